Background: an optimization exercise with open tools, aiming at small area, a short achievable clock period and few clock cycles. Do not read the settings as production practice.
Where RTL was checked, it was by simulation tests only, not by an equivalence proof against the original.
Order is by start time. A run may have started before the one above it ended, and the first run may already hold edits.
Not every run is shown, and edits may drop behaviour that the tests do not exercise.
Only the layout flow was run in runs 2 to 5, 9 to 12, 23 to 25, 27, 30, 31, 38, 40, 49 and 50; the RTL was not checked for function there.

$ cat constraint.sdc
create_clock -name core_clock -period 12.0 [get_ports {clk}]
set_input_delay 2.4000 -clock core_clock [delete_from_list [all_inputs] [get_ports {clk}]]
set_output_delay 2.4000 -clock core_clock [all_outputs]
set_load 0.01 [all_outputs]
$ cat config.mk
export PLATFORM = sky130hd
export DESIGN_NAME = LearningMachine
export DESIGN_NICKNAME = LearningMachine
export VERILOG_FILES = /design/flow/design.v
export SDC_FILE = /design/flow/constraint.sdc
export NUM_CORES = 4
export LEC_CHECK = 0
export CAP_MARGIN = 20
export CORE_MARGIN = 2
export CORE_UTILIZATION = 40
export SLEW_MARGIN = 20
$ cat design.v
`timescale 1ns/1ns
module Controller(input clk, rst, start, compare, flag, output InitYin, InitW1, InitW2, InitB, InitFlag, InitAlpha, LdX1, LdX2, LdT, Select2, LdYin, LdFlag, LdAlphaT, LdW1, LdW2, LdB,ReadEn,Ready, output [1:0] Select1, Sel1, Sel2);
	reg initYin, initW1, initW2, initB, initFlag, initAlpha, ldX1, ldX2, ldT, select2, ldYin, ldFlag, ldAlphaT, ldW1, ldW2, ldB;
	reg [1:0] select1, sel1, sel2;
	reg [3:0] ns, ps;
	reg ldCnt, cntDown;
	reg readEn, ready;
	wire co;
	reg [7:0] Cout;
	always@(ps, start, co, compare, flag)begin
		ns = 4'b0;
		case(ps)
			4'b0000: begin
				ns = (start)? 4'b0001 : 4'b0000;
			  end
			4'b0001: begin
				ns = 4'b0010;
				end
			4'b0010: begin
				ns = 4'b0011;
				end
			4'b0011: begin
				ns = 4'b0100;
				end
			4'b0100: begin
				ns = 4'b0101;
				end
			4'b0101: begin
				ns = compare ? 4'b0110 : 4'b1010;
				end
			4'b0110: begin
				ns = 4'b0111;
				end
			4'b0111: begin
				ns = 4'b1000;
				end
			4'b1000: begin
				ns = 4'b1001;
				end
			4'b1001: begin
				ns = 4'b1010;
				end
			4'b1010: begin
				ns = (co == 0) ? 4'b0010 : 
				     (flag == 1) ? 4'b1011 : 
				     (flag == 0) ? 4'b0000 : 4'b1010;
				end
			4'b1011: begin
			  ns = 4'b0010;
			  end
			default: ns = 4'b0000;
		endcase
	end
	always@(ps)begin
		{initYin, initW1, initW2, initB, initFlag, ldCnt, initAlpha, ldX1, ldX2, ldT, cntDown, select2, ldYin, ldFlag, ldAlphaT, ldW1, ldW2, ldB} = 18'b0;
		readEn = 1'b0;
		ready = 1'b0;
		select1 = 2'b0;
		sel1 = 2'b0;
		sel2 = 2'b0;
		case(ps)
			4'b0000: begin
				ready = 1;
			  end
			4'b0001: begin
				initW1 = 1;
				initW2 = 1;
				initB = 1;
				initYin = 1;
				ldCnt = 1;
				initAlpha = 1;
				end
			4'b0010: begin
				ldX1 = 1;
				ldX2 = 1;
				ldT = 1;
				cntDown = 1;
				readEn = 1;
				end
			4'b0011: begin
				sel1 = 2'b00;
				sel2 = 2'b01;
				select1 = 2'b01;
				select2 = 1;
				ldYin = 1;
				end
			4'b0100: begin
				sel1 = 2'b01;
				sel2 = 2'b10;
				select1 = 2'b00;
				select2 = 1;
				ldYin = 1;
				end
			4'b0101: begin
				end
			4'b0110: begin
				sel1 = 2'b10;
				sel2 = 2'b0;
				ldAlphaT = 1;
				ldFlag = 1;
				end
			4'b0111: begin
				sel1 = 2'b11;
				sel2 = 2'b01;
				select2 = 1;
				select1 = 2'b10;
				ldW1 = 1;
				end
			4'b1000: begin
				sel1 = 2'b11;
				sel2 = 2'b10;
				select2 = 1;
				select1 = 2'b11;
				ldW2 = 1;
				end
			4'b1001: begin
				select2 = 0;
				select1 = 2'b01;
				ldB = 1;
				end
			4'b1010: begin
				end
			4'b1011: begin
			  ldCnt = 1;
			  initFlag = 1;
			  end
		endcase
	end
	always@(posedge clk,posedge rst)begin
		if(rst) ps <= 4'b0000;
		else ps <= ns;
	end
	always@(posedge clk, posedge rst)begin
	  if(rst)
	    Cout = 8'b11001000;
	  else begin
	    if(ldCnt) Cout <= 8'b11001000;
	    else if(cntDown) Cout <= Cout - 1;
	  end
  end
  assign co = ~|{Cout};
  assign InitYin = initYin;
  assign InitW1 = initW1;
  assign InitW2 = initW2;
  assign InitB = initB;
  assign InitFlag = initFlag;
  assign LdCnt = ldCnt;
  assign InitAlpha = initAlpha;
  assign LdX1 = ldX1;
  assign LdX2 = ldX2;
  assign LdT = ldT;
  assign CntDown = cntDown;
  assign Select1 = select1;
  assign Select2 = select2;
  assign LdYin = ldYin;
  assign LdFlag = ldFlag;
  assign LdAlphaT = ldAlphaT;
  assign LdW1 = ldW1;
  assign LdW2 = ldW2;
  assign LdB = ldB;
  assign Sel1 = sel1;
  assign Sel2 = sel2;
  assign ReadEn = readEn;
  assign Ready = ready;
endmodule
`timescale 1ns/1ns
module FlagReg(input clk,rst,loadData,initVal, output out);
  reg outData;
  assign out = outData;
  always@(posedge clk, posedge rst)begin
    if(rst) outData <= 1'b0;
    else
    begin
      if(initVal) outData <= 1'b0;
      else
    begin
    if (loadData) outData <= 1'b1;
    else outData <= outData;
    end
  end
  end
endmodule
`timescale 1ns/1ns
module Reg2bit(input clk,rst,loadData,initVal, input [1:0] inData, output[1:0] out);
  reg [1:0] outData;
  assign out = outData;
  always@(posedge clk, posedge rst)begin
    if(rst) outData <= 2'b0;
    else
    begin
      if(initVal) outData <= 2'b0;
      else
    begin
    if (loadData) outData <= inData;
    else outData <= outData;
    end
  end
  end
endmodule
`timescale 1ns/1ns
module Reg3bit(input clk,rst,loadData,initVal, input [2:0] inData, output[2:0] out);
  reg [2:0] outData;
  assign out = outData;
  always@(posedge clk, posedge rst)begin
    if(rst) outData <= 3'b0;
    else
    begin
      if(initVal) outData <= 3'b0;
      else
    begin
    if (loadData) outData <= inData;
    else outData <= outData;
    end
  end
  end
endmodule
`timescale 1ns/1ns
module Reg7bit(input clk,rst,loadData,initVal, input [6:0] inData, output[6:0] out);
  reg [6:0] outData;
  assign out = outData;
  always@(posedge clk, posedge rst)begin
    if(rst) outData <= 7'b0;
    else
    begin
      if(initVal) outData <= 7'b0;
      else
    begin
    if (loadData) outData <= inData;
    else outData <= outData;
    end
  end
  end
endmodule
`timescale 1ns/1ns
module Reg14bit(input clk,rst,loadData,initVal, input [13:0] inData, output[13:0] out);
  reg [13:0] outData;
  assign out = outData;
  always@(posedge clk, posedge rst)begin
    if(rst) outData <= 14'b0;
    else
    begin
      if(initVal) outData <= 14'b0;
      else
    begin
    if (loadData) outData <= inData;
    else outData <= outData;
    end
  end
  end
endmodule
`timescale 1ns/1ns
module Mux2to1(input select, input [13:0]in1,in2, output [13:0]MuxOut);
  assign MuxOut = ~select ? in1 : in2;
endmodule
`timescale 1ns/1ns
module Mux4to1(input [1:0]select, input [13:0]in1,in2,in3,in4, output [13:0]MuxOut);
  assign MuxOut = select==2'b00 ? in1 :
          select==2'b01 ? in2 :
          select==2'b10 ? in3 :
          select==2'b11 ? in4 : 14'bz;
endmodule
`timescale 1ns/1ns
module adder( input [13:0] op1, op2, output [13:0] result );
  assign result = op1 + op2;
endmodule
`timescale 1ns/1ns
module multiplier( input [13:0] op1, op2, output [13:0] result );
  wire [27:0] w;
  wire signed [13:0] operand1,operand2;
  assign operand1 = op1;
  assign operand2 = op2;
  assign w = operand1 * operand2;
  assign result = w[21:8];
endmodule
`timescale 1ns/1ns
module DataPath(input clk,rst, input [6:0] x1Data,x2Data, input [1:0] tData, input InitYin, InitW1, InitW2, InitB, InitFlag, InitAlpha, LdX1, LdX2, LdT, Select2, LdYin, LdFlag, LdAlphaT, LdW1, LdW2, LdB, input [1:0]  Select1, Sel1, Sel2, output compare, flag, output[1:0] signYin, output[13:0] w1,w2,b,Yin);
  wire [6:0] x1,x2;
  wire [1:0] t;
  wire [2:0] alpha,alphaT;
  wire [13:0] AddOut,MultOut,MultOp1,MultOp2,AddOp1,AddOp2;
  wire [13:0] castedT,castedAlphaT,castedAlpha,castedX1,castedX2;
  assign castedT = t[1] ? {4'b1111, t, 8'b0}: {4'b0, t, 8'b0};
  assign castedAlphaT = alphaT[2] ? {5'b11111, alphaT, 6'b0}: {5'b0, alphaT, 6'b0};
  assign castedAlpha = alpha[2] ? {5'b11111, alpha, 6'b0}: {5'b0, alpha, 6'b0};
  assign castedX1 = x1[6] ? {3'b111, x1, 4'b0}: {3'b0, x1, 4'b0};
  assign castedX2 = x2[6] ? {3'b111, x2, 4'b0}: {3'b0, x2, 4'b0};
  FlagReg FLAG(clk,rst,LdFlag,InitFlag, flag);
  Reg2bit T(clk,rst,LdT,1'b0,tData,t);
  Reg3bit ALPHA(clk,rst,InitAlpha,1'b0,3'b011, alpha);
  Reg3bit ALPHAT(clk,rst,LdAlphaT,1'b0,MultOut[8:6], alphaT);
  Reg7bit X1(clk,rst,LdX1,1'b0,x1Data, x1);
  Reg7bit X2(clk,rst,LdX2,1'b0,x2Data, x2);
  Reg14bit W1(clk,rst,LdW1,InitW1,AddOut, w1);
  Reg14bit W2(clk,rst,LdW2,InitW2,AddOut, w2);
  Reg14bit B (clk,rst,LdB,InitB,AddOut, b);
  Reg14bit YIN (clk,rst,LdYin,InitYin,AddOut, Yin);
  Mux4to1 MULTOP1(Sel1,w1,w2,castedT,castedAlphaT, MultOp1);
  Mux4to1 MULTOP2(Sel2,castedAlpha,castedX1,castedX2,14'b0, MultOp2);
  Mux4to1 ADDOP1(Select1,Yin,b,w1,w2, AddOp1);
  Mux2to1 ADDOP2(Select2,castedAlphaT,MultOut, AddOp2);
  multiplier MULTIPLIER(MultOp1,MultOp2, MultOut);
  adder ADDER(AddOp1,AddOp2, AddOut);
  assign compare = (Yin == 14'b0) ? 1 : (Yin[13] ^ t[1]);
  assign signYin = Yin[13] ? 2'b11 : 2'b01;  
endmodule
`timescale 1ns/1ns
module LearningMachine(input clk,rst, start, input [6:0] x1Data,x2Data, input [1:0] tData, output[1:0] signYin, output[13:0] w1,w2,b,Yin,output ReadEn, Ready);
  wire [1:0]Select1, Sel1, Sel2;
  wire  flag, InitYin, InitW1, InitW2, InitB, InitFlag, InitAlpha, LdX1, LdX2, LdT, Select2, LdYin, LdFlag, LdAlphaT, LdW1, LdW2, LdB;
  Controller controller(clk, rst, start, compare, flag, InitYin, InitW1, InitW2, InitB, InitFlag, InitAlpha, LdX1, LdX2, LdT, Select2, LdYin, LdFlag, LdAlphaT, LdW1, LdW2, LdB, ReadEn, Ready, Select1, Sel1, Sel2);
  DataPath datapath(clk,rst, x1Data,x2Data, tData, InitYin, InitW1, InitW2, InitB, InitFlag, InitAlpha, LdX1, LdX2, LdT, Select2, LdYin, LdFlag, LdAlphaT, LdW1, LdW2, LdB, Select1, Sel1, Sel2, compare, flag, signYin, w1,w2,b,Yin);
endmodule
$ cat run.sh
#!/bin/bash
# synth_recipe.tcl (not shown) runs the flow's synth.tcl, then flattens the netlist and writes it again
# the make line also repeats each setting of config.mk as NAME=value (left out here)
make -C /OpenROAD-flow-scripts/flow DESIGN_CONFIG=/design/flow/config.mk WORK_HOME=/design/flow/orfs CLKGATE_MAP_FILE= SYNTH_SCRIPT=/design/flow/synth_recipe.tcl finish
==> run summary, run 1 <==
Slew @ Worst Pin=around 1000 ps; Post-Synthesis Cells=between 900 and 1000; drt drc=0; Crit-path slowest cell=dfrtp_1; CTS sink cnt=89; # diodes=0; via count=roughly 7000; RSZ-0062 raised after global routing=false; leading cell type in the layout, fill and taps excluded=nand2_1; Worst EP arrival=9440 ps; r2r setup slk=roughly 2900 ps; floorplan die width=about 150 µm; Hold Path Origin=datapath.X1.outData[1]; most frequent cells in the layout=nand2_1, inv_1, dfrtp_1; top achievable clock speed=~110 MHz; Core Box Area=0.02189 mm²; CTS H-tree depth=3; worst reg-to-reg path cell count=33; Placement Cell Area=approximately 0.01 mm²; Final Cycle Share=76.18%; number of synthesized flops with an enable pin=0; antenna-violating nets left=0; share of layout cells above drive strength 1=6.244%; DRT Pass-1 Iters=6; largest net degree at the start of global routing=between 60 and 70; total gr overflow=0; HP Class=reg2reg; worst-path maximum fanout=22; die height=between 150 and 200 µm; worst hold slack=483.8 ps; Buffers on Ports=77; Routed WL=approximately 24 mm; CTS tree=done; Yosys top cell area share=between 20% and 30%; Main synth FF type=dfrtp_1; Critical Path Start Type=flip-flop; Layout Cell Area excl Fill=approximately 0.01 mm²; fraction of registers with async set/reset=100.0%; Starting Density=between 40% and 50%; drt initial violations=between 400 and 500; Max stage delay on crit path=between 800 and 900 ps; hold endpoint=datapath.X1.outData[1]; status=no timing/DRC/antenna violations; synthesized flop and latch total=89; final hold vios=0; Top Ports=79; global-route wire length before repair=slightly below 40 mm; Clock transition at path regs=roughly 80 ps; GP Congestion=between 0.8 and 0.9; area leader, netlist=dfrtp_1; # setup viols final=0; Max Slew Vio Count=0; Yosys cell types=70; routed length per instance=about 18 µm; warning count from the yosys run=10; sequential area share after synthesis=roughly a quarter; worst hold stages=2; dpl hpwl=around 19 mm; hold_buf cts=0; Slew HR=32.91%; Clock Tree Root=clkbuf_16; R2R Path Start=controller.ps[3]; gr usage total=a little over a fifth; MaxCap Viol Count=0; synth-to-layout area growth=14.80%; vias in the first global route=~7100; worst clock skew=12.58 ps; # nets final=between 1000 and 1500; post-CTS setup buffer count=0; mean area per synthesized cell=slightly above 9 µm²; Max clock buf depth=2; Mapped Area=slightly below 0.009 mm²; initial antenna violation count=0; worst r2r dst=datapath.YIN.outData[13]; die area=around 0.024 mm²; placement row count=54; Worst-Skew Late Latency=roughly 370 ps; routed vias/inst=between 5 and 6; Crit Path Class=reg2reg; CTS resizes=0; Final min period=between 9000 and 10000 ps; Crit path required time=about 12000 ps; total CTS buffers=9; setup TNS=0 ps; Synth area leaders=dfrtp_1, fa_1, ha_1; CP endpoint kind=flip-flop
-- worst max-delay path by stage --
stage / start / end / slack, ps / depth (start not counted)
after floorplan: controller.ps[1] / datapath.YIN.outData[13] / 3940 / 33
after global placement: controller.ps[3] / datapath.YIN.outData[13] / 3130 / 30
after detailed placement: controller.ps[3] / datapath.YIN.outData[13] / 2980 / 33
after CTS: controller.ps[3] / datapath.YIN.outData[13] / 2920 / 33
after global routing: controller.ps[1] / datapath.YIN.outData[13] / 2240 / 33
final: controller.ps[3] / datapath.YIN.outData[13] / 2860 / 33
-- layout make-up --
cell class                 instances  area, µm²
fill                            2167      11610
inverter                          96      361.6
clock buffer                       9      225.2
sequential                        89       2231
multi-input combinational        753       6181
clock inverter                     7      81.33
tap                              280      350.3
timing repair buffer              87      845.8
-- state kept, by name, indices dropped and copies added (netlist names), 2 cells and up --
register                 cells
datapath.W2.outData         14
controller.Cout              8
datapath.W1.outData         14
datapath.B.outData          14
datapath.X2.outData          7
datapath.YIN.outData        14
datapath.ALPHAT.outData      3
datapath.T.outData           2
controller.ps                4
datapath.X1.outData          7
-- cell usage after synthesis, types with 5 or more instances --
| cell | instances |
|---|---|
| a211oi_1 | 5 |
| a21o_1 | 14 |
| a21oi_1 | 42 |
| a22o_1 | 13 |
| a22oi_1 | 8 |
| and2_1 | 12 |
| clkbuf_1 | 28 |
| dfrtp_1 | 86 |
| fa_1 | 84 |
| ha_1 | 76 |
| inv_1 | 96 |
| mux2_2 | 5 |
| mux4_2 | 14 |
| nand2_1 | 195 |
| nand2b_1 | 10 |
| nand3_1 | 7 |
| nor2_1 | 66 |
| nor2b_1 | 10 |
| nor3_1 | 11 |
| o21a_1 | 6 |
| o21ai_0 | 57 |
| o21bai_1 | 7 |
| xnor2_1 | 32 |
| xor2_1 | 14 |
-- critical path, delay by kind of cell (launching register included) --
| family | cells | cell delay (ps) |
|---|---|---|
| adders and majority gates | 8 | 3190 |
| xor gates and xnor gates | 3 | 740 |
| buffers and inverters | 3 | 150 |
| AOI/OAI and AO/OA | 11 | 2720 |
| DFF | 1 | 810 |
| and+or+nand+nor | 8 | 1430 |
-- metrics by stage --
stage	utilization, %	instances	setup slack, ps
2_1_floorplan	-	976	3936
3_3_place_gp	45.54	1305	3133
3_5_place_dp	45.54	1305	2983
4_1_cts	46.94	1321	2918
5_1_grt	46.94	1321	2237
6_report	46.94	1321	2859
-- layer usage --
layer  wire length, µm  track usage [%]  up-vias
met2             11410            33.61      207
met3              1319            3.974       38
met5                 0                0        -
met4               456            5.242        0
met1             10890            29.37     3573
li1                  -                -     3366
-- cells by family (layout without fill, tap and decap cells) --
logic type	count (synthesis)	in the layout	synth area share (%)
buffers and inverters	134	199	6.025
other	1	1	0.04189
DFF	89	89	24.92
adders and majority gates	161	161	29.52
AOI/OAI and AO/OA	185	185	13.59
xor gates and xnor gates	48	48	5.018
and+or+nand+nor	335	335	16.28
muxes	23	23	4.599
Testbench counts, summed over its fixed seeds: cycles 833,903.
Power of run 1 is not shown: the default activity estimate is doubtful for this run.
==> run 2, diff against run 1 <==
--- a/design.v
+++ b/design.v
@@ -306,7 +306,66 @@
 `timescale 1ns/1ns
 module LearningMachine(input clk,rst, start, input [6:0] x1Data,x2Data, input [1:0] tData, output[1:0] signYin, output[13:0] w1,w2,b,Yin,output ReadEn, Ready);
-  wire [1:0]Select1, Sel1, Sel2;
-  wire  flag, InitYin, InitW1, InitW2, InitB, InitFlag, InitAlpha, LdX1, LdX2, LdT, Select2, LdYin, LdFlag, LdAlphaT, LdW1, LdW2, LdB;
-  Controller controller(clk, rst, start, compare, flag, InitYin, InitW1, InitW2, InitB, InitFlag, InitAlpha, LdX1, LdX2, LdT, Select2, LdYin, LdFlag, LdAlphaT, LdW1, LdW2, LdB, ReadEn, Ready, Select1, Sel1, Sel2);
-  DataPath datapath(clk,rst, x1Data,x2Data, tData, InitYin, InitW1, InitW2, InitB, InitFlag, InitAlpha, LdX1, LdX2, LdT, Select2, LdYin, LdFlag, LdAlphaT, LdW1, LdW2, LdB, Select1, Sel1, Sel2, compare, flag, signYin, w1,w2,b,Yin);
+  reg busy, rdEn, valid, xlast, flag;
+  reg [7:0] cnt;
+  reg [6:0] x1, x2;
+  reg t;
+  reg [11:0] u1, u2;
+  reg [7:0] v;
+  reg [13:0] yReg;
+  wire signed [18:0] p1 = $signed(u1) * $signed(x1);
+  wire signed [18:0] p2 = $signed(u2) * $signed(x2);
+  wire [13:0] y = {v, 6'b0} + p1[15:2] + p2[15:2];
+  wire mis = (y == 14'd0) | (y[13] ^ t);
+  wire upd = valid & mis;
+  wire [11:0] x1e = {{5{x1[6]}}, x1};
+  wire [11:0] x2e = {{5{x2[6]}}, x2};
+  wire [11:0] d1 = x1e + {x1e[10:0], 1'b0};
+  wire [11:0] d2 = x2e + {x2e[10:0], 1'b0};
+  wire [11:0] u1n = t ? u1 - d1 : u1 + d1;
+  wire [11:0] u2n = t ? u2 - d2 : u2 + d2;
+  wire [7:0]  vn  = t ? v - 8'd3 : v + 8'd3;
+  wire last = (cnt == 8'd199);
+  always @(posedge clk, posedge rst) begin
+    if (rst) begin
+      busy <= 1'b0; rdEn <= 1'b0; valid <= 1'b0; xlast <= 1'b0; flag <= 1'b0;
+      cnt <= 8'd0; x1 <= 7'd0; x2 <= 7'd0; t <= 1'b0;
+      u1 <= 12'd0; u2 <= 12'd0; v <= 8'd0; yReg <= 14'd0;
+    end else begin
+      yReg <= y;
+      if (!busy) begin
+        if (start) begin
+          busy <= 1'b1; rdEn <= 1'b1; valid <= 1'b0; xlast <= 1'b0; flag <= 1'b0;
+          cnt <= 8'd0; u1 <= 12'd0; u2 <= 12'd0; v <= 8'd0;
+        end
+      end else begin
+        valid <= rdEn;
+        if (rdEn) begin
+          x1 <= x1Data; x2 <= x2Data; t <= tData[1];
+          xlast <= last;
+          cnt <= last ? 8'd0 : cnt + 8'd1;
+        end
+        if (upd) begin
+          u1 <= u1n; u2 <= u2n; v <= vn;
+        end
+        if (rdEn && last) begin
+          flag <= 1'b0;
+          rdEn <= flag | upd;
+        end else if (!rdEn && xlast) begin
+          if (valid) begin
+            rdEn <= mis;
+            busy <= mis;
+          end
+        end else if (upd && !xlast) begin
+          flag <= 1'b1;
+        end
+      end
+    end
+  end
+  assign w1 = {u1, 2'b00};
+  assign w2 = {u2, 2'b00};
+  assign b = {v, 6'b0};
+  assign Yin = yReg;
+  assign signYin = {yReg[13], 1'b1};
+  assign ReadEn = rdEn;
+  assign Ready = ~busy;
 endmodule
==> run 2 against run 1 <==
Compared with the run above:
- still clean on timing, DRC and antenna
- routed wire length decreased by 0.61%
- register-to-register slack improved by 700 ps
- via count increased by 10%
- critical path depth did not move
- synthesized cell count up 21%
- clock skew down 2.2 ps
- sequential cell count decreased by 15
- worst setup slack gained 700 ps
- die area is 19% higher
- first-iteration DRC count down 21%
- utilization down 1.3 points
- worst hold slack improved by 18 ps
- highest routed layer unchanged
==> run summary, run 2 <==
Max stage delay on crit path=roughly 630 ps; DRT Pass-1 Iters=16; RSZ-0062 raised after global routing=false; top achievable clock speed=approximately 120 MHz; Mapped Area=about 0.011 mm²; total gr overflow=0; Critical Path Start Type=flip-flop; Final min period=8446 ps; area leader, netlist=fa_1; Largest Register=yReg; placement row count=59; CTS resizes=0; Slew @ Worst Pin=845.1 ps; Worst Setup SP=x2[2]; synth-to-layout area growth=11.52%; sequential area share after synthesis=between 10% and 20%; CTS sink cnt=74; Worst-Skew Late Latency=between 300 and 400 ps; routed length per instance=15.28 µm; initial antenna violation count=0; setup TNS=0 ps; Hold Path Origin=cnt[7]; final hold vios=0; fraction of registers with async set/reset=between 90% and 100%; most frequent cells in the layout=inv_1, ha_1, fa_1; Crit Path Class=reg2reg; largest net degree at the start of global routing=between 70 and 80; mean area per synthesized cell=9.044 µm²; warning count from the yosys run=2; CTS tree=done; post-CTS setup buffer count=0; Worst EP arrival=roughly 8700 ps; Crit-path slowest cell=dfrtp_1; status=no timing/DRC/antenna violations; # setup viols final=0; Placement Cell Area=about 0.012 mm²; via count=7912; R2R Path Start=x2[2]; Main synth FF type=dfrtp_1; CTS H-tree depth=3; drt drc=0; Post-synth top cells=inv_1, ha_1, fa_1; number of synthesized flops with an enable pin=0; Yosys cell types=between 50 and 60; # diodes=0; die area=about 0.028 mm²; GP Congestion=between 0.8 and 0.9; Core Box Area=roughly 0.026 mm²; # nets final=around 1500; CP endpoint kind=flip-flop; Clock transition at path regs=70 ps; vias in the first global route=slightly above 8000; max FFs per register=14; gr usage total=between 15 and 20%; count leader, synth=inv_1; routed vias/inst=about 5.1; Clock Tree Root=clkbuf_16; Routed WL=roughly 24 mm; Buffers on Ports=66; Yosys top cell area share=between 20 and 25%; Layout Cell Area excl Fill=roughly 0.012 mm²; MaxCap Viol Count=0; # fillers=2574; HP Class=reg2reg; Starting Density=between 40% and 50%; Crit path required time=roughly 12000 ps; worst-path maximum fanout=65; synthesized flop and latch total=74; dpl hpwl=18.42 mm; Final Cycle Share=70.38%; hold_buf cts=0; worst hold slack=around 500 ps; antenna-violating nets left=0; Top Ports=slightly below 80; Slew HR=between 40% and 50%; share of layout cells above drive strength 1=3.899%; leading cell type in the layout, fill and taps excluded=inv_1; Max Slew Vio Count=0; Synth area leaders=fa_1, dfrtp_1, ha_1; global-route wire length before repair=between 40 and 50 mm; floorplan die width=~170 µm; fin util=between 40% and 50%; Post-Synthesis Cells=around 1200; total CTS buffers=9; biggest regs=yReg x14, u1 x12, u2 x12; die height=approximately 170 µm; drt initial violations=about 380; worst clock skew=about 10 ps; Max clock buf depth=2
==> run 2: area by class of cell <==
type,instances,area [µm²],area share [%]
Clock buffer,9,225.2,1.889
Clock inverter,7,82.58,0.6927
Inverter,186,699.4,5.867
Multi-Input combinational cell,885,7949,66.68
Sequential cell,74,1852,15.53
Tap cell,335,419.2,3.516
Timing Repair Buffer,70,694.4,5.825
==> run 2: final timing paths <==
check,end,slack [ps],cells past startpoint
worst min-delay path,cnt[7],500,1
min in group asynchronous,cnt[1],2550,3
worst max register to register,v[7],3550,33
worst max-delay path,v[7],3550,33
worst min register to register,cnt[7],500,1
max in group asynchronous,yReg[3],8930,3
==> run 2: routing by layer <==
layer | part of all wire (%) | wire length, µm | GRT usage (%)
met4 | 1.4 | 329 | 4.197
met3 | 3.0 | 723 | 2.293
met5 | 0 | 0 | 0
met2 | 46 | 10960 | 29.73
met1 | 50 | 11920 | 25.67
==> run 2: cells by family after synthesis <==
| logic type | synth area share [%] |
|---|---|
| AO/OA/AOI/OAI | 10.83 |
| XOR/XNOR | 7.619 |
| adder cells (fa/ha/maj) | 36.91 |
| buffers and inverters | 8.638 |
| flip-flops | 17.32 |
| multiplexers | 1.709 |
| other | 0.07025 |
| AND/OR/NAND/NOR | 16.90 |
==> run 2: metrics by stage <==
stage,setup WS (ps),instances
4_1_cts,3588,1566
3_5_place_dp,3639,1550
5_1_grt,2963,1566
6_report,3554,1566
2_1_floorplan,4518,1191
3_3_place_gp,3683,1550
==> run 2: worst max-delay path, delay by kind of cell, from the launching register on <==
family | cells | cell delay [ps]
XOR/XNOR | 4 | 770
AND/OR/NAND/NOR | 6 | 1440
flip-flops | 1 | 630
AO/OA/AOI/OAI | 10 | 1530
multiplexers | 1 | 450
buffers and inverters | 5 | 550
adder cells (fa/ha/maj) | 7 | 2970
Power of run 2 is left out: the tool's default activity adds up to more than one toggle a clock period on the data nets, which glitch-free logic cannot reach.
==> run 3: too many edits to list; what changed since run 2 <==
design.v: 371 -> 953 lines; modules unchanged: 11
  LearningMachine: edited, 65 -> 647 lines, shown in part
==> module LearningMachine, changes in run 3, first 117 of 604 lines <==
@@ -7,8 +7,590 @@
   reg [7:0] v;
   reg [13:0] yReg;
-  wire signed [18:0] p1 = $signed(u1) * $signed(x1);
-  wire signed [18:0] p2 = $signed(u2) * $signed(x2);
-  wire [13:0] y = {v, 6'b0} + p1[15:2] + p2[15:2];
-  wire mis = (y == 14'd0) | (y[13] ^ t);
+  wire bo1;
+  wire bt2;
+  wire n3;
+  wire n4;
+  wire n5;
+  wire n6;
+  wire n7;
+  wire n8;
+  wire n9;
+  wire n10;
+  wire n11;
+  wire n12;
+  wire n13;
+  wire n14;
+  wire n15;
+  wire bo16;
+  wire bt17;
+  wire n18;
+  wire n19;
+  wire n20;
+  wire n21;
+  wire n22;
+  wire n23;
+  wire n24;
+  wire n25;
+  wire n26;
+  wire n27;
+  wire n28;
+  wire n29;
+  wire n30;
+  wire bo31;
+  wire bt32;
+  wire n33;
+  wire n34;
+  wire n35;
+  wire n36;
+  wire n37;
+  wire n38;
+  wire n39;
+  wire n40;
+  wire n41;
+  wire n42;
+  wire n43;
+  wire n44;
+  wire bo45;
+  wire bt46;
+  wire n47;
+  wire n48;
+  wire n49;
+  wire n50;
+  wire n51;
+  wire n52;
+  wire n53;
+  wire n54;
+  wire n55;
+  wire n56;
+  wire n57;
+  wire n58;
+  wire n59;
+  wire n60;
+  wire bo61;
+  wire bt62;
+  wire n63;
+  wire n64;
+  wire n65;
+  wire n66;
+  wire n67;
+  wire n68;
+  wire n69;
+  wire n70;
+  wire n71;
+  wire n72;
+  wire n73;
+  wire n74;
+  wire n75;
+  wire bo76;
+  wire bt77;
+  wire n78;
+  wire n79;
+  wire n80;
+  wire n81;
+  wire n82;
+  wire n83;
+  wire n84;
+  wire n85;
+  wire n86;
+  wire n87;
+  wire n88;
+  wire n89;
+  wire n90;
+  wire bo91;
+  wire bt92;
+  wire n93;
+  wire n94;
+  wire n95;
+  wire n96;
+  wire n97;
+  wire n98;
+  wire n99;
+  wire n100;
+  wire n101;
+  wire n102;
+  wire n103;
+  wire n104;
+  wire bo105;
+  wire bt106;
+  wire n107;
+  wire n108;
+  wire n109;
+  wire n110;
--- a/config.mk
+++ b/config.mk
@@ -6,6 +6,8 @@
 export NUM_CORES = 4
 export LEC_CHECK = 0
+export ABC_CLOCK_PERIOD_IN_PS = 5000
 export CAP_MARGIN = 20
 export CORE_MARGIN = 2
 export CORE_UTILIZATION = 40
+export SETUP_SLACK_MARGIN = 5
 export SLEW_MARGIN = 20
==> run 3 against run 2 <==
Compared with the run above:
- still clean on timing, DRC and antenna
- register-to-register slack gained 1800 ps
- fmax up 26%
- synthesized cell count decreased by 17%
- sequential share of layout area is 2.3 points higher
- die area down 13%
- final cell count down 17%
- critical path type unchanged
==> run summary, run 3 <==
gr usage total=a little under a fifth; Worst Path Buf+Inv=4; dpl hpwl=between 15 and 20 mm; R2R Path Start=x1[3]; Starting Density=40.82%; top achievable clock speed=149.5 MHz; Final Cycle Share=roughly 56%; share of layout cells above drive strength 1=around 8.0%; Largest Register=yReg; warning count from the yosys run=2; Worst Setup SP=x1[3]; routed length per instance=between 15 and 20 µm; fraction of registers with async set/reset=100.0%; # diodes=0; placed cell count=about 1300; Placement Cell Area=0.009957 mm²; # fillers=approximately 2200; routed vias/inst=5.335; Routed WL=roughly 22 mm; CP Cell Sequence=buf_4, ha_1, mux2_4, a22oi_2, xnor2_1, ha_1, inv_1, fa_1, fa_1, fa_1, inv_1, fa_1, ha_2, and2_4, a221o_1, a221oi_2, nand2_2, a311oi_2, o22ai_2, or2_4, buf_12, nand2_1, mux2_2; Clock transition at path regs=70 ps; placement row count=between 50 and 60; Post-synth top cells=inv_1, xnor2_1, ha_1; floorplan die width=between 150 and 200 µm; largest net degree at the start of global routing=75; Yosys cell types=62; Max stage delay on crit path=600 ps; die height=between 150 and 200 µm; hold_buf cts=0; antenna-violating nets left=0; final hold vios=0; Max Slew Vio Count=0; setup TNS=0 ps; Hold Path Origin=cnt[7]; drt initial violations=393; drt drc=0; worst clock skew=around 11 ps; post-route non-filler standard cell count=~1300; footprint of the multi-input gates=around 0.0066 mm²; # nets final=1182; Max clock buf depth=2; GP Congestion=between 0.8 and 0.9; Buffers on Ports=66; die area=0.02434 mm²; Register Area=0.001862 mm²; sequential area share after synthesis=between 20% and 30%; RSZ-0062 raised after global routing=false; Yosys top cell area share=20.04%; most frequent cells in the layout=inv_1, xnor2_1, ha_1; Slew @ Worst Pin=1062 ps; Crit path required time=12240 ps; synthesized flop and latch total=74; worst-path maximum fanout=46; CTS sink cnt=74; Post-Synthesis Cells=around 1000; Slew HR=between 20 and 30%; count leader, synth=inv_1; CTS H-tree depth=3; Core Box Area=roughly 0.023 mm²; DRT Pass-1 Iters=5; Critical Path Start Type=flip-flop; vias in the first global route=slightly below 7000; Worst EP arrival=~6900 ps; Clock Tree Root=clkbuf_16; CTS tree=done; CP endpoint kind=flip-flop; number of synthesized flops with an enable pin=0; status=no timing/DRC/antenna violations; area leader, netlist=dfrtp_1; biggest regs=yReg x14, u1 x12, u2 x12; total gr overflow=0; initial antenna violation count=0; HP Class=reg2reg; Synth area leaders=dfrtp_1, fa_1, xnor2_1; Top Ports=79; Mapped Area=0.009241 mm²; global-route wire length before repair=36.17 mm; MaxCap Viol Count=0; crit-path most repeated cell=fa_1; Final min period=between 6000 and 7000 ps; total CTS buffers=9; leading cell type in the layout, fill and taps excluded=inv_1; Worst-Skew Late Latency=360 ps; Main synth FF type=dfrtp_1; max FFs per register=14; # setup viols final=0; Crit-path slowest cell=fa_1; Layout Cell Area excl Fill=0.01043 mm²; family with the most delay on the worst path=adder cells; via count=around 6900; mean area per synthesized cell=between 9 and 10 µm²; synth-to-layout area growth=12.90%; Crit Path Class=reg2reg
[run 3: changes by cell type after synthesis, sizes merged, moves of 25 or more]
| cell | delta |
|---|---|
| clkbuf | +25 |
| and2 | -97 |
| fa | -43 |
| inv | -59 |
| a22oi | +64 |
| xnor2 | +48 |
| nand2 | -32 |
| ha | -43 |
[run 3: cell type report]
type                    count  area share (%)
repair buffers             79           7.651
well taps                 285           3.418
flip-flops and latches     74           17.84
multi-input cells         714           63.14
clock inverters             7           1.199
inverters                 127           4.593
clock buffers               9           2.159
[run 3: worst paths after layout]
path,end,slack [ps],depth (start not counted)
max in group asynchronous,x1[3],8950,4
min in group asynchronous,cnt[7],2420,3
max,u2[4],5310,23
min,cnt[7],500,1
min reg2reg,cnt[7],500,1
max reg2reg,u2[4],5310,23
[run 3: cells by family (layout without fill, tap and decap cells)]
kind of cell               count (synthesis)  count (layout)  synth area share (%)
buffers and inverters                    205             222                 9.450
AOI/OAI and AO/OA                        208             208                 15.25
other                                      2              11               0.08127
xor gates and xnor gates                 152             152                 14.55
muxes                                     48              48                 5.686
and+or+nand+nor                          137             137                 7.379
DFF                                       74              74                 20.04
adders and majority gates                158             158                 27.57
[run 3: layer usage]
layer	vias up	track usage (%)	part of all wire, %
met5	-	0	0
met4	0	7.820	3.2
met3	38	2.083	3.4
met2	153	30.17	45
met1	3393	26.66	48
li1	3325	-	-
[run 3: repair_timing]
action,4_1_cts,5_1_grt
endpoints found under the setup margin,33,26
setup buffers,3,1
resized for setup,8,14
pin swaps,0,3
[run 3: worst register-to-register path, stage by stage, from the launching register on]
cell and delay (ps):
dfrtp_4 510, buf_4 160, ha_1 170, mux2_4 340, a22oi_2 150, xnor2_1 140, ha_1 160, inv_1 60
fa_1 450, fa_1 480, fa_1 600, inv_1 70, fa_1 530, ha_2 320, and2_4 180, a221o_1 350
a221oi_2 300, nand2_2 130, a311oi_2 300, o22ai_2 180, or2_4 300, buf_12 180, nand2_1 180, mux2_2 340
[run 3: stage by stage]
stage	utilization, %	setup slack, ps	hold WS (ps)
after floorplan	-	5643	444.8
after global placement	43.98	4132	484.5
after detailed placement	43.98	4067	487.7
after CTS	45.71	5010	499.5
after global routing	46.08	5005	526.5
final	46.08	5309	499.5
Power of run 3 is left out for the same reason.
==> run 4, diff against run 3 <==
--- a/config.mk
+++ b/config.mk
@@ -6,8 +6,6 @@
 export NUM_CORES = 4
 export LEC_CHECK = 0
-export ABC_CLOCK_PERIOD_IN_PS = 5000
 export CAP_MARGIN = 20
 export CORE_MARGIN = 2
 export CORE_UTILIZATION = 40
-export SETUP_SLACK_MARGIN = 5
 export SLEW_MARGIN = 20
==> run 4 against run 3 <==
Compared with the run above:
- critical path depth did not move
- register-to-register slack lost 1300 ps
- worst hold slack better by 5.2 ps
- non-clock buffer count shrank 3
- die area did not move
- worst setup slack lost 1300 ps
- first-iteration DRC count is 11% lower
- via count fell by 0.65%
- final cell count shrank 0.23%
- fmax decreased by 16%
- utilization decreased by 0.37 points
==> run summary, run 4 <==
CP Cell Sequence=clkinv_1, ha_1, mux2_2, a22oi_1, xnor2_1, ha_1, inv_1, fa_1, fa_1, fa_1, inv_1, fa_1, ha_1, and2_4, a221o_1, a221oi_2, nand2_1, a31o_2, o22ai_2, or2_2, buf_4, mux2_1, a21o_1; fraction of registers with async set/reset=100.0%; Yosys cell types=62; Synth area leaders=dfrtp_1, fa_1, xnor2_1; antenna-violating nets left=0; number of synthesized flops with an enable pin=0; global-route wire length before repair=about 36 mm; die area=approximately 0.024 mm²; Slew @ Worst Pin=835.2 ps; worst-path maximum fanout=46; placement row count=55; worst clock skew=~10 ps; Final Cycle Share=around 66%; vias in the first global route=between 6000 and 7000; Mapped Area=0.009241 mm²; warning count from the yosys run=2; total gr overflow=0; sequential area share after synthesis=around 20%; DRT Pass-1 Iters=5; CTS H-tree depth=3; MaxCap Viol Count=0; max FFs per register=14; drt initial violations=348; Routed WL=around 22 mm; share of layout cells above drive strength 1=under 10%; Final min period=7977 ps; initial antenna violation count=0; total CTS buffers=9; # nets final=approximately 1200; Max clock buf depth=2; CTS resizes=0; family with the most delay on the worst path=adder cells; Crit-path slowest cell=dfrtp_1; status=no timing/DRC/antenna violations; post-CTS setup buffer count=0; gr usage total=approximately a fifth; Critical Path Start Type=flip-flop; Worst-Skew Late Latency=between 300 and 400 ps; leading cell type in the layout, fill and taps excluded=inv_1; Yosys top cell area share=roughly a fifth; most frequent cells in the layout=inv_1, xnor2_1, ha_1; # diodes=0; Post-Synthesis Cells=~980; Core Box Area=roughly 0.023 mm²; top achievable clock speed=about 130 MHz; mean area per synthesized cell=9.392 µm²; floorplan die width=around 160 µm; via count=roughly 6900; HP Class=reg2reg; hold_buf cts=0; Layout Cell Area excl Fill=0.01035 mm²; Starting Density=40.82%; synthesized flop and latch total=74; biggest regs=yReg x14, u1 x12, u2 x12; Crit path required time=~12000 ps; setup TNS=0 ps; GP Congestion=roughly 0.85; die height=approximately 160 µm; Worst Path Buf+Inv=4; count leader, synth=inv_1; Crit Path Class=reg2reg; drt drc=0; Top Ports=79; CTS tree=done; CTS sink cnt=74; CP endpoint kind=flip-flop; # fillers=roughly 2200; area leader, netlist=dfrtp_1; Buffers on Ports=66; routed vias/inst=5.313; Worst EP arrival=around 8200 ps; synth-to-layout area growth=12.00%; Post-synth top cells=inv_1, xnor2_1, ha_1; Slew HR=about 44%; routed length per instance=17.02 µm; Largest Register=yReg; Placement Cell Area=0.009957 mm²; RSZ-0062 raised after global routing=false; Max Slew Vio Count=0; largest net degree at the start of global routing=75; crit-path most repeated cell=fa_1; # setup viols final=0; dpl hpwl=about 17 mm; Main synth FF type=dfrtp_1; Clock transition at path regs=approximately 70 ps; Clock Tree Root=clkbuf_16; Max stage delay on crit path=just over 800 ps; final hold vios=0
[run 4: cell types whose count changed in the layout (fill, tap and decap cells not counted), moves of 2 or more]
| cell | change |
|---|---|
| buf_6 | -2 |
| dfrtp_4 | -2 |
| ha_2 | -2 |
| ha_1 | +3 |
| dfrtp_1 | +4 |
| dfrtp_2 | -2 |
[run 4: cell families after synthesis]
logic type / count (synthesis) / share of synthesized area [%]
AO/OA/AOI/OAI: 208 / 15.25
buffers and inverters: 205 / 9.450
adder cells (fa/ha/maj): 158 / 27.57
XOR/XNOR: 152 / 14.55
AND/OR/NAND/NOR: 137 / 7.379
flip-flops: 74 / 20.04
multiplexers: 48 / 5.686
other: 2 / 0.08127
[run 4: worst paths after layout]
check | from | end | cells after the start | slack, ps
worst max register to register | x1[3] | u1[11] | 23 | 4020
min in group asynchronous | rst | cnt[7] | 3 | 2420
worst min-delay path | cnt[7] | cnt[7] | 1 | 500
max in group asynchronous | rst | u1[0] | 4 | 8990
worst max-delay path | x1[3] | u1[11] | 23 | 4020
worst min register to register | cnt[7] | cnt[7] | 1 | 500
[run 4: final cells by class]
type	count	area [µm²]	area share [%]
clock inverter	7	125.1	1.209
tap	285	356.6	3.445
timing repair buffer	76	763.2	7.374
inverter	127	478.0	4.618
sequential	74	1852	17.89
multi-input combinational	714	6550	63.29
clock buffer	9	225.2	2.176
[run 4: routing by layer]
| layer | vias to the layer above | GRT usage, % | part of all wire, % |
|---|---|---|---|
| met5 | - | 0 | 0 |
| met4 | 0 | 7.820 | 3.2 |
| met3 | 38 | 2.083 | 3.4 |
| met2 | 152 | 29.96 | 45 |
| met1 | 3360 | 26.57 | 48 |
| li1 | 3314 | - | - |
[run 4: per-stage QoR]
| stage | util, % | hold WS (ps) | setup slack (ps) | cells |
|---|---|---|---|---|
| final | 45.71 | 504.7 | 4023 | 1292 |
| after global placement | 43.98 | 484.5 | 4132 | 1274 |
| after detailed placement | 43.98 | 487.7 | 4067 | 1274 |
| after global routing | 45.71 | 526.5 | 3541 | 1292 |
| after floorplan | - | 444.8 | 5643 | 993 |
| after CTS | 45.53 | 499.5 | 4058 | 1290 |
Power of run 4 is left out for the same reason.
--- run 5: outline of the changes from run 4 ---
design.v: 953 -> 1171 lines; modules unchanged: 11
  LearningMachine: edited, 647 -> 865 lines, shown in part
==> module LearningMachine, changes in run 5, first 105 of 1336 lines <==
@@ -1,12 +1,17 @@
 module LearningMachine(input clk,rst, start, input [6:0] x1Data,x2Data, input [1:0] tData, output[1:0] signYin, output[13:0] w1,w2,b,Yin,output ReadEn, Ready);
-  reg busy, rdEn, valid, xlast, flag;
+  reg busy, rdEn, valid;
+  reg xlast, flag;
   reg [7:0] cnt;
   reg [6:0] x1, x2;
+  reg [3:0] o1, o2;      
+  reg [2:0] tw1, tw2;    
   reg t;
   reg [11:0] u1, u2;
   reg [7:0] v;
   reg [13:0] yReg;
-  wire bo1;
-  wire bt2;
+  wire [13:0] ya, yb;
+  wire [11:0] u1n, u2n;
+  wire n1;
+  wire n2;
   wire n3;
   wire n4;
@@ -22,6 +27,6 @@
   wire n14;
   wire n15;
-  wire bo16;
-  wire bt17;
+  wire n16;
+  wire n17;
   wire n18;
   wire n19;
@@ -37,6 +42,6 @@
   wire n29;
   wire n30;
-  wire bo31;
-  wire bt32;
+  wire n31;
+  wire n32;
   wire n33;
   wire n34;
@@ -51,13 +56,13 @@
   wire n43;
   wire n44;
-  wire bo45;
-  wire bt46;
+  wire n45;
+  wire n46;
   wire n47;
   wire n48;
   wire n49;
-  wire n50;
-  wire n51;
-  wire n52;
-  wire n53;
+  wire s50;
+  wire c51;
+  wire s52;
+  wire c53;
   wire n54;
   wire n55;
@@ -67,6 +72,6 @@
   wire n59;
   wire n60;
-  wire bo61;
-  wire bt62;
+  wire n61;
+  wire n62;
   wire n63;
   wire n64;
@@ -82,6 +87,6 @@
   wire n74;
   wire n75;
-  wire bo76;
-  wire bt77;
+  wire n76;
+  wire n77;
   wire n78;
   wire n79;
@@ -97,6 +102,6 @@
   wire n89;
   wire n90;
-  wire bo91;
-  wire bt92;
+  wire n91;
+  wire n92;
   wire n93;
   wire n94;
@@ -108,485 +113,685 @@
   wire n100;
   wire n101;
-  wire n102;
-  wire n103;
-  wire n104;
-  wire bo105;
-  wire bt106;
-  wire n107;
-  wire n108;
-  wire n109;
-  wire n110;
-  wire n111;
-  wire n112;
-  wire n113;
-  wire n114;
-  wire n115;
-  wire n116;
-  wire n117;
--- a/config.mk
+++ b/config.mk
@@ -6,6 +6,8 @@
 export NUM_CORES = 4
 export LEC_CHECK = 0
+export ABC_CLOCK_PERIOD_IN_PS = 5000
 export CAP_MARGIN = 20
 export CORE_MARGIN = 2
 export CORE_UTILIZATION = 40
+export SETUP_SLACK_MARGIN = 5
 export SLEW_MARGIN = 20
==> run 5 against run 4 <==
Compared with the run above:
- still clean on timing, DRC and antenna
- critical path depth is 4 lower
- worst hold slack worse by 18 ps
- clock skew is 0.95 ps higher
- via count is 2.7% higher
- design area is 4.9% higher
- synthesized area is 5.9% higher
- routed wire length is 2.8% higher
- register-to-register slack better by 1800 ps
- sequential share of layout area is 0.22 points higher
- clock-buffer cell count is 3 higher
- utilization is 0.80 points lower
- synthesized cell count is 7.2% higher
- critical endpoint is now u2[2]
==> run summary, run 5 <==
floorplan die width=~160 µm; share of layout cells above drive strength 1=just over 5%; total gr overflow=0; HP Class=reg2reg; worst hold stages=2; gr usage total=18.51%; Worst EP arrival=between 6000 and 7000 ps; Starting Density=40.47%; # nets final=about 1300; top achievable clock speed=~160 MHz; CP endpoint kind=flip-flop; # setup viols final=0; hold_buf cts=0; # fillers=~2300; Final min period=around 6200 ps; total CTS buffers=9; Yosys cell types=between 50 and 60; biggest regs=yReg x14, u1 x12, u2 x12; CTS sink cnt=86; most frequent cells in the layout=xnor2_1, inv_1, ha_1; vias in the first global route=7297; Post-synth top cells=xnor2_1, inv_1, ha_1; Max stage delay on crit path=about 700 ps; worst-path maximum fanout=between 40 and 50; Yosys top cell area share=roughly 15%; fraction of registers with async set/reset=56.98%; die area=about 0.026 mm²; Core Box Area=between 0.02 and 0.025 mm²; footprint of the multi-input gates=around 0.007 mm²; dpl hpwl=between 15 and 20 mm; global-route wire length before repair=37.93 mm; Synth area leaders=fa_1, dfrtp_1, xnor2_1; via count=~7100; status=no timing/DRC/antenna violations; Crit-path slowest cell=dfxtp_1; final hold vios=0; mean area per synthesized cell=just over 9 µm²; fin util=between 40 and 50%; drt initial violations=between 300 and 400; Worst path depth=19; Placement Cell Area=roughly 0.011 mm²; area leader, netlist=fa_1; # diodes=0; drt drc=0; Layout Cell Area excl Fill=about 0.011 mm²; CTS H-tree depth=3; Post-Synthesis Cells=approximately 1100; Mapped Area=about 0.0098 mm²; crit-path most repeated cell=fa_1; Worst-Skew Late Latency=roughly 360 ps; placement row count=57; setup TNS=0 ps; Clock Tree Root=clkbuf_16; Main synth FF type=dfrtp_1; Top Ports=just under 80; Buffers on Ports=66; antenna-violating nets left=0; synthesized flop and latch total=86; GP Congestion=approximately 0.86; count leader, synth=xnor2_1; CTS resizes=0; Clock transition at path regs=about 70 ps; post-CTS setup buffer count=0; Slew HR=29.17%; Register Area=slightly below 0.002 mm²; warning count from the yosys run=2; largest net degree at the start of global routing=50; Worst Path Buf+Inv=4; Largest Register=yReg; initial antenna violation count=0; sequential area share after synthesis=a little over 20%; MaxCap Viol Count=0; routed vias/inst=around 5.0; max FFs per register=14; Routed WL=~23 mm; worst reg-to-reg path cell count=19; number of synthesized flops with an enable pin=0; Crit Path Class=reg2reg; Max Slew Vio Count=0; Crit path required time=about 12000 ps; Max clock buf depth=2; Slew @ Worst Pin=1059 ps; Critical Path Start Type=flip-flop; CP Cell Sequence=a22oi_1, xor2_1, fa_1, inv_1, fa_1, inv_1, fa_1, fa_1, inv_1, ha_1, o21ai_1, o21ai_1, a21oi_1, a211o_1, a31oi_1, mux2i_2, a21oi_4, buf_4, o41ai_1; leading cell type in the layout, fill and taps excluded=xnor2_1; synth-to-layout area growth=10.97%; die height=approximately 160 µm; DRT Pass-1 Iters=5; Final Cycle Share=51.78%; worst clock skew=10.88 ps; routed length per instance=between 15 and 20 µm; CTS tree=done; RSZ-0062 raised after global routing=false; family with the most delay on the worst path=adder cells
-- run 5: cell types whose count changed after synthesis, sizes merged, moves of 21 or more --
cell,before,now
nand2,26,66
xor2,33,73
dfxtp,0,37
nand3,33,6
dfrtp,74,49
xnor2,118,139
-- run 5: path summary, 6_finish.rpt --
check	from	endpoint	slack, ps
min	cnt[1]	cnt[1]	490
min reg2reg	cnt[1]	cnt[1]	490
max reg2reg	o1[0]	u2[2]	5790
max	o1[0]	u2[2]	5790
min in group asynchronous	rst	rdEn	2570
max in group asynchronous	rst	u2[0]	8940
-- run 5: area by class of cell --
| cell class | count | share of cell area [%] |
|---|---|---|
| multi-input cells | 781 | 64.90 |
| clock buffers | 12 | 2.466 |
| inverters | 121 | 4.183 |
| repair buffers | 70 | 6.361 |
| well taps | 324 | 3.734 |
| clock inverters | 4 | 0.2420 |
| flip-flops and latches | 86 | 18.11 |
-- run 5: through the flow --
stage	hold WS (ps)	worst slack (ps)	std cells
global placement	473.4	5913	1382
floorplan	450.1	6470	1064
global route	515.2	5421	1398
finish	486.3	5786	1398
detailed placement	477.7	5796	1382
CTS	489.3	5761	1398
-- run 5: cell families after synthesis --
| kind of cell | synth area share, % |
|---|---|
| XOR/XNOR | 19.28 |
| AO/OA/AOI/OAI | 14.30 |
| buffers and inverters | 8.299 |
| adder cells (fa/ha/maj) | 26.91 |
| AND/OR/NAND/NOR | 8.031 |
| flip-flops | 20.10 |
| multiplexers | 3.005 |
| other | 0.07675 |
-- run 5: worst register-to-register path: cells and delay by family (launching register included) --
kind	cells	cell delay [ps]
compound gates	8	1880
xor+xnor	1	200
fa+ha+maj	5	2440
buf+inv	4	470
flops	1	720
mux	1	380
-- run 5: metal layers --
metal | track usage (%) | vias up | wire, µm
li1 | - | 3480 | -
met5 | 0 | - | 0
met3 | 3.512 | 18 | 1226
met2 | 30.86 | 163 | 10500
met4 | 4.545 | 0 | 365
met1 | 24.87 | 3391 | 10530
Power of run 5 is left out for the same reason.
## Run 6: large edit since run 5, in outline
design.v: 1171 -> 1045 lines; modules unchanged: 11
  LearningMachine: edited, 865 -> 731 lines, shown in part
  LM_fa: new, 4 lines
  LM_ha: new, 4 lines
==> module LearningMachine as of run 6, first 105 of 731 lines <==
module LearningMachine(input clk,rst, start, input [6:0] x1Data,x2Data, input [1:0] tData, output[1:0] signYin, output[13:0] w1,w2,b,Yin,output ReadEn, Ready);
  reg busy, rdEn, valid;
  reg xlast, flag;
  reg [7:0] cnt;
  reg [6:0] x1, x2;
  reg [3:0] o1, o2;      
  reg [2:0] tw1, tw2;    
  reg t;
  reg [11:0] u1, u2;
  reg [7:0] v;
  reg [13:0] yReg;
  wire [13:0] ya, yb;
  wire [11:0] u1n, u2n;
  wire n1;
  wire n2;
  wire n3;
  wire n4;
  wire n5;
  wire n6;
  wire n7;
  wire n8;
  wire n9;
  wire n10;
  wire n11;
  wire n12;
  wire n13;
  wire n14;
  wire n15;
  wire n16;
  wire n17;
  wire n18;
  wire n19;
  wire n20;
  wire n21;
  wire n22;
  wire n23;
  wire n24;
  wire n25;
  wire n26;
  wire n27;
  wire n28;
  wire n29;
  wire n30;
  wire n31;
  wire n32;
  wire n33;
  wire n34;
  wire n35;
  wire n36;
  wire n37;
  wire n38;
  wire n39;
  wire n40;
  wire n41;
  wire n42;
  wire n43;
  wire n44;
  wire n45;
  wire n46;
  wire n47;
  wire n48;
  wire n49;
  wire s50;
  wire c51;
  wire s52;
  wire c53;
  wire n54;
  wire n55;
  wire n56;
  wire n57;
  wire n58;
  wire n59;
  wire n60;
  wire n61;
  wire n62;
  wire n63;
  wire n64;
  wire n65;
  wire n66;
  wire n67;
  wire n68;
  wire n69;
  wire n70;
  wire n71;
  wire n72;
  wire n73;
  wire n74;
  wire n75;
  wire n76;
  wire n77;
  wire n78;
  wire n79;
  wire n80;
  wire n81;
  wire n82;
  wire n83;
  wire n84;
  wire n85;
  wire n86;
  wire n87;
  wire n88;
  wire n89;
  wire n90;
  wire n91;
  wire n92;
==> module LM_fa as of run 6 <==
module LM_fa(input a, b, c, output s, co);
  assign s = a ^ b ^ c;
  assign co = (a & b) | (a & c) | (b & c);
endmodule
==> module LM_ha as of run 6 <==
module LM_ha(input a, b, output s, co);
  assign s = a ^ b;
  assign co = a & b;
endmodule
--- a/config.mk
+++ b/config.mk
@@ -12,2 +12,4 @@
 export SETUP_SLACK_MARGIN = 5
 export SLEW_MARGIN = 20
+export SYNTH_HIERARCHICAL = 1
+export SYNTH_MINIMUM_KEEP_SIZE = 0
==> run 6 against run 5 <==
Compared with the run above:
- final cell count decreased by 8.8%
- sequential cell count unchanged
- non-clock buffer count unchanged
- sequential share of layout area increased by 0.56 points
- synthesized area decreased by 3.1%
- design area decreased by 3.0%
==> run summary, run 6 <==
status=no timing/DRC/antenna violations; DRT Pass-1 Iters=5; post-CTS setup buffer count=0; number of synthesized flops with an enable pin=0; Critical Path Start Type=flip-flop; die height=about 160 µm; Routed WL=approximately 21 mm; Crit Path Class=reg2reg; final hold vios=0; Slew @ Worst Pin=approximately 1000 ps; Post-synth top cells=xnor2_1, fa_1, ha_1; CTS resizes=0; leading cell type in the layout, fill and taps excluded=xnor2_1; count leader, synth=xnor2_1; share of layout cells above drive strength 1=between 4 and 5%; area leader, netlist=fa_1; gr usage total=between 10% and 20%; antenna-violating nets left=0; worst hold slack=486.0 ps; worst-path maximum fanout=27; Largest Register=yReg; most frequent cells in the layout=xnor2_1, fa_1, ha_1; Final min period=5972 ps; Synth area leaders=fa_1, dfrtp_1, ha_1; total CTS buffers=9; Mapped Area=0.009484 mm²; Max clock buf depth=2; # nets final=around 1200; Hold Path Origin=flag; Layout Cell Area excl Fill=0.01053 mm²; synth-to-layout area growth=11.06%; drt drc=0; routed vias/inst=5.164; r2r setup slk=around 6000 ps; worst clock skew=15.77 ps; dpl hpwl=16.22 mm; MaxCap Viol Count=0; R2R Path Start=x1[3]; Buffers on Ports=66; largest net degree at the start of global routing=50; via count=6584; vias in the first global route=6607; # setup viols final=0; CTS tree=done; synthesized flop and latch total=86; hold endpoint=flag; CTS H-tree depth=3; drt initial violations=421; routed length per instance=between 15 and 20 µm; Yosys top cell area share=21.74%; Yosys cell types=58; Starting Density=approximately two fifths; warning count from the yosys run=8; CTS sink cnt=86; Worst-Skew Late Latency=350 ps; Worst EP arrival=around 6200 ps; Final Cycle Share=between 40 and 50%; Place WS=approximately 6100 ps; fin worst setup slack=about 6000 ps; RSZ-0062 raised after global routing=false; worst hold stages=2; hold_buf cts=0; HP Class=reg2reg; CP endpoint kind=flip-flop; top achievable clock speed=~170 MHz; Clock Tree Root=clkbuf_16; fraction of registers with async set/reset=a little under three fifths; floorplan die width=between 150 and 200 µm; Clock transition at path regs=70 ps; total gr overflow=0; worst reg-to-reg path cell count=16; GP Congestion=0.8477; # diodes=0; biggest regs=yReg x14, u1 x12, u2 x12; worst r2r dst=u1[8]; max FFs per register=14; Top Ports=between 70 and 80; Slew HR=roughly a third; Placement Cell Area=0.01023 mm²; initial antenna violation count=0; Crit path required time=between 10000 and 15000 ps; Main synth FF type=dfrtp_1; Core Box Area=about 0.023 mm²; die area=around 0.025 mm²; Max Slew Vio Count=0; Post-Synthesis Cells=a little over 900; global-route wire length before repair=roughly 35 mm; placement row count=between 50 and 60; mean area per synthesized cell=about 10 µm²; sequential area share after synthesis=roughly a fifth; setup TNS=0 ps
## run 6: cell types whose count changed in the layout (fill, tap and decap cells not counted), moves of 12 or more
| cell | delta |
|---|---|
| nand2_1 | +15 |
| xnor2_1 | -17 |
| inv_1 | -79 |
| fa_1 | +29 |
| xor2_1 | -22 |
| o31ai_1 | -12 |
| mux2i_1 | +26 |
## run 6: per-module statistics from Yosys (local to each module, per instance)
module / cells inside / cell area [µm²] / times used
LearningMachine: 800 / 7064 / 1
LM_ha: 1 / 12.51 / 35
LM_fa: 1 / 20.02 / 99
## run 6: area by class of cell
| class | instances | area, µm² |
|---|---|---|
| flip-flops and latches | 86 | 1967 |
| clock inverters | 5 | 37.54 |
| clock buffers | 11 | 264.0 |
| inverters | 42 | 157.7 |
| repair buffers | 70 | 690.7 |
| fillers | 2303 | 12870 |
| multi-input cells | 742 | 7017 |
| well taps | 319 | 399.1 |
## run 6: metrics by stage
| step | util [%] | cells |
|---|---|---|
| 2_1_floorplan | - | 945 |
| 3_3_place_gp | 43.72 | 1259 |
| 3_5_place_dp | 43.72 | 1259 |
| 4_1_cts | 45.01 | 1275 |
| 5_1_grt | 45.01 | 1275 |
| 6_report | 45.01 | 1275 |
## run 6: worst max-delay path by stage
stage | startpoint | to | slack, ps
after floorplan | x1[1] | v[0] | 6660
after global placement | x1[1] | u1[7] | 6110
after detailed placement | x1[1] | u1[0] | 6080
after CTS | x1[3] | u1[8] | 6040
after global routing | x1[1] | u1[1] | 5720
final | x1[3] | u1[8] | 6030
## run 6: layer usage
| layer | GRT usage (%) | up-vias | part of all wire, % |
|---|---|---|---|
| met4 | 4.462 | 0 | 1.5 |
| met3 | 2.792 | 17 | 3.7 |
| met5 | 0 | - | 0 |
| met1 | 24.70 | 3308 | 49 |
| li1 | - | 3138 | - |
| met2 | 28.07 | 121 | 46 |
## run 6: logic make-up after synthesis
logic type / Yosys count / share of synthesized area, %
AOI/OAI and AO/OA: 168 / 11.86
xor gates and xnor gates: 171 / 15.79
adders and majority gates: 193 / 33.61
buffers and inverters: 117 / 5.712
DFF: 86 / 20.74
muxes: 41 / 4.512
other: 2 / 0.07919
and+or+nand+nor: 156 / 7.692
## run 6: worst max-delay path, stage by stage (launching register included)
cell,delay (ps)
dfxtp_1,900
xnor2_1,200
fa_1,470
fa_1,600
fa_1,470
fa_1,620
inv_1,60
ha_1,330
a211oi_2,260
o21bai_2,130
o21ai_1,220
a21oi_1,120
nor3_2,270
mux2_4,260
nor2b_4,240
buf_4,460
mux2i_1,250
Testbench counts for the RTL of run 6, summed over its fixed seeds: cycles 145,544.
Power of run 6 is left out for the same reason.
==> run 7, diff against run 6 <==
==> flow/run.sh (new file) <==
#!/bin/bash
set -euo pipefail
bash standard.sh SETUP_SLACK_MARGIN=7.5 'BUFFER_PORTS_ARGS=-buffer_cell sky130_fd_sc_hd__buf_1' finish > standard_make.log 2>&1
==> standard.sh (new file) <==
#!/bin/bash
# synth_recipe.tcl (not shown) runs the flow's synth.tcl, then flattens the netlist and writes it again
# the make line also repeats each setting of config.mk as NAME=value (left out here)
make -C /OpenROAD-flow-scripts/flow DESIGN_CONFIG=/design/flow/config.mk WORK_HOME=/design/flow/orfs CLKGATE_MAP_FILE= SYNTH_SCRIPT=/design/flow/synth_recipe.tcl "${@:-finish}"
removed: run.sh
==> run 7 against run 6 <==
Compared with the run above:
- clock skew is 4.9 ps lower
- still clean
- fmax is 18% higher
- worst hold slack hardly changed
- synthesized cell count stayed put
- routed wire length is 11% higher
- via count is 3.2% higher
- highest routed layer unchanged
- utilization is 1.9 points higher
- critical path depth is 3 higher
- first-iteration DRC count is 13% lower
- final cell count is 2.8% higher
==> run summary, run 7 <==
fraction of registers with async set/reset=a little under three fifths; most frequent cells in the layout=xnor2_1, fa_1, nand2_1; MaxCap Viol Count=0; # nets final=between 1000 and 1500; die area=roughly 0.025 mm²; antenna-violating nets left=0; Clock transition at path regs=70 ps; Synth Area in Simple Gates=7.691%; Crit Path Class=reg2reg; Post-synth top cells=xnor2_1, fa_1, ha_1; GP Congestion=approximately 0.83; floorplan die width=approximately 160 µm; final hold vios=0; total CTS buffers=9; # diodes=0; drt initial violations=roughly 370; Main synth FF type=dfrtp_1; Adder-Cell Fraction of Synth Area=about a third; total gr overflow=0; Slew @ Worst Pin=between 900 and 1000 ps; Top Ports=79; Starting Density=about two fifths; RSZ-0062 raised after global routing=true; # setup viols final=0; mean area per synthesized cell=between 10 and 15 µm²; number of synthesized flops with an enable pin=0; Slew HR=between 30% and 40%; worst-path maximum fanout=7; Buffers on Ports=66; routed length per instance=17.49 µm; Post-Synthesis Cells=~930; Worst EP arrival=~5300 ps; Worst-Skew Late Latency=360 ps; biggest regs=yReg x14, u1 x12, u2 x12; XOR/XNOR Fraction of Synth Area=about 16%; global-route wire length before repair=approximately 37 mm; area leader, netlist=fa_1; drt drc=0; routed vias/inst=between 5 and 6; synthesized flop and latch total=86; Max clock buf depth=2; Crit path required time=about 12000 ps; synth-to-layout area growth=15.74%; CP endpoint kind=flip-flop; dpl hpwl=about 17 mm; initial antenna violation count=0; top achievable clock speed=approximately 200 MHz; Max Slew Vio Count=0; Largest Register=yReg; status=no timing/DRC/antenna violations; largest net degree at the start of global routing=50; Final min period=~5100 ps; Routed WL=roughly 23 mm; Max Used Layer=met4; vias in the first global route=6885; HP Class=reg2reg; Core Box Area=between 0.02 and 0.025 mm²; CTS tree=done; CTS sink cnt=86; Critical Path Start Type=flip-flop; via count=around 6800; Met1 Routed Length=between 10 and 15 mm; Yosys cell types=just under 60; die height=158.0 µm; post-synthesis mux area share=between 4 and 5%; placement row count=between 50 and 60; gr usage total=between 10% and 20%; share of layout cells above drive strength 1=between 10% and 20%; # fillers=2205; metal2 WL=~11 mm; Yosys top cell area share=a little over a fifth; Mapped Area=around 0.0095 mm²; Synth area leaders=fa_1, dfrtp_1, ha_1; met3 WL=866 µm; max FFs per register=14; sequential area share after synthesis=20.74%; DRT Pass-1 Iters=5; setup TNS=0 ps; worst clock skew=between 10 and 15 ps; CTS H-tree depth=3; Final Cycle Share=roughly 42%; warning count from the yosys run=8; leading cell type in the layout, fill and taps excluded=xnor2_1; largest family of logic cells by synthesized area=adder cells; Clock Tree Root=clkbuf_16; Synth Area in Compound Gates=a little under an eighth; count leader, synth=xnor2_1
==> run 7: cell type report <==
cell class / count / area (µm²) / share of cell area [%]
clock buffers: 10 / 250.2 / 2.280
clock inverters: 6 / 73.82 / 0.6725
inverters: 42 / 157.7 / 1.436
multi-input cells: 742 / 7412 / 67.53
flip-flops and latches: 86 / 2038 / 18.57
well taps: 319 / 399.1 / 3.636
repair buffers: 106 / 645.6 / 5.882
==> run 7: final timing paths <==
path | slack [ps] | cells past startpoint | start | endpoint
setup / recovery | 6930 | 19 | u1[3] | u1[7]
hold / removal | 490 | 2 | flag | flag
setup reg to reg | 6930 | 19 | u1[3] | u1[7]
hold reg to reg | 490 | 2 | flag | flag
max in group asynchronous | 9260 | 3 | rst | u1[5]
min in group asynchronous | 2210 | 3 | rst | rdEn
==> run 7: repair_timing <==
item / in CTS / in global routing
gates cloned: 2 / 1
endpoints found under the setup margin: 45 / 42
setup buffers: 30 / 3
hold buffers: 0 / 0
hold endpoints to repair: 0 / 0
resized for setup: 81 / 16
pin swaps: 23 / 3
==> run 7: metal layers <==
metal | up-vias | track usage (%)
li1 | 3213 | -
met1 | 3408 | 26.72
met2 | 140 | 31.43
met3 | 32 | 3.039
met4 | 0 | 6.478
met5 | - | 0
==> run 7: modules after synthesis, one instance, submodules excluded <==
module / cells inside / flops+latches
LM_ha: 1 / 0
LearningMachine: 800 / 86
LM_fa: 1 / 0
==> run 7: through the flow <==
| stage | hold slack (ps) | utilization [%] | setup slack (ps) | instance area, µm² | instances |
|---|---|---|---|---|---|
| 3_5_place_dp | 463.2 | 42.89 | 6102 | 10040 | 1259 |
| 5_1_grt | 504.4 | 46.90 | 6714 | 10980 | 1311 |
| 3_3_place_gp | 458.7 | 42.89 | 6129 | 10040 | 1259 |
| 2_1_floorplan | 437.2 | - | 7117 | 9897 | 945 |
| 6_report | 485.8 | 46.90 | 6928 | 10980 | 1311 |
| 4_1_cts | 481.4 | 46.38 | 6940 | 10850 | 1307 |
==> run 7: critical path: stages (launching register included) <==
cell	delay, ps
dfrtp_2	460
buf_4	150
a22oi_2	210
xnor2_2	150
fa_2	460
fa_1	530
fa_2	450
fa_1	540
inv_2	50
ha_4	270
o211ai_1	120
a211oi_2	230
o21ai_2	110
and4_4	160
nor3_4	130
mux2_4	330
nor2b_4	150
buf_4	150
buf_12	140
mux2i_1	120
Power of run 7 is left out for the same reason.
==> run 8, diff against run 7 <==
==> flow/run.sh (replaced) <==
#!/bin/bash
set -euo pipefail
bash standard.sh SETUP_SLACK_MARGIN=6.5 'BUFFER_PORTS_ARGS=-buffer_cell sky130_fd_sc_hd__buf_1' finish > standard_make.log 2>&1
==> run 8 against run 7 <==
Compared with the run above:
- first-iteration DRC count rose by 13%
- register-to-register slack got worse by 210 ps
- non-clock buffer count fell by 9
- critical path type unchanged
- design area fell by 3.4%
==> run summary, run 8 <==
status=no timing/DRC/antenna violations; CTS sink cnt=86; Final Cycle Share=between 40% and 50%; DRT Pass-1 Iters=5; worst-path maximum fanout=6; total gr overflow=0; antenna-violating nets left=0; synth-to-layout area growth=11.81%; Final min period=5284 ps; final hold vios=0; worst clock skew=approximately 14 ps; setup TNS=0 ps; placement row count=56; Slew HR=33.78%; hold endpoint=flag; largest net degree at the start of global routing=50; Main synth FF type=dfrtp_1; share of layout cells above drive strength 1=between 10% and 20%; sequential area share after synthesis=approximately a fifth; total CTS buffers=9; Yosys cell types=58; # diodes=0; Largest Register=yReg; GP Congestion=~0.84; worst reg-to-reg path cell count=17; Worst-Skew Late Latency=~360 ps; Top Ports=79; initial antenna violation count=0; gr usage total=approximately 18%; worst hold stages=2; # nets final=~1200; Synth area leaders=fa_1, dfrtp_1, ha_1; # fillers=between 2000 and 2500; drt drc=0; most frequent cells in the layout=xnor2_1, fa_1, nand2_1, ha_1, buf_1; worst r2r dst=yReg[12]; routed length per instance=between 15 and 20 µm; warning count from the yosys run=8; number of synthesized flops with an enable pin=0; drt initial violations=412; routed vias/inst=5.064; RSZ-0062 raised after global routing=false; CP endpoint kind=flip-flop; Core Box Area=0.02340 mm²; Routed WL=~21 mm; Buffers on Ports=between 60 and 70; Crit-path slowest cell=fa_1; fraction of registers with async set/reset=a little under three fifths; top achievable clock speed=about 190 MHz; floorplan die width=approximately 160 µm; Starting Density=roughly two fifths; Max Slew Vio Count=0; Post-synth top cells=xnor2_1, fa_1, ha_1; crit-path most repeated cell=fa_1; family with the most delay on the worst path=adder cells; mean area per synthesized cell=10.15 µm²; hold_buf cts=0; Max clock buf depth=2; Clock transition at path regs=around 70 ps; Mapped Area=0.009484 mm²; CP Cell Sequence=a22oi_2, xnor2_2, fa_1, fa_1, fa_1, fa_2, buf_4, buf_4, fa_1, a21o_1, a21o_1, a21oi_1, o21a_1, nor3_1, o31a_1, or3_1, a31o_1; Yosys top cell area share=21.74%; Post-Synthesis Cells=934; CTS tree=done; Worst EP arrival=5520 ps; Clock Tree Root=clkbuf_16; leading cell type in the layout, fill and taps excluded=xnor2_1; Slew @ Worst Pin=about 990 ps; synthesized flop and latch total=between 80 and 90; global-route wire length before repair=between 30 and 40 mm; Hold Path Origin=flag; max FFs per register=14; HP Class=reg2reg; MaxCap Viol Count=0; r2r setup slk=6720 ps; die area=roughly 0.025 mm²; Worst Path Buf+Inv=2; via count=around 6600; vias in the first global route=between 6000 and 7000; R2R Path Start=u1[1]; fin util=45.31%; die height=approximately 160 µm; area leader, netlist=fa_1; Crit path required time=12230 ps; Worst path depth=17; Critical Path Start Type=flip-flop; CTS H-tree depth=3; biggest regs=yReg x14, u1 x12, u2 x12; Max stage delay on crit path=620 ps; # setup viols final=0; dpl hpwl=~16 mm; count leader, synth=xnor2_1; Crit Path Class=reg2reg
## run 8: cell counts after synthesis
No cell type changed its count.
## run 8: worst max path at each step
stage                      from  endpoint  slack (ps)
final                     u1[1]  yReg[12]        6720
after global routing      u1[8]     u2[4]        6480
after CTS                 u1[1]     u1[1]        6520
after detailed placement  x1[3]     u1[1]        5950
after global placement    x1[1]     u1[7]        6060
after floorplan           x1[1]      v[0]        6660
## run 8: final cells by class
type	count	area, µm²	share of cell area, %
clock buffers	13	282.8	2.667
clock inverters	3	46.29	0.4366
inverters	42	157.7	1.487
multi-input cells	742	7161	67.53
flip-flops and latches	86	2037	19.21
well taps	319	399.1	3.764
repair buffers	97	520.5	4.909
## run 8: modules after synthesis (local to each module, per instance)
module / cells / flip-flops and latches
LM_fa: 1 / 0
LM_ha: 1 / 0
LearningMachine: 800 / 86
## run 8: what timing repair did
action,CTS,global route
resized for setup,17,69
pin swaps,1,13
setup endpoints to repair,32,33
buffers inserted,3,23
cloned,1,0
## run 8: stage by stage
stage | instances | area (µm²) | hold WS (ps) | setup WS [ps]
final | 1302 | 10600 | 483.7 | 6716
after global routing | 1302 | 10600 | 507.5 | 6484
after CTS | 1279 | 10240 | 487.2 | 6519
after detailed placement | 1259 | 9818 | 472.1 | 5954
after global placement | 1259 | 9818 | 458.3 | 6059
after floorplan | 945 | 9525 | 437.2 | 6661
## run 8: worst register-to-register path: stages, from the launching register on
cell     delay (ps)
dfrtp_2         450
a22oi_2         220
xnor2_2         100
fa_1            420
fa_1            530
fa_1            620
fa_2            460
buf_4           150
buf_4           130
fa_1            440
a21o_1          180
a21o_1          200
a21oi_1         200
o21a_1          180
nor3_1           70
o31a_1          290
or3_1           310
a31o_1          220
## run 8: logic make-up (layout without fill, tap and decap cells)
family                   Yosys count  after routing  synth area share [%]
adder cells (fa/ha/maj)          193            193                 33.61
XOR/XNOR                         171            171                 15.79
AO/OA/AOI/OAI                    168            168                 11.86
AND/OR/NAND/NOR                  156            156                 7.692
buffers and inverters            117            155                 5.712
flip-flops                        86             86                 20.74
multiplexers                      41             41                 4.512
other                              2             13               0.07919
## run 8: routing by layer
metal / global-route usage, % / up-vias / share of wire (%)
li1: - / 3191 / -
met1: 25.71 / 3249 / 50
met2: 28.22 / 138 / 46
met3: 2.354 / 15 / 3.3
met4: 3.904 / 0 / 1.1
met5: 0 / - / 0
Power of run 8 is left out for the same reason.
## Run 9: large edit since run 8, in outline
design.v: 1045 -> 1049 lines; modules unchanged: 13
  LearningMachine: edited, 731 -> 735 lines, shown in part
==> module LearningMachine, changes in run 9, first 72 of 384 lines <==
@@ -2,5 +2,5 @@
   reg busy, rdEn, valid;
   reg xlast, flag;
-  reg [7:0] cnt;
+  reg [7:0] cnt;      
   reg [6:0] x1, x2;
   reg [3:0] o1, o2;      
@@ -285,6 +285,6 @@
   wire s272;
   wire c273;
-  wire n274;
-  wire n275;
+  wire s274;
+  wire c275;
   wire n276;
   wire n277;
@@ -297,6 +297,6 @@
   wire n284;
   wire n285;
-  wire s286;
-  wire c287;
+  wire n286;
+  wire n287;
   wire s288;
   wire c289;
@@ -343,6 +343,6 @@
   wire s330;
   wire c331;
-  wire n332;
-  wire n333;
+  wire s332;
+  wire c333;
   wire n334;
   wire n335;
@@ -355,6 +355,6 @@
   wire n342;
   wire n343;
-  wire s344;
-  wire c345;
+  wire n344;
+  wire n345;
   wire s346;
   wire c347;
@@ -401,4 +401,6 @@
   wire s388;
   wire c389;
+  wire s390;
+  wire c391;
   assign n1 = ((o1[0] & u1[0])) ^ x1[1];
   assign n2 = ((o1[0] & u1[1]) | (tw1[0] & u1[0])) ^ x1[1];
@@ -502,169 +504,171 @@
   LM_ha hs102(n54, x2[1], s102, c103);
   LM_ha hs104(n55, c103, s104, c105);
-  LM_fa fs106(n3, n14, x1[3], s106, c107);
-  LM_fa fs108(n5, n16, n27, s108, c109);
+  LM_fa fs106(x1[3], x2[3], n3, s106, c107);
+  LM_fa fs108(x1[5], x2[5], n5, s108, c109);
   LM_ha hs110(n6, n17, s110, c111);
-  LM_fa fs112(n7, n18, n29, s112, c113);
-  LM_fa fs114(n39, n60, n71, s114, c115);
+  LM_fa fs112(x2[6], n7, n18, s112, c113);
+  LM_fa fs114(n29, n39, n60, s114, c115);
   LM_fa fs116(n8, n19, n30, s116, c117);
   LM_fa fs118(n40, n41, n61, s118, c119);
   LM_ha hs120(n72, n83, s120, c121);
-  LM_fa fs122(n9, n20, n31, s122, c123);
-  LM_fa fs124(n42, n62, n73, s124, c125);
-  LM_fa fs126(n84, n94, v[0], s126, c127);
-  LM_fa fs128(n10, n21, n32, s128, c129);
-  LM_fa fs130(n43, n63, n74, s130, c131);
-  LM_fa fs132(n85, n95, v[1], s132, c133);
-  LM_fa fs134(n11, n22, n33, s134, c135);
==> flow/run.sh (replaced) <==
#!/bin/bash
set -euo pipefail
bash standard.sh SETUP_SLACK_MARGIN=7 'BUFFER_PORTS_ARGS=-buffer_cell sky130_fd_sc_hd__buf_1' finish > standard_make.log 2>&1
==> run 9 against run 8 <==
Compared with the run above:
- die area grew 0.26%
- clock skew shrank 4.8 ps
- fmax grew 6.0%
- via count grew 4.4%
- critical path depth is the same
- global-route usage grew 1.6 points
- sequential cell count is the same
- register-to-register slack gained 300 ps
- largest cell class unchanged
- highest routed layer unchanged
==> run summary, run 9 <==
status=no timing/DRC/antenna violations; global-route wire length before repair=roughly 37 mm; fraction of registers with async set/reset=56.98%; Worst-Skew Late Latency=360 ps; most frequent cells in the layout=xnor2_1, fa_1, ha_1; leading cell type in the layout, fill and taps excluded=xnor2_1; RSZ-0062 raised after global routing=true; Slew HR=roughly 36%; die area=approximately 0.025 mm²; mean area per synthesized cell=approximately 10 µm²; vias in the first global route=6825; Final min period=around 5000 ps; largest net degree at the start of global routing=50; Crit path required time=around 12000 ps; CP Cell Sequence=buf_4, a22oi_2, xnor2_2, fa_1, fa_1, fa_1, fa_1, inv_1, ha_4, xnor2_1, nor4_2, and4_1, a21o_1, mux2i_4, nor2_4, clkbuf_16, mux2i_1; total CTS buffers=9; antenna-violating nets left=0; floorplan die width=roughly 160 µm; worst-path maximum fanout=8; CTS H-tree depth=3; Largest Register=yReg; Max clock buf depth=2; Yosys top cell area share=21.68%; drt initial violations=between 300 and 400; Slew @ Worst Pin=959.7 ps; worst clock skew=roughly 9 ps; crit-path most repeated cell=fa_1; number of synthesized flops with an enable pin=0; top achievable clock speed=200.6 MHz; Clock Tree Root=clkbuf_16; die height=158.2 µm; DRT Pass-1 Iters=5; MaxCap Viol Count=0; CTS tree=done; footprint of the multi-input gates=around 0.0074 mm²; hold_buf cts=0; sequential area share after synthesis=around a fifth; area leader, netlist=fa_1; initial antenna violation count=0; # diodes=0; Final Cycle Share=about 42%; share of layout cells above drive strength 1=between 15 and 20%; Core Box Area=~0.023 mm²; # setup viols final=0; via count=roughly 6900; total gr overflow=0; Buffers on Ports=66; CTS sink cnt=86; dpl hpwl=17.20 mm; Clock transition at path regs=about 70 ps; worst hold slack=484.3 ps; Crit-path slowest cell=fa_1; Max Slew Vio Count=0; routed vias/inst=slightly above 5; final hold vios=0; Worst EP arrival=5260 ps; GP Congestion=around 0.84; Synth area leaders=fa_1, dfrtp_1, xnor2_1; synthesized flop and latch total=86; # nets final=approximately 1200; Main synth FF type=dfrtp_1; Crit Path Class=reg2reg; biggest regs=yReg x14, u1 x12, u2 x12; placement row count=56; Starting Density=40.63%; drt drc=0; synth-to-layout area growth=15.47%; Max stage delay on crit path=roughly 570 ps; Post-Synthesis Cells=951; Mapped Area=0.009509 mm²; Post-synth top cells=xnor2_1, fa_1, ha_1; max FFs per register=14; HP Class=reg2reg; count leader, synth=xnor2_1; setup TNS=0 ps; gr usage total=a little under 20%; CP endpoint kind=flip-flop; # fillers=2244; Critical Path Start Type=flip-flop; warning count from the yosys run=8; Yosys cell types=53; Register Area=~0.002 mm²; routed length per instance=about 17 µm; Top Ports=79; Routed WL=about 23 mm
run 9: per-module statistics from Yosys, one instance, submodules excluded:
| module | flip-flops and latches | times used |
|---|---|---|
| LearningMachine | 86 | 1 |
| LM_fa | 0 | 99 |
| LM_ha | 0 | 36 |
run 9: kinds of logic after synthesis:
group	count (synthesis)	share of synthesized area (%)
buf+inv	117	5.237
compound gates	196	13.83
xor+xnor	169	15.57
flops	86	20.68
simple gates	159	7.921
fa+ha+maj	193	33.53
other cells	2	0.07898
mux	29	3.158
run 9: stage by stage:
step	cells	setup WS, ps	utilization (%)	area (µm²)
2_1_floorplan	962	7032	-	9557
3_3_place_gp	1274	6268	42.26	9889
3_5_place_dp	1274	6205	42.26	9889
4_1_cts	1322	6981	45.67	10690
5_1_grt	1332	6855	46.92	10980
6_report	1332	7014	46.92	10980
run 9: worst max-delay path: cells and delay by family, from the launching register on:
family	cells	cell delay (ps)
fa+ha+maj	5	2300
compound gates	2	350
flops	1	480
buf+inv	3	480
xor+xnor	2	180
simple gates	3	790
mux	2	300
run 9: worst paths after layout:
check                      start  endpoint  slack (ps)  depth (start not counted)
setup / recovery           u1[7]     u2[6]        7010                         17
hold / removal              flag      flag         480                          2
setup reg to reg           u1[7]     u2[6]        7010                         17
hold reg to reg             flag      flag         480                          2
max in group asynchronous    rst     u1[9]        9270                          3
min in group asynchronous    rst      busy        2210                          3
run 9: layout make-up:
class,instances,area share (%)
inverter,38,1.299
clock inverter,7,0.6495
tap,319,3.635
clock buffer,9,2.051
sequential,86,18.63
multi-input combinational,759,67.58
timing repair buffer,114,6.153
run 9: repair_timing:
| action | 4_1_cts | 5_1_grt |
|---|---|---|
| gates cloned | 1 | 2 |
| setup buffers | 31 | 8 |
| gates resized for setup | 79 | 49 |
| endpoints found under the setup margin | 36 | 35 |
| pin swaps | 19 | 12 |
run 9: routing by layer:
metal  GRT usage (%)  vias up  routed length, µm
met5               0        -                  0
met4           4.805        0                499
met3           4.161       32               1325
met2           30.72      174              10810
met1           26.73     3366              10650
li1                -     3313                  -
Power of run 9 is left out for the same reason.
==> run 10, diff against run 9 <==
--- a/design.v
+++ b/design.v
@@ -593,16 +593,16 @@
   wire s274;
   wire c275;
-  wire n276;
-  wire n277;
-  wire n278;
-  wire n279;
-  wire n280;
-  wire n281;
-  wire n282;
-  wire n283;
-  wire n284;
-  wire n285;
-  wire n286;
-  wire n287;
+  wire s276;
+  wire c277;
+  wire s278;
+  wire c279;
+  wire s280;
+  wire c281;
+  wire s282;
+  wire c283;
+  wire s284;
+  wire c285;
+  wire s286;
+  wire c287;
   wire s288;
   wire c289;
@@ -621,92 +621,183 @@
   wire s302;
   wire c303;
-  wire s304;
-  wire c305;
-  wire s306;
-  wire c307;
-  wire s308;
-  wire c309;
-  wire s310;
-  wire c311;
-  wire s312;
-  wire c313;
-  wire s314;
-  wire c315;
-  wire s316;
-  wire c317;
-  wire s318;
-  wire c319;
-  wire s320;
-  wire c321;
-  wire s322;
-  wire c323;
-  wire s324;
-  wire c325;
-  wire s326;
-  wire c327;
-  wire s328;
-  wire c329;
-  wire s330;
-  wire c331;
-  wire s332;
-  wire c333;
-  wire n334;
-  wire n335;
-  wire n336;
-  wire n337;
-  wire n338;
-  wire n339;
-  wire n340;
-  wire n341;
-  wire n342;
-  wire n343;
-  wire n344;
-  wire n345;
-  wire s346;
-  wire c347;
-  wire s348;
-  wire c349;
-  wire s350;
-  wire c351;
-  wire s352;
-  wire c353;
-  wire s354;
-  wire c355;
-  wire s356;
-  wire c357;
-  wire s358;
-  wire c359;
-  wire s360;
-  wire c361;
-  wire s362;
-  wire c363;
-  wire s364;
-  wire c365;
-  wire s366;
-  wire c367;
-  wire s368;
-  wire c369;
-  wire s370;
-  wire c371;
-  wire s372;
-  wire c373;
-  wire s374;
-  wire c375;
-  wire s376;
-  wire c377;
-  wire s378;
-  wire c379;
-  wire s380;
-  wire c381;
-  wire s382;
-  wire c383;
-  wire s384;
-  wire c385;
-  wire s386;
-  wire c387;
-  wire s388;
-  wire c389;
-  wire s390;
-  wire c391;
+  wire g304;
+  wire p305;
+  wire g306;
+  wire p307;
+  wire g308;
+  wire p309;
+  wire g310;
+  wire p311;
+  wire g312;
+  wire p313;
+  wire g314;
+  wire p315;
+  wire g316;
+  wire p317;
+  wire g318;
+  wire p319;
+  wire g320;
+  wire p321;
+  wire g322;
+  wire p323;
+  wire g324;
+  wire p325;
+  wire g326;
+  wire p327;
+  wire g328;
+  wire p329;
+  wire g330;
+  wire p331;
+  wire g332;
+  wire p333;
+  wire g334;
+  wire p335;
+  wire g336;
+  wire p337;
+  wire g338;
+  wire p339;
+  wire g340;
+  wire p341;
+  wire g342;
+  wire p343;
+  wire g344;
+  wire p345;
+  wire g346;
+  wire p347;
+  wire g348;
+  wire p349;
+  wire g350;
+  wire p351;
+  wire g352;
+  wire p353;
+  wire y354;
+  wire y355;
+  wire y356;
+  wire y357;
+  wire y358;
+  wire y359;
+  wire y360;
+  wire y361;
+  wire y362;
+  wire y363;
+  wire y364;
+  wire y365;
+  wire y366;
+  wire n367;
+  wire n368;
+  wire n369;
+  wire n370;
+  wire n371;
+  wire n372;
+  wire n373;
+  wire n374;
+  wire n375;
+  wire n376;
+  wire n377;
+  wire n378;
+  wire s379;
+  wire c380;
+  wire s381;
+  wire c382;
+  wire s383;
+  wire c384;
+  wire s385;
+  wire c386;
+  wire s387;
+  wire c388;
+  wire s389;
+  wire c390;
+  wire s391;
+  wire c392;
+  wire s393;
+  wire c394;
+  wire s395;
+  wire c396;
+  wire s397;
+  wire c398;
+  wire s399;
+  wire c400;
+  wire s401;
+  wire c402;
+  wire s403;
+  wire c404;
+  wire s405;
+  wire c406;
+  wire s407;
+  wire c408;
+  wire s409;
+  wire c410;
+  wire s411;
+  wire c412;
+  wire s413;
+  wire c414;
+  wire s415;
+  wire c416;
+  wire s417;
+  wire c418;
+  wire s419;
+  wire c420;
+  wire s421;
+  wire c422;
+  wire s423;
+  wire c424;
+  wire n425;
+  wire n426;
+  wire n427;
+  wire n428;
+  wire n429;
+  wire n430;
+  wire n431;
+  wire n432;
+  wire n433;
+  wire n434;
+  wire n435;
+  wire n436;
+  wire s437;
+  wire c438;
+  wire s439;
+  wire c440;
+  wire s441;
+  wire c442;
+  wire s443;
+  wire c444;
+  wire s445;
+  wire c446;
+  wire s447;
+  wire c448;
+  wire s449;
+  wire c450;
+  wire s451;
+  wire c452;
+  wire s453;
+  wire c454;
+  wire s455;
+  wire c456;
+  wire s457;
+  wire c458;
+  wire s459;
+  wire c460;
+  wire s461;
+  wire c462;
+  wire s463;
+  wire c464;
+  wire s465;
+  wire c466;
+  wire s467;
+  wire c468;
+  wire s469;
+  wire c470;
+  wire s471;
+  wire c472;
+  wire s473;
+  wire c474;
+  wire s475;
+  wire c476;
+  wire s477;
+  wire c478;
+  wire s479;
+  wire c480;
+  wire s481;
+  wire c482;
   assign n1 = ((o1[0] & u1[0])) ^ x1[1];
   assign n2 = ((o1[0] & u1[1]) | (tw1[0] & u1[0])) ^ x1[1];
@@ -897,77 +988,130 @@
   assign ya = {c273, c271, c269, c267, c265, c263, c261, c259, c257, c255, c253, c251, c249, s248};
   assign yb = {s274, s272, s270, s268, s266, s264, s262, s260, s258, s256, s254, s252, s250, s220};
-  assign n276 = x1[0] ^ t;
-  assign n277 = x1[1] ^ t;
-  assign n278 = x1[2] ^ t;
-  assign n279 = x1[3] ^ t;
-  assign n280 = x1[4] ^ t;
-  assign n281 = x1[5] ^ t;
-  assign n282 = x1[6] ^ t;
-  assign n283 = x1[6] ^ t;
-  assign n284 = x1[6] ^ t;
-  assign n285 = x1[6] ^ t;
-  assign n286 = x1[6] ^ t;
-  assign n287 = x1[6] ^ t;
-  LM_ha hs288(u1[1], n277, s288, c289);
-  LM_ha hs290(u1[2], n278, s290, c291);
-  LM_ha hs292(u1[3], n279, s292, c293);
-  LM_ha hs294(u1[4], n280, s294, c295);
-  LM_ha hs296(u1[5], n281, s296, c297);
-  LM_ha hs298(u1[6], n282, s298, c299);
-  LM_ha hs300(u1[7], n283, s300, c301);
-  LM_ha hs302(u1[8], n284, s302, c303);
-  LM_ha hs304(u1[9], n285, s304, c305);
-  LM_ha hs306(u1[10], n286, s306, c307);
-  LM_ha hs308(u1[11], n287, s308, c309);
-  LM_ha hs310(u1[0], n276, s310, c311);
-  LM_fa fs312(n276, t, s288, s312, c313);
-  LM_fa fs314(n277, c289, s290, s314, c315);
-  LM_fa fs316(n278, c291, s292, s316, c317);
-  LM_fa fs318(n279, c293, s294, s318, c319);
-  LM_fa fs320(n280, c295, s296, s320, c321);
-  LM_fa fs322(n281, c297, s298, s322, c323);
-  LM_fa fs324(n282, c299, s300, s324, c325);
-  LM_fa fs326(n283, c301, s302, s326, c327);
-  LM_fa fs328(n284, c303, s304, s328, c329);
-  LM_fa fs330(n285, c305, s306, s330, c331);
-  LM_fa fs332(n286, c307, s308, s332, c333);
-  assign u1n = {c331, c329, c327, c325, c323, c321, c319, c317, c315, c313, c311, s310} + {s332, s330, s328, s326, s324, s322, s320, s318, s316, s314, s312, t};
-  assign n334 = x2[0] ^ t;
-  assign n335 = x2[1] ^ t;
-  assign n336 = x2[2] ^ t;
-  assign n337 = x2[3] ^ t;
-  assign n338 = x2[4] ^ t;
-  assign n339 = x2[5] ^ t;
-  assign n340 = x2[6] ^ t;
-  assign n341 = x2[6] ^ t;
-  assign n342 = x2[6] ^ t;
-  assign n343 = x2[6] ^ t;
-  assign n344 = x2[6] ^ t;
-  assign n345 = x2[6] ^ t;
-  LM_ha hs346(u2[1], n335, s346, c347);
-  LM_ha hs348(u2[2], n336, s348, c349);
-  LM_ha hs350(u2[3], n337, s350, c351);
-  LM_ha hs352(u2[4], n338, s352, c353);
-  LM_ha hs354(u2[5], n339, s354, c355);
-  LM_ha hs356(u2[6], n340, s356, c357);
-  LM_ha hs358(u2[7], n341, s358, c359);
-  LM_ha hs360(u2[8], n342, s360, c361);
-  LM_ha hs362(u2[9], n343, s362, c363);
-  LM_ha hs364(u2[10], n344, s364, c365);
-  LM_ha hs366(u2[11], n345, s366, c367);
-  LM_ha hs368(u2[0], n334, s368, c369);
-  LM_fa fs370(n334, t, s346, s370, c371);
-  LM_fa fs372(n335, c347, s348, s372, c373);
-  LM_fa fs374(n336, c349, s350, s374, c375);
-  LM_fa fs376(n337, c351, s352, s376, c377);
-  LM_fa fs378(n338, c353, s354, s378, c379);
-  LM_fa fs380(n339, c355, s356, s380, c381);
-  LM_fa fs382(n340, c357, s358, s382, c383);
-  LM_fa fs384(n341, c359, s360, s384, c385);
-  LM_fa fs386(n342, c361, s362, s386, c387);
-  LM_fa fs388(n343, c363, s364, s388, c389);
-  LM_fa fs390(n344, c365, s366, s390, c391);
-  assign u2n = {c389, c387, c385, c383, c381, c379, c377, c375, c373, c371, c369, s368} + {s390, s388, s386, s384, s382, s380, s378, s376, s374, s372, s370, t};
-  wire [13:0] yt = ya + yb;
+  LM_ha hs276(s248, s220, s276, c277);
+  LM_ha hs278(c249, s250, s278, c279);
+  LM_ha hs280(c251, s252, s280, c281);
+  LM_ha hs282(c253, s254, s282, c283);
+  LM_ha hs284(c255, s256, s284, c285);
+  LM_ha hs286(c257, s258, s286, c287);
+  LM_ha hs288(c259, s260, s288, c289);
+  LM_ha hs290(c261, s262, s290, c291);
+  LM_ha hs292(c263, s264, s292, c293);
+  LM_ha hs294(c265, s266, s294, c295);
+  LM_ha hs296(c267, s268, s296, c297);
+  LM_ha hs298(c269, s270, s298, c299);
+  LM_ha hs300(c271, s272, s300, c301);
+  LM_ha hs302(c273, s274, s302, c303);
+  LM_g qg304(c279, s278, c277, g304);
+  LM_gp qg306(c283, s282, c281, s280, g306, p307);
+  LM_gp qg308(c287, s286, c285, s284, g308, p309);
+  LM_gp qg310(c291, s290, c289, s288, g310, p311);
+  LM_gp qg312(c295, s294, c293, s292, g312, p313);
+  LM_gp qg314(c299, s298, c297, s296, g314, p315);
+  LM_gp qg316(c303, s302, c301, s300, g316, p317);
+  LM_g qg318(c281, s280, g304, g318);
+  LM_g qg320(g306, p307, g304, g320);
+  LM_gp qg322(c289, s288, g308, p309, g322, p323);
+  LM_gp qg324(g310, p311, g308, p309, g324, p325);
+  LM_gp qg326(c297, s296, g312, p313, g326, p327);
+  LM_gp qg328(g314, p315, g312, p313, g328, p329);
+  LM_g qg330(c285, s284, g320, g330);
+  LM_g qg332(g308, p309, g320, g332);
+  LM_g qg334(g322, p323, g320, g334);
+  LM_g qg336(g324, p325, g320, g336);
+  LM_gp qg338(c301, s300, g328, p329, g338, p339);
+  LM_gp qg340(g316, p317, g328, p329, g340, p341);
+  LM_g qg342(c293, s292, g336, g342);
+  LM_g qg344(g312, p313, g336, g344);
+  LM_g qg346(g326, p327, g336, g346);
+  LM_g qg348(g328, p329, g336, g348);
+  LM_g qg350(g338, p339, g336, g350);
+  LM_g qg352(g340, p341, g336, g352);
+  assign y354 = s278 ^ c277;
+  assign y355 = s280 ^ g304;
+  assign y356 = s282 ^ g318;
+  assign y357 = s284 ^ g320;
+  assign y358 = s286 ^ g330;
+  assign y359 = s288 ^ g332;
+  assign y360 = s290 ^ g334;
+  assign y361 = s292 ^ g336;
+  assign y362 = s294 ^ g342;
+  assign y363 = s296 ^ g344;
+  assign y364 = s298 ^ g346;
+  assign y365 = s300 ^ g348;
+  assign y366 = s302 ^ g350;
+  assign yt = {y366, y365, y364, y363, y362, y361, y360, y359, y358, y357, y356, y355, y354, s276};
+  assign n367 = x1[0] ^ t;
+  assign n368 = x1[1] ^ t;
+  assign n369 = x1[2] ^ t;
+  assign n370 = x1[3] ^ t;
+  assign n371 = x1[4] ^ t;
+  assign n372 = x1[5] ^ t;
+  assign n373 = x1[6] ^ t;
+  assign n374 = x1[6] ^ t;
+  assign n375 = x1[6] ^ t;
+  assign n376 = x1[6] ^ t;
+  assign n377 = x1[6] ^ t;
+  assign n378 = x1[6] ^ t;
+  LM_ha hs379(u1[1], n368, s379, c380);
+  LM_ha hs381(u1[2], n369, s381, c382);
+  LM_ha hs383(u1[3], n370, s383, c384);
+  LM_ha hs385(u1[4], n371, s385, c386);
+  LM_ha hs387(u1[5], n372, s387, c388);
+  LM_ha hs389(u1[6], n373, s389, c390);
+  LM_ha hs391(u1[7], n374, s391, c392);
+  LM_ha hs393(u1[8], n375, s393, c394);
+  LM_ha hs395(u1[9], n376, s395, c396);
+  LM_ha hs397(u1[10], n377, s397, c398);
+  LM_ha hs399(u1[11], n378, s399, c400);
+  LM_ha hs401(u1[0], n367, s401, c402);
+  LM_fa fs403(n367, t, s379, s403, c404);
+  LM_fa fs405(n368, c380, s381, s405, c406);
+  LM_fa fs407(n369, c382, s383, s407, c408);
+  LM_fa fs409(n370, c384, s385, s409, c410);
+  LM_fa fs411(n371, c386, s387, s411, c412);
+  LM_fa fs413(n372, c388, s389, s413, c414);
+  LM_fa fs415(n373, c390, s391, s415, c416);
+  LM_fa fs417(n374, c392, s393, s417, c418);
+  LM_fa fs419(n375, c394, s395, s419, c420);
+  LM_fa fs421(n376, c396, s397, s421, c422);
+  LM_fa fs423(n377, c398, s399, s423, c424);
+  assign u1n = {c422, c420, c418, c416, c414, c412, c410, c408, c406, c404, c402, s401} + {s423, s421, s419, s417, s415, s413, s411, s409, s407, s405, s403, t};
+  assign n425 = x2[0] ^ t;
+  assign n426 = x2[1] ^ t;
+  assign n427 = x2[2] ^ t;
+  assign n428 = x2[3] ^ t;
+  assign n429 = x2[4] ^ t;
+  assign n430 = x2[5] ^ t;
+  assign n431 = x2[6] ^ t;
+  assign n432 = x2[6] ^ t;
+  assign n433 = x2[6] ^ t;
+  assign n434 = x2[6] ^ t;
+  assign n435 = x2[6] ^ t;
+  assign n436 = x2[6] ^ t;
+  LM_ha hs437(u2[1], n426, s437, c438);
+  LM_ha hs439(u2[2], n427, s439, c440);
+  LM_ha hs441(u2[3], n428, s441, c442);
+  LM_ha hs443(u2[4], n429, s443, c444);
+  LM_ha hs445(u2[5], n430, s445, c446);
+  LM_ha hs447(u2[6], n431, s447, c448);
+  LM_ha hs449(u2[7], n432, s449, c450);
+  LM_ha hs451(u2[8], n433, s451, c452);
+  LM_ha hs453(u2[9], n434, s453, c454);
+  LM_ha hs455(u2[10], n435, s455, c456);
+  LM_ha hs457(u2[11], n436, s457, c458);
+  LM_ha hs459(u2[0], n425, s459, c460);
+  LM_fa fs461(n425, t, s437, s461, c462);
+  LM_fa fs463(n426, c438, s439, s463, c464);
+  LM_fa fs465(n427, c440, s441, s465, c466);
+  LM_fa fs467(n428, c442, s443, s467, c468);
+  LM_fa fs469(n429, c444, s445, s469, c470);
+  LM_fa fs471(n430, c446, s447, s471, c472);
+  LM_fa fs473(n431, c448, s449, s473, c474);
+  LM_fa fs475(n432, c450, s451, s475, c476);
+  LM_fa fs477(n433, c452, s453, s477, c478);
+  LM_fa fs479(n434, c454, s455, s479, c480);
+  LM_fa fs481(n435, c456, s457, s481, c482);
+  assign u2n = {c480, c478, c476, c474, c472, c470, c468, c466, c464, c462, c460, s459} + {s481, s479, s477, s475, s473, s471, s469, s467, s465, s463, s461, t};
+  wire [13:0] yt;    
   wire [13:0] y = {yt[13] ^ t, yt[12:0]};
   wire [13:0] zx = ya ^ yb ^ {ya[12:0] | yb[12:0], 1'b0} ^ {t, 13'd0};
@@ -1048,2 +1192,9 @@
   assign co = a & b;
 endmodule
+module LM_gp(input gh, ph, gl, pl, output g, p);
+  assign g = gh | (ph & gl);
+  assign p = ph & pl;
+endmodule
+module LM_g(input gh, ph, gl, output g);
+  assign g = gh | (ph & gl);
+endmodule
==> run 10 against run 9 <==
Compared with the run above:
- still clean
- register-to-register slack got worse by 30 ps
- worst setup slack got worse by 28 ps
- die area fell by 1.4%
- utilization rose by 0.63 points
- routed wire length rose by 4.5%
- design area rose by 0.73%
- clock skew rose by 2.5 ps
- global-route usage rose by 0.59 points
- fmax fell by 0.55%
- sequential cell count did not move
- clock-buffer cell count rose by 1
- critical endpoint is now v[2]
- highest routed layer unchanged
==> run summary, run 10 <==
leading cell type in the layout, fill and taps excluded=xnor2_1; Max Used Layer=met4; Worst-Skew Late Latency=about 360 ps; CTS tree=done; number of synthesized flops with an enable pin=0; Clock transition at path regs=70 ps; status=no timing/DRC/antenna violations; Critical Path Start Type=flip-flop; synthesized flop and latch total=between 80 and 90; largest net degree at the start of global routing=50; Top Ports=just under 80; floorplan die width=approximately 160 µm; dpl hpwl=approximately 17 mm; most frequent cells in the layout=xnor2_1, fa_1, ha_1; Synth area leaders=fa_1, dfrtp_1, ha_1; met1 Use GR=28.25%; area leader, netlist=fa_1; Crit Path Class=reg2reg; Worst Path Buf+Inv=2; Core Box Area=between 0.02 and 0.025 mm²; CTS sink cnt=86; crit-path most repeated cell=a21o_1; setup TNS=0 ps; # nets final=approximately 1200; share of layout cells above drive strength 1=roughly a fifth; sequential area share after synthesis=between 20% and 30%; initial antenna violation count=0; DRT Pass-1 Iters=5; CTS H-tree depth=3; Yosys cell types=54; HP Class=reg2reg; metal2 WL=11.46 mm; Place WS=around 6000 ps; Register Area=0.002052 mm²; vias in the first global route=6728; GRT Max-Usage Layer=met2; routed length per instance=18.38 µm; Clock Tree Root=clkbuf_16; Slew @ Worst Pin=around 1000 ps; global-route wire length before repair=about 38 mm; Final Cycle Share=41.78%; GP Congestion=~0.86; family with the most delay on the worst path=adder cells; Mapped Area=0.009376 mm²; # setup viols final=0; CP endpoint kind=flip-flop; mean area per synthesized cell=~10 µm²; Slew HR=approximately a third; biggest regs=yReg x14, u1 x12, u2 x12; Largest Register=yReg; Starting Density=between 40% and 50%; antenna-violating nets left=0; RSZ-0062 raised after global routing=true; Post-Synthesis Cells=926; placed cell count=1253; Max Slew Vio Count=0; drt initial violations=606; Worst EP arrival=around 5300 ps; total CTS buffers=9; Post-synth top cells=xnor2_1, fa_1, ha_1; total gr overflow=0; count leader, synth=xnor2_1; Main synth FF type=dfrtp_1; Buffers on Ports=between 60 and 70; MaxCap Viol Count=0; Crit path required time=around 12000 ps; placement row count=56; CP Cell Sequence=buf_4, a22oi_1, xnor2_1, fa_1, fa_1, fa_1, fa_2, ha_4, a21o_1, a21o_1, a21o_1, a21o_1, xor2_2, a22o_4, a21oi_4, buf_12, o41ai_4; Layout Cell Area excl Fill=between 0.01 and 0.015 mm²; top achievable clock speed=~200 MHz; Max clock buf depth=2; routed vias/inst=between 5 and 6; Routed WL=about 24 mm; GR Util met2=31.98%; Placement Cell Area=a little under 0.01 mm²; Met1 Routed Length=~11 mm; Final min period=about 5000 ps; met3 Resource Use GR=around 3.2%; drt drc=0; met3 WL=1.309 mm; Max stage delay on crit path=about 650 ps; max FFs per register=14; worst clock skew=11.42 ps; fraction of registers with async set/reset=between 50 and 60%; die height=between 150 and 200 µm; warning count from the yosys run=8; synth-to-layout area growth=17.96%; Crit-path slowest cell=fa_2; # fillers=approximately 2200; footprint of the multi-input gates=~0.0075 mm²; Yosys top cell area share=21.78%; final hold vios=0; die area=0.02468 mm²; via count=about 7000; fin worst setup slack=approximately 7000 ps; post-route non-filler standard cell count=roughly 1300; worst-path maximum fanout=11; gr usage total=19.88%
run 10: cell count changes in the layout (fill, tap and decap cells not counted), sizes merged, moves of 8 or more:
cell,before,now
a21o,12,30
a22o,1,24
and2,2,12
buf,112,120
mux2i,21,5
nand2,71,50
nand2b,16,7
nand3,18,7
nor2,19,43
o21ai,45,21
run 10: what timing repair did:
item,CTS,global route
pin swaps,8,38
gates cloned,4,2
setup buffers,34,14
gates resized for setup,60,86
setup endpoints to repair,36,36
hold buffers,0,0
run 10: worst paths after layout:
kind                        from     end  slack, ps  cells past startpoint
max in group asynchronous    rst  u2[11]       9260                      3
hold reg to reg             flag    flag        470                      2
setup / recovery           u1[7]    v[2]       6990                     17
hold / removal              flag    flag        470                      2
min in group asynchronous    rst   u1[1]       2210                      3
setup reg to reg           u1[7]    v[2]       6990                     17
run 10: cell type report:
| type | count | share of cell area (%) |
|---|---|---|
| Clock inverter | 6 | 0.5995 |
| Multi-Input combinational cell | 744 | 67.57 |
| Timing Repair Buffer | 120 | 6.290 |
| Inverter | 38 | 1.290 |
| Tap cell | 319 | 3.609 |
| Clock buffer | 10 | 2.070 |
| Sequential cell | 86 | 18.55 |
| Antenna cell | 1 | 0.02262 |
run 10: worst reg2reg max path: stages (launching register included):
cell and delay (ps):
dfrtp_2 460, buf_4 180, a22oi_1 220, xnor2_1 130
fa_1 410, fa_1 530, fa_1 450, fa_2 650
ha_4 240, a21o_1 160, a21o_1 160, a21o_1 170
a21o_1 180, xor2_2 220, a22o_4 250, a21oi_4 50
buf_12 160, o41ai_4 320
run 10: modules after synthesis, one instance, submodules excluded:
module	copies in the design	cell area [µm²]	flip-flops and latches
LearningMachine	1	6541	86
LM_fa	99	20.02	0
LM_gp	10	13.76	0
LM_ha	50	12.51	0
LM_g	12	7.507	0
run 10: through the flow:
stage / hold WS, ps / utilization (%)
floorplan: 428.4 / -
global placement: 439.2 / 42.06
detailed placement: 447.6 / 42.06
CTS: 458.4 / 45.47
global route: 500.4 / 47.54
finish: 465.5 / 47.55
run 10: cells by family (layout without fill, tap and decap cells):
family / after synthesis / after routing / share of synthesized area, %
adder cells (fa/ha/maj): 193 / 193 / 33.92
XOR/XNOR: 168 / 168 / 15.77
AND/OR/NAND/NOR: 148 / 148 / 7.526
buffers and inverters: 113 / 174 / 5.124
flip-flops: 86 / 86 / 20.98
multiplexers: 8 / 8 / 0.8940
AO/OA/AOI/OAI: 208 / 214 / 15.71
other: 2 / 14 / 0.08009
Power of run 10 is left out for the same reason.
==> run 11, diff against run 10 <==
==> design.v: back to that of run 9 <==
==> flow/run.sh (replaced) <==
#!/bin/bash
set -euo pipefail
bash standard.sh SETUP_SLACK_MARGIN=8 'BUFFER_PORTS_ARGS=-buffer_cell sky130_fd_sc_hd__buf_1' finish > standard_make.log 2>&1
==> run 11 against run 10 <==
Compared with the run above:
- critical endpoint is now u2[8]
- still clean on timing, DRC and antenna
- non-clock buffer count unchanged
- routed wire length down 0.71%
- worst hold slack better by 22 ps
==> run summary, run 11 <==
status=no timing/DRC/antenna violations; XOR/XNOR Fraction of Synth Area=roughly 16%; Crit Path Class=reg2reg; initial antenna violation count=0; drt drc=0; # setup viols final=0; worst-path maximum fanout=11; floorplan die width=around 160 µm; total gr overflow=0; die height=about 160 µm; via count=roughly 7000; max FFs per register=14; Synth Area in Compound Gates=between 10 and 15%; CTS H-tree depth=3; Largest Register=yReg; gr usage total=20.62%; worst reg-to-reg path cell count=16; CTS tree=done; Yosys cell types=53; final hold vios=0; die area=0.02502 mm²; warning count from the yosys run=8; share of layout cells above drive strength 1=23.55%; GP Congestion=0.8582; dpl hpwl=about 18 mm; Place WS=roughly 6500 ps; setup TNS=0 ps; number of synthesized flops with an enable pin=0; top achievable clock speed=slightly above 200 MHz; Core Box Area=roughly 0.023 mm²; largest family of logic cells by synthesized area=adder cells; Max Slew Vio Count=0; worst clock skew=between 10 and 15 ps; Buffers on Ports=66; hold_buf cts=0; fraction of registers with async set/reset=56.98%; Worst-Skew Late Latency=370 ps; RSZ-0062 raised after global routing=true; total CTS buffers=9; MaxCap Viol Count=0; Final Cycle Share=41.44%; Max clock buf depth=2; worst hold slack=487.5 ps; drt initial violations=between 300 and 400; Post-Synthesis Cells=951; # nets final=~1200; biggest regs=yReg x14, u1 x12, u2 x12; Main synth FF type=dfrtp_1; Crit path required time=between 10000 and 15000 ps; Synth Area in Simple Gates=roughly 7.9%; post-synthesis mux area share=3.158%; Final min period=4973 ps; synthesized flop and latch total=86; # diodes=0; placement row count=56; HP Class=reg2reg; Worst EP arrival=5210 ps; synth-to-layout area growth=18.92%; Mapped Area=~0.0095 mm²; largest net degree at the start of global routing=50; Top Ports=79; routed length per instance=18.06 µm; r2r setup slk=7030 ps; routed vias/inst=approximately 5.2; Critical Path Start Type=flip-flop; antenna-violating nets left=0; leading cell type in the layout, fill and taps excluded=xnor2_1; Adder-Cell Fraction of Synth Area=between 30% and 40%; mean area per synthesized cell=9.999 µm²; DRT Pass-1 Iters=6; fin worst setup slack=roughly 7000 ps; area leader, netlist=fa_1; Routed WL=roughly 24 mm; global-route wire length before repair=roughly 39 mm; count leader, synth=xnor2_1; sequential area share after synthesis=between 20% and 30%; Post-synth top cells=xnor2_1, fa_1, ha_1; CTS sink cnt=86; Slew HR=about 40%; most frequent cells in the layout=xnor2_1, ha_1, fa_1; worst hold stages=2; vias in the first global route=a little over 7000; Starting Density=between 40% and 50%; CP endpoint kind=flip-flop; Slew @ Worst Pin=883.6 ps; Clock transition at path regs=approximately 70 ps; Synth area leaders=fa_1, dfrtp_1, xnor2_1; Clock Tree Root=clkbuf_16; Yosys top cell area share=approximately 22%
==> run 11: cell types whose count changed after synthesis, moves of 7 or more <==
cell,change
xnor2_1,+8
nand3_1,+11
a21o_1,-18
o31ai_1,-7
nand2b_1,+9
mux2i_1,+16
and2_1,-10
a22o_1,-20
nor2_1,-24
nand2_1,+21
o21ai_0,+22
==> run 11: metrics by stage <==
step | area, µm² | cells | utilization (%)
2_1_floorplan | 9847 | 962 | -
3_3_place_gp | 10060 | 1274 | 42.97
3_5_place_dp | 10060 | 1274 | 42.97
4_1_cts | 11150 | 1335 | 47.63
5_1_grt | 11310 | 1338 | 48.32
6_report | 11310 | 1338 | 48.32
==> run 11: metal layers <==
| metal | GRT usage (%) | share of wire (%) |
|---|---|---|
| met1 | 27.83 | 45 |
| met2 | 34.18 | 48 |
| met3 | 3.723 | 4.7 |
| met4 | 5.405 | 1.6 |
| met5 | 0 | 0 |
==> run 11: cells by family after synthesis <==
group,after synthesis
buf+inv,117
flops,86
other cells,2
compound gates,196
fa+ha+maj,193
simple gates,159
mux,29
xor+xnor,169
==> run 11: final timing paths <==
check / to / startpoint
min in group asynchronous: yReg[11] / rst
max in group asynchronous: u1[11] / rst
worst max register to register: u2[8] / x1[6]
worst min register to register: cnt[2] / cnt[2]
worst max-delay path: u2[8] / x1[6]
worst min-delay path: cnt[2] / cnt[2]
==> run 11: worst max-delay path: stages (launching register included) <==
cell      delay, ps
dfxtp_2         580
xnor2_1         180
fa_1            440
fa_1            540
fa_1            440
fa_1            560
inv_2            50
ha_4            220
a21o_4          240
nor3_4          170
a211oi_4        120
a211oi_4        360
mux2i_4         430
nor2_4          100
buf_12          150
buf_12          140
mux2i_1         120
==> run 11: per-module statistics from Yosys, one instance, submodules excluded <==
module	flip-flops and latches	times used	cell area, µm²	cells inside
LM_ha	0	36	12.51	1
LM_fa	0	99	20.02	1
LearningMachine	86	1	7077	816
==> run 11: cell type report <==
class,count,area [µm²]
Multi-Input combinational cell,759,7682
Fill cell,2235,12090
Tap cell,319,399.1
Clock inverter,7,66.31
Inverter,38,142.6
Timing Repair Buffer,120,739.5
Clock buffer,9,225.2
Sequential cell,86,2053
==> run 11: repair_timing <==
action                     4_1_cts  5_1_grt
pin swaps                       43       20
buffers inserted                43        2
setup endpoints to repair       44       44
gates cloned                     2        1
resized for setup              120       31
Power of run 11 is left out for the same reason.
==> run 12, diff against run 11 <==
==> design.v: back to that of run 10 <==
==> run 12 against run 11 <==
Compared with the run above:
- fmax up 1.7%
- via count up 0.75%
- design area down 0.30%
- register-to-register slack better by 80 ps
- critical path depth up 1
- largest cell class unchanged
==> run summary, run 12 <==
final hold vios=0; CP endpoint kind=flip-flop; die area=~0.025 mm²; CTS sink cnt=86; Met1 Routed Length=roughly 11 mm; most frequent cells in the layout=xnor2_1, ha_1, fa_1; GR Util met2=about a third; Buffers on Ports=66; Main synth FF type=dfrtp_1; Synth area leaders=fa_1, dfrtp_1, ha_1; fraction of registers with async set/reset=a little under three fifths; warning count from the yosys run=8; total CTS buffers=9; Post-Synthesis Cells=926; # setup viols final=0; hold_buf cts=0; max FFs per register=14; met3 WL=between 1 and 1.5 mm; leading cell type in the layout, fill and taps excluded=xnor2_1; worst reg-to-reg path cell count=17; # nets final=between 1000 and 1500; GP Congestion=~0.86; share of layout cells above drive strength 1=about a quarter; mean area per synthesized cell=~10 µm²; MaxCap Viol Count=0; largest net degree at the start of global routing=50; die height=157.1 µm; placed cell count=around 1300; hold endpoint=flag; sequential area share after synthesis=20.98%; Top Ports=79; Final Cycle Share=40.76%; Crit Path Class=reg2reg; # diodes=0; placement row count=56; Max Slew Vio Count=0; Critical Path Start Type=flip-flop; antenna-violating nets left=0; Final min period=roughly 4900 ps; DRT Pass-1 Iters=6; worst r2r dst=v[0]; Clock Tree Root=clkbuf_16; synthesized flop and latch total=86; Starting Density=40.31%; post-route non-filler standard cell count=1319; # fillers=~2200; Core Box Area=between 0.02 and 0.025 mm²; Routed WL=~24 mm; floorplan die width=approximately 160 µm; Slew @ Worst Pin=914.2 ps; top achievable clock speed=roughly 200 MHz; metal2 WL=11.59 mm; biggest regs=yReg x14, u1 x12, u2 x12; CTS tree=done; Clock transition at path regs=about 70 ps; CTS H-tree depth=3; synth-to-layout area growth=20.24%; Post-synth top cells=xnor2_1, fa_1, ha_1; via count=around 7000; initial antenna violation count=0; global-route wire length before repair=a little under 40 mm; count leader, synth=xnor2_1; number of synthesized flops with an enable pin=0; drt drc=0; routed length per instance=roughly 19 µm; gr usage total=between 20% and 30%; vias in the first global route=7136; worst hold slack=477.7 ps; GRT Max-Usage Layer=met2; Worst EP arrival=about 5100 ps; total gr overflow=0; r2r setup slk=a little over 7000 ps; Crit path required time=approximately 12000 ps; routed vias/inst=roughly 5.3; HP Class=reg2reg; Yosys cell types=54; met1 Use GR=between 20% and 30%; area leader, netlist=fa_1; Largest Register=yReg; drt initial violations=about 420; Hold Path Origin=flag; Placement Cell Area=0.009950 mm²; Max Used Layer=met4; Yosys top cell area share=between 20% and 30%; Worst-Skew Late Latency=~360 ps; dpl hpwl=between 15 and 20 mm; status=no timing/DRC/antenna violations; worst hold stages=2; Max clock buf depth=2; RSZ-0062 raised after global routing=true; Slew HR=about two fifths; Mapped Area=about 0.0094 mm²; met3 Resource Use GR=3.331%; worst clock skew=13.24 ps; Layout Cell Area excl Fill=around 0.011 mm²; worst-path maximum fanout=6; R2R Path Start=u2[8]; setup TNS=0 ps
==> run 12: cell count changes after synthesis, moves of 9 or more <==
| cell | previous run | this run |
|---|---|---|
| nand2b_1 | 16 | 7 |
| a21o_1 | 12 | 30 |
| nand3_1 | 18 | 7 |
| o21ai_0 | 42 | 20 |
| nand2_1 | 71 | 50 |
| a22o_1 | 1 | 21 |
| nor2_1 | 19 | 43 |
| and2_1 | 2 | 12 |
| mux2i_1 | 21 | 5 |
==> run 12: per-stage QoR <==
stage / util (%) / setup slack (ps)
floorplan: - / 7283
global placement: 42.77 / 6078
detailed placement: 42.77 / 6039
CTS: 47.47 / 7157
global route: 48.47 / 6976
finish: 48.47 / 7109
==> run 12: layout make-up <==
cell class                      instances  area, µm²  area share (%)
Sequential cell                        86       2059           18.27
Tap cell                              319      399.1           3.540
Multi-Input combinational cell        744       7687           68.18
Clock buffer                            9      225.2           1.998
Timing Repair Buffer                  116      706.9           6.270
Clock inverter                          7      53.80          0.4772
Inverter                               38      142.6           1.265
==> run 12: per-module statistics from Yosys, one instance, submodules excluded <==
module / flops+latches / area [µm²]
LM_fa: 0 / 20.02
LM_g: 0 / 7.507
LM_ha: 0 / 12.51
LearningMachine: 86 / 6541
LM_gp: 0 / 13.76
==> run 12: critical path, cell delays in order (launching register included) <==
cell     delay, ps
dfrtp_2        490
buf_4          180
a22oi_2        160
xnor2_1        150
ha_1           300
fa_1           590
fa_1           440
fa_2           620
ha_4           230
and2_4         130
a21o_1         180
a21o_1         150
a21o_1         180
xor2_2         210
a22o_4         280
a21oi_4         60
buf_12         160
mux2_4         250
==> run 12: logic make-up (layout without fill, tap and decap cells) <==
group                    count (synthesis)  count (layout)  synth area share [%]
AO/OA/AOI/OAI                          208             214                 15.71
XOR/XNOR                               168             168                 15.77
adder cells (fa/ha/maj)                193             193                 33.92
buffers and inverters                  113             170                 5.124
flip-flops                              86              86                 20.98
multiplexers                             8               8                0.8940
other                                    2              13               0.08009
AND/OR/NAND/NOR                        148             148                 7.526
==> run 12: how the worst max path moves through the flow <==
stage | start | to | slack, ps
2_1_floorplan | u1[8] | v[2] | 7280
5_1_grt | u2[8] | v[0] | 6980
6_report | u2[8] | v[0] | 7110
3_3_place_gp | x1[5] | u2[4] | 6080
3_5_place_dp | x1[5] | v[0] | 6040
4_1_cts | u1[7] | v[0] | 7160
==> run 12: repair_timing <==
action,CTS,global route
cloned,6,0
pin swaps,67,23
endpoints found under the setup margin,44,43
resized for setup,131,38
buffers inserted,39,6
hold endpoints to repair,0,0
Power of run 12 is left out for the same reason.
==> run 13, diff against run 12 <==
--- a/design.v
+++ b/design.v
@@ -684,120 +684,4 @@
   wire y365;
   wire y366;
-  wire n367;
-  wire n368;
-  wire n369;
-  wire n370;
-  wire n371;
-  wire n372;
-  wire n373;
-  wire n374;
-  wire n375;
-  wire n376;
-  wire n377;
-  wire n378;
-  wire s379;
-  wire c380;
-  wire s381;
-  wire c382;
-  wire s383;
-  wire c384;
-  wire s385;
-  wire c386;
-  wire s387;
-  wire c388;
-  wire s389;
-  wire c390;
-  wire s391;
-  wire c392;
-  wire s393;
-  wire c394;
-  wire s395;
-  wire c396;
-  wire s397;
-  wire c398;
-  wire s399;
-  wire c400;
-  wire s401;
-  wire c402;
-  wire s403;
-  wire c404;
-  wire s405;
-  wire c406;
-  wire s407;
-  wire c408;
-  wire s409;
-  wire c410;
-  wire s411;
-  wire c412;
-  wire s413;
-  wire c414;
-  wire s415;
-  wire c416;
-  wire s417;
-  wire c418;
-  wire s419;
-  wire c420;
-  wire s421;
-  wire c422;
-  wire s423;
-  wire c424;
-  wire n425;
-  wire n426;
-  wire n427;
-  wire n428;
-  wire n429;
-  wire n430;
-  wire n431;
-  wire n432;
-  wire n433;
-  wire n434;
-  wire n435;
-  wire n436;
-  wire s437;
-  wire c438;
-  wire s439;
-  wire c440;
-  wire s441;
-  wire c442;
-  wire s443;
-  wire c444;
-  wire s445;
-  wire c446;
-  wire s447;
-  wire c448;
-  wire s449;
-  wire c450;
-  wire s451;
-  wire c452;
-  wire s453;
-  wire c454;
-  wire s455;
-  wire c456;
-  wire s457;
-  wire c458;
-  wire s459;
-  wire c460;
-  wire s461;
-  wire c462;
-  wire s463;
-  wire c464;
-  wire s465;
-  wire c466;
-  wire s467;
-  wire c468;
-  wire s469;
-  wire c470;
-  wire s471;
-  wire c472;
-  wire s473;
-  wire c474;
-  wire s475;
-  wire c476;
-  wire s477;
-  wire c478;
-  wire s479;
-  wire c480;
-  wire s481;
-  wire c482;
   assign n1 = ((o1[0] & u1[0])) ^ x1[1];
   assign n2 = ((o1[0] & u1[1]) | (tw1[0] & u1[0])) ^ x1[1];
@@ -1041,76 +925,10 @@
   assign y366 = s302 ^ g350;
   assign yt = {y366, y365, y364, y363, y362, y361, y360, y359, y358, y357, y356, y355, y354, s276};
-  assign n367 = x1[0] ^ t;
-  assign n368 = x1[1] ^ t;
-  assign n369 = x1[2] ^ t;
-  assign n370 = x1[3] ^ t;
-  assign n371 = x1[4] ^ t;
-  assign n372 = x1[5] ^ t;
-  assign n373 = x1[6] ^ t;
-  assign n374 = x1[6] ^ t;
-  assign n375 = x1[6] ^ t;
-  assign n376 = x1[6] ^ t;
-  assign n377 = x1[6] ^ t;
-  assign n378 = x1[6] ^ t;
-  LM_ha hs379(u1[1], n368, s379, c380);
-  LM_ha hs381(u1[2], n369, s381, c382);
-  LM_ha hs383(u1[3], n370, s383, c384);
-  LM_ha hs385(u1[4], n371, s385, c386);
-  LM_ha hs387(u1[5], n372, s387, c388);
-  LM_ha hs389(u1[6], n373, s389, c390);
-  LM_ha hs391(u1[7], n374, s391, c392);
-  LM_ha hs393(u1[8], n375, s393, c394);
-  LM_ha hs395(u1[9], n376, s395, c396);
-  LM_ha hs397(u1[10], n377, s397, c398);
-  LM_ha hs399(u1[11], n378, s399, c400);
-  LM_ha hs401(u1[0], n367, s401, c402);
-  LM_fa fs403(n367, t, s379, s403, c404);
-  LM_fa fs405(n368, c380, s381, s405, c406);
-  LM_fa fs407(n369, c382, s383, s407, c408);
-  LM_fa fs409(n370, c384, s385, s409, c410);
-  LM_fa fs411(n371, c386, s387, s411, c412);
-  LM_fa fs413(n372, c388, s389, s413, c414);
-  LM_fa fs415(n373, c390, s391, s415, c416);
-  LM_fa fs417(n374, c392, s393, s417, c418);
-  LM_fa fs419(n375, c394, s395, s419, c420);
-  LM_fa fs421(n376, c396, s397, s421, c422);
-  LM_fa fs423(n377, c398, s399, s423, c424);
-  assign u1n = {c422, c420, c418, c416, c414, c412, c410, c408, c406, c404, c402, s401} + {s423, s421, s419, s417, s415, s413, s411, s409, s407, s405, s403, t};
-  assign n425 = x2[0] ^ t;
-  assign n426 = x2[1] ^ t;
-  assign n427 = x2[2] ^ t;
-  assign n428 = x2[3] ^ t;
-  assign n429 = x2[4] ^ t;
-  assign n430 = x2[5] ^ t;
-  assign n431 = x2[6] ^ t;
-  assign n432 = x2[6] ^ t;
-  assign n433 = x2[6] ^ t;
-  assign n434 = x2[6] ^ t;
-  assign n435 = x2[6] ^ t;
-  assign n436 = x2[6] ^ t;
-  LM_ha hs437(u2[1], n426, s437, c438);
-  LM_ha hs439(u2[2], n427, s439, c440);
-  LM_ha hs441(u2[3], n428, s441, c442);
-  LM_ha hs443(u2[4], n429, s443, c444);
-  LM_ha hs445(u2[5], n430, s445, c446);
-  LM_ha hs447(u2[6], n431, s447, c448);
-  LM_ha hs449(u2[7], n432, s449, c450);
-  LM_ha hs451(u2[8], n433, s451, c452);
-  LM_ha hs453(u2[9], n434, s453, c454);
-  LM_ha hs455(u2[10], n435, s455, c456);
-  LM_ha hs457(u2[11], n436, s457, c458);
-  LM_ha hs459(u2[0], n425, s459, c460);
-  LM_fa fs461(n425, t, s437, s461, c462);
-  LM_fa fs463(n426, c438, s439, s463, c464);
-  LM_fa fs465(n427, c440, s441, s465, c466);
-  LM_fa fs467(n428, c442, s443, s467, c468);
-  LM_fa fs469(n429, c444, s445, s469, c470);
-  LM_fa fs471(n430, c446, s447, s471, c472);
-  LM_fa fs473(n431, c448, s449, s473, c474);
-  LM_fa fs475(n432, c450, s451, s475, c476);
-  LM_fa fs477(n433, c452, s453, s477, c478);
-  LM_fa fs479(n434, c454, s455, s479, c480);
-  LM_fa fs481(n435, c456, s457, s481, c482);
-  assign u2n = {c480, c478, c476, c474, c472, c470, c468, c466, c464, c462, c460, s459} + {s481, s479, s477, s475, s473, s471, s469, s467, s465, s463, s461, t};
+  wire [5:0] xl1 = x1[5:0] ^ {6{t}};
+  wire xs1 = x1[6] ^ t;
+  assign u1n = u1 + {4'd0, ~xs1, xs1, xl1} + {4'd0, ~xs1, xl1, t} + {4'b1111, 6'd0, t, 1'b0};
+  wire [5:0] xl2 = x2[5:0] ^ {6{t}};
+  wire xs2 = x2[6] ^ t;
+  assign u2n = u2 + {4'd0, ~xs2, xs2, xl2} + {4'd0, ~xs2, xl2, t} + {4'b1111, 6'd0, t, 1'b0};
   wire [13:0] yt;    
   wire [13:0] y = {yt[13] ^ t, yt[12:0]};
@@ -1119,5 +937,5 @@
   wire mis = yzero | yt[13];
   wire upd = valid & mis;
-  wire [7:0] vn = t ? v - 8'd3 : v + 8'd3;
+  wire [7:0] vn = v + {{6{t}}, ~t, 1'b1};    
   wire last = (cnt == 8'd14);
   function [6:0] booth(input [6:0] x);
==> flow/run.sh (replaced) <==
#!/bin/bash
set -euo pipefail
bash standard.sh SETUP_SLACK_MARGIN=7 'BUFFER_PORTS_ARGS=-buffer_cell sky130_fd_sc_hd__buf_1' finish > standard_make.log 2>&1
==> run 13 against run 12 <==
Compared with the run above:
- via count down 1.8%
- global-route usage shrank 0.65 points
- clock skew fell by 0.98 ps
- non-clock buffer count grew 11
- die area decreased by 4.3%
- critical path depth grew 1
- critical path type unchanged
==> run summary, run 13 <==
status=no timing/DRC/antenna violations; Post-synth top cells=xnor2_1, fa_1, inv_1; Routed WL=23.95 mm; Synth area leaders=fa_1, dfrtp_1, xnor2_1; area leader, netlist=fa_1; MaxCap Viol Count=0; CTS tree=done; Mapped Area=0.008962 mm²; Post-Synthesis Cells=between 900 and 1000; final hold vios=0; routed vias/inst=between 5 and 6; gr usage total=20.13%; Buffers on Ports=66; Critical Path Start Type=flip-flop; Crit-path slowest cell=fa_2; most frequent cells in the layout=xnor2_1, inv_1, buf_1; RSZ-0062 raised after global routing=true; drt initial violations=446; Slew HR=a little under two fifths; Slew @ Worst Pin=935.5 ps; family with the most delay on the worst path=adder cells; sequential area share after synthesis=between 20% and 30%; CP Cell Sequence=a22oi_2, xnor2_2, fa_2, fa_2, fa_1, fa_2, ha_4, a21o_1, a21o_1, a21o_4, a21o_1, xnor2_2, nor2_2, a21oi_4, buf_4, buf_12, buf_16, a32o_1; dpl hpwl=roughly 16 mm; die area=0.02362 mm²; global-route wire length before repair=37.49 mm; total gr overflow=0; # nets final=between 1000 and 1500; Clock Tree Root=clkbuf_16; biggest regs=yReg x14, u1 x12, u2 x12; hold_buf cts=0; placement row count=54; Yosys top cell area share=between 20% and 30%; Max clock buf depth=2; Core Box Area=between 0.02 and 0.025 mm²; mean area per synthesized cell=between 9 and 10 µm²; Top Ports=79; Max stage delay on crit path=640 ps; Worst-Skew Late Latency=between 300 and 400 ps; Max Slew Vio Count=0; largest net degree at the start of global routing=50; Yosys cell types=between 50 and 60; Clock transition at path regs=approximately 70 ps; worst clock skew=roughly 12 ps; count leader, synth=xnor2_1; # diodes=0; max FFs per register=14; GRT Max-Usage Layer=met2; Main synth FF type=dfrtp_1; CP endpoint kind=flip-flop; # setup viols final=0; Crit path required time=12250 ps; met1 Use GR=a little over a quarter; synthesized flop and latch total=86; Starting Density=40.94%; Final min period=around 5100 ps; Met1 Routed Length=10.54 mm; share of layout cells above drive strength 1=roughly 22%; total CTS buffers=9; Final Cycle Share=a little over two fifths; antenna-violating nets left=0; initial antenna violation count=0; vias in the first global route=roughly 7000; via count=about 7000; CTS sink cnt=between 80 and 90; worst-path maximum fanout=15; number of synthesized flops with an enable pin=0; drt drc=0; metal2 WL=11.33 mm; CTS H-tree depth=3; floorplan die width=between 150 and 200 µm; top achievable clock speed=a little under 200 MHz; GR Util met2=approximately a third; leading cell type in the layout, fill and taps excluded=xnor2_1; Worst Path Buf+Inv=3; warning count from the yosys run=8; setup TNS=0 ps; Max Used Layer=met4; routed length per instance=about 18 µm; HP Class=reg2reg; # fillers=a little over 2000; Largest Register=yReg; met3 Resource Use GR=approximately 3.6%; Worst EP arrival=between 5000 and 6000 ps; die height=153.7 µm; Crit Path Class=reg2reg; GP Congestion=0.8310; met3 WL=around 1.3 mm; fraction of registers with async set/reset=~57%; synth-to-layout area growth=19.80%; DRT Pass-1 Iters=5
==> run 13: changes by cell type in the layout (fill, tap and decap cells not counted), moves of 7 or more <==
cell	previous run	this run
fa_1	70	62
xnor2_1	117	109
nor2_1	43	34
nand2_2	7	0
inv_1	37	69
o21ai_0	18	35
buf_4	37	49
nand3_1	7	29
ha_1	83	58
a22o_1	19	0
==> run 13: worst reg2reg max path, stage by stage (launching register included) <==
cell and delay, ps:
dfrtp_2 500, a22oi_2 240, xnor2_2 150, fa_2 480
fa_2 360, fa_1 500, fa_2 640, ha_4 220
a21o_1 190, a21o_1 190, a21o_4 190, a21o_1 180
xnor2_2 150, nor2_2 170, a21oi_4 60, buf_4 170
buf_12 140, buf_16 160, a32o_1 260
==> run 13: layout make-up <==
class	instances	area, µm²	share of cell area (%)
tap	280	350.3	3.263
multi-input combinational	717	6925	64.50
clock buffer	10	250.2	2.331
sequential	86	2062	19.21
inverter	70	262.8	2.447
clock inverter	6	57.56	0.5361
timing repair buffer	127	828.3	7.715
==> run 13: kinds of logic (layout without fill, tap and decap cells) <==
kind of cell | after synthesis | after routing | share of synthesized area [%]
compound gates | 197 | 197 | 14.84
simple gates | 174 | 174 | 9.396
xor+xnor | 167 | 167 | 16.40
fa+ha+maj | 155 | 155 | 29.18
buf+inv | 148 | 213 | 6.841
flops | 86 | 86 | 21.95
mux | 11 | 11 | 1.312
other cells | 2 | 13 | 0.08380
==> run 13: final timing paths <==
check | slack, ps | endpoint | cells past startpoint | start
max in group asynchronous | 9240 | u2[11] | 3 | rst
min | 480 | flag | 2 | flag
min in group asynchronous | 2200 | rdEn | 3 | rst
max reg2reg | 6930 | u1[5] | 18 | u1[5]
max | 6930 | u1[5] | 18 | u1[5]
min reg2reg | 480 | flag | 2 | flag
==> run 13: repair_timing <==
item / CTS / global route
hold endpoints to repair: 0 / 0
cloned: 2 / 3
pin swaps: 31 / 36
setup buffers: 43 / 9
resized for setup: 114 / 56
endpoints found under the setup margin: 36 / 33
==> run 13: stage by stage <==
step / hold slack [ps] / instances / setup WS (ps) / utilization (%) / cell area [µm²]
floorplan: 446.4 / 951 / 7003 / - / 9060
global placement: 470.2 / 1223 / 5978 / 42.54 / 9313
detailed placement: 469.5 / 1223 / 5936 / 42.54 / 9313
CTS: 484.7 / 1284 / 6943 / 47.42 / 10380
global route: 506.7 / 1296 / 6766 / 49.05 / 10740
finish: 481.0 / 1296 / 6926 / 49.05 / 10740
Testbench counts for the RTL of run 13, summed over its fixed seeds: cycles 145,544.
Power of run 13 is left out for the same reason.
==> run 14, diff against run 13 <==
==> flow/run.sh (replaced) <==
#!/bin/bash
set -euo pipefail
bash standard.sh SETUP_SLACK_MARGIN=7.5 'BUFFER_PORTS_ARGS=-buffer_cell sky130_fd_sc_hd__buf_1' finish > standard_make.log 2>&1
==> run 14 against run 13 <==
Compared with the run above:
- utilization up 0.27 points
- design area up 0.55%
- global-route usage down 0.22 points
- final cell count about the same
- clock-buffer cell count up 4
- critical path depth unchanged
- routed wire length down 5.0%
- clock skew about the same
==> run summary, run 14 <==
dpl hpwl=between 15 and 20 mm; worst-path maximum fanout=8; die height=around 150 µm; R2R Path Start=u1[7]; total gr overflow=0; Worst EP arrival=just over 5000 ps; worst clock skew=between 10 and 15 ps; Post-Synthesis Cells=940; Met1 Routed Length=10.37 mm; top achievable clock speed=approximately 200 MHz; routed vias/inst=approximately 5.3; largest net degree at the start of global routing=50; Clock Tree Root=clkbuf_16; routed length per instance=approximately 18 µm; hold_buf cts=0; leading cell type in the layout, fill and taps excluded=xnor2_1; status=no timing/DRC/antenna violations; biggest regs=yReg x14, u1 x12, u2 x12; worst r2r dst=u1[5]; RSZ-0062 raised after global routing=true; Largest Register=yReg; worst reg-to-reg path cell count=18; synth-to-layout area growth=20.45%; Worst-Skew Late Latency=roughly 360 ps; GP Congestion=approximately 0.83; r2r setup slk=between 7000 and 8000 ps; number of synthesized flops with an enable pin=0; MaxCap Viol Count=0; CTS sink cnt=86; fraction of registers with async set/reset=between 50% and 60%; HP Class=reg2reg; global-route wire length before repair=roughly 37 mm; Max Used Layer=met4; count leader, synth=xnor2_1; Yosys cell types=55; via count=just under 7000; Synth area leaders=fa_1, dfrtp_1, xnor2_1; Slew @ Worst Pin=roughly 1000 ps; initial antenna violation count=0; CTS H-tree depth=3; Slew HR=35.02%; Top Ports=79; floorplan die width=about 150 µm; Final min period=roughly 5000 ps; Mapped Area=between 0.008 and 0.009 mm²; hold endpoint=flag; CTS tree=done; antenna-violating nets left=0; Core Box Area=between 0.02 and 0.025 mm²; Crit Path Class=reg2reg; met3 WL=~930 µm; # fillers=2003; share of layout cells above drive strength 1=22.86%; worst hold stages=2; Buffers on Ports=66; die area=between 0.02 and 0.025 mm²; metal2 WL=approximately 11 mm; Max clock buf depth=2; Max Slew Vio Count=0; Post-synth top cells=xnor2_1, fa_1, inv_1; Critical Path Start Type=flip-flop; synthesized flop and latch total=between 80 and 90; vias in the first global route=between 7000 and 8000; Clock transition at path regs=around 60 ps; sequential area share after synthesis=21.95%; most frequent cells in the layout=xnor2_1, inv_1, buf_1; area leader, netlist=fa_1; # diodes=0; Starting Density=between 40% and 50%; # setup viols final=0; drt drc=0; Main synth FF type=dfrtp_1; Crit path required time=12240 ps; max FFs per register=14; Final Cycle Share=41.02%; DRT Pass-1 Iters=4; Hold Path Origin=flag; setup TNS=0 ps; warning count from the yosys run=8; drt initial violations=429; final hold vios=0; placement row count=54; # nets final=between 1000 and 1500; mean area per synthesized cell=~9.5 µm²; Yosys top cell area share=about a fifth; Routed WL=about 23 mm; gr usage total=19.92%; total CTS buffers=9; CP endpoint kind=flip-flop
==> run 14: area by class of cell <==
| cell class | count | area [µm²] | area share, % |
|---|---|---|---|
| sequential | 86 | 2067 | 19.15 |
| multi-input combinational | 717 | 6985 | 64.71 |
| timing repair buffer | 126 | 815.8 | 7.557 |
| clock inverter | 2 | 38.79 | 0.3593 |
| clock buffer | 14 | 275.3 | 2.550 |
| tap | 280 | 350.3 | 3.245 |
| inverter | 70 | 262.8 | 2.434 |
==> run 14: stage by stage <==
step / hold WS, ps / cells / utilization, % / setup WS (ps) / instance area (µm²)
after floorplan: 446.4 / 951 / - / 7112 / 9301
after global placement: 468.9 / 1223 / 43.16 / 6061 / 9448
after detailed placement: 474.1 / 1223 / 43.16 / 6060 / 9448
after CTS: 483.9 / 1290 / 48.67 / 7068 / 10650
after global routing: 521.8 / 1295 / 49.31 / 6911 / 10800
final: 478.0 / 1295 / 49.31 / 7078 / 10800
==> run 14: worst max path at each step <==
stage               cells after the start    end   from  slack (ps)
global route                           18  u1[5]  u2[5]        6910
CTS                                    17  u1[5]  u2[6]        7070
detailed placement                     17   v[7]  x2[3]        6060
finish                                 18  u1[5]  u1[7]        7080
floorplan                              17  u1[5]  u2[6]        7110
global placement                       18   v[7]  o2[0]        6060
==> run 14: critical path, cell delays in order (launching register included) <==
cell and delay (ps):
dfrtp_2 500, buf_6 150, a22oi_2 160, xnor2_2 150, fa_2 480, fa_2 400, fa_2 540, fa_2 490
ha_4 260, and2_1 160, and2_1 150, and2_1 130, a21o_1 200, xnor2_2 160, nor2_2 70, a21oi_4 160
buf_12 150, mux2_4 300, a32o_1 200
==> run 14: modules after synthesis (local to each module, per instance) <==
module,flops+latches,times used,cells inside
LM_g,0,12,1
LM_ha,0,26,1
LM_gp,0,10,2
LM_fa,0,77,1
LearningMachine,86,1,805
==> run 14: routing by layer <==
layer | up-vias | track usage [%]
met2 | 139 | 33.63
met5 | - | 0
met1 | 3415 | 27.13
li1 | 3259 | -
met3 | 17 | 2.762
met4 | 0 | 4.849
==> run 14: repair_timing <==
item                                    CTS  global route
endpoints found under the hold margin     0             0
buffers inserted                         49             4
gates cloned                              2             1
endpoints found under the setup margin   40            40
gates resized for setup                 133            21
pin swaps                                61            23
==> run 14: cell families after synthesis <==
logic type | count (synthesis) | synth area share [%]
AND/OR/NAND/NOR | 174 | 9.396
XOR/XNOR | 167 | 16.40
flip-flops | 86 | 21.95
multiplexers | 11 | 1.312
AO/OA/AOI/OAI | 197 | 14.84
other | 2 | 0.08380
adder cells (fa/ha/maj) | 155 | 29.18
buffers and inverters | 148 | 6.841
Power of run 14 is left out for the same reason.
==> run 15, diff against run 14 <==
--- a/config.mk
+++ b/config.mk
@@ -9,5 +9,5 @@
 export CAP_MARGIN = 20
 export CORE_MARGIN = 2
-export CORE_UTILIZATION = 40
+export CORE_UTILIZATION = 60
 export SETUP_SLACK_MARGIN = 5
 export SLEW_MARGIN = 20
==> run 15 against run 14 <==
Compared with the run above:
- largest cell class unchanged
- synthesized area stayed put
- highest routed layer unchanged
- sequential cell count stayed put
- still clean on timing, DRC and antenna
- fmax shrank 2.0%
==> run summary, run 15 <==
status=no timing/DRC/antenna violations; # setup viols final=0; largest net degree at the start of global routing=48; Slew HR=a little over a third; crit path capture=u1[5]; floorplan die width=roughly 130 µm; Max clock buf depth=2; # nets final=between 1000 and 1500; drt drc=0; global-route wire length before repair=~36 mm; Mapped Area=~0.009 mm²; Routed WL=roughly 23 mm; die height=~130 µm; area leader, netlist=fa_1; CTS H-tree depth=3; Starting Density=61.43%; number of synthesized flops with an enable pin=0; mean area per synthesized cell=about 9.5 µm²; fraction of registers with async set/reset=56.98%; # fillers=1076; total gr overflow=0; antenna-violating nets left=0; Crit Path Class=reg2reg; synthesized flop and latch total=86; fin util=73.64%; hold_buf cts=0; drt initial violations=538; sequential area share after synthesis=between 20% and 30%; most frequent cells in the layout=xnor2_1, inv_1, buf_1; Clock transition at path regs=about 80 ps; Yosys cell types=55; Core Box Area=approximately 0.015 mm²; CTS tree=done; worst r2r dst=u1[5]; worst-path maximum fanout=7; Buffers on Ports=66; Clock Tree Root=clkbuf_16; max FFs per register=14; warning count from the yosys run=8; Post-synth top cells=xnor2_1, fa_1, inv_1; routed length per instance=between 15 and 20 µm; Main synth FF type=dfrtp_1; routed vias/inst=a little under 6; Crit-path slowest cell=fa_2; Max stage delay on crit path=slightly above 600 ps; crit-path most repeated cell=a21o_1; placement row count=44; Worst-Skew Late Latency=~360 ps; total CTS buffers=9; RSZ-0062 raised after global routing=true; worst hold stages=2; Max Slew Vio Count=0; R2R Path Start=u1[10]; Largest Register=yReg; leading cell type in the layout, fill and taps excluded=xnor2_1; biggest regs=yReg x14, u1 x12, u2 x12; Crit path required time=between 10000 and 15000 ps; fin worst setup slack=roughly 7000 ps; HP Class=reg2reg; CP endpoint kind=flip-flop; setup TNS=0 ps; Slew @ Worst Pin=about 950 ps; gr usage total=~29%; r2r setup slk=between 6000 and 7000 ps; Worst EP arrival=between 5000 and 6000 ps; Post-Synthesis Cells=940; via count=between 7000 and 8000; worst hold slack=479.7 ps; # diodes=0; final hold vios=0; die area=0.01593 mm²; CP Cell Sequence=a22oi_2, xnor2_1, fa_2, fa_2, fa_1, fa_2, ha_4, a21o_1, a21o_1, a21o_1, a21o_1, xnor2_2, nor2_2, a21oi_4, buf_12, mux2_4, a32o_1; worst clock skew=about 13 ps; Yosys top cell area share=20.10%; top achievable clock speed=about 200 MHz; dpl hpwl=15.51 mm; Final min period=roughly 5000 ps; synth-to-layout area growth=19.87%; count leader, synth=xnor2_1; initial antenna violation count=0; Critical Path Start Type=flip-flop; CTS sink cnt=between 80 and 90; Final Cycle Share=between 40% and 50%; Place WS=approximately 6000 ps; MaxCap Viol Count=0; Worst Setup SP=u1[10]; Top Ports=79; share of layout cells above drive strength 1=roughly a quarter; GP Congestion=0.8522; worst reg-to-reg path cell count=17; DRT Pass-1 Iters=5; Synth area leaders=fa_1, dfrtp_1, xnor2_1; vias in the first global route=roughly 7000
run 15: cell counts after synthesis:
No cell type changed its count.
run 15: final cells by class:
| type | instances | area, µm² | share of cell area [%] |
|---|---|---|---|
| Multi-Input combinational cell | 717 | 7030 | 65.44 |
| Sequential cell | 86 | 2062 | 19.19 |
| Tap cell | 184 | 230.2 | 2.143 |
| Inverter | 70 | 262.8 | 2.446 |
| Timing Repair Buffer | 125 | 839.6 | 7.815 |
| Clock buffer | 11 | 275.3 | 2.562 |
| Clock inverter | 5 | 42.54 | 0.3960 |
run 15: logic make-up after synthesis:
| logic type | count (synthesis) | synth area share [%] |
|---|---|---|
| other cells | 2 | 0.08380 |
| fa+ha+maj | 155 | 29.18 |
| simple gates | 174 | 9.396 |
| xor+xnor | 167 | 16.40 |
| flops | 86 | 21.95 |
| buf+inv | 148 | 6.841 |
| mux | 11 | 1.312 |
| compound gates | 197 | 14.84 |
run 15: how the worst min path moves through the flow:
stage	startpoint	end	slack, ps
6_report	flag	flag	480
5_1_grt	flag	flag	510
4_1_cts	flag	flag	480
3_5_place_dp	flag	flag	480
3_3_place_gp	flag	flag	460
2_1_floorplan	flag	flag	450
run 15: repair_timing:
item	4_1_cts	5_1_grt
cloned	2	4
setup endpoints to repair	41	40
setup buffers	37	12
gates resized for setup	85	86
pin swaps	28	40
run 15: critical path, delay by kind of cell, from the launching register on:
kind	cells	cell delay (ps)
adder cells (fa/ha/maj)	5	2230
AO/OA/AOI/OAI	7	1310
flip-flops	1	460
XOR/XNOR	2	380
multiplexers	1	290
buffers and inverters	1	160
AND/OR/NAND/NOR	1	80
run 15: metal layers:
metal | vias to the layer above | routed length (µm) | global-route usage (%)
met5 | - | 0 | 0
met4 | 0 | 646 | 9.632
met3 | 36 | 1439 | 3.738
met2 | 251 | 11680 | 49.15
met1 | 3520 | 9439 | 37.22
li1 | 3258 | - | -
run 15: modules after synthesis (local to each module, per instance):
module           times used  area (µm²)  cells  flip-flops and latches
LM_gp                    10       13.76      2                       0
LM_g                     12       7.507      1                       0
LM_ha                    26       12.51      1                       0
LearningMachine           1        6868    805                      86
LM_fa                    77       20.02      1                       0
run 15: metrics by stage:
step / cells / cell area, µm²
finish: 1198 / 10740
global placement: 1127 / 9328
global route: 1198 / 10740
detailed placement: 1127 / 9328
CTS: 1182 / 10230
floorplan: 951 / 9301
Power of run 15 is left out for the same reason.
==> run 16, diff against run 15 <==
--- a/design.v
+++ b/design.v
@@ -937,4 +937,5 @@
   wire mis = yzero | yt[13];
   wire upd = valid & mis;
+  wire clr = ~busy & start;
   wire [7:0] vn = v + {{6{t}}, ~t, 1'b1};    
   wire last = (cnt == 8'd14);
@@ -975,14 +976,13 @@
     end else begin
       if (valid) yReg <= y;
+      u1 <= upd ? u1n : u1 & {12{~clr}};
+      u2 <= upd ? u2n : u2 & {12{~clr}};
+      v <= upd ? vn : v & {8{~clr}};
       if (!busy) begin
         if (start) begin
           busy <= 1'b1; rdEn <= 1'b1; valid <= 1'b0;
-          u1 <= 12'd0; u2 <= 12'd0; v <= 8'd0;
         end
       end else begin
         valid <= rdEn;
-        if (upd) begin
-          u1 <= u1n; u2 <= u2n; v <= vn;
-        end
         if (rdEn && last) begin
           rdEn <= flag | upd;
--- a/config.mk
+++ b/config.mk
@@ -9,5 +9,5 @@
 export CAP_MARGIN = 20
 export CORE_MARGIN = 2
-export CORE_UTILIZATION = 60
+export CORE_UTILIZATION = 40
 export SETUP_SLACK_MARGIN = 5
 export SLEW_MARGIN = 20
==> run 16 against run 15 <==
Compared with the run above:
- synthesized area is 0.74% lower
- die area is 47% higher
- highest routed layer unchanged
- utilization is 26 points lower
- final cell count is 6.7% higher
- still clean on timing, DRC and antenna
- design area is 2.7% lower
- critical path depth is 1 higher
==> run summary, run 16 <==
largest net degree at the start of global routing=50; # diodes=0; Yosys top cell area share=20.25%; RSZ-0062 raised after global routing=true; Max clock buf depth=2; placement row count=54; Post-Synthesis Cells=approximately 930; Top Ports=79; DRT Pass-1 Iters=6; HP Class=reg2reg; footprint of the multi-input gates=0.006804 mm²; CTS tree=done; drt drc=0; share of layout cells above drive strength 1=20.44%; die area=about 0.023 mm²; Final min period=about 5000 ps; routed vias/inst=5.251; total gr overflow=0; Post-synth top cells=xnor2_1, fa_1, a22oi_1; count leader, synth=xnor2_1; MaxCap Viol Count=0; hold_buf cts=0; CTS H-tree depth=3; Routed WL=about 22 mm; leading cell type in the layout, fill and taps excluded=xnor2_1; Worst Setup SP=u1[6]; Worst-Skew Late Latency=about 360 ps; Slew HR=36.14%; drt initial violations=316; r2r setup slk=6960 ps; Starting Density=40.76%; Mapped Area=0.008896 mm²; fraction of registers with async set/reset=between 50% and 60%; warning count from the yosys run=8; # setup viols final=0; Critical Path Start Type=flip-flop; crit path capture=u1[11]; dpl hpwl=15.65 mm; via count=approximately 6700; Slew @ Worst Pin=957.9 ps; Synth area leaders=fa_1, dfrtp_1, xnor2_1; mean area per synthesized cell=around 9.6 µm²; antenna-violating nets left=0; # fillers=about 2000; status=no timing/DRC/antenna violations; Largest Register=yReg; vias in the first global route=~6700; total CTS buffers=9; synthesized flop and latch total=86; Clock Tree Root=clkbuf_16; final hold vios=0; worst r2r dst=u1[11]; gr usage total=19.23%; setup TNS=0 ps; floorplan die width=~150 µm; worst reg-to-reg path cell count=18; Clock transition at path regs=70 ps; area leader, netlist=fa_1; global-route wire length before repair=35.69 mm; sequential area share after synthesis=roughly 22%; Main synth FF type=dfrtp_1; worst clock skew=about 13 ps; Crit Path Class=reg2reg; Register Area=about 0.002 mm²; most frequent cells in the layout=xnor2_1, buf_1, fa_1; top achievable clock speed=between 150 and 200 MHz; Final Cycle Share=41.98%; Max Slew Vio Count=0; CP endpoint kind=flip-flop; Buffers on Ports=66; CTS sink cnt=86; max FFs per register=14; die height=153.1 µm; routed length per instance=approximately 17 µm; number of synthesized flops with an enable pin=0; synth-to-layout area growth=17.50%; Core Box Area=~0.022 mm²; initial antenna violation count=0; Crit path required time=about 12000 ps; biggest regs=yReg x14, u1 x12, u2 x12; R2R Path Start=u1[6]; GP Congestion=approximately 0.87; # nets final=roughly 1200; Yosys cell types=slightly above 50; worst-path maximum fanout=7; Worst EP arrival=approximately 5300 ps
==> run 16: worst min path at each step <==
stage	from	endpoint	slack, ps	cells past startpoint
detailed placement	flag	flag	450	1
global route	flag	flag	510	1
finish	flag	flag	460	1
floorplan	flag	flag	440	1
global placement	flag	flag	440	1
CTS	flag	flag	470	1
==> run 16: cell families after synthesis <==
logic type	after synthesis	share of synthesized area (%)
AOI/OAI and AO/OA	195	14.54
xor gates and xnor gates	173	17.03
and+or+nand+nor	167	9.086
adders and majority gates	155	29.40
buffers and inverters	143	6.821
DFF	86	22.11
muxes	8	0.9283
other	2	0.08442
==> run 16: area by class of cell <==
class                           instances  area share (%)
Multi-Input combinational cell        711           65.09
Sequential cell                        86           19.69
Timing Repair Buffer                  121           6.931
Tap cell                              280           3.352
Inverter                               64           2.298
Clock buffer                            9           2.155
Clock inverter                          7          0.4788
==> run 16: worst max-delay path, stage by stage (launching register included) <==
cell      delay, ps
dfrtp_2         480
buf_4           160
a22oi_2         190
xnor2_2         150
fa_2            470
fa_2            350
fa_1            460
fa_2            610
ha_4            230
a21o_1          180
a21o_1          190
a21o_1          170
a21o_1          180
xnor2_2         200
nand2b_4        160
o41a_4          250
and2_4          260
o21bai_1        130
a22o_1          130
==> run 16: metrics by stage <==
step / std cells / instance area [µm²] / hold WS (ps) / setup slack [ps] / util (%)
5_1_grt: 1278 / 10450 / 510.2 / 6790 / 47.90
3_5_place_dp: 1211 / 9283 / 449.8 / 5993 / 42.54
3_3_place_gp: 1211 / 9283 / 444.1 / 6099 / 42.54
6_report: 1278 / 10450 / 460.6 / 6963 / 47.90
2_1_floorplan: 940 / 9112 / 435.2 / 7128 / -
4_1_cts: 1265 / 10220 / 466.0 / 7003 / 46.83
==> run 16: Yosys stat by module, one instance, submodules excluded <==
module,cells,flops+latches,times used
LM_fa,1,0,77
LM_g,1,0,12
LM_gp,2,0,10
LM_ha,1,0,26
LearningMachine,794,86,1
==> run 16: repair_timing <==
item                                    CTS  global route
endpoints found under the setup margin   40            38
gates resized for setup                 110            32
cloned                                    2             0
pin swaps                                39            41
buffers inserted                         36            13
==> run 16: metal layers <==
| metal | vias up | global-route usage, % | wire (µm) |
|---|---|---|---|
| met3 | 32 | 3.431 | 1048 |
| met2 | 159 | 30.14 | 10180 |
| met4 | 0 | 6.658 | 548 |
| met1 | 3335 | 26.86 | 10100 |
| li1 | 3185 | - | - |
| met5 | - | 0 | 0 |
Testbench counts for the RTL of run 16, summed over its fixed seeds: cycles 145,544.
Power of run 16 is left out for the same reason.
==> run 17, diff against run 16 <==
--- a/config.mk
+++ b/config.mk
@@ -10,4 +10,5 @@
 export CORE_MARGIN = 2
 export CORE_UTILIZATION = 40
+export CTS_BUF_LIST = sky130_fd_sc_hd__clkbuf_8
 export SETUP_SLACK_MARGIN = 5
 export SLEW_MARGIN = 20
==> run 17 against run 16 <==
Compared with the run above:
- still clean on timing, DRC and antenna
- design area increased by 0.34%
- worst hold slack improved by 8.4 ps
- synthesized area unchanged
- register-to-register slack about the same
- clock skew increased by 4.4 ps
- sequential cell count unchanged
- synthesized cell count unchanged
- final cell count increased by 0.31%
- sequential share of layout area about the same
- largest cell class unchanged
==> run summary, run 17 <==
status=no timing/DRC/antenna violations; fin worst setup slack=approximately 7000 ps; Hold Path Origin=flag; area leader, netlist=fa_1; # fillers=2043; warning count from the yosys run=8; share of layout cells above drive strength 1=a little over a fifth; Buffers on Ports=66; number of synthesized flops with an enable pin=0; leading cell type in the layout, fill and taps excluded=xnor2_1; CTS tree=done; vias in the first global route=about 6700; worst r2r dst=u1[11]; placement row count=54; family with the most delay on the worst path=adder cells; Final min period=5043 ps; die height=roughly 150 µm; total gr overflow=0; drt initial violations=349; Core Box Area=approximately 0.022 mm²; most frequent cells in the layout=xnor2_1, buf_1, fa_1; HP Class=reg2reg; Worst Setup SP=u1[10]; synth-to-layout area growth=17.89%; fraction of registers with async set/reset=56.98%; Worst path depth=17; routed length per instance=between 15 and 20 µm; count leader, synth=xnor2_1; antenna-violating nets left=0; Crit path required time=12330 ps; Max stage delay on crit path=610 ps; GP Congestion=around 0.87; Post-synth top cells=xnor2_1, fa_1, a22oi_1; DRT Pass-1 Iters=7; Worst-Skew Late Latency=400 ps; dpl hpwl=about 16 mm; Clock transition at path regs=roughly 100 ps; top achievable clock speed=198.3 MHz; Largest Register=yReg; Layout Cell Area excl Fill=0.01049 mm²; global-route wire length before repair=between 30 and 40 mm; # setup viols final=0; Slew @ Worst Pin=between 900 and 1000 ps; Place WS=between 5000 and 6000 ps; worst hold slack=about 470 ps; Slew HR=between 30% and 40%; via count=between 6000 and 7000; Max clock buf depth=2; largest net degree at the start of global routing=50; Clock Tree Root=clkbuf_8; gr usage total=around a fifth; Top Ports=79; final hold vios=0; worst reg-to-reg path cell count=17; crit path capture=u1[11]; Yosys cell types=51; Crit Path Class=reg2reg; Main synth FF type=dfrtp_1; # diodes=0; mean area per synthesized cell=about 9.6 µm²; CTS H-tree depth=3; biggest regs=yReg x14, u1 x12, u2 x12; Worst Path Buf+Inv=0; Synth area leaders=fa_1, dfrtp_1, xnor2_1; worst clock skew=around 18 ps; Final Cycle Share=42.03%; Crit-path slowest cell=fa_2; crit-path most repeated cell=a21o_1; initial antenna violation count=0; floorplan die width=between 150 and 200 µm; R2R Path Start=u1[10]; Yosys top cell area share=around a fifth; Starting Density=just over 40%; Placement Cell Area=between 0.009 and 0.01 mm²; Worst EP arrival=5370 ps; Routed WL=22.51 mm; r2r setup slk=between 6000 and 7000 ps; CP Cell Sequence=a22oi_1, xnor2_1, fa_2, fa_2, fa_1, fa_2, ha_4, a21o_1, a21o_1, a21o_1, a21o_1, xnor2_2, nand2b_4, o41a_4, and2_4, o21bai_1, a22o_1; CP endpoint kind=flip-flop; hold_buf cts=0; max FFs per register=14; die area=~0.023 mm²; Critical Path Start Type=flip-flop; routed vias/inst=5.279; worst-path maximum fanout=6; sequential area share after synthesis=between 20 and 25%; total CTS buffers=9; CTS sink cnt=between 80 and 90; setup TNS=0 ps; drt drc=0; synthesized flop and latch total=86; RSZ-0062 raised after global routing=true; MaxCap Viol Count=0; # nets final=1171; Max Slew Vio Count=0; Mapped Area=between 0.008 and 0.009 mm²; Post-Synthesis Cells=a little over 900
[run 17: cells by family (layout without fill, tap and decap cells)]
family,Yosys count,in the layout,share of synthesized area [%]
and+or+nand+nor,167,167,9.086
AOI/OAI and AO/OA,195,195,14.54
other,2,13,0.08442
DFF,86,86,22.11
muxes,8,8,0.9283
adders and majority gates,155,155,29.40
xor gates and xnor gates,173,173,17.03
buffers and inverters,143,205,6.821
[run 17: Yosys stat by module, one instance, submodules excluded]
module           cells  copies in the design
LM_fa                1                    77
LM_g                 1                    12
LM_gp                2                    10
LM_ha                1                    26
LearningMachine    794                     1
[run 17: final cells by class]
class                           count  area (µm²)  share of cell area, %
Tap cell                          280       350.3                  3.340
Timing Repair Buffer              125       813.3                  7.755
Clock buffer                        9       123.9                  1.181
Inverter                           64       240.2                  2.291
Clock inverter                      7       50.05                 0.4772
Sequential cell                    86        2061                  19.65
Multi-Input combinational cell    711        6849                  65.31
[run 17: worst register-to-register path, cell delays in order, from the launching register on]
cell and delay, ps:
dfrtp_2 480, a22oi_1 270, xnor2_1 180, fa_2 500
fa_2 400, fa_1 460, fa_2 610, ha_4 230
a21o_1 190, a21o_1 170, a21o_1 150, a21o_1 180
xnor2_2 210, nand2b_4 160, o41a_4 260, and2_4 270
o21bai_1 130, a22o_1 140
[run 17: through the flow]
stage          utilization, %  instances
3_5_place_dp            42.54       1211
5_1_grt                 48.06       1282
6_report                48.06       1282
3_3_place_gp            42.54       1211
2_1_floorplan               -        940
4_1_cts                 46.50       1267
[run 17: worst min-delay path by stage]
stage | endpoint | slack (ps) | cells after the start
global route | flag | 520 | 1
finish | flag | 470 | 1
CTS | flag | 470 | 1
global placement | flag | 440 | 1
detailed placement | flag | 450 | 1
floorplan | flag | 440 | 1
[run 17: timing repair]
| item | in CTS | in global routing |
|---|---|---|
| setup buffers | 38 | 12 |
| gates resized for setup | 109 | 45 |
| endpoints found under the hold margin | 0 | 0 |
| setup endpoints to repair | 40 | 37 |
| cloned | 2 | 3 |
| pin swaps | 52 | 19 |
[run 17: metal layers]
layer,vias to the layer above,GRT usage (%),part of all wire (%)
met2,164,30.57,47
met5,-,0,0
met3,36,3.204,4.5
met1,3369,26.58,46
met4,0,6.349,2.2
li1,3199,-,-
Power of run 17 is left out for the same reason.
==> run 18, diff against run 17 <==
==> flow/run.sh (replaced) <==
#!/bin/bash
set -euo pipefail
bash standard.sh SETUP_SLACK_MARGIN=8 'BUFFER_PORTS_ARGS=-buffer_cell sky130_fd_sc_hd__buf_1' finish > standard_make.log 2>&1
--- a/config.mk
+++ b/config.mk
@@ -10,5 +10,4 @@
 export CORE_MARGIN = 2
 export CORE_UTILIZATION = 40
-export CTS_BUF_LIST = sky130_fd_sc_hd__clkbuf_8
 export SETUP_SLACK_MARGIN = 5
 export SLEW_MARGIN = 20
==> run 18 against run 17 <==
Compared with the run above:
- clock-buffer cell count is 4 higher
- via count fell by 1.5%
- critical path depth stayed put
- worst hold slack worse by 8.8 ps
- clock skew shrank 7.4 ps
- highest routed layer unchanged
==> run summary, run 18 <==
Slew @ Worst Pin=around 940 ps; Max Slew Vio Count=0; Starting Density=40.76%; antenna-violating nets left=0; routed length per instance=around 17 µm; Top Ports=79; Max clock buf depth=2; dpl hpwl=15.50 mm; count leader, synth=xnor2_1; worst reg-to-reg path cell count=17; via count=roughly 6700; hold endpoint=flag; global-route wire length before repair=35.62 mm; CP endpoint kind=flip-flop; max FFs per register=14; # fillers=between 2000 and 2500; MaxCap Viol Count=0; total gr overflow=0; share of layout cells above drive strength 1=a little over a fifth; total CTS buffers=9; R2R Path Start=u2[5]; floorplan die width=153.1 µm; vias in the first global route=roughly 6500; DRT Pass-1 Iters=5; gr usage total=19.11%; Critical Path Start Type=flip-flop; top achievable clock speed=between 200 and 250 MHz; Yosys cell types=a little over 50; Clock transition at path regs=70 ps; placement row count=between 50 and 60; worst r2r dst=u1[11]; synth-to-layout area growth=18.07%; Routed WL=roughly 22 mm; sequential area share after synthesis=about 22%; worst hold slack=roughly 460 ps; area leader, netlist=fa_1; Placement Cell Area=roughly 0.0093 mm²; Final Cycle Share=41.48%; Post-synth top cells=xnor2_1, fa_1, a22oi_1; drt initial violations=392; Post-Synthesis Cells=roughly 930; hold_buf cts=0; die height=153.1 µm; RSZ-0062 raised after global routing=true; CTS sink cnt=86; biggest regs=yReg x14, u1 x12, u2 x12; Crit path required time=approximately 12000 ps; Worst EP arrival=~5300 ps; number of synthesized flops with an enable pin=0; Register Area=about 0.0021 mm²; Layout Cell Area excl Fill=between 0.01 and 0.015 mm²; Mapped Area=0.008896 mm²; largest net degree at the start of global routing=50; worst clock skew=~10 ps; # nets final=approximately 1200; status=no timing/DRC/antenna violations; CTS tree=done; Yosys top cell area share=around 20%; Crit Path Class=reg2reg; fraction of registers with async set/reset=between 50% and 60%; footprint of the multi-input gates=about 0.0068 mm²; r2r setup slk=roughly 7000 ps; worst hold stages=1; Hold Path Origin=flag; die area=roughly 0.023 mm²; Slew HR=between 30% and 40%; GP Congestion=roughly 0.87; Synth area leaders=fa_1, dfrtp_1, xnor2_1; Worst-Skew Late Latency=around 360 ps; Buffers on Ports=between 60 and 70; most frequent cells in the layout=xnor2_1, buf_1, inv_1; leading cell type in the layout, fill and taps excluded=xnor2_1; # diodes=0; worst-path maximum fanout=7; synthesized flop and latch total=86; final hold vios=0; Final min period=between 4000 and 5000 ps; routed vias/inst=5.238; Core Box Area=between 0.02 and 0.025 mm²; mean area per synthesized cell=approximately 9.6 µm²; Largest Register=yReg; HP Class=reg2reg; initial antenna violation count=0; Main synth FF type=dfrtp_1; # setup viols final=0; warning count from the yosys run=8; setup TNS=0 ps; drt drc=0; CTS H-tree depth=3; Clock Tree Root=clkbuf_16
==> run 18: layout make-up <==
class                   count  area share [%]
clock buffers              13           2.680
clock inverters             3          0.2144
inverters                  64           2.287
multi-input cells         711           65.15
flip-flops and latches     86           19.60
well taps                 280           3.335
repair buffers            116           6.742
==> run 18: worst max-delay path, cell delays in order, from the launching register on <==
cell      delay, ps
dfrtp_2         490
a22oi_2         250
xnor2_2         160
fa_2            480
fa_2            400
fa_1            500
fa_2            590
ha_4            220
and2_4          160
and2_1          150
a21o_1          180
a21o_1          220
xnor2_2         160
nand2b_4        150
o41a_4          260
and2_4          260
o21bai_1        140
a22o_1          140
==> run 18: worst max-delay path by stage <==
stage | startpoint | to | slack [ps] | depth (start not counted)
after floorplan | u1[6] | u1[11] | 7130 | 19
after global placement | x1[3] | u2[8] | 6100 | 16
after detailed placement | x1[3] | u1[11] | 5990 | 16
after CTS | u1[7] | u1[11] | 7090 | 16
after global routing | u2[6] | u2[0] | 6860 | 18
final | u2[5] | u1[11] | 7020 | 17
==> run 18: metal layers <==
layer	track usage [%]	part of all wire, %
met4	5.908	2.1
met3	3.005	4.5
met2	30.14	47
met1	27.08	46
met5	0	0
==> run 18: kinds of logic after synthesis <==
kind of cell	count (synthesis)	share of synthesized area (%)
compound gates	195	14.54
xor+xnor	173	17.03
fa+ha+maj	155	29.40
buf+inv	143	6.821
flops	86	22.11
mux	8	0.9283
other cells	2	0.08442
simple gates	167	9.086
==> run 18: metrics by stage <==
step	utilization [%]	worst slack [ps]	instances
after global placement	42.54	6095	1211
final	48.13	7022	1273
after detailed placement	42.54	5994	1211
after CTS	47.57	7088	1267
after global routing	48.13	6864	1273
after floorplan	-	7128	940
==> run 18: per-module statistics from Yosys, one instance, submodules excluded <==
| module | times used | cell area, µm² |
|---|---|---|
| LM_g | 12 | 7.507 |
| LM_gp | 10 | 13.76 |
| LM_ha | 26 | 12.51 |
| LM_fa | 77 | 20.02 |
| LearningMachine | 1 | 6802 |
==> run 18: repair_timing <==
item / in CTS / in global routing
endpoints found under the setup margin: 45 / 44
pin swaps: 62 / 15
setup buffers: 38 / 6
resized for setup: 133 / 21
gates cloned: 2 / 0
Power of run 18 is left out for the same reason.
==> run 19, diff against run 18 <==
--- a/config.mk
+++ b/config.mk
@@ -6,4 +6,5 @@
 export NUM_CORES = 4
 export LEC_CHECK = 0
+export ABC_AREA = 1
 export ABC_CLOCK_PERIOD_IN_PS = 5000
 export CAP_MARGIN = 20
==> run 19 against run 18 <==
Compared with the run above:
- first-iteration DRC count rose by 58%
- non-clock buffer count rose by 6
- clock-buffer cell count fell by 1
- critical path depth rose by 6
- fmax rose by 5.8%
- sequential share of layout area fell by 2.0 points
- critical endpoint is now u1[6]
- highest routed layer unchanged
==> run summary, run 19 <==
status=no timing/DRC/antenna violations; Final Cycle Share=39.20%; Slew @ Worst Pin=~1100 ps; worst hold slack=455.6 ps; share of layout cells above drive strength 1=18.78%; Buffers on Ports=66; routed vias/inst=4.985; Clock Tree Root=clkbuf_16; sequential area share after synthesis=roughly a fifth; Starting Density=between 40% and 50%; fraction of registers with async set/reset=56.98%; Largest Register=yReg; synthesized flop and latch total=between 80 and 90; Mapped Area=0.009459 mm²; biggest regs=yReg x14, u1 x12, u2 x12; most frequent cells in the layout=nand2_1, inv_1, xor2_1; leading cell type in the layout, fill and taps excluded=nand2_1; CTS H-tree depth=3; antenna-violating nets left=0; CTS sink cnt=86; Yosys cell types=37; GP Congestion=roughly 0.9; CP Cell Sequence=clkinvlp_4, buf_6, o22ai_2, xor2_1, fa_1, fa_2, fa_1, fa_2, ha_4, nand2_1, inv_1, nand2_1, inv_1, nand2_1, inv_1, nand2_2, nand2_4, xnor2_4, buf_12, nand2_8, nand2_8, nand3_2, nand2_1; RSZ-0062 raised after global routing=true; R2R Path Start=o1[1]; synth-to-layout area growth=20.91%; drt drc=0; # setup viols final=0; family with the most delay on the worst path=adder cells; crit-path most repeated cell=nand2_1; Crit Path Class=reg2reg; max FFs per register=14; Worst-Skew Late Latency=between 300 and 400 ps; Worst EP arrival=4940 ps; mean area per synthesized cell=8.016 µm²; vias in the first global route=approximately 7700; CP endpoint kind=flip-flop; Routed WL=around 26 mm; Crit-path slowest cell=fa_1; Critical Path Start Type=flip-flop; Max clock buf depth=2; worst-path maximum fanout=8; footprint of the multi-input gates=between 0.007 and 0.008 mm²; routed length per instance=16.34 µm; global-route wire length before repair=between 40 and 50 mm; Hold Path Origin=flag; HP Class=reg2reg; hold_buf cts=0; Max Slew Vio Count=0; Register Area=between 0.002 and 0.0025 mm²; Final min period=about 4700 ps; MaxCap Viol Count=0; area leader, netlist=fa_1; count leader, synth=nand2_1; worst hold stages=2; placement row count=56; die area=around 0.025 mm²; dpl hpwl=around 19 mm; Crit path required time=approximately 12000 ps; floorplan die width=around 160 µm; # fillers=about 2200; Max stage delay on crit path=approximately 550 ps; final hold vios=0; worst clock skew=between 10 and 15 ps; die height=approximately 160 µm; Post-synth top cells=nand2_1, inv_1, xor2_1; hold endpoint=flag; # diodes=0; setup TNS=0 ps; Synth area leaders=fa_1, dfrtp_1, xor2_1; Post-Synthesis Cells=1180; total gr overflow=0; warning count from the yosys run=8; Top Ports=79; largest net degree at the start of global routing=50; Main synth FF type=dfrtp_1; Worst Path Buf+Inv=6; r2r setup slk=between 7000 and 8000 ps; total CTS buffers=9; initial antenna violation count=0; number of synthesized flops with an enable pin=0; DRT Pass-1 Iters=5; via count=between 7000 and 8000; Slew HR=29.81%; Core Box Area=~0.023 mm²; worst reg-to-reg path cell count=23; top achievable clock speed=212.6 MHz; gr usage total=a little over a fifth; Clock transition at path regs=~70 ps; Yosys top cell area share=a little under a fifth; # nets final=~1500; drt initial violations=620; CTS tree=done; worst r2r dst=u1[6]
-- run 19: how the worst max path moves through the flow --
stage	from	to	slack [ps]	cells after the start
final	o1[1]	u1[6]	7300	23
after global routing	o2[2]	u2[2]	7100	23
after CTS	o1[1]	v[4]	7360	19
after detailed placement	x2[3]	u1[5]	6410	15
after global placement	x2[3]	u1[5]	6450	18
after floorplan	u2[8]	u1[5]	7790	22
-- run 19: final cells by class --
type                    count  share of cell area [%]
multi-input cells         874                   62.91
flip-flops and latches     86                   17.61
repair buffers            122                   6.848
inverters                 182                   6.312
well taps                 319                   3.490
clock buffers              12                   2.440
clock inverters             4                  0.2297
repair inverters            3                  0.1532
-- run 19: repair_timing --
item	CTS	global route
gates cloned	7	2
pin swaps	26	34
endpoints found under the setup margin	43	44
buffers inserted	40	12
resized for setup	74	51
-- run 19: cell families (layout without fill, tap and decap cells) --
family | count (synthesis) | count (layout) | share of synthesized area, %
compound gates | 150 | 151 | 9.273
flops | 86 | 86 | 20.79
other cells | 2 | 13 | 0.07939
buf+inv | 236 | 323 | 10.40
xor+xnor | 148 | 148 | 14.10
fa+ha+maj | 155 | 155 | 27.65
simple gates | 399 | 403 | 17.24
mux | 4 | 4 | 0.4762
-- run 19: stage by stage --
step / std cells / util (%) / area [µm²] / setup WS, ps
6_report: 1602 / 49.02 / 11440 / 7296
5_1_grt: 1602 / 49.02 / 11440 / 7098
4_1_cts: 1588 / 47.66 / 11120 / 7363
3_5_place_dp: 1525 / 43.27 / 10100 / 6405
3_3_place_gp: 1525 / 43.27 / 10100 / 6450
2_1_floorplan: 1191 / - / 9823 / 7795
-- run 19: worst reg2reg max path, delay by kind of cell, from the launching register on --
kind                     cells  cell delay (ps)
adder cells (fa/ha/maj)      5             2210
AND/OR/NAND/NOR              9              840
buffers and inverters        6              660
flip-flops                   1              390
XOR/XNOR                     2              350
AO/OA/AOI/OAI                1              140
-- run 19: Yosys stat by module, one instance, submodules excluded --
module	cells	copies in the design	cell area, µm²	flip-flops and latches
LearningMachine	991	1	7269	86
LM_fa	1	77	20.02	0
LM_g	3	12	11.26	0
LM_ha	1	26	12.51	0
LM_gp	5	10	18.77	0
-- run 19: layer usage --
layer,global-route usage [%],vias to the layer above,wire length [µm]
met5,0,-,0
met1,30.21,3812,11740
met3,3.340,41,1511
met2,35.20,230,12100
met4,7.706,0,830
li1,-,3903,-
Power of run 19 is left out for the same reason.
## Run 20: large edit since run 19, in outline
design.v: 1018 -> 1010 lines; modules unchanged: 15
  LearningMachine: edited, 697 -> 689 lines, shown in part
==> module LearningMachine, changes in run 20, first 81 of 439 lines <==
@@ -61,8 +61,8 @@
   wire n48;
   wire n49;
-  wire s50;
-  wire c51;
-  wire s52;
-  wire c53;
+  wire n50;
+  wire n51;
+  wire n52;
+  wire n53;
   wire n54;
   wire n55;
@@ -111,6 +111,6 @@
   wire n98;
   wire n99;
-  wire n100;
-  wire n101;
+  wire s100;
+  wire c101;
   wire s102;
   wire c103;
@@ -309,10 +309,10 @@
   wire s296;
   wire c297;
-  wire s298;
-  wire c299;
-  wire s300;
-  wire c301;
-  wire s302;
-  wire c303;
+  wire g298;
+  wire p299;
+  wire g300;
+  wire p301;
+  wire g302;
+  wire p303;
   wire g304;
   wire p305;
@@ -359,10 +359,10 @@
   wire g346;
   wire p347;
-  wire g348;
-  wire p349;
-  wire g350;
-  wire p351;
-  wire g352;
-  wire p353;
+  wire y348;
+  wire y349;
+  wire y350;
+  wire y351;
+  wire y352;
+  wire y353;
   wire y354;
   wire y355;
@@ -372,10 +372,4 @@
   wire y359;
   wire y360;
-  wire y361;
-  wire y362;
-  wire y363;
-  wire y364;
-  wire y365;
-  wire y366;
   assign n1 = ((o1[0] & u1[0])) ^ x1[1];
   assign n2 = ((o1[0] & u1[1]) | (tw1[0] & u1[0])) ^ x1[1];
@@ -427,144 +421,145 @@
   assign n48 = ((o1[3] & u1[8])) ^ x1[6];
   assign n49 = ((o1[3] & u1[9])) ^ x1[6];
-  LM_ha hs50(n1, x1[1], s50, c51);
-  LM_ha hs52(n2, c51, s52, c53);
-  assign n54 = ((o2[0] & u2[0])) ^ x2[1];
-  assign n55 = ((o2[0] & u2[1]) | (tw2[0] & u2[0])) ^ x2[1];
-  assign n56 = ((o2[0] & u2[2]) | (tw2[0] & u2[1])) ^ x2[1];
-  assign n57 = ((o2[0] & u2[3]) | (tw2[0] & u2[2])) ^ x2[1];
-  assign n58 = ((o2[0] & u2[4]) | (tw2[0] & u2[3])) ^ x2[1];
-  assign n59 = ((o2[0] & u2[5]) | (tw2[0] & u2[4])) ^ x2[1];
-  assign n60 = ((o2[0] & u2[6]) | (tw2[0] & u2[5])) ^ x2[1];
-  assign n61 = ((o2[0] & u2[7]) | (tw2[0] & u2[6])) ^ x2[1];
-  assign n62 = ((o2[0] & u2[8]) | (tw2[0] & u2[7])) ^ x2[1];
--- a/config.mk
+++ b/config.mk
@@ -6,5 +6,4 @@
 export NUM_CORES = 4
 export LEC_CHECK = 0
-export ABC_AREA = 1
 export ABC_CLOCK_PERIOD_IN_PS = 5000
 export CAP_MARGIN = 20
==> run 20 against run 19 <==
Compared with the run above:
- non-clock buffer count shrank 7
- clock skew is 2.9 ps lower
- sequential share of layout area rose by 2.4 points
- critical endpoint is now u2[8]
- synthesized area down 6.7%
- critical path depth shrank 6
- first-iteration DRC count is 29% lower
- clock-buffer cell count grew 2
- highest routed layer unchanged
- design area decreased by 10%
==> run summary, run 20 <==
status=no timing/DRC/antenna violations; Layout Cell Area excl Fill=just over 0.01 mm²; placed cell count=between 1000 and 1500; Core Box Area=between 0.02 and 0.025 mm²; worst hold stages=1; worst reg-to-reg path cell count=17; warning count from the yosys run=8; global-route wire length before repair=between 30 and 40 mm; Post-Synthesis Cells=925; final hold vios=0; post-route non-filler standard cell count=around 1300; antenna-violating nets left=0; hold_buf cts=0; Clock transition at path regs=approximately 60 ps; leading cell type in the layout, fill and taps excluded=xnor2_1; Placement Cell Area=around 0.009 mm²; share of layout cells above drive strength 1=about 18%; Yosys cell types=50; Post-synth top cells=xnor2_1, fa_1, a22oi_1; Synth area leaders=fa_1, dfrtp_1, xnor2_1; initial antenna violation count=0; Critical Path Start Type=flip-flop; Final Cycle Share=about two fifths; Final min period=about 5000 ps; die area=0.02327 mm²; area leader, netlist=fa_1; Hold Path Origin=flag; CTS H-tree depth=3; Top Ports=79; gr usage total=between 10% and 20%; Main synth FF type=dfrtp_1; # diodes=0; Starting Density=between 40% and 50%; fin util=between 40% and 50%; Worst-Skew Late Latency=360 ps; r2r setup slk=7020 ps; top achievable clock speed=around 200 MHz; Worst EP arrival=roughly 5200 ps; Register Area=approximately 0.0021 mm²; worst-path maximum fanout=24; hold endpoint=flag; max FFs per register=14; Routed WL=approximately 22 mm; biggest regs=yReg x14, u1 x12, u2 x12; Yosys top cell area share=approximately a fifth; Crit Path Class=reg2reg; drt drc=0; Slew @ Worst Pin=between 900 and 1000 ps; synthesized flop and latch total=86; GP Congestion=between 0.8 and 0.9; drt initial violations=between 400 and 500; RSZ-0062 raised after global routing=true; CTS tree=done; MaxCap Viol Count=0; synth-to-layout area growth=16.67%; count leader, synth=xnor2_1; Largest Register=yReg; footprint of the multi-input gates=about 0.0067 mm²; largest net degree at the start of global routing=50; HP Class=reg2reg; number of synthesized flops with an enable pin=0; Mapped Area=approximately 0.0088 mm²; Crit path required time=between 10000 and 15000 ps; # nets final=between 1000 and 1500; setup TNS=0 ps; worst clock skew=~9 ps; Max clock buf depth=2; routed length per instance=~17 µm; most frequent cells in the layout=xnor2_1, fa_1, buf_1; total CTS buffers=9; # setup viols final=0; Buffers on Ports=66; Slew HR=a little over a third; CP endpoint kind=flip-flop; Clock Tree Root=clkbuf_16; vias in the first global route=6658; sequential area share after synthesis=between 20 and 25%; worst r2r dst=u2[8]; CTS sink cnt=86; Max Slew Vio Count=0; floorplan die width=roughly 150 µm; placement row count=54; die height=~150 µm; dpl hpwl=roughly 16 mm; routed vias/inst=around 5.3; # fillers=just over 2000; R2R Path Start=u1[11]; via count=~6700; DRT Pass-1 Iters=5; total gr overflow=0; Worst Setup SP=u1[11]; fraction of registers with async set/reset=roughly 57%; mean area per synthesized cell=between 9 and 10 µm²
-- run 20: critical path, cell delays in order, from the launching register on --
cell	delay, ps
dfrtp_2	480
o21ai_1	130
xor2_1	240
fa_1	500
fa_1	450
fa_1	480
fa_2	640
ha_4	230
and2_1	160
a21o_1	160
a21o_1	170
a21o_1	170
xnor2_2	140
nand2b_4	140
o41a_4	200
buf_4	190
buf_16	160
a31o_2	230
-- run 20: routing by layer --
layer	GRT usage, %	up-vias	routed length [µm]
li1	-	3163	-
met1	27.51	3346	10220
met2	31.00	159	10310
met3	3.072	33	1004
met4	6.305	0	522
met5	0	-	0
-- run 20: cells by family (layout without fill, tap and decap cells) --
logic type      after synthesis  after routing  synth area share (%)
mux                           8              8                0.9356
xor+xnor                    169            169                 16.77
flops                        86             86                 22.29
buf+inv                     143            195                 6.847
fa+ha+maj                   151            151                 29.06
compound gates              197            197                 14.77
other cells                   2             13               0.08509
simple gates                169            169                 9.243
-- run 20: worst max path at each step --
| stage | to | slack [ps] | cells after the start |
|---|---|---|---|
| 4_1_cts | u1[11] | 7010 | 17 |
| 3_5_place_dp | u2[8] | 6040 | 16 |
| 5_1_grt | v[7] | 6840 | 18 |
| 2_1_floorplan | u1[11] | 7130 | 19 |
| 6_report | u2[8] | 7020 | 17 |
| 3_3_place_gp | u2[8] | 6070 | 16 |
-- run 20: timing repair --
action / in CTS / in global routing
pin swaps: 36 / 15
setup buffers: 34 / 9
cloned: 2 / 0
setup endpoints to repair: 44 / 43
resized for setup: 101 / 24
-- run 20: cell type report --
cell class | instances | share of cell area, %
clock inverter | 2 | 0.3767
multi-input combinational | 707 | 64.73
inverter | 64 | 2.333
sequential | 86 | 20.00
tap | 280 | 3.402
clock buffer | 14 | 2.661
timing repair buffer | 115 | 6.501
-- run 20: metrics by stage --
step,hold WS [ps],setup WS [ps]
2_1_floorplan,435.2,7129
3_3_place_gp,445.0,6068
3_5_place_dp,455.5,6044
4_1_cts,470.4,7014
5_1_grt,485.0,6843
6_report,466.8,7019
-- run 20: modules after synthesis, one instance, submodules excluded --
module,cells,times used
LearningMachine,794,1
LM_fa,1,77
LM_gp,2,10
LM_ha,1,22
LM_g,1,12
Testbench counts for the RTL of run 20, summed over its fixed seeds: cycles 145,544.
Power of run 20 is left out for the same reason.
==> run 21, diff against run 20 <==
==> flow/run.sh (replaced) <==
#!/bin/bash
set -euo pipefail
bash standard.sh SETUP_SLACK_MARGIN=8 SKIP_REPAIR_TIE_FANOUT=1 'BUFFER_PORTS_ARGS=-buffer_cell sky130_fd_sc_hd__buf_1' finish > standard_make.log 2>&1
==> run 21 against run 20 <==
Compared with the run above:
- clock skew grew 2.8 ps
- design area grew 1.1%
- register-to-register slack got worse by 20 ps
- critical endpoint unchanged
- largest cell class unchanged
==> run summary, run 21 <==
status=no timing/DRC/antenna violations; Final Cycle Share=between 40% and 50%; biggest regs=yReg x14, u1 x12, u2 x12; Worst EP arrival=roughly 5200 ps; die height=about 150 µm; initial antenna violation count=0; Synth area leaders=fa_1, dfrtp_1, xnor2_1; total CTS buffers=9; post-route non-filler standard cell count=between 1000 and 1500; Crit path required time=about 12000 ps; worst-path maximum fanout=11; Clock transition at path regs=around 70 ps; synth-to-layout area growth=17.95%; Clock Tree Root=clkbuf_16; worst clock skew=~12 ps; Top Ports=79; Crit Path Class=reg2reg; total gr overflow=0; count leader, synth=xnor2_1; leading cell type in the layout, fill and taps excluded=xnor2_1; number of synthesized flops with an enable pin=0; Slew HR=a little over a third; CTS tree=done; CP endpoint kind=flip-flop; top achievable clock speed=about 200 MHz; Yosys top cell area share=between 20% and 30%; Main synth FF type=dfrtp_1; global-route wire length before repair=between 30 and 40 mm; MaxCap Viol Count=0; setup TNS=0 ps; max FFs per register=14; placement row count=54; mean area per synthesized cell=~9.5 µm²; Core Box Area=0.02176 mm²; Critical Path Start Type=flip-flop; synthesized flop and latch total=86; Worst-Skew Late Latency=between 300 and 400 ps; fin util=between 40% and 50%; Routed WL=around 23 mm; DRT Pass-1 Iters=5; drt initial violations=slightly above 400; via count=6674; gr usage total=roughly 19%; CTS H-tree depth=3; # nets final=1149; routed vias/inst=roughly 5.3; Slew @ Worst Pin=~960 ps; placed cell count=about 1200; dpl hpwl=approximately 16 mm; # diodes=0; Buffers on Ports=66; Post-Synthesis Cells=around 900; Max clock buf depth=2; CTS sink cnt=86; Starting Density=around 41%; HP Class=reg2reg; # setup viols final=0; warning count from the yosys run=8; area leader, netlist=fa_1; fraction of registers with async set/reset=56.98%; routed length per instance=17.84 µm; vias in the first global route=around 6600; Mapped Area=roughly 0.009 mm²; RSZ-0062 raised after global routing=true; fin worst setup slack=between 7000 and 8000 ps; GP Congestion=~0.84; die area=0.02327 mm²; sequential area share after synthesis=around 22%; share of layout cells above drive strength 1=21.46%; largest net degree at the start of global routing=50; Yosys cell types=50; Max Slew Vio Count=0; Final min period=about 5000 ps; most frequent cells in the layout=xnor2_1, buf_1, inv_1; drt drc=0; Post-synth top cells=xnor2_1, fa_1, a22oi_1; Place WS=~6000 ps; antenna-violating nets left=0; floorplan die width=about 150 µm; Largest Register=yReg; final hold vios=0
run 21: cell counts after synthesis:
Identical to the previous run, type by type.
run 21: what timing repair did:
item	4_1_cts	5_1_grt
gates resized for setup	95	57
setup endpoints to repair	44	44
pin swaps	41	26
buffers inserted	31	17
hold buffers	0	0
cloned	2	2
run 21: final timing paths:
kind / cells past startpoint / slack, ps / start / to
min in group asynchronous: 3 / 2220 / rst / v[7]
worst max-delay path: 17 / 7000 / u1[10] / u2[8]
worst min register to register: 1 / 460 / flag / flag
worst max register to register: 17 / 7000 / u1[10] / u2[8]
max in group asynchronous: 3 / 9260 / rst / u2[9]
worst min-delay path: 1 / 460 / flag / flag
run 21: through the flow:
step	cell area [µm²]	hold slack, ps
after global placement	9161	443.6
after floorplan	8980	435.2
final	10410	462.6
after detailed placement	9161	448.4
after CTS	10010	464.1
after global routing	10410	512.6
run 21: modules after synthesis, one instance, submodules excluded:
module | cells inside | times used | area, µm² | flip-flops and latches
LearningMachine | 794 | 1 | 6782 | 86
LM_ha | 1 | 22 | 12.51 | 0
LM_g | 1 | 12 | 7.507 | 0
LM_fa | 1 | 77 | 20.02 | 0
LM_gp | 2 | 10 | 13.76 | 0
run 21: cells by family after synthesis:
| group | Yosys count | synth area share, % |
|---|---|---|
| other | 2 | 0.08509 |
| and+or+nand+nor | 169 | 9.243 |
| muxes | 8 | 0.9356 |
| adders and majority gates | 151 | 29.06 |
| xor gates and xnor gates | 169 | 16.77 |
| AOI/OAI and AO/OA | 197 | 14.77 |
| DFF | 86 | 22.29 |
| buffers and inverters | 143 | 6.847 |
run 21: worst max-delay path, cell delays in order (launching register included):
cell	delay [ps]
dfrtp_2	460
a22oi_2	240
xnor2_2	120
fa_1	470
fa_2	580
fa_1	430
fa_2	620
ha_4	230
and2_1	150
a21o_1	160
a21o_1	170
a21o_1	180
xnor2_2	140
nand2b_4	140
o41a_4	190
buf_4	200
clkbuf_16	170
a31o_2	230
run 21: final cells by class:
type,count,area [µm²]
fillers,2067,11350
multi-input cells,696,6749
flip-flops and latches,86,2053
repair buffers,122,760.7
well taps,280,350.3
inverters,64,240.2
clock buffers,12,236.5
clock inverters,3,20.02
run 21: metal layers:
metal | vias to the layer above | GRT usage, % | wire (µm)
met4 | 0 | 5.776 | 384
met1 | 3324 | 27.01 | 10580
met3 | 22 | 3.129 | 1037
li1 | 3184 | - | -
met2 | 144 | 31.34 | 10530
met5 | - | 0 | 0
Power of run 21 is left out for the same reason.
==> run 22, diff against run 21 <==
==> flow/run.sh (replaced) <==
#!/bin/bash
set -euo pipefail
bash standard.sh SETUP_SLACK_MARGIN=8 'BUFFER_PORTS_ARGS=-buffer_cell sky130_fd_sc_hd__buf_1' finish > standard_make.log 2>&1
--- a/config.mk
+++ b/config.mk
@@ -10,4 +10,6 @@
 export CORE_MARGIN = 2
 export CORE_UTILIZATION = 40
+export CTS_CLUSTER_DIAMETER = 100
+export CTS_CLUSTER_SIZE = 40
 export SETUP_SLACK_MARGIN = 5
 export SLEW_MARGIN = 20
==> run 22 against run 21 <==
Compared with the run above:
- still clean
- design area down 1.1%
- register-to-register slack better by 20 ps
- clock-buffer cell count increased by 2
- fmax rose by 0.37%
- critical path depth unchanged
- worst hold slack improved by 4.2 ps
- sequential share of layout area up 0.28 points
- sequential cell count unchanged
- clock skew is 2.8 ps lower
- synthesized area is the same
- routed wire length fell by 2.1%
- non-clock buffer count decreased by 7
- largest cell class unchanged
- highest routed layer unchanged
==> run summary, run 22 <==
Crit Path Class=reg2reg; Yosys top cell area share=20.41%; Crit path required time=12250 ps; synth-to-layout area growth=16.67%; antenna-violating nets left=0; Max clock buf depth=2; Slew @ Worst Pin=approximately 970 ps; total gr overflow=0; Crit-path slowest cell=fa_2; Core Box Area=0.02176 mm²; Top Ports=79; Max Slew Vio Count=0; HP Class=reg2reg; status=no timing/DRC/antenna violations; warning count from the yosys run=8; Clock Tree Root=clkbuf_16; CTS sink cnt=86; worst-path maximum fanout=24; count leader, synth=xnor2_1; floorplan die width=~150 µm; max FFs per register=14; # setup viols final=0; Max stage delay on crit path=640 ps; Worst-Skew Late Latency=360 ps; Buffers on Ports=66; worst clock skew=slightly above 9 ps; Main synth FF type=dfrtp_1; GP Congestion=around 0.84; # diodes=0; final hold vios=0; routed length per instance=approximately 17 µm; share of layout cells above drive strength 1=18.42%; CP endpoint kind=flip-flop; placement row count=between 50 and 60; CTS H-tree depth=3; CTS tree=done; Slew HR=between 30% and 40%; mean area per synthesized cell=between 9 and 10 µm²; synthesized flop and latch total=86; sequential area share after synthesis=between 20% and 30%; RSZ-0062 raised after global routing=true; Largest Register=yReg; drt initial violations=around 440; initial antenna violation count=0; Final Cycle Share=41.51%; Routed WL=~22 mm; Starting Density=40.57%; leading cell type in the layout, fill and taps excluded=xnor2_1; Critical Path Start Type=flip-flop; Mapped Area=0.008826 mm²; drt drc=0; total CTS buffers=9; Post-Synthesis Cells=just over 900; Clock transition at path regs=about 60 ps; fraction of registers with async set/reset=roughly 57%; largest net degree at the start of global routing=50; setup TNS=0 ps; CP Cell Sequence=o21ai_1, xor2_1, fa_1, fa_1, fa_1, fa_2, ha_4, and2_1, a21o_1, a21o_1, a21o_1, xnor2_2, nand2b_4, o41a_4, buf_4, buf_16, a31o_2; # fillers=2060; most frequent cells in the layout=xnor2_1, fa_1, buf_1; vias in the first global route=~6700; number of synthesized flops with an enable pin=0; Worst EP arrival=~5200 ps; routed vias/inst=roughly 5.3; top achievable clock speed=200.7 MHz; biggest regs=yReg x14, u1 x12, u2 x12; Yosys cell types=50; dpl hpwl=about 16 mm; DRT Pass-1 Iters=5; global-route wire length before repair=between 30 and 40 mm; Final min period=about 5000 ps; via count=6701; MaxCap Viol Count=0; area leader, netlist=fa_1; # nets final=approximately 1200; Post-synth top cells=xnor2_1, fa_1, a22oi_1; die height=between 150 and 200 µm; die area=0.02327 mm²; Synth area leaders=fa_1, dfrtp_1, xnor2_1; gr usage total=approximately 20%
-- run 22: cell counts after synthesis --
Identical to the previous run, type by type.
-- run 22: critical path: cells and delay by family (launching register included) --
| family | cells | cell delay [ps] |
|---|---|---|
| flip-flops | 1 | 480 |
| buffers and inverters | 2 | 350 |
| XOR/XNOR | 2 | 380 |
| AND/OR/NAND/NOR | 2 | 300 |
| adder cells (fa/ha/maj) | 5 | 2300 |
| AO/OA/AOI/OAI | 6 | 1060 |
-- run 22: area by class of cell --
type	instances	area [µm²]	share of cell area, %
Clock inverter	2	38.79	0.3767
Inverter	64	240.2	2.333
Tap cell	280	350.3	3.402
Sequential cell	86	2059	20.00
Multi-Input combinational cell	707	6665	64.73
Clock buffer	14	274.0	2.661
Timing Repair Buffer	115	669.4	6.501
-- run 22: cells by family after synthesis --
group	synth area share [%]
buf+inv	6.847
mux	0.9356
compound gates	14.77
other cells	0.08509
flops	22.29
xor+xnor	16.77
simple gates	9.243
fa+ha+maj	29.06
-- run 22: metrics by stage --
step                util (%)  instance area (µm²)  hold slack (ps)  instances  setup slack [ps]
global placement       42.30                 9203            445.0       1207              6068
global route           47.33                10300            485.0       1268              6843
detailed placement     42.30                 9203            455.5       1207              6044
finish                 47.33                10300            466.8       1268              7019
floorplan                  -                 9021            435.2        936              7129
CTS                    46.61                10140            470.4       1259              7014
-- run 22: metal layers --
layer | routed length, µm | GRT usage (%)
met2 | 10310 | 31.00
met1 | 10220 | 27.51
met4 | 522 | 6.305
met3 | 1004 | 3.072
met5 | 0 | 0
-- run 22: per-module statistics from Yosys (local to each module, per instance) --
| module | times used | cells | flops+latches |
|---|---|---|---|
| LM_ha | 22 | 1 | 0 |
| LM_fa | 77 | 1 | 0 |
| LM_gp | 10 | 2 | 0 |
| LM_g | 12 | 1 | 0 |
| LearningMachine | 1 | 794 | 86 |
-- run 22: repair_timing --
item                                    4_1_cts  5_1_grt
endpoints found under the setup margin       44       43
hold buffers                                  0        0
setup buffers                                34        9
cloned                                        2        0
gates resized for setup                     101       24
pin swaps                                    36       15
-- run 22: worst paths after layout --
check                      startpoint     to  slack [ps]  depth (start not counted)
setup / recovery               u1[11]  u2[8]        7020                         17
hold / removal                   flag   flag         470                          1
setup reg to reg               u1[11]  u2[8]        7020                         17
hold reg to reg                  flag   flag         470                          1
max in group asynchronous         rst  u2[3]        9250                          3
min in group asynchronous         rst   rdEn        2220                          3
Power of run 22 is left out for the same reason.
==> run 23, diff against run 22 <==
--- a/design.v
+++ b/design.v
@@ -678,4 +678,18 @@
   wire y359;
   wire y360;
+  wire z361;
+  wire z362;
+  wire z363;
+  wire z364;
+  wire z365;
+  wire z366;
+  wire z367;
+  wire z368;
+  wire z369;
+  wire z370;
+  wire z371;
+  wire z372;
+  wire z373;
+  wire z374;
   assign n1 = ((o1[0] & u1[0])) ^ x1[1];
   assign n2 = ((o1[0] & u1[1]) | (tw1[0] & u1[0])) ^ x1[1];
@@ -917,4 +931,19 @@
   assign y360 = s296 ^ g344;
   assign yt = {y360, y359, y358, y357, y356, y355, y354, y353, y352, y351, y350, y349, y348, s270};
+  assign z361 = s272 ^ (c271 | s270);
+  assign z362 = s274 ^ (c273 | s272);
+  assign z363 = s276 ^ (c275 | s274);
+  assign z364 = s278 ^ (c277 | s276);
+  assign z365 = s280 ^ (c279 | s278);
+  assign z366 = s282 ^ (c281 | s280);
+  assign z367 = s284 ^ (c283 | s282);
+  assign z368 = s286 ^ (c285 | s284);
+  assign z369 = s288 ^ (c287 | s286);
+  assign z370 = s290 ^ (c289 | s288);
+  assign z371 = s292 ^ (c291 | s290);
+  assign z372 = s294 ^ (c293 | s292);
+  assign z373 = s296 ^ (c295 | s294);
+  assign z374 = z373 ^ t;
+  assign zx = {z374, z372, z371, z370, z369, z368, z367, z366, z365, z364, z363, z362, z361, s270};
   wire [5:0] xl1 = x1[5:0] ^ {6{t}};
   wire xs1 = x1[6] ^ t;
@@ -925,5 +954,5 @@
   wire [13:0] yt;    
   wire [13:0] y = {yt[13] ^ t, yt[12:0]};
-  wire [13:0] zx = ya ^ yb ^ {ya[12:0] | yb[12:0], 1'b0} ^ {t, 13'd0};
+  wire [13:0] zx;
   wire yzero = ~|zx;
   wire mis = yzero | yt[13];
--- a/config.mk
+++ b/config.mk
@@ -10,6 +10,4 @@
 export CORE_MARGIN = 2
 export CORE_UTILIZATION = 40
-export CTS_CLUSTER_DIAMETER = 100
-export CTS_CLUSTER_SIZE = 40
 export SETUP_SLACK_MARGIN = 5
 export SLEW_MARGIN = 20
==> run 23 against run 22 <==
Compared with the run above:
- largest cell class unchanged
- synthesized area shrank 1.4%
- critical endpoint is now v[7]
- sequential cell count stayed put
- critical path depth up 1
- sequential share of layout area shrank 1.1 points
- design area up 6.1%
- fmax shrank 0.95%
- global-route usage up 1.3 points
- clock skew shrank 3.3 ps
- die area is 1.4% lower
- utilization rose by 4.3 points
- still clean
==> run summary, run 23 <==
status=no timing/DRC/antenna violations; HP Class=reg2reg; Starting Density=slightly above 40%; Place WS=between 5000 and 6000 ps; Max Slew Vio Count=0; routed length per instance=around 18 µm; most frequent cells in the layout=xnor2_1, buf_1, fa_1; vias in the first global route=about 6600; die height=~150 µm; Synth Area in Compound Gates=16.81%; fin worst setup slack=6971 ps; Synth area leaders=fa_1, dfrtp_1, xnor2_1; Routed WL=roughly 23 mm; biggest regs=yReg x14, u1 x12, u2 x12; leading cell type in the layout, fill and taps excluded=xnor2_1; CTS sink cnt=86; Max clock buf depth=2; routed vias/inst=~5.3; Slew HR=a little over half; worst-path maximum fanout=6; GP Congestion=approximately 0.80; count leader, synth=xnor2_1; Yosys top cell area share=20.71%; die area=0.02294 mm²; area leader, netlist=fa_1; crit-path most repeated cell=a21o_1; Clock Tree Root=clkbuf_16; CTS H-tree depth=3; # diodes=0; Buffers on Ports=66; synthesized flop and latch total=86; Worst EP arrival=between 5000 and 6000 ps; Worst-Skew Late Latency=about 360 ps; number of synthesized flops with an enable pin=0; Synth Area in Simple Gates=roughly a tenth; CP endpoint kind=flip-flop; Final Cycle Share=41.91%; synth-to-layout area growth=25.59%; largest net degree at the start of global routing=50; Top Ports=79; # nets final=1158; gr usage total=approximately a fifth; RSZ-0062 raised after global routing=true; Crit-path slowest cell=fa_1; mean area per synthesized cell=9.623 µm²; CTS tree=done; dpl hpwl=about 15 mm; total CTS buffers=9; total gr overflow=0; Mapped Area=approximately 0.0087 mm²; post-synthesis mux area share=under 10%; global-route wire length before repair=between 30 and 40 mm; Core Box Area=0.02115 mm²; placement row count=53; DRT Pass-1 Iters=6; # setup viols final=0; setup TNS=0 ps; Crit path required time=~12000 ps; sequential area share after synthesis=22.61%; fraction of registers with async set/reset=56.98%; drt drc=0; Adder-Cell Fraction of Synth Area=approximately 28%; Crit Path Class=reg2reg; Post-synth top cells=xnor2_1, fa_1, a22oi_1; largest family of logic cells by synthesized area=adder cells; floorplan die width=151.5 µm; MaxCap Viol Count=0; max FFs per register=14; XOR/XNOR Fraction of Synth Area=between 10% and 20%; warning count from the yosys run=8; CP Cell Sequence=buf_4, a22oi_2, xnor2_2, fa_2, fa_2, fa_1, fa_1, ha_4, a21o_1, a21o_1, a21o_4, a21o_1, xnor2_2, o31ai_4, nand2_4, buf_12, mux2_4, a21o_1; Final min period=5029 ps; Largest Register=yReg; Critical Path Start Type=flip-flop; share of layout cells above drive strength 1=~27%; Post-Synthesis Cells=between 900 and 1000; Yosys cell types=between 50 and 60; via count=6833; worst clock skew=5.934 ps; drt initial violations=428; initial antenna violation count=0; Main synth FF type=dfrtp_1; final hold vios=0; antenna-violating nets left=0; # fillers=1904; Clock transition at path regs=~70 ps; Slew @ Worst Pin=706.9 ps; hold_buf cts=0; top achievable clock speed=between 150 and 200 MHz; Max stage delay on crit path=550 ps
run 23: cell families after synthesis:
| group | after synthesis |
|---|---|
| XOR/XNOR | 155 |
| adder cells (fa/ha/maj) | 138 |
| flip-flops | 86 |
| other | 2 |
| multiplexers | 11 |
| buffers and inverters | 120 |
| AND/OR/NAND/NOR | 181 |
| AO/OA/AOI/OAI | 211 |
run 23: worst paths after layout:
check | start | endpoint | slack (ps) | cells past startpoint
max | u1[4] | v[7] | 6970 | 18
min | flag | flag | 470 | 1
max reg2reg | u1[4] | v[7] | 6970 | 18
min reg2reg | flag | flag | 470 | 1
max in group asynchronous | rst | u2[10] | 9270 | 3
min in group asynchronous | rst | valid | 2210 | 3
run 23: Yosys stat by module (local to each module, per instance):
module	flops+latches	times used	cell area, µm²
LearningMachine	86	1	6655
LM_fa	0	77	20.02
LM_gp	0	10	13.76
LM_ha	0	22	12.51
LM_g	0	12	7.507
run 23: cell type report:
cell class              instances  area, µm²  area share [%]
clock buffers                  10      229.0           2.096
multi-input cells             710       6893           63.09
inverters                      40      150.1           1.374
flip-flops and latches         86       2067           18.92
well taps                     275      344.1           3.149
repair buffers                154       1166           10.67
clock inverters                 6      76.32          0.6986
run 23: what timing repair did:
item,4_1_cts,5_1_grt
cloned,7,0
resized for setup,103,57
pin swaps,40,21
setup buffers,57,20
endpoints found under the setup margin,44,42
run 23: critical path: cells and delay by family, from the launching register on:
kind / cells / cell delay (ps)
muxes: 1 / 300
adders and majority gates: 5 / 2100
DFF: 1 / 450
xor gates and xnor gates: 2 / 350
AOI/OAI and AO/OA: 7 / 1270
and+or+nand+nor: 1 / 130
buffers and inverters: 2 / 300
run 23: stage by stage:
step                utilization [%]  cell area [µm²]  hold WS, ps  cells
global route                  51.65            10930        498.5   1281
floorplan                         -             9221        435.2    915
CTS                           49.75            10520        468.7   1261
finish                        51.65            10930        465.3   1281
detailed placement            43.82             9270        451.0   1181
global placement              43.82             9270        448.3   1181
run 23: layer usage:
metal | global-route usage (%) | up-vias | share of wire, %
met5 | 0 | - | 0
li1 | - | 3254 | -
met3 | 2.904 | 25 | 3.7
met1 | 28.94 | 3392 | 46
met4 | 4.626 | 0 | 1.6
met2 | 34.84 | 162 | 48
Power of run 23 is left out for the same reason.
==> run 24, diff against run 23 <==
==> flow/run.sh (replaced) <==
#!/bin/bash
set -euo pipefail
bash standard.sh SETUP_SLACK_MARGIN=8.5 'BUFFER_PORTS_ARGS=-buffer_cell sky130_fd_sc_hd__buf_1' finish > standard_make.log 2>&1
==> run 24 against run 23 <==
Compared with the run above:
- synthesized cell count unchanged
- routed wire length up 1.6%
- sequential share of layout area down 0.40 points
- fmax shrank 0.34%
- first-iteration DRC count fell by 14%
- worst hold slack improved by 1.2 ps
- synthesized area did not move
- via count is 0.70% higher
- register-to-register slack lost 20 ps
- critical path depth did not move
- worst setup slack worse by 17 ps
==> run summary, run 24 <==
die area=roughly 0.023 mm²; total CTS buffers=9; Crit path required time=~12000 ps; worst-path maximum fanout=7; crit-path most repeated cell=a21o_1; Yosys top cell area share=between 20% and 30%; max FFs per register=14; gr usage total=between 20% and 30%; # setup viols final=0; R2R Path Start=u2[8]; met3 WL=around 1.1 mm; drt drc=0; HP Class=reg2reg; DRT Pass-1 Iters=5; area leader, netlist=fa_1; Slew @ Worst Pin=871.8 ps; total gr overflow=0; worst hold slack=between 400 and 500 ps; mean area per synthesized cell=slightly below 10 µm²; antenna-violating nets left=0; fraction of registers with async set/reset=a little under three fifths; Post-Synthesis Cells=between 900 and 1000; Max stage delay on crit path=a little over 600 ps; Core Box Area=roughly 0.021 mm²; largest net degree at the start of global routing=50; setup TNS=0 ps; CP Cell Sequence=buf_4, a22oi_1, xnor2_1, ha_1, fa_1, fa_1, fa_2, ha_4, and2_1, a21o_1, a21o_1, a21o_1, xnor2_2, o31ai_4, buf_12, nand2_8, mux2_1, a21o_1; floorplan die width=151.5 µm; final hold vios=0; Critical Path Start Type=flip-flop; synth-to-layout area growth=28.33%; top achievable clock speed=~200 MHz; CTS tree=done; Top Ports=about 80; Placement Cell Area=0.009296 mm²; Worst-Skew Late Latency=around 360 ps; # nets final=1174; Largest Register=yReg; number of synthesized flops with an enable pin=0; crit path capture=v[7]; worst clock skew=about 11 ps; Yosys cell types=55; Crit Path Class=reg2reg; Layout Cell Area excl Fill=around 0.011 mm²; drt initial violations=370; warning count from the yosys run=8; # diodes=0; Clock Tree Root=clkbuf_16; Slew HR=about two fifths; routed vias/inst=between 5 and 6; initial antenna violation count=0; Synth area leaders=fa_1, dfrtp_1, xnor2_1; Final min period=5046 ps; routed length per instance=around 18 µm; Met1 Routed Length=about 11 mm; Buffers on Ports=66; count leader, synth=xnor2_1; worst hold stages=1; r2r setup slk=approximately 7000 ps; share of layout cells above drive strength 1=a little over 30%; RSZ-0062 raised after global routing=true; Routed WL=roughly 24 mm; Worst EP arrival=roughly 5300 ps; leading cell type in the layout, fill and taps excluded=xnor2_1; global-route wire length before repair=~37 mm; MaxCap Viol Count=0; Mapped Area=roughly 0.0087 mm²; worst reg-to-reg path cell count=18; Crit-path slowest cell=fa_2; status=no timing/DRC/antenna violations; GP Congestion=about 0.79; metal2 WL=about 11 mm; Post-synth top cells=xnor2_1, fa_1, a22oi_1; synthesized flop and latch total=86; CTS H-tree depth=3; dpl hpwl=15.08 mm; biggest regs=yReg x14, u1 x12, u2 x12; Final Cycle Share=42.05%; Main synth FF type=dfrtp_1; via count=6881; Starting Density=about two fifths; Clock transition at path regs=~70 ps; worst r2r dst=v[7]; most frequent cells in the layout=xnor2_1, fa_1, buf_4; Max Slew Vio Count=0; placement row count=53; sequential area share after synthesis=22.61%; Max clock buf depth=2; Max Used Layer=met4; die height=151.5 µm; CP endpoint kind=flip-flop; CTS sink cnt=86; Worst Setup SP=u2[8]; vias in the first global route=6714
==> run 24: cell type report <==
class                      instances  area (µm²)
fill                            1897        9990
tap                              275       344.1
inverter                          40       153.9
clock inverter                     6       68.82
clock buffer                      10       229.0
multi-input combinational        713        7004
sequential                        86        2067
timing repair buffer             167        1297
==> run 24: logic make-up (layout without fill, tap and decap cells) <==
group,after synthesis,count (layout),synth area share (%)
AO/OA/AOI/OAI,211,211,16.81
XOR/XNOR,155,155,15.69
adder cells (fa/ha/maj),138,138,27.61
buffers and inverters,120,223,5.897
flip-flops,86,86,22.61
multiplexers,11,11,1.338
other,2,13,0.08633
AND/OR/NAND/NOR,181,185,9.953
==> run 24: Yosys stat by module, one instance, submodules excluded <==
module / flops+latches / cells / times used / cell area (µm²)
LM_fa: 0 / 1 / 77 / 20.02
LearningMachine: 86 / 773 / 1 / 6655
LM_gp: 0 / 2 / 10 / 13.76
LM_ha: 0 / 1 / 22 / 12.51
LM_g: 0 / 1 / 12 / 7.507
==> run 24: timing repair <==
item | 4_1_cts | 5_1_grt
hold buffers | 0 | 0
pin swaps | 52 | 16
cloned | 3 | 1
resized for setup | 167 | 46
endpoints found under the setup margin | 72 | 68
setup buffers | 69 | 28
hold endpoints to repair | 0 | 0
==> run 24: critical path: cells and delay by family (launching register included) <==
kind | cells | cell delay, ps
and+or+nand+nor | 2 | 300
adders and majority gates | 5 | 2160
AOI/OAI and AO/OA | 6 | 990
muxes | 1 | 340
buffers and inverters | 2 | 310
xor gates and xnor gates | 2 | 360
DFF | 1 | 480
==> run 24: worst min-delay path by stage <==
stage,start,slack [ps],endpoint
floorplan,flag,440,flag
global placement,flag,450,flag
detailed placement,flag,450,flag
CTS,flag,470,flag
global route,flag,490,flag
finish,flag,470,flag
==> run 24: per-layer routing <==
metal | vias to the layer above | GRT usage [%]
met1 | 3389 | 29.58
met5 | - | 0
met2 | 177 | 34.50
met4 | 0 | 6.308
met3 | 27 | 3.503
li1 | 3288 | -
==> run 24: stage by stage <==
stage / utilization, % / instances / setup WS [ps]
after global placement: 43.95 / 1180 / 6019
after floorplan: - / 915 / 7208
final: 52.78 / 1297 / 6954
after CTS: 50.78 / 1268 / 6989
after detailed placement: 43.95 / 1180 / 5990
after global routing: 52.78 / 1297 / 6831
Power of run 24 is left out for the same reason.
==> run 25, diff against run 24 <==
==> flow/run.sh (replaced) <==
#!/bin/bash
set -euo pipefail
bash standard.sh SETUP_SLACK_MARGIN=7.5 'BUFFER_PORTS_ARGS=-buffer_cell sky130_fd_sc_hd__buf_1' finish > standard_make.log 2>&1
==> run 25 against run 24 <==
Compared with the run above:
- critical path depth unchanged
- still clean
- worst hold slack lost 6.2 ps
- register-to-register slack worse by 40 ps
- routed wire length down 4.3%
- synthesized cell count stayed put
- final cell count decreased by 2.8%
- worst setup slack lost 36 ps
- largest cell class unchanged
==> run summary, run 25 <==
leading cell type in the layout, fill and taps excluded=xnor2_1; CTS tree=done; Max stage delay on crit path=between 500 and 600 ps; share of layout cells above drive strength 1=roughly 24%; status=no timing/DRC/antenna violations; Buffers on Ports=between 60 and 70; initial antenna violation count=0; vias in the first global route=~6600; most frequent cells in the layout=xnor2_1, fa_1, buf_1; count leader, synth=xnor2_1; drt drc=0; Worst-Skew Late Latency=360 ps; worst-path maximum fanout=7; r2r setup slk=6920 ps; die area=around 0.023 mm²; via count=approximately 6700; sequential area share after synthesis=a little under a quarter; Critical Path Start Type=flip-flop; Crit-path slowest cell=fa_2; Synth area leaders=fa_1, dfrtp_1, xnor2_1; Post-Synthesis Cells=904; family with the most delay on the worst path=adder cells; HP Class=reg2reg; worst reg-to-reg path cell count=18; # diodes=0; worst hold stages=1; hold endpoint=flag; worst r2r dst=v[7]; Yosys cell types=55; worst clock skew=roughly 11 ps; gr usage total=a little over a fifth; Mapped Area=slightly below 0.009 mm²; final hold vios=0; global-route wire length before repair=between 30 and 40 mm; Final min period=5082 ps; CP Cell Sequence=buf_4, a22oi_1, xnor2_1, fa_1, fa_1, fa_1, fa_2, ha_4, and2_1, a21o_1, a21o_1, a21o_1, xnor2_2, o31ai_4, buf_6, nand2_8, mux2_4, a21o_1; antenna-violating nets left=0; Post-synth top cells=xnor2_1, fa_1, a22oi_1; Largest Register=yReg; # setup viols final=0; floorplan die width=about 150 µm; Yosys top cell area share=around a fifth; number of synthesized flops with an enable pin=0; CTS sink cnt=86; area leader, netlist=fa_1; Final Cycle Share=a little over two fifths; max FFs per register=14; Top Ports=79; Slew HR=~40%; Hold Path Origin=flag; R2R Path Start=u2[7]; drt initial violations=approximately 440; largest net degree at the start of global routing=50; biggest regs=yReg x14, u1 x12, u2 x12; Worst EP arrival=roughly 5300 ps; MaxCap Viol Count=0; Worst Path Buf+Inv=2; Main synth FF type=dfrtp_1; Crit Path Class=reg2reg; routed vias/inst=5.292; Core Box Area=0.02115 mm²; Clock Tree Root=clkbuf_16; Max Slew Vio Count=0; Clock transition at path regs=~70 ps; dpl hpwl=around 15 mm; RSZ-0062 raised after global routing=true; total CTS buffers=9; crit-path most repeated cell=a21o_1; Starting Density=about two fifths; warning count from the yosys run=8; Slew @ Worst Pin=898.1 ps; placement row count=between 50 and 60; setup TNS=0 ps; fraction of registers with async set/reset=a little under three fifths; synth-to-layout area growth=20.68%; Max clock buf depth=2; Worst Setup SP=u2[7]; total gr overflow=0; # nets final=1138; routed length per instance=17.98 µm; top achievable clock speed=196.8 MHz; CP endpoint kind=flip-flop; mean area per synthesized cell=approximately 9.6 µm²; Crit path required time=around 12000 ps; Routed WL=22.68 mm; DRT Pass-1 Iters=5; synthesized flop and latch total=86; GP Congestion=0.8228; die height=around 150 µm; CTS H-tree depth=3
-- run 25: cell counts after synthesis --
No cell type changed its count.
-- run 25: logic make-up after synthesis --
kind of cell | Yosys count | synth area share, %
compound gates | 211 | 16.81
xor+xnor | 155 | 15.69
fa+ha+maj | 138 | 27.61
buf+inv | 120 | 5.897
flops | 86 | 22.61
mux | 11 | 1.338
other cells | 2 | 0.08633
simple gates | 181 | 9.953
-- run 25: routing by layer --
metal  global-route usage, %  up-vias  share of wire [%]
met2                   33.12      147                 45
li1                        -     3202                  -
met5                       0        -                  0
met1                   29.50     3292                 47
met3                   3.533       32                4.4
met4                   7.430        0                3.0
-- run 25: stage by stage --
stage | util (%) | instances | hold slack (ps) | setup slack (ps) | cell area, µm²
floorplan | - | 915 | 435.2 | 7207 | 9221
global placement | 43.79 | 1180 | 449.4 | 5978 | 9263
detailed placement | 43.79 | 1180 | 447.5 | 5949 | 9263
CTS | 48.54 | 1245 | 461.6 | 6962 | 10270
global route | 49.63 | 1261 | 469.2 | 6746 | 10500
finish | 49.63 | 1261 | 460.3 | 6918 | 10500
-- run 25: worst max-delay path by stage --
stage | endpoint | slack [ps] | cells after the start
global route | v[7] | 6750 | 16
CTS | v[7] | 6960 | 17
finish | v[7] | 6920 | 18
global placement | v[7] | 5980 | 13
detailed placement | v[7] | 5950 | 13
floorplan | u1[11] | 7210 | 15
-- run 25: cell type report --
cell class / count / area (µm²)
clock buffer: 11 / 242.7
clock inverter: 5 / 60.06
fill: 1923 / 10660
inverter: 40 / 150.1
multi-input combinational: 714 / 6877
sequential: 86 / 2042
tap: 275 / 344.1
timing repair buffer: 130 / 783.3
-- run 25: per-module statistics from Yosys (local to each module, per instance) --
module / times used / area (µm²) / flops+latches
LM_fa: 77 / 20.02 / 0
LM_g: 12 / 7.507 / 0
LM_gp: 10 / 13.76 / 0
LM_ha: 22 / 12.51 / 0
LearningMachine: 1 / 6655 / 86
-- run 25: repair_timing --
action                                  in CTS  in global routing
gates resized for setup                     95                 24
hold buffers                                 0                  0
endpoints found under the setup margin      40                 40
buffers inserted                            44                 16
gates cloned                                 5                  0
pin swaps                                   31                 32
Power of run 25 is left out for the same reason.
==> run 26, diff against run 25 <==
--- a/design.v
+++ b/design.v
@@ -678,18 +678,4 @@
   wire y359;
   wire y360;
-  wire z361;
-  wire z362;
-  wire z363;
-  wire z364;
-  wire z365;
-  wire z366;
-  wire z367;
-  wire z368;
-  wire z369;
-  wire z370;
-  wire z371;
-  wire z372;
-  wire z373;
-  wire z374;
   assign n1 = ((o1[0] & u1[0])) ^ x1[1];
   assign n2 = ((o1[0] & u1[1]) | (tw1[0] & u1[0])) ^ x1[1];
@@ -931,19 +917,4 @@
   assign y360 = s296 ^ g344;
   assign yt = {y360, y359, y358, y357, y356, y355, y354, y353, y352, y351, y350, y349, y348, s270};
-  assign z361 = s272 ^ (c271 | s270);
-  assign z362 = s274 ^ (c273 | s272);
-  assign z363 = s276 ^ (c275 | s274);
-  assign z364 = s278 ^ (c277 | s276);
-  assign z365 = s280 ^ (c279 | s278);
-  assign z366 = s282 ^ (c281 | s280);
-  assign z367 = s284 ^ (c283 | s282);
-  assign z368 = s286 ^ (c285 | s284);
-  assign z369 = s288 ^ (c287 | s286);
-  assign z370 = s290 ^ (c289 | s288);
-  assign z371 = s292 ^ (c291 | s290);
-  assign z372 = s294 ^ (c293 | s292);
-  assign z373 = s296 ^ (c295 | s294);
-  assign z374 = z373 ^ t;
-  assign zx = {z374, z372, z371, z370, z369, z368, z367, z366, z365, z364, z363, z362, z361, s270};
   wire [5:0] xl1 = x1[5:0] ^ {6{t}};
   wire xs1 = x1[6] ^ t;
@@ -954,5 +925,5 @@
   wire [13:0] yt;    
   wire [13:0] y = {yt[13] ^ t, yt[12:0]};
-  wire [13:0] zx;
+  wire [13:0] zx = ya ^ yb ^ {ya[12:0] | yb[12:0], 1'b0} ^ {t, 13'd0};
   wire yzero = ~|zx;
   wire mis = yzero | yt[13];
==> flow/run.sh (replaced) <==
#!/bin/bash
set -euo pipefail
bash standard.sh SETUP_SLACK_MARGIN=8 SETUP_MOVE_SEQUENCE=unbuffer,size_down,sizeup,swap,clone 'BUFFER_PORTS_ARGS=-buffer_cell sky130_fd_sc_hd__buf_1' finish > standard_make.log 2>&1
==> run 26 against run 25 <==
Compared with the run above:
- still clean
- critical path depth shrank 1
- via count down 0.99%
- design area is 4.4% lower
- clock-buffer cell count grew 3
- global-route usage is 1.2 points lower
- register-to-register slack got worse by 110 ps
- die area grew 1.4%
- sequential share of layout area grew 0.82 points
- first-iteration DRC count increased by 7.4%
- worst hold slack about the same
- largest cell class unchanged
==> run summary, run 26 <==
Routed WL=between 20 and 25 mm; worst hold slack=~460 ps; Crit path required time=roughly 12000 ps; routed vias/inst=5.367; Worst Path Buf+Inv=0; biggest regs=yReg x14, u1 x12, u2 x12; CTS tree=done; Max Used Layer=met4; CP endpoint kind=flip-flop; Crit-path slowest cell=fa_2; hold_buf cts=0; total gr overflow=0; Worst-Skew Late Latency=around 350 ps; drt drc=0; status=no timing/DRC/antenna violations; crit-path most repeated cell=fa_2; CTS sink cnt=86; # setup viols final=0; gr usage total=between 10% and 20%; synth-to-layout area growth=13.72%; MaxCap Viol Count=0; fraction of registers with async set/reset=approximately 57%; share of layout cells above drive strength 1=14.09%; Buffers on Ports=between 60 and 70; worst-path maximum fanout=10; post-CTS setup buffer count=0; vias in the first global route=~6400; GP Congestion=about 0.84; Starting Density=between 40% and 50%; HP Class=reg2reg; CTS H-tree depth=3; DRT Pass-1 Iters=5; Clock Tree Root=clkbuf_16; area leader, netlist=fa_1; top achievable clock speed=192.4 MHz; initial antenna violation count=0; met3 WL=about 1.1 mm; worst clock skew=roughly 9.4 ps; CP Cell Sequence=a22oi_2, xnor2_2, fa_2, fa_2, fa_2, fa_2, ha_4, a21o_1, a21o_1, a21o_4, a21o_1, xnor2_2, nand2b_4, o41a_4, and2_4, o21bai_1, a22o_1; antenna-violating nets left=0; Final Cycle Share=between 40% and 50%; RSZ-0062 raised after global routing=true; Post-synth top cells=xnor2_1, fa_1, a22oi_1; family with the most delay on the worst path=adder cells; Critical Path Start Type=flip-flop; Mapped Area=around 0.0088 mm²; Max clock buf depth=2; routed length per instance=approximately 18 µm; fin util=between 40% and 50%; Post-Synthesis Cells=a little over 900; die height=between 150 and 200 µm; count leader, synth=xnor2_1; Final min period=just over 5000 ps; floorplan die width=between 150 and 200 µm; Yosys top cell area share=around 20%; metal2 WL=just over 10 mm; Main synth FF type=dfrtp_1; placement row count=54; final hold vios=0; Synth area leaders=fa_1, dfrtp_1, xnor2_1; most frequent cells in the layout=xnor2_1, fa_1, buf_1; setup TNS=0 ps; Crit Path Class=reg2reg; Met1 Routed Length=~10 mm; leading cell type in the layout, fill and taps excluded=xnor2_1; Worst EP arrival=about 5500 ps; Top Ports=between 70 and 80; dpl hpwl=15.72 mm; Yosys cell types=50; max FFs per register=14; Place WS=around 6000 ps; synthesized flop and latch total=86; mean area per synthesized cell=~9.5 µm²; drt initial violations=477; Max Slew Vio Count=0; fin worst setup slack=6803 ps; # diodes=0; die area=roughly 0.023 mm²; Largest Register=yReg; Max stage delay on crit path=between 600 and 700 ps; largest net degree at the start of global routing=50; total CTS buffers=9; global-route wire length before repair=approximately 37 mm; Core Box Area=around 0.022 mm²; via count=6607; # nets final=1116; Slew @ Worst Pin=between 900 and 1000 ps; # fillers=approximately 2100; sequential area share after synthesis=between 20% and 30%; Clock transition at path regs=60 ps; number of synthesized flops with an enable pin=0; Slew HR=around 36%; warning count from the yosys run=8
-- run 26: cell count changes in the layout (fill, tap and decap cells not counted), moves of 8 or more --
cell,change
o21ai_0,+19
xnor2_1,+8
inv_1,+23
xor2_1,+8
ha_1,+15
nand3_1,+13
fa_2,-9
buf_4,-51
buf_6,-8
fa_1,+9
nand3_2,-13
-- run 26: path summary, 6_finish.rpt --
kind | from | depth (start not counted) | slack, ps | end
hold / removal | flag | 1 | 460 | flag
hold reg to reg | flag | 1 | 460 | flag
setup reg to reg | u1[6] | 17 | 6800 | u1[11]
min in group asynchronous | rst | 3 | 2220 | rdEn
max in group asynchronous | rst | 3 | 9280 | u2[3]
setup / recovery | u1[6] | 17 | 6800 | u1[11]
-- run 26: cell families after synthesis --
| family | after synthesis | synth area share [%] |
|---|---|---|
| adder cells (fa/ha/maj) | 151 | 29.06 |
| AND/OR/NAND/NOR | 169 | 9.243 |
| other | 2 | 0.08509 |
| XOR/XNOR | 169 | 16.77 |
| multiplexers | 8 | 0.9356 |
| AO/OA/AOI/OAI | 197 | 14.77 |
| flip-flops | 86 | 22.29 |
| buffers and inverters | 143 | 6.847 |
-- run 26: per-layer routing --
layer / GRT usage (%) / vias up
li1: - / 3103
met1: 28.59 / 3296
met2: 30.61 / 169
met3: 3.271 / 39
met4: 6.878 / 0
met5: 0 / -
-- run 26: metrics by stage --
| step | std cells | area (µm²) |
|---|---|---|
| CTS | 1231 | 9983 |
| floorplan | 936 | 9021 |
| global placement | 1207 | 9203 |
| global route | 1231 | 10040 |
| detailed placement | 1207 | 9203 |
| finish | 1231 | 10040 |
-- run 26: what timing repair did --
item / in CTS / in global routing
pin swaps: 31 / 15
setup endpoints to repair: 44 / 43
cloned: 8 / 0
resized for setup: 134 / 48
-- run 26: area by class of cell --
cell class / instances / area, µm² / area share (%)
multi-input combinational: 710 / 6661 / 66.37
sequential: 86 / 2034 / 20.27
timing repair buffer: 75 / 437.9 / 4.363
tap: 280 / 350.3 / 3.490
clock buffer: 14 / 274.0 / 2.730
inverter: 64 / 240.2 / 2.393
clock inverter: 2 / 38.79 / 0.3864
-- run 26: per-module statistics from Yosys, one instance, submodules excluded --
| module | area (µm²) | flops+latches | cells inside | times used |
|---|---|---|---|---|
| LM_ha | 12.51 | 0 | 1 | 22 |
| LM_g | 7.507 | 0 | 1 | 12 |
| LM_fa | 20.02 | 0 | 1 | 77 |
| LearningMachine | 6782 | 86 | 794 | 1 |
| LM_gp | 13.76 | 0 | 2 | 10 |
Testbench counts for the RTL of run 26, summed over its fixed seeds: cycles 145,544.
Power of run 26 is left out for the same reason.
==> run 27, diff against run 26 <==
--- a/design.v
+++ b/design.v
@@ -678,4 +678,18 @@
   wire y359;
   wire y360;
+  wire z361;
+  wire z362;
+  wire z363;
+  wire z364;
+  wire z365;
+  wire z366;
+  wire z367;
+  wire z368;
+  wire z369;
+  wire z370;
+  wire z371;
+  wire z372;
+  wire z373;
+  wire z374;
   assign n1 = ((o1[0] & u1[0])) ^ x1[1];
   assign n2 = ((o1[0] & u1[1]) | (tw1[0] & u1[0])) ^ x1[1];
@@ -917,4 +931,19 @@
   assign y360 = s296 ^ g344;
   assign yt = {y360, y359, y358, y357, y356, y355, y354, y353, y352, y351, y350, y349, y348, s270};
+  assign z361 = s272 ^ (c271 | s270);
+  assign z362 = s274 ^ (c273 | s272);
+  assign z363 = s276 ^ (c275 | s274);
+  assign z364 = s278 ^ (c277 | s276);
+  assign z365 = s280 ^ (c279 | s278);
+  assign z366 = s282 ^ (c281 | s280);
+  assign z367 = s284 ^ (c283 | s282);
+  assign z368 = s286 ^ (c285 | s284);
+  assign z369 = s288 ^ (c287 | s286);
+  assign z370 = s290 ^ (c289 | s288);
+  assign z371 = s292 ^ (c291 | s290);
+  assign z372 = s294 ^ (c293 | s292);
+  assign z373 = s296 ^ (c295 | s294);
+  assign z374 = z373 ^ t;
+  assign zx = {z374, z372, z371, z370, z369, z368, z367, z366, z365, z364, z363, z362, z361, s270};
   wire [5:0] xl1 = x1[5:0] ^ {6{t}};
   wire xs1 = x1[6] ^ t;
@@ -925,5 +954,5 @@
   wire [13:0] yt;    
   wire [13:0] y = {yt[13] ^ t, yt[12:0]};
-  wire [13:0] zx = ya ^ yb ^ {ya[12:0] | yb[12:0], 1'b0} ^ {t, 13'd0};
+  wire [13:0] zx;
   wire yzero = ~|zx;
   wire mis = yzero | yt[13];
==> run 27 against run 26 <==
Compared with the run above:
- largest cell class unchanged
- via count shrank 2.9%
- routed wire length shrank 4.5%
- fmax shrank 1.1%
- first-iteration DRC count shrank 8.4%
- worst setup slack lost 56 ps
==> run summary, run 27 <==
CTS resizes=around 120; worst clock skew=between 6 and 7 ps; biggest regs=yReg x14, u1 x12, u2 x12; placement row count=between 50 and 60; floorplan die width=roughly 150 µm; Synth area leaders=fa_1, dfrtp_1, xnor2_1; family with the most delay on the worst path=adder cells; post-CTS setup buffer count=0; warning count from the yosys run=8; Slew HR=36.48%; Clock transition at path regs=~70 ps; # setup viols final=0; crit-path most repeated cell=fa_2; via count=6415; mean area per synthesized cell=~9.6 µm²; Final Cycle Share=approximately 44%; Worst-Skew Late Latency=~360 ps; synthesized flop and latch total=86; initial antenna violation count=0; Worst EP arrival=about 5500 ps; antenna-violating nets left=0; dpl hpwl=approximately 15 mm; DRT Pass-1 Iters=6; Post-synth top cells=xnor2_1, fa_1, a22oi_1; Max stage delay on crit path=between 500 and 600 ps; Routed WL=around 22 mm; Place WS=~6000 ps; die height=151.5 µm; Largest Register=yReg; worst r2r dst=v[7]; largest net degree at the start of global routing=50; Max clock buf depth=2; HP Class=reg2reg; sequential area share after synthesis=a little under a quarter; # nets final=roughly 1100; routed vias/inst=5.328; Crit Path Class=reg2reg; routed length per instance=17.87 µm; Yosys top cell area share=roughly 21%; CTS H-tree depth=3; Crit-path slowest cell=fa_1; total gr overflow=0; Slew @ Worst Pin=944.7 ps; R2R Path Start=u1[10]; final hold vios=0; CTS sink cnt=86; count leader, synth=xnor2_1; die area=about 0.023 mm²; worst-path maximum fanout=10; status=no timing/DRC/antenna violations; number of synthesized flops with an enable pin=0; CP endpoint kind=flip-flop; GP Congestion=between 0.8 and 0.9; Clock Tree Root=clkbuf_16; MaxCap Viol Count=0; Register Area=just over 0.002 mm²; Core Box Area=roughly 0.021 mm²; Post-Synthesis Cells=904; leading cell type in the layout, fill and taps excluded=xnor2_1; fraction of registers with async set/reset=a little under three fifths; # diodes=0; synth-to-layout area growth=15.07%; Yosys cell types=55; Buffers on Ports=66; CTS tree=done; vias in the first global route=6194; footprint of the multi-input gates=between 0.006 and 0.007 mm²; # fillers=between 2000 and 2500; share of layout cells above drive strength 1=~18%; most frequent cells in the layout=xnor2_1, fa_1, buf_1; worst reg-to-reg path cell count=15; Crit path required time=approximately 12000 ps; area leader, netlist=fa_1; Max Slew Vio Count=0; max FFs per register=14; worst hold stages=1; total CTS buffers=9; hold_buf cts=0; gr usage total=19.63%; Critical Path Start Type=flip-flop; Top Ports=just under 80; Starting Density=about two fifths; r2r setup slk=approximately 6700 ps; CP Cell Sequence=a22oi_2, xnor2_2, fa_2, fa_2, fa_1, fa_2, ha_4, o21ba_4, a2111oi_4, nand4_1, o31ai_4, nand2_4, buf_8, mux2_4, a21o_1; Hold Path Origin=flag; RSZ-0062 raised after global routing=true; top achievable clock speed=between 150 and 200 MHz; Mapped Area=0.008700 mm²; hold endpoint=flag; Main synth FF type=dfrtp_1; drt drc=0; global-route wire length before repair=34.54 mm; fin worst setup slack=approximately 6700 ps; Worst Path Buf+Inv=1; drt initial violations=roughly 440; setup TNS=0 ps; Final min period=about 5300 ps
[run 27: cell count changes in the layout (fill, tap and decap cells not counted), sizes merged, moves of 5 or more]
| cell | before | now |
|---|---|---|
| nor3 | 6 | 13 |
| o21a | 3 | 10 |
| xor2 | 38 | 31 |
| xnor2 | 131 | 124 |
| nor3b | 0 | 5 |
| o21ai | 47 | 37 |
| nand2 | 45 | 56 |
| inv | 63 | 44 |
| ha | 61 | 48 |
| o211ai | 1 | 6 |
[run 27: area by class of cell]
cell class                 count  area share, %
clock buffer                  10          2.287
clock inverter                 6         0.7624
inverter                      40          1.500
multi-input combinational    713          67.64
sequential                    86          20.47
tap                          275          3.437
timing repair buffer          74          3.899
[run 27: per-stage QoR]
step / hold WS [ps] / util (%) / cell area [µm²] / cells
2_1_floorplan: 435.2 / - / 9221 / 915
3_3_place_gp: 448.3 / 43.82 / 9270 / 1181
3_5_place_dp: 451.0 / 43.82 / 9270 / 1181
4_1_cts: 468.7 / 46.54 / 9846 / 1204
5_1_grt: 498.5 / 47.32 / 10010 / 1204
6_report: 464.1 / 47.32 / 10010 / 1204
[run 27: kinds of logic (layout without fill, tap and decap cells)]
group / count (synthesis) / in the layout / synth area share [%]
compound gates: 211 / 212 / 16.81
xor+xnor: 155 / 155 / 15.69
fa+ha+maj: 138 / 138 / 27.61
buf+inv: 120 / 130 / 5.897
flops: 86 / 86 / 22.61
mux: 11 / 11 / 1.338
other cells: 2 / 13 / 0.08633
simple gates: 181 / 184 / 9.953
[run 27: how the worst max path moves through the flow]
stage                     startpoint  endpoint  slack (ps)  cells past startpoint
after floorplan                u1[9]    u1[11]        7210                     15
after global placement         o2[0]      v[7]        5980                     17
after detailed placement       o2[0]      v[7]        5930                     17
after CTS                     u2[10]      v[7]        6670                     15
after global routing          u1[10]      v[7]        6540                     15
final                         u1[10]      v[7]        6750                     15
[run 27: modules after synthesis (local to each module, per instance)]
module | cells inside | flip-flops and latches | area [µm²] | times used
LM_fa | 1 | 0 | 20.02 | 77
LM_g | 1 | 0 | 7.507 | 12
LM_gp | 2 | 0 | 13.76 | 10
LM_ha | 1 | 0 | 12.51 | 22
LearningMachine | 773 | 86 | 6655 | 1
[run 27: layer usage]
| metal | GRT usage (%) | vias to the layer above | share of wire (%) |
|---|---|---|---|
| met5 | 0 | - | 0 |
| met1 | 27.52 | 3150 | 47 |
| li1 | - | 3096 | - |
| met4 | 5.748 | 0 | 1.3 |
| met3 | 3.503 | 14 | 4.6 |
| met2 | 31.11 | 155 | 47 |
Power of run 27 is left out for the same reason.
==> run 28, diff against run 27 <==
--- a/design.v
+++ b/design.v
@@ -678,18 +678,4 @@
   wire y359;
   wire y360;
-  wire z361;
-  wire z362;
-  wire z363;
-  wire z364;
-  wire z365;
-  wire z366;
-  wire z367;
-  wire z368;
-  wire z369;
-  wire z370;
-  wire z371;
-  wire z372;
-  wire z373;
-  wire z374;
   assign n1 = ((o1[0] & u1[0])) ^ x1[1];
   assign n2 = ((o1[0] & u1[1]) | (tw1[0] & u1[0])) ^ x1[1];
@@ -931,19 +917,4 @@
   assign y360 = s296 ^ g344;
   assign yt = {y360, y359, y358, y357, y356, y355, y354, y353, y352, y351, y350, y349, y348, s270};
-  assign z361 = s272 ^ (c271 | s270);
-  assign z362 = s274 ^ (c273 | s272);
-  assign z363 = s276 ^ (c275 | s274);
-  assign z364 = s278 ^ (c277 | s276);
-  assign z365 = s280 ^ (c279 | s278);
-  assign z366 = s282 ^ (c281 | s280);
-  assign z367 = s284 ^ (c283 | s282);
-  assign z368 = s286 ^ (c285 | s284);
-  assign z369 = s288 ^ (c287 | s286);
-  assign z370 = s290 ^ (c289 | s288);
-  assign z371 = s292 ^ (c291 | s290);
-  assign z372 = s294 ^ (c293 | s292);
-  assign z373 = s296 ^ (c295 | s294);
-  assign z374 = z373 ^ t;
-  assign zx = {z374, z372, z371, z370, z369, z368, z367, z366, z365, z364, z363, z362, z361, s270};
   wire [5:0] xl1 = x1[5:0] ^ {6{t}};
   wire xs1 = x1[6] ^ t;
@@ -954,5 +925,5 @@
   wire [13:0] yt;    
   wire [13:0] y = {yt[13] ^ t, yt[12:0]};
-  wire [13:0] zx;
+  wire [13:0] zx = ya ^ yb ^ {ya[12:0] | yb[12:0], 1'b0} ^ {t, 13'd0};
   wire yzero = ~|zx;
   wire mis = yzero | yt[13];
==> flow/run.sh (replaced) <==
#!/bin/bash
set -euo pipefail
bash standard.sh SETUP_SLACK_MARGIN=9 SETUP_MOVE_SEQUENCE=unbuffer,size_down,sizeup,swap,clone 'BUFFER_PORTS_ARGS=-buffer_cell sky130_fd_sc_hd__buf_1' finish > standard_make.log 2>&1
==> run 28 against run 27 <==
Compared with the run above:
- via count up 3.5%
- utilization up 1.4 points
- synthesized cell count up 2.3%
- routed wire length up 7.9%
- design area up 5.9%
- clock-buffer cell count unchanged
- fmax down 0.42%
- sequential cell count unchanged
- synthesized area up 1.5%
- worst setup slack worse by 22 ps
- first-iteration DRC count down 19%
- sequential share of layout area down 1.0 points
- critical endpoint is now u1[11]
- largest cell class unchanged
==> run summary, run 28 <==
final hold vios=0; area leader, netlist=fa_1; # setup viols final=0; Crit Path Class=reg2reg; CTS tree=done; worst-path maximum fanout=9; synthesized flop and latch total=86; global-route wire length before repair=about 37 mm; Worst-Skew Late Latency=~350 ps; Met1 Routed Length=10.62 mm; Crit-path slowest cell=fa_2; Max clock buf depth=2; Slew HR=between 50% and 60%; Final Cycle Share=a little over two fifths; # fillers=slightly above 2000; largest net degree at the start of global routing=50; count leader, synth=xnor2_1; floorplan die width=between 150 and 200 µm; gr usage total=approximately a fifth; Max Slew Vio Count=0; CTS sink cnt=86; metal2 WL=10.98 mm; Final min period=~5300 ps; Post-synth top cells=xnor2_1, fa_1, a22oi_1; routed length per instance=about 19 µm; HP Class=reg2reg; Starting Density=between 40% and 50%; Yosys cell types=50; # diodes=0; placement row count=54; Core Box Area=roughly 0.022 mm²; setup TNS=0 ps; max FFs per register=14; Main synth FF type=dfrtp_1; drt drc=0; via count=approximately 6600; Register Area=~0.0021 mm²; MaxCap Viol Count=0; CTS H-tree depth=3; most frequent cells in the layout=xnor2_1, fa_1, inv_1; CP endpoint kind=flip-flop; footprint of the multi-input gates=around 0.0070 mm²; drt initial violations=around 350; total CTS buffers=9; fin worst setup slack=6725 ps; Clock Tree Root=clkbuf_16; leading cell type in the layout, fill and taps excluded=xnor2_1; dpl hpwl=15.50 mm; met3 WL=1.171 mm; RSZ-0062 raised after global routing=true; Largest Register=yReg; Top Ports=slightly below 80; initial antenna violation count=0; Worst EP arrival=~5600 ps; placed cell count=between 1000 and 1500; biggest regs=yReg x14, u1 x12, u2 x12; # nets final=between 1000 and 1500; worst clock skew=just under 9 ps; DRT Pass-1 Iters=5; number of synthesized flops with an enable pin=0; post-CTS setup buffer count=0; Mapped Area=0.008826 mm²; die height=between 150 and 200 µm; Layout Cell Area excl Fill=roughly 0.011 mm²; Routed WL=around 23 mm; Synth area leaders=fa_1, dfrtp_1, xnor2_1; antenna-violating nets left=0; Crit path required time=about 12000 ps; CP Cell Sequence=a22oi_2, xnor2_1, fa_2, fa_1, fa_1, fa_2, ha_4, and2_4, a21o_1, a21o_1, a21o_1, xnor2_2, nand2b_4, o41a_4, and2_4, o21bai_1, a22o_1; warning count from the yosys run=8; share of layout cells above drive strength 1=25.39%; post-route non-filler standard cell count=between 1000 and 1500; synth-to-layout area growth=20.10%; top achievable clock speed=189.6 MHz; sequential area share after synthesis=between 20% and 30%; Clock transition at path regs=~70 ps; Buffers on Ports=66; Post-Synthesis Cells=925; fraction of registers with async set/reset=56.98%; status=no timing/DRC/antenna violations; Max Used Layer=met4; crit-path most repeated cell=a21o_1; GP Congestion=0.8496; Place WS=6033 ps; Critical Path Start Type=flip-flop; Max stage delay on crit path=between 600 and 700 ps; Placement Cell Area=around 0.009 mm²; mean area per synthesized cell=around 9.5 µm²; total gr overflow=0; routed vias/inst=between 5 and 6; Slew @ Worst Pin=681.3 ps; Yosys top cell area share=between 20 and 25%; vias in the first global route=6569; die area=around 0.023 mm²
==> run 28: cell types whose count changed after synthesis, moves of 4 or more <==
cell / delta
xor2_1: +8
buf_2: -5
nand2_1: -7
nor3_1: -7
a21o_1: -4
o21ai_0: +21
ha_1: +13
nor3b_1: -5
inv_1: +23
o21a_1: -7
xnor2_1: +7
o21ai_1: -10
o211ai_1: -5
nand2b_1: +4
==> run 28: stage by stage <==
stage / util [%] / hold slack [ps]
after floorplan: - / 435.2
after global placement: 42.60 / 444.1
after detailed placement: 42.60 / 450.8
after CTS: 47.27 / 482.9
after global routing: 48.72 / 493.5
final: 48.72 / 474.2
==> run 28: what timing repair did <==
item,in CTS,in global routing
pin swaps,47,59
resized for setup,244,188
endpoints found under the setup margin,97,97
endpoints found under the hold margin,0,0
hold buffers,0,0
gates cloned,8,1
==> run 28: path summary, 6_finish.rpt <==
check                                to  depth (start not counted)    from  slack, ps
max in group asynchronous         u2[6]                          3     rst       9240
worst max register to register   u1[11]                         17  u1[10]       6720
worst min-delay path               flag                          1    flag        470
worst min register to register     flag                          1    flag        470
min in group asynchronous       yReg[5]                          3     rst       2230
worst max-delay path             u1[11]                         17  u1[10]       6720
==> run 28: critical path, delay by kind of cell, from the launching register on <==
kind                     cells  cell delay (ps)
XOR/XNOR                     2              540
AND/OR/NAND/NOR              3              620
adder cells (fa/ha/maj)      5             2350
AO/OA/AOI/OAI                7             1170
flip-flops                   1              500
==> run 28: final cells by class <==
type                    instances  area share (%)
clock inverters                 6          0.3423
clock buffers                  10           2.160
flip-flops and latches         86           19.45
repair buffers                 77           6.811
multi-input cells             710           65.58
inverters                      64           2.349
well taps                     280           3.305
==> run 28: cells by family after synthesis <==
family,Yosys count,synth area share (%)
XOR/XNOR,169,16.77
adder cells (fa/ha/maj),151,29.06
flip-flops,86,22.29
multiplexers,8,0.9356
other,2,0.08509
buffers and inverters,143,6.847
AO/OA/AOI/OAI,197,14.77
AND/OR/NAND/NOR,169,9.243
==> run 28: modules after synthesis, one instance, submodules excluded <==
module	times used	cell area [µm²]	flip-flops and latches	cells
LM_gp	10	13.76	0	2
LearningMachine	1	6782	86	794
LM_fa	77	20.02	0	1
LM_g	12	7.507	0	1
LM_ha	22	12.51	0	1
==> run 28: per-layer routing <==
metal	vias to the layer above	track usage (%)
met4	0	4.938
li1	3119	-
met1	3297	27.92
met3	30	3.527
met2	191	31.83
met5	-	0
Testbench counts for the RTL of run 28, summed over its fixed seeds: cycles 145,544.
Power of run 28 is left out for the same reason.
==> run 29, diff against run 28 <==
==> flow/run.sh (replaced) <==
#!/bin/bash
set -euo pipefail
bash standard.sh SETUP_SLACK_MARGIN=10 SETUP_MOVE_SEQUENCE=unbuffer,size_down,sizeup,swap,clone 'BUFFER_PORTS_ARGS=-buffer_cell sky130_fd_sc_hd__buf_1' finish > standard_make.log 2>&1
==> run 29 against run 28 <==
Compared with the run above:
- still clean
- first-iteration DRC count shrank 19%
- final cell count rose by 0.32%
- die area stayed put
- sequential share of layout area shrank 0.40 points
- global-route usage rose by 0.43 points
- worst hold slack got worse by 16 ps
- design area increased by 1.7%
- routed wire length hardly changed
- clock-buffer cell count increased by 2
- critical path type unchanged
- critical endpoint unchanged
==> run summary, run 29 <==
worst hold slack=458.4 ps; floorplan die width=between 150 and 200 µm; Yosys top cell area share=20.41%; dpl hpwl=roughly 15 mm; post-route non-filler standard cell count=between 1000 and 1500; routed vias/inst=between 5 and 6; Routed WL=between 20 and 25 mm; Post-Synthesis Cells=between 900 and 1000; count leader, synth=xnor2_1; hold_buf cts=0; largest net degree at the start of global routing=30; drt drc=0; crit path capture=u1[11]; Mapped Area=0.008826 mm²; synth-to-layout area growth=22.09%; Clock transition at path regs=approximately 70 ps; # fillers=~2000; GP Congestion=roughly 0.82; DRT Pass-1 Iters=7; antenna-violating nets left=0; # setup viols final=0; fin worst setup slack=6771 ps; Starting Density=approximately two fifths; Slew @ Worst Pin=between 600 and 700 ps; die area=roughly 0.023 mm²; total gr overflow=0; initial antenna violation count=0; CP Cell Sequence=o21ai_1, xor2_1, fa_1, fa_1, fa_1, fa_2, inv_1, ha_1, xor2_1, nand4_1, o41a_4, and2_4, o21bai_1, a22o_1; r2r setup slk=approximately 6800 ps; most frequent cells in the layout=xnor2_1, fa_1, inv_1; Max Slew Vio Count=0; Main synth FF type=dfrtp_1; worst r2r dst=u1[11]; number of synthesized flops with an enable pin=0; Worst Setup SP=o1[0]; setup TNS=0 ps; Largest Register=yReg; Max stage delay on crit path=660 ps; footprint of the multi-input gates=0.006815 mm²; Top Ports=79; Worst EP arrival=around 5500 ps; area leader, netlist=fa_1; sequential area share after synthesis=22.29%; RSZ-0062 raised after global routing=true; Clock Tree Root=clkbuf_16; vias in the first global route=between 6000 and 7000; placement row count=54; Core Box Area=about 0.022 mm²; Place WS=between 5000 and 6000 ps; Post-synth top cells=xnor2_1, fa_1, a22oi_1; CTS tree=done; MaxCap Viol Count=0; final hold vios=0; worst clock skew=approximately 12 ps; # nets final=1122; warning count from the yosys run=8; drt initial violations=roughly 290; Crit path required time=between 10000 and 15000 ps; synthesized flop and latch total=86; family with the most delay on the worst path=adder cells; Crit Path Class=reg2reg; die height=between 150 and 200 µm; Buffers on Ports=66; status=no timing/DRC/antenna violations; worst reg-to-reg path cell count=14; Register Area=slightly above 0.002 mm²; CP endpoint kind=flip-flop; share of layout cells above drive strength 1=between 20% and 30%; total CTS buffers=9; CTS sink cnt=86; via count=~6600; Worst path depth=14; gr usage total=20.25%; worst-path maximum fanout=18; Max clock buf depth=2; biggest regs=yReg x14, u1 x12, u2 x12; Synth area leaders=fa_1, dfrtp_1, xnor2_1; HP Class=reg2reg; Worst-Skew Late Latency=approximately 350 ps; CTS H-tree depth=3; # diodes=0; leading cell type in the layout, fill and taps excluded=xnor2_1; crit-path most repeated cell=fa_1; Crit-path slowest cell=o41a_4; R2R Path Start=o1[0]; max FFs per register=14; Worst Path Buf+Inv=1; Slew HR=54.43%; routed length per instance=between 15 and 20 µm; Final Cycle Share=43.58%; global-route wire length before repair=~37 mm; Critical Path Start Type=flip-flop; top achievable clock speed=between 150 and 200 MHz; placed cell count=around 1200; fraction of registers with async set/reset=56.98%; Final min period=approximately 5200 ps; Yosys cell types=50; mean area per synthesized cell=roughly 9.5 µm²
-- run 29: cell types whose count changed in the layout (fill, tap and decap cells not counted), sizes merged --
cell | before | now
clkinv | 5 | 0
buf | 61 | 65
clkbuf | 23 | 25
clkinvlp | 2 | 4
bufinv | 0 | 1
-- run 29: stage by stage --
stage	util, %	area [µm²]
detailed placement	42.76	9303
global route	49.53	10780
global placement	42.76	9303
CTS	48.71	10600
finish	49.53	10780
floorplan	-	9216
-- run 29: kinds of logic after synthesis --
group	Yosys count	share of synthesized area, %
fa+ha+maj	151	29.06
compound gates	197	14.77
other cells	2	0.08509
simple gates	169	9.243
xor+xnor	169	16.77
mux	8	0.9356
buf+inv	143	6.847
flops	86	22.29
-- run 29: area by class of cell --
cell class,count,area share [%]
clock buffers,12,2.380
clock inverters,4,0.4993
inverters,64,2.299
multi-input cells,710,63.25
flip-flops and latches,86,19.05
well taps,280,3.251
repair buffers,81,9.266
-- run 29: worst min path at each step --
| stage | end | slack [ps] | cells past startpoint | startpoint |
|---|---|---|---|---|
| 5_1_grt | flag | 480 | 1 | flag |
| 3_5_place_dp | flag | 450 | 1 | flag |
| 6_report | flag | 460 | 1 | flag |
| 2_1_floorplan | flag | 440 | 1 | flag |
| 3_3_place_gp | flag | 440 | 1 | flag |
| 4_1_cts | flag | 460 | 1 | flag |
-- run 29: worst reg2reg max path: cells and delay by family (launching register included) --
family / cells / cell delay, ps
adder cells (fa/ha/maj): 5 / 2350
AO/OA/AOI/OAI: 4 / 1220
AND/OR/NAND/NOR: 2 / 660
flip-flops: 1 / 430
XOR/XNOR: 2 / 400
buffers and inverters: 1 / 60
-- run 29: what timing repair did --
item | in CTS | in global routing
pin swaps | 51 | 18
setup buffers | 0 | 0
hold endpoints to repair | 0 | 0
endpoints found under the setup margin | 175 | 175
gates resized for setup | 296 | 110
cloned | 13 | 0
-- run 29: layer usage --
metal  wire, µm  track usage (%)  share of wire, %
met3       1434            5.774               6.2
met5          0                0                 0
met1      10600            27.36                46
met2      10520            31.08                45
met4        688            7.496               3.0
-- run 29: Yosys stat by module, one instance, submodules excluded --
module | cells inside | area [µm²] | times used
LearningMachine | 794 | 6782 | 1
LM_g | 1 | 7.507 | 12
LM_gp | 2 | 13.76 | 10
LM_ha | 1 | 12.51 | 22
LM_fa | 1 | 20.02 | 77
Power of run 29 is left out for the same reason.
==> run 30, diff against run 29 <==
--- a/design.v
+++ b/design.v
@@ -310,7 +310,7 @@
   reg [7:0] cnt;      
   reg [6:0] x1, x2;
-  reg [3:0] o1, o2;      
-  reg [2:0] tw1, tw2;    
   reg t;
+  wire [3:0] o1, o2;      
+  wire [2:0] tw1, tw2;    
   reg [11:0] u1, u2;
   reg [7:0] v;
@@ -932,21 +932,11 @@
   wire [7:0] vn = v + {{6{t}}, ~t, 1'b1};    
   wire last = (cnt == 8'd14);
-  function [6:0] booth(input [6:0] x);
-    reg [8:0] e;
-    integer i;
-    begin
-      e = {x[6], x, 1'b0};
-      for (i = 0; i < 4; i = i + 1)
-        booth[i] = e[2*i+1] ^ e[2*i];
-      for (i = 0; i < 3; i = i + 1)
-        booth[4+i] = (e[2*i+2] & ~e[2*i+1] & ~e[2*i]) | (~e[2*i+2] & e[2*i+1] & e[2*i]);
-    end
-  endfunction
-  wire [6:0] bd1 = booth(x1Data);
-  wire [6:0] bd2 = booth(x2Data);
+  wire [6:0] bd1, bd2;
+  LM_bdec dec1(x1, bd1);
+  LM_bdec dec2(x2, bd2);
+  assign o1 = bd1[3:0]; assign tw1 = bd1[6:4];
+  assign o2 = bd2[3:0]; assign tw2 = bd2[6:4];
   always @(posedge clk) begin
     x1 <= x1Data; x2 <= x2Data; t <= tData[1];
-    o1 <= bd1[3:0]; tw1 <= bd1[6:4];
-    o2 <= bd2[3:0]; tw2 <= bd2[6:4];
   end
   always @(posedge clk) begin
@@ -994,4 +984,18 @@
   assign Ready = ~busy;
 endmodule
+module LM_bdec(input [6:0] x, output [6:0] d);
+  function [6:0] booth(input [6:0] x);
+    reg [8:0] e;
+    integer i;
+    begin
+      e = {x[6], x, 1'b0};
+      for (i = 0; i < 4; i = i + 1)
+        booth[i] = e[2*i+1] ^ e[2*i];
+      for (i = 0; i < 3; i = i + 1)
+        booth[4+i] = (e[2*i+2] & ~e[2*i+1] & ~e[2*i]) | (~e[2*i+2] & e[2*i+1] & e[2*i]);
+    end
+  endfunction
+  assign d = booth(x);
+endmodule
 module LM_fa(input a, b, c, output s, co);
   assign s = a ^ b ^ c;
==> flow/run.sh (replaced) <==
#!/bin/bash
set -euo pipefail
bash standard.sh SETUP_SLACK_MARGIN=8 'BUFFER_PORTS_ARGS=-buffer_cell sky130_fd_sc_hd__buf_1' finish > standard_make.log 2>&1
==> run 30 against run 29 <==
Compared with the run above:
- still clean on timing, DRC and antenna
- via count is 4.8% higher
- clock skew is 2.2 ps lower
- worst setup slack worse by 120 ps
- fmax is 2.3% lower
- synthesized cell count is 1.1% lower
- register-to-register slack worse by 120 ps
- final cell count is 5.2% higher
- largest cell class unchanged
==> run summary, run 30 <==
status=no timing/DRC/antenna violations; share of layout cells above drive strength 1=between 20% and 30%; sequential area share after synthesis=about 20%; Clock Tree Root=clkbuf_16; Worst-Skew Late Latency=approximately 360 ps; Post-synth top cells=xnor2_1, fa_1, a22oi_1, inv_1, ha_1; hold_buf cts=0; drt drc=0; fin util=between 50% and 60%; antenna-violating nets left=0; synth-to-layout area growth=28.91%; warning count from the yosys run=9; placement row count=53; Critical Path Start Type=flip-flop; Main synth FF type=dfrtp_1; mean area per synthesized cell=about 9.4 µm²; worst-path maximum fanout=7; setup TNS=0 ps; Core Box Area=around 0.021 mm²; Slew @ Worst Pin=roughly 740 ps; fraction of registers with async set/reset=between 60% and 70%; top achievable clock speed=186.9 MHz; CTS tree=done; # nets final=1191; largest net degree at the start of global routing=50; final hold vios=0; Routed WL=~24 mm; Buffers on Ports=66; routed length per instance=~19 µm; worst clock skew=9.918 ps; RSZ-0062 raised after global routing=true; MaxCap Viol Count=0; vias in the first global route=7009; die height=roughly 150 µm; CTS sink cnt=between 70 and 80; CTS H-tree depth=3; Crit path required time=approximately 12000 ps; drt initial violations=416; worst hold slack=approximately 480 ps; Final Cycle Share=between 40 and 50%; area leader, netlist=fa_1; fin worst setup slack=6650 ps; global-route wire length before repair=roughly 37 mm; Max clock buf depth=2; total CTS buffers=9; Place WS=5343 ps; biggest regs=yReg x14, u1 x12, u2 x12; Crit Path Class=reg2reg; # diodes=0; Final min period=roughly 5400 ps; via count=roughly 6900; max FFs per register=14; floorplan die width=around 150 µm; synthesized flop and latch total=74; Starting Density=between 40% and 50%; most frequent cells in the layout=xnor2_1, buf_1, inv_1; Mapped Area=0.008646 mm²; leading cell type in the layout, fill and taps excluded=xnor2_1; Slew HR=between 50 and 60%; count leader, synth=xnor2_1; Yosys cell types=52; number of synthesized flops with an enable pin=0; dpl hpwl=around 16 mm; Worst EP arrival=5640 ps; routed vias/inst=5.312; Max Slew Vio Count=0; initial antenna violation count=0; Synth area leaders=fa_1, dfrtp_1, xnor2_1; total gr overflow=0; GP Congestion=roughly 0.83; CP endpoint kind=flip-flop; HP Class=reg2reg; # setup viols final=0; gr usage total=a little over a fifth; Yosys top cell area share=20.84%; Post-Synthesis Cells=around 920; Clock transition at path regs=around 70 ps; Top Ports=79; DRT Pass-1 Iters=5; die area=0.02281 mm²; Largest Register=yReg
[run 30: timing repair]
action	CTS	global route
pin swaps	79	61
gates resized for setup	117	72
setup buffers	68	16
setup endpoints to repair	47	44
hold endpoints to repair	0	0
gates cloned	5	2
[run 30: routing by layer]
layer  global-route usage, %  share of wire [%]  wire length, µm  vias to the layer above
met4                   6.308                2.0              473                        0
met3                   2.801                5.1             1219                       29
met1                   28.54                 43            10290                     3431
met5                       0                  0                0                        -
met2                   37.02                 50            12140                      212
li1                        -                  -                -                     3239
[run 30: metrics by stage]
stage / cell area, µm² / cells
after floorplan: 8939 / 926
after global placement: 9136 / 1194
after detailed placement: 9136 / 1194
after CTS: 10610 / 1283
after global routing: 11150 / 1301
final: 11150 / 1301
[run 30: worst paths after layout]
check | from | endpoint | slack [ps] | depth (start not counted)
max | x2[5] | u2[11] | 6650 | 23
min | flag | flag | 480 | 2
max reg2reg | x2[5] | u2[11] | 6650 | 23
min reg2reg | flag | flag | 480 | 2
max in group asynchronous | rst | v[4] | 9270 | 3
min in group asynchronous | rst | yReg[2] | 2230 | 3
[run 30: critical path, stage by stage (launching register included)]
cell and delay (ps):
dfxtp_2 340, buf_12 120, buf_8 120, xor2_4 160, buf_6 130, buf_4 120, nand2_2 60, xnor2_2 180
fa_2 380, fa_2 580, fa_2 450, fa_2 640, ha_4 220, and2_4 140, and2_1 140, and2_1 130
a21o_1 180, xor2_2 150, and2_4 140, a31oi_4 220, buf_12 180, and2_4 220, o21bai_4 140, a22o_1 120
[run 30: per-module statistics from Yosys, one instance, submodules excluded]
| module | cell area (µm²) | times used | flip-flops and latches |
|---|---|---|---|
| LearningMachine | 6451 | 1 | 74 |
| LM_bdec | 75.07 | 2 | 0 |
| LM_fa | 20.02 | 77 | 0 |
| LM_g | 7.507 | 12 | 0 |
| LM_ha | 12.51 | 22 | 0 |
| LM_gp | 13.76 | 10 | 0 |
[run 30: kinds of logic (layout without fill, tap and decap cells)]
kind of cell               after synthesis  in the layout  share of synthesized area, %
buffers and inverters                  144            244                         7.221
xor gates and xnor gates               168            168                         17.32
DFF                                     74             74                         19.97
other                                    2             13                       0.08686
AOI/OAI and AO/OA                      195            195                         15.14
adders and majority gates              151            151                         29.67
muxes                                    9              9                         1.085
and+or+nand+nor                        172            172                         9.508
[run 30: layout make-up]
class	count	area (µm²)
clock buffers	9	225.2
clock inverters	7	60.06
fillers	1919	9942
inverters	64	240.2
multi-input cells	708	7132
flip-flops and latches	74	1768
well taps	275	344.1
repair buffers	164	1376
Power of run 30 is left out for the same reason.
==> run 31, diff against run 30 <==
==> flow/run.sh (replaced) <==
#!/bin/bash
set -euo pipefail
bash standard.sh SETUP_SLACK_MARGIN=7.5 'BUFFER_PORTS_ARGS=-buffer_cell sky130_fd_sc_hd__buf_1' finish > standard_make.log 2>&1
==> run 31 against run 30 <==
Compared with the run above:
- sequential share of layout area increased by 0.081 points
- clock skew hardly changed
- register-to-register slack worse by 70 ps
- final cell count up 1.5%
- first-iteration DRC count increased by 26%
- critical endpoint unchanged
- highest routed layer unchanged
==> run summary, run 31 <==
Crit path required time=~12000 ps; Adder-Cell Fraction of Synth Area=29.67%; Largest Register=yReg; Starting Density=between 40% and 50%; Main synth FF type=dfrtp_1; Core Box Area=between 0.02 and 0.025 mm²; Top Ports=79; synth-to-layout area growth=28.26%; CP Cell Sequence=buf_12, xor2_4, buf_4, buf_6, nand2_1, xnor2_2, fa_2, fa_2, fa_1, fa_2, ha_4, and2_1, a21o_1, a21o_1, a21o_1, xor2_2, and2_4, a31oi_4, buf_12, and2_4, o21bai_1, a22o_1; post-synthesis mux area share=~1.1%; mean area per synthesized cell=9.449 µm²; sequential area share after synthesis=19.97%; CTS sink cnt=74; CP endpoint kind=flip-flop; Worst Path Buf+Inv=4; # fillers=around 1900; Slew @ Worst Pin=around 760 ps; setup TNS=0 ps; Post-Synthesis Cells=~900; Yosys cell types=52; warning count from the yosys run=9; worst hold stages=2; fraction of registers with async set/reset=66.22%; HP Class=reg2reg; total CTS buffers=9; r2r setup slk=about 6600 ps; worst r2r dst=u2[11]; Post-synth top cells=xnor2_1, fa_1, a22oi_1, inv_1, ha_1; Max stage delay on crit path=approximately 640 ps; Synth Area in Compound Gates=15.14%; Crit Path Class=reg2reg; family with the most delay on the worst path=adder cells; placement row count=53; leading cell type in the layout, fill and taps excluded=xnor2_1; Crit-path slowest cell=fa_2; via count=between 7000 and 8000; routed length per instance=roughly 18 µm; die height=approximately 150 µm; number of synthesized flops with an enable pin=0; most frequent cells in the layout=xnor2_1, buf_4, buf_1; RSZ-0062 raised after global routing=true; hold_buf cts=0; Clock transition at path regs=around 70 ps; Clock Tree Root=clkbuf_16; # diodes=0; DRT Pass-1 Iters=6; drt initial violations=around 530; Worst EP arrival=5720 ps; Yosys top cell area share=a little over a fifth; share of layout cells above drive strength 1=roughly 25%; drt drc=0; worst-path maximum fanout=6; largest family of logic cells by synthesized area=adder cells; routed vias/inst=roughly 5.4; floorplan die width=roughly 150 µm; R2R Path Start=x1[5]; vias in the first global route=6793; hold endpoint=flag; gr usage total=between 20 and 25%; initial antenna violation count=0; MaxCap Viol Count=0; Worst-Skew Late Latency=360 ps; CTS H-tree depth=3; worst reg-to-reg path cell count=22; final hold vios=0; global-route wire length before repair=between 30 and 40 mm; total gr overflow=0; die area=roughly 0.023 mm²; status=no timing/DRC/antenna violations; Synth Area in Simple Gates=9.508%; Slew HR=48.00%; Critical Path Start Type=flip-flop; # setup viols final=0; biggest regs=yReg x14, u1 x12, u2 x12; max FFs per register=14; Max Slew Vio Count=0; Routed WL=24.06 mm; XOR/XNOR Fraction of Synth Area=about 17%; CTS tree=done; Buffers on Ports=66; antenna-violating nets left=0; worst clock skew=9.570 ps; area leader, netlist=fa_1; GP Congestion=~0.87; Final min period=5420 ps; Mapped Area=approximately 0.0086 mm²; dpl hpwl=about 15 mm; synthesized flop and latch total=between 70 and 80; # nets final=approximately 1200; Max clock buf depth=2; Synth area leaders=fa_1, dfrtp_1, xnor2_1; count leader, synth=xnor2_1; top achievable clock speed=between 150 and 200 MHz; Final Cycle Share=a little under half; Hold Path Origin=flag; largest net degree at the start of global routing=50
[run 31: timing repair]
item / CTS / global route
buffers inserted: 76 / 29
endpoints found under the setup margin: 44 / 41
gates resized for setup: 115 / 31
pin swaps: 79 / 65
gates cloned: 5 / 0
[run 31: worst max path at each step]
stage	start	endpoint	slack (ps)	cells past startpoint
after floorplan	x1[4]	v[7]	6980	22
after global placement	x2[5]	u2[11]	5250	20
after detailed placement	x2[5]	u2[11]	5180	20
after CTS	x1[3]	u2[11]	6710	20
after global routing	x2[1]	u1[0]	6430	21
final	x1[5]	u2[11]	6580	22
[run 31: tightest hold or removal path, stage by stage (launching register included)]
cell,delay (ps)
dfxtp_1,330
nor2_1,50
nor2_1,80
[run 31: per-layer routing]
layer | global-route usage (%) | up-vias | routed length, µm
li1 | - | 3290 | -
met3 | 3.524 | 53 | 1355
met1 | 29.37 | 3477 | 10530
met4 | 8.738 | 0 | 809
met5 | 0 | - | 0
met2 | 34.09 | 283 | 11370
[run 31: modules after synthesis (local to each module, per instance)]
module	cells inside	area, µm²	copies in the design
LM_ha	1	12.51	22
LM_bdec	11	75.07	2
LearningMachine	762	6451	1
LM_g	1	7.507	12
LM_gp	2	13.76	10
LM_fa	1	20.02	77
[run 31: area by class of cell]
class / instances / area, µm² / area share (%)
multi-input combinational: 711 / 7092 / 63.95
sequential: 74 / 1768 / 15.94
timing repair buffer: 180 / 1331 / 12.00
tap: 275 / 344.1 / 3.103
clock buffer: 11 / 275.3 / 2.482
inverter: 64 / 240.2 / 2.166
clock inverter: 5 / 38.79 / 0.3498
[run 31: kinds of logic after synthesis]
| logic type | after synthesis |
|---|---|
| adder cells (fa/ha/maj) | 151 |
| flip-flops | 74 |
| AO/OA/AOI/OAI | 195 |
| multiplexers | 9 |
| XOR/XNOR | 168 |
| other | 2 |
| buffers and inverters | 144 |
| AND/OR/NAND/NOR | 172 |
[run 31: metrics by stage]
stage	hold slack, ps	util [%]	cells	instance area (µm²)	setup slack, ps
after floorplan	435.6	-	926	8939	6979
after global placement	450.5	43.33	1194	9136	5249
after detailed placement	463.2	43.33	1194	9136	5180
after CTS	486.2	50.70	1291	10690	6713
after global routing	505.6	52.59	1320	11090	6430
final	494.0	52.59	1320	11090	6580
Power of run 31 is left out for the same reason.
==> run 32, diff against run 31 <==
--- a/design.v
+++ b/design.v
@@ -310,7 +310,7 @@
   reg [7:0] cnt;      
   reg [6:0] x1, x2;
+  reg [3:0] o1, o2;      
+  reg [2:0] tw1, tw2;    
   reg t;
-  wire [3:0] o1, o2;      
-  wire [2:0] tw1, tw2;    
   reg [11:0] u1, u2;
   reg [7:0] v;
@@ -932,11 +932,21 @@
   wire [7:0] vn = v + {{6{t}}, ~t, 1'b1};    
   wire last = (cnt == 8'd14);
-  wire [6:0] bd1, bd2;
-  LM_bdec dec1(x1, bd1);
-  LM_bdec dec2(x2, bd2);
-  assign o1 = bd1[3:0]; assign tw1 = bd1[6:4];
-  assign o2 = bd2[3:0]; assign tw2 = bd2[6:4];
+  function [6:0] booth(input [6:0] x);
+    reg [8:0] e;
+    integer i;
+    begin
+      e = {x[6], x, 1'b0};
+      for (i = 0; i < 4; i = i + 1)
+        booth[i] = e[2*i+1] ^ e[2*i];
+      for (i = 0; i < 3; i = i + 1)
+        booth[4+i] = (e[2*i+2] & ~e[2*i+1] & ~e[2*i]) | (~e[2*i+2] & e[2*i+1] & e[2*i]);
+    end
+  endfunction
+  wire [6:0] bd1 = booth(x1Data);
+  wire [6:0] bd2 = booth(x2Data);
   always @(posedge clk) begin
     x1 <= x1Data; x2 <= x2Data; t <= tData[1];
+    o1 <= bd1[3:0]; tw1 <= bd1[6:4];
+    o2 <= bd2[3:0]; tw2 <= bd2[6:4];
   end
   always @(posedge clk) begin
@@ -984,18 +994,4 @@
   assign Ready = ~busy;
 endmodule
-module LM_bdec(input [6:0] x, output [6:0] d);
-  function [6:0] booth(input [6:0] x);
-    reg [8:0] e;
-    integer i;
-    begin
-      e = {x[6], x, 1'b0};
-      for (i = 0; i < 4; i = i + 1)
-        booth[i] = e[2*i+1] ^ e[2*i];
-      for (i = 0; i < 3; i = i + 1)
-        booth[4+i] = (e[2*i+2] & ~e[2*i+1] & ~e[2*i]) | (~e[2*i+2] & e[2*i+1] & e[2*i]);
-    end
-  endfunction
-  assign d = booth(x);
-endmodule
 module LM_fa(input a, b, c, output s, co);
   assign s = a ^ b ^ c;
==> run 32 against run 31 <==
Compared with the run above:
- still clean
- sequential cell count rose by 12
- synthesized cell count rose by 1.1%
- sequential share of layout area rose by 3.8 points
- fmax rose by 8.7%
- utilization fell by 4.6 points
- first-iteration DRC count fell by 9.1%
- non-clock buffer count fell by 58
- design area fell by 5.8%
- critical path depth fell by 5
- clock skew fell by 2.6 ps
- die area rose by 2.0%
- critical path type unchanged
- critical endpoint is now u2[8]
- largest cell class unchanged
==> run summary, run 32 <==
# setup viols final=0; DRT Pass-1 Iters=5; vias in the first global route=between 6000 and 7000; post-synthesis mux area share=0.9356%; top achievable clock speed=200.5 MHz; CTS sink cnt=86; # fillers=2049; family with the most delay on the worst path=adder cells; via count=between 6000 and 7000; dpl hpwl=around 16 mm; Buffers on Ports=between 60 and 70; largest net degree at the start of global routing=50; final hold vios=0; CP Cell Sequence=a22oi_2, xnor2_1, fa_2, fa_2, fa_1, fa_2, ha_4, and2_4, a21o_1, a21o_1, a21o_1, xnor2_2, nand2b_4, o41a_4, buf_4, clkbuf_16, a31o_2; Max stage delay on crit path=roughly 670 ps; most frequent cells in the layout=xnor2_1, buf_1, inv_1; Clock Tree Root=clkbuf_16; status=no timing/DRC/antenna violations; worst clock skew=between 7 and 8 ps; routed length per instance=between 15 and 20 µm; global-route wire length before repair=between 30 and 40 mm; Hold Path Origin=flag; Starting Density=about two fifths; MaxCap Viol Count=0; Slew HR=approximately a third; routed vias/inst=5.227; share of layout cells above drive strength 1=a little over a fifth; Core Box Area=approximately 0.022 mm²; HP Class=reg2reg; XOR/XNOR Fraction of Synth Area=~17%; Worst path depth=17; Critical Path Start Type=flip-flop; placement row count=54; die area=approximately 0.023 mm²; Yosys top cell area share=between 20% and 30%; warning count from the yosys run=8; synthesized flop and latch total=86; Max clock buf depth=2; total CTS buffers=9; sequential area share after synthesis=22.29%; # nets final=~1200; Post-Synthesis Cells=approximately 900; Final Cycle Share=about 42%; Crit path required time=between 10000 and 15000 ps; number of synthesized flops with an enable pin=0; Post-synth top cells=xnor2_1, fa_1, a22oi_1; Slew @ Worst Pin=~980 ps; Routed WL=about 23 mm; area leader, netlist=fa_1; GP Congestion=approximately 0.83; Max Slew Vio Count=0; gr usage total=about a fifth; total gr overflow=0; Top Ports=between 70 and 80; biggest regs=yReg x14, u1 x12, u2 x12; Synth Area in Compound Gates=14.77%; antenna-violating nets left=0; Worst Setup SP=u1[9]; Crit-path slowest cell=fa_2; Synth Area in Simple Gates=9.243%; Adder-Cell Fraction of Synth Area=between 20% and 30%; footprint of the multi-input gates=around 0.0068 mm²; Worst EP arrival=between 5000 and 6000 ps; leading cell type in the layout, fill and taps excluded=xnor2_1; fraction of registers with async set/reset=a little under three fifths; Worst Path Buf+Inv=2; Yosys cell types=50; die height=~150 µm; Synth area leaders=fa_1, dfrtp_1, xnor2_1; Main synth FF type=dfrtp_1; synth-to-layout area growth=18.33%; count leader, synth=xnor2_1; # diodes=0; Worst-Skew Late Latency=roughly 360 ps; drt drc=0; r2r setup slk=7010 ps; largest family of logic cells by synthesized area=adder cells; worst reg-to-reg path cell count=17; CP endpoint kind=flip-flop; max FFs per register=14; mean area per synthesized cell=approximately 9.5 µm²; CTS tree=done; drt initial violations=approximately 480; CTS H-tree depth=3; Crit Path Class=reg2reg; Mapped Area=roughly 0.009 mm²; initial antenna violation count=0; Largest Register=yReg; R2R Path Start=u1[9]; Final min period=4988 ps; floorplan die width=approximately 150 µm; Clock transition at path regs=60 ps; worst-path maximum fanout=11; crit path capture=u2[8]; hold_buf cts=0; Register Area=0.002062 mm²; worst r2r dst=u2[8]; RSZ-0062 raised after global routing=true; setup TNS=0 ps
run 32: cell count changes after synthesis, sizes merged, moves of 2 or more:
cell	change
dfxtp	+12
buf	-6
xnor2	+6
clkbuf	+5
xor2	-5
nor3	-4
o21ai	+3
o22ai	-3
a31oi	+2
nand3	-2
nor4	+2
or2	+2
run 32: per-layer routing:
metal / global-route usage [%] / up-vias / share of wire, %
met5: 0 / - / 0
li1: - / 3180 / -
met4: 5.511 / 0 / 2.4
met2: 32.60 / 164 / 47
met3: 4.522 / 32 / 5.1
met1: 27.11 / 3289 / 45
run 32: area by class of cell:
class | instances | area share, %
multi-input cells | 707 | 64.68
clock buffers | 14 | 2.540
inverters | 64 | 2.300
repair buffers | 122 | 7.248
well taps | 280 | 3.354
flip-flops and latches | 86 | 19.74
clock inverters | 2 | 0.1318
run 32: logic make-up (layout without fill, tap and decap cells):
group | after synthesis | in the layout
AOI/OAI and AO/OA | 197 | 197
xor gates and xnor gates | 169 | 169
and+or+nand+nor | 169 | 169
adders and majority gates | 151 | 151
buffers and inverters | 143 | 202
DFF | 86 | 86
muxes | 8 | 8
other | 2 | 13
run 32: worst min path at each step:
stage                       to  depth (start not counted)
after floorplan           flag                          1
after global placement    flag                          1
after detailed placement  flag                          1
after CTS                 flag                          1
after global routing      flag                          1
final                     flag                          1
run 32: Yosys stat by module, one instance, submodules excluded:
module	copies in the design	cells inside	cell area (µm²)
LM_g	12	1	7.507
LM_gp	10	2	13.76
LM_ha	22	1	12.51
LearningMachine	1	794	6782
LM_fa	77	1	20.02
run 32: through the flow:
stage          instance area (µm²)  worst slack, ps  instances  hold WS, ps  utilization (%)
2_1_floorplan                 9021             7129        936        435.2                -
3_3_place_gp                  9203             6032       1207        444.8            42.30
3_5_place_dp                  9203             5973       1207        454.8            42.30
4_1_cts                      10280             7079       1269        470.0            47.27
5_1_grt                      10440             6890       1275        498.1            48.00
6_report                     10440             7012       1275        474.1            48.00
run 32: worst register-to-register path: cells and delay by family (launching register included):
kind	cells	cell delay, ps
adder cells (fa/ha/maj)	5	2280
AO/OA/AOI/OAI	6	1140
flip-flops	1	490
buffers and inverters	2	370
XOR/XNOR	2	320
AND/OR/NAND/NOR	2	280
run 32: timing repair:
item | 4_1_cts | 5_1_grt
pin swaps | 51 | 10
resized for setup | 127 | 25
buffers inserted | 44 | 5
gates cloned | 2 | 1
endpoints found under the setup margin | 40 | 38
Testbench counts for the RTL of run 32, summed over its fixed seeds: cycles 145,544.
Power of run 32 is left out for the same reason.
==> run 33, diff against run 32 <==
==> flow/run.sh (replaced) <==
#!/bin/bash
set -euo pipefail
bash standard.sh SETUP_SLACK_MARGIN=8.5 'BUFFER_PORTS_ARGS=-buffer_cell sky130_fd_sc_hd__buf_1' finish > standard_make.log 2>&1
==> run 33 against run 32 <==
Compared with the run above:
- routed wire length up 2.1%
- non-clock buffer count up 28
- synthesized cell count unchanged
- critical path type unchanged
- worst setup slack better by 33 ps
- register-to-register slack better by 30 ps
- global-route usage up 0.20 points
- still clean on timing, DRC and antenna
- critical path depth up 1
==> run summary, run 33 <==
status=no timing/DRC/antenna violations; worst clock skew=about 12 ps; Clock Tree Root=clkbuf_16; r2r setup slk=around 7000 ps; MaxCap Viol Count=0; gr usage total=a little over 20%; biggest regs=yReg x14, u1 x12, u2 x12; worst reg-to-reg path cell count=18; Synth area leaders=fa_1, dfrtp_1, xnor2_1; setup TNS=0 ps; count leader, synth=xnor2_1; # fillers=about 2000; Final min period=~5000 ps; hold_buf cts=0; Max clock buf depth=2; antenna-violating nets left=0; global-route wire length before repair=~37 mm; via count=a little under 7000; most frequent cells in the layout=xnor2_1, inv_1, fa_1; warning count from the yosys run=8; max FFs per register=14; routed vias/inst=roughly 5.3; routed length per instance=17.84 µm; Slew @ Worst Pin=approximately 700 ps; Mapped Area=0.008826 mm²; total gr overflow=0; vias in the first global route=6792; Register Area=between 0.002 and 0.0025 mm²; Crit path required time=~12000 ps; footprint of the multi-input gates=~0.0069 mm²; CTS H-tree depth=3; Final Cycle Share=between 40% and 50%; Clock transition at path regs=~70 ps; Worst Setup SP=u1[9]; Buffers on Ports=66; synthesized flop and latch total=86; Top Ports=around 80; initial antenna violation count=0; Post-synth top cells=xnor2_1, fa_1, a22oi_1; worst r2r dst=u2[11]; leading cell type in the layout, fill and taps excluded=xnor2_1; # diodes=0; Max Slew Vio Count=0; mean area per synthesized cell=roughly 9.5 µm²; number of synthesized flops with an enable pin=0; placement row count=54; drt initial violations=between 300 and 400; # setup viols final=0; Worst EP arrival=roughly 5200 ps; top achievable clock speed=201.8 MHz; CTS sink cnt=86; worst-path maximum fanout=6; Largest Register=yReg; crit path capture=u2[11]; Yosys top cell area share=between 20% and 30%; total CTS buffers=9; Worst-Skew Late Latency=between 300 and 400 ps; HP Class=reg2reg; fraction of registers with async set/reset=between 50% and 60%; floorplan die width=between 150 and 200 µm; final hold vios=0; largest net degree at the start of global routing=50; share of layout cells above drive strength 1=27.37%; Critical Path Start Type=flip-flop; Crit Path Class=reg2reg; Starting Density=about 41%; RSZ-0062 raised after global routing=true; dpl hpwl=roughly 16 mm; Core Box Area=0.02176 mm²; Main synth FF type=dfrtp_1; # nets final=~1200; R2R Path Start=u1[9]; CP endpoint kind=flip-flop; GP Congestion=about 0.85; die height=between 150 and 200 µm; DRT Pass-1 Iters=5; Yosys cell types=50; synth-to-layout area growth=25.45%; CTS tree=done; Routed WL=23.25 mm; drt drc=0; area leader, netlist=fa_1; die area=roughly 0.023 mm²; sequential area share after synthesis=22.29%; Slew HR=between 50% and 60%; Post-Synthesis Cells=about 930
run 33: worst min path at each step:
stage | from | end | slack, ps | cells after the start
after floorplan | flag | flag | 440 | 1
after global placement | flag | flag | 440 | 1
after detailed placement | flag | flag | 450 | 1
after CTS | flag | flag | 460 | 1
after global routing | flag | flag | 500 | 1
final | flag | flag | 460 | 1
run 33: stage by stage:
step / utilization, % / cell area (µm²) / hold slack (ps) / instances / worst slack, ps
floorplan: - / 9061 / 435.2 / 936 / 7129
global placement: 42.41 / 9226 / 443.2 / 1208 / 6094
detailed placement: 42.41 / 9226 / 449.0 / 1208 / 6023
CTS: 49.40 / 10750 / 464.0 / 1283 / 7099
global route: 50.89 / 11070 / 503.6 / 1303 / 6924
finish: 50.89 / 11070 / 461.1 / 1303 / 7046
run 33: metal layers:
metal  global-route usage [%]  share of wire, %  vias up
met5                        0                 0        -
met3                    3.441               5.4       33
met2                    32.02                48      193
met1                    28.17                44     3390
met4                    7.275               2.5        0
li1                         -                 -     3255
run 33: cell type report:
cell class / instances / area share (%)
clock buffers: 12 / 2.317
clock inverters: 4 / 0.6893
inverters: 64 / 2.215
multi-input cells: 707 / 62.10
flip-flops and latches: 86 / 18.59
well taps: 280 / 3.164
repair buffers: 150 / 10.93
run 33: cells by family after synthesis:
family | synth area share [%]
and+or+nand+nor | 9.243
muxes | 0.9356
xor gates and xnor gates | 16.77
DFF | 22.29
AOI/OAI and AO/OA | 14.77
buffers and inverters | 6.847
other | 0.08509
adders and majority gates | 29.06
run 33: worst max-delay path, stage by stage (launching register included):
cell,delay (ps)
dfrtp_2,490
a22oi_2,250
xnor2_2,100
fa_2,390
fa_1,570
fa_1,450
fa_2,620
ha_4,240
and2_4,160
a21o_1,180
a21o_1,150
a21o_1,180
xnor2_2,150
nand2b_4,150
o41a_4,250
buf_12,150
buf_12,110
clkbuf_16,140
o21ai_1,70
run 33: Yosys stat by module, one instance, submodules excluded:
module	flip-flops and latches	cells inside	cell area (µm²)
LM_ha	0	1	12.51
LM_g	0	1	7.507
LM_fa	0	1	20.02
LearningMachine	86	794	6782
LM_gp	0	2	13.76
run 33: timing repair:
action	CTS	global route
endpoints found under the setup margin	72	65
pin swaps	77	38
gates resized for setup	186	45
buffers inserted	55	19
gates cloned	4	1
Power of run 33 is left out for the same reason.
==> run 34: too many edits to list; what changed since run 33 <==
design.v: 1010 -> 1247 lines; modules unchanged: 15
  LearningMachine: edited, 689 -> 920 lines, shown in part
  LM_x2: new, 3 lines
  LM_mj: new, 3 lines
==> module LearningMachine, changes in run 34, first 110 of 977 lines <==
@@ -111,265 +111,342 @@
   wire n98;
   wire n99;
-  wire s100;
-  wire c101;
-  wire s102;
-  wire c103;
+  wire t100;
+  wire s101;
+  wire c102;
+  wire t103;
   wire s104;
   wire c105;
   wire s106;
   wire c107;
-  wire s108;
-  wire c109;
-  wire s110;
-  wire c111;
+  wire t108;
+  wire s109;
+  wire c110;
+  wire t111;
   wire s112;
   wire c113;
-  wire s114;
-  wire c115;
-  wire s116;
-  wire c117;
+  wire t114;
+  wire s115;
+  wire c116;
+  wire t117;
   wire s118;
   wire c119;
   wire s120;
   wire c121;
-  wire s122;
-  wire c123;
-  wire s124;
-  wire c125;
+  wire t122;
+  wire s123;
+  wire c124;
+  wire t125;
   wire s126;
   wire c127;
-  wire s128;
-  wire c129;
-  wire s130;
-  wire c131;
+  wire t128;
+  wire s129;
+  wire c130;
+  wire t131;
   wire s132;
   wire c133;
-  wire s134;
-  wire c135;
-  wire s136;
-  wire c137;
+  wire t134;
+  wire s135;
+  wire c136;
+  wire t137;
   wire s138;
   wire c139;
-  wire s140;
-  wire c141;
-  wire s142;
-  wire c143;
+  wire t140;
+  wire s141;
+  wire c142;
+  wire t143;
   wire s144;
   wire c145;
-  wire s146;
-  wire c147;
-  wire s148;
-  wire c149;
+  wire t146;
+  wire s147;
+  wire c148;
+  wire t149;
   wire s150;
   wire c151;
-  wire s152;
-  wire c153;
-  wire s154;
-  wire c155;
+  wire t152;
+  wire s153;
+  wire c154;
+  wire t155;
   wire s156;
   wire c157;
-  wire s158;
-  wire c159;
-  wire s160;
-  wire c161;
+  wire t158;
+  wire s159;
+  wire c160;
+  wire t161;
   wire s162;
   wire c163;
-  wire s164;
-  wire c165;
-  wire s166;
==> module LM_x2 as of run 34 <==
module LM_x2(input a, b, output y);
  assign y = a ^ b;
endmodule
==> module LM_mj as of run 34 <==
module LM_mj(input a, b, c, output y);
  assign y = (a & b) | (a & c) | (b & c);
endmodule
==> flow/run.sh (replaced) <==
#!/bin/bash
set -euo pipefail
bash standard.sh SETUP_SLACK_MARGIN=8 'BUFFER_PORTS_ARGS=-buffer_cell sky130_fd_sc_hd__buf_1' finish > standard_make.log 2>&1
==> run 34 against run 33 <==
Compared with the run above:
- still clean
- critical path depth grew 4
- worst setup slack gained 330 ps
- register-to-register slack gained 330 ps
- critical path type unchanged
==> run summary, run 34 <==
Crit Path Class=reg2reg; # setup viols final=0; sequential area share after synthesis=a little over a fifth; Main synth FF type=dfrtp_1; largest net degree at the start of global routing=50; warning count from the yosys run=8; worst r2r dst=u1[11]; share of layout cells above drive strength 1=about a quarter; count leader, synth=xor2_1; worst-path maximum fanout=8; placement row count=56; synth-to-layout area growth=21.88%; CTS H-tree depth=3; Starting Density=between 40% and 50%; Max Slew Vio Count=0; Worst Setup SP=u2[5]; Mapped Area=0.009442 mm²; antenna-violating nets left=0; worst reg-to-reg path cell count=22; biggest regs=yReg x14, u1 x12, u2 x12; dpl hpwl=16.76 mm; Slew HR=approximately 47%; routed vias/inst=roughly 5.1; leading cell type in the layout, fill and taps excluded=xor2_1; Buffers on Ports=66; MaxCap Viol Count=0; hold endpoint=flag; initial antenna violation count=0; final hold vios=0; worst hold stages=1; Routed WL=~25 mm; Yosys cell types=51; Clock transition at path regs=around 70 ps; die height=157.6 µm; Largest Register=yReg; DRT Pass-1 Iters=6; post-route non-filler standard cell count=about 1500; Post-Synthesis Cells=1075; floorplan die width=approximately 160 µm; setup TNS=0 ps; CP endpoint kind=flip-flop; synthesized flop and latch total=86; Slew @ Worst Pin=around 770 ps; Yosys top cell area share=around 18%; number of synthesized flops with an enable pin=0; CTS tree=done; gr usage total=19.61%; Hold Path Origin=flag; Top Ports=79; R2R Path Start=u2[5]; max FFs per register=14; Crit path required time=12240 ps; drt drc=0; via count=7654; drt initial violations=513; routed length per instance=around 16 µm; vias in the first global route=7285; Clock Tree Root=clkbuf_16; total CTS buffers=9; die area=approximately 0.025 mm²; worst hold slack=468.1 ps; top achievable clock speed=around 220 MHz; hold_buf cts=0; total gr overflow=0; Post-synth top cells=xor2_1, xnor2_1, maj3_2; Core Box Area=about 0.023 mm²; fraction of registers with async set/reset=a little under three fifths; status=no timing/DRC/antenna violations; Final min period=4627 ps; Synth area leaders=xor2_1, dfrtp_1, xnor2_1; # fillers=about 2200; HP Class=reg2reg; GP Congestion=0.8383; Final Cycle Share=38.56%; mean area per synthesized cell=~9 µm²; most frequent cells in the layout=xor2_1, xnor2_1, buf_4; # diodes=0; Critical Path Start Type=flip-flop; RSZ-0062 raised after global routing=true; r2r setup slk=approximately 7400 ps; Worst EP arrival=4870 ps; # nets final=1272; placed cell count=roughly 1400; CTS sink cnt=86; Max clock buf depth=2; global-route wire length before repair=about 38 mm; worst clock skew=between 10 and 15 ps; Worst-Skew Late Latency=360 ps; area leader, netlist=xor2_1
-- run 34: logic make-up (layout without fill, tap and decap cells) --
group / Yosys count / count (layout) / share of synthesized area, %
AO/OA/AOI/OAI: 197 / 197 / 13.81
other: 2 / 15 / 0.07954
XOR/XNOR: 323 / 323 / 29.96
multiplexers: 8 / 8 / 0.8746
adder cells (fa/ha/maj): 146 / 146 / 19.43
flip-flops: 86 / 86 / 20.83
buffers and inverters: 143 / 239 / 6.401
AND/OR/NAND/NOR: 170 / 170 / 8.614
-- run 34: worst max-delay path by stage --
stage	end	cells after the start
detailed placement	u1[11]	19
CTS	u1[11]	19
global placement	u1[11]	19
floorplan	u1[11]	20
finish	u1[11]	22
global route	u1[11]	21
-- run 34: what timing repair did --
item                       4_1_cts  5_1_grt
gates resized for setup         83       74
buffers inserted                59       23
gates cloned                     3        3
pin swaps                       40       54
setup endpoints to repair       40       40
-- run 34: per-module statistics from Yosys, one instance, submodules excluded --
| module | cells inside | cell area [µm²] | times used | flops+latches |
|---|---|---|---|---|
| LearningMachine | 795 | 6779 | 1 | 86 |
| LM_x2 | 1 | 8.758 | 154 | 0 |
| LM_gp | 2 | 13.76 | 10 | 0 |
| LM_ha | 1 | 12.51 | 22 | 0 |
| LM_g | 1 | 7.507 | 12 | 0 |
| LM_mj | 1 | 11.26 | 72 | 0 |
-- run 34: worst max-delay path: stages, from the launching register on --
cell and delay, ps:
dfrtp_2 510, buf_4 180, a22oi_2 160, xnor2_2 100
buf_4 160, xor2_2 190, maj3_2 360, maj3_2 350
xor2_1 200, xor2_1 200, buf_4 150, ha_4 200
and2_4 140, a21o_1 140, a21o_1 180, a21o_1 190
xnor2_2 140, nand2b_4 140, o41a_4 140, buf_12 160
and2_4 180, o21bai_1 160, a22o_1 180
-- run 34: per-stage QoR --
stage	utilization [%]	setup WS [ps]	cell area, µm²
2_1_floorplan	-	7622	9659
3_3_place_gp	42.24	6576	9854
3_5_place_dp	42.24	6524	9854
4_1_cts	46.92	7474	10950
5_1_grt	49.32	7166	11510
6_report	49.32	7373	11510
-- run 34: final cells by class --
cell class | instances | area [µm²] | share of cell area (%)
multi-input combinational | 859 | 7415 | 64.43
inverter | 64 | 240.2 | 2.088
clock inverter | 5 | 57.56 | 0.5002
timing repair buffer | 159 | 1106 | 9.612
clock buffer | 11 | 242.7 | 2.109
sequential | 86 | 2047 | 17.79
tap | 319 | 399.1 | 3.469
-- run 34: routing by layer --
layer,part of all wire (%),GRT usage (%),vias to the layer above
met4,1.3,4.286,0
met1,47,26.75,3663
li1,-,-,3784
met3,4.0,3.477,22
met5,0,0,-
met2,47,32.38,185
Testbench counts for the RTL of run 34, summed over its fixed seeds: cycles 145,544.
Power of run 34 is left out for the same reason.
==> run 35, diff against run 34 <==
==> flow/run.sh (replaced) <==
#!/bin/bash
set -euo pipefail
bash standard.sh SETUP_SLACK_MARGIN=8.5 'BUFFER_PORTS_ARGS=-buffer_cell sky130_fd_sc_hd__buf_1' finish > standard_make.log 2>&1
==> run 35 against run 34 <==
Compared with the run above:
- still clean
- design area rose by 4.5%
- global-route usage rose by 0.48 points
- synthesized cell count did not move
- worst hold slack improved by 11 ps
- die area did not move
- clock skew barely moved
- routed wire length rose by 3.0%
- fmax fell by 0.14%
- synthesized area did not move
- critical path depth fell by 1
- via count rose by 1.4%
==> run summary, run 35 <==
number of synthesized flops with an enable pin=0; GP Congestion=0.8936; # diodes=0; gr usage total=about a fifth; Buffers on Ports=66; Final min period=around 4600 ps; Routed WL=~26 mm; RSZ-0062 raised after global routing=true; Yosys cell types=just over 50; hold_buf cts=0; vias in the first global route=~7400; sequential area share after synthesis=around a fifth; Post-synth top cells=xor2_1, xnor2_1, maj3_2; global-route wire length before repair=roughly 39 mm; warning count from the yosys run=8; top achievable clock speed=about 220 MHz; met3 WL=approximately 1000 µm; most frequent cells in the layout=xor2_1, xnor2_1, buf_4; final hold vios=0; max FFs per register=14; worst-path maximum fanout=8; drt drc=0; Post-Synthesis Cells=1075; dpl hpwl=~17 mm; floorplan die width=between 150 and 200 µm; Main synth FF type=dfrtp_1; leading cell type in the layout, fill and taps excluded=xor2_1; Slew @ Worst Pin=~760 ps; synth-to-layout area growth=27.37%; drt initial violations=460; biggest regs=yReg x14, u1 x12, u2 x12; Met1 Routed Length=roughly 12 mm; GR Util met2=about 34%; Core Box Area=between 0.02 and 0.025 mm²; Clock transition at path regs=about 70 ps; Mapped Area=0.009442 mm²; # setup viols final=0; die area=about 0.025 mm²; Yosys top cell area share=about 18%; CP endpoint kind=flip-flop; Max Slew Vio Count=0; mean area per synthesized cell=about 8.8 µm²; worst hold slack=478.9 ps; Clock Tree Root=clkbuf_16; initial antenna violation count=0; antenna-violating nets left=0; Worst EP arrival=approximately 5000 ps; worst clock skew=10.08 ps; Slew HR=approximately half; HP Class=reg2reg; GRT Max-Usage Layer=met2; synthesized flop and latch total=86; # nets final=between 1000 and 1500; fin worst setup slack=approximately 7400 ps; Synth area leaders=xor2_1, dfrtp_1, xnor2_1; CTS sink cnt=86; Place WS=roughly 6500 ps; routed vias/inst=between 5 and 6; Critical Path Start Type=flip-flop; met1 Use GR=a little over a quarter; CTS tree=done; DRT Pass-1 Iters=5; Max clock buf depth=2; count leader, synth=xor2_1; fraction of registers with async set/reset=56.98%; Crit Path Class=reg2reg; placement row count=56; Largest Register=yReg; Top Ports=79; largest net degree at the start of global routing=50; status=no timing/DRC/antenna violations; area leader, netlist=xor2_1; setup TNS=0 ps; Final Cycle Share=38.61%; CTS H-tree depth=3; share of layout cells above drive strength 1=a little under a third; Max Used Layer=met4; Starting Density=between 40% and 50%; die height=approximately 160 µm; Crit path required time=approximately 12000 ps; routed length per instance=between 15 and 20 µm; MaxCap Viol Count=0; total gr overflow=0; met3 Resource Use GR=around 2.8%; total CTS buffers=9; via count=~7800; Worst-Skew Late Latency=360 ps; metal2 WL=about 13 mm
[run 35: cell counts after synthesis]
No cell type changed its count.
[run 35: layout make-up]
type / count / area, µm²
fillers: 2136 / 11310
multi-input cells: 859 / 7585
flip-flops and latches: 86 / 2053
repair buffers: 182 / 1450
well taps: 319 / 399.1
inverters: 64 / 245.2
clock buffers: 10 / 239.0
clock inverters: 6 / 53.80
[run 35: stage by stage]
step,std cells,utilization (%),cell area [µm²]
final,1526,51.54,12030
after global routing,1526,51.54,12030
after CTS,1484,48.04,11210
after detailed placement,1399,42.26,9861
after global placement,1399,42.26,9861
after floorplan,1088,-,9668
[run 35: final timing paths]
| path | from | to | slack (ps) | depth (start not counted) |
|---|---|---|---|---|
| min in group asynchronous | rst | rdEn | 2260 | 3 |
| setup / recovery | u1[5] | u1[11] | 7370 | 21 |
| max in group asynchronous | rst | u1[2] | 9190 | 3 |
| hold / removal | flag | flag | 480 | 1 |
| setup reg to reg | u1[5] | u1[11] | 7370 | 21 |
| hold reg to reg | flag | flag | 480 | 1 |
[run 35: cells by family (layout without fill, tap and decap cells)]
| kind of cell | count (synthesis) | count (layout) | synth area share (%) |
|---|---|---|---|
| other | 2 | 15 | 0.07954 |
| buffers and inverters | 143 | 262 | 6.401 |
| flip-flops | 86 | 86 | 20.83 |
| XOR/XNOR | 323 | 323 | 29.96 |
| adder cells (fa/ha/maj) | 146 | 146 | 19.43 |
| AO/OA/AOI/OAI | 197 | 197 | 13.81 |
| multiplexers | 8 | 8 | 0.8746 |
| AND/OR/NAND/NOR | 170 | 170 | 8.614 |
[run 35: critical path, stage by stage (launching register included)]
cell and delay, ps:
dfrtp_2 500, a22oi_2 230, xnor2_2 150, xor2_1 210, xor2_1 280, maj3_2 320, xor2_2 210, xor2_2 110
buf_4 140, maj3_2 340, ha_4 240, and2_4 150, a21o_1 180, a21o_4 190, a21o_1 180, xnor2_2 150
nand2b_4 140, o41a_4 130, buf_12 160, and2_4 160, o21bai_1 150, a22o_1 180
[run 35: per-module statistics from Yosys, one instance, submodules excluded]
module | cell area [µm²] | times used
LM_x2 | 8.758 | 154
LM_gp | 13.76 | 10
LM_g | 7.507 | 12
LearningMachine | 6779 | 1
LM_mj | 11.26 | 72
LM_ha | 12.51 | 22
[run 35: timing repair]
| action | in CTS | in global routing |
|---|---|---|
| setup buffers | 64 | 42 |
| pin swaps | 67 | 74 |
| gates cloned | 5 | 0 |
| gates resized for setup | 150 | 102 |
| endpoints found under the setup margin | 69 | 67 |
| hold endpoints to repair | 0 | 0 |
Power of run 35 is left out for the same reason.
==> run 36, diff against run 35 <==
==> flow/run.sh (replaced) <==
#!/bin/bash
set -euo pipefail
bash standard.sh SETUP_SLACK_MARGIN=7 'BUFFER_PORTS_ARGS=-buffer_cell sky130_fd_sc_hd__buf_1' finish > standard_make.log 2>&1
==> run 36 against run 35 <==
Compared with the run above:
- die area stayed put
- utilization is 6.9 points lower
- synthesized cell count stayed put
- sequential share of layout area is 2.4 points higher
- sequential cell count stayed put
- register-to-register slack worse by 110 ps
- non-clock buffer count is 94 lower
- global-route usage is 2.0 points lower
- first-iteration DRC count is 20% lower
- critical path type unchanged
- critical path depth is 1 lower
- synthesized area stayed put
- final cell count is 6.2% lower
==> run summary, run 36 <==
Worst-Skew Late Latency=360 ps; placement row count=56; setup TNS=0 ps; GRT Max-Usage Layer=met2; worst-path maximum fanout=32; # nets final=around 1200; Routed WL=22.98 mm; share of layout cells above drive strength 1=15.18%; max FFs per register=14; family with the most delay on the worst path=compound AO/OA/AOI/OAI gates; Top Ports=79; floorplan die width=around 160 µm; Crit path required time=12270 ps; GP Congestion=0.8892; Max clock buf depth=2; final hold vios=0; Slew @ Worst Pin=approximately 700 ps; drt drc=0; drt initial violations=roughly 370; Clock transition at path regs=roughly 70 ps; CP Cell Sequence=a22oi_1, xnor2_1, xor2_1, xor2_1, buf_4, maj3_2, maj3_2, xor2_1, xor2_1, ha_1, and2_1, and2_1, a21o_4, a21o_1, xnor2_2, nand2b_1, o41a_4, buf_4, clkbuf_16, o41ai_2; most frequent cells in the layout=xor2_1, xnor2_1, maj3_2; MaxCap Viol Count=0; DRT Pass-1 Iters=5; Critical Path Start Type=flip-flop; fraction of registers with async set/reset=a little under three fifths; Starting Density=40.47%; RSZ-0062 raised after global routing=false; Yosys top cell area share=between 15 and 20%; Worst Setup SP=u1[5]; sequential area share after synthesis=a little over a fifth; top achievable clock speed=roughly 210 MHz; HP Class=reg2reg; Worst EP arrival=roughly 5000 ps; GR Util met2=roughly 31%; Slew HR=53.57%; Max stage delay on crit path=~470 ps; Max Used Layer=met4; vias in the first global route=approximately 6900; gr usage total=approximately 18%; die height=about 160 µm; die area=approximately 0.025 mm²; worst clock skew=10.43 ps; R2R Path Start=u1[5]; Final Cycle Share=between 30 and 40%; Place WS=6519 ps; status=no timing/DRC/antenna violations; number of synthesized flops with an enable pin=0; biggest regs=yReg x14, u1 x12, u2 x12; Buffers on Ports=66; Core Box Area=around 0.023 mm²; hold_buf cts=0; count leader, synth=xor2_1; Largest Register=yReg; Post-synth top cells=xor2_1, xnor2_1, maj3_2; Main synth FF type=dfrtp_1; CTS H-tree depth=3; CTS tree=done; met1 Use GR=23.82%; initial antenna violation count=0; CP endpoint kind=flip-flop; Final min period=approximately 4700 ps; global-route wire length before repair=roughly 36 mm; total CTS buffers=9; crit-path most repeated cell=xor2_1; fin worst setup slack=roughly 7300 ps; Synth area leaders=xor2_1, dfrtp_1, xnor2_1; largest net degree at the start of global routing=between 60 and 70; via count=7329; Clock Tree Root=clkbuf_16; met3 Resource Use GR=under 10%; Max Slew Vio Count=0; Crit Path Class=reg2reg; # setup viols final=0; leading cell type in the layout, fill and taps excluded=xor2_1; Hold Path Origin=flag; met3 WL=942 µm; antenna-violating nets left=0; total gr overflow=0; area leader, netlist=xor2_1; synth-to-layout area growth=10.32%; mean area per synthesized cell=just under 9 µm²; Mapped Area=0.009442 mm²; Met1 Routed Length=10.70 mm; dpl hpwl=between 15 and 20 mm; CTS sink cnt=between 80 and 90; # diodes=0; Post-Synthesis Cells=roughly 1100; Yosys cell types=51; routed length per instance=16.05 µm; synthesized flop and latch total=86; Worst Path Buf+Inv=3; Crit-path slowest cell=dfrtp_2; metal2 WL=approximately 11 mm; warning count from the yosys run=8; routed vias/inst=roughly 5.1
-- run 36: cell count changes in the layout (fill, tap and decap cells not counted), moves of 11 or more --
cell	previous run	this run
nand3_1	6	31
buf_4	77	16
xnor2_1	116	128
nand3_2	22	0
xor2_2	14	3
buf_1	53	66
o21ai_0	14	45
a22oi_1	41	63
buf_6	32	0
xnor2_2	15	3
xor2_1	178	189
o21ai_1	22	2
a22oi_2	23	1
-- run 36: final cells by class --
class                      count  area, µm²
multi-input combinational    859       6987
tap                          319      399.1
clock inverter                 4      33.78
fill                        2330      12920
sequential                    86       2026
inverter                      64      240.2
clock buffer                  12      277.8
timing repair buffer          88      452.9
-- run 36: logic make-up (layout without fill, tap and decap cells) --
| logic type | after synthesis | after routing | share of synthesized area (%) |
|---|---|---|---|
| xor gates and xnor gates | 323 | 323 | 29.96 |
| AOI/OAI and AO/OA | 197 | 197 | 13.81 |
| and+or+nand+nor | 170 | 170 | 8.614 |
| adders and majority gates | 146 | 146 | 19.43 |
| buffers and inverters | 143 | 168 | 6.401 |
| DFF | 86 | 86 | 20.83 |
| muxes | 8 | 8 | 0.8746 |
| other | 2 | 15 | 0.07954 |
-- run 36: path summary, 6_finish.rpt --
check,to,slack [ps],cells after the start
setup / recovery,u2[7],7260,20
hold / removal,flag,460,1
setup reg to reg,u2[7],7260,20
hold reg to reg,flag,460,1
max in group asynchronous,u1[3],9280,3
min in group asynchronous,yReg[4],2200,3
-- run 36: worst register-to-register path: cells and delay by family, from the launching register on --
family	cells	cell delay, ps
flops	1	470
fa+ha+maj	3	960
buf+inv	3	550
xor+xnor	6	1040
simple gates	3	510
compound gates	5	1130
-- run 36: per-module statistics from Yosys (local to each module, per instance) --
module | cells | copies in the design | area [µm²] | flip-flops and latches
LearningMachine | 795 | 1 | 6779 | 86
LM_gp | 2 | 10 | 13.76 | 0
LM_mj | 1 | 72 | 11.26 | 0
LM_x2 | 1 | 154 | 8.758 | 0
LM_ha | 1 | 22 | 12.51 | 0
LM_g | 1 | 12 | 7.507 | 0
-- run 36: repair_timing --
item	4_1_cts	5_1_grt
pin swaps	0	3
endpoints found under the setup margin	34	33
gates cloned	0	2
buffers inserted	0	15
endpoints found under the hold margin	0	0
resized for setup	28	28
-- run 36: metrics by stage --
stage	utilization, %	cell area [µm²]	hold slack, ps	std cells
2_1_floorplan	-	9490	435.2	1088
3_3_place_gp	42.05	9812	447.4	1399
3_5_place_dp	42.05	9812	449.1	1399
4_1_cts	43.58	10170	467.3	1415
5_1_grt	44.64	10420	517.3	1432
6_report	44.64	10420	462.8	1432
Power of run 36 is left out for the same reason.
==> run 37, diff against run 36 <==
==> flow/run.sh (replaced) <==
#!/bin/bash
set -euo pipefail
bash standard.sh SETUP_SLACK_MARGIN=6.5 'BUFFER_PORTS_ARGS=-buffer_cell sky130_fd_sc_hd__buf_1' finish > standard_make.log 2>&1
==> run 37 against run 36 <==
Compared with the run above:
- still clean
- die area did not move
- via count fell by 1.9%
- first-iteration DRC count rose by 8.7%
- worst hold slack got worse by 0.87 ps
- register-to-register slack got worse by 400 ps
- largest cell class unchanged
==> run summary, run 37 <==
Clock transition at path regs=70 ps; worst clock skew=about 10 ps; largest family of logic cells by synthesized area=XOR/XNOR gates; drt initial violations=400; DRT Pass-1 Iters=5; initial antenna violation count=0; die height=about 160 µm; family with the most delay on the worst path=XOR/XNOR gates; fraction of registers with async set/reset=between 50% and 60%; Yosys cell types=roughly 50; Final Cycle Share=a little over two fifths; RSZ-0062 raised after global routing=false; global-route wire length before repair=35.60 mm; crit-path most repeated cell=xor2_1; Post-Synthesis Cells=1075; total CTS buffers=9; Top Ports=79; CP endpoint kind=flip-flop; Max clock buf depth=2; Yosys top cell area share=between 10% and 20%; CTS tree=done; drt drc=0; Core Box Area=0.02333 mm²; HP Class=reg2reg; number of synthesized flops with an enable pin=0; Critical Path Start Type=flip-flop; biggest regs=yReg x14, u1 x12, u2 x12; Synth Area in Compound Gates=13.81%; routed vias/inst=between 5 and 6; Adder-Cell Fraction of Synth Area=between 10% and 20%; Starting Density=40.47%; placement row count=56; CTS sink cnt=86; Largest Register=yReg; Synth area leaders=xor2_1, dfrtp_1, xnor2_1; synth-to-layout area growth=7.527%; final hold vios=0; antenna-violating nets left=0; Slew HR=49.29%; most frequent cells in the layout=xor2_1, xnor2_1, maj3_2; Max Slew Vio Count=0; status=no timing/DRC/antenna violations; die area=0.02485 mm²; floorplan die width=around 160 µm; Final min period=5140 ps; mean area per synthesized cell=between 8 and 9 µm²; MaxCap Viol Count=0; Synth Area in Simple Gates=under 10%; top achievable clock speed=about 190 MHz; # diodes=0; largest net degree at the start of global routing=65; Worst Path Buf+Inv=1; synthesized flop and latch total=86; vias in the first global route=about 7000; CTS H-tree depth=3; post-synthesis mux area share=0.8746%; Crit path required time=12300 ps; Crit-path slowest cell=dfrtp_1; Worst EP arrival=around 5400 ps; CP Cell Sequence=a22oi_1, xnor2_1, xor2_1, xor2_1, maj3_2, xor2_1, xor2_1, maj3_2, ha_1, and2_1, and2_1, a21o_1, a21o_1, xnor2_1, nand2b_1, o41a_2, clkbuf_8, and2_4, o21bai_1, a22o_1; leading cell type in the layout, fill and taps excluded=xor2_1; via count=7189; GP Congestion=0.8892; count leader, synth=xor2_1; total gr overflow=0; setup TNS=0 ps; Worst-Skew Late Latency=roughly 370 ps; gr usage total=18.08%; area leader, netlist=xor2_1; sequential area share after synthesis=a little over a fifth; # setup viols final=0; share of layout cells above drive strength 1=between 10 and 15%; XOR/XNOR Fraction of Synth Area=between 20% and 30%; Slew @ Worst Pin=between 700 and 800 ps; Routed WL=about 22 mm; max FFs per register=14; Main synth FF type=dfrtp_1; Post-synth top cells=xor2_1, xnor2_1, maj3_2; routed length per instance=15.46 µm; Clock Tree Root=clkbuf_16; # nets final=1184; Mapped Area=between 0.009 and 0.01 mm²; Max stage delay on crit path=between 600 and 700 ps; Buffers on Ports=66; Crit Path Class=reg2reg; warning count from the yosys run=8; worst-path maximum fanout=64; dpl hpwl=between 15 and 20 mm
-- run 37: final cells by class --
class                      count  area [µm²]
fill                        2341       13180
multi-input combinational    859        6920
sequential                    86        1989
tap                          319       399.1
timing repair buffer          71       291.5
clock buffer                  12       277.8
inverter                      64       240.2
clock inverter                 4       33.78
-- run 37: cell families (layout without fill, tap and decap cells) --
family / count (synthesis) / count (layout)
xor gates and xnor gates: 323 / 323
AOI/OAI and AO/OA: 197 / 197
and+or+nand+nor: 170 / 170
adders and majority gates: 146 / 146
buffers and inverters: 143 / 151
DFF: 86 / 86
muxes: 8 / 8
other: 2 / 15
-- run 37: final timing paths --
kind                        from  endpoint  slack, ps  cells past startpoint
max in group asynchronous    rst     u1[3]       9280                      3
max reg2reg                u1[5]    u1[11]       6860                     20
min in group asynchronous    rst   yReg[4]       2200                      3
max                        u1[5]    u1[11]       6860                     20
min                         flag      flag        460                      1
min reg2reg                 flag      flag        460                      1
-- run 37: worst reg2reg max path: stages (launching register included) --
cell and delay (ps):
dfrtp_1 610, a22oi_1 180, xnor2_1 250, xor2_1 200, xor2_1 340, maj3_2 290, xor2_1 170, xor2_1 120
maj3_2 330, ha_1 340, and2_1 180, and2_1 150, a21o_1 250, a21o_1 190, xnor2_1 270, nand2b_1 150
o41a_2 140, clkbuf_8 340, and2_4 320, o21bai_1 130, a22o_1 140
-- run 37: routing by layer --
layer  GRT usage (%)  part of all wire (%)
met3           2.464                   3.7
met5               0                     0
met2           30.75                    47
met4           5.541                   1.6
met1           23.78                    47
-- run 37: modules after synthesis (local to each module, per instance) --
module | cells | area (µm²)
LearningMachine | 795 | 6779
LM_gp | 2 | 13.76
LM_ha | 1 | 12.51
LM_mj | 1 | 11.26
LM_x2 | 1 | 8.758
LM_g | 1 | 7.507
-- run 37: stage by stage --
step                hold slack (ps)  util (%)  worst slack, ps  cell area [µm²]  instances
floorplan                     435.2         -             7226             9490       1088
global route                  517.3     43.51             6509            10150       1415
finish                        461.9     43.51             6860            10150       1415
CTS                           467.3     43.39             6516            10120       1415
detailed placement            449.1     42.05             6519             9812       1399
global placement              447.4     42.05             6616             9812       1399
-- run 37: timing repair --
| item | 4_1_cts | 5_1_grt |
|---|---|---|
| buffers inserted | 0 | 0 |
| hold buffers | 0 | 0 |
| endpoints found under the setup margin | 1 | 33 |
| gates resized for setup | 1 | 19 |
Power of run 37 is left out for the same reason.
==> run 38, diff against run 37 <==
--- a/design.v
+++ b/design.v
@@ -860,5 +860,6 @@
   LM_x2 xs104(t103, n5, s104);
   LM_mj mc105(x1[5], x2[5], n5, c105);
-  LM_ha hs106(n6, n17, s106, c107);
+  LM_x2 xs106(n6, n17, s106);
+  assign c107 = n6 & n17;
   LM_x2 xt108(x2[6], n7, t108);
   LM_x2 xs109(t108, n18, s109);
@@ -873,5 +874,6 @@
   LM_x2 xs118(t117, n58, s118);
   LM_mj mc119(n40, n41, n58, c119);
-  LM_ha hs120(n69, n80, s120, c121);
+  LM_x2 xs120(n69, n80, s120);
+  assign c121 = n69 & n80;
   LM_x2 xt122(v[0], n9, t122);
   LM_x2 xs123(t122, n20, s123);
@@ -925,5 +927,6 @@
   LM_x2 xs171(t170, n75, s171);
   LM_mj mc172(n36, n47, n75, c172);
-  LM_ha hs173(n86, n96, s173, c174);
+  LM_x2 xs173(n86, n96, s173);
+  assign c174 = n86 & n96;
   LM_x2 xt175(1'b1, v[6], t175);
   LM_x2 xs176(t175, n26, s176);
@@ -932,9 +935,11 @@
   LM_x2 xs179(t178, n76, s179);
   LM_mj mc180(n37, n48, n76, c180);
-  LM_ha hs181(n87, n97, s181, c182);
+  LM_x2 xs181(n87, n97, s181);
+  assign c182 = n87 & n97;
   LM_x2 xt183(v[7], n38, t183);
   LM_x2 xs184(t183, n49, s184);
   LM_mj mc185(v[7], n38, n49, c185);
-  LM_ha hs186(n88, n98, s186, c187);
+  LM_x2 xs186(n88, n98, s186);
+  assign c187 = n88 & n98;
   LM_x2 xt188(n14, n50, t188);
   LM_x2 xs189(t188, n53, s189);
@@ -946,5 +951,6 @@
   LM_x2 xs195(t194, n55, s195);
   LM_mj mc196(n16, n27, n55, c196);
-  LM_ha hs197(n66, n77, s197, c198);
+  LM_x2 xs197(n66, n77, s197);
+  assign c198 = n66 & n77;
   LM_x2 xt199(n28, n56, t199);
   LM_x2 xs200(t199, n67, s200);
@@ -1013,5 +1019,6 @@
   LM_x2 xs263(t262, s184, s263);
   LM_mj mc264(c177, c180, s184, c264);
-  LM_ha hs265(n64, n99, s265, c266);
+  LM_x2 xs265(n64, n99, s265);
+  assign c266 = n64 & n99;
   LM_x2 xt267(n65, c102, t267);
   LM_x2 xs268(t267, c190, s268);
@@ -1053,5 +1060,6 @@
   LM_x2 xs304(t303, c258, s304);
   LM_mj mc305(c255, s260, c258, c305);
-  LM_ha hs306(s265, s101, s306, c307);
+  LM_x2 xs306(s265, s101, s306);
+  assign c307 = s265 & s101;
   LM_x2 xt308(c266, s192, t308);
   LM_x2 xs309(t308, s268, s309);
@@ -1095,18 +1103,32 @@
   assign ya = {c343, c340, c337, c334, c331, c328, c325, c322, c319, c316, c313, c310, c307, s306};
   assign yb = {s345, s342, s339, s336, s333, s330, s327, s324, s321, s318, s315, s312, s309, s189};
-  LM_ha hs347(s306, s189, s347, c348);
-  LM_ha hs349(c307, s309, s349, c350);
-  LM_ha hs351(c310, s312, s351, c352);
-  LM_ha hs353(c313, s315, s353, c354);
-  LM_ha hs355(c316, s318, s355, c356);
-  LM_ha hs357(c319, s321, s357, c358);
-  LM_ha hs359(c322, s324, s359, c360);
-  LM_ha hs361(c325, s327, s361, c362);
-  LM_ha hs363(c328, s330, s363, c364);
-  LM_ha hs365(c331, s333, s365, c366);
-  LM_ha hs367(c334, s336, s367, c368);
-  LM_ha hs369(c337, s339, s369, c370);
-  LM_ha hs371(c340, s342, s371, c372);
-  LM_ha hs373(c343, s345, s373, c374);
+  LM_x2 xs347(s306, s189, s347);
+  assign c348 = s306 & s189;
+  LM_x2 xs349(c307, s309, s349);
+  assign c350 = c307 & s309;
+  LM_x2 xs351(c310, s312, s351);
+  assign c352 = c310 & s312;
+  LM_x2 xs353(c313, s315, s353);
+  assign c354 = c313 & s315;
+  LM_x2 xs355(c316, s318, s355);
+  assign c356 = c316 & s318;
+  LM_x2 xs357(c319, s321, s357);
+  assign c358 = c319 & s321;
+  LM_x2 xs359(c322, s324, s359);
+  assign c360 = c322 & s324;
+  LM_x2 xs361(c325, s327, s361);
+  assign c362 = c325 & s327;
+  LM_x2 xs363(c328, s330, s363);
+  assign c364 = c328 & s330;
+  LM_x2 xs365(c331, s333, s365);
+  assign c366 = c331 & s333;
+  LM_x2 xs367(c334, s336, s367);
+  assign c368 = c334 & s336;
+  LM_x2 xs369(c337, s339, s369);
+  assign c370 = c337 & s339;
+  LM_x2 xs371(c340, s342, s371);
+  assign c372 = c340 & s342;
+  LM_x2 xs373(c343, s345, s373);
+  assign c374 = c343 & s345;
   LM_g qg375(c350, s349, c348, g375);
   LM_gp qg377(c354, s353, c352, s351, g377, p378);
==> flow/run.sh (replaced) <==
#!/bin/bash
set -euo pipefail
bash standard.sh SETUP_SLACK_MARGIN=7 'BUFFER_PORTS_ARGS=-buffer_cell sky130_fd_sc_hd__buf_1' finish > standard_make.log 2>&1
==> run 38 against run 37 <==
Compared with the run above:
- synthesized cell count rose by 1.8%
- synthesized area rose by 1.8%
- sequential share of layout area fell by 0.68 points
- design area rose by 6.0%
- first-iteration DRC count rose by 39%
- clock-buffer cell count fell by 1
- critical endpoint unchanged
- highest routed layer unchanged
- final cell count rose by 3.1%
==> run summary, run 38 <==
placement row count=56; synth-to-layout area growth=11.88%; RSZ-0062 raised after global routing=true; biggest regs=yReg x14, u1 x12, u2 x12; largest family of logic cells by synthesized area=XOR/XNOR gates; most frequent cells in the layout=xor2_1, xnor2_1, maj3_2; # setup viols final=0; setup TNS=0 ps; CTS tree=done; Buffers on Ports=66; post-route non-filler standard cell count=approximately 1500; top achievable clock speed=roughly 210 MHz; XOR/XNOR Fraction of Synth Area=31.23%; hold_buf cts=0; die height=about 160 µm; # fillers=between 2000 and 2500; fin worst setup slack=~7200 ps; total CTS buffers=9; synthesized flop and latch total=86; routed length per instance=approximately 16 µm; Max Slew Vio Count=0; warning count from the yosys run=8; share of layout cells above drive strength 1=about 18%; Synth Area in Simple Gates=8.796%; CP Cell Sequence=a22oi_1, xnor2_1, xor2_1, xor2_1, xor2_1, xor2_1, xor2_1, xor2_1, inv_1, ha_1, xnor2_1, nor4_2, nand3_1, buf_4, o31ai_2, nand3_1, a2bb2oi_1; Crit path required time=between 10000 and 15000 ps; drt initial violations=~560; Yosys top cell area share=approximately a fifth; Slew @ Worst Pin=between 800 and 900 ps; final hold vios=0; Crit-path slowest cell=o31ai_2; Clock Tree Root=clkbuf_16; placed cell count=1419; Final Cycle Share=about two fifths; Worst EP arrival=slightly above 5000 ps; fraction of registers with async set/reset=between 50 and 60%; Worst Path Buf+Inv=2; Routed WL=23.08 mm; max FFs per register=14; vias in the first global route=between 7000 and 8000; number of synthesized flops with an enable pin=0; drt drc=0; Clock transition at path regs=approximately 70 ps; worst-path maximum fanout=7; routed vias/inst=5.079; global-route wire length before repair=about 37 mm; Layout Cell Area excl Fill=roughly 0.011 mm²; via count=about 7400; Final min period=roughly 4800 ps; dpl hpwl=17.11 mm; Register Area=just over 0.002 mm²; # nets final=about 1200; Post-Synthesis Cells=1094; floorplan die width=159.0 µm; Max clock buf depth=2; leading cell type in the layout, fill and taps excluded=xor2_1; total gr overflow=0; HP Class=reg2reg; post-synthesis mux area share=less than 1%; count leader, synth=xor2_1; CP endpoint kind=flip-flop; family with the most delay on the worst path=XOR/XNOR gates; Critical Path Start Type=flip-flop; DRT Pass-1 Iters=6; Starting Density=between 40% and 50%; Top Ports=79; status=no timing/DRC/antenna violations; footprint of the multi-input gates=0.007306 mm²; sequential area share after synthesis=around 20%; Place WS=around 6400 ps; largest net degree at the start of global routing=63; Crit Path Class=reg2reg; gr usage total=between 15 and 20%; Mapped Area=approximately 0.0096 mm²; Slew HR=42.34%; Core Box Area=roughly 0.024 mm²; Worst-Skew Late Latency=around 360 ps; area leader, netlist=xor2_1; die area=approximately 0.025 mm²; Post-synth top cells=xor2_1, xnor2_1, maj3_2; Adder-Cell Fraction of Synth Area=~18%; GP Congestion=between 0.8 and 0.9; mean area per synthesized cell=around 8.8 µm²; Max stage delay on crit path=between 700 and 800 ps; # diodes=0; MaxCap Viol Count=0; Synth Area in Compound Gates=roughly 14%; Synth area leaders=xor2_1, dfrtp_1, xnor2_1; crit-path most repeated cell=xor2_1; worst clock skew=roughly 10 ps; antenna-violating nets left=0; Main synth FF type=dfrtp_1; initial antenna violation count=0; CTS H-tree depth=3; Placement Cell Area=roughly 0.01 mm²; Largest Register=yReg; Yosys cell types=between 50 and 60; CTS sink cnt=between 80 and 90
[run 38: cell types whose count changed after synthesis, moves of 3 or more]
cell	before	now
xor2_1	192	210
ha_1	61	52
nor2_1	41	34
a21o_1	30	35
and2_1	14	19
nand2_1	47	42
clkbuf_1	54	51
nor2b_1	6	9
o21ai_0	45	42
or3_1	0	3
[run 38: Yosys stat by module, one instance, submodules excluded]
| module | area [µm²] | flip-flops and latches |
|---|---|---|
| LearningMachine | 7035 | 86 |
| LM_gp | 13.76 | 0 |
| LM_mj | 11.26 | 0 |
| LM_x2 | 8.758 | 0 |
| LM_g | 7.507 | 0 |
[run 38: worst reg2reg max path, stage by stage (launching register included)]
cell	delay [ps]
dfrtp_2	470
a22oi_1	220
xnor2_1	170
xor2_1	260
xor2_1	240
xor2_1	310
xor2_1	200
xor2_1	240
xor2_1	280
inv_1	80
ha_1	290
xnor2_1	150
nor4_2	360
nand3_1	190
buf_4	180
o31ai_2	740
nand3_1	160
a2bb2oi_1	180
[run 38: layout make-up]
| cell class | instances | area share (%) |
|---|---|---|
| flip-flops and latches | 86 | 18.91 |
| multi-input cells | 878 | 67.91 |
| well taps | 319 | 3.710 |
| clock buffers | 11 | 2.349 |
| inverters | 65 | 2.268 |
| repair buffers | 95 | 4.559 |
| clock inverters | 5 | 0.2908 |
[run 38: final timing paths]
check	startpoint	end	slack, ps	depth (start not counted)
max reg2reg	u2[3]	u1[11]	7210	17
min in group asynchronous	rst	yReg[13]	2200	3
min reg2reg	flag	flag	470	1
max in group asynchronous	rst	u1[8]	9290	3
max	u2[3]	u1[11]	7210	17
min	flag	flag	470	1
[run 38: stage by stage]
| step | util [%] | hold WS [ps] |
|---|---|---|
| after detailed placement | 42.47 | 454.1 |
| after global routing | 45.70 | 502.5 |
| after CTS | 44.03 | 469.4 |
| final | 45.70 | 467.0 |
| after global placement | 42.47 | 448.0 |
| after floorplan | - | 435.2 |
[run 38: kinds of logic (layout without fill, tap and decap cells)]
group / Yosys count / in the layout
compound gates: 204 / 204
xor+xnor: 342 / 342
fa+ha+maj: 137 / 137
buf+inv: 143 / 176
flops: 86 / 86
mux: 9 / 9
other cells: 2 / 15
simple gates: 171 / 171
[run 38: routing by layer]
metal	GRT usage (%)	wire [µm]
met1	24.68	11100
met2	28.93	10620
met3	2.813	885
met4	5.413	471
met5	0	0
[run 38: repair_timing]
item / in CTS / in global routing
gates resized for setup: 42 / 38
endpoints found under the setup margin: 35 / 35
cloned: 0 / 1
setup buffers: 0 / 23
pin swaps: 0 / 16
Power of run 38 is left out for the same reason.
==> run 39, diff against run 38 <==
==> design.v: back to that of run 34 <==
==> flow/run.sh (replaced) <==
#!/bin/bash
set -euo pipefail
bash standard.sh SETUP_SLACK_MARGIN=7.5 'BUFFER_PORTS_ARGS=-buffer_cell sky130_fd_sc_hd__buf_1' finish > standard_make.log 2>&1
==> run 39 against run 38 <==
Compared with the run above:
- routed wire length grew 3.0%
- synthesized cell count is 1.7% lower
- worst hold slack worse by 5.1 ps
- final cell count grew 1.4%
- die area shrank 1.8%
- worst setup slack improved by 200 ps
- design area up 3.2%
- clock skew is 0.91 ps lower
- utilization rose by 1.9 points
- critical path depth up 3
- first-iteration DRC count shrank 27%
==> run summary, run 39 <==
status=no timing/DRC/antenna violations; count leader, synth=xor2_1; setup TNS=0 ps; Mapped Area=~0.0094 mm²; # setup viols final=0; number of synthesized flops with an enable pin=0; largest net degree at the start of global routing=50; Place WS=6547 ps; Post-Synthesis Cells=~1100; worst hold stages=1; Main synth FF type=dfrtp_1; Buffers on Ports=66; Worst path depth=20; die height=157.6 µm; final hold vios=0; Clock Tree Root=clkbuf_16; top achievable clock speed=217.8 MHz; die area=~0.025 mm²; HP Class=reg2reg; CTS tree=done; warning count from the yosys run=8; drt drc=0; RSZ-0062 raised after global routing=true; worst-path maximum fanout=9; Crit path required time=~12000 ps; global-route wire length before repair=around 38 mm; drt initial violations=~400; synthesized flop and latch total=86; Max stage delay on crit path=roughly 500 ps; # fillers=2210; Crit-path slowest cell=dfrtp_2; Yosys top cell area share=between 10% and 20%; mean area per synthesized cell=around 9 µm²; Largest Register=yReg; gr usage total=about a fifth; total CTS buffers=9; # diodes=0; Final Cycle Share=a little under two fifths; placement row count=between 50 and 60; Final min period=around 4600 ps; fin worst setup slack=7409 ps; DRT Pass-1 Iters=7; Slew HR=between 40% and 50%; Worst Path Buf+Inv=2; biggest regs=yReg x14, u1 x12, u2 x12; Routed WL=around 24 mm; CP Cell Sequence=buf_4, a22oi_2, xnor2_2, maj3_2, maj3_2, maj3_2, xor2_2, xor2_1, ha_1, a21o_1, a21o_1, a21o_1, a21o_1, xnor2_2, nand2b_4, o41a_4, buf_12, and2_4, o21bai_1, a22o_1; total gr overflow=0; Post-synth top cells=xor2_1, xnor2_1, maj3_2; hold_buf cts=0; Clock transition at path regs=approximately 70 ps; CP endpoint kind=flip-flop; worst reg-to-reg path cell count=20; Max Slew Vio Count=0; share of layout cells above drive strength 1=a little over a fifth; floorplan die width=between 150 and 200 µm; Worst EP arrival=approximately 4800 ps; Yosys cell types=51; routed vias/inst=5.089; area leader, netlist=xor2_1; crit-path most repeated cell=a21o_1; leading cell type in the layout, fill and taps excluded=xor2_1; vias in the first global route=7246; Max clock buf depth=2; Synth area leaders=xor2_1, dfrtp_1, xnor2_1; Critical Path Start Type=flip-flop; max FFs per register=14; sequential area share after synthesis=a little over a fifth; GP Congestion=between 0.8 and 0.9; Starting Density=approximately two fifths; Core Box Area=approximately 0.023 mm²; MaxCap Viol Count=0; Crit Path Class=reg2reg; dpl hpwl=16.51 mm; initial antenna violation count=0; antenna-violating nets left=0; worst clock skew=9.087 ps; CTS H-tree depth=3; most frequent cells in the layout=xor2_1, xnor2_1, maj3_2; family with the most delay on the worst path=adder cells; fraction of registers with async set/reset=between 50% and 60%; Top Ports=slightly below 80; synth-to-layout area growth=17.61%; CTS sink cnt=between 80 and 90; Worst-Skew Late Latency=~360 ps; routed length per instance=16.06 µm; via count=between 7000 and 8000; Slew @ Worst Pin=around 770 ps; # nets final=around 1200
[run 39: per-layer routing]
layer	wire length (µm)	global-route usage (%)	part of all wire, %
met3	975	2.354	4.1
met2	11300	31.80	48
met5	0	0	0
met1	11130	26.82	47
met4	359	5.714	1.5
[run 39: cells by family (layout without fill, tap and decap cells)]
| logic type | Yosys count | after routing | synth area share (%) |
|---|---|---|---|
| AO/OA/AOI/OAI | 197 | 197 | 13.81 |
| XOR/XNOR | 323 | 323 | 29.96 |
| adder cells (fa/ha/maj) | 146 | 146 | 19.43 |
| buffers and inverters | 143 | 216 | 6.401 |
| flip-flops | 86 | 86 | 20.83 |
| multiplexers | 8 | 8 | 0.8746 |
| other | 2 | 15 | 0.07954 |
| AND/OR/NAND/NOR | 170 | 170 | 8.614 |
[run 39: final timing paths]
check / slack, ps / endpoint / startpoint
worst max-delay path: 7410 / u1[11] / u2[7]
worst min-delay path: 460 / flag / flag
worst max register to register: 7410 / u1[11] / u2[7]
worst min register to register: 460 / flag / flag
max in group asynchronous: 9290 / u1[1] / rst
min in group asynchronous: 2200 / rdEn / rst
[run 39: layout make-up]
type	count	area [µm²]	area share, %
tap	319	399.1	3.594
multi-input combinational	859	7177	64.63
clock inverter	5	61.31	0.5521
inverter	64	240.2	2.163
sequential	86	2051	18.47
clock buffer	11	254.0	2.287
timing repair buffer	136	922.1	8.304
[run 39: timing repair]
item,in CTS,in global routing
setup buffers,41,18
endpoints found under the setup margin,36,34
pin swaps,23,31
endpoints found under the hold margin,0,0
gates cloned,2,4
gates resized for setup,66,61
[run 39: stage by stage]
step	util [%]	instance area [µm²]	cells	hold WS (ps)
2_1_floorplan	-	9509	1088	435.2
3_3_place_gp	42.05	9812	1399	446.6
3_5_place_dp	42.05	9812	1399	449.8
4_1_cts	45.85	10700	1458	465.0
5_1_grt	47.59	11100	1480	498.8
6_report	47.59	11100	1480	461.9
[run 39: per-module statistics from Yosys, one instance, submodules excluded]
module / area [µm²] / flops+latches / cells
LM_x2: 8.758 / 0 / 1
LearningMachine: 6779 / 86 / 795
LM_gp: 13.76 / 0 / 2
LM_ha: 12.51 / 0 / 1
LM_mj: 11.26 / 0 / 1
LM_g: 7.507 / 0 / 1
Testbench counts for the RTL of run 39, summed over its fixed seeds: cycles 145,544.
Power of run 39 is left out for the same reason.
==> run 40, diff against run 39 <==
--- a/design.v
+++ b/design.v
@@ -755,4 +755,18 @@
   wire y436;
   wire y437;
+  wire z438;
+  wire z439;
+  wire z440;
+  wire z441;
+  wire z442;
+  wire z443;
+  wire z444;
+  wire z445;
+  wire z446;
+  wire z447;
+  wire z448;
+  wire z449;
+  wire z450;
+  wire z451;
   assign n1 = ((o1[0] & u1[0])) ^ x1[1];
   assign n2 = ((o1[0] & u1[1]) | (tw1[0] & u1[0])) ^ x1[1];
@@ -1148,4 +1162,19 @@
   assign y437 = s373 ^ g421;
   assign yt = {y437, y436, y435, y434, y433, y432, y431, y430, y429, y428, y427, y426, y425, s347};
+  assign z438 = s349 ^ (c348 | s347);
+  assign z439 = s351 ^ (c350 | s349);
+  assign z440 = s353 ^ (c352 | s351);
+  assign z441 = s355 ^ (c354 | s353);
+  assign z442 = s357 ^ (c356 | s355);
+  assign z443 = s359 ^ (c358 | s357);
+  assign z444 = s361 ^ (c360 | s359);
+  assign z445 = s363 ^ (c362 | s361);
+  assign z446 = s365 ^ (c364 | s363);
+  assign z447 = s367 ^ (c366 | s365);
+  assign z448 = s369 ^ (c368 | s367);
+  assign z449 = s371 ^ (c370 | s369);
+  assign z450 = s373 ^ (c372 | s371);
+  assign z451 = z450 ^ t;
+  assign zx = {z451, z449, z448, z447, z446, z445, z444, z443, z442, z441, z440, z439, z438, s347};
   wire [5:0] xl1 = x1[5:0] ^ {6{t}};
   wire xs1 = x1[6] ^ t;
@@ -1156,5 +1185,5 @@
   wire [13:0] yt;    
   wire [13:0] y = {yt[13] ^ t, yt[12:0]};
-  wire [13:0] zx = ya ^ yb ^ {ya[12:0] | yb[12:0], 1'b0} ^ {t, 13'd0};
+  wire [13:0] zx;
   wire yzero = ~|zx;
   wire mis = yzero | yt[13];
==> flow/run.sh (replaced) <==
#!/bin/bash
set -euo pipefail
bash standard.sh SETUP_SLACK_MARGIN=7 'BUFFER_PORTS_ARGS=-buffer_cell sky130_fd_sc_hd__buf_1' finish > standard_make.log 2>&1
==> run 40 against run 39 <==
Compared with the run above:
- first-iteration DRC count grew 23%
- global-route usage shrank 0.95 points
- register-to-register slack lost 250 ps
- critical endpoint is now v[7]
- highest routed layer unchanged
==> run summary, run 40 <==
dpl hpwl=around 16 mm; Worst-Skew Late Latency=around 350 ps; Yosys cell types=56; Starting Density=~40%; total CTS buffers=9; Core Box Area=around 0.023 mm²; antenna-violating nets left=0; max FFs per register=14; Yosys top cell area share=between 15 and 20%; routed length per instance=16.19 µm; HP Class=reg2reg; CTS sink cnt=86; fraction of registers with async set/reset=a little under three fifths; Final min period=just under 5000 ps; CTS tree=done; total gr overflow=0; # diodes=0; top achievable clock speed=a little over 200 MHz; area leader, netlist=xor2_1; Main synth FF type=dfrtp_1; largest net degree at the start of global routing=50; MaxCap Viol Count=0; DRT Pass-1 Iters=7; warning count from the yosys run=8; share of layout cells above drive strength 1=between 10% and 20%; Final Cycle Share=around 40%; status=no timing/DRC/antenna violations; drt initial violations=about 500; sequential area share after synthesis=21.11%; # setup viols final=0; Post-synth top cells=xor2_1, xnor2_1, maj3_2; Clock transition at path regs=approximately 70 ps; GR Util met2=a little under a third; # fillers=2249; Crit path required time=between 10000 and 15000 ps; leading cell type in the layout, fill and taps excluded=xor2_1; synth-to-layout area growth=10.97%; Placement Cell Area=0.009671 mm²; Post-Synthesis Cells=~1100; Slew HR=between 50% and 60%; setup TNS=0 ps; Buffers on Ports=66; CP endpoint kind=flip-flop; Top Ports=79; hold_buf cts=0; Layout Cell Area excl Fill=0.01034 mm²; worst clock skew=between 8 and 9 ps; die area=0.02453 mm²; Mapped Area=0.009315 mm²; via count=7319; Routed WL=22.78 mm; # nets final=1169; Slew @ Worst Pin=about 690 ps; mean area per synthesized cell=8.838 µm²; vias in the first global route=roughly 7000; drt drc=0; Largest Register=yReg; biggest regs=yReg x14, u1 x12, u2 x12; RSZ-0062 raised after global routing=false; final hold vios=0; die height=between 150 and 200 µm; Max clock buf depth=2; GP Congestion=approximately 0.86; r2r setup slk=between 7000 and 8000 ps; global-route wire length before repair=roughly 36 mm; floorplan die width=~160 µm; Max Slew Vio Count=0; Crit Path Class=reg2reg; most frequent cells in the layout=xor2_1, xnor2_1, maj3_2; Worst EP arrival=roughly 5100 ps; number of synthesized flops with an enable pin=0; initial antenna violation count=0; placement row count=55; synthesized flop and latch total=between 80 and 90; routed vias/inst=5.202; worst-path maximum fanout=8; GRT Max-Usage Layer=met2; Clock Tree Root=clkbuf_16; Critical Path Start Type=flip-flop; count leader, synth=xor2_1; gr usage total=18.47%; CTS H-tree depth=3; met3 Resource Use GR=about 3.4%; Synth area leaders=xor2_1, dfrtp_1, xnor2_1; met1 Use GR=between 20 and 30%
run 40: routing by layer:
layer	wire, µm	share of wire, %	vias up
met5	0	0	-
met4	413	1.8	0
met3	849	3.7	20
met2	10510	46	162
met1	11010	48	3485
li1	-	-	3652
run 40: what timing repair did:
| action | CTS | global route |
|---|---|---|
| resized for setup | 34 | 30 |
| pin swaps | 2 | 14 |
| setup buffers | 2 | 16 |
| endpoints found under the setup margin | 33 | 33 |
| cloned | 1 | 2 |
run 40: worst paths after layout:
check                      cells after the start    end   from
hold reg to reg                                1   flag   flag
max in group asynchronous                      3  u2[6]    rst
setup reg to reg                              20   v[7]  u1[7]
setup / recovery                              20   v[7]  u1[7]
min in group asynchronous                      3   rdEn    rst
hold / removal                                 1   flag   flag
run 40: logic make-up (layout without fill, tap and decap cells):
family | after synthesis | count (layout) | share of synthesized area [%]
other | 2 | 15 | 0.08062
xor gates and xnor gates | 309 | 309 | 29.13
adders and majority gates | 133 | 133 | 17.95
and+or+nand+nor | 182 | 185 | 9.268
buffers and inverters | 120 | 144 | 5.507
muxes | 11 | 11 | 1.249
DFF | 86 | 86 | 21.11
AOI/OAI and AO/OA | 211 | 211 | 15.70
run 40: critical path: stages, from the launching register on:
cell     delay [ps]
dfrtp_2         460
buf_2           190
a22oi_1         210
xnor2_1         200
xor2_1          210
xor2_1          120
maj3_2          360
maj3_2          340
xor2_1          250
xor2_2          260
ha_4            270
and2_1          170
a21o_1          170
a21o_1          170
a21o_1          180
xnor2_2         240
o31ai_4         120
buf_12          170
nand2_8         130
mux2_1          330
a21o_1          180
run 40: modules after synthesis, one instance, submodules excluded:
module	cell area (µm²)	flops+latches	times used
LM_ha	12.51	0	22
LM_g	7.507	0	12
LearningMachine	6653	86	1
LM_mj	11.26	0	72
LM_gp	13.76	0	10
LM_x2	8.758	0	154
run 40: through the flow:
stage	hold slack [ps]	util [%]	instances	worst slack, ps
floorplan	435.2	-	1067	7165
global placement	446.1	42.46	1370	6359
detailed placement	456.6	42.46	1370	6304
CTS	471.9	44.21	1389	7024
global route	519.4	45.38	1407	6970
finish	466.0	45.38	1407	7158
run 40: final cells by class:
type / count / area (µm²) / area share [%]
clock inverters: 7 / 73.82 / 0.7141
well taps: 313 / 391.6 / 3.788
multi-input cells: 864 / 7046 / 68.16
repair buffers: 88 / 422.9 / 4.091
inverters: 40 / 150.1 / 1.452
flip-flops and latches: 86 / 2028 / 19.62
clock buffers: 9 / 225.2 / 2.179
Power of run 40 is left out for the same reason.
==> run 41, diff against run 40 <==
--- a/design.v
+++ b/design.v
@@ -755,18 +755,4 @@
   wire y436;
   wire y437;
-  wire z438;
-  wire z439;
-  wire z440;
-  wire z441;
-  wire z442;
-  wire z443;
-  wire z444;
-  wire z445;
-  wire z446;
-  wire z447;
-  wire z448;
-  wire z449;
-  wire z450;
-  wire z451;
   assign n1 = ((o1[0] & u1[0])) ^ x1[1];
   assign n2 = ((o1[0] & u1[1]) | (tw1[0] & u1[0])) ^ x1[1];
@@ -1162,19 +1148,4 @@
   assign y437 = s373 ^ g421;
   assign yt = {y437, y436, y435, y434, y433, y432, y431, y430, y429, y428, y427, y426, y425, s347};
-  assign z438 = s349 ^ (c348 | s347);
-  assign z439 = s351 ^ (c350 | s349);
-  assign z440 = s353 ^ (c352 | s351);
-  assign z441 = s355 ^ (c354 | s353);
-  assign z442 = s357 ^ (c356 | s355);
-  assign z443 = s359 ^ (c358 | s357);
-  assign z444 = s361 ^ (c360 | s359);
-  assign z445 = s363 ^ (c362 | s361);
-  assign z446 = s365 ^ (c364 | s363);
-  assign z447 = s367 ^ (c366 | s365);
-  assign z448 = s369 ^ (c368 | s367);
-  assign z449 = s371 ^ (c370 | s369);
-  assign z450 = s373 ^ (c372 | s371);
-  assign z451 = z450 ^ t;
-  assign zx = {z451, z449, z448, z447, z446, z445, z444, z443, z442, z441, z440, z439, z438, s347};
   wire [5:0] xl1 = x1[5:0] ^ {6{t}};
   wire xs1 = x1[6] ^ t;
@@ -1185,5 +1156,5 @@
   wire [13:0] yt;    
   wire [13:0] y = {yt[13] ^ t, yt[12:0]};
-  wire [13:0] zx;
+  wire [13:0] zx = ya ^ yb ^ {ya[12:0] | yb[12:0], 1'b0} ^ {t, 13'd0};
   wire yzero = ~|zx;
   wire mis = yzero | yt[13];
==> flow/run.sh (replaced) <==
#!/bin/bash
set -euo pipefail
bash standard.sh SETUP_SLACK_MARGIN=7 SETUP_MOVE_SEQUENCE=unbuffer,size_down,sizeup,swap,clone 'BUFFER_PORTS_ARGS=-buffer_cell sky130_fd_sc_hd__buf_1' finish > standard_make.log 2>&1
==> run 41 against run 40 <==
Compared with the run above:
- critical path depth decreased by 1
- non-clock buffer count shrank 14
- fmax is 0.35% higher
- global-route usage decreased by 0.36 points
- die area is 1.3% higher
- utilization decreased by 1.1 points
- routed wire length shrank 0.25%
- clock-buffer cell count rose by 3
- synthesized cell count is 2.0% higher
- design area hardly changed
- sequential cell count did not move
==> run summary, run 41 <==
Top Ports=between 70 and 80; Max Slew Vio Count=0; sequential area share after synthesis=a little over a fifth; post-CTS setup buffer count=0; Mapped Area=about 0.0094 mm²; DRT Pass-1 Iters=5; status=no timing/DRC/antenna violations; drt initial violations=332; max FFs per register=14; share of layout cells above drive strength 1=~14%; antenna-violating nets left=0; floorplan die width=157.6 µm; area leader, netlist=xor2_1; mean area per synthesized cell=between 8 and 9 µm²; worst hold stages=1; Yosys top cell area share=between 10% and 20%; setup TNS=0 ps; r2r setup slk=around 7200 ps; CP endpoint kind=flip-flop; leading cell type in the layout, fill and taps excluded=xor2_1; Layout Cell Area excl Fill=between 0.01 and 0.015 mm²; routed length per instance=about 16 µm; initial antenna violation count=0; die area=around 0.025 mm²; Clock transition at path regs=roughly 70 ps; Register Area=0.002027 mm²; # fillers=roughly 2300; Buffers on Ports=66; worst reg-to-reg path cell count=19; synthesized flop and latch total=86; GP Congestion=0.8892; Final Cycle Share=between 40% and 50%; final hold vios=0; largest net degree at the start of global routing=65; worst r2r dst=u1[11]; CTS H-tree depth=3; Worst EP arrival=approximately 5000 ps; count leader, synth=xor2_1; top achievable clock speed=approximately 210 MHz; post-route non-filler standard cell count=approximately 1400; number of synthesized flops with an enable pin=0; die height=~160 µm; most frequent cells in the layout=xor2_1, xnor2_1, maj3_2, buf_1, inv_1; global-route wire length before repair=35.64 mm; Placement Cell Area=0.009812 mm²; Slew HR=53.57%; Clock Tree Root=clkbuf_16; synth-to-layout area growth=9.382%; RSZ-0062 raised after global routing=false; CTS tree=done; Synth area leaders=xor2_1, dfrtp_1, xnor2_1; Main synth FF type=dfrtp_1; Starting Density=40.47%; CTS sink cnt=between 80 and 90; total CTS buffers=9; Hold Path Origin=flag; # setup viols final=0; MaxCap Viol Count=0; routed vias/inst=roughly 5.1; placed cell count=1399; gr usage total=a little under a fifth; R2R Path Start=u2[6]; worst-path maximum fanout=10; worst clock skew=10.53 ps; Max clock buf depth=2; HP Class=reg2reg; via count=between 7000 and 8000; Post-Synthesis Cells=about 1100; placement row count=56; total gr overflow=0; Post-synth top cells=xor2_1, xnor2_1, maj3_2; hold endpoint=flag; biggest regs=yReg x14, u1 x12, u2 x12; Core Box Area=0.02333 mm²; Largest Register=yReg; hold_buf cts=0; Final min period=4825 ps; Worst-Skew Late Latency=between 300 and 400 ps; dpl hpwl=~17 mm; Slew @ Worst Pin=696.5 ps; Critical Path Start Type=flip-flop; # diodes=0; Yosys cell types=between 50 and 60; vias in the first global route=6888; # nets final=1187; Crit Path Class=reg2reg; drt drc=0; Crit path required time=approximately 12000 ps; Routed WL=between 20 and 25 mm; fraction of registers with async set/reset=between 50% and 60%; footprint of the multi-input gates=roughly 0.0070 mm²; warning count from the yosys run=8
run 41: layer usage:
metal	vias up	GRT usage [%]	routed length, µm
met5	-	0	0
met4	0	5.541	359
met3	18	2.464	855
met2	131	30.81	10860
met1	3459	23.82	10650
li1	3633	-	-
run 41: area by class of cell:
type                       count  share of cell area (%)
timing repair buffer          74                   3.610
clock inverter                 4                  0.3271
multi-input combinational    859                   67.56
inverter                      64                   2.326
sequential                    86                   19.63
clock buffer                  12                   2.690
tap                          319                   3.865
run 41: stage by stage:
step	hold WS [ps]	util [%]	setup WS, ps
after floorplan	435.2	-	7226
after global placement	447.4	42.05	6616
after detailed placement	449.1	42.05	6519
after CTS	467.3	43.58	7031
after global routing	517.3	44.26	6957
final	462.7	44.26	7175
run 41: per-module statistics from Yosys (local to each module, per instance):
module,flip-flops and latches,cells inside
LM_x2,0,1
LM_ha,0,1
LM_gp,0,2
LM_g,0,1
LM_mj,0,1
LearningMachine,86,795
run 41: how the worst max path moves through the flow:
stage | from | end | slack, ps
floorplan | x1[3] | u2[1] | 7230
global placement | o1[0] | u1[11] | 6620
detailed placement | o1[0] | u1[11] | 6520
CTS | u1[0] | u1[11] | 7030
global route | u2[6] | u1[11] | 6960
finish | u2[6] | u1[11] | 7180
run 41: timing repair:
action | CTS | global route
endpoints found under the setup margin | 34 | 33
gates resized for setup | 28 | 46
endpoints found under the hold margin | 0 | 0
pin swaps | 0 | 5
gates cloned | 0 | 3
run 41: critical path: stages, from the launching register on:
cell      delay (ps)
dfrtp_2          520
a22oi_1          250
xnor2_1          150
maj3_2           380
maj3_2           330
maj3_1           390
xor2_1           190
xor2_1           230
ha_1             300
and2_1           180
and2_1           160
a21o_4           240
a21o_1           180
xnor2_2          150
nand2b_1         170
o41a_4           180
buf_12           180
and2_4           180
o21bai_1         160
a22o_1           170
run 41: cell families (layout without fill, tap and decap cells):
group	Yosys count	count (layout)	share of synthesized area [%]
xor+xnor	323	323	29.96
compound gates	197	197	13.81
simple gates	170	170	8.614
fa+ha+maj	146	146	19.43
buf+inv	143	154	6.401
flops	86	86	20.83
mux	8	8	0.8746
other cells	2	15	0.07954
Testbench counts for the RTL of run 41, summed over its fixed seeds: cycles 145,544.
Power of run 41 is left out for the same reason.
==> run 42, diff against run 41 <==
==> flow/run.sh (replaced) <==
#!/bin/bash
set -euo pipefail
bash standard.sh SETUP_SLACK_MARGIN=7.5 SETUP_MOVE_SEQUENCE=unbuffer,size_down,sizeup,swap,clone 'BUFFER_PORTS_ARGS=-buffer_cell sky130_fd_sc_hd__buf_1' finish > standard_make.log 2>&1
==> run 42 against run 41 <==
Compared with the run above:
- first-iteration DRC count grew 19%
- via count shrank 1.1%
- global-route usage is 0.95 points higher
- non-clock buffer count unchanged
- critical path type unchanged
- highest routed layer unchanged
==> run summary, run 42 <==
drt initial violations=~400; Max clock buf depth=2; CTS sink cnt=86; worst hold stages=1; CP endpoint kind=flip-flop; top achievable clock speed=~210 MHz; hold_buf cts=0; # diodes=0; die area=0.02485 mm²; worst-path maximum fanout=10; synthesized flop and latch total=86; antenna-violating nets left=0; Worst EP arrival=5060 ps; Clock transition at path regs=~70 ps; Worst-Skew Late Latency=360 ps; dpl hpwl=about 17 mm; met1 Use GR=a little over a quarter; via count=just over 7000; Core Box Area=0.02333 mm²; footprint of the multi-input gates=approximately 0.0073 mm²; Starting Density=between 40% and 50%; Crit Path Class=reg2reg; synth-to-layout area growth=12.71%; Largest Register=yReg; sequential area share after synthesis=a little over a fifth; Register Area=0.002038 mm²; Slew @ Worst Pin=676.7 ps; gr usage total=between 10% and 20%; warning count from the yosys run=8; Post-Synthesis Cells=about 1100; area leader, netlist=xor2_1; Mapped Area=approximately 0.0094 mm²; setup TNS=0 ps; Final min period=between 4000 and 5000 ps; DRT Pass-1 Iters=5; HP Class=reg2reg; number of synthesized flops with an enable pin=0; worst reg-to-reg path cell count=19; routed vias/inst=just over 5; # nets final=around 1200; # fillers=2249; routed length per instance=approximately 16 µm; Max Slew Vio Count=0; die height=roughly 160 µm; MaxCap Viol Count=0; Clock Tree Root=clkbuf_16; placement row count=56; Crit path required time=12300 ps; count leader, synth=xor2_1; global-route wire length before repair=37.46 mm; Synth area leaders=xor2_1, dfrtp_1, xnor2_1; largest net degree at the start of global routing=50; Routed WL=22.31 mm; total CTS buffers=9; fraction of registers with async set/reset=between 50% and 60%; GRT Max-Usage Layer=met2; worst hold slack=~460 ps; Top Ports=between 70 and 80; Placement Cell Area=0.009812 mm²; biggest regs=yReg x14, u1 x12, u2 x12; GR Util met2=between 30% and 40%; vias in the first global route=around 7000; Final Cycle Share=39.73%; met3 Resource Use GR=around 2.5%; final hold vios=0; worst clock skew=about 6.5 ps; CTS H-tree depth=3; CTS tree=done; share of layout cells above drive strength 1=approximately 17%; floorplan die width=approximately 160 µm; max FFs per register=14; status=no timing/DRC/antenna violations; GP Congestion=around 0.88; Layout Cell Area excl Fill=between 0.01 and 0.015 mm²; most frequent cells in the layout=xor2_1, xnor2_1, buf_1; RSZ-0062 raised after global routing=true; fin util=a little under half; Main synth FF type=dfrtp_1; mean area per synthesized cell=slightly below 9 µm²; Buffers on Ports=66; Slew HR=a little over half; Critical Path Start Type=flip-flop; drt drc=0; total gr overflow=0; Yosys cell types=51; leading cell type in the layout, fill and taps excluded=xor2_1; # setup viols final=0; Yosys top cell area share=17.81%; Post-synth top cells=xor2_1, xnor2_1, maj3_2; initial antenna violation count=0
-- run 42: cell counts after synthesis --
No cell type changed its count.
-- run 42: worst paths after layout --
kind | slack, ps | to | start
max | 7230 | u1[11] | u2[4]
min | 460 | flag | flag
max reg2reg | 7230 | u1[11] | u2[4]
min reg2reg | 460 | flag | flag
max in group asynchronous | 9290 | u1[2] | rst
min in group asynchronous | 2200 | rdEn | rst
-- run 42: kinds of logic after synthesis --
kind of cell / count (synthesis) / share of synthesized area, %
buffers and inverters: 143 / 6.401
adders and majority gates: 146 / 19.43
AOI/OAI and AO/OA: 197 / 13.81
DFF: 86 / 20.83
and+or+nand+nor: 170 / 8.614
xor gates and xnor gates: 323 / 29.96
other: 2 / 0.07954
muxes: 8 / 0.8746
-- run 42: per-layer routing --
layer	share of wire [%]	vias to the layer above	wire [µm]
met5	0	-	0
met4	1.9	0	416
met3	3.5	23	784
met2	47	141	10510
met1	47	3366	10590
li1	-	3633	-
-- run 42: worst max-delay path, cell delays in order (launching register included) --
cell and delay (ps):
dfrtp_2 530, a22oi_2 250, xnor2_2 110, maj3_1 410, maj3_1 400, maj3_2 350
xor2_2 180, xor2_1 170, ha_1 350, a21o_1 190, a21o_1 190, a21o_1 170
a21o_1 170, xnor2_2 190, nand2b_4 170, o41a_4 240, buf_12 150, and2_4 210
o21bai_1 120, a22o_1 130
-- run 42: final cells by class --
cell class	count	area share (%)
tap	319	3.751
clock inverter	5	0.5761
sequential	86	19.15
timing repair buffer	74	3.668
multi-input combinational	859	68.21
inverter	64	2.257
clock buffer	11	2.387
-- run 42: timing repair --
item                       in CTS  in global routing
setup endpoints to repair      36                 34
pin swaps                      11                 19
resized for setup              85                104
setup buffers                   0                  0
cloned                          3                  0
-- run 42: per-stage QoR --
| step | instances | worst slack, ps |
|---|---|---|
| 5_1_grt | 1418 | 7020 |
| 3_5_place_dp | 1399 | 6547 |
| 6_report | 1418 | 7233 |
| 4_1_cts | 1418 | 7320 |
| 3_3_place_gp | 1399 | 6629 |
| 2_1_floorplan | 1088 | 7515 |
-- run 42: Yosys stat by module (local to each module, per instance) --
module	cells	flip-flops and latches
LM_ha	1	0
LM_g	1	0
LM_x2	1	0
LM_mj	1	0
LearningMachine	795	86
LM_gp	2	0
Power of run 42 is left out for the same reason.
==> run 43, diff against run 42 <==
--- a/design.v
+++ b/design.v
@@ -693,27 +693,27 @@
   wire c374;
   wire g375;
-  wire p376;
-  wire g377;
-  wire p378;
-  wire g379;
-  wire p380;
-  wire g381;
-  wire p382;
-  wire g383;
-  wire p384;
-  wire g385;
-  wire p386;
-  wire g387;
-  wire p388;
+  wire g376;
+  wire p377;
+  wire g378;
+  wire p379;
+  wire g380;
+  wire p381;
+  wire g382;
+  wire p383;
+  wire g384;
+  wire p385;
+  wire g386;
+  wire p387;
+  wire i388;
   wire g389;
-  wire p390;
-  wire g391;
-  wire p392;
+  wire g390;
+  wire i391;
+  wire i392;
   wire g393;
   wire p394;
   wire g395;
   wire p396;
-  wire g397;
-  wire p398;
+  wire i397;
+  wire i398;
   wire g399;
   wire p400;
@@ -721,25 +721,25 @@
   wire p402;
   wire g403;
-  wire p404;
+  wire i404;
   wire g405;
-  wire p406;
+  wire i406;
   wire g407;
-  wire p408;
+  wire g408;
   wire g409;
   wire p410;
-  wire g411;
-  wire p412;
+  wire i411;
+  wire i412;
   wire g413;
   wire p414;
-  wire g415;
-  wire p416;
+  wire i415;
+  wire g416;
   wire g417;
-  wire p418;
-  wire g419;
-  wire p420;
+  wire g418;
+  wire i419;
+  wire g420;
   wire g421;
-  wire p422;
+  wire i422;
   wire g423;
-  wire p424;
+  wire y424;
   wire y425;
   wire y426;
@@ -754,5 +754,4 @@
   wire y435;
   wire y436;
-  wire y437;
   assign n1 = ((o1[0] & u1[0])) ^ x1[1];
   assign n2 = ((o1[0] & u1[1]) | (tw1[0] & u1[0])) ^ x1[1];
@@ -1109,43 +1108,55 @@
   LM_ha hs371(c340, s342, s371, c372);
   LM_ha hs373(c343, s345, s373, c374);
-  LM_g qg375(c350, s349, c348, g375);
-  LM_gp qg377(c354, s353, c352, s351, g377, p378);
-  LM_gp qg379(c358, s357, c356, s355, g379, p380);
-  LM_gp qg381(c362, s361, c360, s359, g381, p382);
-  LM_gp qg383(c366, s365, c364, s363, g383, p384);
-  LM_gp qg385(c370, s369, c368, s367, g385, p386);
-  LM_gp qg387(c374, s373, c372, s371, g387, p388);
-  LM_g qg389(c352, s351, g375, g389);
-  LM_g qg391(g377, p378, g375, g391);
-  LM_gp qg393(c360, s359, g379, p380, g393, p394);
-  LM_gp qg395(g381, p382, g379, p380, g395, p396);
-  LM_gp qg397(c368, s367, g383, p384, g397, p398);
-  LM_gp qg399(g385, p386, g383, p384, g399, p400);
-  LM_g qg401(c356, s355, g391, g401);
-  LM_g qg403(g379, p380, g391, g403);
-  LM_g qg405(g393, p394, g391, g405);
-  LM_g qg407(g395, p396, g391, g407);
-  LM_gp qg409(c372, s371, g399, p400, g409, p410);
-  LM_gp qg411(g387, p388, g399, p400, g411, p412);
-  LM_g qg413(c364, s363, g407, g413);
-  LM_g qg415(g383, p384, g407, g415);
-  LM_g qg417(g397, p398, g407, g417);
-  LM_g qg419(g399, p400, g407, g419);
-  LM_g qg421(g409, p410, g407, g421);
-  LM_g qg423(g411, p412, g407, g423);
-  assign y425 = s349 ^ c348;
-  assign y426 = s351 ^ g375;
-  assign y427 = s353 ^ g389;
-  assign y428 = s355 ^ g391;
-  assign y429 = s357 ^ g401;
-  assign y430 = s359 ^ g403;
-  assign y431 = s361 ^ g405;
-  assign y432 = s363 ^ g407;
-  assign y433 = s365 ^ g413;
-  assign y434 = s367 ^ g415;
-  assign y435 = s369 ^ g417;
-  assign y436 = s371 ^ g419;
-  assign y437 = s373 ^ g421;
-  assign yt = {y437, y436, y435, y434, y433, y432, y431, y430, y429, y428, y427, y426, y425, s347};
+  LM_gi qg375(c350, s349, c348, g375);
+  LM_gpi qg376(c354, s353, c352, s351, g376, p377);
+  LM_gpi qg378(c358, s357, c356, s355, g378, p379);
+  LM_gpi qg380(c362, s361, c360, s359, g380, p381);
+  LM_gpi qg382(c366, s365, c364, s363, g382, p383);
+  LM_gpi qg384(c370, s369, c368, s367, g384, p385);
+  LM_gpi qg386(c374, s373, c372, s371, g386, p387);
+  assign i388 = ~g375;
+  LM_gi qg389(c352, s351, i388, g389);
+  LM_go qg390(g376, p377, g375, g390);
+  assign i391 = ~g378;
+  assign i392 = ~p379;
+  LM_gpi qg393(c360, s359, i391, i392, g393, p394);
+  LM_gpo qg395(g380, p381, g378, p379, g395, p396);
+  assign i397 = ~g382;
+  assign i398 = ~p383;
+  LM_gpi qg399(c368, s367, i397, i398, g399, p400);
+  LM_gpo qg401(g384, p385, g382, p383, g401, p402);
+  LM_gi qg403(c356, s355, g390, g403);
+  assign i404 = ~g390;
+  LM_go qg405(g378, p379, i404, g405);
+  assign i406 = ~g390;
+  LM_go qg407(g393, p394, i406, g407);
+  LM_gi qg408(g395, p396, g390, g408);
+  LM_gpi qg409(c372, s371, g401, p402, g409, p410);
+  assign i411 = ~g401;
+  assign i412 = ~p402;
+  LM_gpo qg413(g386, p387, i411, i412, g413, p414);
+  assign i415 = ~g408;
+  LM_gi qg416(c364, s363, i415, g416);
+  LM_go qg417(g382, p383, g408, g417);
+  LM_go qg418(g399, p400, g408, g418);
+  assign i419 = ~g408;
+  LM_gi qg420(g401, p402, i419, g420);
+  LM_go qg421(g409, p410, g408, g421);
+  assign i422 = ~g408;
+  LM_gi qg423(g413, p414, i422, g423);
+  assign y424 = s349 ^ c348;
+  assign y425 = s351 ^ ~g375;
+  assign y426 = s353 ^ ~g389;
+  assign y427 = s355 ^ g390;
+  assign y428 = s357 ^ ~g403;
+  assign y429 = s359 ^ g405;
+  assign y430 = s361 ^ g407;
+  assign y431 = s363 ^ ~g408;
+  assign y432 = s365 ^ ~g416;
+  assign y433 = s367 ^ g417;
+  assign y434 = s369 ^ g418;
+  assign y435 = s371 ^ ~g420;
+  assign y436 = s373 ^ g421;
+  assign yt = {y436, y435, y434, y433, y432, y431, y430, y429, y428, y427, y426, y425, y424, s347};
   wire [5:0] xl1 = x1[5:0] ^ {6{t}};
   wire xs1 = x1[6] ^ t;
@@ -1225,4 +1236,18 @@
   assign Ready = ~busy;
 endmodule
+module LM_gpi(input gh, ph, gl, pl, output gn, pn);
+  assign gn = ~(gh | (ph & gl));
+  assign pn = ~(ph & pl);
+endmodule
+module LM_gi(input gh, ph, gl, output gn);
+  assign gn = ~(gh | (ph & gl));
+endmodule
+module LM_gpo(input ghn, phn, gln, pln, output g, p);
+  assign g = ~(ghn & (phn | gln));
+  assign p = ~(phn | pln);
+endmodule
+module LM_go(input ghn, phn, gln, output g);
+  assign g = ~(ghn & (phn | gln));
+endmodule
 module LM_x2(input a, b, output y);
   assign y = a ^ b;
==> flow/run.sh (replaced) <==
#!/bin/bash
set -euo pipefail
bash standard.sh SETUP_SLACK_MARGIN=7.5 'BUFFER_PORTS_ARGS=-buffer_cell sky130_fd_sc_hd__buf_1' finish > standard_make.log 2>&1
==> run 43 against run 42 <==
Compared with the run above:
- non-clock buffer count grew 61
- worst hold slack gained 11 ps
- sequential share of layout area fell by 0.77 points
- design area increased by 4.6%
- critical path depth fell by 2
- critical endpoint is now u2[8]
- fmax grew 9.0%
- sequential cell count unchanged
- register-to-register slack improved by 390 ps
- synthesized cell count increased by 0.37%
- global-route usage about the same
- highest routed layer unchanged
- still clean on timing, DRC and antenna
==> run summary, run 43 <==
Worst EP arrival=between 4000 and 5000 ps; Main synth FF type=dfrtp_1; Starting Density=around 41%; Max clock buf depth=2; worst hold slack=474.2 ps; count leader, synth=xor2_1; Final min period=around 4400 ps; via count=7516; largest net degree at the start of global routing=50; post-route non-filler standard cell count=about 1500; share of layout cells above drive strength 1=24.51%; number of synthesized flops with an enable pin=0; family with the most delay on the worst path=XOR/XNOR gates; Core Box Area=approximately 0.023 mm²; Clock transition at path regs=70 ps; Slew @ Worst Pin=between 700 and 800 ps; floorplan die width=approximately 160 µm; Final Cycle Share=36.44%; # fillers=between 2000 and 2500; top achievable clock speed=~230 MHz; CTS sink cnt=between 80 and 90; worst-path maximum fanout=13; MaxCap Viol Count=0; vias in the first global route=7258; biggest regs=yReg x14, u1 x12, u2 x12; Post-synth top cells=xor2_1, xnor2_1, inv_1, maj3_2, a22oi_1; fin util=a little under half; Place WS=approximately 6700 ps; setup TNS=0 ps; max FFs per register=14; Post-Synthesis Cells=roughly 1100; Worst-Skew Late Latency=360 ps; CTS tree=done; drt initial violations=407; Routed WL=around 24 mm; global-route wire length before repair=37.47 mm; status=no timing/DRC/antenna violations; HP Class=reg2reg; CP Cell Sequence=a22oi_2, xnor2_2, maj3_2, xor2_1, xor2_1, maj3_2, xor2_2, xor2_1, inv_1, ha_1, xor2_1, nand4_1, or3_4, o31a_4, buf_12, and3_1, a31o_2; fin worst setup slack=about 7600 ps; area leader, netlist=xor2_1; Crit-path slowest cell=dfrtp_2; Synth area leaders=xor2_1, dfrtp_1, xnor2_1; Yosys top cell area share=17.66%; Critical Path Start Type=flip-flop; Largest Register=yReg; routed vias/inst=approximately 5.1; total gr overflow=0; GP Congestion=between 0.8 and 0.9; Max Slew Vio Count=0; Mapped Area=around 0.0095 mm²; worst clock skew=~11 ps; Slew HR=a little over half; die height=between 150 and 200 µm; # setup viols final=0; dpl hpwl=around 17 mm; leading cell type in the layout, fill and taps excluded=xor2_1; mean area per synthesized cell=a little under 9 µm²; CTS H-tree depth=3; total CTS buffers=9; Crit path required time=12260 ps; synth-to-layout area growth=17.51%; DRT Pass-1 Iters=5; initial antenna violation count=0; Placement Cell Area=0.009842 mm²; # nets final=1251; # diodes=0; Crit Path Class=reg2reg; synthesized flop and latch total=86; Buffers on Ports=66; placement row count=56; antenna-violating nets left=0; CP endpoint kind=flip-flop; RSZ-0062 raised after global routing=true; Max stage delay on crit path=a little over 500 ps; drt drc=0; Layout Cell Area excl Fill=about 0.011 mm²; final hold vios=0; Top Ports=just under 80; placed cell count=between 1000 and 1500; Yosys cell types=50; hold_buf cts=0; gr usage total=19.10%; Clock Tree Root=clkbuf_16; die area=0.02492 mm²; routed length per instance=~16 µm; sequential area share after synthesis=between 20% and 30%; Worst Path Buf+Inv=2; fraction of registers with async set/reset=a little under three fifths; warning count from the yosys run=8; crit-path most repeated cell=xor2_1; most frequent cells in the layout=xor2_1, xnor2_1, maj3_2
run 43: changes by cell type after synthesis, moves of 4 or more:
| cell | previous run | this run |
|---|---|---|
| and2_1 | 14 | 5 |
| o21ai_1 | 2 | 6 |
| a21o_1 | 30 | 11 |
| nand2b_1 | 13 | 8 |
| nand2_1 | 47 | 58 |
| a21oi_1 | 31 | 24 |
| mux2_2 | 2 | 8 |
| a21oi_2 | 0 | 14 |
| inv_1 | 63 | 72 |
| nor2_1 | 41 | 35 |
run 43: repair_timing:
item / in CTS / in global routing
setup endpoints to repair: 36 / 35
resized for setup: 60 / 61
gates cloned: 1 / 1
endpoints found under the hold margin: 0 / 0
buffers inserted: 17 / 45
pin swaps: 3 / 40
run 43: final cells by class:
type	count	area [µm²]	area share, %
Multi-Input combinational cell	854	7272	65.35
Sequential cell	86	2046	18.38
Timing Repair Buffer	135	825.8	7.421
Tap cell	319	399.1	3.587
Inverter	72	270.3	2.429
Clock buffer	11	232.7	2.091
Clock inverter	5	82.58	0.7421
run 43: final timing paths:
| check | from | end | slack (ps) | cells after the start |
|---|---|---|---|---|
| setup / recovery | u2[9] | u2[8] | 7630 | 17 |
| hold / removal | flag | flag | 470 | 1 |
| setup reg to reg | u2[9] | u2[8] | 7630 | 17 |
| hold reg to reg | flag | flag | 470 | 1 |
| max in group asynchronous | rst | u1[2] | 9260 | 3 |
| min in group asynchronous | rst | valid | 2200 | 3 |
run 43: routing by layer:
layer,vias up,global-route usage (%),share of wire (%)
met2,161,33.31,48
li1,3732,-,-
met3,28,2.464,4.3
met1,3595,24.85,46
met5,-,0,0
met4,0,4.978,1.6
run 43: per-module statistics from Yosys, one instance, submodules excluded:
module / flip-flops and latches / cell area, µm² / copies in the design
LM_ha: 0 / 12.51 / 22
LM_gi: 0 / 8.758 / 6
LM_gpi: 0 / 12.51 / 8
LM_mj: 0 / 11.26 / 72
LM_x2: 0 / 8.758 / 154
LearningMachine: 86 / 6828 / 1
LM_go: 0 / 5.005 / 6
LM_gpo: 0 / 12.51 / 2
run 43: logic make-up after synthesis:
| group | after synthesis | share of synthesized area, % |
|---|---|---|
| compound gates | 189 | 13.45 |
| other cells | 2 | 0.07930 |
| buf+inv | 152 | 6.685 |
| xor+xnor | 323 | 29.87 |
| mux | 15 | 1.691 |
| fa+ha+maj | 146 | 19.37 |
| simple gates | 166 | 8.086 |
| flops | 86 | 20.77 |
Testbench counts for the RTL of run 43, summed over its fixed seeds: cycles 145,544.
Power of run 43 is left out for the same reason.
==> run 44, diff against run 43 <==
==> flow/run.sh (replaced) <==
#!/bin/bash
set -euo pipefail
bash standard.sh SETUP_SLACK_MARGIN=7 'BUFFER_PORTS_ARGS=-buffer_cell sky130_fd_sc_hd__buf_1' finish > standard_make.log 2>&1
==> run 44 against run 43 <==
Compared with the run above:
- utilization is 3.8 points lower
- synthesized cell count stayed put
- clock skew is 2.0 ps lower
- global-route usage is 0.93 points lower
- design area is 7.9% lower
- fmax is 7.5% lower
==> run summary, run 44 <==
# diodes=0; worst clock skew=between 9 and 10 ps; Max stage delay on crit path=between 800 and 900 ps; DRT Pass-1 Iters=5; Post-synth top cells=xor2_1, xnor2_1, inv_1, maj3_2, a22oi_1; Core Box Area=between 0.02 and 0.025 mm²; top achievable clock speed=211.5 MHz; synthesized flop and latch total=86; CTS H-tree depth=3; CTS sink cnt=86; Layout Cell Area excl Fill=0.01025 mm²; drt drc=0; Slew HR=40.72%; Buffers on Ports=66; Post-Synthesis Cells=between 1000 and 1500; # setup viols final=0; Worst-Skew Late Latency=350 ps; die area=roughly 0.025 mm²; final hold vios=0; Final min period=4727 ps; largest net degree at the start of global routing=67; total CTS buffers=9; antenna-violating nets left=0; drt initial violations=about 320; Main synth FF type=dfrtp_1; Worst EP arrival=approximately 5000 ps; Critical Path Start Type=flip-flop; gr usage total=between 10% and 20%; Yosys cell types=50; initial antenna violation count=0; routed length per instance=about 15 µm; Final Cycle Share=a little under 40%; hold_buf cts=0; GP Congestion=~0.87; Max Slew Vio Count=0; CTS tree=done; total gr overflow=0; dpl hpwl=between 15 and 20 mm; number of synthesized flops with an enable pin=0; Clock Tree Root=clkbuf_16; Placement Cell Area=a little under 0.01 mm²; biggest regs=yReg x14, u1 x12, u2 x12; worst-path maximum fanout=66; Top Ports=between 70 and 80; placement row count=56; Clock transition at path regs=approximately 70 ps; vias in the first global route=just under 7000; setup TNS=0 ps; HP Class=reg2reg; mean area per synthesized cell=8.777 µm²; leading cell type in the layout, fill and taps excluded=xor2_1; Yosys top cell area share=17.66%; Max clock buf depth=2; synth-to-layout area growth=8.244%; die height=157.9 µm; count leader, synth=xor2_1; Crit-path slowest cell=dfxtp_1; Crit path required time=12250 ps; max FFs per register=14; # fillers=around 2300; Routed WL=21.74 mm; Mapped Area=0.009470 mm²; most frequent cells in the layout=xor2_1, xnor2_1, maj3_2; Slew @ Worst Pin=approximately 900 ps; warning count from the yosys run=8; fraction of registers with async set/reset=56.98%; status=no timing/DRC/antenna violations; CP Cell Sequence=xnor2_1, maj3_2, maj3_2, maj3_2, xor2_1, xor2_1, inv_1, ha_1, xor2_1, nand4_1, or3_1, o31a_2, buf_12, nand2_2, o21ai_0, a22o_1; RSZ-0062 raised after global routing=false; share of layout cells above drive strength 1=between 10 and 15%; Largest Register=yReg; floorplan die width=157.9 µm; area leader, netlist=xor2_1; global-route wire length before repair=35.89 mm; CP endpoint kind=flip-flop; Synth area leaders=xor2_1, dfrtp_1, xnor2_1; Starting Density=approximately two fifths; sequential area share after synthesis=between 20% and 30%; # nets final=between 1000 and 1500; via count=around 7200; routed vias/inst=5.094; Crit Path Class=reg2reg; MaxCap Viol Count=0
==> run 44: layer usage <==
metal  wire (µm)  vias up  share of wire, %  global-route usage (%)
met5           0        -                 0                       0
met3         721       19               3.3                   2.601
met1       10330     3465                47                   24.52
met4         357        0               1.6                   4.545
li1            -     3621                 -                       -
met2       10340      113                48                   30.52
==> run 44: kinds of logic after synthesis <==
logic type | after synthesis | synth area share (%)
other | 2 | 0.07930
XOR/XNOR | 323 | 29.87
AND/OR/NAND/NOR | 166 | 8.086
multiplexers | 15 | 1.691
adder cells (fa/ha/maj) | 146 | 19.37
AO/OA/AOI/OAI | 189 | 13.45
flip-flops | 86 | 20.77
buffers and inverters | 152 | 6.685
==> run 44: layout make-up <==
cell class	instances	area, µm²	share of cell area [%]
clock buffers	12	256.5	2.502
clock inverters	4	77.57	0.7567
inverters	72	270.3	2.636
multi-input cells	854	6945	67.75
flip-flops and latches	86	2012	19.63
well taps	319	399.1	3.894
repair buffers	70	290.3	2.832
==> run 44: path summary, 6_finish.rpt <==
path	startpoint	endpoint	slack (ps)	depth (start not counted)
min in group asynchronous	rst	yReg[7]	2210	3
worst min-delay path	flag	flag	480	1
worst min register to register	flag	flag	480	1
worst max-delay path	x2[6]	u2[11]	7270	16
max in group asynchronous	rst	u1[0]	9280	3
worst max register to register	x2[6]	u2[11]	7270	16
==> run 44: worst max-delay path: cells and delay by family, from the launching register on <==
family | cells | cell delay (ps)
compound gates | 3 | 660
xor+xnor | 4 | 830
fa+ha+maj | 4 | 1310
buf+inv | 2 | 260
flops | 1 | 830
simple gates | 3 | 670
==> run 44: Yosys stat by module, one instance, submodules excluded, a selection <==
module | flops+latches | cells inside | area, µm²
LearningMachine | 86 | 799 | 6828
LM_gpi | 0 | 2 | 12.51
LM_go | 0 | 1 | 5.005
LM_ha | 0 | 1 | 12.51
LM_gpo | 0 | 2 | 12.51
LM_gi | 0 | 1 | 8.758
==> run 44: metrics by stage <==
step | setup slack (ps) | cells | hold slack, ps | util, %
2_1_floorplan | 7489 | 1092 | 435.2 | -
3_3_place_gp | 6708 | 1401 | 448.5 | 42.15
3_5_place_dp | 6619 | 1401 | 462.0 | 42.15
4_1_cts | 7000 | 1417 | 477.4 | 43.66
5_1_grt | 7002 | 1417 | 507.9 | 43.94
6_report | 7273 | 1417 | 476.9 | 43.94
==> run 44: what timing repair did <==
item                                    4_1_cts  5_1_grt
gates resized for setup                      13       30
endpoints found under the setup margin       13       34
buffers inserted                              0        0
Power of run 44 is left out for the same reason.
==> run 45, diff against run 44 <==
--- a/design.v
+++ b/design.v
@@ -1168,5 +1168,11 @@
   wire [13:0] y = {yt[13] ^ t, yt[12:0]};
   wire [13:0] zx = ya ^ yb ^ {ya[12:0] | yb[12:0], 1'b0} ^ {t, 13'd0};
-  wire yzero = ~|zx;
+  wire [3:0] zn;
+  LM_nd4 zn0(~zx[3:0], zn[0]);
+  LM_nd4 zn1(~zx[7:4], zn[1]);
+  LM_nd4 zn2(~zx[11:8], zn[2]);
+  LM_nd4 zn3({2'b11, ~zx[13:12]}, zn[3]);
+  wire yzero;
+  LM_nr4 zr(zn, yzero);
   wire mis = yzero | yt[13];
   wire upd = valid & mis;
@@ -1236,4 +1242,10 @@
   assign Ready = ~busy;
 endmodule
+module LM_nd4(input [3:0] a, output y);
+  assign y = ~&a;
+endmodule
+module LM_nr4(input [3:0] a, output y);
+  assign y = ~|a;
+endmodule
 module LM_gpi(input gh, ph, gl, pl, output gn, pn);
   assign gn = ~(gh | (ph & gl));
==> flow/run.sh (replaced) <==
#!/bin/bash
set -euo pipefail
bash standard.sh SETUP_SLACK_MARGIN=7.5 'BUFFER_PORTS_ARGS=-buffer_cell sky130_fd_sc_hd__buf_1' finish > standard_make.log 2>&1
==> run 45 against run 44 <==
Compared with the run above:
- non-clock buffer count rose by 107
- fmax increased by 5.9%
- utilization increased by 6.4 points
- sequential share of layout area down 2.2 points
- worst setup slack improved by 260 ps
- via count is 7.4% higher
- critical endpoint is now u1[11]
- highest routed layer unchanged
==> run summary, run 45 <==
gr usage total=18.65%; top achievable clock speed=224.0 MHz; largest family of logic cells by synthesized area=XOR/XNOR gates; die height=~160 µm; floorplan die width=between 150 and 200 µm; CP Cell Sequence=clkbuf_2, a22oi_1, xnor2_1, maj3_2, xor2_1, xor2_2, maj3_2, xor2_2, xor2_2, ha_4, nand2_1, o21ai_2, a21oi_2, o21ai_2, xor2_2, buf_6, nor2_4, nor2b_2, buf_6, a21oi_4, a31oi_1, o21bai_1; Routed WL=approximately 25 mm; Worst Setup SP=u2[9]; biggest regs=yReg x14, u1 x12, u2 x12; area leader, netlist=xor2_1; family with the most delay on the worst path=XOR/XNOR gates; CP endpoint kind=flip-flop; Synth area leaders=xor2_1, dfrtp_1, xnor2_1; Yosys top cell area share=between 10% and 20%; routed length per instance=approximately 16 µm; via count=approximately 7800; fraction of registers with async set/reset=roughly 57%; hold_buf cts=0; Max Slew Vio Count=0; R2R Path Start=u2[9]; most frequent cells in the layout=xor2_1, xnor2_1, buf_4; Post-synth top cells=xor2_1, xnor2_1, inv_1, maj3_2, a22oi_1; leading cell type in the layout, fill and taps excluded=xor2_1; total gr overflow=0; synth-to-layout area growth=24.14%; mean area per synthesized cell=~8.8 µm²; global-route wire length before repair=around 37 mm; DRT Pass-1 Iters=5; worst hold slack=roughly 500 ps; r2r setup slk=between 7000 and 8000 ps; worst clock skew=between 10 and 15 ps; max FFs per register=14; placed cell count=1404; Slew HR=52.33%; HP Class=reg2reg; Worst Path Buf+Inv=3; warning count from the yosys run=8; largest net degree at the start of global routing=57; Final min period=between 4000 and 5000 ps; number of synthesized flops with an enable pin=0; Worst path depth=22; antenna-violating nets left=0; Crit-path slowest cell=dfrtp_2; Mapped Area=approximately 0.0095 mm²; crit path capture=u1[11]; sequential area share after synthesis=20.80%; # nets final=between 1000 and 1500; vias in the first global route=about 7000; final hold vios=0; CTS sink cnt=86; Synth Area in Compound Gates=13.34%; crit-path most repeated cell=xor2_2; Top Ports=79; Critical Path Start Type=flip-flop; Max clock buf depth=2; drt drc=0; routed vias/inst=5.084; Core Box Area=roughly 0.023 mm²; GP Congestion=0.8551; total CTS buffers=9; share of layout cells above drive strength 1=29.93%; worst r2r dst=u1[11]; Adder-Cell Fraction of Synth Area=about a fifth; XOR/XNOR Fraction of Synth Area=29.92%; # setup viols final=0; Largest Register=yReg; count leader, synth=xor2_1; die area=0.02488 mm²; RSZ-0062 raised after global routing=true; Main synth FF type=dfrtp_1; worst-path maximum fanout=6; Worst EP arrival=4740 ps; CTS tree=done; Max stage delay on crit path=~460 ps; drt initial violations=~480; Buffers on Ports=66; Yosys cell types=52; post-synthesis mux area share=1.694%; setup TNS=0 ps; Starting Density=40.52%; placement row count=between 50 and 60; MaxCap Viol Count=0; status=no timing/DRC/antenna violations; worst reg-to-reg path cell count=22; Synth Area in Simple Gates=under 10%; Crit Path Class=reg2reg; CTS H-tree depth=3; Final Cycle Share=37.20%; Crit path required time=around 12000 ps; Worst-Skew Late Latency=360 ps; synthesized flop and latch total=86; post-route non-filler standard cell count=1525; Slew @ Worst Pin=a little over 700 ps; Post-Synthesis Cells=1078; dpl hpwl=16.75 mm; Clock Tree Root=clkbuf_16; initial antenna violation count=0; Clock transition at path regs=~70 ps; # diodes=0
run 45: cell count changes in the layout (fill, tap and decap cells not counted), sizes merged, moves of 6 or more:
cell	previous run	this run
a21o	11	3
a21oi	38	44
buf	70	172
nand2	58	65
o21ai	51	58
xnor2	132	123
xor2	191	197
run 45: cell families (layout without fill, tap and decap cells):
| kind of cell | after synthesis | in the layout |
|---|---|---|
| muxes | 15 | 15 |
| adders and majority gates | 146 | 146 |
| DFF | 86 | 86 |
| and+or+nand+nor | 165 | 165 |
| AOI/OAI and AO/OA | 192 | 192 |
| buffers and inverters | 152 | 265 |
| other | 2 | 17 |
| xor gates and xnor gates | 320 | 320 |
run 45: worst min path at each step:
stage | from | end | slack [ps] | cells after the start
global route | yReg[5] | yReg[5] | 530 | 1
floorplan | flag | flag | 440 | 2
finish | yReg[5] | yReg[5] | 500 | 1
global placement | flag | flag | 460 | 2
detailed placement | flag | flag | 470 | 2
CTS | flag | flag | 490 | 2
run 45: area by class of cell:
cell class	instances	area, µm²
multi-input cells	855	7518
well taps	319	399.1
inverters	73	274.0
fillers	2183	11590
clock inverters	4	55.05
clock buffers	11	254.0
flip-flops and latches	86	2048
repair buffers	177	1189
run 45: per-stage QoR:
step	util (%)	setup slack, ps	cell area, µm²
floorplan	-	7516	9518
global placement	42.24	6529	9856
detailed placement	42.24	6495	9856
CTS	44.92	7508	10480
global route	50.31	7373	11740
finish	50.31	7536	11740
run 45: timing repair:
item / in CTS / in global routing
hold endpoints to repair: 0 / 0
cloned: 0 / 3
pin swaps: 14 / 86
setup endpoints to repair: 36 / 34
resized for setup: 56 / 120
setup buffers: 23 / 79
run 45: per-layer routing:
| layer | GRT usage, % | vias to the layer above | share of wire, % |
|---|---|---|---|
| met1 | 23.99 | 3755 | 45 |
| li1 | - | 3808 | - |
| met2 | 31.90 | 166 | 49 |
| met4 | 5.368 | 0 | 1.5 |
| met3 | 3.312 | 24 | 4.4 |
| met5 | 0 | - | 0 |
run 45: modules after synthesis, one instance, submodules excluded:
| module | cells inside | flops+latches |
|---|---|---|
| LearningMachine | 793 | 86 |
| LM_gpi | 2 | 0 |
| LM_gpo | 2 | 0 |
| LM_ha | 1 | 0 |
| LM_nr4 | 1 | 0 |
| LM_mj | 1 | 0 |
| LM_gi | 1 | 0 |
| LM_x2 | 1 | 0 |
| LM_nd4 | 1 | 0 |
| LM_go | 1 | 0 |
Testbench counts for the RTL of run 45, summed over its fixed seeds: cycles 145,544.
Power of run 45 is left out for the same reason.
==> run 46: too many edits to list; what changed since run 45 <==
design.v: 1284 -> 1287 lines; modules unchanged: 23
  LearningMachine: edited, 937 -> 940 lines, not shown
==> flow/run.sh (replaced) <==
#!/bin/bash
set -euo pipefail
bash standard.sh SETUP_SLACK_MARGIN=7 'BUFFER_PORTS_ARGS=-buffer_cell sky130_fd_sc_hd__buf_1' finish > standard_make.log 2>&1
==> run 46 against run 45 <==
Compared with the run above:
- largest cell class unchanged
- still clean on timing, DRC and antenna
- worst setup slack got worse by 110 ps
- synthesized area did not move
- worst hold slack got worse by 12 ps
- utilization fell by 6.3 points
- die area did not move
- critical path depth fell by 2
- synthesized cell count did not move
- clock-buffer cell count rose by 1
- global-route usage fell by 0.47 points
- routed wire length fell by 14%
- register-to-register slack got worse by 110 ps
- non-clock buffer count fell by 106
==> run summary, run 46 <==
Clock Tree Root=clkbuf_16; Mapped Area=0.009455 mm²; HP Class=reg2reg; Critical Path Start Type=flip-flop; family with the most delay on the worst path=XOR/XNOR gates; Synth area leaders=xor2_1, dfrtp_1, xnor2_1; Crit Path Class=reg2reg; initial antenna violation count=0; Starting Density=40.52%; count leader, synth=xor2_1; post-CTS setup buffer count=0; Max Used Layer=met4; max FFs per register=14; Core Box Area=roughly 0.023 mm²; warning count from the yosys run=8; leading cell type in the layout, fill and taps excluded=xor2_1; final hold vios=0; die area=about 0.025 mm²; Top Ports=79; worst-path maximum fanout=10; Max stage delay on crit path=about 510 ps; top achievable clock speed=218.7 MHz; drt initial violations=349; fraction of registers with async set/reset=56.98%; total CTS buffers=9; Post-synth top cells=xor2_1, xnor2_1, inv_1, maj3_2, a22oi_1; CTS sink cnt=86; CTS tree=done; mean area per synthesized cell=between 8 and 9 µm²; Clock transition at path regs=70 ps; # fillers=between 2000 and 2500; dpl hpwl=16.69 mm; Post-Synthesis Cells=~1100; # nets final=roughly 1200; crit-path most repeated cell=xor2_1; gr usage total=between 10% and 20%; floorplan die width=roughly 160 µm; largest net degree at the start of global routing=57; metal2 WL=slightly below 10 mm; Main synth FF type=dfrtp_1; Max clock buf depth=2; vias in the first global route=around 6900; CP endpoint kind=flip-flop; Largest Register=yReg; total gr overflow=0; global-route wire length before repair=35.95 mm; Final Cycle Share=a little under two fifths; Worst-Skew Late Latency=360 ps; die height=157.7 µm; Register Area=a little over 0.002 mm²; footprint of the multi-input gates=around 0.007 mm²; drt drc=0; Slew @ Worst Pin=roughly 1000 ps; routed length per instance=between 10 and 15 µm; Yosys top cell area share=a little under a fifth; GP Congestion=about 0.83; most frequent cells in the layout=xor2_1, xnor2_1, maj3_2; synth-to-layout area growth=8.496%; Yosys cell types=52; Crit path required time=~12000 ps; CP Cell Sequence=a22oi_1, xnor2_1, xor2_1, xor2_1, maj3_2, xor2_1, xor2_1, maj3_2, ha_1, nand2_1, nor2_1, nand2_1, o21ai_2, xor2_2, nor2_2, nor2b_1, buf_4, a21oi_4, o21ai_0, o21ai_0; via count=between 7000 and 8000; number of synthesized flops with an enable pin=0; worst clock skew=12.61 ps; RSZ-0062 raised after global routing=false; Slew HR=between 30 and 40%; Crit-path slowest cell=dfrtp_2; biggest regs=yReg x14, u1 x12, u2 x12; setup TNS=0 ps; placement row count=56; Final min period=about 4600 ps; Max Slew Vio Count=0; Buffers on Ports=66; routed vias/inst=5.044; # diodes=0; share of layout cells above drive strength 1=between 15 and 20%; # setup viols final=0; Worst EP arrival=between 4000 and 5000 ps; Met1 Routed Length=about 10 mm; sequential area share after synthesis=a little over a fifth; antenna-violating nets left=0; DRT Pass-1 Iters=5; Routed WL=around 21 mm; CTS H-tree depth=3; met3 WL=around 900 µm; synthesized flop and latch total=86; area leader, netlist=xor2_1; Worst Path Buf+Inv=1; status=no timing/DRC/antenna violations; MaxCap Viol Count=0
run 46: cell types whose count changed after synthesis, sizes merged:
cell / change
buf: -2
clkbuf: +2
run 46: logic make-up after synthesis:
family | Yosys count | share of synthesized area, %
flops | 86 | 20.80
mux | 15 | 1.694
other cells | 2 | 0.07943
fa+ha+maj | 146 | 19.40
simple gates | 165 | 8.151
buf+inv | 152 | 6.616
xor+xnor | 320 | 29.92
compound gates | 192 | 13.34
run 46: path summary, 6_finish.rpt:
path | startpoint | to | slack (ps) | cells after the start
setup / recovery | u2[6] | u2[0] | 7430 | 20
hold / removal | flag | flag | 490 | 2
setup reg to reg | u2[6] | u2[0] | 7430 | 20
hold reg to reg | flag | flag | 490 | 2
max in group asynchronous | rst | u2[10] | 9260 | 3
min in group asynchronous | rst | yReg[2] | 2200 | 3
run 46: what timing repair did:
action | in CTS | in global routing
pin swaps | 0 | 1
hold buffers | 0 | 0
gates resized for setup | 15 | 35
cloned | 0 | 0
endpoints found under the setup margin | 7 | 34
run 46: layout make-up:
class	instances	share of cell area, %
Multi-Input combinational cell	855	68.15
Sequential cell	86	19.67
Tap cell	319	3.891
Timing Repair Buffer	71	2.817
Inverter	73	2.671
Clock buffer	12	2.305
Clock inverter	4	0.4879
run 46: stage by stage:
stage / util (%) / instance area [µm²] / setup WS (ps) / hold slack, ps / cells
final: 43.97 / 10260 / 7428 / 492.6 / 1420
after global routing: 43.97 / 10260 / 6984 / 520.3 / 1420
after floorplan: - / 9512 / 7318 / 441.6 / 1093
after CTS: 43.59 / 10170 / 7099 / 498.1 / 1420
after global placement: 42.24 / 9856 / 6577 / 466.1 / 1404
after detailed placement: 42.24 / 9856 / 6565 / 482.6 / 1404
run 46: per-module statistics from Yosys, one instance, submodules excluded, a selection:
module	area (µm²)	flip-flops and latches	times used
LM_gi	8.758	0	6
LM_mj	11.26	0	72
LM_nd4	6.256	0	4
LM_x2	8.758	0	154
LM_nr4	12.51	0	1
LM_ha	12.51	0	22
LM_go	5.005	0	6
LM_gpo	12.51	0	2
LM_gpi	12.51	0	8
run 46: layer usage:
layer / track usage (%) / up-vias
li1: - / 3614
met1: 24.57 / 3375
met2: 29.83 / 145
met3: 2.765 / 29
met4: 5.584 / 0
met5: 0 / -
Testbench counts for the RTL of run 46, summed over its fixed seeds: cycles 145,544.
Power of run 46 is left out for the same reason.
==> run 47, diff against run 46 <==
==> flow/run.sh (replaced) <==
#!/bin/bash
set -euo pipefail
bash standard.sh SETUP_SLACK_MARGIN=7.25 'BUFFER_PORTS_ARGS=-buffer_cell sky130_fd_sc_hd__buf_1' finish > standard_make.log 2>&1
==> run 47 against run 46 <==
Compared with the run above:
- sequential cell count is the same
- routed wire length is 0.71% higher
- clock skew hardly changed
- non-clock buffer count increased by 11
- largest cell class unchanged
==> run summary, run 47 <==
total CTS buffers=9; vias in the first global route=between 6000 and 7000; # nets final=1200; worst-path maximum fanout=8; GR Util met2=around 30%; family with the most delay on the worst path=XOR/XNOR gates; hold_buf cts=0; Mapped Area=between 0.009 and 0.01 mm²; area leader, netlist=xor2_1; worst clock skew=12.81 ps; Synth area leaders=xor2_1, dfrtp_1, xnor2_1; Largest Register=yReg; Worst EP arrival=between 4000 and 5000 ps; Final min period=roughly 4500 ps; Worst-Skew Late Latency=360 ps; DRT Pass-1 Iters=5; Crit-path slowest cell=dfrtp_2; CP Cell Sequence=buf_2, a22oi_2, xnor2_1, maj3_2, xor2_1, xor2_1, maj3_2, xor2_1, xor2_1, inv_1, ha_1, xor2_1, nand4_1, nor4_4, buf_4, nor2_4, nor2b_1, buf_6, buf_4, a31oi_1, o21bai_1; top achievable clock speed=222.2 MHz; CTS tree=done; Yosys top cell area share=~18%; Crit path required time=roughly 12000 ps; routed length per instance=14.91 µm; CP endpoint kind=flip-flop; Max stage delay on crit path=between 400 and 500 ps; Slew HR=between 30% and 40%; share of layout cells above drive strength 1=between 10% and 20%; final hold vios=0; Starting Density=between 40% and 50%; crit-path most repeated cell=xor2_1; fraction of registers with async set/reset=a little under three fifths; Clock Tree Root=clkbuf_16; Top Ports=79; sequential area share after synthesis=a little over a fifth; routed vias/inst=5.020; global-route wire length before repair=35.97 mm; met3 Resource Use GR=roughly 2.8%; MaxCap Viol Count=0; antenna-violating nets left=0; total gr overflow=0; Worst Path Buf+Inv=5; via count=about 7200; GP Congestion=0.8314; gr usage total=approximately 18%; Slew @ Worst Pin=between 1000 and 1500 ps; floorplan die width=approximately 160 µm; GRT Max-Usage Layer=met2; Max Slew Vio Count=0; setup TNS=0 ps; number of synthesized flops with an enable pin=0; Buffers on Ports=66; metal2 WL=roughly 10 mm; biggest regs=yReg x14, u1 x12, u2 x12; Crit Path Class=reg2reg; dpl hpwl=16.69 mm; Routed WL=around 21 mm; die height=around 160 µm; placement row count=between 50 and 60; warning count from the yosys run=8; Critical Path Start Type=flip-flop; drt initial violations=around 390; initial antenna violation count=0; status=no timing/DRC/antenna violations; Met1 Routed Length=9.976 mm; drt drc=0; # diodes=0; mean area per synthesized cell=8.771 µm²; largest net degree at the start of global routing=57; Max clock buf depth=2; Clock transition at path regs=70 ps; Post-synth top cells=xor2_1, xnor2_1, inv_1, maj3_2, a22oi_1; RSZ-0062 raised after global routing=false; Main synth FF type=dfrtp_1; CTS H-tree depth=3; Max Used Layer=met4; leading cell type in the layout, fill and taps excluded=xor2_1; Final Cycle Share=a little under two fifths; Core Box Area=between 0.02 and 0.025 mm²; met1 Use GR=24.57%; # setup viols final=0; max FFs per register=14; Post-Synthesis Cells=1078; synthesized flop and latch total=86; most frequent cells in the layout=xor2_1, xnor2_1, maj3_2; Yosys cell types=52; die area=roughly 0.025 mm²; CTS sink cnt=86; synth-to-layout area growth=10.03%; HP Class=reg2reg; met3 WL=slightly below 1 mm; count leader, synth=xor2_1
[run 47: worst reg2reg max path, stage by stage (launching register included)]
cell and delay [ps]:
dfrtp_2 460, buf_2 190, a22oi_2 170, xnor2_1 130
maj3_2 360, xor2_1 160, xor2_1 180, maj3_2 330
xor2_1 190, xor2_1 310, inv_1 80, ha_1 300
xor2_1 160, nand4_1 170, nor4_4 290, buf_4 170
nor2_4 50, nor2b_1 160, buf_6 140, buf_4 180
a31oi_1 100, o21bai_1 140
[run 47: worst paths after layout]
path | slack [ps] | from | endpoint | depth (start not counted)
min in group asynchronous | 2190 | rst | yReg[2] | 3
setup / recovery | 7500 | u1[7] | u2[11] | 21
hold / removal | 500 | flag | flag | 2
hold reg to reg | 500 | flag | flag | 2
max in group asynchronous | 9260 | rst | u2[10] | 3
setup reg to reg | 7500 | u1[7] | u2[11] | 21
[run 47: stage by stage]
stage               hold WS, ps  worst slack (ps)  cells  utilization, %  cell area [µm²]
global placement          466.1              6577   1404           42.24             9856
floorplan                 441.6              7318   1093               -             9512
global route              520.3              7192   1431           44.59            10400
finish                    501.6              7499   1431           44.59            10400
CTS                       498.1              7266   1420           43.74            10210
detailed placement        482.6              6565   1404           42.24             9856
[run 47: area by class of cell]
class	count	area, µm²
fillers	2304	12930
multi-input cells	855	7044
flip-flops and latches	86	2018
well taps	319	399.1
repair buffers	82	381.6
inverters	73	274.0
clock buffers	12	236.5
clock inverters	4	50.05
[run 47: modules after synthesis, one instance, submodules excluded]
module           flops+latches  times used  cells
LearningMachine             86           1    793
LM_go                        0           6      1
LM_gpo                       0           2      2
LM_ha                        0          22      1
LM_gi                        0           6      1
LM_gpi                       0           8      2
LM_x2                        0         154      1
LM_mj                        0          72      1
LM_nd4                       0           4      1
LM_nr4                       0           1      1
[run 47: repair_timing]
item	CTS	global route
buffers inserted	0	11
gates resized for setup	33	32
endpoints found under the setup margin	34	34
pin swaps	0	10
[run 47: logic make-up (layout without fill, tap and decap cells)]
| family | after synthesis | after routing | share of synthesized area (%) |
|---|---|---|---|
| other | 2 | 17 | 0.07943 |
| multiplexers | 15 | 15 | 1.694 |
| AO/OA/AOI/OAI | 192 | 192 | 13.34 |
| XOR/XNOR | 320 | 320 | 29.92 |
| buffers and inverters | 152 | 171 | 6.616 |
| adder cells (fa/ha/maj) | 146 | 146 | 19.40 |
| flip-flops | 86 | 86 | 20.80 |
| AND/OR/NAND/NOR | 165 | 165 | 8.151 |
Power of run 47 is left out for the same reason.
==> run 48, diff against run 47 <==
==> design.v: back to that of run 45 <==
==> flow/run.sh (replaced) <==
#!/bin/bash
set -euo pipefail
bash standard.sh SETUP_SLACK_MARGIN=7 'BUFFER_PORTS_ARGS=-buffer_cell sky130_fd_sc_hd__buf_1' finish > standard_make.log 2>&1
==> run 48 against run 47 <==
Compared with the run above:
- global-route usage rose by 0.051 points
- clock skew grew 0.70 ps
- worst setup slack worse by 160 ps
- first-iteration DRC count down 0.26%
- register-to-register slack worse by 160 ps
- utilization down 0.61 points
- synthesized cell count is the same
- synthesized area stayed put
==> run summary, run 48 <==
Main synth FF type=dfrtp_1; initial antenna violation count=0; Register Area=roughly 0.0020 mm²; HP Class=reg2reg; Yosys top cell area share=around 18%; R2R Path Start=u2[7]; Post-synth top cells=xor2_1, xnor2_1, inv_1, maj3_2, a22oi_1; synthesized flop and latch total=86; GR Util met2=29.94%; area leader, netlist=xor2_1; drt drc=0; Routed WL=around 22 mm; Slew HR=about half; Critical Path Start Type=flip-flop; dpl hpwl=16.72 mm; synth-to-layout area growth=8.535%; post-CTS setup buffer count=0; count leader, synth=xor2_1; mean area per synthesized cell=8.771 µm²; GP Congestion=between 0.8 and 0.9; die height=roughly 160 µm; CTS tree=done; CP Cell Sequence=a22oi_1, xnor2_1, xor2_1, xor2_1, maj3_2, maj3_2, xor2_1, xor2_1, inv_1, ha_1, xor2_1, xnor2_1, nand4_1, nor4_2, nor2_2, nor2b_1, buf_4, a21oi_4, o21ai_0, o21ai_0; biggest regs=yReg x14, u1 x12, u2 x12; footprint of the multi-input gates=roughly 0.0070 mm²; worst-path maximum fanout=10; CTS sink cnt=86; worst hold stages=2; CTS H-tree depth=3; GRT Max-Usage Layer=met2; # diodes=0; Post-Synthesis Cells=around 1100; hold_buf cts=0; max FFs per register=14; # nets final=1190; Clock Tree Root=clkbuf_16; r2r setup slk=around 7300 ps; worst clock skew=~14 ps; routed vias/inst=a little over 5; sequential area share after synthesis=about a fifth; family with the most delay on the worst path=XOR/XNOR gates; vias in the first global route=roughly 6900; Final min period=roughly 4700 ps; fraction of registers with async set/reset=56.98%; placement row count=56; Top Ports=79; Placement Cell Area=around 0.0099 mm²; RSZ-0062 raised after global routing=false; most frequent cells in the layout=xor2_1, xnor2_1, maj3_2; floorplan die width=157.7 µm; Largest Register=yReg; via count=about 7000; gr usage total=around 18%; worst r2r dst=u1[0]; status=no timing/DRC/antenna violations; Max stage delay on crit path=a little over 500 ps; Worst EP arrival=about 4900 ps; total CTS buffers=9; DRT Pass-1 Iters=5; Layout Cell Area excl Fill=slightly above 0.01 mm²; Crit Path Class=reg2reg; share of layout cells above drive strength 1=about 15%; total gr overflow=0; number of synthesized flops with an enable pin=0; hold endpoint=flag; setup TNS=0 ps; # setup viols final=0; Synth area leaders=xor2_1, dfrtp_1, xnor2_1; Crit path required time=between 10000 and 15000 ps; routed length per instance=about 15 µm; die area=around 0.025 mm²; worst reg-to-reg path cell count=20; Worst-Skew Late Latency=around 360 ps; largest net degree at the start of global routing=between 50 and 60; Core Box Area=approximately 0.023 mm²; Yosys cell types=52; final hold vios=0; Buffers on Ports=between 60 and 70; Crit-path slowest cell=dfrtp_2; Max clock buf depth=2; global-route wire length before repair=~36 mm; Mapped Area=between 0.009 and 0.01 mm²; met1 Use GR=roughly 25%; MaxCap Viol Count=0; met3 Resource Use GR=approximately 2.2%; Hold Path Origin=flag; drt initial violations=390; top achievable clock speed=214.4 MHz; warning count from the yosys run=8; crit-path most repeated cell=xor2_1; antenna-violating nets left=0; Clock transition at path regs=70 ps; Final Cycle Share=~39%; Slew @ Worst Pin=between 700 and 800 ps; Starting Density=40.52%; Worst Path Buf+Inv=2; # fillers=between 2000 and 2500; Max Slew Vio Count=0; leading cell type in the layout, fill and taps excluded=xor2_1; CP endpoint kind=flip-flop
-- run 48: changes by cell type after synthesis, sizes merged --
cell    delta
buf        +2
clkbuf     -2
-- run 48: logic make-up (layout without fill, tap and decap cells) --
group	Yosys count	count (layout)	synth area share [%]
XOR/XNOR	320	320	29.92
AO/OA/AOI/OAI	192	192	13.34
AND/OR/NAND/NOR	165	165	8.151
buffers and inverters	152	161	6.616
adder cells (fa/ha/maj)	146	146	19.40
flip-flops	86	86	20.80
multiplexers	15	15	1.694
other	2	17	0.07943
-- run 48: routing by layer --
| layer | routed length (µm) | part of all wire (%) | vias to the layer above |
|---|---|---|---|
| met5 | 0 | 0 | - |
| met4 | 411 | 1.9 | 0 |
| met3 | 808 | 3.7 | 23 |
| met2 | 10080 | 47 | 131 |
| met1 | 10290 | 48 | 3405 |
| li1 | - | - | 3612 |
-- run 48: tightest hold or removal path, stage by stage (launching register included) --
cell     delay (ps)
dfxtp_1         330
nor2_1           50
nor2_1           70
-- run 48: layout make-up --
| type | instances | share of cell area, % |
|---|---|---|
| inverters | 73 | 2.670 |
| well taps | 319 | 3.889 |
| repair buffers | 72 | 2.963 |
| clock buffers | 9 | 2.195 |
| clock inverters | 7 | 0.7803 |
| flip-flops and latches | 86 | 19.65 |
| multi-input cells | 855 | 67.85 |
-- run 48: worst max-delay path by stage --
stage          startpoint     end  slack, ps  cells past startpoint
2_1_floorplan       x1[3]  u2[10]       7350                     20
3_3_place_gp        x2[3]   u2[0]       6520                     19
3_5_place_dp        x2[3]   u2[0]       6450                     19
4_1_cts             u1[9]   u2[0]       7070                     20
5_1_grt             u1[9]   u2[0]       7010                     20
6_report            u2[7]   u1[0]       7340                     20
-- run 48: stage by stage --
step	hold WS, ps	instances	util (%)	setup WS (ps)
after floorplan	441.6	1093	-	7350
after global placement	464.2	1404	42.24	6517
after detailed placement	467.4	1404	42.24	6452
after CTS	483.2	1420	43.65	7074
after global routing	524.4	1421	43.98	7009
final	475.2	1421	43.98	7336
-- run 48: modules after synthesis, one instance, submodules excluded --
module / cell area (µm²) / flip-flops and latches
LearningMachine: 6775 / 86
LM_gpi: 12.51 / 0
LM_gpo: 12.51 / 0
LM_ha: 12.51 / 0
LM_nr4: 12.51 / 0
LM_mj: 11.26 / 0
LM_gi: 8.758 / 0
LM_x2: 8.758 / 0
LM_nd4: 6.256 / 0
LM_go: 5.005 / 0
-- run 48: timing repair --
item	CTS	global route
endpoints found under the setup margin	7	34
gates cloned	0	0
pin swaps	0	1
resized for setup	11	34
endpoints found under the hold margin	0	0
Testbench counts for the RTL of run 48, summed over its fixed seeds: cycles 145,544.
Power of run 48 is left out for the same reason.
==> run 49: too many edits to list; what changed since run 48 <==
design.v: 1284 -> 1257 lines; modules unchanged: 23
  LearningMachine: edited, 937 -> 910 lines, shown in part
==> module LearningMachine, changes in run 49, first 128 of 1169 lines <==
@@ -111,96 +111,96 @@
   wire n98;
   wire n99;
-  wire t100;
-  wire s101;
-  wire c102;
-  wire t103;
+  wire s100;
+  wire c101;
+  wire s102;
+  wire c103;
   wire s104;
   wire c105;
-  wire s106;
-  wire c107;
-  wire t108;
-  wire s109;
-  wire c110;
-  wire t111;
-  wire s112;
-  wire c113;
-  wire t114;
-  wire s115;
-  wire c116;
-  wire t117;
+  wire t106;
+  wire s107;
+  wire c108;
+  wire t109;
+  wire s110;
+  wire c111;
+  wire t112;
+  wire s113;
+  wire c114;
+  wire t115;
+  wire s116;
+  wire c117;
   wire s118;
   wire c119;
-  wire s120;
-  wire c121;
-  wire t122;
-  wire s123;
-  wire c124;
-  wire t125;
-  wire s126;
-  wire c127;
-  wire t128;
-  wire s129;
-  wire c130;
-  wire t131;
-  wire s132;
-  wire c133;
-  wire t134;
-  wire s135;
-  wire c136;
-  wire t137;
-  wire s138;
-  wire c139;
-  wire t140;
-  wire s141;
-  wire c142;
-  wire t143;
-  wire s144;
-  wire c145;
-  wire t146;
-  wire s147;
-  wire c148;
-  wire t149;
-  wire s150;
-  wire c151;
-  wire t152;
-  wire s153;
-  wire c154;
-  wire t155;
-  wire s156;
-  wire c157;
-  wire t158;
-  wire s159;
-  wire c160;
-  wire t161;
-  wire s162;
-  wire c163;
-  wire t164;
-  wire s165;
-  wire c166;
-  wire t167;
-  wire s168;
-  wire c169;
-  wire t170;
+  wire t120;
+  wire s121;
+  wire c122;
+  wire t123;
+  wire s124;
+  wire c125;
+  wire t126;
+  wire s127;
+  wire c128;
+  wire t129;
+  wire s130;
+  wire c131;
+  wire t132;
+  wire s133;
+  wire c134;
+  wire t135;
+  wire s136;
+  wire c137;
+  wire t138;
+  wire s139;
+  wire c140;
+  wire t141;
+  wire s142;
+  wire c143;
+  wire t144;
+  wire s145;
+  wire c146;
+  wire t147;
+  wire s148;
+  wire c149;
+  wire t150;
+  wire s151;
+  wire c152;
+  wire t153;
+  wire s154;
+  wire c155;
+  wire t156;
+  wire s157;
==> run 49 against run 48 <==
Compared with the run above:
- critical path depth is the same
- global-route usage rose by 0.38 points
- fmax fell by 3.2%
- design area is 3.9% higher
- highest routed layer unchanged
==> run summary, run 49 <==
met3 WL=~1.1 mm; fin worst setup slack=a little over 7000 ps; routed vias/inst=approximately 5.1; Buffers on Ports=66; dpl hpwl=17.09 mm; global-route wire length before repair=36.68 mm; Critical Path Start Type=flip-flop; Largest Register=yReg; worst r2r dst=u2[11]; status=no timing/DRC/antenna violations; share of layout cells above drive strength 1=a little under a fifth; Clock transition at path regs=roughly 70 ps; leading cell type in the layout, fill and taps excluded=xor2_1; Starting Density=between 40% and 50%; # nets final=1216; Max Slew Vio Count=0; Crit path required time=12280 ps; Met1 Routed Length=between 10 and 15 mm; placed cell count=about 1400; Place WS=around 6300 ps; placement row count=56; die height=between 150 and 200 µm; synthesized flop and latch total=between 80 and 90; MaxCap Viol Count=0; R2R Path Start=u1[7]; worst-path maximum fanout=8; Max clock buf depth=2; final hold vios=0; largest net degree at the start of global routing=between 50 and 60; biggest regs=yReg x14, u1 x12, u2 x12; via count=approximately 7400; Crit Path Class=reg2reg; worst hold slack=a little under 500 ps; Yosys cell types=between 60 and 70; # setup viols final=0; Worst EP arrival=5100 ps; r2r setup slk=just over 7000 ps; CTS tree=done; initial antenna violation count=1; most frequent cells in the layout=xor2_1, xnor2_1, nand2_1; fraction of registers with async set/reset=a little under three fifths; worst hold stages=2; Slew HR=41.40%; count leader, synth=xor2_1; Mapped Area=between 0.009 and 0.01 mm²; area leader, netlist=xor2_1; # diodes=0; Top Ports=roughly 80; CTS sink cnt=86; total CTS buffers=9; post-route non-filler standard cell count=approximately 1400; synth-to-layout area growth=12.68%; gr usage total=a little under a fifth; Worst-Skew Late Latency=~360 ps; drt initial violations=roughly 360; total gr overflow=0; Final Cycle Share=approximately 40%; CP endpoint kind=flip-flop; max FFs per register=14; setup TNS=0 ps; worst clock skew=~10 ps; antenna-violating nets left=0; Clock Tree Root=clkbuf_16; HP Class=reg2reg; hold endpoint=cnt[2]; Final min period=roughly 4800 ps; GP Congestion=roughly 0.89; Layout Cell Area excl Fill=0.01066 mm²; Slew @ Worst Pin=a little under 900 ps; Post-Synthesis Cells=roughly 1100; sequential area share after synthesis=about 21%; CTS H-tree depth=3; Yosys top cell area share=16.57%; Placement Cell Area=between 0.009 and 0.01 mm²; die area=approximately 0.025 mm²; top achievable clock speed=between 200 and 250 MHz; Core Box Area=0.02333 mm²; Post-synth top cells=xor2_1, xnor2_1, nand2_1; fin util=45.70%; DRT Pass-1 Iters=5; hold_buf cts=0; warning count from the yosys run=8; floorplan die width=~160 µm; vias in the first global route=between 7000 and 8000; number of synthesized flops with an enable pin=0; Max Used Layer=met4; Main synth FF type=dfrtp_1; mean area per synthesized cell=between 8 and 9 µm²; worst reg-to-reg path cell count=20; RSZ-0062 raised after global routing=false; Routed WL=~24 mm; routed length per instance=16.44 µm; metal2 WL=11.36 mm; Synth area leaders=xor2_1, dfrtp_1, xnor2_1; Hold Path Origin=cnt[1]; drt drc=0
[run 49: changes by cell type in the layout (fill, tap and decap cells not counted), sizes merged, moves of 4 or more]
cell and delta:
a21o +7, nor2 -4, inv -9, o21bai -6, xor2 -17, clkbuf +7, nand2 +6, buf +23
maj3 -9, fa +9, a21oi +4
[run 49: routing by layer]
layer,vias up,global-route usage [%]
met3,20,2.464
met2,175,31.28
li1,3639,-
met1,3548,25.14
met4,0,4.892
met5,-,0
[run 49: logic make-up after synthesis]
kind of cell / after synthesis / share of synthesized area [%]
AO/OA/AOI/OAI: 200 / 13.91
AND/OR/NAND/NOR: 170 / 8.540
XOR/XNOR: 305 / 28.31
adder cells (fa/ha/maj): 146 / 20.21
buffers and inverters: 147 / 6.359
flip-flops: 86 / 20.78
multiplexers: 16 / 1.811
other: 2 / 0.07935
[run 49: final cells by class]
| class | count | area, µm² |
|---|---|---|
| Tap cell | 319 | 399.1 |
| Sequential cell | 86 | 2023 |
| Inverter | 66 | 247.7 |
| Fill cell | 2269 | 12670 |
| Clock inverter | 2 | 17.52 |
| Timing Repair Buffer | 97 | 525.5 |
| Clock buffer | 14 | 306.5 |
| Multi-Input combinational cell | 854 | 7144 |
[run 49: worst max path at each step]
stage,from,end,cells past startpoint
floorplan,x1[3],u2[11],17
global placement,o2[0],u2[0],15
detailed placement,o2[0],u2[0],15
CTS,u2[3],u2[11],16
global route,u2[9],u2[11],19
finish,u1[7],u2[11],20
[run 49: per-module statistics from Yosys (local to each module, per instance), a selection]
module	copies in the design	flip-flops and latches	cell area [µm²]
LM_ha	22	0	12.51
LM_nr4	1	0	12.51
LM_fa	9	0	20.02
LM_gpi	8	0	12.51
LM_x2	136	0	8.758
LM_go	6	0	5.005
LM_gi	6	0	8.758
LearningMachine	1	86	6863
LM_mj	63	0	11.26
LM_nd4	4	0	6.256
[run 49: timing repair]
| action | 4_1_cts | 5_1_grt |
|---|---|---|
| endpoints found under the setup margin | 34 | 5 |
| buffers inserted | 0 | 24 |
| pin swaps | 1 | 21 |
| gates resized for setup | 34 | 41 |
| endpoints found under the hold margin | 0 | 0 |
| gates cloned | 0 | 2 |
[run 49: worst max-delay path: stages (launching register included)]
cell and delay (ps):
dfrtp_2 460, buf_2 180, a22oi_1 190, xnor2_1 140
maj3_2 360, maj3_2 340, maj3_2 350, xor2_2 200
xor2_2 220, buf_4 170, ha_4 280, nand2_1 80
nor2_2 160, nand2_1 90, o21ai_2 170, xor2_2 300
o21ai_4 110, buf_12 190, or3_1 320, mux2_1 320
o211ai_1 90
Power of run 49 is left out for the same reason.
## Run 50: large edit since run 49, in outline
design.v: 1257 -> 1227 lines; modules unchanged: 23
  LearningMachine: edited, 910 -> 880 lines, shown in part
==> module LearningMachine, changes in run 50, first 127 of 995 lines <==
@@ -117,80 +117,80 @@
   wire s104;
   wire c105;
-  wire t106;
-  wire s107;
-  wire c108;
-  wire t109;
-  wire s110;
-  wire c111;
-  wire t112;
-  wire s113;
-  wire c114;
-  wire t115;
+  wire s106;
+  wire c107;
+  wire s108;
+  wire c109;
+  wire t110;
+  wire s111;
+  wire c112;
+  wire t113;
+  wire s114;
+  wire c115;
   wire s116;
   wire c117;
-  wire s118;
-  wire c119;
-  wire t120;
-  wire s121;
-  wire c122;
-  wire t123;
-  wire s124;
-  wire c125;
-  wire t126;
-  wire s127;
-  wire c128;
-  wire t129;
-  wire s130;
-  wire c131;
-  wire t132;
-  wire s133;
-  wire c134;
-  wire t135;
-  wire s136;
-  wire c137;
-  wire t138;
-  wire s139;
-  wire c140;
-  wire t141;
-  wire s142;
-  wire c143;
-  wire t144;
-  wire s145;
-  wire c146;
-  wire t147;
-  wire s148;
-  wire c149;
-  wire t150;
-  wire s151;
-  wire c152;
-  wire t153;
-  wire s154;
-  wire c155;
-  wire t156;
-  wire s157;
-  wire c158;
-  wire t159;
-  wire s160;
-  wire c161;
-  wire t162;
-  wire s163;
-  wire c164;
-  wire t165;
-  wire s166;
-  wire c167;
-  wire t168;
+  wire t118;
+  wire s119;
+  wire c120;
+  wire t121;
+  wire s122;
+  wire c123;
+  wire t124;
+  wire s125;
+  wire c126;
+  wire t127;
+  wire s128;
+  wire c129;
+  wire t130;
+  wire s131;
+  wire c132;
+  wire t133;
+  wire s134;
+  wire c135;
+  wire t136;
+  wire s137;
+  wire c138;
+  wire t139;
+  wire s140;
+  wire c141;
+  wire t142;
+  wire s143;
+  wire c144;
+  wire t145;
+  wire s146;
+  wire c147;
+  wire t148;
+  wire s149;
+  wire c150;
+  wire t151;
+  wire s152;
+  wire c153;
+  wire t154;
+  wire s155;
+  wire c156;
+  wire t157;
+  wire s158;
+  wire c159;
+  wire t160;
+  wire s161;
+  wire c162;
+  wire t163;
+  wire s164;
+  wire c165;
+  wire t166;
+  wire s167;
+  wire c168;
==> run 50 against run 49 <==
Compared with the run above:
- register-to-register slack gained 40 ps
- via count is 1.4% lower
- sequential share of layout area up 0.27 points
- still clean on timing, DRC and antenna
- fmax grew 0.90%
- utilization shrank 0.41 points
- final cell count is 1.6% lower
- worst hold slack better by 4.1 ps
- non-clock buffer count decreased by 3
- clock skew barely moved
- critical path type unchanged
==> run summary, run 50 <==
status=no timing/DRC/antenna violations; die height=approximately 160 µm; max FFs per register=14; drt initial violations=approximately 370; Final min period=approximately 4800 ps; initial antenna violation count=0; placement row count=56; Mapped Area=between 0.009 and 0.01 mm²; Clock Tree Root=clkbuf_16; Slew HR=roughly 40%; biggest regs=yReg x14, u1 x12, u2 x12; Clock transition at path regs=roughly 70 ps; # nets final=roughly 1200; Crit Path Class=reg2reg; Yosys cell types=61; Max Slew Vio Count=0; CP Cell Sequence=a22oi_1, xnor2_1, fa_1, fa_1, maj3_2, xor2_1, xor2_1, ha_1, nand2_1, nor2_1, a21oi_2, o21ai_2, xor2_2, o21ai_4, buf_12, or3_1, mux2_1, o211ai_1; # fillers=roughly 2300; gr usage total=approximately a fifth; Max stage delay on crit path=480 ps; DRT Pass-1 Iters=7; area leader, netlist=xor2_1; dpl hpwl=between 15 and 20 mm; Main synth FF type=dfrtp_1; leading cell type in the layout, fill and taps excluded=xor2_1; largest net degree at the start of global routing=about 60; CTS H-tree depth=3; Buffers on Ports=66; MaxCap Viol Count=0; RSZ-0062 raised after global routing=true; routed length per instance=16.20 µm; total CTS buffers=9; synth-to-layout area growth=12.37%; drt drc=0; number of synthesized flops with an enable pin=0; Synth area leaders=xor2_1, dfrtp_1, xnor2_1; Yosys top cell area share=approximately 15%; Crit path required time=12270 ps; hold_buf cts=0; Max clock buf depth=2; setup TNS=0 ps; global-route wire length before repair=roughly 36 mm; Slew @ Worst Pin=887.1 ps; die area=between 0.02 and 0.025 mm²; total gr overflow=0; Worst-Skew Late Latency=around 360 ps; # diodes=0; mean area per synthesized cell=between 8 and 9 µm²; Top Ports=79; Worst EP arrival=5050 ps; most frequent cells in the layout=xor2_1, xnor2_1, nand2_1; Core Box Area=roughly 0.023 mm²; HP Class=reg2reg; CTS tree=done; share of layout cells above drive strength 1=18.16%; Routed WL=about 23 mm; count leader, synth=xor2_1; sequential area share after synthesis=20.98%; Final Cycle Share=39.80%; synthesized flop and latch total=86; GP Congestion=roughly 0.83; Post-Synthesis Cells=around 1100; Largest Register=yReg; final hold vios=0; Critical Path Start Type=flip-flop; CP endpoint kind=flip-flop; routed vias/inst=approximately 5.1; worst clock skew=roughly 11 ps; Starting Density=between 40 and 50%; top achievable clock speed=209.4 MHz; worst-path maximum fanout=10; CTS sink cnt=86; antenna-violating nets left=0; warning count from the yosys run=8; Post-synth top cells=xor2_1, xnor2_1, nand2_1; Crit-path slowest cell=fa_1; # setup viols final=0; vias in the first global route=a little under 7000; floorplan die width=157.1 µm; fraction of registers with async set/reset=a little under three fifths; via count=between 7000 and 8000
==> run 50: layout make-up <==
class | instances | area (µm²) | area share [%]
multi-input combinational | 834 | 7034 | 66.76
sequential | 86 | 2027 | 19.24
timing repair buffer | 94 | 500.5 | 4.750
tap | 319 | 399.1 | 3.788
inverter | 66 | 247.7 | 2.351
clock buffer | 9 | 225.2 | 2.138
clock inverter | 7 | 102.6 | 0.9737
==> run 50: logic make-up after synthesis <==
group | synth area share (%)
XOR/XNOR | 26.70
flip-flops | 20.98
other | 0.08009
buffers and inverters | 6.418
adder cells (fa/ha/maj) | 21.34
multiplexers | 1.828
AO/OA/AOI/OAI | 14.04
AND/OR/NAND/NOR | 8.620
==> run 50: modules after synthesis (local to each module, per instance) <==
module | area, µm² | flops+latches
LM_go | 5.005 | 0
LM_x2 | 8.758 | 0
LM_gi | 8.758 | 0
LM_gpo | 12.51 | 0
LM_nr4 | 12.51 | 0
LM_gpi | 12.51 | 0
LearningMachine | 6863 | 86
LM_nd4 | 6.256 | 0
LM_mj | 11.26 | 0
LM_ha | 12.51 | 0
LM_fa | 20.02 | 0
==> run 50: stage by stage <==
stage	utilization [%]	setup slack (ps)	hold WS (ps)	cell area [µm²]	instances
finish	45.29	7224	491.0	10540	1415
global route	45.29	6979	518.9	10540	1415
CTS	43.74	7003	497.2	10180	1393
global placement	41.99	6189	461.7	9767	1375
floorplan	-	7037	440.3	9433	1067
detailed placement	41.99	6103	481.0	9767	1375
==> run 50: path summary, 6_finish.rpt <==
path	to	slack [ps]	depth (start not counted)	startpoint
setup / recovery	u2[11]	7220	18	u2[6]
setup reg to reg	u2[11]	7220	18	u2[6]
max in group asynchronous	u2[3]	9260	3	rst
min in group asynchronous	yReg[2]	2190	3	rst
hold / removal	flag	490	2	flag
hold reg to reg	flag	490	2	flag
==> run 50: what timing repair did <==
action / 4_1_cts / 5_1_grt
pin swaps: 3 / 9
setup endpoints to repair: 34 / 7
buffers inserted: 2 / 20
gates resized for setup: 29 / 46
cloned: 0 / 2
==> run 50: layer usage <==
layer | track usage [%] | vias to the layer above | part of all wire (%)
li1 | - | 3578 | -
met1 | 24.91 | 3520 | 46
met2 | 30.97 | 154 | 47
met3 | 3.001 | 30 | 4.2
met4 | 6.623 | 0 | 2.4
met5 | 0 | - | 0
==> run 50: critical path, delay by kind of cell (launching register included) <==
family / cells / cell delay [ps]
xor gates and xnor gates: 4 / 820
AOI/OAI and AO/OA: 5 / 740
adders and majority gates: 4 / 1620
muxes: 1 / 310
DFF: 1 / 470
buffers and inverters: 1 / 190
and+or+nand+nor: 3 / 540
Power of run 50 is left out for the same reason.

[what the ideal ports hide]
In the flow no input, the clock included, has a driving cell. The finished layouts below were timed again as built, in two steps. Step 1, drivers: a clkbuf_16 drives clk and a buf_2 each remaining input, both assumed. Step 2 moves the port delays by t, midway between the first and last clock arrival at a register: inputs arrive t later, outputs are due t later. That takes back most of the time a late clock gives input paths. a / b / c = ideal ports / drivers / drivers and shift; a / b = the first two.
run | t, ns | slack for setup (ns) | clock arrival spread, ns | worst register clock-pin slew, ns
run 1 | 0.400 | 2.859 / 2.859 / 2.859 | 0.013 / 0.013 | 0.08 / 0.08
run 2 | 0.393 | 3.554 / 3.554 / 3.554 | 0.010 / 0.010 | 0.07 / 0.07
run 3 | 0.397 | 5.309 / 5.309 / 5.309 | 0.011 / 0.010 | 0.07 / 0.07
run 4 | 0.397 | 4.023 / 4.023 / 4.023 | 0.009 / 0.010 | 0.07 / 0.07
run 5 | 0.398 | 5.786 / 5.786 / 5.786 | 0.011 / 0.011 | 0.07 / 0.07
run 6 | 0.391 | 6.028 / 6.028 / 6.028 | 0.016 / 0.016 | 0.07 / 0.07
run 7 | 0.401 | 6.928 / 6.928 / 6.928 | 0.011 / 0.011 | 0.08 / 0.08
run 8 | 0.395 | 6.716 / 6.716 / 6.716 | 0.014 / 0.014 | 0.07 / 0.07
run 9 | 0.399 | 7.014 / 7.014 / 7.014 | 0.009 / 0.009 | 0.07 / 0.07
run 10 | 0.393 | 6.986 / 6.986 / 6.986 | 0.011 / 0.012 | 0.07 / 0.07
run 11 | 0.410 | 7.028 / 7.028 / 7.028 | 0.014 / 0.014 | 0.08 / 0.08
run 12 | 0.395 | 7.109 / 7.109 / 7.109 | 0.013 / 0.013 | 0.07 / 0.07
run 13 | 0.399 | 6.926 / 6.926 / 6.926 | 0.013 / 0.013 | 0.07 / 0.07
run 14 | 0.393 | 7.078 / 7.078 / 7.078 | 0.012 / 0.012 | 0.07 / 0.07
run 15 | 0.403 | 6.976 / 6.976 / 6.976 | 0.013 / 0.013 | 0.08 / 0.08
run 16 | 0.400 | 6.963 / 6.963 / 6.963 | 0.014 / 0.014 | 0.07 / 0.07
run 17 | 0.427 | 6.957 / 6.957 / 6.957 | 0.018 / 0.017 | 0.10 / 0.10
run 18 | 0.396 | 7.022 / 7.022 / 7.022 | 0.010 / 0.010 | 0.07 / 0.07
run 19 | 0.395 | 7.296 / 7.296 / 7.296 | 0.012 / 0.013 | 0.07 / 0.07
run 20 | 0.395 | 7.019 / 7.019 / 7.019 | 0.010 / 0.009 | 0.06 / 0.06
run 21 | 0.398 | 7.000 / 7.000 / 7.000 | 0.012 / 0.012 | 0.07 / 0.07
run 22 | 0.395 | 7.019 / 7.019 / 7.019 | 0.010 / 0.009 | 0.06 / 0.06
run 23 | 0.403 | 6.971 / 6.971 / 6.971 | 0.006 / 0.006 | 0.07 / 0.07
run 24 | 0.400 | 6.954 / 6.954 / 6.954 | 0.011 / 0.012 | 0.07 / 0.07
run 25 | 0.398 | 6.918 / 6.918 / 6.918 | 0.011 / 0.011 | 0.07 / 0.07
run 26 | 0.394 | 6.803 / 6.803 / 6.803 | 0.009 / 0.010 | 0.06 / 0.06
run 27 | 0.400 | 6.747 / 6.747 / 6.747 | 0.007 / 0.007 | 0.07 / 0.07
run 28 | 0.398 | 6.725 / 6.725 / 6.725 | 0.009 / 0.009 | 0.07 / 0.07
run 29 | 0.390 | 6.771 / 6.771 / 6.771 | 0.013 / 0.012 | 0.07 / 0.07
run 30 | 0.392 | 6.650 / 6.650 / 6.650 | 0.010 / 0.010 | 0.07 / 0.07
run 31 | 0.401 | 6.580 / 6.580 / 6.580 | 0.011 / 0.011 | 0.07 / 0.07
run 32 | 0.397 | 7.012 / 7.012 / 7.012 | 0.007 / 0.007 | 0.07 / 0.07
run 33 | 0.397 | 7.046 / 7.046 / 7.046 | 0.013 / 0.013 | 0.07 / 0.07
run 34 | 0.396 | 7.373 / 7.373 / 7.373 | 0.010 / 0.010 | 0.07 / 0.07
run 35 | 0.393 | 7.366 / 7.366 / 7.366 | 0.010 / 0.010 | 0.08 / 0.08
run 36 | 0.404 | 7.261 / 7.261 / 7.261 | 0.010 / 0.010 | 0.07 / 0.07
run 37 | 0.405 | 6.860 / 6.860 / 6.860 | 0.010 / 0.011 | 0.07 / 0.07
run 38 | 0.402 | 7.211 / 7.211 / 7.211 | 0.010 / 0.010 | 0.07 / 0.07
run 39 | 0.402 | 7.409 / 7.409 / 7.409 | 0.009 / 0.009 | 0.07 / 0.07
run 40 | 0.398 | 7.158 / 7.158 / 7.158 | 0.009 / 0.009 | 0.07 / 0.07
run 41 | 0.405 | 7.175 / 7.175 / 7.175 | 0.010 / 0.011 | 0.07 / 0.07
run 42 | 0.401 | 7.233 / 7.233 / 7.233 | 0.007 / 0.007 | 0.07 / 0.07
run 43 | 0.403 | 7.627 / 7.627 / 7.627 | 0.011 / 0.012 | 0.07 / 0.07
run 44 | 0.394 | 7.273 / 7.273 / 7.273 | 0.009 / 0.009 | 0.07 / 0.07
run 45 | 0.391 | 7.536 / 7.536 / 7.536 | 0.014 / 0.014 | 0.07 / 0.07
run 46 | 0.391 | 7.428 / 7.428 / 7.428 | 0.013 / 0.013 | 0.07 / 0.07
run 47 | 0.393 | 7.499 / 7.499 / 7.499 | 0.012 / 0.013 | 0.07 / 0.07
run 48 | 0.399 | 7.336 / 7.336 / 7.336 | 0.014 / 0.014 | 0.07 / 0.07
run 49 | 0.397 | 7.181 / 7.181 / 7.181 | 0.011 / 0.011 | 0.07 / 0.07
run 50 | 0.395 | 7.224 / 7.224 / 7.224 | 0.011 / 0.010 | 0.07 / 0.07
After both steps setup and hold are still met in every run listed.
